Background: an optimization exercise with open tools, aiming at small area and a short achievable clock period. Do not read the settings as production practice. Where RTL was checked, it was by simulation tests only, not by an equivalence proof against the original. Order is by start time. A run may have started before the one above it ended, and the first run may already hold edits. The series may have gaps, and a smaller design here may also do less where the tests do not look. Only the layout flow was run in runs 3 to 5, 15 to 19, 22, 27, 28, 32, 34, 36 and 40; the RTL was not checked for function there. Power and IR drop assume default switching activity.

--- flow/run.sh ---
#!/bin/bash
# synth_recipe.tcl (not shown) runs the flow's synth.tcl, then flattens the netlist and writes it again
# the make line also repeats each setting of config.mk as NAME=value (left out here)
make -C /OpenROAD-flow-scripts/flow DESIGN_CONFIG=/design/flow/config.mk WORK_HOME=/design/flow/orfs CLKGATE_MAP_FILE= SYNTH_SCRIPT=/design/flow/synth_recipe.tcl finish
--- flow/config.mk ---
export PLATFORM = sky130hd
export DESIGN_NAME = Processor_with_Power_Gating
export DESIGN_NICKNAME = Processor_with_Power_Gating
export VERILOG_FILES = /design/flow/design.v
export SDC_FILE = /design/flow/constraint.sdc
export NUM_CORES = 4
export LEC_CHECK = 0
export CAP_MARGIN = 20
export CORE_MARGIN = 2
export CORE_UTILIZATION = 40
export SLEW_MARGIN = 20
--- flow/constraint.sdc ---
create_clock -name core_clock -period 90.0 [get_ports {clk}]
set_input_delay 18.0000 -clock core_clock [delete_from_list [all_inputs] [get_ports {clk}]]
set_output_delay 18.0000 -clock core_clock [all_outputs]
set_load 0.01 [all_outputs]
--- flow/design.v ---
module ALU_with_power_gating(
    input  wire clk,
    input  wire reset,
    input  wire [3:0] A,
    input  wire [3:0] B,
    input  wire [2:0] opcode,
    output reg  [3:0] result,
    output reg  idle_detect,
    output wire power_gated,       
    output wire clk_en           
);
    parameter IDLE_THRESHOLD = 5;
    parameter POWER_GATE_DELAY = 2;  
    reg [3:0] prev_A, prev_B;
    reg [2:0] prev_opcode;
    reg [3:0] idle_counter;
    reg [3:0] alu_out;
    reg [3:0] result_retention;     
    reg enable_clock;                
    reg power_domain_on;             
    reg [2:0] power_gate_counter;    
    wire activity_detected;
    assign activity_detected = (A != prev_A) 
    || (B != prev_B) || (opcode != prev_opcode);
    assign clk_en = enable_clock;
    assign power_gated = ~power_domain_on;
    always @(*) begin
        case (opcode)
            3'b000: alu_out = A + B;               
            3'b001: alu_out = A - B;               
            3'b010: alu_out = A & B;               
            3'b011: alu_out = A | B;               
            3'b100: alu_out = A ^ B;               
            3'b101: alu_out = ~A;                  
            3'b110: alu_out = A << 1;              
            3'b111: alu_out = A >> 1;              
            default: alu_out = 4'b0000;
        endcase
    end
    always @(posedge clk or posedge reset) begin
        if (reset) begin
            prev_A              <= 4'b0000;
            prev_B              <= 4'b0000;
            prev_opcode         <= 3'b000;
            idle_counter        <= 4'b0000;
            idle_detect         <= 1'b0;
            result              <= 4'b0000;
            result_retention    <= 4'b0000;
            enable_clock        <= 1'b1;
            power_domain_on     <= 1'b1;
            power_gate_counter  <= 3'b000;
        end 
        else begin
            if (activity_detected) begin
                idle_counter        <= 4'b0000;
                idle_detect         <= 1'b0;
                enable_clock        <= 1'b1;
                power_domain_on     <= 1'b1;
                power_gate_counter  <= 3'b000;
                result              <= alu_out;
                result_retention    <= alu_out;
            end 
            else begin
                if (idle_counter < IDLE_THRESHOLD + POWER_GATE_DELAY) begin
                    idle_counter <= idle_counter + 1;
                end
                if (idle_counter >= IDLE_THRESHOLD) begin
                    idle_detect <= 1'b1;
                    if (power_gate_counter < POWER_GATE_DELAY) begin
                        power_gate_counter <= power_gate_counter + 1;
                    end 
                    else begin
                        enable_clock    <= 1'b0;   
                        power_domain_on <= 1'b0;   
                    end
                end
            end
            prev_A      <= A;
            prev_B      <= B;
            prev_opcode <= opcode;
        end
    end
endmodule
module Memory_with_power_gating(
    input  wire clk,
    input  wire reset,
    input  wire [3:0] addr,
    input  wire [7:0] data_in,
    input  wire write_en,
    input  wire req_valid,
    output reg  [7:0] data_out,
    output reg  idle_detect,
    output wire power_gated,
    output wire clk_en
);
    parameter IDLE_THRESHOLD = 5;
    parameter POWER_GATE_DELAY = 2;
    reg [7:0] mem [0:15];
    reg [3:0] prev_addr;
    reg [7:0] prev_data_in;
    reg prev_write_en;
    reg prev_req_valid;
    reg [3:0] idle_counter;
    reg enable_clock;
    reg power_domain_on;
    reg [2:0] power_gate_counter;
    reg [7:0] data_retention;
    wire activity_detected;
    assign activity_detected = req_valid || 
                               (addr != prev_addr) || 
                               (data_in != prev_data_in) || 
                               (write_en != prev_write_en);
    assign clk_en = enable_clock;
    assign power_gated = ~power_domain_on;
    integer i;
    always @(posedge clk or posedge reset) begin
        if (reset) begin
            data_out            <= 8'b00000000;
            prev_addr           <= 4'b0000;
            prev_data_in        <= 8'b00000000;
            prev_write_en       <= 1'b0;
            prev_req_valid      <= 1'b0;
            idle_counter        <= 4'b0000;
            idle_detect         <= 1'b0;
            enable_clock        <= 1'b1;
            power_domain_on     <= 1'b1;
            power_gate_counter  <= 3'b000;
            data_retention      <= 8'b00000000;
            for (i = 0; i < 16; i = i + 1) begin
                mem[i] <= 8'b00000000;
            end
        end 
        else begin
            if (activity_detected) begin
                if (req_valid) begin
                    if (write_en) begin
                        mem[addr]       <= data_in;
                        data_out        <= data_in;
                        data_retention  <= data_in;
                    end 
                    else begin
                        data_out        <= mem[addr];
                        data_retention  <= mem[addr];
                    end
                end
                idle_counter        <= 4'b0000;
                idle_detect         <= 1'b0;
                enable_clock        <= 1'b1;
                power_domain_on     <= 1'b1;
                power_gate_counter  <= 3'b000;
            end 
            else begin
                if (idle_counter < IDLE_THRESHOLD + POWER_GATE_DELAY) begin
                    idle_counter <= idle_counter + 1;
                end
                if (idle_counter >= IDLE_THRESHOLD) begin
                    idle_detect <= 1'b1;
                    if (power_gate_counter < POWER_GATE_DELAY) begin
                        power_gate_counter <= power_gate_counter + 1;
                    end 
                    else begin
                        enable_clock    <= 1'b0;
                        power_domain_on <= 1'b0;
                    end
                end
                data_out <= data_retention;
            end
            prev_addr       <= addr;
            prev_data_in    <= data_in;
            prev_write_en   <= write_en;
            prev_req_valid  <= req_valid;
        end
    end
endmodule
module IO_with_power_gating(
    input  wire clk,
    input  wire reset,
    input  wire [7:0] io_in,
    input  wire write_en,
    input  wire read_request,
    output reg  [7:0] io_out,
    output reg  idle_detect,
    output wire power_gated,
    output wire clk_en
);
    parameter IDLE_THRESHOLD = 5;
    parameter POWER_GATE_DELAY = 2;
    reg [7:0] prev_io_in;
    reg [7:0] retained_out;
    reg [3:0] idle_counter;
    reg prev_write_en;
    reg prev_read_request;
    reg enable_clock;
    reg power_domain_on;
    reg [2:0] power_gate_counter;
    wire activity_detected;
    assign activity_detected = write_en ||
     read_request || (io_in != prev_io_in);
    assign clk_en = enable_clock;
    assign power_gated = ~power_domain_on;
    always @(posedge clk or posedge reset) begin
        if (reset) begin
            io_out              <= 8'b00000000;
            retained_out        <= 8'b00000000;
            prev_io_in          <= 8'b00000000;
            prev_write_en       <= 1'b0;
            prev_read_request   <= 1'b0;
            idle_counter        <= 4'b0000;
            idle_detect         <= 1'b0;
            enable_clock        <= 1'b1;
            power_domain_on     <= 1'b1;
            power_gate_counter  <= 3'b000;
        end 
        else begin
            if (activity_detected) begin
                if (write_en) begin
                    retained_out <= io_in;
                    io_out       <= io_in;
                end 
                else if (read_request) begin
                    io_out <= retained_out;
                end
                idle_counter        <= 4'b0000;
                idle_detect         <= 1'b0;
                enable_clock        <= 1'b1;
                power_domain_on     <= 1'b1;
                power_gate_counter  <= 3'b000;
            end 
            else begin
                if (idle_counter < IDLE_THRESHOLD +
                 POWER_GATE_DELAY) begin
                    idle_counter <= idle_counter + 1;
                end
                if (idle_counter >= IDLE_THRESHOLD) begin
                    idle_detect <= 1'b1;
                  if (power_gate_counter < POWER_GATE_DELAY) begin
                     power_gate_counter <= power_gate_counter + 1;
                    end 
                    else begin
                        enable_clock    <= 1'b0;
                        power_domain_on <= 1'b0;
                    end
                end
                io_out <= retained_out;
            end
            prev_io_in          <= io_in;
            prev_write_en       <= write_en;
            prev_read_request   <= read_request;
        end
    end
endmodule
module Power_Management_Controller(
    input  wire clk,
    input  wire reset,
    input  wire alu_idle,
    input  wire mem_idle,
    input  wire io_idle,
    input  wire alu_power_gated,
    input  wire mem_power_gated,
    input  wire io_power_gated,
    output reg  system_power_save_mode,
    output reg  [1:0] active_modules_count,
    output reg  [7:0] power_efficiency_metric
);
    reg [7:0] total_cycles;
    reg [7:0] gated_cycles;
    always @(posedge clk or posedge reset) begin
        if (reset) begin
            system_power_save_mode  <= 1'b0;
            active_modules_count    <= 2'b11;
            power_efficiency_metric <= 8'd0;
            total_cycles            <= 8'd0;
            gated_cycles            <= 8'd0;
        end 
        else begin
            if (total_cycles < 8'd255)
                total_cycles <= total_cycles + 1;
            active_modules_count <= {1'b0, ~alu_power_gated} + {1'b0, ~mem_power_gated} + {1'b0, ~io_power_gated};
            system_power_save_mode <= alu_power_gated & mem_power_gated & io_power_gated;
            if (system_power_save_mode && gated_cycles < 8'd255)
                gated_cycles <= gated_cycles + 1;
            if (total_cycles > 0)
                power_efficiency_metric <= (gated_cycles * 100) / total_cycles;
        end
    end
endmodule
module Processor_with_Power_Gating(
    input  wire clk,
    input  wire reset,
    input  wire [3:0] alu_a,
    input  wire [3:0] alu_b,
    input  wire [2:0] alu_opcode,
    output wire [3:0] alu_result,
    input  wire [3:0] mem_addr,
    input  wire [7:0] mem_data_in,
    input  wire mem_write_en,
    input  wire mem_req_valid,
    output wire [7:0] mem_data_out,
    input  wire [7:0] io_in,
    input  wire io_write_en,
    input  wire io_read_request,
    output wire [7:0] io_out,
    output wire alu_idle,
    output wire mem_idle,
    output wire io_idle,
    output wire alu_power_gated,
    output wire mem_power_gated,
    output wire io_power_gated,
    output wire system_power_save_mode,
    output wire [1:0] active_modules_count,
    output wire [7:0] power_efficiency_metric,
    output wire alu_clk_en,
    output wire mem_clk_en,
    output wire io_clk_en
);
    ALU_with_power_gating alu_inst (
        .clk(clk),
        .reset(reset),
        .A(alu_a),
        .B(alu_b),
        .opcode(alu_opcode),
        .result(alu_result),
        .idle_detect(alu_idle),
        .power_gated(alu_power_gated),
        .clk_en(alu_clk_en)
    );
    Memory_with_power_gating mem_inst (
        .clk(clk),
        .reset(reset),
        .addr(mem_addr),
        .data_in(mem_data_in),
        .write_en(mem_write_en),
        .req_valid(mem_req_valid),
        .data_out(mem_data_out),
        .idle_detect(mem_idle),
        .power_gated(mem_power_gated),
        .clk_en(mem_clk_en)
    );
    IO_with_power_gating io_inst (
        .clk(clk),
        .reset(reset),
        .io_in(io_in),
        .write_en(io_write_en),
        .read_request(io_read_request),
        .io_out(io_out),
        .idle_detect(io_idle),
        .power_gated(io_power_gated),
        .clk_en(io_clk_en)
    );
    Power_Management_Controller pmc_inst (
        .clk(clk),
        .reset(reset),
        .alu_idle(alu_idle),
        .mem_idle(mem_idle),
        .io_idle(io_idle),
        .alu_power_gated(alu_power_gated),
        .mem_power_gated(mem_power_gated),
        .io_power_gated(io_power_gated),
        .system_power_save_mode(system_power_save_mode),
        .active_modules_count(active_modules_count),
        .power_efficiency_metric(power_efficiency_metric)
    );
endmodule
==> summary.md, run 1 <==
| Metric | Value |
|---|---|
| Hold Path Origin | mem_inst.data_retention[4] |
| GRT overflow | 0 |
| Top cells by count, synth | nor2_1 (590), a21oi_1 (450), nand2_1 (450) |
| GRT Total Usage | 26.8% |
| Initial antenna violation count | 2 |
| Layout cells sized above 1 | 14.0% |
| Flops & latches, synth | 250 |
| Syn avg cell area | 7.66 µm² |
| Reg2Reg Launch Point | pmc_inst.gated_cycles[2] |
| Die W | 335 µm |
| Overall Power | 289 µW |
| Cell Count, Final, Fillers Out | 7,262 |
| Ys async rst share | 100% |
| Register Area | 0.00627 mm² |
| Synth Flop Type | dfrtp_1 |
| Skew final | 0.0143 ns |
| Number of enable flip-flop cells after synthesis | 0 |
| Clock buffer depth | 3 |
| Synthesis warning total | 5 |
| Initial core utilization | 40.3% |
| Sink Count | 250 |
| Pwr Density | 6.01 mW/mm² |
| Register area share after synthesis | 14.3% |
| Syn Std Cell Area | 0.0439 mm² |
| Setup crit start kind | flip-flop |
| Final Max Slew Viols | 0 |
| CTS tree | done |
| Setup violators final | 0 |
| # hold bufs at CTS | 0 |
| TritonRoute pass-1 iters | 7 |
| Final Hold Fails | 0 |
| Hold Crit Endpoint | mem_inst.data_retention[4] |
| Synth area leader | dfrtp_1 |
| Max_cap viols | 0 |
| Area grow syn2layout | 9.58% |
| Worst path bufs/invs | 25 |
| Final setup TNS | 0 ns |
| Final antenna-violating net count | 0 |
| Least-Margin Pin Slew | 1.14 ns |
| # IOs | 77 |
| Vias in the first global route | 43,100 |
| Reg2Reg Depth | 422 |
| Slowest cell on the critical path | or4_1 |
| Core Rows | 121 |
| Reg2Reg Setup Slack | 6.12 ns |
| Area contributors post-synth | dfrtp_1 (14%), ha_1 (8.2%), xnor2_1 (5.6%), a21oi_1 (5.1%), nor2_1 (5.0%) |
| Hold Crit Depth | 1 |
| Count leader, synth | nor2_1 |
| Filler cells | 11,000 |
| Clock Pin Slew Worst Setup and Hold Paths | 0.07 ns |
| CP delay by family, top | compound AO/OA/AOI/OAI gates |
| Kind of critical path | reg2reg |
| Dpl cells | 7,165 |
| Worst Path Required | 90.43 ns |
| R2R Path End | pmc_inst.power_efficiency_metric[0] |
| Dpl hpwl | 121 mm |
| Root Buffer | clkbuf_16 |
| Final net count | 6,154 |
| Max Fanout on Critical Path | 18 |
| Core box area | 0.109 mm² |
| Htree depth | 1 |
| Initial DRC count | 4,661 |
| Die ar. | 0.112 mm² |
| Leak pwr | 21.4 nW |
| Yosys top cell area share | 14.0% |
| Final hold slack | 0.485 ns |
| Total number of vias | 46,200 |
| Largest net degree at the start of global routing | 127 |
| Routed WL per cell | 21.7 µm |
| Status | no timing/DRC/antenna violations |
| Critical path arrival | 84.30 ns |
| Crit path largest cell delay | 0.57 ns |
| Synthesized instance count | 5,729 |
| Fmax | 11.9 MHz |
| Num CTS Buffers | 28 |
| Worst skew pair latency | 0.58 ns |
| First-pass GRT wire length | 247 mm |
| Rel. slew slack | 23.8% |
| Vias/cell | 6.37 |
| Area of the multi-input gates | 0.0362 mm² |
| HP Class | reg2reg |
| Worst VDD drop | 0.0141 mV |
| Final core occ | 44.2% |
| Die Ht | 335 µm |
| Total wire length | 158 mm |
| Endpoint type of the worst setup path | flip-flop |
| Synth cell types | 173 |
| DRC violations left | 0 |
| Crit share post-route | 93.2% |
| Port Buffers | 76 |
| Crit-path most repeated cell | a21oi_1 |
| Final min period | 83.88 ns |
| GP Congestion | 0.970 |
## sequential cells by signal, summed over array words and instances, names as in the netlist, 8 cells and up
register / cells
mem_inst.prev_data_in: 8
mem_inst.data_retention: 8
io_inst.prev_io_in: 8
io_inst.io_out: 8
mem_inst.data_out: 8
pmc_inst.gated_cycles: 8
io_inst.retained_out: 8
pmc_inst.total_cycles: 8
mem_inst.mem: 128
pmc_inst.power_efficiency_metric: 8
## metal layers
metal,up-vias,share of wire (%),track usage (%)
met1,22100,47,38.5
met3,277,7.3,3.40
met4,2,2.5,6.20
met2,1868,44,42.5
li1,22000,-,-
met5,-,0.0082,0
## metrics by stage
stage,worst slack [ns],instance area [µm²]
3_5_place_dp,-1.53,46300
3_3_place_gp,0.827,46300
6_report,6.12,48100
5_1_grt,-0.257,48100
2_1_floorplan,4.89,43900
4_1_cts,0.00338,47300
## layout by cell type (no fill, tap or decap), types with 51 or more instances in the layout
master           count
nor3_1             170
xor2_1             187
nor2_1             582
a211oi_1            51
a21o_1             172
and3_1              62
buf_4              205
nand2b_1            76
nor4_1              80
nor2b_1             59
inv_1              138
nand2_1            443
o21ai_0            265
a31oi_1            101
o21a_1              72
mux2i_1             68
a21oi_1            435
nand3_1            171
and2_1              62
o21ai_1             54
mux2_2             188
ha_1               285
nand4_1            108
clkdlybuf4s50_1     75
xnor2_1            277
dfrtp_1            242
## kinds of logic after synthesis
kind of cell | share of synthesized area, %
simple gates | 27.0
xor+xnor | 9.65
fa+ha+maj | 8.47
mux | 7.01
buf+inv | 4.45
flops | 14.3
compound gates | 29.1
## worst max-delay path by stage
stage	start	to	slack, ns	cells past startpoint
after floorplan	pmc_inst.gated_cycles[2]	pmc_inst.power_efficiency_metric[0]	4.89	460
after global placement	pmc_inst.gated_cycles[2]	pmc_inst.power_efficiency_metric[0]	0.83	423
after detailed placement	pmc_inst.gated_cycles[2]	pmc_inst.power_efficiency_metric[0]	-1.53	423
after CTS	pmc_inst.gated_cycles[2]	pmc_inst.power_efficiency_metric[0]	0.003	422
after global routing	pmc_inst.gated_cycles[2]	pmc_inst.power_efficiency_metric[0]	-0.26	439
final	pmc_inst.gated_cycles[2]	pmc_inst.power_efficiency_metric[0]	6.12	422
## worst reg2reg max path, delay by kind of cell, from the launching register on
family | cells | cell delay (ns)
flops | 1 | 0.51
fa+ha+maj | 36 | 11.60
xor+xnor | 1 | 0.11
buf+inv | 25 | 3.81
simple gates | 160 | 29.01
mux | 5 | 1.58
compound gates | 195 | 37.06
## where the power goes
group          total (mW)  internal [mW]  switching (mW)
registers           0.133          0.126         0.00677
clock network       0.120         0.0696          0.0502
logic              0.0362         0.0187          0.0175
total               0.289          0.215          0.0745
## timing repair
item,CTS,global route
setup buffers,1,42
resized for setup,7,106
hold endpoints to repair,0,0
gates cloned,0,1
setup endpoints to repair,1,3
pin swaps,0,26
## layout make-up
| class | count | share of cell area (%) |
|---|---|---|
| Antenna cell | 1 | 0.00520 |
| Clock buffer | 37 | 1.69 |
| Clock inverter | 15 | 0.317 |
| Inverter | 153 | 1.22 |
| Multi-Input combinational cell | 5109 | 75.2 |
| Sequential cell | 250 | 13.0 |
| Tap cell | 1414 | 3.68 |
| Timing Repair Buffer | 283 | 4.82 |
==> run 2, diff against run 1 <==
==> flow/design.v (replaced) <==
module pg_ctrl(
    input  wire clk,
    input  wire reset,
    input  wire active,
    output wire idle_detect,
    output wire power_gated,
    output wire clk_en
);
    reg [3:0] s;
    always @(posedge clk or posedge reset) begin
        if (reset)
            s <= 4'd0;
        else if (active)
            s <= 4'd0;
        else if (!s[3])
            s <= s + 4'd1;
    end
    assign idle_detect = s[3] | (s[2] & s[1]);
    assign power_gated = s[3];
    assign clk_en      = ~s[3];
endmodule
module ALU_with_power_gating(
    input  wire clk,
    input  wire reset,
    input  wire [3:0] A,
    input  wire [3:0] B,
    input  wire [2:0] opcode,
    output reg  [3:0] result,
    output wire idle_detect,
    output wire power_gated,
    output wire clk_en
);
    reg [3:0] prev_A, prev_B;
    reg [2:0] prev_opcode;
    wire activity_detected = (A != prev_A) || (B != prev_B) || (opcode != prev_opcode);
    always @(*) begin
        case (prev_opcode)
            3'b000: result = prev_A + prev_B;
            3'b001: result = prev_A - prev_B;
            3'b010: result = prev_A & prev_B;
            3'b011: result = prev_A | prev_B;
            3'b100: result = prev_A ^ prev_B;
            3'b101: result = ~prev_A;
            3'b110: result = prev_A << 1;
            default: result = prev_A >> 1;
        endcase
    end
    always @(posedge clk or posedge reset) begin
        if (reset) begin
            prev_A      <= 4'b0000;
            prev_B      <= 4'b0000;
            prev_opcode <= 3'b000;
        end else begin
            prev_A      <= A;
            prev_B      <= B;
            prev_opcode <= opcode;
        end
    end
    pg_ctrl ctrl (
        .clk(clk), .reset(reset), .active(activity_detected),
        .idle_detect(idle_detect), .power_gated(power_gated), .clk_en(clk_en)
    );
endmodule
module Memory_with_power_gating(
    input  wire clk,
    input  wire reset,
    input  wire [3:0] addr,
    input  wire [7:0] data_in,
    input  wire write_en,
    input  wire req_valid,
    output wire [7:0] data_out,
    output wire idle_detect,
    output wire power_gated,
    output wire clk_en
);
    reg [7:0] mem [0:15];
    reg [15:0] valid;
    reg [3:0] prev_addr;
    reg [7:0] prev_data_in;
    reg       prev_write_en;
    reg [3:0] rd_addr;
    wire activity_detected = req_valid || (addr != prev_addr) ||
                             (data_in != prev_data_in) || (write_en != prev_write_en);
    always @(posedge clk) begin
        if (req_valid && write_en)
            mem[addr] <= data_in;
    end
    always @(posedge clk or posedge reset) begin
        if (reset) begin
            valid         <= 16'd0;
            rd_addr       <= 4'd0;
            prev_addr     <= 4'd0;
            prev_data_in  <= 8'd0;
            prev_write_en <= 1'b0;
        end else begin
            if (req_valid && write_en)
                valid[addr] <= 1'b1;
            if (req_valid)
                rd_addr <= addr;
            prev_addr     <= addr;
            prev_data_in  <= data_in;
            prev_write_en <= write_en;
        end
    end
    assign data_out = valid[rd_addr] ? mem[rd_addr] : 8'd0;
    pg_ctrl ctrl (
        .clk(clk), .reset(reset), .active(activity_detected),
        .idle_detect(idle_detect), .power_gated(power_gated), .clk_en(clk_en)
    );
endmodule
module IO_with_power_gating(
    input  wire clk,
    input  wire reset,
    input  wire [7:0] io_in,
    input  wire write_en,
    input  wire read_request,
    output reg  [7:0] io_out,
    output wire idle_detect,
    output wire power_gated,
    output wire clk_en
);
    reg [7:0] prev_io_in;
    wire activity_detected = write_en || read_request || (io_in != prev_io_in);
    always @(posedge clk or posedge reset) begin
        if (reset) begin
            io_out     <= 8'b00000000;
            prev_io_in <= 8'b00000000;
        end else begin
            if (write_en)
                io_out <= io_in;
            prev_io_in <= io_in;
        end
    end
    pg_ctrl ctrl (
        .clk(clk), .reset(reset), .active(activity_detected),
        .idle_detect(idle_detect), .power_gated(power_gated), .clk_en(clk_en)
    );
endmodule
module Power_Management_Controller(
    input  wire clk,
    input  wire reset,
    input  wire alu_idle,
    input  wire mem_idle,
    input  wire io_idle,
    input  wire alu_power_gated,
    input  wire mem_power_gated,
    input  wire io_power_gated,
    output reg  system_power_save_mode,
    output reg  [1:0] active_modules_count,
    output wire [7:0] power_efficiency_metric
);
    reg [7:0] total_cycles;
    reg [7:0] gated_cycles;
    reg [6:0] metric;
    assign power_efficiency_metric = {1'b0, metric};
    wire [7:0]  d   = (total_cycles == 8'd0) ? 8'd1 : total_cycles;
    wire [14:0] num = gated_cycles * 7'd100;
    reg  [8:0]  p;
    reg  [9:0]  diff;
    reg  [6:0]  q;
    integer k;
    always @(*) begin
        p = num[14:6];
        for (k = 6; k >= 0; k = k - 1) begin
            diff = {1'b0, p} - {2'b00, d};
            q[k] = ~diff[9];
            if (k > 0)
                p = {(q[k] ? diff[7:0] : p[7:0]), num[k-1]};
        end
    end
    always @(posedge clk or posedge reset) begin
        if (reset) begin
            system_power_save_mode <= 1'b0;
            active_modules_count   <= 2'b11;
            metric                 <= 7'd0;
            total_cycles           <= 8'd0;
            gated_cycles           <= 8'd0;
        end else begin
            if (total_cycles != 8'd255)
                total_cycles <= total_cycles + 8'd1;
            active_modules_count <= {1'b0, ~alu_power_gated} + {1'b0, ~mem_power_gated} + {1'b0, ~io_power_gated};
            system_power_save_mode <= alu_power_gated & mem_power_gated & io_power_gated;
            if (system_power_save_mode && gated_cycles != 8'd255)
                gated_cycles <= gated_cycles + 8'd1;
            metric <= q;
        end
    end
endmodule
module Processor_with_Power_Gating(
    input  wire clk,
    input  wire reset,
    input  wire [3:0] alu_a,
    input  wire [3:0] alu_b,
    input  wire [2:0] alu_opcode,
    output wire [3:0] alu_result,
    input  wire [3:0] mem_addr,
    input  wire [7:0] mem_data_in,
    input  wire mem_write_en,
    input  wire mem_req_valid,
    output wire [7:0] mem_data_out,
    input  wire [7:0] io_in,
    input  wire io_write_en,
    input  wire io_read_request,
    output wire [7:0] io_out,
    output wire alu_idle,
    output wire mem_idle,
    output wire io_idle,
    output wire alu_power_gated,
    output wire mem_power_gated,
    output wire io_power_gated,
    output wire system_power_save_mode,
    output wire [1:0] active_modules_count,
    output wire [7:0] power_efficiency_metric,
    output wire alu_clk_en,
    output wire mem_clk_en,
    output wire io_clk_en
);
    ALU_with_power_gating alu_inst (
        .clk(clk),
        .reset(reset),
        .A(alu_a),
        .B(alu_b),
        .opcode(alu_opcode),
        .result(alu_result),
        .idle_detect(alu_idle),
        .power_gated(alu_power_gated),
        .clk_en(alu_clk_en)
    );
    Memory_with_power_gating mem_inst (
        .clk(clk),
        .reset(reset),
        .addr(mem_addr),
        .data_in(mem_data_in),
        .write_en(mem_write_en),
        .req_valid(mem_req_valid),
        .data_out(mem_data_out),
        .idle_detect(mem_idle),
        .power_gated(mem_power_gated),
        .clk_en(mem_clk_en)
    );
    IO_with_power_gating io_inst (
        .clk(clk),
        .reset(reset),
        .io_in(io_in),
        .write_en(io_write_en),
        .read_request(io_read_request),
        .io_out(io_out),
        .idle_detect(io_idle),
        .power_gated(io_power_gated),
        .clk_en(io_clk_en)
    );
    Power_Management_Controller pmc_inst (
        .clk(clk),
        .reset(reset),
        .alu_idle(alu_idle),
        .mem_idle(mem_idle),
        .io_idle(io_idle),
        .alu_power_gated(alu_power_gated),
        .mem_power_gated(mem_power_gated),
        .io_power_gated(io_power_gated),
        .system_power_save_mode(system_power_save_mode),
        .active_modules_count(active_modules_count),
        .power_efficiency_metric(power_efficiency_metric)
    );
endmodule
==> summary.md, run 2 <==
| Metric | Value |
|---|---|
| Status | no timing/DRC/antenna violations |
| Worst Path Required | 72.00 ns |
| First-pass GRT wire length | 43.3 mm |
| Final Hold Fails | 0 |
| Area contributors post-synth | edfxtp_1 (30%), dfrtp_1 (19%), ha_1 (10%), mux4_2 (8.0%), xnor2_1 (3.4%) |
| Final Max Slew Viols | 0 |
| Reg2Reg Launch Point | pmc_inst.gated_cycles[3] |
| GP Congestion | 0.795 |
| Hold Crit Endpoint | mem_inst.valid[5] |
| # hold bufs at CTS | 0 |
| R2R Path End | pmc_inst.metric[0] |
| Layout cells sized above 1 | 12.9% |
| Kind of critical path | reg2out |
| GRT busiest layer | met2 |
| Unrepaired setup endpoints after global routing | false |
| Clock Pin Slew Worst Setup and Hold Paths | 0.06 ns |
| Skew final | 0.0180 ns |
| Reg2Reg Setup Slack | 71.60 ns |
| Max_cap viols | 0 |
| Routed WL per cell | 17.2 µm |
| Port Buffers | 75 |
| Yosys top cell area share | 30.2% |
| Synth area leader | edfxtp_1 |
| Most frequent cells in the layout | edfxtp_1 (128), ha_1 (105), dfrtp_1 (95) |
| Final setup TNS | 0 ns |
| Worst skew pair latency | 0.55 ns |
| CTS tree | done |
| Synthesized instance count | 1,001 |
| Flops & latches, synth | 226 |
| DRC violations left | 0 |
| Critical path arrival | 3.43 ns |
| Synth Flop Type | edfxtp_1 |
| Vias in the first global route | 8,107 |
| Pwr Density | 16.5 mW/mm² |
| Met2 GRT Util | 26.8% |
| Core Rows | 65 |
| Number of enable flip-flop cells after synthesis | 128 |
| Largest regs | mem_inst.mem: 128 flops, mem_inst.valid: 16 flops |
| Crit share post-route | 23.8% |
| Dpl hpwl | 18.9 mm |
| GRT overflow | 0 |
| HP Class | reg2reg |
| Final net count | 1,241 |
| Worst VDD drop | 0.0153 mV |
| Initial antenna violation count | 0 |
| Count leader, synth | edfxtp_1 |
| Hold Crit Depth | 1 |
| Syn Std Cell Area | 0.0127 mm² |
| Largest register FFs | 128 |
| Max Fanout on Critical Path | 13 |
| Biggest register | mem_inst.mem |
| Leak pwr | 6.13 nW |
| Largest net degree at the start of global routing | 70 |
| Overall Power | 244 µW |
| Setup violators final | 0 |
| Most common cell after layout, fill and taps aside | edfxtp_1 |
| Initial core utilization | 40.5% |
| GR Layer Usage met1 | 22.2% |
| Initial DRC count | 412 |
| Total wire length | 26.1 mm |
| TritonRoute pass-1 iters | 4 |
| Die Ht | 182 µm |
| Register area share after synthesis | 49.5% |
| Final antenna-violating net count | 0 |
| Synthesis warning total | 5 |
| Root Buffer | clkbuf_16 |
| Least-Margin Pin Slew | 0.928 ns |
| Reg2Reg Depth | 74 |
| Syn avg cell area | 12.7 µm² |
| Die W | 182 µm |
| Endpoint type of the worst setup path | output port |
| Core box area | 0.0315 mm² |
| Area grow syn2layout | 16.1% |
| M3 GR Usage | 2.89% |
| Final min period | 21.43 ns |
| Setup bufs post-CTS | 0 |
| Clock buffer depth | 3 |
| Final hold slack | 0.453 ns |
| Num CTS Buffers | 27 |
| Total number of vias | 7,853 |
| Die ar. | 0.0333 mm² |
| Vias/cell | 5.20 |
| Crit path launch | alu_inst.prev_opcode[2] |
| # IOs | 77 |
| # diodes | 0 |
| Synth cell types | 63 |
| Fmax | 46.7 MHz |
| Ys async rst share | 43.4% |
| Rel. slew slack | 37.5% |
| Sink Count | 226 |
| Hold Path Origin | mem_inst.valid[5] |
| Setup crit start kind | flip-flop |
| Top cells by count, synth | edfxtp_1 (128), ha_1 (105), dfrtp_1 (96) |
| Number of gates resized after cts | 0 |
| Htree depth | 1 |
| GRT Total Usage | 16.1% |
-- run 2: cell count changes in the layout (fill, tap and decap cells not counted), sizes merged, moves of 147 or more --
cell / delta
a21o: -147
a21oi: -411
buf: -202
dfrtp: -149
ha: -181
mux2: -157
nand2: -416
nand3: -166
nor2: -534
nor3: -186
o21ai: -285
xnor2: -237
xor2: -148
-- run 2: worst max path at each step --
| stage | to | slack, ns | cells past startpoint |
|---|---|---|---|
| floorplan | alu_inst.ctrl.s[0] | 69.44 | 1 |
| global placement | mem_data_out[6] | 69.14 | 5 |
| detailed placement | mem_data_out[3] | 69.06 | 5 |
| CTS | mem_data_out[3] | 68.48 | 5 |
| global route | mem_data_out[4] | 68.26 | 5 |
| finish | alu_result[3] | 68.57 | 9 |
-- run 2: metrics by stage --
stage / cell area, µm² / instances / setup slack, ns / utilization (%)
finish: 14800 / 1511 / 68.57 / 47.0
detailed placement: 13900 / 1461 / 69.06 / 44.3
global placement: 13900 / 1461 / 69.14 / 44.3
CTS: 14800 / 1511 / 68.48 / 47.0
floorplan: 12700 / 1001 / 69.44 / -
global route: 14800 / 1511 / 68.26 / 47.0
-- run 2: routing by layer --
metal	routed length, µm	up-vias
li1	-	3833
met1	12300	3865
met2	12200	128
met4	423	0
met3	1040	27
met5	0	-
-- run 2: power breakdown --
group | internal (mW) | switching (mW)
Combinational | 0.0133 | 0.0103
Clock | 0.0590 | 0.0443
Sequential | 0.114 | 0.00317
Total | 0.186 | 0.0578
-- run 2: critical path, stage by stage, from the launching register on --
cell             delay [ns]
dfrtp_1                0.61
nor2_1                 0.14
nand2_1                0.13
mux2i_1                0.31
ha_1                   0.29
a21o_1                 0.18
a21oi_1                0.20
xnor2_1                0.09
mux4_2                 0.45
clkdlybuf4s50_1        0.49
-- run 2: cell families (layout without fill, tap and decap cells) --
kind of cell,Yosys count,after routing,share of synthesized area (%)
AO/OA/AOI/OAI,177,177,8.93
XOR/XNOR,91,91,6.26
adder cells (fa/ha/maj),116,116,12.0
buffers and inverters,90,198,2.74
flip-flops,226,226,49.5
multiplexers,96,96,12.6
other,1,1,0.0294
AND/OR/NAND/NOR,204,204,7.94
-- run 2: cell type report --
class / instances / area, µm²
fillers: 2788 / 16700
clock inverters: 17 / 146
flip-flops and latches: 226 / 6300
multi-input cells: 685 / 6090
well taps: 402 / 503
repair buffers: 81 / 796
inverters: 67 / 254
clock buffers: 33 / 698
==> run 3, diff against run 2 <==
--- a/flow/design.v
+++ b/flow/design.v
@@ -3,20 +3,31 @@
     input  wire reset,
     input  wire active,
-    output wire idle_detect,
-    output wire power_gated,
-    output wire clk_en
-);
-    reg [3:0] s;
-    always @(posedge clk or posedge reset) begin
-        if (reset)
-            s <= 4'd0;
-        else if (active)
-            s <= 4'd0;
-        else if (!s[3])
-            s <= s + 4'd1;
-    end
-    assign idle_detect = s[3] | (s[2] & s[1]);
-    assign power_gated = s[3];
-    assign clk_en      = ~s[3];
+    output reg  idle_detect,
+    output reg  power_gated,
+    output reg  clk_en
+);
+    reg [2:0] idle_counter;
+    always @(posedge clk or posedge reset) begin
+        if (reset) begin
+            idle_counter <= 3'd0;
+            idle_detect  <= 1'b0;
+            power_gated  <= 1'b0;
+            clk_en       <= 1'b1;
+        end else if (active) begin
+            idle_counter <= 3'd0;
+            idle_detect  <= 1'b0;
+            power_gated  <= 1'b0;
+            clk_en       <= 1'b1;
+        end else begin
+            if (idle_counter != 3'd7)
+                idle_counter <= idle_counter + 3'd1;
+            if (idle_counter >= 3'd5)
+                idle_detect <= 1'b1;
+            if (idle_counter == 3'd7) begin
+                power_gated <= 1'b1;
+                clk_en      <= 1'b0;
+            end
+        end
+    end
 endmodule
 module ALU_with_power_gating(
@@ -33,15 +44,16 @@
     reg [3:0] prev_A, prev_B;
     reg [2:0] prev_opcode;
+    reg [3:0] alu_out;
     wire activity_detected = (A != prev_A) || (B != prev_B) || (opcode != prev_opcode);
     always @(*) begin
-        case (prev_opcode)
-            3'b000: result = prev_A + prev_B;
-            3'b001: result = prev_A - prev_B;
-            3'b010: result = prev_A & prev_B;
-            3'b011: result = prev_A | prev_B;
-            3'b100: result = prev_A ^ prev_B;
-            3'b101: result = ~prev_A;
-            3'b110: result = prev_A << 1;
-            default: result = prev_A >> 1;
+        case (opcode)
+            3'b000: alu_out = A + B;
+            3'b001: alu_out = A - B;
+            3'b010: alu_out = A & B;
+            3'b011: alu_out = A | B;
+            3'b100: alu_out = A ^ B;
+            3'b101: alu_out = ~A;
+            3'b110: alu_out = A << 1;
+            default: alu_out = A >> 1;
         endcase
     end
@@ -51,8 +63,10 @@
             prev_B      <= 4'b0000;
             prev_opcode <= 3'b000;
+            result      <= 4'b0000;
         end else begin
             prev_A      <= A;
             prev_B      <= B;
             prev_opcode <= opcode;
+            result      <= alu_out;
         end
     end
@@ -69,33 +83,42 @@
     input  wire write_en,
     input  wire req_valid,
-    output wire [7:0] data_out,
+    output reg  [7:0] data_out,
     output wire idle_detect,
     output wire power_gated,
     output wire clk_en
 );
-    reg [7:0] mem [0:15];
+    reg [7:0]  mem [0:15];
     reg [15:0] valid;
     reg [3:0] prev_addr;
     reg [7:0] prev_data_in;
     reg       prev_write_en;
-    reg [3:0] rd_addr;
     wire activity_detected = req_valid || (addr != prev_addr) ||
                              (data_in != prev_data_in) || (write_en != prev_write_en);
+    wire [15:0] sel = 16'd1 << addr;
+    wire        wr  = req_valid & write_en;
+    wire [15:0] rd_sel = valid & sel;
+    reg  [7:0]  rd_data;
+    integer j;
+    always @(*) begin
+        rd_data = 8'd0;
+        for (j = 0; j < 16; j = j + 1)
+            rd_data = rd_data | (mem[j] & {8{rd_sel[j]}});
+    end
     always @(posedge clk) begin
-        if (req_valid && write_en)
+        if (wr)
             mem[addr] <= data_in;
     end
     always @(posedge clk or posedge reset) begin
         if (reset) begin
+            data_out      <= 8'd0;
             valid         <= 16'd0;
-            rd_addr       <= 4'd0;
             prev_addr     <= 4'd0;
             prev_data_in  <= 8'd0;
             prev_write_en <= 1'b0;
         end else begin
-            if (req_valid && write_en)
-                valid[addr] <= 1'b1;
             if (req_valid)
-                rd_addr <= addr;
+                data_out <= write_en ? data_in : rd_data;
+            if (wr)
+                valid <= valid | sel;
             prev_addr     <= addr;
             prev_data_in  <= data_in;
@@ -103,5 +126,4 @@
         end
     end
-    assign data_out = valid[rd_addr] ? mem[rd_addr] : 8'd0;
     pg_ctrl ctrl (
         .clk(clk), .reset(reset), .active(activity_detected),
@@ -136,4 +158,22 @@
         .idle_detect(idle_detect), .power_gated(power_gated), .clk_en(clk_en)
     );
+endmodule
+module pmc_rca #(parameter W = 8) (
+    input  wire [W-1:0] a,
+    input  wire [W-1:0] b,
+    input  wire         ci,
+    output wire [W-1:0] s,
+    output wire         co
+);
+    wire [W:0] c;
+    assign c[0] = ci;
+    genvar i;
+    generate
+        for (i = 0; i < W; i = i + 1) begin : bit_
+            assign s[i]   = a[i] ^ b[i] ^ c[i];
+            assign c[i+1] = (a[i] & b[i]) | (a[i] & c[i]) | (b[i] & c[i]);
+        end
+    endgenerate
+    assign co = c[W];
 endmodule
 module Power_Management_Controller(
@@ -150,23 +190,35 @@
     output wire [7:0] power_efficiency_metric
 );
-    reg [7:0] total_cycles;
+    reg [7:0] total_neg;
     reg [7:0] gated_cycles;
     reg [6:0] metric;
     assign power_efficiency_metric = {1'b0, metric};
-    wire [7:0]  d   = (total_cycles == 8'd0) ? 8'd1 : total_cycles;
-    wire [14:0] num = gated_cycles * 7'd100;
-    reg  [8:0]  p;
-    reg  [9:0]  diff;
-    reg  [6:0]  q;
-    integer k;
-    always @(*) begin
-        p = num[14:6];
-        for (k = 6; k >= 0; k = k - 1) begin
-            diff = {1'b0, p} - {2'b00, d};
-            q[k] = ~diff[9];
-            if (k > 0)
-                p = {(q[k] ? diff[7:0] : p[7:0]), num[k-1]};
-        end
-    end
+    wire [11:0] g9;
+    wire [12:0] g25;
+    wire        co9, co25;
+    assign g9[2:0] = gated_cycles[2:0];
+    pmc_rca #(8) add9  (.a({3'b000, gated_cycles[7:3]}), .b(gated_cycles), .ci(1'b0),
+                        .s(g9[10:3]), .co(co9));
+    assign g9[11] = co9;
+    assign g25[3:0] = g9[3:0];
+    pmc_rca #(8) add25 (.a(g9[11:4]), .b(gated_cycles), .ci(1'b0),
+                        .s(g25[11:4]), .co(co25));
+    assign g25[12] = co25;
+    wire [14:0] num = {g25, 2'b00};
+    wire [8:0] p   [0:6];
+    wire [7:0] s   [0:6];
+    wire [6:0] co;
+    wire [6:0] q;
+    assign p[6] = num[14:6];
+    genvar k;
+    generate
+        for (k = 6; k >= 0; k = k - 1) begin : step
+            pmc_rca #(8) sub (.a(p[k][7:0]), .b(total_neg), .ci(1'b0), .s(s[k]), .co(co[k]));
+            assign q[k] = p[k][8] | co[k];
+            if (k > 0) begin : next
+                assign p[k-1] = {(q[k] ? s[k] : p[k][7:0]), num[k-1]};
+            end
+        end
+    endgenerate
     always @(posedge clk or posedge reset) begin
         if (reset) begin
@@ -174,9 +226,9 @@
             active_modules_count   <= 2'b11;
             metric                 <= 7'd0;
-            total_cycles           <= 8'd0;
+            total_neg              <= 8'h00;
             gated_cycles           <= 8'd0;
         end else begin
-            if (total_cycles != 8'd255)
-                total_cycles <= total_cycles + 8'd1;
+            if (total_neg != 8'd1)
+                total_neg <= total_neg - 8'd1;
             active_modules_count <= {1'b0, ~alu_power_gated} + {1'b0, ~mem_power_gated} + {1'b0, ~io_power_gated};
             system_power_save_mode <= alu_power_gated & mem_power_gated & io_power_gated;
==> summary.md, run 3 <==
| Metric | Value |
|---|---|
| Core Rows | 63 |
| Pwr Density | 17.8 mW/mm² |
| Crit share post-route | 29.0% |
| Reg2Reg Launch Point | pmc_inst.gated_cycles[3] |
| Design area | 0.0141 mm² |
| Final Hold Fails | 0 |
| First-pass GRT wire length | 44.9 mm |
| Setup crit start kind | flip-flop |
| Pre-CTS WS | 63.88 ns |
| Worst Path Required | 90.46 ns |
| # diodes | 0 |
| Setup bufs post-CTS | 0 |
| Final antenna-violating net count | 0 |
| Reg2Reg Depth | 88 |
| Vias/cell | 5.37 |
| Dpl hpwl | 19.0 mm |
| Total wire length | 28.0 mm |
| Core box area | 0.0295 mm² |
| Vias in the first global route | 7,860 |
| Largest regs | mem_inst.mem: 128 flops, mem_inst.valid: 16 flops |
| Initial DRC count | 717 |
| Number of enable flip-flop cells after synthesis | 128 |
| Hold Crit Endpoint | mem_inst.valid[5] |
| Synth area leader | edfxtp_1 |
| Layout cells sized above 1 | 13.5% |
| Hold Crit Depth | 1 |
| Crit path largest cell delay | 0.63 ns |
| Register area share after synthesis | 55.7% |
| Fmax | 38.3 MHz |
| Flops & latches, synth | 240 |
| Syn Std Cell Area | 0.0119 mm² |
| Synthesis warning total | 5 |
| Crit-path most repeated cell | fa_1 |
| Register Area | 0.00665 mm² |
| Final net count | 1,132 |
| Max Fanout on Critical Path | 12 |
| CP delay by family, top | adder cells |
| # IOs | 77 |
| GP Congestion | 0.878 |
| Unrepaired setup endpoints after global routing | false |
| Die Ht | 177 µm |
| Dpl cells | 1,368 |
| Die W | 177 µm |
| GRT Total Usage | 18.6% |
| Htree depth | 1 |
| Worst skew pair latency | 0.55 ns |
| Routed WL per cell | 19.8 µm |
| Root Buffer | clkbuf_16 |
| Cell Count, Final, Fillers Out | 1,416 |
| Largest register FFs | 128 |
| Area grow syn2layout | 17.9% |
| R2R Path End | pmc_inst.metric[0] |
| Setup violators final | 0 |
| Kind of critical path | reg2reg |
| Ys async rst share | 46.7% |
| Leak pwr | 5.71 nW |
| Final hold slack | 0.457 ns |
| HP Class | reg2reg |
| Top cells by count, synth | edfxtp_1 (128), dfrtp_1 (107), nor2_1 (61) |
| Filler cells | 2,646 |
| Area of the multi-input gates | 0.00488 mm² |
| Synth cell types | 71 |
| Most common cell after layout, fill and taps aside | edfxtp_1 |
| Overall Power | 251 µW |
| Rel. slew slack | 24.2% |
| Synthesized instance count | 920 |
| Slowest cell on the critical path | fa_1 |
| Die ar. | 0.0312 mm² |
| Port Buffers | 75 |
| GRT overflow | 0 |
| Sink Count | 240 |
| Reg2Reg Setup Slack | 63.89 ns |
| Hold Path Origin | mem_inst.valid[5] |
| Final core occ | 47.7% |
| Initial antenna violation count | 0 |
| Clock Pin Slew Worst Setup and Hold Paths | 0.06 ns |
| Status | no timing/DRC/antenna violations |
| Biggest register | mem_inst.mem |
| Area contributors post-synth | edfxtp_1 (32%), dfrtp_1 (22%), fa_1 (8.9%), ha_1 (3.8%), mux2_2 (3.3%) |
| Least-Margin Pin Slew | 1.13 ns |
| DRC violations left | 0 |
| Worst VDD drop | 0.0117 mV |
| Final setup TNS | 0 ns |
| Endpoint type of the worst setup path | flip-flop |
| Synth Flop Type | edfxtp_1 |
| Yosys top cell area share | 32.2% |
| Largest net degree at the start of global routing | 59 |
| Critical path arrival | 26.58 ns |
| Number of gates resized after cts | 0 |
| CTS tree | done |
| DP Area | 0.0132 mm² |
| Most frequent cells in the layout | edfxtp_1 (128), dfrtp_1 (107), clkdlybuf4s50_1 (75) |
| Clock buffer depth | 3 |
| Final min period | 26.11 ns |
| Count leader, synth | edfxtp_1 |
| PnR worst setup slack | 63.89 ns |
| Num CTS Buffers | 26 |
| Worst path bufs/invs | 16 |
| TritonRoute pass-1 iters | 5 |
| # hold bufs at CTS | 0 |
| Final Max Slew Viols | 0 |
| Max_cap viols | 0 |
| Stages on worst setup path | 88 |
| Initial core utilization | 40.5% |
| Skew final | 0.0201 ns |
| Syn avg cell area | 13.0 µm² |
| Total number of vias | 7,601 |
-- run 3: cell types whose count changed after synthesis, moves of 22 or more --
cell     delta
a22oi_1    +34
o21ai_0    -22
mux4_2     -45
fa_1       +42
xnor2_1    -24
a21o_1     -22
a21oi_1    -27
ha_1       -69
-- run 3: worst max-delay path by stage --
| stage | from | end | slack [ns] |
|---|---|---|---|
| 4_1_cts | pmc_inst.gated_cycles[3] | pmc_inst.metric[0] | 63.80 |
| 2_1_floorplan | pmc_inst.gated_cycles[3] | pmc_inst.metric[0] | 66.24 |
| 3_5_place_dp | pmc_inst.gated_cycles[3] | pmc_inst.metric[0] | 63.88 |
| 5_1_grt | pmc_inst.gated_cycles[3] | pmc_inst.metric[0] | 62.32 |
| 3_3_place_gp | pmc_inst.gated_cycles[3] | pmc_inst.metric[0] | 64.56 |
| 6_report | pmc_inst.gated_cycles[3] | pmc_inst.metric[0] | 63.89 |
-- run 3: cell families after synthesis --
group / synth area share [%]
DFF: 55.7
adders and majority gates: 12.7
xor gates and xnor gates: 3.82
buffers and inverters: 3.43
muxes: 4.77
and+or+nand+nor: 9.57
AOI/OAI and AO/OA: 9.90
other: 0.0314
-- run 3: layout make-up --
cell class	instances	share of cell area, %
Clock buffer	39	5.29
Sequential cell	240	47.3
Tap cell	390	3.47
Multi-Input combinational cell	580	34.7
Timing Repair Buffer	96	6.51
Inverter	62	1.71
Clock inverter	9	1.09
-- run 3: layer usage --
metal,GRT usage (%),wire length (µm)
met5,0,0
met2,28.8,12700
met4,5.30,617
met3,3.46,1750
met1,26.9,12900
-- run 3: power by group --
group          switching [mW]  internal, mW  total, mW
clock network          0.0449        0.0665      0.111
registers             0.00166         0.120      0.122
logic                 0.00957       0.00854     0.0181
total                  0.0561         0.195      0.251
==> run 4, diff against run 3 <==
--- a/flow/design.v
+++ b/flow/design.v
@@ -177,4 +177,16 @@
     assign co = c[W];
 endmodule
+module pmc_div_step(
+    input  wire [8:0] p,
+    input  wire [7:0] tneg,
+    output wire       q,
+    output wire [7:0] r
+);
+    wire [7:0] s;
+    wire       co;
+    pmc_rca #(8) sub (.a(p[7:0]), .b(tneg), .ci(1'b0), .s(s), .co(co));
+    assign q = p[8] | co;
+    assign r = q ? s : p[7:0];
+endmodule
 module Power_Management_Controller(
     input  wire clk,
@@ -190,35 +202,27 @@
     output wire [7:0] power_efficiency_metric
 );
-    reg [7:0] total_neg;
-    reg [7:0] gated_cycles;
-    reg [6:0] metric;
+    reg  [7:0]  total_neg;
+    reg  [12:0] gated25;
+    reg  [6:0]  metric;
     assign power_efficiency_metric = {1'b0, metric};
-    wire [11:0] g9;
-    wire [12:0] g25;
-    wire        co9, co25;
-    assign g9[2:0] = gated_cycles[2:0];
-    pmc_rca #(8) add9  (.a({3'b000, gated_cycles[7:3]}), .b(gated_cycles), .ci(1'b0),
-                        .s(g9[10:3]), .co(co9));
-    assign g9[11] = co9;
-    assign g25[3:0] = g9[3:0];
-    pmc_rca #(8) add25 (.a(g9[11:4]), .b(gated_cycles), .ci(1'b0),
-                        .s(g25[11:4]), .co(co25));
-    assign g25[12] = co25;
-    wire [14:0] num = {g25, 2'b00};
-    wire [8:0] p   [0:6];
-    wire [7:0] s   [0:6];
-    wire [6:0] co;
-    wire [6:0] q;
-    assign p[6] = num[14:6];
-    genvar k;
-    generate
-        for (k = 6; k >= 0; k = k - 1) begin : step
-            pmc_rca #(8) sub (.a(p[k][7:0]), .b(total_neg), .ci(1'b0), .s(s[k]), .co(co[k]));
-            assign q[k] = p[k][8] | co[k];
-            if (k > 0) begin : next
-                assign p[k-1] = {(q[k] ? s[k] : p[k][7:0]), num[k-1]};
-            end
-        end
-    endgenerate
+    wire [7:0]  total_neg_next = (total_neg != 8'd1) ? total_neg - 8'd1 : total_neg;
+    wire [12:0] gated25_next   = (system_power_save_mode && gated25 != 13'd6375) ?
+                                 gated25 + 13'd25 : gated25;
+    reg  [7:0]  div_r;
+    reg  [2:0]  div_q;
+    wire [14:0] num_next = {gated25_next, 2'b00};
+    wire [8:0]  p6 = num_next[14:6];
+    wire        q6, q5, q4;
+    wire [7:0]  r6, r5, r4;
+    pmc_div_step st6 (.p(p6),                 .tneg(total_neg_next), .q(q6), .r(r6));
+    pmc_div_step st5 (.p({r6, num_next[5]}),  .tneg(total_neg_next), .q(q5), .r(r5));
+    pmc_div_step st4 (.p({r5, num_next[4]}),  .tneg(total_neg_next), .q(q4), .r(r4));
+    wire [14:0] num = {gated25, 2'b00};
+    wire        q3, q2, q1, q0;
+    wire [7:0]  r3, r2, r1, r0;
+    pmc_div_step st3 (.p({div_r, num[3]}), .tneg(total_neg), .q(q3), .r(r3));
+    pmc_div_step st2 (.p({r3, num[2]}),    .tneg(total_neg), .q(q2), .r(r2));
+    pmc_div_step st1 (.p({r2, num[1]}),    .tneg(total_neg), .q(q1), .r(r1));
+    pmc_div_step st0 (.p({r1, num[0]}),    .tneg(total_neg), .q(q0), .r(r0));
     always @(posedge clk or posedge reset) begin
         if (reset) begin
@@ -227,13 +231,15 @@
             metric                 <= 7'd0;
             total_neg              <= 8'h00;
-            gated_cycles           <= 8'd0;
+            gated25                <= 13'd0;
+            div_r                  <= 8'd0;
+            div_q                  <= 3'd0;
         end else begin
-            if (total_neg != 8'd1)
-                total_neg <= total_neg - 8'd1;
+            total_neg <= total_neg_next;
+            gated25   <= gated25_next;
             active_modules_count <= {1'b0, ~alu_power_gated} + {1'b0, ~mem_power_gated} + {1'b0, ~io_power_gated};
             system_power_save_mode <= alu_power_gated & mem_power_gated & io_power_gated;
-            if (system_power_save_mode && gated_cycles != 8'd255)
-                gated_cycles <= gated_cycles + 8'd1;
-            metric <= q;
+            div_r  <= r4;
+            div_q  <= {q6, q5, q4};
+            metric <= {div_q, q3, q2, q1, q0};
         end
     end
==> summary.md, run 4 <==
| Metric | Value |
|---|---|
| Status | no timing/DRC/antenna violations |
| Synth cell types | 65 |
| Rel. slew slack | 23.4% |
| Worst skew pair latency | 0.56 ns |
| Worst Path Required | 90.41 ns |
| Vias in the first global route | 7,892 |
| Die Ht | 178 µm |
| TritonRoute pass-1 iters | 7 |
| Max Fanout on Critical Path | 13 |
| Final Hold Fails | 0 |
| Port Buffers | 75 |
| Core box area | 0.0297 mm² |
| HP Class | reg2reg |
| Crit path largest cell delay | 0.74 ns |
| Number of enable flip-flop cells after synthesis | 128 |
| CTS tree | done |
| Synthesized instance count | 956 |
| Initial DRC count | 619 |
| Initial antenna violation count | 0 |
| Final net count | 1,146 |
| Area contributors post-synth | edfxtp_1 (32%), dfrtp_1 (25%), fa_1 (6.9%), a22oi_1 (4.1%), ha_1 (3.2%) |
| DRC violations left | 0 |
| Synthesis warning total | 5 |
| Most frequent cells in the layout | edfxtp_1 (128), dfrtp_1 (123), clkdlybuf4s50_1 (75) |
| Critical path, cell by cell | clkdlybuf4s50_1 > inv_1 > nor3_1 > mux2_2 > fa_1 > xor2_1 > nor2_1 > a31oi_1 > nor2_1 > a221oi_1 > a41oi_1 |
| Flops & latches, synth | 256 |
| Register area share after synthesis | 58.2% |
| Syn avg cell area | 12.7 µm² |
| Area grow syn2layout | 18.1% |
| Syn Std Cell Area | 0.0121 mm² |
| Num CTS Buffers | 28 |
| Final antenna-violating net count | 0 |
| Worst VDD drop | 0.0158 mV |
| Count leader, synth | edfxtp_1 |
| Layout cells sized above 1 | 11.8% |
| # IOs | 77 |
| Setup bufs post-CTS | 0 |
| Largest regs | mem_inst.mem: 128 flops, mem_inst.valid: 16 flops, pmc_inst.gated25: 13 flops |
| Synth Flop Type | edfxtp_1 |
| First-pass GRT wire length | 44.4 mm |
| Slowest cell on the critical path | clkdlybuf4s50_1 |
| Die W | 178 µm |
| Sink Count | 256 |
| Endpoint type of the worst setup path | flip-flop |
| Kind of critical path | in2reg |
| Total number of vias | 7,668 |
| Leak pwr | 5.83 nW |
| Final core occ | 48.2% |
| Biggest register | mem_inst.mem |
| Pre-CTS WS | 69.06 ns |
| Critical path arrival | 20.79 ns |
| Fmax | 49.1 MHz |
| Max_cap viols | 0 |
| Skew final | 0.0118 ns |
| Final min period | 20.38 ns |
| Least-Margin Pin Slew | 1.14 ns |
| Setup crit start kind | input pin |
| GRT Total Usage | 18.1% |
| Dpl hpwl | 19.2 mm |
| GRT overflow | 0 |
| Final Max Slew Viols | 0 |
| Largest register FFs | 128 |
| Number of gates resized after cts | 0 |
| # hold bufs at CTS | 0 |
| Largest net degree at the start of global routing | 73 |
| Clock buffer depth | 3 |
| Htree depth | 1 |
| Yosys top cell area share | 31.7% |
| Setup violators final | 0 |
| Crit share post-route | 22.6% |
| Pwr Density | 18.9 mW/mm² |
| GP Congestion | 0.832 |
| Most common cell after layout, fill and taps aside | edfxtp_1 |
| Crit-path most repeated cell | nor2_1 |
| Synth area leader | edfxtp_1 |
| Ys async rst share | 50.0% |
| Die ar. | 0.0317 mm² |
| Unrepaired setup endpoints after global routing | false |
| Routed WL per cell | 19.1 µm |
| Core Rows | 63 |
| Vias/cell | 5.29 |
| Root Buffer | clkbuf_16 |
| Clock Pin Slew Worst Setup and Hold Paths | 0.06 ns |
| Total wire length | 27.7 mm |
| Initial core utilization | 40.8% |
| Top cells by count, synth | edfxtp_1 (128), dfrtp_1 (123), inv_1 (70) |
| PnR worst setup slack | 69.62 ns |
| Final setup TNS | 0 ns |
==> run 4: cell count changes after synthesis, sizes merged, moves of 5 or more <==
| cell | change |
|---|---|
| inv | +9 |
| nand3 | -7 |
| ha | -5 |
| fa | -11 |
| nor3 | +15 |
| nor4 | +7 |
| nand4 | +7 |
| a22o | -16 |
| a221oi | -14 |
| o21ai | +9 |
| nand2 | +6 |
| dfrtp | +16 |
| a22oi | +31 |
| mux2 | -5 |
==> run 4: final timing paths <==
check,start,end,slack (ns),cells past startpoint
max,alu_opcode[0],alu_inst.result[2],69.62,11
min reg2reg,pmc_inst.div_q[0],pmc_inst.metric[4],0.35,0
max reg2reg,pmc_inst.total_neg[2],pmc_inst.div_r[6],76.73,42
min in group asynchronous,reset,pmc_inst.div_q[0],17.88,2
min,pmc_inst.div_q[0],pmc_inst.metric[4],0.35,0
max in group asynchronous,reset,io_inst.io_out[3],70.78,3
==> run 4: power breakdown <==
group          switching [mW]  internal [mW]
clock network          0.0479         0.0758
registers             0.00178          0.127
logic                 0.00995        0.00834
==> run 4: final cells by class <==
type | instances | area, µm²
antenna | 1 | 2.50
clock buffer | 33 | 729
clock inverter | 19 | 284
fill | 2636 | 15400
inverter | 72 | 275
multi-input combinational | 588 | 4620
sequential | 256 | 7050
tap | 390 | 488
timing repair buffer | 90 | 863
==> run 4: cell families (layout without fill, tap and decap cells) <==
family | Yosys count | in the layout | synth area share [%]
xor+xnor | 56 | 56 | 4.04
mux | 43 | 43 | 3.90
fa+ha+maj | 74 | 74 | 10.2
compound gates | 160 | 160 | 9.24
simple gates | 254 | 254 | 10.7
flops | 256 | 256 | 58.2
other cells | 1 | 2 | 0.0309
buf+inv | 112 | 214 | 3.71
==> run 4: per-stage QoR <==
step                      hold WS [ns]  cells  instance area [µm²]  total power, mW
after global placement           0.334   1395                13300            0.150
after detailed placement         0.337   1395                13300            0.150
after global routing             0.357   1448                14300            0.281
after CTS                        0.350   1447                14300            0.274
after floorplan                  0.331    956                12100            0.140
final                            0.349   1449                14300            0.271
==> run 4: critical path, delay by kind of cell <==
family	cells	cell delay, ns
adder cells (fa/ha/maj)	1	0.37
multiplexers	1	0.41
XOR/XNOR	1	0.17
AO/OA/AOI/OAI	3	0.46
buffers and inverters	2	0.91
AND/OR/NAND/NOR	3	0.47
==> run 4: routing by layer <==
layer,wire length (µm),up-vias,track usage (%)
met3,2010,46,3.47
met1,12900,3788,26.3
met2,12100,252,27.6
met4,687,0,5.67
met5,0,-,0
li1,-,3582,-
==> run 5, diff against run 4 <==
==> flow/flow/run.sh (new file) <==
#!/bin/bash
# The standard layout (standard.sh, unchanged synthesis and steps),
# with one change: the port buffers that global placement inserts on every
# input and output are sky130_fd_sc_hd__buf_2 instead of the cell
# buffer_ports picks by default (a clkdlybuf4s50_1 delay cell).
set -euo pipefail
export BUFFER_PORTS_ARGS="-buffer_cell sky130_fd_sc_hd__buf_2"
bash standard.sh > standard.log 2>&1
==> flow/standard.sh (new file) <==
#!/bin/bash
# synth_recipe.tcl (not shown) runs the flow's synth.tcl, then flattens the netlist and writes it again
# the make line also repeats each setting of config.mk as NAME=value (left out here)
make -C /OpenROAD-flow-scripts/flow DESIGN_CONFIG=/design/flow/config.mk WORK_HOME=/design/flow/orfs CLKGATE_MAP_FILE= SYNTH_SCRIPT=/design/flow/synth_recipe.tcl "${@:-finish}"
removed: flow/run.sh
==> summary.md, run 5 <==
| Metric | Value |
|---|---|
| Core Rows | 63 |
| GR Layer Usage met1 | 26.1% |
| Synthesis warning total | 5 |
| First-pass GRT wire length | 44.3 mm |
| Dpl hpwl | 19.2 mm |
| Final hold slack | 0.346 ns |
| Max Fanout on Critical Path | 13 |
| Crit path launch | alu_opcode[0] |
| Design area | 0.0137 mm² |
| Top cells by count, synth | edfxtp_1 (128), dfrtp_1 (123), inv_1 (70) |
| # IOs | 77 |
| GRT Total Usage | 18.2% |
| Rel. slew slack | 28.0% |
| DRC violations left | 0 |
| Final Hold Fails | 0 |
| Synth Flop Type | edfxtp_1 |
| Flops & latches, synth | 256 |
| Number of enable flip-flop cells after synthesis | 128 |
| Total number of vias | 7,652 |
| Clock Pin Slew Worst Setup and Hold Paths | 0.06 ns |
| Initial core utilization | 40.8% |
| TritonRoute pass-1 iters | 5 |
| Total wire length | 27.7 mm |
| Logic gate share of total power | 6.3% |
| M3 GR Usage | 3.47% |
| Register area share after synthesis | 58.2% |
| Clock buffer depth | 3 |
| Worst skew pair latency | 0.54 ns |
| Leak pwr | 5.73 nW |
| Initial DRC count | 506 |
| Final net count | 1,135 |
| Die ar. | 0.0317 mm² |
| Count leader, synth | edfxtp_1 |
| Final Max Slew Viols | 0 |
| Area grow syn2layout | 13.1% |
| HP Class | reg2reg |
| Int Pwr | 196 µW |
| Most common cell after layout, fill and taps aside | edfxtp_1 |
| Skew final | 0.0154 ns |
| Num CTS Buffers | 27 |
| Worst Path Required | 90.40 ns |
| Die W | 178 µm |
| GRT busiest layer | met2 |
| Final min period | 19.78 ns |
| Routed WL per cell | 19.3 µm |
| Fmax | 50.5 MHz |
| Vias in the first global route | 7,771 |
| Htree depth | 1 |
| Clock group share of total power | 42.4% |
| Setup violators final | 0 |
| Final setup TNS | 0 ns |
| Met2 GRT Util | 28.4% |
| Largest register FFs | 128 |
| Hold Path Origin | pmc_inst.div_q[0] |
| Number of gates resized after cts | 0 |
| Reg2Reg Launch Point | pmc_inst.total_neg[2] |
| Max_cap viols | 0 |
| GP Congestion | 0.871 |
| Most frequent cells in the layout | edfxtp_1 (128), dfrtp_1 (123), buf_2 (75) |
| Die Ht | 178 µm |
| Layout cells sized above 1 | 17.6% |
| Unrepaired setup endpoints after global routing | false |
| Endpoint type of the worst setup path | flip-flop |
| Biggest register | mem_inst.mem |
| Area contributors post-synth | edfxtp_1 (32%), dfrtp_1 (25%), fa_1 (6.9%), a22oi_1 (4.1%), ha_1 (3.2%) |
| Syn Std Cell Area | 0.0121 mm² |
| Port Buffers | 75 |
| Ys async rst share | 50.0% |
| # hold bufs at CTS | 0 |
| Syn avg cell area | 12.7 µm² |
| Filler cells | 2,655 |
| Synth cell types | 65 |
| Largest net degree at the start of global routing | 67 |
| Largest regs | mem_inst.mem: 128 flops, mem_inst.valid: 16 flops, pmc_inst.gated25: 13 flops |
| Kind of critical path | in2reg |
| Pre-CTS WS | 69.68 ns |
| Pwr Density | 18.4 mW/mm² |
| Sw power | 56.1 µW |
| Final antenna-violating net count | 0 |
| Seq pwr share | 51.3% |
| Sink Count | 256 |
| Vias/cell | 5.32 |
| Setup bufs post-CTS | 0 |
| Worst VDD drop | 0.0146 mV |
| GRT overflow | 0 |
| Root Buffer | clkbuf_16 |
| Synthesized instance count | 956 |
| CTS tree | done |
| Core box area | 0.0297 mm² |
| Status | no timing/DRC/antenna violations |
| Sw Share | 22.3% |
| Initial antenna violation count | 5 |
| PnR worst setup slack | 70.22 ns |
| DP Area | 0.0129 mm² |
| Critical path arrival | 20.18 ns |
| Crit share post-route | 22.0% |
| Setup crit start kind | input pin |
| Synth area leader | edfxtp_1 |
| Yosys top cell area share | 31.7% |
| Least-Margin Pin Slew | 1.08 ns |
==> run 5: cell counts after synthesis <==
No cell type changed its count.
==> run 5: power by group through the flow <==
| stage | clock (mW) | sequential, mW | combinational, mW |
|---|---|---|---|
| finish | 0.107 | 0.129 | 0.0159 |
| global route | 0.115 | 0.130 | 0.0178 |
| CTS | 0.109 | 0.129 | 0.0162 |
| detailed placement | 0 | 0.131 | 0.0162 |
| global placement | 0 | 0.131 | 0.0159 |
| floorplan | 0 | 0.131 | 0.00903 |
==> run 5: logic make-up after synthesis <==
kind of cell,after synthesis,synth area share [%]
AO/OA/AOI/OAI,160,9.24
AND/OR/NAND/NOR,254,10.7
adder cells (fa/ha/maj),74,10.2
XOR/XNOR,56,4.04
multiplexers,43,3.90
flip-flops,256,58.2
buffers and inverters,112,3.71
other,1,0.0309
==> run 5: through the flow <==
step	cells	total power, mW	utilization, %
after floorplan	956	0.140	-
after global placement	1386	0.147	43.3
after detailed placement	1386	0.147	43.3
after CTS	1435	0.255	46.1
after global routing	1436	0.262	46.1
final	1437	0.252	46.1
==> run 5: worst paths after layout <==
check	endpoint	slack [ns]	cells past startpoint
setup reg to reg	pmc_inst.div_r[0]	76.64	42
hold reg to reg	pmc_inst.metric[4]	0.35	0
max in group asynchronous	io_inst.io_out[4]	71.21	3
setup / recovery	alu_inst.result[2]	70.22	11
hold / removal	pmc_inst.metric[4]	0.35	0
min in group asynchronous	pmc_inst.total_neg[7]	17.55	2
==> run 5: final cells by class <==
| class | count | area [µm²] | share of cell area [%] |
|---|---|---|---|
| sequential | 256 | 7050 | 51.4 |
| antenna | 2 | 5.00 | 0.0365 |
| multi-input combinational | 588 | 4630 | 33.8 |
| clock inverter | 11 | 116 | 0.849 |
| clock buffer | 38 | 727 | 5.30 |
| timing repair buffer | 80 | 413 | 3.01 |
| tap | 390 | 488 | 3.56 |
| inverter | 72 | 275 | 2.01 |
==> run 5: critical path, stage by stage <==
cell	delay, ns
buf_2	0.22
inv_1	0.12
nor3_1	0.35
mux2_2	0.40
fa_1	0.38
xor2_1	0.16
nor2_1	0.06
a31oi_1	0.15
nor2_1	0.05
a221oi_1	0.22
a41oi_1	0.07
==> run 5: metal layers <==
layer,vias up,routed length (µm)
met5,-,32
met4,6,796
met3,55,1760
met2,214,12500
met1,3819,12600
li1,3558,-
==> run 6, diff against run 5 <==
--- a/flow/design.v
+++ b/flow/design.v
@@ -46,14 +46,28 @@
     reg [3:0] alu_out;
     wire activity_detected = (A != prev_A) || (B != prev_B) || (opcode != prev_opcode);
+    wire [3:0] g  = A & B;           
+    wire [3:0] t  = A | B;           
+    wire [3:0] gb = ~A & B;          
+    wire [3:0] tb = ~A | B;          
+    wire [3:0] x  = A ^ B;
+    wire [3:0] c, bw;
+    assign c[0]  = 1'b0;
+    assign c[1]  = g[0];
+    assign c[2]  = g[1] | (t[1] & g[0]);
+    assign c[3]  = g[2] | (t[2] & g[1]) | (t[2] & t[1] & g[0]);
+    assign bw[0] = 1'b0;
+    assign bw[1] = gb[0];
+    assign bw[2] = gb[1] | (tb[1] & gb[0]);
+    assign bw[3] = gb[2] | (tb[2] & gb[1]) | (tb[2] & tb[1] & gb[0]);
     always @(*) begin
         case (opcode)
-            3'b000: alu_out = A + B;
-            3'b001: alu_out = A - B;
-            3'b010: alu_out = A & B;
-            3'b011: alu_out = A | B;
-            3'b100: alu_out = A ^ B;
+            3'b000: alu_out = x ^ c;               
+            3'b001: alu_out = x ^ bw;              
+            3'b010: alu_out = g;
+            3'b011: alu_out = t;
+            3'b100: alu_out = x;
             3'b101: alu_out = ~A;
-            3'b110: alu_out = A << 1;
-            default: alu_out = A >> 1;
+            3'b110: alu_out = {A[2:0], 1'b0};
+            default: alu_out = {1'b0, A[3:1]};
         endcase
     end
@@ -97,11 +111,12 @@
     wire [15:0] sel = 16'd1 << addr;
     wire        wr  = req_valid & write_en;
-    wire [15:0] rd_sel = valid & sel;
-    reg  [7:0]  rd_data;
+    wire        rd  = req_valid & ~write_en;
+    wire [15:0] rd_sel = valid & sel & {16{rd}};
+    reg  [7:0]  data_out_next;
     integer j;
     always @(*) begin
-        rd_data = 8'd0;
+        data_out_next = ({8{wr}} & data_in) | ({8{~req_valid}} & data_out);
         for (j = 0; j < 16; j = j + 1)
-            rd_data = rd_data | (mem[j] & {8{rd_sel[j]}});
+            data_out_next = data_out_next | (mem[j] & {8{rd_sel[j]}});
     end
     always @(posedge clk) begin
@@ -117,6 +132,5 @@
             prev_write_en <= 1'b0;
         end else begin
-            if (req_valid)
-                data_out <= write_en ? data_in : rd_data;
+            data_out <= data_out_next;
             if (wr)
                 valid <= valid | sel;
==> summary.md, run 6 <==
| Metric | Value |
|---|---|
| Status | no timing/DRC/antenna violations |
| Register Area | 0.00705 mm² |
| Num CTS Buffers | 28 |
| Hold Path Origin | pmc_inst.div_q[1] |
| Rel. slew slack | 26.9% |
| Synthesis warning total | 5 |
| Crit path largest cell delay | 0.55 ns |
| Die ar. | 0.0314 mm² |
| Final Hold Fails | 0 |
| Final net count | 1,121 |
| Worst VDD drop | 0.0144 mV |
| Root Buffer | clkbuf_16 |
| Vias in the first global route | 7,874 |
| Count leader, synth | edfxtp_1 |
| DP Area | 0.0128 mm² |
| Synth cell types | 67 |
| Clock buffer depth | 3 |
| Area contributors post-synth | edfxtp_1 (32%), dfrtp_1 (26%), fa_1 (6.8%), ha_1 (3.3%), xor2_1 (2.5%) |
| Area of the multi-input gates | 0.00454 mm² |
| # hold bufs at CTS | 0 |
| Clock Pin Slew Worst Setup and Hold Paths | 0.06 ns |
| Synth Flop Type | edfxtp_1 |
| Reg2Reg Depth | 42 |
| Biggest register | mem_inst.mem |
| Synth area leader | edfxtp_1 |
| Reg2Reg Setup Slack | 76.24 ns |
| Crit share post-route | 21.8% |
| Worst path bufs/invs | 1 |
| Filler cells | 2,684 |
| Final Max Slew Viols | 0 |
| Core box area | 0.0296 mm² |
| Kind of critical path | in2reg |
| Critical path, cell by cell | buf_2 > nor2b_1 > nor3b_1 > and3_1 > a221oi_1 > and3_1 > nand4_1 |
| Syn Std Cell Area | 0.0120 mm² |
| Total number of vias | 7,799 |
| Leak pwr | 5.64 nW |
| Die Ht | 177 µm |
| Design area | 0.0137 mm² |
| Number of enable flip-flop cells after synthesis | 128 |
| Unrepaired setup endpoints after global routing | false |
| Port Buffers | 75 |
| GRT Total Usage | 19.0% |
| GRT overflow | 0 |
| Final antenna-violating net count | 0 |
| Least-Margin Pin Slew | 1.09 ns |
| Total wire length | 29.0 mm |
| Critical path arrival | 20.13 ns |
| Synthesized instance count | 937 |
| Hold Crit Depth | 0 |
| CTS tree | done |
| Initial DRC count | 726 |
| Vias/cell | 5.48 |
| Flops & latches, synth | 256 |
| Yosys top cell area share | 32.0% |
| TritonRoute pass-1 iters | 6 |
| Worst Path Required | 90.47 ns |
| Most common cell after layout, fill and taps aside | edfxtp_1 |
| Largest net degree at the start of global routing | 69 |
| Number of gates resized after cts | 0 |
| Max_cap viols | 0 |
| First-pass GRT wire length | 45.8 mm |
| Slowest cell on the critical path | and3_1 |
| Routed WL per cell | 20.4 µm |
| Max Fanout on Critical Path | 20 |
| Hold Crit Endpoint | pmc_inst.metric[5] |
| Area grow syn2layout | 14.4% |
| Register area share after synthesis | 58.7% |
| Syn avg cell area | 12.8 µm² |
| Initial antenna violation count | 0 |
| Dpl hpwl | 20.3 mm |
| Layout cells sized above 1 | 16.8% |
| Ys async rst share | 50.0% |
| Htree depth | 1 |
| Crit path launch | mem_req_valid |
| Final setup TNS | 0 ns |
| Endpoint type of the worst setup path | flip-flop |
| Worst skew pair latency | 0.54 ns |
| Setup crit start kind | input pin |
| R2R Path End | pmc_inst.div_r[1] |
| # IOs | 77 |
| Die W | 177 µm |
| Sink Count | 256 |
| Core Rows | 63 |
| Initial core utilization | 40.5% |
| Setup bufs post-CTS | 0 |
| HP Class | reg2reg |
| Final core occ | 46.3% |
| Most frequent cells in the layout | edfxtp_1 (128), dfrtp_1 (123), nor2_1 (75), buf_2 (75), inv_1 (67) |
| Crit-path most repeated cell | and3_1 |
| Final min period | 19.66 ns |
| # diodes | 0 |
| Largest regs | mem_inst.mem: 128 flops, mem_inst.valid: 16 flops, pmc_inst.gated25: 13 flops |
| DRC violations left | 0 |
| Fmax | 50.9 MHz |
| Pwr Density | 19.1 mW/mm² |
| Top cells by count, synth | edfxtp_1 (128), dfrtp_1 (123), nor2_1 (75) |
| Reg2Reg Launch Point | pmc_inst.gated25[8] |
| Setup violators final | 0 |
| Largest register FFs | 128 |
| Skew final | 0.00810 ns |
| GP Congestion | 0.916 |
| CP delay by family, top | simple AND/OR/NAND/NOR gates |
==> run 6: area by class of cell <==
class	count	area share (%)
clock inverter	11	1.18
timing repair buffer	81	3.06
clock buffer	41	5.84
sequential	256	51.4
inverter	70	1.95
multi-input combinational	574	33.1
tap	390	3.55
==> run 6: how the worst max path moves through the flow <==
stage,endpoint,slack [ns],cells past startpoint
floorplan,alu_inst.ctrl.idle_counter[0],68.60,1
global placement,mem_inst.data_out[3],69.94,8
detailed placement,mem_inst.data_out[3],69.92,8
CTS,mem_inst.data_out[3],70.46,8
global route,mem_inst.data_out[4],70.29,8
finish,mem_inst.data_out[4],70.34,7
==> run 6: metal layers <==
layer  up-vias  global-route usage, %  share of wire (%)
met2       316                   29.6                 45
li1       3526                      -                  -
met3        60                   3.44                7.8
met1      3897                   27.2                 44
met4         0                   6.05                3.0
met5         -                      0                  0
==> run 6: cell families (layout without fill, tap and decap cells) <==
kind of cell	after synthesis	in the layout	share of synthesized area, %
AOI/OAI and AO/OA	165	165	10.1
and+or+nand+nor	243	243	10.2
other	1	1	0.0312
muxes	36	36	3.21
buffers and inverters	107	203	3.45
adders and majority gates	73	73	10.2
DFF	256	256	58.7
xor gates and xnor gates	56	56	4.08
==> run 6: metrics by stage <==
step / hold WS, ns / setup WS (ns) / power [mW] / cells
final: 0.349 / 70.34 / 0.262 / 1423
after global routing: 0.361 / 70.29 / 0.270 / 1423
after CTS: 0.352 / 70.46 / 0.264 / 1423
after detailed placement: 0.337 / 69.92 / 0.145 / 1371
after global placement: 0.335 / 69.94 / 0.145 / 1371
after floorplan: 0.331 / 68.60 / 0.139 / 937
==> run 6: worst register-to-register path: cells and delay by family, from the launching register on <==
family | cells | cell delay, ns
flops | 1 | 0.46
simple gates | 7 | 1.78
buf+inv | 7 | 0.73
mux | 3 | 0.64
xor+xnor | 1 | 0.33
fa+ha+maj | 21 | 8.58
compound gates | 3 | 1.16
==> run 6: report_power, final <==
| group | switching [mW] | leakage, nW | internal [mW] |
|---|---|---|---|
| clock | 0.0453 | 0.461 | 0.0732 |
| combinational | 0.00839 | 2.44 | 0.00513 |
| sequential | 0.00253 | 2.74 | 0.127 |
==> run 7, diff against run 6 <==
--- a/flow/config.mk
+++ b/flow/config.mk
@@ -6,6 +6,6 @@
 export NUM_CORES = 4
 export LEC_CHECK = 0
-export CAP_MARGIN = 20
+export CAP_MARGIN = 80
 export CORE_MARGIN = 2
 export CORE_UTILIZATION = 40
-export SLEW_MARGIN = 20
+export SLEW_MARGIN = 80
==> summary.md, run 7 <==
| Metric | Value |
|---|---|
| Status | no timing/DRC/antenna violations |
| Synth Flop Type | edfxtp_1 |
| Top cells by count, synth | edfxtp_1 (128), dfrtp_1 (123), nor2_1 (75) |
| Number of gates resized after cts | 0 |
| Layout cells sized above 1 | 28.4% |
| Final Hold Fails | 0 |
| Count leader, synth | edfxtp_1 |
| Clock Pin Slew Worst Setup and Hold Paths | 0.06 ns |
| Die ar. | 0.0314 mm² |
| Setup bufs post-CTS | 0 |
| GP Congestion | 0.916 |
| Number of enable flip-flop cells after synthesis | 128 |
| Most common cell after layout, fill and taps aside | edfxtp_1 |
| Pwr Density | 17.8 mW/mm² |
| Htree depth | 1 |
| Worst Path Required | 90.43 ns |
| Most frequent cells in the layout | edfxtp_1 (128), dfrtp_1 (112), buf_2 (81) |
| Kind of critical path | in2reg |
| Largest net degree at the start of global routing | 62 |
| Initial DRC count | 807 |
| Area contributors post-synth | edfxtp_1 (32%), dfrtp_1 (26%), fa_1 (6.8%), ha_1 (3.3%), xor2_1 (2.5%) |
| Pre-CTS WS | 69.74 ns |
| CTS tree | done |
| Routed WL per cell | 20.4 µm |
| Worst VDD drop | 0.0166 mV |
| Root Buffer | clkbuf_16 |
| Core Rows | 63 |
| Ys async rst share | 50.0% |
| Clock buffer depth | 3 |
| Fmax | 50.7 MHz |
| Die Ht | 177 µm |
| Synthesized instance count | 937 |
| GRT overflow | 0 |
| Setup violators final | 0 |
| Synth area leader | edfxtp_1 |
| Worst skew pair latency | 0.54 ns |
| Final Max Slew Viols | 0 |
| Crit path largest cell delay | 0.57 ns |
| Final min period | 19.74 ns |
| First-pass GRT wire length | 46.9 mm |
| Synthesis warning total | 5 |
| Skew final | 0.00970 ns |
| Die W | 177 µm |
| Vias in the first global route | 8,217 |
| Syn Std Cell Area | 0.0120 mm² |
| DRC violations left | 0 |
| Design area | 0.0148 mm² |
| PnR worst setup slack | 70.26 ns |
| GRT Total Usage | 19.5% |
| Total wire length | 30.0 mm |
| Critical path, cell by cell | buf_4 > nor2b_1 > and3_1 > and3_2 > a22oi_1 > clkdlybuf4s50_1 > nand4_1 > a2111oi_2 > nand2_1 |
| Area grow syn2layout | 23.1% |
| Initial core utilization | 40.5% |
| Port Buffers | 75 |
| Critical path arrival | 20.16 ns |
| Final antenna-violating net count | 0 |
| Max_cap viols | 0 |
| Num CTS Buffers | 28 |
| HP Class | reg2reg |
| Final net count | 1,171 |
| # IOs | 77 |
| Flops & latches, synth | 256 |
| Largest register FFs | 128 |
| TritonRoute pass-1 iters | 6 |
| Unrepaired setup endpoints after global routing | false |
| # hold bufs at CTS | 0 |
| Leak pwr | 5.94 nW |
| Final core occ | 49.9% |
| Initial antenna violation count | 0 |
| Biggest register | mem_inst.mem |
| Crit share post-route | 21.9% |
| Total number of vias | 8,102 |
| Yosys top cell area share | 32.0% |
| Setup crit start kind | input pin |
| Max Fanout on Critical Path | 20 |
| Final setup TNS | 0 ns |
| Register area share after synthesis | 58.7% |
| Dpl hpwl | 21.6 mm |
| DP Area | 0.0136 mm² |
| Largest regs | mem_inst.mem: 128 flops, mem_inst.valid: 16 flops, pmc_inst.gated25: 13 flops |
| Sink Count | 256 |
| Syn avg cell area | 12.8 µm² |
| Synth cell types | 67 |
| Vias/cell | 5.50 |
| # diodes | 0 |
| Slowest cell on the critical path | clkdlybuf4s50_1 |
| Core box area | 0.0296 mm² |
| Endpoint type of the worst setup path | flip-flop |
## run 7: cell count changes in the layout (fill, tap and decap cells not counted), sizes merged
cell	change
inv	-1
clkinv	+7
clkdlybuf4s25	+3
clkdlybuf4s50	+8
dlymetal6s2s	+1
buf	+34
clkbuf	-2
## run 7: critical path, delay by kind of cell
family / cells / cell delay (ns)
buffers and inverters: 2 / 0.76
AND/OR/NAND/NOR: 5 / 0.95
AO/OA/AOI/OAI: 2 / 0.44
## run 7: metal layers
metal  global-route usage (%)  share of wire, %  wire length, µm  vias to the layer above
met5                        0                 0                0                        -
met4                     7.04               3.7             1100                        0
met3                     3.26               7.4             2210                       79
met2                     30.6                46            13700                      337
met1                     27.4                43            13000                     4062
li1                         -                 -                -                     3624
## run 7: area by class of cell
class / instances / area, µm²
repair buffers: 131 / 838
well taps: 390 / 488
inverters: 70 / 289
clock buffers: 35 / 758
fillers: 2600 / 14900
multi-input cells: 574 / 5150
flip-flops and latches: 256 / 7070
clock inverters: 17 / 195
## run 7: logic make-up (layout without fill, tap and decap cells)
| group | after synthesis | in the layout | synth area share [%] |
|---|---|---|---|
| AO/OA/AOI/OAI | 165 | 165 | 10.1 |
| XOR/XNOR | 56 | 56 | 4.08 |
| adder cells (fa/ha/maj) | 73 | 73 | 10.2 |
| buffers and inverters | 107 | 253 | 3.45 |
| flip-flops | 256 | 256 | 58.7 |
| multiplexers | 36 | 36 | 3.21 |
| other | 1 | 1 | 0.0312 |
| AND/OR/NAND/NOR | 243 | 243 | 10.2 |
## run 7: metrics by stage
stage | hold slack [ns] | std cells | power, mW
2_1_floorplan | 0.331 | 937 | 0.139
3_3_place_gp | 0.335 | 1371 | 0.145
3_5_place_dp | 0.337 | 1413 | 0.147
4_1_cts | 0.351 | 1465 | 0.265
5_1_grt | 0.354 | 1473 | 0.272
6_report | 0.348 | 1473 | 0.263
## run 7: worst paths after layout
path | startpoint | to | slack (ns) | cells past startpoint
setup / recovery | mem_req_valid | mem_inst.data_out[6] | 70.26 | 9
hold / removal | pmc_inst.div_q[1] | pmc_inst.metric[5] | 0.35 | 0
setup reg to reg | pmc_inst.total_neg[2] | pmc_inst.div_r[1] | 76.02 | 46
hold reg to reg | pmc_inst.div_q[1] | pmc_inst.metric[5] | 0.35 | 0
max in group asynchronous | reset | pmc_inst.total_neg[3] | 71.78 | 5
min in group asynchronous | reset | alu_inst.result[0] | 17.43 | 2
## run 7: power by group
group	switching, mW	internal (mW)	leakage [nW]
combinational	0.00927	0.00633	2.76
clock	0.0466	0.0712	0.460
sequential	0.00254	0.127	2.72
total	0.0585	0.205	5.94
==> run 8, diff against run 7 <==
--- a/flow/config.mk
+++ b/flow/config.mk
@@ -6,6 +6,6 @@
 export NUM_CORES = 4
 export LEC_CHECK = 0
-export CAP_MARGIN = 80
+export CAP_MARGIN = 50
 export CORE_MARGIN = 2
 export CORE_UTILIZATION = 40
-export SLEW_MARGIN = 80
+export SLEW_MARGIN = 50
==> summary.md, run 8 <==
| Metric | Value |
|---|---|
| Status | no timing/DRC/antenna violations |
| Area contributors post-synth | edfxtp_1 (32%), dfrtp_1 (26%), fa_1 (6.8%), ha_1 (3.3%), xor2_1 (2.5%) |
| Least-Margin Pin Slew | 0.664 ns |
| Syn Std Cell Area | 0.0120 mm² |
| Syn avg cell area | 12.8 µm² |
| Leak pwr | 5.63 nW |
| Initial core utilization | 40.5% |
| Setup bufs post-CTS | 0 |
| Initial DRC count | 753 |
| Sink Count | 256 |
| Clock buffer depth | 3 |
| GP Congestion | 0.916 |
| Setup crit start kind | input pin |
| Num CTS Buffers | 28 |
| Ys async rst share | 50.0% |
| GRT overflow | 0 |
| Die ar. | 0.0314 mm² |
| Overall Power | 257 µW |
| Kind of critical path | in2reg |
| Final antenna-violating net count | 0 |
| GRT Total Usage | 19.1% |
| Synth Flop Type | edfxtp_1 |
| Htree depth | 1 |
| Largest net degree at the start of global routing | 69 |
| Worst skew pair latency | 0.55 ns |
| Critical path arrival | 20.10 ns |
| Number of enable flip-flop cells after synthesis | 128 |
| Synth area leader | edfxtp_1 |
| Final Hold Fails | 0 |
| Rel. slew slack | 55.3% |
| # diodes | 0 |
| Final setup TNS | 0 ns |
| Core Rows | 63 |
| CTS tree | done |
| Top cells by count, synth | edfxtp_1 (128), dfrtp_1 (123), nor2_1 (75) |
| Most frequent cells in the layout | edfxtp_1 (128), dfrtp_1 (123), buf_2 (75) |
| Dpl hpwl | 20.2 mm |
| Initial antenna violation count | 0 |
| Die W | 177 µm |
| Clock Pin Slew Worst Setup and Hold Paths | 0.06 ns |
| Synthesis warning total | 5 |
| # hold bufs at CTS | 0 |
| Unrepaired setup endpoints after global routing | false |
| Most common cell after layout, fill and taps aside | edfxtp_1 |
| Max_cap viols | 0 |
| Pwr Density | 18.7 mW/mm² |
| Max Fanout on Critical Path | 20 |
| # IOs | 77 |
| Total wire length | 28.9 mm |
| Port Buffers | 75 |
| TritonRoute pass-1 iters | 6 |
| Vias/cell | 5.45 |
| Area grow syn2layout | 14.7% |
| Worst VDD drop | 0.0145 mV |
| DRC violations left | 0 |
| Final net count | 1,121 |
| Routed WL per cell | 20.3 µm |
| Largest regs | mem_inst.mem: 128 flops, mem_inst.valid: 16 flops, pmc_inst.gated25: 13 flops |
| Setup violators final | 0 |
| Final hold slack | 0.349 ns |
| Biggest register | mem_inst.mem |
| Yosys top cell area share | 32.0% |
| Fmax | 50.9 MHz |
| Layout cells sized above 1 | 18.7% |
| Skew final | 0.0234 ns |
| Crit share post-route | 21.8% |
| Core box area | 0.0296 mm² |
| Largest register FFs | 128 |
| Endpoint type of the worst setup path | flip-flop |
| Register area share after synthesis | 58.7% |
| HP Class | reg2reg |
| Vias in the first global route | 7,844 |
| Die Ht | 177 µm |
| Worst Path Required | 90.46 ns |
| Total number of vias | 7,759 |
| Final Max Slew Viols | 0 |
| Filler cells | 2,707 |
| Root Buffer | clkbuf_16 |
| Number of gates resized after cts | 0 |
| Count leader, synth | edfxtp_1 |
| Flops & latches, synth | 256 |
| First-pass GRT wire length | 45.9 mm |
| Synthesized instance count | 937 |
| Synth cell types | 67 |
| Final min period | 19.64 ns |
-- run 8: cell counts after synthesis --
Identical to the previous run, type by type.
-- run 8: layout make-up --
class	count	area [µm²]	area share [%]
flip-flops and latches	256	7050	51.2
multi-input cells	574	4600	33.4
well taps	390	488	3.54
clock buffers	46	841	6.11
repair buffers	81	427	3.10
inverters	70	268	1.94
clock inverters	6	86.3	0.627
-- run 8: cell families after synthesis --
kind of cell               synth area share [%]
DFF                                        58.7
and+or+nand+nor                            10.2
AOI/OAI and AO/OA                          10.1
buffers and inverters                      3.45
adders and majority gates                  10.2
xor gates and xnor gates                   4.08
muxes                                      3.21
other                                    0.0312
-- run 8: routing by layer --
layer / wire, µm / up-vias / track usage, %
met1: 12800 / 3841 / 27.5
met2: 13000 / 322 / 29.4
li1: - / 3535 / -
met3: 2170 / 61 / 3.07
met4: 988 / 0 / 6.63
met5: 0 / - / 0
-- run 8: path summary, 6_finish.rpt --
path,startpoint,end,slack (ns),cells past startpoint
min in group asynchronous,reset,alu_inst.result[0],17.52,2
max,mem_req_valid,mem_inst.data_out[4],70.36,8
max in group asynchronous,reset,pmc_inst.div_q[0],71.42,3
min,pmc_inst.div_q[1],pmc_inst.metric[5],0.35,0
min reg2reg,pmc_inst.div_q[1],pmc_inst.metric[5],0.35,0
max reg2reg,pmc_inst.gated25[8],pmc_inst.div_r[1],76.46,42
-- run 8: metrics by stage --
step | util [%] | cells | setup WS, ns | instance area [µm²]
CTS | 46.4 | 1423 | 70.47 | 13800
global placement | 43.1 | 1371 | 69.94 | 12800
global route | 46.4 | 1423 | 70.27 | 13800
finish | 46.4 | 1423 | 70.36 | 13800
floorplan | - | 937 | 68.60 | 12000
detailed placement | 43.3 | 1371 | 69.93 | 12800
-- run 8: worst max-delay path: stages --
cell      delay (ns)
buf_2           0.31
nor2b_1         0.31
nor3b_1         0.37
and3_1          0.47
a22o_1          0.21
a221oi_1        0.07
and3_1          0.23
nand4_1         0.13
-- run 8: report_power, final --
| group | internal, mW | switching [mW] | total, mW |
|---|---|---|---|
| clock network | 0.0693 | 0.0448 | 0.114 |
| registers | 0.127 | 0.00249 | 0.130 |
| logic | 0.00517 | 0.00848 | 0.0137 |
==> run 9, diff against run 8 <==
==> flow/flow/run.sh (replaced) <==
#!/bin/bash
# The standard layout (standard.sh, unchanged synthesis and steps),
# with two changes:
#  - the port buffers that global placement inserts on every input and output
#    are sky130_fd_sc_hd__buf_2 instead of the default clkdlybuf4s50_1 delay
#    cell;
#  - clock tree synthesis inserts no dummy load cells, and builds the tree
#    from small clock buffers.
set -euo pipefail
export BUFFER_PORTS_ARGS="-buffer_cell sky130_fd_sc_hd__buf_2"
export CTS_ARGS="-sink_clustering_enable -repair_clock_nets -dont_use_dummy_load -buf_list {sky130_fd_sc_hd__clkbuf_8}"
bash standard.sh > standard.log 2>&1
--- a/flow/config.mk
+++ b/flow/config.mk
@@ -6,6 +6,6 @@
 export NUM_CORES = 4
 export LEC_CHECK = 0
-export CAP_MARGIN = 50
+export CAP_MARGIN = 20
 export CORE_MARGIN = 2
 export CORE_UTILIZATION = 40
-export SLEW_MARGIN = 50
+export SLEW_MARGIN = 20
==> summary.md, run 9 <==
| Metric | Value |
|---|---|
| Biggest register | mem_inst.mem |
| Initial core utilization | 40.5% |
| Clock buffer depth | 3 |
| Status | no timing/DRC/antenna violations |
| Critical path, cell by cell | buf_2 > nor2b_1 > and3_1 > and3_1 > a22o_1 > a221o_1 > a2111oi_0 > nand2_1 |
| Vias/cell | 5.53 |
| Unrepaired setup endpoints after global routing | false |
| Setup crit start kind | input pin |
| Synthesized instance count | 937 |
| Endpoint type of the worst setup path | flip-flop |
| Number of gates resized after cts | 0 |
| Pwr Density | 16.9 mW/mm² |
| Die Ht | 177 µm |
| Reg2Reg Depth | 42 |
| Least-Margin Pin Slew | 1.12 ns |
| Worst Path Required | 90.39 ns |
| Reg2Reg Setup Slack | 76.31 ns |
| R2R Path End | pmc_inst.div_r[1] |
| CP delay by family, top | compound AO/OA/AOI/OAI gates |
| Final Hold Fails | 0 |
| Most frequent cells in the layout | edfxtp_1 (128), dfrtp_1 (123), nor2_1 (75), buf_2 (75), inv_1 (67) |
| Routed WL per cell | 20.6 µm |
| Sw Share | 22.7% |
| Met2 wire length | 13.0 mm |
| Syn avg cell area | 12.8 µm² |
| Synth area leader | edfxtp_1 |
| Register area share after synthesis | 58.7% |
| Setup bufs post-CTS | 0 |
| Core Rows | 63 |
| Final net count | 1,136 |
| Largest regs | mem_inst.mem: 128 flops, mem_inst.valid: 16 flops, pmc_inst.gated25: 13 flops |
| Fmax | 50.9 MHz |
| Rel. slew slack | 24.8% |
| Sw power | 51.1 µW |
| Ys async rst share | 50.0% |
| Total number of vias | 7,823 |
| Layout cells sized above 1 | 17.3% |
| Leak pwr | 5.49 nW |
| Crit-path most repeated cell | and3_1 |
| Synthesis warning total | 5 |
| Most common cell after layout, fill and taps aside | edfxtp_1 |
| # IOs | 77 |
| Synth cell types | 67 |
| Yosys top cell area share | 32.0% |
| Final setup TNS | 0 ns |
| Filler cells | 2,715 |
| Slowest cell on the critical path | a2111oi_0 |
| Int Pwr | 174 µW |
| Htree depth | 2 |
| Kind of critical path | in2reg |
| Hold Crit Endpoint | pmc_inst.metric[5] |
| Clock group share of total power | 36.4% |
| Worst skew pair latency | 0.53 ns |
| Max_cap viols | 0 |
| DRC violations left | 0 |
| Count leader, synth | edfxtp_1 |
| Flops & latches, synth | 256 |
| Final antenna-violating net count | 0 |
| Initial DRC count | 761 |
| Total wire length | 29.1 mm |
| Highest metal used | met4 |
| GRT Total Usage | 19.2% |
| Die W | 177 µm |
| Top cells by count, synth | edfxtp_1 (128), dfrtp_1 (123), nor2_1 (75) |
| CTS tree | done |
| # diodes | 0 |
| Critical path arrival | 20.03 ns |
| GRT overflow | 0 |
| Vias in the first global route | 7,919 |
| GP Congestion | 0.916 |
| Hold Path Origin | pmc_inst.div_q[1] |
| Worst VDD drop | 0.00999 mV |
| Seq pwr share | 57.6% |
| Syn Std Cell Area | 0.0120 mm² |
| Worst path bufs/invs | 1 |
| Final min period | 19.64 ns |
| Initial antenna violation count | 0 |
| TritonRoute pass-1 iters | 6 |
| Crit path largest cell delay | 0.39 ns |
| Logic gate share of total power | 6.0% |
| Port Buffers | 75 |
| Die ar. | 0.0314 mm² |
| Sink Count | 256 |
| Max Fanout on Critical Path | 20 |
| Clock Pin Slew Worst Setup and Hold Paths | 0.05 ns |
| # hold bufs at CTS | 0 |
| Root Buffer | clkbuf_8 |
| Hold Crit Depth | 0 |
| Final hold slack | 0.347 ns |
| Crit share post-route | 21.8% |
| Number of enable flip-flop cells after synthesis | 128 |
| Reg2Reg Launch Point | pmc_inst.gated25[8] |
| Area contributors post-synth | edfxtp_1 (32%), dfrtp_1 (26%), fa_1 (6.8%), ha_1 (3.3%), xor2_1 (2.5%) |
| Setup violators final | 0 |
| Skew final | 0.0256 ns |
| Routed met3 length | 2.38 mm |
| Area grow syn2layout | 11.3% |
| Num CTS Buffers | 43 |
| Routed met1 length | 12.8 mm |
| Dpl hpwl | 20.3 mm |
| Largest register FFs | 128 |
| Largest net degree at the start of global routing | 69 |
| Final Max Slew Viols | 0 |
| Synth Flop Type | edfxtp_1 |
| Core box area | 0.0296 mm² |
| HP Class | reg2reg |
| First-pass GRT wire length | 46.0 mm |
==> run 9: cell count changes in the layout (fill, tap and decap cells not counted), sizes merged <==
cell,before,now
bufinv,2,0
clkbuf,47,43
clkinv,3,0
buf,80,81
clkinvlp,1,0
==> run 9: cell families after synthesis <==
logic type	share of synthesized area, %
other	0.0312
AND/OR/NAND/NOR	10.2
multiplexers	3.21
XOR/XNOR	4.08
AO/OA/AOI/OAI	10.1
adder cells (fa/ha/maj)	10.2
buffers and inverters	3.45
flip-flops	58.7
==> run 9: worst reg2reg max path, delay by kind of cell, from the launching register on <==
kind / cells / cell delay (ns)
fa+ha+maj: 21 / 8.57
xor+xnor: 1 / 0.32
flops: 1 / 0.46
mux: 3 / 0.61
simple gates: 7 / 1.75
compound gates: 3 / 1.16
buf+inv: 7 / 0.72
==> run 9: cell type report <==
type,count,area [µm²],share of cell area (%)
Clock buffer,43,592,4.43
Timing Repair Buffer,81,420,3.15
Tap cell,390,488,3.65
Multi-Input combinational cell,574,4540,34.0
Inverter,70,268,2.00
Sequential cell,256,7050,52.8
==> run 9: worst max path at each step <==
stage	to	start	slack [ns]	cells after the start
final	mem_inst.data_out[3]	mem_req_valid	70.36	8
after global routing	mem_inst.data_out[4]	mem_req_valid	70.29	8
after CTS	mem_inst.data_out[3]	mem_req_valid	70.47	8
after detailed placement	mem_inst.data_out[3]	mem_req_valid	69.92	8
after global placement	mem_inst.data_out[3]	mem_req_valid	69.94	8
after floorplan	alu_inst.ctrl.idle_counter[0]	reset	68.60	1
==> run 9: layer usage <==
metal	vias to the layer above	GRT usage, %
met4	0	6.52
met1	3868	27.3
met2	354	29.4
met3	72	3.74
met5	-	0
li1	3529	-
==> run 9: through the flow <==
step                      worst slack [ns]  area [µm²]  cells  util [%]  total power, mW
after floorplan                      68.60       12000    937         -            0.139
after global placement               69.94       12800   1371      43.1            0.145
after detailed placement             69.92       12800   1371      43.1            0.145
after CTS                            70.47       13400   1414      45.1            0.228
after global routing                 70.29       13400   1414      45.1            0.235
final                                70.36       13400   1414      45.1            0.226
==> run 9: power by group through the flow <==
stage / combinational, mW / sequential, mW / clock [mW]
after detailed placement: 0.0136 / 0.132 / 0
after global routing: 0.0150 / 0.130 / 0.0896
final: 0.0135 / 0.130 / 0.0822
after CTS: 0.0136 / 0.130 / 0.0846
after floorplan: 0.00750 / 0.131 / 0
after global placement: 0.0134 / 0.132 / 0
==> run 10, diff against run 9 <==
--- a/flow/flow/run.sh
+++ b/flow/flow/run.sh
@@ -9,4 +9,4 @@
 set -euo pipefail
 export BUFFER_PORTS_ARGS="-buffer_cell sky130_fd_sc_hd__buf_2"
-export CTS_ARGS="-sink_clustering_enable -repair_clock_nets -dont_use_dummy_load -buf_list {sky130_fd_sc_hd__clkbuf_8}"
+export CTS_ARGS="-sink_clustering_enable -repair_clock_nets -dont_use_dummy_load -buf_list {sky130_fd_sc_hd__clkbuf_4}"
 bash standard.sh > standard.log 2>&1
==> summary.md, run 10 <==
| Metric | Value |
|---|---|
| Vias in the first global route | 8,203 |
| Seq pwr share | 59.2% |
| Htree depth | 3 |
| Synth cell types | 67 |
| # IOs | 77 |
| Worst VDD drop | 0.00821 mV |
| Yosys top cell area share | 32.0% |
| Syn Std Cell Area | 0.0120 mm² |
| Syn avg cell area | 12.8 µm² |
| Total wire length | 29.3 mm |
| Kind of critical path | in2reg |
| HP Class | reg2reg |
| Crit-path most repeated cell | and3_1 |
| Final Max Slew Viols | 0 |
| Status | no timing/DRC/antenna violations |
| Synthesized instance count | 937 |
| Number of gates resized after cts | 0 |
| Logic gate share of total power | 6.2% |
| Setup bufs post-CTS | 0 |
| Top cells by count, synth | edfxtp_1 (128), dfrtp_1 (123), nor2_1 (75) |
| Critical path, cell by cell | buf_2 > nor2b_1 > nor3b_1 > and3_1 > a221oi_1 > and3_1 > nand4_1 |
| Number of enable flip-flop cells after synthesis | 128 |
| Synth Flop Type | edfxtp_1 |
| Most frequent cells in the layout | edfxtp_1 (128), dfrtp_1 (123), nor2_1 (75), buf_2 (75), clkbuf_4 (70) |
| Slowest cell on the critical path | and3_1 |
| Max Fanout on Critical Path | 20 |
| Area grow syn2layout | 10.7% |
| Routed WL per cell | 20.3 µm |
| Ys async rst share | 50.0% |
| Max_cap viols | 0 |
| Root Buffer | clkbuf_4 |
| Die W | 177 µm |
| Clock Pin Slew Worst Setup and Hold Paths | 0.06 ns |
| Die Ht | 177 µm |
| Endpoint type of the worst setup path | flip-flop |
| Die ar. | 0.0314 mm² |
| Dpl hpwl | 20.3 mm |
| Vias/cell | 5.55 |
| First-pass GRT wire length | 46.4 mm |
| Initial antenna violation count | 2 |
| Initial core utilization | 40.5% |
| Largest register FFs | 128 |
| Sw Share | 23.5% |
| Register area share after synthesis | 58.7% |
| GP Congestion | 0.916 |
| # hold bufs at CTS | 0 |
| Setup crit start kind | input pin |
| DRC violations left | 0 |
| Sink Count | 256 |
| Leak pwr | 5.50 nW |
| Num CTS Buffers | 70 |
| Rel. slew slack | 22.4% |
| Flops & latches, synth | 256 |
| Core Rows | 63 |
| GRT overflow | 0 |
| Clock buffer depth | 3 |
| Hold Path Origin | pmc_inst.div_q[1] |
| Crit share post-route | 21.7% |
| Total number of vias | 8,001 |
| Sw power | 51.6 µW |
| Port Buffers | 75 |
| Fmax | 51.1 MHz |
| Largest net degree at the start of global routing | 69 |
| Setup violators final | 0 |
| Pwr Density | 16.5 mW/mm² |
| Final net count | 1,163 |
| Skew final | 0.0538 ns |
| Final antenna-violating net count | 0 |
| Least-Margin Pin Slew | 1.16 ns |
| TritonRoute pass-1 iters | 6 |
| Crit path largest cell delay | 0.54 ns |
| Synth area leader | edfxtp_1 |
| Int Pwr | 168 µW |
| Count leader, synth | edfxtp_1 |
| CTS tree | done |
| Crit path launch | mem_req_valid |
| Unrepaired setup endpoints after global routing | false |
| GRT Total Usage | 19.6% |
| Final setup TNS | 0 ns |
| Worst Path Required | 90.55 ns |
| Biggest register | mem_inst.mem |
| Largest regs | mem_inst.mem: 128 flops, mem_inst.valid: 16 flops, pmc_inst.gated25: 13 flops |
| Most common cell after layout, fill and taps aside | edfxtp_1 |
| Area contributors post-synth | edfxtp_1 (32%), dfrtp_1 (26%), fa_1 (6.8%), ha_1 (3.3%), xor2_1 (2.5%) |
| Synthesis warning total | 5 |
| Clock group share of total power | 34.7% |
| Core box area | 0.0296 mm² |
| Layout cells sized above 1 | 19.4% |
| Critical path arrival | 20.11 ns |
| Initial DRC count | 735 |
| Overall Power | 219 µW |
| Worst skew pair latency | 0.63 ns |
| Reg2Reg Launch Point | pmc_inst.gated25[8] |
| Final min period | 19.56 ns |
| Final Hold Fails | 0 |
## run 10: cell types whose count changed in the layout (fill, tap and decap cells not counted)
cell,change
clkbuf_4,+70
clkbuf_8,-43
diode_2,+1
## run 10: kinds of logic after synthesis
group	after synthesis	synth area share, %
adder cells (fa/ha/maj)	73	10.2
other	1	0.0312
AND/OR/NAND/NOR	243	10.2
multiplexers	36	3.21
flip-flops	256	58.7
buffers and inverters	107	3.45
XOR/XNOR	56	4.08
AO/OA/AOI/OAI	165	10.1
## run 10: power by group through the flow
stage          sequential (mW)  combinational [mW]  clock (mW)
5_1_grt                  0.130              0.0150      0.0856
4_1_cts                  0.130              0.0136      0.0794
3_5_place_dp             0.132              0.0136           0
3_3_place_gp             0.132              0.0134           0
2_1_floorplan            0.131             0.00750           0
6_report                 0.130              0.0135      0.0760
## run 10: routing by layer
layer  track usage (%)  vias to the layer above  share of wire (%)
met5                 0                        -              0.044
met2              29.9                      380                 45
met4              8.33                        2                3.2
met1              26.8                     3943                 43
li1                  -                     3603                  -
met3              4.60                       73                8.7
## run 10: per-stage QoR
| step | setup WS [ns] | util [%] | hold slack [ns] | cell area [µm²] | std cells |
|---|---|---|---|---|---|
| 2_1_floorplan | 68.60 | - | 0.331 | 12000 | 937 |
| 3_3_place_gp | 69.94 | 43.1 | 0.335 | 12800 | 1371 |
| 6_report | 70.44 | 44.9 | 0.348 | 13300 | 1442 |
| 4_1_cts | 70.59 | 44.9 | 0.350 | 13300 | 1441 |
| 3_5_place_dp | 69.92 | 43.1 | 0.337 | 12800 | 1371 |
| 5_1_grt | 70.40 | 44.9 | 0.369 | 13300 | 1442 |
## run 10: final timing paths
path / endpoint / slack, ns / cells past startpoint
max in group asynchronous: pmc_inst.metric[0] / 71.14 / 3
worst max-delay path: mem_inst.data_out[4] / 70.44 / 7
worst min register to register: pmc_inst.metric[5] / 0.35 / 0
worst max register to register: pmc_inst.div_r[1] / 76.30 / 42
min in group asynchronous: alu_inst.prev_opcode[1] / 17.41 / 2
worst min-delay path: pmc_inst.metric[5] / 0.35 / 0
## run 10: worst max-delay path: cells and delay by family
family	cells	cell delay [ns]
compound gates	1	0.25
simple gates	5	1.54
buf+inv	1	0.31
## run 10: area by class of cell
cell class,count,area (µm²)
Multi-Input combinational cell,574,4540
Antenna cell,1,2.50
Sequential cell,256,7050
Tap cell,390,488
Clock buffer,70,526
Fill cell,2752,16300
Inverter,70,268
Timing Repair Buffer,81,420
==> run 11, diff against run 10 <==
--- a/flow/flow/run.sh
+++ b/flow/flow/run.sh
@@ -9,4 +9,4 @@
 set -euo pipefail
 export BUFFER_PORTS_ARGS="-buffer_cell sky130_fd_sc_hd__buf_2"
-export CTS_ARGS="-sink_clustering_enable -repair_clock_nets -dont_use_dummy_load -buf_list {sky130_fd_sc_hd__clkbuf_4}"
+export CTS_ARGS="-sink_clustering_enable -repair_clock_nets -dont_use_dummy_load -buf_list {sky130_fd_sc_hd__clkbuf_2}"
 bash standard.sh > standard.log 2>&1
==> summary.md, run 11 <==
| Metric | Value |
|---|---|
| Critical path arrival | 1.46 ns |
| Slowest cell on the critical path | dfstp_2 |
| Area grow syn2layout | 9.24% |
| Stages on worst setup path | 1 |
| Reg2Reg Launch Point | pmc_inst.gated25[8] |
| Ys async rst share | 50.0% |
| Reg2Reg Setup Slack | 76.30 ns |
| Max_cap viols | 0 |
| Worst VDD drop | 0.00765 mV |
| Reg2Reg Depth | 42 |
| Synthesized instance count | 937 |
| # hold bufs at CTS | 0 |
| Setup crit start kind | flip-flop |
| Initial DRC count | 732 |
| Final min period | 19.46 ns |
| Skew final | 0.0926 ns |
| Crit path launch | io_inst.ctrl.clk_en |
| Worst Path Required | 72.00 ns |
| Number of enable flip-flop cells after synthesis | 128 |
| Synth cell types | 67 |
| Area of the multi-input gates | 0.00454 mm² |
| Flops & latches, synth | 256 |
| Total wire length | 29.2 mm |
| Dpl hpwl | 20.3 mm |
| Max Fanout on Critical Path | 2 |
| Number of gates resized after cts | 0 |
| Rel. slew slack | 23.3% |
| Final antenna-violating net count | 0 |
| CP endpoint | io_clk_en |
| Critical path, cell by cell | buf_2 |
| Crit path largest cell delay | 0.54 ns |
| Endpoint type of the worst setup path | output port |
| R2R Path End | pmc_inst.div_r[1] |
| GRT Total Usage | 19.4% |
| Filler cells | 2,776 |
| Pwr Density | 15.6 mW/mm² |
| Htree depth | 3 |
| Kind of critical path | reg2out |
| Core Rows | 63 |
| TritonRoute pass-1 iters | 6 |
| Initial core utilization | 40.5% |
| Largest net degree at the start of global routing | 69 |
| Unrepaired setup endpoints after global routing | false |
| Register area share after synthesis | 58.7% |
| Final setup TNS | 0 ns |
| Register Area | 0.00705 mm² |
| Synth area leader | edfxtp_1 |
| Status | no timing/DRC/antenna violations |
| Die Ht | 177 µm |
| Initial antenna violation count | 1 |
| Layout cells sized above 1 | 19.3% |
| Largest regs | mem_inst.mem: 128 flops, mem_inst.valid: 16 flops, pmc_inst.gated25: 13 flops |
| Die W | 177 µm |
| Root Buffer | clkbuf_2 |
| GP Congestion | 0.916 |
| Num CTS Buffers | 69 |
| Sink Count | 256 |
| Leak pwr | 5.46 nW |
| Least-Margin Pin Slew | 1.15 ns |
| # IOs | 77 |
| First-pass GRT wire length | 46.3 mm |
| DP Area | 0.0128 mm² |
| Area contributors post-synth | edfxtp_1 (32%), dfrtp_1 (26%), fa_1 (6.8%), ha_1 (3.3%), xor2_1 (2.5%) |
| Fmax | 51.4 MHz |
| GRT overflow | 0 |
| Setup bufs post-CTS | 0 |
| Most frequent cells in the layout | edfxtp_1 (128), dfrtp_1 (123), nor2_1 (75), buf_2 (75), clkbuf_2 (69) |
| Design area | 0.0131 mm² |
| Top cells by count, synth | edfxtp_1 (128), dfrtp_1 (123), nor2_1 (75) |
| Syn avg cell area | 12.8 µm² |
| Routed WL per cell | 20.3 µm |
| HP Class | reg2reg |
| Yosys top cell area share | 32.0% |
| Final hold slack | 0.357 ns |
| Vias in the first global route | 8,150 |
| Syn Std Cell Area | 0.0120 mm² |
| Clock Pin Slew Worst Setup and Hold Paths | 0.09 ns |
| Final net count | 1,162 |
| Crit share post-route | 21.6% |
| CTS tree | done |
| Worst path bufs/invs | 1 |
| DRC violations left | 0 |
| Most common cell after layout, fill and taps aside | edfxtp_1 |
| Synth Flop Type | edfxtp_1 |
| Largest register FFs | 128 |
| Final Max Slew Viols | 0 |
| Synthesis warning total | 5 |
| CP delay by family, top | flip-flops |
| Total number of vias | 7,955 |
| Port Buffers | 75 |
| Final Hold Fails | 0 |
| Clock buffer depth | 3 |
| Count leader, synth | edfxtp_1 |
| Die ar. | 0.0314 mm² |
| Setup violators final | 0 |
| Hold Path Origin | pmc_inst.div_q[1] |
| Biggest register | mem_inst.mem |
| Core box area | 0.0296 mm² |
| Vias/cell | 5.52 |
| Worst skew pair latency | 0.80 ns |
## run 11: cell families (layout without fill, tap and decap cells)
family,after synthesis,after routing,share of synthesized area [%]
muxes,36,36,3.21
buffers and inverters,107,220,3.45
other,1,2,0.0312
xor gates and xnor gates,56,56,4.08
adders and majority gates,73,73,10.2
and+or+nand+nor,243,243,10.2
AOI/OAI and AO/OA,165,165,10.1
DFF,256,256,58.7
## run 11: power by group
group          switching (mW)  internal (mW)  total [mW]
Sequential            0.00249          0.127       0.130
Clock                  0.0410         0.0199      0.0610
Combinational         0.00838        0.00513      0.0135
## run 11: worst min path at each step
stage / to / depth (start not counted)
2_1_floorplan: pmc_inst.metric[4] / 0
3_3_place_gp: pmc_inst.metric[5] / 0
3_5_place_dp: pmc_inst.metric[5] / 0
4_1_cts: pmc_inst.metric[5] / 0
5_1_grt: pmc_inst.metric[5] / 0
6_report: pmc_inst.metric[5] / 0
## run 11: routing by layer
metal | GRT usage (%) | up-vias | routed length (µm)
li1 | - | 3599 | -
met1 | 27.0 | 3950 | 12900
met5 | 0 | - | 0
met2 | 29.7 | 346 | 13100
met4 | 7.34 | 0 | 869
met3 | 4.64 | 60 | 2410
## run 11: per-stage QoR
step | worst slack (ns) | instances | power, mW | util, %
3_3_place_gp | 69.94 | 1371 | 0.145 | 43.1
5_1_grt | 70.43 | 1441 | 0.214 | 44.3
6_report | 70.54 | 1441 | 0.204 | 44.3
4_1_cts | 70.46 | 1440 | 0.206 | 44.3
2_1_floorplan | 68.60 | 937 | 0.139 | -
3_5_place_dp | 69.92 | 1371 | 0.145 | 43.1
## run 11: final cells by class
class                   count  share of cell area (%)
diodes                      1                  0.0191
well taps                 390                    3.72
flip-flops and latches    256                    53.8
multi-input cells         574                    34.6
repair buffers             81                    3.20
clock buffers              69                    2.63
inverters                  70                    2.04
==> run 12, diff against run 11 <==
--- a/flow/flow/run.sh
+++ b/flow/flow/run.sh
@@ -10,3 +10,4 @@
 export BUFFER_PORTS_ARGS="-buffer_cell sky130_fd_sc_hd__buf_2"
 export CTS_ARGS="-sink_clustering_enable -repair_clock_nets -dont_use_dummy_load -buf_list {sky130_fd_sc_hd__clkbuf_2}"
+export SETUP_SLACK_MARGIN=70.8
 bash standard.sh > standard.log 2>&1
==> summary.md, run 12 <==
| Metric | Value |
|---|---|
| Flops & latches, synth | 256 |
| Int Pwr | 152 µW |
| # hold bufs at CTS | 0 |
| Synthesized instance count | 937 |
| Synth Flop Type | edfxtp_1 |
| Final Hold Fails | 0 |
| Register area share after synthesis | 58.7% |
| Unrepaired setup endpoints after global routing | true |
| Dpl cells | 1,371 |
| Worst path bufs/invs | 1 |
| First-pass GRT wire length | 44.9 mm |
| Vias/cell | 5.39 |
| Fmax | 51.5 MHz |
| Largest regs | mem_inst.mem: 128 flops, mem_inst.valid: 16 flops, pmc_inst.gated25: 13 flops |
| Cell Count, Final, Fillers Out | 1,445 |
| Initial DRC count | 609 |
| Clock Pin Slew Worst Setup and Hold Paths | 0.09 ns |
| Initial antenna violation count | 2 |
| Area grow syn2layout | 12.1% |
| Final setup TNS | 0 ns |
| Max_cap viols | 0 |
| Num CTS Buffers | 67 |
| Number of enable flip-flop cells after synthesis | 128 |
| Critical path arrival | 1.41 ns |
| Die W | 177 µm |
| Area contributors post-synth | edfxtp_1 (32%), dfrtp_1 (26%), fa_1 (6.8%), ha_1 (3.3%), xor2_1 (2.5%) |
| Pwr Density | 15.2 mW/mm² |
| Most common cell after layout, fill and taps aside | edfxtp_1 |
| Max Fanout on Critical Path | 2 |
| CP delay by family, top | flip-flops |
| Yosys top cell area share | 32.0% |
| # IOs | 77 |
| Sink Count | 256 |
| Ys async rst share | 50.0% |
| Largest register FFs | 128 |
| Largest net degree at the start of global routing | 51 |
| Critical path, cell by cell | buf_6 |
| Worst VDD drop | 0.00669 mV |
| Crit path largest cell delay | 0.55 ns |
| Die Ht | 177 µm |
| Final min period | 19.41 ns |
| CTS tree | done |
| Synth cell types | 67 |
| GRT overflow | 0 |
| Slowest cell on the critical path | dfstp_2 |
| Clock buffer depth | 3 |
| Dpl hpwl | 19.8 mm |
| Htree depth | 3 |
| Synthesis warning total | 5 |
| Vias in the first global route | 8,012 |
| DRC violations left | 0 |
| Port Buffers | 75 |
| Core box area | 0.0296 mm² |
| GRT Total Usage | 18.9% |
| Total number of vias | 7,786 |
| Worst skew pair latency | 0.83 ns |
| Biggest register | mem_inst.mem |
| Layout cells sized above 1 | 24.0% |
| GP Congestion | 0.860 |
| Overall Power | 204 µW |
| Core Rows | 63 |
| Status | no timing/DRC/antenna violations |
| Root Buffer | clkbuf_2 |
| TritonRoute pass-1 iters | 5 |
| Final Max Slew Viols | 0 |
| Crit share post-route | 21.6% |
| Count leader, synth | edfxtp_1 |
| Kind of critical path | reg2out |
| Routed WL per cell | 19.8 µm |
| Final hold slack | 0.344 ns |
| Die ar. | 0.0314 mm² |
| Total wire length | 28.7 mm |
| Most frequent cells in the layout | edfxtp_1 (128), dfrtp_1 (121), inv_1 (67), clkbuf_2 (67), nor2_1 (59) |
| Clock group share of total power | 29.6% |
| Setup crit start kind | flip-flop |
| Syn Std Cell Area | 0.0120 mm² |
| HP Class | reg2reg |
| Syn avg cell area | 12.8 µm² |
| Endpoint type of the worst setup path | output port |
| Leak pwr | 5.53 nW |
| Logic gate share of total power | 7.0% |
| Final net count | 1,166 |
| Top cells by count, synth | edfxtp_1 (128), dfrtp_1 (123), nor2_1 (75) |
| Sw power | 51.9 µW |
| Least-Margin Pin Slew | 0.761 ns |
| Final antenna-violating net count | 0 |
| Seq pwr share | 63.4% |
| Setup violators final | 0 |
| Worst Path Required | 72.00 ns |
| Sw Share | 25.4% |
| Skew final | 0.130 ns |
| Rel. slew slack | 48.9% |
| Synth area leader | edfxtp_1 |
| Initial core utilization | 40.5% |
[run 12: cell count changes in the layout (fill, tap and decap cells not counted), sizes merged]
cell,previous run,this run
buf,81,86
clkinvlp,0,1
clkbuf,69,68
inv,70,69
[run 12: repair_timing]
| item | in CTS | in global routing |
|---|---|---|
| resized for setup | 14 | 11 |
| buffers inserted | 4 | 2 |
| pin swaps | 0 | 0 |
| setup endpoints to repair | 42 | 48 |
[run 12: layout make-up]
class	count	area (µm²)
inverter	70	267
antenna	1	2.50
timing repair buffer	87	576
tap	390	488
fill	2774	16200
clock buffer	67	335
multi-input combinational	574	4740
sequential	256	7060
[run 12: final timing paths]
path,start,to,slack [ns],cells after the start
max,io_inst.ctrl.clk_en,io_clk_en,70.59,1
min,pmc_inst.div_q[1],pmc_inst.metric[5],0.34,0
max reg2reg,pmc_inst.gated25[8],pmc_inst.div_r[1],76.21,43
min reg2reg,pmc_inst.div_q[1],pmc_inst.metric[5],0.34,0
max in group asynchronous,reset,mem_inst.prev_data_in[4],71.22,4
min in group asynchronous,reset,pmc_inst.total_neg[0],17.36,2
[run 12: logic make-up after synthesis]
kind of cell             Yosys count  synth area share (%)
XOR/XNOR                          56                  4.08
AO/OA/AOI/OAI                    165                  10.1
adder cells (fa/ha/maj)           73                  10.2
flip-flops                       256                  58.7
other                              1                0.0312
AND/OR/NAND/NOR                  243                  10.2
multiplexers                      36                  3.21
buffers and inverters            107                  3.45
[run 12: routing by layer]
metal | wire length (µm) | track usage (%) | vias up
li1 | - | - | 3598
met1 | 13000 | 26.7 | 3832
met2 | 13000 | 29.0 | 311
met3 | 2210 | 4.66 | 43
met4 | 426 | 5.87 | 2
met5 | 13 | 0 | -
[run 12: stage by stage]
step | utilization (%) | worst slack [ns] | instance area, µm²
finish | 45.4 | 70.59 | 13500
global route | 45.4 | 70.44 | 13500
CTS | 45.2 | 70.49 | 13400
detailed placement | 43.8 | 69.99 | 13000
global placement | 43.8 | 70.04 | 13000
floorplan | - | 70.42 | 12400
[run 12: power groups by stage]
stage / Clock [mW] / Sequential [mW] / Combinational, mW
after global routing: 0.0690 / 0.130 / 0.0160
after detailed placement: 0 / 0.132 / 0.0141
after global placement: 0 / 0.132 / 0.0137
after CTS: 0.0636 / 0.129 / 0.0142
final: 0.0605 / 0.129 / 0.0143
after floorplan: 0 / 0.131 / 0.00853
==> run 13, diff against run 12 <==
--- a/flow/flow/run.sh
+++ b/flow/flow/run.sh
@@ -9,5 +9,5 @@
 set -euo pipefail
 export BUFFER_PORTS_ARGS="-buffer_cell sky130_fd_sc_hd__buf_2"
-export CTS_ARGS="-sink_clustering_enable -repair_clock_nets -dont_use_dummy_load -buf_list {sky130_fd_sc_hd__clkbuf_2}"
+export CTS_ARGS="-sink_clustering_enable -repair_clock_nets -dont_use_dummy_load -buf_list {sky130_fd_sc_hd__clkbuf_8}"
 export SETUP_SLACK_MARGIN=70.8
 bash standard.sh > standard.log 2>&1
==> summary.md, run 13 <==
| Metric | Value |
|---|---|
| Status | no timing/DRC/antenna violations |
| Synth area leader | edfxtp_1 |
| Final setup TNS | 0 ns |
| GP Congestion | 0.860 |
| Initial DRC count | 585 |
| Syn avg cell area | 12.8 µm² |
| Most frequent cells in the layout | edfxtp_1 (128), dfrtp_1 (122), buf_2 (70) |
| Leak pwr | 5.50 nW |
| Yosys top cell area share | 32.0% |
| Worst VDD drop | 0.0105 mV |
| Critical path, cell by cell | buf_6 |
| Unrepaired setup endpoints after global routing | true |
| Final Hold Fails | 0 |
| # diodes | 0 |
| Pwr Density | 16.6 mW/mm² |
| Initial core utilization | 40.5% |
| Synth cell types | 67 |
| Port Buffers | 75 |
| TritonRoute pass-1 iters | 5 |
| Final min period | 19.17 ns |
| Die Ht | 177 µm |
| Layout cells sized above 1 | 22.7% |
| Synth Flop Type | edfxtp_1 |
| Top cells by count, synth | edfxtp_1 (128), dfrtp_1 (123), nor2_1 (75) |
| Crit share post-route | 21.3% |
| Clock buffer depth | 3 |
| # IOs | 77 |
| CTS tree | done |
| CP delay by family, top | flip-flops |
| Total wire length | 28.5 mm |
| Kind of critical path | reg2out |
| XOR/XNOR Fraction of Synth Area | 4.08% |
| Num CTS Buffers | 43 |
| Reg2Reg Launch Point | pmc_inst.gated25[8] |
| Initial antenna violation count | 1 |
| Core Rows | 63 |
| Least-Margin Pin Slew | 0.771 ns |
| Total number of vias | 7,626 |
| Worst path bufs/invs | 1 |
| Worst skew pair latency | 0.55 ns |
| Area contributors post-synth | edfxtp_1 (32%), dfrtp_1 (26%), fa_1 (6.8%), ha_1 (3.3%), xor2_1 (2.5%) |
| DRC violations left | 0 |
| Mux cell area share after synthesis | 3.21% |
| Root Buffer | clkbuf_8 |
| PnR worst setup slack | 70.83 ns |
| Core box area | 0.0296 mm² |
| First-pass GRT wire length | 44.6 mm |
| Largest net degree at the start of global routing | 51 |
| Vias/cell | 5.39 |
| HP Class | reg2reg |
| Ys async rst share | 50.0% |
| Largest register FFs | 128 |
| Biggest register | mem_inst.mem |
| Flops & latches, synth | 256 |
| Final net count | 1,137 |
| Die W | 177 µm |
| Most common cell after layout, fill and taps aside | edfxtp_1 |
| Skew final | 0.0527 ns |
| Die ar. | 0.0314 mm² |
| Rel. slew slack | 48.5% |
| Syn Std Cell Area | 0.0120 mm² |
| Count leader, synth | edfxtp_1 |
| Worst Path Required | 72.00 ns |
| Htree depth | 2 |
| Stages on worst setup path | 1 |
| CP endpoint | io_clk_en |
| R2R Path End | pmc_inst.div_r[1] |
| Setup crit start kind | flip-flop |
| Synthesized instance count | 937 |
| Largest family of logic cells by synthesized area | simple AND/OR/NAND/NOR gates |
| Final Max Slew Viols | 0 |
| Critical path arrival | 1.17 ns |
| Final antenna-violating net count | 0 |
| Number of enable flip-flop cells after synthesis | 128 |
| Vias in the first global route | 7,841 |
| Slowest cell on the critical path | dfstp_2 |
| Fmax | 52.2 MHz |
| Sink Count | 256 |
| Max Fanout on Critical Path | 2 |
| GRT overflow | 0 |
| Final core occ | 46.0% |
| Routed WL per cell | 20.2 µm |
| Adder-cell share of the synthesized area | 10.2% |
| Synthesis warning total | 5 |
| GRT Total Usage | 18.7% |
| Clock Pin Slew Worst Setup and Hold Paths | 0.05 ns |
| Crit path launch | io_inst.ctrl.clk_en |
| Largest regs | mem_inst.mem: 128 flops, mem_inst.valid: 16 flops, pmc_inst.gated25: 13 flops |
| Reg2Reg Setup Slack | 76.24 ns |
| # hold bufs at CTS | 0 |
| Area grow syn2layout | 13.5% |
| Pre-CTS WS | 69.99 ns |
| Compound-Gate Fraction of Synth Area | 10.1% |
| Max_cap viols | 0 |
| Reg2Reg Depth | 43 |
| Endpoint type of the worst setup path | output port |
| Dpl hpwl | 19.8 mm |
| Simple-gate area share of the yosys netlist | 10.2% |
| Setup violators final | 0 |
| Register area share after synthesis | 58.7% |
| Crit path largest cell delay | 0.53 ns |
==> run 13: cell type report <==
type	count	area, µm²
Clock buffer	43	592
Fill cell	2735	16000
Inverter	70	267
Multi-Input combinational cell	574	4770
Sequential cell	256	7050
Tap cell	390	488
Timing Repair Buffer	81	455
Timing Repair inverter	1	5.00
==> run 13: worst min path at each step <==
| stage | from | to | depth (start not counted) |
|---|---|---|---|
| 6_report | pmc_inst.div_q[1] | pmc_inst.metric[5] | 0 |
| 5_1_grt | pmc_inst.div_q[1] | pmc_inst.metric[5] | 0 |
| 4_1_cts | pmc_inst.div_q[1] | pmc_inst.metric[5] | 0 |
| 3_5_place_dp | pmc_inst.div_q[1] | pmc_inst.metric[5] | 0 |
| 3_3_place_gp | pmc_inst.div_q[1] | pmc_inst.metric[5] | 0 |
| 2_1_floorplan | pmc_inst.div_q[0] | pmc_inst.metric[4] | 0 |
==> run 13: kinds of logic (layout without fill, tap and decap cells) <==
group           after synthesis  count (layout)
flops                       256             256
xor+xnor                     56              56
simple gates                243             243
buf+inv                     107             195
fa+ha+maj                    73              73
mux                          36              36
other cells                   1               1
compound gates              165             165
==> run 13: per-layer routing <==
metal  up-vias  wire [µm]  GRT usage, %
met2       276      12800          29.0
li1       3526          -             -
met1      3775      13100          26.6
met5         -         13             0
met3        47       2060          4.02
met4         2        552          4.92
==> run 13: report_power, final <==
group | switching [mW] | internal (mW) | total (mW)
registers | 0.00220 | 0.127 | 0.130
logic | 0.00850 | 0.00554 | 0.0141
clock network | 0.0407 | 0.0420 | 0.0827
total | 0.0514 | 0.175 | 0.226
==> run 13: through the flow <==
step	hold WS, ns	cells	total power, mW	area [µm²]
after floorplan	0.331	937	0.140	12400
after detailed placement	0.340	1371	0.146	13000
after global placement	0.332	1371	0.145	13000
after global routing	0.338	1415	0.236	13600
final	0.340	1415	0.226	13600
after CTS	0.343	1414	0.229	13600
==> run 13: timing repair <==
| action | 4_1_cts | 5_1_grt |
|---|---|---|
| gates cloned | 0 | 1 |
| gates resized for setup | 16 | 8 |
| setup buffers | 0 | 0 |
| setup endpoints to repair | 61 | 22 |
==> run 14, diff against run 13 <==
--- a/flow/flow/run.sh
+++ b/flow/flow/run.sh
@@ -9,5 +9,4 @@
 set -euo pipefail
 export BUFFER_PORTS_ARGS="-buffer_cell sky130_fd_sc_hd__buf_2"
-export CTS_ARGS="-sink_clustering_enable -repair_clock_nets -dont_use_dummy_load -buf_list {sky130_fd_sc_hd__clkbuf_8}"
-export SETUP_SLACK_MARGIN=70.8
+export CTS_ARGS="-sink_clustering_enable -repair_clock_nets -dont_use_dummy_load -buf_list {sky130_fd_sc_hd__clkbuf_4 sky130_fd_sc_hd__clkbuf_8}"
 bash standard.sh > standard.log 2>&1
==> summary.md, run 14 <==
| Metric | Value |
|---|---|
| Register area share after synthesis | 58.7% |
| Rel. slew slack | 24.8% |
| Worst path bufs/invs | 1 |
| Core box area | 0.0296 mm² |
| Core Rows | 63 |
| Final antenna-violating net count | 0 |
| HP Class | reg2reg |
| Crit-path most repeated cell | and3_1 |
| GRT Total Usage | 19.2% |
| Fmax | 50.9 MHz |
| Final Hold Fails | 0 |
| Most common cell after layout, fill and taps aside | edfxtp_1 |
| Cell Count, Final, Fillers Out | 1,414 |
| DRC violations left | 0 |
| Number of enable flip-flop cells after synthesis | 128 |
| First-pass GRT wire length | 46.0 mm |
| Skew final | 0.0256 ns |
| Crit path largest cell delay | 0.39 ns |
| Crit share post-route | 21.8% |
| Worst Path Required | 90.39 ns |
| Setup violators final | 0 |
| Largest regs | mem_inst.mem: 128 flops, mem_inst.valid: 16 flops, pmc_inst.gated25: 13 flops |
| Clock buffer depth | 3 |
| Status | no timing/DRC/antenna violations |
| Htree depth | 2 |
| # hold bufs at CTS | 0 |
| Initial DRC count | 761 |
| Area contributors post-synth | edfxtp_1 (32%), dfrtp_1 (26%), fa_1 (6.8%), ha_1 (3.3%), xor2_1 (2.5%) |
| PnR worst setup slack | 70.36 ns |
| Final min period | 19.64 ns |
| Count leader, synth | edfxtp_1 |
| Synth cell types | 67 |
| TritonRoute pass-1 iters | 6 |
| Die W | 177 µm |
| Vias in the first global route | 7,919 |
| Most frequent cells in the layout | edfxtp_1 (128), dfrtp_1 (123), nor2_1 (75), buf_2 (75), inv_1 (67) |
| Syn avg cell area | 12.8 µm² |
| Largest register FFs | 128 |
| Crit path launch | mem_req_valid |
| Unrepaired setup endpoints after global routing | false |
| Top cells by count, synth | edfxtp_1 (128), dfrtp_1 (123), nor2_1 (75) |
| CP delay by family, top | compound AO/OA/AOI/OAI gates |
| CTS tree | done |
| Dpl hpwl | 20.3 mm |
| Critical path, cell by cell | buf_2 > nor2b_1 > and3_1 > and3_1 > a22o_1 > a221o_1 > a2111oi_0 > nand2_1 |
| Layout cells sized above 1 | 17.3% |
| Biggest register | mem_inst.mem |
| Die Ht | 177 µm |
| Flops & latches, synth | 256 |
| M3 GR Usage | 3.74% |
| Setup bufs post-CTS | 0 |
| Endpoint type of the worst setup path | flip-flop |
| GRT overflow | 0 |
| Hold Path Origin | pmc_inst.div_q[1] |
| Root Buffer | clkbuf_8 |
| Worst skew pair latency | 0.53 ns |
| GP Congestion | 0.916 |
| Final Max Slew Viols | 0 |
| Synth area leader | edfxtp_1 |
| Max Fanout on Critical Path | 20 |
| Hold Crit Depth | 0 |
| Initial antenna violation count | 0 |
| Worst VDD drop | 0.00999 mV |
| Vias/cell | 5.53 |
| Syn Std Cell Area | 0.0120 mm² |
| GRT busiest layer | met2 |
| Int Pwr | 174 µW |
| Synth Flop Type | edfxtp_1 |
| Num CTS Buffers | 43 |
| Number of gates resized after cts | 0 |
| Least-Margin Pin Slew | 1.12 ns |
| Setup crit start kind | input pin |
| Leak pwr | 5.49 nW |
| Area grow syn2layout | 11.3% |
| Yosys top cell area share | 32.0% |
| GR Layer Usage met1 | 27.3% |
| Stages on worst setup path | 8 |
| Final net count | 1,136 |
| Logic gate share of total power | 6.0% |
| Die ar. | 0.0314 mm² |
| Slowest cell on the critical path | a2111oi_0 |
| Kind of critical path | in2reg |
| Reg2Reg Launch Point | pmc_inst.gated25[8] |
| Dpl cells | 1,371 |
| # IOs | 77 |
| Pwr Density | 16.9 mW/mm² |
| Total number of vias | 7,823 |
| Sw power | 51.1 µW |
| Clock group share of total power | 36.4% |
| Met2 GRT Util | 29.4% |
| Critical path arrival | 20.03 ns |
| Clock Pin Slew Worst Setup and Hold Paths | 0.05 ns |
| Synthesis warning total | 5 |
| # diodes | 0 |
| Total wire length | 29.1 mm |
| Routed WL per cell | 20.6 µm |
| Ys async rst share | 50.0% |
| Largest net degree at the start of global routing | 69 |
| Final setup TNS | 0 ns |
| Seq pwr share | 57.6% |
| Synthesized instance count | 937 |
| Sink Count | 256 |
| Sw Share | 22.7% |
| Port Buffers | 75 |
| Initial core utilization | 40.5% |
| Max_cap viols | 0 |
| Pre-CTS WS | 69.92 ns |
| Reg2Reg Depth | 42 |
## run 14: cell count changes in the layout (fill, tap and decap cells not counted), sizes merged
cell / delta
inv: +1
clkinvlp: -2
## run 14: metrics by stage
step	hold WS, ns	total power [mW]	util (%)	cell area (µm²)
6_report	0.347	0.226	45.1	13400
2_1_floorplan	0.331	0.139	-	12000
5_1_grt	0.370	0.235	45.1	13400
3_3_place_gp	0.335	0.145	43.1	12800
3_5_place_dp	0.337	0.145	43.1	12800
4_1_cts	0.350	0.228	45.1	13400
## run 14: worst paths after layout
kind,end,slack (ns)
max,mem_inst.data_out[3],70.36
min,pmc_inst.metric[5],0.35
max reg2reg,pmc_inst.div_r[1],76.31
min reg2reg,pmc_inst.metric[5],0.35
max in group asynchronous,pmc_inst.metric[0],71.06
min in group asynchronous,alu_inst.result[0],17.54
## run 14: area by class of cell
class                      instances  area, µm²
fill                            2715      16300
inverter                          70        268
multi-input combinational        574       4540
tap                              390        488
timing repair buffer              81        420
clock buffer                      43        592
sequential                       256       7050
## run 14: layer usage
metal | part of all wire (%) | vias to the layer above
li1 | - | 3529
met1 | 44 | 3868
met3 | 8.2 | 72
met4 | 3.3 | 0
met5 | 0 | -
met2 | 45 | 354
## run 14: power groups by stage
stage          Sequential, mW  Clock [mW]  Combinational [mW]
3_3_place_gp            0.132           0              0.0134
6_report                0.130      0.0822              0.0135
3_5_place_dp            0.132           0              0.0136
2_1_floorplan           0.131           0             0.00750
5_1_grt                 0.130      0.0896              0.0150
4_1_cts                 0.130      0.0846              0.0136
## run 14: cell families (layout without fill, tap and decap cells)
kind of cell	after synthesis	after routing	share of synthesized area [%]
flops	256	256	58.7
simple gates	243	243	10.2
compound gates	165	165	10.1
buf+inv	107	194	3.45
fa+ha+maj	73	73	10.2
xor+xnor	56	56	4.08
mux	36	36	3.21
other cells	1	1	0.0312
## run 14: worst reg2reg max path, delay by kind of cell (launching register included)
kind                       cells  cell delay (ns)
buffers and inverters          7             0.72
AOI/OAI and AO/OA              3             1.16
DFF                            1             0.46
adders and majority gates     21             8.57
and+or+nand+nor                7             1.75
muxes                          3             0.61
xor gates and xnor gates       1             0.32
==> run 15, diff against run 14 <==
--- a/flow/design.v
+++ b/flow/design.v
@@ -5,6 +5,7 @@
     output reg  idle_detect,
     output reg  power_gated,
-    output reg  clk_en
+    output wire clk_en
 );
+    assign clk_en = ~power_gated;
     reg [2:0] idle_counter;
     always @(posedge clk or posedge reset) begin
@@ -13,10 +14,8 @@
             idle_detect  <= 1'b0;
             power_gated  <= 1'b0;
-            clk_en       <= 1'b1;
         end else if (active) begin
             idle_counter <= 3'd0;
             idle_detect  <= 1'b0;
             power_gated  <= 1'b0;
-            clk_en       <= 1'b1;
         end else begin
             if (idle_counter != 3'd7)
@@ -24,8 +23,6 @@
             if (idle_counter >= 3'd5)
                 idle_detect <= 1'b1;
-            if (idle_counter == 3'd7) begin
+            if (idle_counter == 3'd7)
                 power_gated <= 1'b1;
-                clk_en      <= 1'b0;
-            end
         end
     end
@@ -109,8 +106,18 @@
     wire activity_detected = req_valid || (addr != prev_addr) ||
                              (data_in != prev_data_in) || (write_en != prev_write_en);
-    wire [15:0] sel = 16'd1 << addr;
-    wire        wr  = req_valid & write_en;
-    wire        rd  = req_valid & ~write_en;
-    wire [15:0] rd_sel = valid & sel & {16{rd}};
+    wire [3:0] lo   = 4'd1 << addr[1:0];
+    wire [3:0] hi   = 4'd1 << addr[3:2];
+    wire       wr   = req_valid & write_en;
+    wire       rd   = req_valid & ~write_en;
+    wire [3:0] hi_w = hi & {4{wr}};
+    wire [3:0] hi_r = hi & {4{rd}};
+    wire [15:0] we_w, rd_sel;
+    genvar w;
+    generate
+        for (w = 0; w < 16; w = w + 1) begin : word
+            assign we_w[w]   = lo[w % 4] & hi_w[w / 4];
+            assign rd_sel[w] = lo[w % 4] & hi_r[w / 4] & valid[w];
+        end
+    endgenerate
     reg  [7:0]  data_out_next;
     integer j;
@@ -120,7 +127,9 @@
             data_out_next = data_out_next | (mem[j] & {8{rd_sel[j]}});
     end
+    integer m;
     always @(posedge clk) begin
-        if (wr)
-            mem[addr] <= data_in;
+        for (m = 0; m < 16; m = m + 1)
+            if (we_w[m])
+                mem[m] <= data_in;
     end
     always @(posedge clk or posedge reset) begin
@@ -133,6 +142,5 @@
         end else begin
             data_out <= data_out_next;
-            if (wr)
-                valid <= valid | sel;
+            valid <= valid | we_w;
             prev_addr     <= addr;
             prev_data_in  <= data_in;
@@ -213,5 +221,5 @@
     input  wire io_power_gated,
     output reg  system_power_save_mode,
-    output reg  [1:0] active_modules_count,
+    output wire [1:0] active_modules_count,
     output wire [7:0] power_efficiency_metric
 );
@@ -219,4 +227,6 @@
     reg  [12:0] gated25;
     reg  [6:0]  metric;
+    reg  [1:0]  gated_units;
+    assign active_modules_count = ~gated_units;
     assign power_efficiency_metric = {1'b0, metric};
     wire [7:0]  total_neg_next = (total_neg != 8'd1) ? total_neg - 8'd1 : total_neg;
@@ -242,5 +252,5 @@
         if (reset) begin
             system_power_save_mode <= 1'b0;
-            active_modules_count   <= 2'b11;
+            gated_units            <= 2'b00;
             metric                 <= 7'd0;
             total_neg              <= 8'h00;
@@ -251,5 +261,5 @@
             total_neg <= total_neg_next;
             gated25   <= gated25_next;
-            active_modules_count <= {1'b0, ~alu_power_gated} + {1'b0, ~mem_power_gated} + {1'b0, ~io_power_gated};
+            gated_units <= {1'b0, alu_power_gated} + {1'b0, mem_power_gated} + {1'b0, io_power_gated};
             system_power_save_mode <= alu_power_gated & mem_power_gated & io_power_gated;
             div_r  <= r4;
==> summary.md, run 15 <==
| Metric | Value |
|---|---|
| Status | no timing/DRC/antenna violations |
| Unrepaired setup endpoints after global routing | false |
| Critical path, cell by cell | buf_2 > and2_1 > nand3b_1 > nor2_1 |
| Reg2Reg Depth | 42 |
| Final net count | 1,085 |
| Top cells by count, synth | edfxtp_1 (128), dfrtp_1 (125), inv_1 (74) |
| DP Area | 0.0125 mm² |
| Initial core utilization | 40.9% |
| Slowest cell on the critical path | nor2_1 |
| Reg2Reg Launch Point | pmc_inst.gated25[10] |
| Largest register FFs | 128 |
| Setup crit start kind | input pin |
| M3 GR Usage | 4.55% |
| Final hold slack | 0.347 ns |
| Register Area | 0.00697 mm² |
| Synth area leader | edfxtp_1 |
| Area grow syn2layout | 11.4% |
| Total wire length | 28.7 mm |
| Crit path largest cell delay | 0.86 ns |
| GP Congestion | 0.912 |
| Worst VDD drop | 0.00675 mV |
| Core Rows | 62 |
| Register area share after synthesis | 59.1% |
| Synthesized instance count | 884 |
| Largest regs | mem_inst.mem: 128 flops, mem_inst.valid: 16 flops, pmc_inst.gated25: 13 flops |
| Routed WL per cell | 21.1 µm |
| Number of enable flip-flop cells after synthesis | 128 |
| R2R Path End | pmc_inst.div_r[1] |
| Max_cap viols | 0 |
| Final Hold Fails | 0 |
| Ys async rst share | 49.4% |
| CTS tree | done |
| Num CTS Buffers | 44 |
| Vias/cell | 5.53 |
| Max Fanout on Critical Path | 12 |
| Initial antenna violation count | 0 |
| Count leader, synth | edfxtp_1 |
| Vias in the first global route | 7,578 |
| GR Layer Usage met1 | 27.1% |
| Synthesis warning total | 6 |
| Number of gates resized after cts | 0 |
| Largest net degree at the start of global routing | 71 |
| Crit path launch | mem_write_en |
| Reg2Reg Setup Slack | 76.76 ns |
| # IOs | 77 |
| Least-Margin Pin Slew | 1.08 ns |
| Clock buffer depth | 3 |
| Fmax | 51.0 MHz |
| DRC violations left | 0 |
| Core box area | 0.0289 mm² |
| Flops & latches, synth | 253 |
| Sink Count | 253 |
| HP Class | reg2reg |
| Critical path arrival | 19.73 ns |
| Hold Path Origin | pmc_inst.div_q[0] |
| Endpoint type of the worst setup path | flip-flop |
| Synth Flop Type | edfxtp_1 |
| Die W | 176 µm |
| Dpl hpwl | 19.8 mm |
| Syn Std Cell Area | 0.0118 mm² |
| Pwr Density | 17.2 mW/mm² |
| Die Ht | 176 µm |
| Layout cells sized above 1 | 18.1% |
| Met2 GRT Util | 28.2% |
| TritonRoute pass-1 iters | 8 |
| Initial DRC count | 841 |
| Setup violators final | 0 |
| Final antenna-violating net count | 0 |
| Final min period | 19.62 ns |
| Yosys top cell area share | 32.6% |
| Final setup TNS | 0 ns |
| GRT Total Usage | 19.0% |
| Leak pwr | 5.45 nW |
| Worst skew pair latency | 0.59 ns |
| Port Buffers | 75 |
| Filler cells | 2,635 |
| Most common cell after layout, fill and taps aside | edfxtp_1 |
| Skew final | 0.104 ns |
| Kind of critical path | in2reg |
| Biggest register | mem_inst.mem |
| Area of the multi-input gates | 0.00439 mm² |
| GRT busiest layer | met2 |
| Hold Crit Depth | 0 |
| Area contributors post-synth | edfxtp_1 (33%), dfrtp_1 (27%), fa_1 (7.0%), ha_1 (3.4%), inv_1 (2.4%) |
| Worst Path Required | 90.11 ns |
| Synth cell types | 63 |
| Clock Pin Slew Worst Setup and Hold Paths | 0.05 ns |
| Most frequent cells in the layout | edfxtp_1 (128), dfrtp_1 (125), buf_2 (75) |
| GRT overflow | 0 |
| Final Max Slew Viols | 0 |
| Root Buffer | clkbuf_8 |
| # diodes | 0 |
| Setup bufs post-CTS | 0 |
| Total number of vias | 7,498 |
| First-pass GRT wire length | 45.0 mm |
| Syn avg cell area | 13.3 µm² |
| Htree depth | 2 |
| Hold Crit Endpoint | pmc_inst.metric[4] |
| Design area | 0.0131 mm² |
| # hold bufs at CTS | 0 |
| Crit share post-route | 21.8% |
| Rel. slew slack | 27.8% |
| Die ar. | 0.0309 mm² |
## run 15: changes by cell type after synthesis, moves of 5 or more
cell       delta
nor2_1       -17
a22oi_1       -8
inv_1         +6
dfstp_2       -5
a21oi_1      -13
nand2_1      -27
a2111oi_0     -6
xor2_1        -5
a222oi_1      +8
## run 15: worst max path at each step
stage / to / slack [ns] / cells after the start
after floorplan: alu_inst.ctrl.idle_counter[0] / 68.67 / 1
after global placement: mem_inst.mem[3][2] / 69.91 / 4
after detailed placement: mem_inst.mem[3][2] / 69.84 / 4
after CTS: mem_inst.mem[10][2] / 70.43 / 4
after global routing: mem_inst.mem[3][0] / 70.33 / 4
final: mem_inst.mem[9][1] / 70.38 / 4
## run 15: final cells by class
class                           instances  area share (%)
Sequential cell                       253            53.1
Multi-Input combinational cell        523            33.4
Clock buffer                           44            4.61
Tap cell                              384            3.66
Timing Repair Buffer                   79            3.11
Inverter                               74            2.15
## run 15: worst max-delay path: cells and delay by family
kind          cells  cell delay [ns]
buf+inv           1             0.17
simple gates      3             1.55
## run 15: routing by layer
| metal | wire length, µm | vias to the layer above |
|---|---|---|
| met1 | 12500 | 3692 |
| met5 | 0 | - |
| li1 | - | 3353 |
| met4 | 1030 | 0 |
| met3 | 2440 | 88 |
| met2 | 12700 | 365 |
## run 15: logic make-up after synthesis
| kind of cell | synth area share (%) |
|---|---|
| and+or+nand+nor | 9.51 |
| adders and majority gates | 10.5 |
| other | 0.0318 |
| muxes | 4.34 |
| buffers and inverters | 3.71 |
| AOI/OAI and AO/OA | 8.81 |
| xor gates and xnor gates | 4.01 |
| DFF | 59.1 |
## run 15: through the flow
stage	cells	setup slack, ns	utilization [%]	power [mW]
5_1_grt	1357	70.33	45.5	0.235
3_3_place_gp	1312	69.91	43.4	0.144
6_report	1357	70.38	45.5	0.226
2_1_floorplan	884	68.67	-	0.137
4_1_cts	1356	70.43	45.5	0.229
3_5_place_dp	1312	69.84	43.4	0.144
## run 15: report_power, final
group	total [mW]	switching [mW]	internal [mW]	leakage (nW)
logic	0.0134	0.00813	0.00528	2.42
clock network	0.0841	0.0413	0.0429	0.316
registers	0.129	0.00253	0.126	2.72
==> run 16, diff against run 15 <==
--- a/flow/flow/run.sh
+++ b/flow/flow/run.sh
@@ -9,4 +9,4 @@
 set -euo pipefail
 export BUFFER_PORTS_ARGS="-buffer_cell sky130_fd_sc_hd__buf_2"
-export CTS_ARGS="-sink_clustering_enable -repair_clock_nets -dont_use_dummy_load -buf_list {sky130_fd_sc_hd__clkbuf_4 sky130_fd_sc_hd__clkbuf_8}"
+export CTS_ARGS="-sink_clustering_enable -repair_clock_nets -dont_use_dummy_load -root_buf sky130_fd_sc_hd__clkbuf_16 -buf_list {sky130_fd_sc_hd__clkbuf_2}"
 bash standard.sh > standard.log 2>&1
==> summary.md, run 16 <==
| Metric | Value |
|---|---|
| Status | no timing/DRC/antenna violations |
| Total number of vias | 7,563 |
| Worst Path Required | 90.11 ns |
| Area of the multi-input gates | 0.00439 mm² |
| Vias/cell | 5.48 |
| Initial core utilization | 40.9% |
| CP delay by family, top | simple AND/OR/NAND/NOR gates |
| Final net count | 1,108 |
| GP Congestion | 0.912 |
| Count leader, synth | edfxtp_1 |
| Synth cell types | 63 |
| Syn avg cell area | 13.3 µm² |
| Biggest register | mem_inst.mem |
| DRC violations left | 0 |
| GRT Total Usage | 19.2% |
| Crit share post-route | 21.9% |
| Synth Flop Type | edfxtp_1 |
| Routed WL per cell | 20.8 µm |
| Number of gates resized after cts | 0 |
| Synth area leader | edfxtp_1 |
| Least-Margin Pin Slew | 1.16 ns |
| Layout cells sized above 1 | 20.0% |
| HP Class | reg2reg |
| Leak pwr | 5.49 nW |
| Crit path largest cell delay | 0.61 ns |
| Initial antenna violation count | 1 |
| Core Rows | 62 |
| Initial DRC count | 847 |
| Largest net degree at the start of global routing | 71 |
| Worst VDD drop | 0.0103 mV |
| GRT overflow | 0 |
| Setup crit start kind | input pin |
| Dpl hpwl | 19.8 mm |
| Skew final | 0.0557 ns |
| Slowest cell on the critical path | nor2_1 |
| Sink Count | 253 |
| Filler cells | 2,682 |
| Die Ht | 176 µm |
| Die ar. | 0.0309 mm² |
| Top cells by count, synth | edfxtp_1 (128), dfrtp_1 (125), inv_1 (74) |
| Worst skew pair latency | 0.52 ns |
| Worst path bufs/invs | 1 |
| Most frequent cells in the layout | edfxtp_1 (128), dfrtp_1 (125), buf_2 (75) |
| Area grow syn2layout | 10.6% |
| Rel. slew slack | 22.2% |
| CTS tree | done |
| Unrepaired setup endpoints after global routing | false |
| Most common cell after layout, fill and taps aside | edfxtp_1 |
| Root Buffer | clkbuf_16 |
| Setup bufs post-CTS | 0 |
| Synthesis warning total | 6 |
| Endpoint type of the worst setup path | flip-flop |
| Critical path arrival | 19.81 ns |
| Kind of critical path | in2reg |
| Htree depth | 3 |
| Die W | 176 µm |
| Core box area | 0.0289 mm² |
| Final Max Slew Viols | 0 |
| Critical path, cell by cell | buf_2 > and2_1 > or3b_2 > nor2_1 |
| Port Buffers | 75 |
| # hold bufs at CTS | 0 |
| Register area share after synthesis | 59.1% |
| Clock Pin Slew Worst Setup and Hold Paths | 0.09 ns |
| Ys async rst share | 49.4% |
| Area contributors post-synth | edfxtp_1 (33%), dfrtp_1 (27%), fa_1 (7.0%), ha_1 (3.4%), inv_1 (2.4%) |
| Flops & latches, synth | 253 |
| Final core occ | 45.2% |
| Largest register FFs | 128 |
| Yosys top cell area share | 32.6% |
| Final Hold Fails | 0 |
| Number of enable flip-flop cells after synthesis | 128 |
| Vias in the first global route | 7,753 |
| Final min period | 19.70 ns |
| Setup violators final | 0 |
| Total wire length | 28.7 mm |
| Pwr Density | 16.8 mW/mm² |
| Largest regs | mem_inst.mem: 128 flops, mem_inst.valid: 16 flops, pmc_inst.gated25: 13 flops |
| Num CTS Buffers | 68 |
| Final antenna-violating net count | 0 |
| Syn Std Cell Area | 0.0118 mm² |
| Final setup TNS | 0 ns |
| Max_cap viols | 0 |
| # IOs | 77 |
| Synthesized instance count | 884 |
| Max Fanout on Critical Path | 12 |
| Clock buffer depth | 3 |
| First-pass GRT wire length | 45.1 mm |
| TritonRoute pass-1 iters | 6 |
| Fmax | 50.8 MHz |
| Register Area | 0.00697 mm² |
[run 16: per-stage QoR]
stage          hold WS [ns]  instance area [µm²]  std cells  power, mW  setup WS (ns)
4_1_cts               0.349                13000       1380      0.223          70.36
5_1_grt               0.356                13000       1381      0.230          70.24
3_5_place_dp          0.336                12500       1312      0.144          69.84
3_3_place_gp          0.333                12500       1312      0.144          69.91
6_report              0.341                13000       1381      0.220          70.30
2_1_floorplan         0.331                11800        884      0.137          68.67
[run 16: final timing paths]
check	startpoint	to	slack [ns]	cells after the start
min in group asynchronous	reset	mem_inst.data_out[0]	17.55	2
worst min register to register	pmc_inst.div_q[0]	pmc_inst.metric[4]	0.34	0
worst min-delay path	pmc_inst.div_q[0]	pmc_inst.metric[4]	0.34	0
worst max-delay path	mem_write_en	mem_inst.mem[1][2]	70.30	4
max in group asynchronous	reset	alu_inst.prev_A[1]	71.11	3
worst max register to register	pmc_inst.gated25[10]	pmc_inst.div_r[6]	76.75	42
[run 16: worst register-to-register path, delay by kind of cell, from the launching register on]
family / cells / cell delay, ns
AO/OA/AOI/OAI: 4 / 1.68
buffers and inverters: 4 / 0.27
multiplexers: 3 / 0.91
XOR/XNOR: 1 / 0.31
adder cells (fa/ha/maj): 21 / 7.45
flip-flops: 1 / 0.42
AND/OR/NAND/NOR: 9 / 2.11
[run 16: kinds of logic after synthesis]
logic type               after synthesis  share of synthesized area [%]
AO/OA/AOI/OAI                        137                           8.81
XOR/XNOR                              54                           4.01
adder cells (fa/ha/maj)               75                           10.5
buffers and inverters                108                           3.71
flip-flops                           253                           59.1
multiplexers                          46                           4.34
other                                  1                         0.0318
AND/OR/NAND/NOR                      210                           9.51
[run 16: layout make-up]
| type | count | area share [%] |
|---|---|---|
| Inverter | 74 | 2.17 |
| Clock buffer | 68 | 3.99 |
| Multi-Input combinational cell | 523 | 33.7 |
| Antenna cell | 1 | 0.0192 |
| Timing Repair Buffer | 78 | 3.05 |
| Sequential cell | 253 | 53.4 |
| Tap cell | 384 | 3.68 |
[run 16: report_power, final]
group	internal [mW]	total, mW	leakage [nW]	switching [mW]
sequential	0.126	0.128	2.72	0.00252
clock	0.0353	0.0779	0.356	0.0427
combinational	0.00527	0.0134	2.41	0.00808
[run 16: routing by layer]
layer | track usage (%) | wire, µm | up-vias
met5 | 0 | 0 | -
met4 | 7.99 | 947 | 0
met3 | 5.11 | 2510 | 71
met2 | 28.6 | 12800 | 364
met1 | 26.6 | 12400 | 3713
li1 | - | - | 3415
==> run 17, diff against run 16 <==
--- a/flow/flow/run.sh
+++ b/flow/flow/run.sh
@@ -10,3 +10,4 @@
 export BUFFER_PORTS_ARGS="-buffer_cell sky130_fd_sc_hd__buf_2"
 export CTS_ARGS="-sink_clustering_enable -repair_clock_nets -dont_use_dummy_load -root_buf sky130_fd_sc_hd__clkbuf_16 -buf_list {sky130_fd_sc_hd__clkbuf_2}"
+export SETUP_SLACK_MARGIN=70.75
 bash standard.sh > standard.log 2>&1
==> summary.md, run 17 <==
| Metric | Value |
|---|---|
| Status | no timing/DRC/antenna violations |
| Overall Power | 221 µW |
| Final core occ | 46.2% |
| Max_cap viols | 0 |
| Register Area | 0.00697 mm² |
| Area of the multi-input gates | 0.00465 mm² |
| Area contributors post-synth | edfxtp_1 (33%), dfrtp_1 (27%), fa_1 (7.0%), ha_1 (3.4%), inv_1 (2.4%) |
| Syn avg cell area | 13.3 µm² |
| GP Congestion | 0.915 |
| Kind of critical path | in2reg |
| Initial core utilization | 40.9% |
| Worst skew pair latency | 0.50 ns |
| Num CTS Buffers | 70 |
| Clock Pin Slew Worst Setup and Hold Paths | 0.09 ns |
| Worst Path Required | 90.12 ns |
| Pre-CTS WS | 70.03 ns |
| Design area | 0.0133 mm² |
| Die W | 176 µm |
| # diodes | 0 |
| Final net count | 1,112 |
| Largest regs | mem_inst.mem: 128 flops, mem_inst.valid: 16 flops, pmc_inst.gated25: 13 flops |
| Endpoint type of the worst setup path | flip-flop |
| Critical path arrival | 19.38 ns |
| Clock buffer depth | 3 |
| Max Fanout on Critical Path | 12 |
| Initial antenna violation count | 0 |
| Vias in the first global route | 7,870 |
| Crit share post-route | 21.4% |
| Reg2Reg Launch Point | pmc_inst.total_neg[2] |
| Area grow syn2layout | 13.1% |
| DRC violations left | 0 |
| Crit path launch | mem_write_en |
| HP Class | reg2reg |
| Dpl cells | 1,312 |
| GRT Total Usage | 19.2% |
| Pwr Density | 16.5 mW/mm² |
| Final antenna-violating net count | 0 |
| Total wire length | 28.3 mm |
| Htree depth | 3 |
| Synth cell types | 63 |
| Biggest register | mem_inst.mem |
| Worst VDD drop | 0.00890 mV |
| Layout cells sized above 1 | 25.4% |
| Synth Flop Type | edfxtp_1 |
| Most frequent cells in the layout | edfxtp_1 (128), dfrtp_1 (124), buf_2 (74) |
| Largest register FFs | 128 |
| Routed met3 length | 2.64 mm |
| Met2 wire length | 12.5 mm |
| Core box area | 0.0289 mm² |
| Synth area leader | edfxtp_1 |
| Clock group share of total power | 35.3% |
| Seq pwr share | 58.2% |
| TritonRoute pass-1 iters | 7 |
| Unrepaired setup endpoints after global routing | true |
| Setup violators final | 0 |
| Sw Share | 24.2% |
| Number of enable flip-flop cells after synthesis | 128 |
| Most common cell after layout, fill and taps aside | edfxtp_1 |
| GRT overflow | 0 |
| Setup crit start kind | input pin |
| Hold Crit Depth | 0 |
| Sink Count | 253 |
| Synthesized instance count | 884 |
| Least-Margin Pin Slew | 0.908 ns |
| Final hold slack | 0.339 ns |
| Final setup TNS | 0 ns |
| Ys async rst share | 49.4% |
| # IOs | 77 |
| Port Buffers | 75 |
| Leak pwr | 5.53 nW |
| Filler cells | 2,661 |
| Final Hold Fails | 0 |
| Register area share after synthesis | 59.1% |
| Highest metal used | met4 |
| Sw power | 53.3 µW |
| Initial DRC count | 852 |
| Skew final | 0.0648 ns |
| Root Buffer | clkbuf_16 |
| Die Ht | 176 µm |
| PnR worst setup slack | 70.74 ns |
| Routed WL per cell | 20.5 µm |
| Largest net degree at the start of global routing | 79 |
| Synthesis warning total | 6 |
| Int Pwr | 167 µW |
| Flops & latches, synth | 253 |
| Hold Path Origin | pmc_inst.div_q[2] |
| Dpl hpwl | 19.6 mm |
| Vias/cell | 5.52 |
| Routed met1 length | 12.3 mm |
| Die ar. | 0.0309 mm² |
| Final min period | 19.26 ns |
| DP Area | 0.0127 mm² |
| # hold bufs at CTS | 0 |
| Final Max Slew Viols | 0 |
| Total number of vias | 7,642 |
| Fmax | 51.9 MHz |
| Rel. slew slack | 38.6% |
| Yosys top cell area share | 32.6% |
| Count leader, synth | edfxtp_1 |
| First-pass GRT wire length | 45.3 mm |
| Logic gate share of total power | 6.5% |
| Syn Std Cell Area | 0.0118 mm² |
| Reg2Reg Depth | 43 |
| Top cells by count, synth | edfxtp_1 (128), dfrtp_1 (125), inv_1 (74) |
| Cell Count, Final, Fillers Out | 1,384 |
| Core Rows | 62 |
| CTS tree | done |
-- run 17: per-layer routing --
layer  vias to the layer above  GRT usage (%)
li1                       3450              -
met1                      3740           27.2
met2                       379           28.7
met3                        73           4.81
met4                         0           7.37
met5                         -              0
-- run 17: power by group through the flow --
stage	sequential (mW)	clock (mW)	combinational, mW
final	0.128	0.0778	0.0144
after global routing	0.129	0.0868	0.0159
after CTS	0.128	0.0815	0.0145
after detailed placement	0.131	0	0.0144
after global placement	0.131	0	0.0142
after floorplan	0.130	0	0.00851
-- run 17: critical path, stage by stage --
cell and delay [ns]:
clkbuf_4 0.19, and2_2 0.31, nand3b_1 0.36, nor2_2 0.51
-- run 17: area by class of cell --
class                      instances  share of cell area, %
multi-input combinational        523                   34.8
timing repair buffer              80                   3.14
tap                              384                   3.60
inverter                          74                   2.17
clock buffer                      70                   3.98
sequential                       253                   52.3
-- run 17: final timing paths --
check	to	slack [ns]
worst max register to register	pmc_inst.div_r[7]	76.80
worst min-delay path	pmc_inst.metric[6]	0.34
min in group asynchronous	pmc_inst.metric[6]	17.70
worst min register to register	pmc_inst.metric[6]	0.34
worst max-delay path	mem_inst.mem[10][3]	70.74
max in group asynchronous	mem_inst.valid[15]	71.12
-- run 17: timing repair --
action	4_1_cts	5_1_grt
pin swaps	0	0
hold endpoints to repair	0	0
setup endpoints to repair	152	65
resized for setup	7	16
setup buffers	0	2
-- run 17: cell families after synthesis --
logic type | count (synthesis) | share of synthesized area [%]
flops | 253 | 59.1
simple gates | 210 | 9.51
compound gates | 137 | 8.81
buf+inv | 108 | 3.71
fa+ha+maj | 75 | 10.5
xor+xnor | 54 | 4.01
mux | 46 | 4.34
other cells | 1 | 0.0318
==> run 18, diff against run 17 <==
--- a/flow/design.v
+++ b/flow/design.v
@@ -104,18 +104,22 @@
     reg [7:0] prev_data_in;
     reg       prev_write_en;
-    wire activity_detected = req_valid || (addr != prev_addr) ||
+    reg       prev_req_valid;
+    wire addr_same = (addr == prev_addr);
+    wire activity_detected = req_valid || !addr_same ||
                              (data_in != prev_data_in) || (write_en != prev_write_en);
+    wire        pending = prev_req_valid & prev_write_en;
+    wire [15:0] wr_word = {16{pending}} & (16'd1 << prev_addr);
+    wire [15:0] readable = valid & ~wr_word;
     wire [3:0] lo   = 4'd1 << addr[1:0];
     wire [3:0] hi   = 4'd1 << addr[3:2];
     wire       wr   = req_valid & write_en;
     wire       rd   = req_valid & ~write_en;
-    wire [3:0] hi_w = hi & {4{wr}};
     wire [3:0] hi_r = hi & {4{rd}};
-    wire [15:0] we_w, rd_sel;
+    wire       fwd  = rd & pending & addr_same;
+    wire [15:0] rd_sel;
     genvar w;
     generate
         for (w = 0; w < 16; w = w + 1) begin : word
-            assign we_w[w]   = lo[w % 4] & hi_w[w / 4];
-            assign rd_sel[w] = lo[w % 4] & hi_r[w / 4] & valid[w];
+            assign rd_sel[w] = lo[w % 4] & hi_r[w / 4] & readable[w];
         end
     endgenerate
@@ -123,5 +127,6 @@
     integer j;
     always @(*) begin
-        data_out_next = ({8{wr}} & data_in) | ({8{~req_valid}} & data_out);
+        data_out_next = ({8{wr}} & data_in) | ({8{~req_valid}} & data_out) |
+                        ({8{fwd}} & prev_data_in);
         for (j = 0; j < 16; j = j + 1)
             data_out_next = data_out_next | (mem[j] & {8{rd_sel[j]}});
@@ -130,20 +135,22 @@
     always @(posedge clk) begin
         for (m = 0; m < 16; m = m + 1)
-            if (we_w[m])
-                mem[m] <= data_in;
+            if (wr_word[m])
+                mem[m] <= prev_data_in;
     end
     always @(posedge clk or posedge reset) begin
         if (reset) begin
-            data_out      <= 8'd0;
-            valid         <= 16'd0;
-            prev_addr     <= 4'd0;
-            prev_data_in  <= 8'd0;
-            prev_write_en <= 1'b0;
+            data_out       <= 8'd0;
+            valid          <= 16'd0;
+            prev_addr      <= 4'd0;
+            prev_data_in   <= 8'd0;
+            prev_write_en  <= 1'b0;
+            prev_req_valid <= 1'b0;
         end else begin
-            data_out <= data_out_next;
-            valid <= valid | we_w;
-            prev_addr     <= addr;
-            prev_data_in  <= data_in;
-            prev_write_en <= write_en;
+            data_out       <= data_out_next;
+            valid          <= valid | wr_word;
+            prev_addr      <= addr;
+            prev_data_in   <= data_in;
+            prev_write_en  <= write_en;
+            prev_req_valid <= req_valid;
         end
     end
--- a/flow/flow/run.sh
+++ b/flow/flow/run.sh
@@ -10,4 +10,3 @@
 export BUFFER_PORTS_ARGS="-buffer_cell sky130_fd_sc_hd__buf_2"
 export CTS_ARGS="-sink_clustering_enable -repair_clock_nets -dont_use_dummy_load -root_buf sky130_fd_sc_hd__clkbuf_16 -buf_list {sky130_fd_sc_hd__clkbuf_2}"
-export SETUP_SLACK_MARGIN=70.75
 bash standard.sh > standard.log 2>&1
==> summary.md, run 18 <==
| Metric | Value |
|---|---|
| Status | no timing/DRC/antenna violations |
| # diodes | 0 |
| Synthesis warning total | 6 |
| GP Congestion | 0.875 |
| Number of gates resized after cts | 0 |
| Vias in the first global route | 8,107 |
| Synthesized instance count | 918 |
| Final Hold Fails | 0 |
| Reg2Reg Depth | 41 |
| Top cells by count, synth | edfxtp_1 (128), dfrtp_1 (126), nor2_1 (67) |
| Kind of critical path | in2reg |
| Biggest register | mem_inst.mem |
| Count leader, synth | edfxtp_1 |
| DRC violations left | 0 |
| Largest regs | mem_inst.mem: 128 flops, mem_inst.valid: 16 flops, pmc_inst.gated25: 13 flops |
| Register area share after synthesis | 58.7% |
| Filler cells | 2,762 |
| Dpl hpwl | 19.7 mm |
| Endpoint type of the worst setup path | flip-flop |
| Register Area | 0.00700 mm² |
| Hold Crit Endpoint | pmc_inst.metric[5] |
| Core box area | 0.0295 mm² |
| Clock Pin Slew Worst Setup and Hold Paths | 0.09 ns |
| Dpl cells | 1,377 |
| Core Rows | 63 |
| Largest net degree at the start of global routing | 79 |
| Final net count | 1,168 |
| Die W | 177 µm |
| Sw Share | 24.2% |
| Syn avg cell area | 13.0 µm² |
| First-pass GRT wire length | 44.9 mm |
| Worst VDD drop | 0.0111 mV |
| Pwr Density | 16.5 mW/mm² |
| Initial DRC count | 574 |
| Largest register FFs | 128 |
| Setup violators final | 0 |
| Area of the multi-input gates | 0.00462 mm² |
| Initial antenna violation count | 1 |
| HP Class | reg2reg |
| Yosys top cell area share | 32.2% |
| Reg2Reg Launch Point | pmc_inst.gated25[1] |
| Clock buffer depth | 3 |
| Root Buffer | clkbuf_16 |
| Setup bufs post-CTS | 0 |
| Cell Count, Final, Fillers Out | 1,446 |
| Unrepaired setup endpoints after global routing | false |
| Ys async rst share | 49.6% |
| Flops & latches, synth | 254 |
| Total number of vias | 7,775 |
| Synth area leader | edfxtp_1 |
| Critical path arrival | 20.41 ns |
| Max Fanout on Critical Path | 20 |
| Most frequent cells in the layout | edfxtp_1 (128), dfrtp_1 (126), buf_2 (75) |
| Hold Path Origin | pmc_inst.div_q[1] |
| Num CTS Buffers | 69 |
| Final setup TNS | 0 ns |
| Area grow syn2layout | 11.9% |
| Vias/cell | 5.38 |
| TritonRoute pass-1 iters | 10 |
| Port Buffers | 75 |
| Seq pwr share | 58.8% |
| Int Pwr | 167 µW |
| Htree depth | 3 |
| Clock group share of total power | 35.5% |
| Syn Std Cell Area | 0.0119 mm² |
| Layout cells sized above 1 | 20.4% |
| Routed WL per cell | 19.5 µm |
| Synth Flop Type | edfxtp_1 |
| R2R Path End | pmc_inst.div_r[7] |
| Leak pwr | 5.51 nW |
| GRT overflow | 0 |
| Fmax | 49.9 MHz |
| Number of enable flip-flop cells after synthesis | 128 |
| Logic gate share of total power | 5.7% |
| Final Max Slew Viols | 0 |
| # IOs | 77 |
| Least-Margin Pin Slew | 1.12 ns |
| Setup crit start kind | input pin |
| Area contributors post-synth | edfxtp_1 (32%), dfrtp_1 (26%), fa_1 (6.9%), ha_1 (3.4%), a22oi_1 (2.9%) |
| Hold Crit Depth | 0 |
| Die ar. | 0.0312 mm² |
| Reg2Reg Setup Slack | 76.89 ns |
| Synth cell types | 67 |
| Worst Path Required | 90.39 ns |
| Initial core utilization | 40.5% |
| Crit share post-route | 22.2% |
| Final hold slack | 0.341 ns |
| Total wire length | 28.1 mm |
| Max_cap viols | 0 |
| Sw power | 53.2 µW |
| CTS tree | done |
| Skew final | 0.0443 ns |
| Sink Count | 254 |
| Final antenna-violating net count | 0 |
| Worst skew pair latency | 0.50 ns |
| # hold bufs at CTS | 0 |
| Rel. slew slack | 25.0% |
| Final min period | 20.02 ns |
| Most common cell after layout, fill and taps aside | edfxtp_1 |
| Overall Power | 220 µW |
| Die Ht | 177 µm |
| GRT Total Usage | 19.0% |
[run 18: cell count changes in the layout (fill, tap and decap cells not counted), sizes merged, moves of 7 or more]
cell	delta
a22oi	+21
and3	-22
inv	-10
buf	+10
a222oi	-16
o21ai	+7
nand2	+31
nor2	+9
a21oi	+10
nor3	+24
[run 18: metrics by stage]
stage	utilization [%]	worst slack, ns	cell area [µm²]
floorplan	-	68.64	11900
global placement	43.4	69.68	12800
detailed placement	43.4	69.60	12800
CTS	45.2	70.11	13300
global route	45.3	69.85	13400
finish	45.3	69.98	13400
[run 18: cell type report]
| class | instances | area share (%) |
|---|---|---|
| multi-input combinational | 581 | 34.6 |
| timing repair buffer | 89 | 3.60 |
| tap | 390 | 3.65 |
| sequential | 254 | 52.4 |
| clock buffer | 69 | 3.94 |
| inverter | 63 | 1.83 |
[run 18: power by group through the flow]
stage / Clock [mW] / Combinational [mW] / Sequential [mW]
floorplan: 0 / 0.00772 / 0.131
CTS: 0.0814 / 0.0127 / 0.129
global placement: 0 / 0.0126 / 0.132
finish: 0.0780 / 0.0126 / 0.129
global route: 0.0872 / 0.0142 / 0.130
detailed placement: 0 / 0.0127 / 0.132
[run 18: critical path, stage by stage]
cell      delay, ns
buf_2          0.34
nand2b_1       0.16
or3_1          0.39
nor3_1         0.85
a22o_1         0.27
a221oi_1       0.05
and4_1         0.26
nand4_1        0.09
[run 18: how the worst max path moves through the flow]
stage | from | endpoint | slack (ns)
6_report | mem_req_valid | mem_inst.data_out[1] | 69.98
5_1_grt | mem_req_valid | mem_inst.data_out[7] | 69.85
4_1_cts | mem_req_valid | mem_inst.data_out[5] | 70.11
3_5_place_dp | mem_req_valid | mem_inst.data_out[4] | 69.60
3_3_place_gp | mem_req_valid | mem_inst.data_out[5] | 69.68
2_1_floorplan | reset | alu_inst.ctrl.idle_counter[0] | 68.64
[run 18: logic make-up (layout without fill, tap and decap cells)]
logic type,count (synthesis),in the layout,synth area share (%)
AOI/OAI and AO/OA,153,153,9.13
xor gates and xnor gates,55,55,4.04
adders and majority gates,76,76,10.5
buffers and inverters,83,221,2.85
DFF,254,254,58.7
muxes,43,43,3.98
other,1,1,0.0314
and+or+nand+nor,253,253,10.8
[run 18: layer usage]
| layer | up-vias | global-route usage (%) | wire, µm |
|---|---|---|---|
| met5 | - | 0 | 7 |
| met4 | 2 | 7.64 | 802 |
| li1 | 3583 | - | - |
| met3 | 63 | 4.77 | 2330 |
| met2 | 343 | 27.9 | 12300 |
| met1 | 3784 | 27.0 | 12700 |
==> run 19, diff against run 18 <==
--- a/flow/design.v
+++ b/flow/design.v
@@ -9,4 +9,5 @@
     assign clk_en = ~power_gated;
     reg [2:0] idle_counter;
+    wire [2:0] count_next = (idle_counter == 3'd7) ? 3'd7 : idle_counter + 3'd1;
     always @(posedge clk or posedge reset) begin
         if (reset) begin
@@ -14,15 +15,8 @@
             idle_detect  <= 1'b0;
             power_gated  <= 1'b0;
-        end else if (active) begin
-            idle_counter <= 3'd0;
-            idle_detect  <= 1'b0;
-            power_gated  <= 1'b0;
         end else begin
-            if (idle_counter != 3'd7)
-                idle_counter <= idle_counter + 3'd1;
-            if (idle_counter >= 3'd5)
-                idle_detect <= 1'b1;
-            if (idle_counter == 3'd7)
-                power_gated <= 1'b1;
+            idle_counter <= active ? 3'd0 : count_next;
+            idle_detect  <= ~active & (idle_counter >= 3'd5);
+            power_gated  <= ~active & (idle_counter == 3'd7);
         end
     end
@@ -57,14 +51,14 @@
     assign bw[2] = gb[1] | (tb[1] & gb[0]);
     assign bw[3] = gb[2] | (tb[2] & gb[1]) | (tb[2] & tb[1] & gb[0]);
+    wire [3:0] arith = x ^ (opcode[0] ? bw : c);
+    wire [3:0] logic_r = opcode[0] ? t : g;
+    wire [3:0] shift = opcode[0] ? {1'b0, A[3:1]} : {A[2:0], 1'b0};
+    wire [3:0] unary = opcode[0] ? ~A : x;
     always @(*) begin
-        case (opcode)
-            3'b000: alu_out = x ^ c;               
-            3'b001: alu_out = x ^ bw;              
-            3'b010: alu_out = g;
-            3'b011: alu_out = t;
-            3'b100: alu_out = x;
-            3'b101: alu_out = ~A;
-            3'b110: alu_out = {A[2:0], 1'b0};
-            default: alu_out = {1'b0, A[3:1]};
+        case (opcode[2:1])
+            2'b00: alu_out = arith;
+            2'b01: alu_out = logic_r;
+            2'b10: alu_out = unary;
+            default: alu_out = shift;
         endcase
     end
==> summary.md, run 19 <==
| Metric | Value |
|---|---|
| Hold Path Origin | pmc_inst.div_q[0] |
| Synthesized instance count | 916 |
| Dpl hpwl | 20.2 mm |
| Routed WL per cell | 19.8 µm |
| Final Max Slew Viols | 0 |
| GP Congestion | 0.829 |
| Worst VDD drop | 0.00976 mV |
| Worst skew pair latency | 0.51 ns |
| Most common cell after layout, fill and taps aside | edfxtp_1 |
| Total wire length | 28.9 mm |
| Root Buffer | clkbuf_16 |
| Kind of critical path | in2reg |
| Final Hold Fails | 0 |
| Top cells by count, synth | edfxtp_1 (128), dfrtp_1 (126), inv_1 (75) |
| First-pass GRT wire length | 45.2 mm |
| Reg2Reg Depth | 41 |
| Register area share after synthesis | 58.0% |
| Crit path largest cell delay | 0.73 ns |
| Status | no timing/DRC/antenna violations |
| Die W | 178 µm |
| Area of the multi-input gates | 0.00472 mm² |
| R2R Path End | pmc_inst.div_r[7] |
| Largest net degree at the start of global routing | 74 |
| Filler cells | 2,729 |
| Final net count | 1,176 |
| Largest regs | mem_inst.mem: 128 flops, mem_inst.valid: 16 flops, pmc_inst.gated25: 13 flops |
| Setup crit start kind | input pin |
| Worst Path Required | 90.42 ns |
| Max Fanout on Critical Path | 23 |
| Pwr Density | 16.2 mW/mm² |
| CTS tree | done |
| Core box area | 0.0296 mm² |
| Endpoint type of the worst setup path | flip-flop |
| Critical path arrival | 20.33 ns |
| Synth area leader | edfxtp_1 |
| Reg2Reg Launch Point | pmc_inst.gated25[0] |
| Layout cells sized above 1 | 22.4% |
| Design area | 0.0136 mm² |
| HP Class | reg2reg |
| Count leader, synth | edfxtp_1 |
| Clock Pin Slew Worst Setup and Hold Paths | 0.08 ns |
| Clock buffer depth | 3 |
| Least-Margin Pin Slew | 1.08 ns |
| Setup bufs post-CTS | 0 |
| Setup violators final | 0 |
| Hold Crit Endpoint | pmc_inst.metric[4] |
| Synth Flop Type | edfxtp_1 |
| Synthesis warning total | 6 |
| Critical path, cell by cell | buf_2 > or4b_2 > nor3_2 > a22o_1 > a221oi_1 > and3_1 > nand4_1 |
| Number of gates resized after cts | 0 |
| Fmax | 50.2 MHz |
| Vias in the first global route | 8,119 |
| Max_cap viols | 0 |
| Area grow syn2layout | 12.7% |
| Ys async rst share | 49.6% |
| # hold bufs at CTS | 0 |
| Register Area | 0.00700 mm² |
| Num CTS Buffers | 69 |
| DRC violations left | 0 |
| Largest register FFs | 128 |
| Initial core utilization | 40.7% |
| Die ar. | 0.0316 mm² |
| Reg2Reg Setup Slack | 76.57 ns |
| GRT overflow | 0 |
| Skew final | 0.0379 ns |
| GRT Total Usage | 18.9% |
| Die Ht | 178 µm |
| Crit share post-route | 22.1% |
| Syn avg cell area | 13.2 µm² |
| Unrepaired setup endpoints after global routing | false |
| TritonRoute pass-1 iters | 5 |
| Area contributors post-synth | edfxtp_1 (32%), dfrtp_1 (26%), fa_1 (6.8%), ha_1 (3.0%), xor2_1 (2.4%) |
| Rel. slew slack | 27.5% |
| Most frequent cells in the layout | edfxtp_1 (128), dfrtp_1 (126), buf_2 (76) |
| Port Buffers | 75 |
| Final antenna-violating net count | 0 |
| DP Area | 0.0131 mm² |
| Core Rows | 63 |
| # diodes | 0 |
| Yosys top cell area share | 31.8% |
| Htree depth | 3 |
| Flops & latches, synth | 254 |
| Biggest register | mem_inst.mem |
| CP delay by family, top | simple AND/OR/NAND/NOR gates |
| Initial antenna violation count | 0 |
| Vias/cell | 5.46 |
| Number of enable flip-flop cells after synthesis | 128 |
| Sink Count | 254 |
| Synth cell types | 81 |
| Leak pwr | 5.63 nW |
| Total number of vias | 7,955 |
| Hold Crit Depth | 0 |
| Final setup TNS | 0 ns |
| # IOs | 77 |
| Syn Std Cell Area | 0.0121 mm² |
| Worst path bufs/invs | 1 |
| Slowest cell on the critical path | or4b_2 |
| Initial DRC count | 625 |
| Final min period | 19.90 ns |
[run 19: cell types whose count changed after synthesis, sizes merged, moves of 4 or more]
cell,before,now
inv,63,76
nand4,18,14
a221oi,18,31
a211oi,1,8
a22o,11,22
nand4bb,0,5
mux2i,21,13
o21ai,25,20
nor2,67,50
and3,2,8
a22oi,46,21
or3,5,0
nand2,55,45
nor3b,1,8
[run 19: cells by family (layout without fill, tap and decap cells)]
logic type	Yosys count	after routing	share of synthesized area, %
AO/OA/AOI/OAI	167	167	10.8
XOR/XNOR	53	53	3.85
adder cells (fa/ha/maj)	71	71	9.89
buffers and inverters	97	248	3.12
flip-flops	254	254	58.0
multiplexers	37	37	3.70
other	1	1	0.0311
AND/OR/NAND/NOR	236	236	10.7
[run 19: layout make-up]
type | instances | share of cell area [%]
clock buffer | 69 | 3.86
inverter | 77 | 2.20
multi-input combinational | 565 | 34.7
sequential | 254 | 51.4
tap | 390 | 3.59
timing repair buffer | 102 | 4.23
[run 19: through the flow]
step                total power [mW]  instances  setup slack (ns)  util (%)  hold slack, ns
finish                         0.220       1457             70.10      45.9           0.336
global route                   0.230       1457             70.02      45.9           0.352
CTS                            0.224       1457             69.79      45.9           0.341
detailed placement             0.145       1388             69.27      44.1           0.341
global placement               0.144       1387             69.31      44.0           0.335
floorplan                      0.139        916             68.64         -           0.331
[run 19: report_power, final]
group	leakage, nW	internal [mW]	switching (mW)
clock network	0.360	0.0356	0.0423
registers	2.72	0.126	0.00318
logic	2.54	0.00543	0.00735
total	5.63	0.167	0.0528
[run 19: routing by layer]
layer	global-route usage, %	share of wire [%]	vias to the layer above
met5	0	0	-
met4	7.86	2.9	0
met3	3.62	5.9	64
met2	28.9	46	268
met1	26.5	45	3959
li1	-	-	3664
[run 19: worst max-delay path by stage]
stage | cells past startpoint | start | to
CTS | 7 | mem_req_valid | mem_inst.data_out[0]
floorplan | 1 | reset | alu_inst.ctrl.idle_counter[0]
global route | 7 | mem_req_valid | mem_inst.data_out[0]
finish | 7 | mem_req_valid | mem_inst.data_out[0]
global placement | 7 | mem_req_valid | mem_inst.data_out[0]
detailed placement | 7 | mem_req_valid | mem_inst.data_out[0]
==> run 20, diff against run 19 <==
--- a/flow/design.v
+++ b/flow/design.v
@@ -98,22 +98,18 @@
     reg [7:0] prev_data_in;
     reg       prev_write_en;
-    reg       prev_req_valid;
-    wire addr_same = (addr == prev_addr);
-    wire activity_detected = req_valid || !addr_same ||
+    wire activity_detected = req_valid || (addr != prev_addr) ||
                              (data_in != prev_data_in) || (write_en != prev_write_en);
-    wire        pending = prev_req_valid & prev_write_en;
-    wire [15:0] wr_word = {16{pending}} & (16'd1 << prev_addr);
-    wire [15:0] readable = valid & ~wr_word;
     wire [3:0] lo   = 4'd1 << addr[1:0];
     wire [3:0] hi   = 4'd1 << addr[3:2];
     wire       wr   = req_valid & write_en;
     wire       rd   = req_valid & ~write_en;
+    wire [3:0] hi_w = hi & {4{wr}};
     wire [3:0] hi_r = hi & {4{rd}};
-    wire       fwd  = rd & pending & addr_same;
-    wire [15:0] rd_sel;
+    wire [15:0] we_w, rd_sel;
     genvar w;
     generate
         for (w = 0; w < 16; w = w + 1) begin : word
-            assign rd_sel[w] = lo[w % 4] & hi_r[w / 4] & readable[w];
+            assign we_w[w]   = lo[w % 4] & hi_w[w / 4];
+            assign rd_sel[w] = lo[w % 4] & hi_r[w / 4] & valid[w];
         end
     endgenerate
@@ -121,6 +117,5 @@
     integer j;
     always @(*) begin
-        data_out_next = ({8{wr}} & data_in) | ({8{~req_valid}} & data_out) |
-                        ({8{fwd}} & prev_data_in);
+        data_out_next = ({8{wr}} & data_in) | ({8{~req_valid}} & data_out);
         for (j = 0; j < 16; j = j + 1)
             data_out_next = data_out_next | (mem[j] & {8{rd_sel[j]}});
@@ -129,22 +124,20 @@
     always @(posedge clk) begin
         for (m = 0; m < 16; m = m + 1)
-            if (wr_word[m])
-                mem[m] <= prev_data_in;
+            if (we_w[m])
+                mem[m] <= data_in;
     end
     always @(posedge clk or posedge reset) begin
         if (reset) begin
-            data_out       <= 8'd0;
-            valid          <= 16'd0;
-            prev_addr      <= 4'd0;
-            prev_data_in   <= 8'd0;
-            prev_write_en  <= 1'b0;
-            prev_req_valid <= 1'b0;
+            data_out      <= 8'd0;
+            valid         <= 16'd0;
+            prev_addr     <= 4'd0;
+            prev_data_in  <= 8'd0;
+            prev_write_en <= 1'b0;
         end else begin
-            data_out       <= data_out_next;
-            valid          <= valid | wr_word;
-            prev_addr      <= addr;
-            prev_data_in   <= data_in;
-            prev_write_en  <= write_en;
-            prev_req_valid <= req_valid;
+            data_out <= data_out_next;
+            valid <= valid | we_w;
+            prev_addr     <= addr;
+            prev_data_in  <= data_in;
+            prev_write_en <= write_en;
         end
     end
==> summary.md, run 20 <==
| Metric | Value |
|---|---|
| Status | no timing/DRC/antenna violations |
| First-pass GRT wire length | 44.5 mm |
| Routed met3 length | 1.98 mm |
| Dpl hpwl | 19.4 mm |
| Most common cell after layout, fill and taps aside | edfxtp_1 |
| Pwr Density | 16.3 mW/mm² |
| Reg2Reg Launch Point | pmc_inst.total_neg[2] |
| Reg2Reg Setup Slack | 77.44 ns |
| Synth Flop Type | edfxtp_1 |
| Largest net degree at the start of global routing | 82 |
| Setup violators final | 0 |
| Kind of critical path | in2reg |
| Largest family of logic cells by synthesized area | adder cells |
| GP Congestion | 0.962 |
| CTS tree | done |
| Fmax | 50.7 MHz |
| Core Rows | 62 |
| Htree depth | 2 |
| Final antenna-violating net count | 0 |
| Routed WL per cell | 20.4 µm |
| Syn avg cell area | 13.3 µm² |
| Adder-cell share of the synthesized area | 10.2% |
| Vias/cell | 5.45 |
| Core box area | 0.0288 mm² |
| Initial core utilization | 40.7% |
| Hold Path Origin | pmc_inst.div_q[0] |
| Max Fanout on Critical Path | 12 |
| Die ar. | 0.0307 mm² |
| # diodes | 0 |
| Setup crit start kind | input pin |
| Ys async rst share | 49.4% |
| Least-Margin Pin Slew | 1.11 ns |
| Setup bufs post-CTS | 0 |
| Endpoint type of the worst setup path | flip-flop |
| Area contributors post-synth | edfxtp_1 (33%), dfrtp_1 (27%), fa_1 (7.0%), ha_1 (3.1%), inv_1 (2.4%) |
| Final setup TNS | 0 ns |
| Synth area leader | edfxtp_1 |
| Syn Std Cell Area | 0.0117 mm² |
| Worst VDD drop | 0.00833 mV |
| Number of enable flip-flop cells after synthesis | 128 |
| Design area | 0.0129 mm² |
| Port Buffers | 75 |
| Crit path launch | mem_write_en |
| Highest metal used | met4 |
| Largest regs | mem_inst.mem: 128 flops, mem_inst.valid: 16 flops, pmc_inst.gated25: 13 flops |
| GRT Total Usage | 18.9% |
| Mux cell area share after synthesis | 3.77% |
| Worst skew pair latency | 0.48 ns |
| Max_cap viols | 0 |
| Flops & latches, synth | 253 |
| Initial DRC count | 656 |
| Critical path arrival | 19.82 ns |
| Die Ht | 175 µm |
| Logic gate share of total power | 6.5% |
| Simple-gate area share of the yosys netlist | 9.84% |
| XOR/XNOR Fraction of Synth Area | 3.96% |
| Area grow syn2layout | 9.85% |
| Total number of vias | 7,450 |
| Top cells by count, synth | edfxtp_1 (128), dfrtp_1 (125), inv_1 (74) |
| Final net count | 1,093 |
| Register area share after synthesis | 59.5% |
| # hold bufs at CTS | 0 |
| Largest register FFs | 128 |
| Skew final | 0.0397 ns |
| Sink Count | 253 |
| Synthesized instance count | 878 |
| Leak pwr | 5.43 nW |
| Synthesis warning total | 6 |
| Clock group share of total power | 32.3% |
| Synth cell types | 67 |
| Root Buffer | clkbuf_16 |
| Initial antenna violation count | 0 |
| Int Pwr | 158 µW |
| Vias in the first global route | 7,730 |
| Compound-Gate Fraction of Synth Area | 9.07% |
| Total wire length | 28.0 mm |
| Final Hold Fails | 0 |
| Count leader, synth | edfxtp_1 |
| DP Area | 0.0125 mm² |
| Layout cells sized above 1 | 19.7% |
| GRT overflow | 0 |
| Number of gates resized after cts | 0 |
| Yosys top cell area share | 32.8% |
| Final min period | 19.72 ns |
| Worst Path Required | 90.10 ns |
| Crit share post-route | 21.9% |
| Unrepaired setup endpoints after global routing | false |
| Met2 wire length | 12.8 mm |
| TritonRoute pass-1 iters | 6 |
| Clock Pin Slew Worst Setup and Hold Paths | 0.07 ns |
| Sw Share | 24.7% |
| Routed met1 length | 12.4 mm |
| Die W | 175 µm |
| Rel. slew slack | 26.0% |
| Biggest register | mem_inst.mem |
| Seq pwr share | 61.3% |
| # IOs | 77 |
| Clock buffer depth | 3 |
| DRC violations left | 0 |
| Final Max Slew Viols | 0 |
| Sw power | 51.6 µW |
| Most frequent cells in the layout | edfxtp_1 (128), dfrtp_1 (125), buf_2 (75) |
| HP Class | reg2reg |
| Num CTS Buffers | 61 |
==> run 20: metrics by stage <==
stage          power [mW]  hold WS [ns]  instances  util (%)  setup WS (ns)
2_1_floorplan       0.137         0.331        878         -          68.67
3_3_place_gp        0.144         0.334       1307      43.3          69.86
3_5_place_dp        0.144         0.341       1307      43.3          69.86
4_1_cts             0.212         0.357       1368      44.7          70.35
5_1_grt             0.219         0.360       1368      44.7          70.24
6_report            0.209         0.352       1368      44.7          70.28
==> run 20: logic make-up after synthesis <==
logic type                 after synthesis
AOI/OAI and AO/OA                      136
other                                    1
adders and majority gates               71
xor gates and xnor gates                53
muxes                                   37
DFF                                    253
and+or+nand+nor                        218
buffers and inverters                  109
==> run 20: worst max-delay path, stage by stage <==
cell and delay (ns):
buf_2 0.16, and2_1 0.48, or3b_2 0.54, nor2_1 0.63
==> run 20: layout make-up <==
cell class                 instances  area (µm²)
sequential                       253        6970
multi-input combinational        516        4320
fill                            2615       15900
tap                              384         480
clock buffer                      61         405
timing repair buffer              78         398
inverter                          76         290
==> run 20: routing by layer <==
metal | up-vias | GRT usage (%)
met5 | - | 0
met4 | 0 | 6.91
met3 | 71 | 3.83
met2 | 333 | 29.8
met1 | 3682 | 26.1
li1 | 3364 | -
==> run 20: path summary, 6_finish.rpt <==
path | endpoint | depth (start not counted)
max reg2reg | pmc_inst.div_r[7] | 39
min reg2reg | pmc_inst.metric[4] | 0
min | pmc_inst.metric[4] | 0
max in group asynchronous | pmc_inst.div_r[1] | 3
min in group asynchronous | alu_inst.result[2] | 2
max | mem_inst.mem[0][2] | 4
==> run 20: power groups by stage <==
stage	Sequential [mW]	Combinational [mW]	Clock, mW
2_1_floorplan	0.130	0.00750	0
3_3_place_gp	0.131	0.0135	0
3_5_place_dp	0.130	0.0138	0
4_1_cts	0.128	0.0138	0.0701
5_1_grt	0.128	0.0151	0.0757
6_report	0.128	0.0135	0.0675
==> run 21, diff against run 20 <==
--- a/flow/config.mk
+++ b/flow/config.mk
@@ -10,2 +10,3 @@
 export CORE_UTILIZATION = 40
 export SLEW_MARGIN = 20
+export SYNTH_HIERARCHICAL = 1
==> summary.md, run 21 <==
| Metric | Value |
|---|---|
| Skew final | 0.0596 ns |
| Die ar. | 0.0326 mm² |
| M3 GR Usage | 4.55% |
| Met2 GRT Util | 27.3% |
| # hold bufs at CTS | 0 |
| Vias in the first global route | 8,301 |
| Area grow syn2layout | 10.3% |
| HP Class | reg2reg |
| Num CTS Buffers | 70 |
| Initial antenna violation count | 0 |
| Largest regs | mem_inst.mem: 128 flops, mem_inst.valid: 16 flops, pmc_inst.gated25: 13 flops |
| Setup violators final | 0 |
| Core Rows | 64 |
| Endpoint type of the worst setup path | flip-flop |
| Pwr Density | 16.5 mW/mm² |
| Largest register FFs | 128 |
| Layout cells sized above 1 | 22.5% |
| # diodes | 0 |
| Initial DRC count | 635 |
| Die Ht | 181 µm |
| Clock buffer depth | 3 |
| Final Max Slew Viols | 0 |
| DRC violations left | 0 |
| Final min period | 19.77 ns |
| Synthesis warning total | 12 |
| Crit share post-route | 22.0% |
| Total number of vias | 7,915 |
| Die W | 181 µm |
| # IOs | 77 |
| GRT overflow | 0 |
| Worst Path Required | 90.34 ns |
| Routed WL per cell | 19.0 µm |
| Reg2Reg Setup Slack | 76.41 ns |
| Syn avg cell area | 13.1 µm² |
| GRT Total Usage | 17.7% |
| Final Hold Fails | 0 |
| Synthesized instance count | 953 |
| Max Fanout on Critical Path | 48 |
| Number of gates resized after cts | 0 |
| Dpl hpwl | 19.2 mm |
| TritonRoute pass-1 iters | 7 |
| Final net count | 1,192 |
| Setup bufs post-CTS | 0 |
| Syn Std Cell Area | 0.0125 mm² |
| CTS tree | done |
| GRT busiest layer | met2 |
| Clock Pin Slew Worst Setup and Hold Paths | 0.07 ns |
| Setup crit start kind | input pin |
| Total wire length | 27.9 mm |
| Leak pwr | 5.85 nW |
| Worst skew pair latency | 0.50 ns |
| GP Congestion | 0.927 |
| Root Buffer | clkbuf_16 |
| Most common cell after layout, fill and taps aside | edfxtp_1 |
| Filler cells | 2,878 |
| Critical path arrival | 20.10 ns |
| Fmax | 50.6 MHz |
| Final antenna-violating net count | 0 |
| Final hold slack | 0.351 ns |
| Rel. slew slack | 37.4% |
| Least-Margin Pin Slew | 0.939 ns |
| Vias/cell | 5.38 |
| GR Layer Usage met1 | 24.4% |
| Max_cap viols | 0 |
| Status | no timing/DRC/antenna violations |
| Biggest register | mem_inst.mem |
| Largest net degree at the start of global routing | 49 |
| Initial core utilization | 40.7% |
| Kind of critical path | in2reg |
| Core box area | 0.0307 mm² |
| Sink Count | 253 |
| Worst VDD drop | 0.0101 mV |
| Port Buffers | 75 |
| Htree depth | 3 |
| First-pass GRT wire length | 45.6 mm |
| Most frequent cells in the layout | edfxtp_1 (128), dfrtp_1 (125), inv_1 (107) |
| Final setup TNS | 0 ns |
| Unrepaired setup endpoints after global routing | false |
run 21: changes by cell type in the layout (fill, tap and decap cells not counted), moves of 9 or more:
cell      previous run  this run
nor2_1              63        34
a22oi_1             33         8
nor3_1               9        24
mux2_2              19        59
inv_1               73       107
a222oi_1            16         4
xnor2_1             22        13
and3_1              24        14
nand3_1             14        34
conb_1               1        11
a32oi_1              0        21
fa_1                41        57
run 21: power breakdown:
group          internal (mW)  switching [mW]
sequential             0.126         0.00421
combinational        0.00740          0.0116
clock                 0.0359          0.0426
total                  0.169          0.0584
run 21: per-stage QoR:
step                      total power [mW]  cell area, µm²  setup WS [ns]  util [%]  instances
final                                0.227           13800          70.23      44.8       1470
after global routing                 0.240           13800          70.09      44.8       1470
after CTS                            0.231           13700          70.29      44.8       1470
after detailed placement             0.151           13200          69.79      43.1       1400
after global placement               0.151           13200          69.87      43.1       1400
after floorplan                      0.143           12500          70.09         -        956
run 21: critical path: stages:
cell and delay, ns:
buf_2 0.70, nor2_1 0.41, and3_1 0.30, a31oi_1 0.14
o221ai_1 0.13, or3_1 0.39
run 21: final timing paths:
kind | startpoint | to | cells after the start
hold / removal | pmc_inst.div_q[2] | pmc_inst.metric[6] | 0
setup reg to reg | pmc_inst.total_neg[0] | pmc_inst.metric[0] | 47
setup / recovery | mem_addr[1] | mem_inst.data_out[2] | 6
max in group asynchronous | reset | pmc_inst.div_q[2] | 2
min in group asynchronous | reset | alu_inst.ctrl.idle_counter[2] | 2
hold reg to reg | pmc_inst.div_q[2] | pmc_inst.metric[6] | 0
run 21: metal layers:
metal  part of all wire [%]  up-vias
li1                       -     3608
met1                     44     3941
met2                     47      302
met3                    7.0       64
met4                    2.5        0
met5                      0        -
run 21: layout make-up:
cell class	instances	area (µm²)	share of cell area [%]
clock buffer	70	531	3.86
sequential	253	6970	50.7
multi-input combinational	564	4950	36.0
inverter	108	405	2.95
tap	396	495	3.60
timing repair buffer	79	405	2.95
==> run 22, diff against run 21 <==
--- a/flow/design.v
+++ b/flow/design.v
@@ -81,23 +81,16 @@
     );
 endmodule
-module Memory_with_power_gating(
-    input  wire clk,
-    input  wire reset,
-    input  wire [3:0] addr,
-    input  wire [7:0] data_in,
-    input  wire write_en,
-    input  wire req_valid,
-    output reg  [7:0] data_out,
-    output wire idle_detect,
-    output wire power_gated,
-    output wire clk_en
+module Memory_bank #(parameter W = 4) (
+    input  wire         clk,
+    input  wire         reset,
+    input  wire [3:0]   addr,
+    input  wire [W-1:0] data_in,
+    input  wire         write_en,
+    input  wire         req_valid,
+    input  wire [15:0]  valid,
+    output wire [15:0]  we_word,
+    output reg  [W-1:0] data_out
 );
-    reg [7:0]  mem [0:15];
-    reg [15:0] valid;
-    reg [3:0] prev_addr;
-    reg [7:0] prev_data_in;
-    reg       prev_write_en;
-    wire activity_detected = req_valid || (addr != prev_addr) ||
-                             (data_in != prev_data_in) || (write_en != prev_write_en);
+    reg [W-1:0] mem [0:15];
     wire [3:0] lo   = 4'd1 << addr[1:0];
     wire [3:0] hi   = 4'd1 << addr[3:2];
@@ -106,28 +99,63 @@
     wire [3:0] hi_w = hi & {4{wr}};
     wire [3:0] hi_r = hi & {4{rd}};
-    wire [15:0] we_w, rd_sel;
+    wire [15:0] rd_sel;
     genvar w;
     generate
         for (w = 0; w < 16; w = w + 1) begin : word
-            assign we_w[w]   = lo[w % 4] & hi_w[w / 4];
-            assign rd_sel[w] = lo[w % 4] & hi_r[w / 4] & valid[w];
+            assign we_word[w] = lo[w % 4] & hi_w[w / 4];
+            assign rd_sel[w]  = lo[w % 4] & hi_r[w / 4] & valid[w];
         end
     endgenerate
-    reg  [7:0]  data_out_next;
+    reg [W-1:0] data_out_next;
     integer j;
     always @(*) begin
-        data_out_next = ({8{wr}} & data_in) | ({8{~req_valid}} & data_out);
+        data_out_next = ({W{wr}} & data_in) | ({W{~req_valid}} & data_out);
         for (j = 0; j < 16; j = j + 1)
-            data_out_next = data_out_next | (mem[j] & {8{rd_sel[j]}});
+            data_out_next = data_out_next | (mem[j] & {W{rd_sel[j]}});
     end
     integer m;
     always @(posedge clk) begin
         for (m = 0; m < 16; m = m + 1)
-            if (we_w[m])
+            if (we_word[m])
                 mem[m] <= data_in;
     end
     always @(posedge clk or posedge reset) begin
+        if (reset)
+            data_out <= {W{1'b0}};
+        else
+            data_out <= data_out_next;
+    end
+endmodule
+module Memory_with_power_gating(
+    input  wire clk,
+    input  wire reset,
+    input  wire [3:0] addr,
+    input  wire [7:0] data_in,
+    input  wire write_en,
+    input  wire req_valid,
+    output wire [7:0] data_out,
+    output wire idle_detect,
+    output wire power_gated,
+    output wire clk_en
+);
+    reg [15:0] valid;
+    reg [3:0] prev_addr;
+    reg [7:0] prev_data_in;
+    reg       prev_write_en;
+    wire activity_detected = req_valid || (addr != prev_addr) ||
+                             (data_in != prev_data_in) || (write_en != prev_write_en);
+    wire [15:0] we_lo, we_hi;
+    Memory_bank #(4) bank_lo (
+        .clk(clk), .reset(reset), .addr(addr), .data_in(data_in[3:0]),
+        .write_en(write_en), .req_valid(req_valid), .valid(valid),
+        .we_word(we_lo), .data_out(data_out[3:0])
+    );
+    Memory_bank #(4) bank_hi (
+        .clk(clk), .reset(reset), .addr(addr), .data_in(data_in[7:4]),
+        .write_en(write_en), .req_valid(req_valid), .valid(valid),
+        .we_word(we_hi), .data_out(data_out[7:4])
+    );
+    always @(posedge clk or posedge reset) begin
         if (reset) begin
-            data_out      <= 8'd0;
             valid         <= 16'd0;
             prev_addr     <= 4'd0;
@@ -135,6 +163,5 @@
             prev_write_en <= 1'b0;
         end else begin
-            data_out <= data_out_next;
-            valid <= valid | we_w;
+            valid         <= valid | we_lo;
             prev_addr     <= addr;
             prev_data_in  <= data_in;
==> summary.md, run 22 <==
| Metric | Value |
|---|---|
| Skew final | 0.0504 ns |
| M3 GR Usage | 3.64% |
| Crit share post-route | 21.9% |
| Seq pwr share | 56.7% |
| Total number of vias | 8,249 |
| Largest regs | mem_inst.bank_hi.mem: 64 flops, mem_inst.bank_lo.mem: 64 flops, mem_inst.valid: 16 flops |
| Syn avg cell area | 12.5 µm² |
| First-pass GRT wire length | 46.4 mm |
| Setup violators final | 0 |
| Largest net degree at the start of global routing | 101 |
| PnR worst setup slack | 70.32 ns |
| Final min period | 19.68 ns |
| Die W | 184 µm |
| Unrepaired setup endpoints after global routing | false |
| Worst skew pair latency | 0.51 ns |
| Cell Count, Final, Fillers Out | 1,592 |
| Die ar. | 0.0339 mm² |
| GP Congestion | 0.830 |
| Hold Path Origin | pmc_inst.div_q[2] |
| Num CTS Buffers | 71 |
| Vias in the first global route | 8,617 |
| Final net count | 1,275 |
| TritonRoute pass-1 iters | 5 |
| Met2 GRT Util | 28.0% |
| Reg2Reg Launch Point | pmc_inst.total_neg[0] |
| Crit path launch | mem_req_valid |
| Setup bufs post-CTS | 0 |
| Sw Share | 26.7% |
| Root Buffer | clkbuf_16 |
| Int Pwr | 170 µW |
| HP Class | reg2reg |
| Number of gates resized after cts | 0 |
| Clock group share of total power | 34.7% |
| Max_cap viols | 0 |
| Vias/cell | 5.18 |
| Setup crit start kind | input pin |
| # IOs | 77 |
| # diodes | 0 |
| Most common cell after layout, fill and taps aside | edfxtp_1 |
| Port Buffers | 75 |
| Overall Power | 231 µW |
| Least-Margin Pin Slew | 1.09 ns |
| Synthesized instance count | 1,039 |
| Critical path arrival | 20.10 ns |
| Logic gate share of total power | 8.6% |
| Pwr Density | 16.2 mW/mm² |
| Initial DRC count | 628 |
| Final hold slack | 0.355 ns |
| Clock Pin Slew Worst Setup and Hold Paths | 0.08 ns |
| Sink Count | 253 |
| Area grow syn2layout | 9.77% |
| GRT Total Usage | 17.5% |
| Endpoint type of the worst setup path | flip-flop |
| Pre-CTS WS | 69.88 ns |
| Max Fanout on Critical Path | 33 |
| Layout cells sized above 1 | 21.5% |
| Fmax | 50.8 MHz |
| Most frequent cells in the layout | edfxtp_1 (128), dfrtp_1 (125), inv_1 (108) |
| Filler cells | 2,945 |
| DRC violations left | 0 |
| Initial antenna violation count | 0 |
| Die Ht | 184 µm |
| GRT overflow | 0 |
| Core box area | 0.0318 mm² |
| Worst Path Required | 90.42 ns |
| GR Layer Usage met1 | 23.7% |
| Rel. slew slack | 26.1% |
| Final Max Slew Viols | 0 |
| Final Hold Fails | 0 |
| Core Rows | 65 |
| Dpl hpwl | 18.9 mm |
| Synthesis warning total | 13 |
| Total wire length | 28.0 mm |
| Initial core utilization | 40.8% |
| Final setup TNS | 0 ns |
| Dpl cells | 1,521 |
| Routed WL per cell | 17.6 µm |
| Design area | 0.0143 mm² |
| Syn Std Cell Area | 0.0130 mm² |
| # hold bufs at CTS | 0 |
| DP Area | 0.0137 mm² |
| Leak pwr | 6.06 nW |
| CTS tree | done |
| Htree depth | 3 |
| Clock buffer depth | 3 |
| Worst VDD drop | 0.00903 mV |
| Final core occ | 44.8% |
| Final antenna-violating net count | 0 |
| Status | no timing/DRC/antenna violations |
| GRT busiest layer | met2 |
| Kind of critical path | in2reg |
| Sw power | 61.9 µW |
[run 22: layer usage]
layer	part of all wire, %	vias up
met5	0	-
met4	2.2	0
met3	5.3	54
met2	47	211
met1	45	4106
li1	-	3878
[run 22: final cells by class]
cell class,instances,area (µm²),share of cell area (%)
clock buffer,71,536,3.76
tap,435,544,3.82
inverter,111,419,2.94
timing repair buffer,78,398,2.79
multi-input combinational,644,5390,37.8
sequential,253,6970,48.9
[run 22: final timing paths]
path | to | slack, ns | cells past startpoint
max | mem_inst.bank_lo.data_out[0] | 70.32 | 5
min | pmc_inst.metric[6] | 0.35 | 0
max reg2reg | pmc_inst.metric[0] | 76.39 | 47
min reg2reg | pmc_inst.metric[6] | 0.35 | 0
max in group asynchronous | pmc_inst.total_neg[4] | 71.48 | 2
min in group asynchronous | mem_inst.bank_hi.data_out[3] | 17.58 | 2
[run 22: power groups by stage]
stage | Combinational [mW] | Sequential, mW | Clock (mW)
floorplan | 0.0128 | 0.132 | 0
global placement | 0.0197 | 0.134 | 0
detailed placement | 0.0200 | 0.134 | 0
CTS | 0.0201 | 0.131 | 0.0848
global route | 0.0224 | 0.132 | 0.0903
finish | 0.0198 | 0.131 | 0.0804
[run 22: critical path, cell delays in order]
cell,delay [ns]
buf_2,0.49
nor4bb_1,1.01
o21ai_0,0.21
a21oi_1,0.24
or4_1,0.14
==> run 23, diff against run 22 <==
==> flow/design.v: back to that of run 20 <==
--- a/flow/flow/run.sh
+++ b/flow/flow/run.sh
@@ -9,4 +9,4 @@
 set -euo pipefail
 export BUFFER_PORTS_ARGS="-buffer_cell sky130_fd_sc_hd__buf_2"
-export CTS_ARGS="-sink_clustering_enable -repair_clock_nets -dont_use_dummy_load -root_buf sky130_fd_sc_hd__clkbuf_16 -buf_list {sky130_fd_sc_hd__clkbuf_2}"
+export CTS_ARGS="-sink_clustering_enable -repair_clock_nets -dont_use_dummy_load -root_buf sky130_fd_sc_hd__clkbuf_16 -buf_list {sky130_fd_sc_hd__clkbuf_4} -sink_clustering_size 12"
 bash standard.sh > standard.log 2>&1
--- a/flow/config.mk
+++ b/flow/config.mk
@@ -10,3 +10,2 @@
 export CORE_UTILIZATION = 40
 export SLEW_MARGIN = 20
-export SYNTH_HIERARCHICAL = 1
==> summary.md, run 23 <==
| Metric | Value |
|---|---|
| Status | no timing/DRC/antenna violations |
| Compound-Gate Fraction of Synth Area | 9.07% |
| Final net count | 1,099 |
| Leak pwr | 5.51 nW |
| Max_cap viols | 0 |
| PnR worst setup slack | 70.30 ns |
| Kind of critical path | in2reg |
| GRT Total Usage | 19.2% |
| Syn Std Cell Area | 0.0117 mm² |
| Skew final | 0.0401 ns |
| Flops & latches, synth | 253 |
| Max Fanout on Critical Path | 9 |
| Synthesized instance count | 878 |
| Die Ht | 175 µm |
| Most common cell after layout, fill and taps aside | edfxtp_1 |
| Number of gates resized after cts | 0 |
| Rel. slew slack | 23.6% |
| Core box area | 0.0288 mm² |
| Clock Pin Slew Worst Setup and Hold Paths | 0.06 ns |
| Largest family of logic cells by synthesized area | adder cells |
| Critical path arrival | 20.13 ns |
| Ys async rst share | 49.4% |
| Sink Count | 253 |
| Worst skew pair latency | 0.49 ns |
| Largest regs | mem_inst.mem: 128 flops, mem_inst.valid: 16 flops, pmc_inst.gated25: 13 flops |
| Least-Margin Pin Slew | 1.14 ns |
| Design area | 0.0131 mm² |
| Number of enable flip-flop cells after synthesis | 128 |
| Biggest register | mem_inst.mem |
| Cell Count, Final, Fillers Out | 1,374 |
| Count leader, synth | edfxtp_1 |
| Area grow syn2layout | 12.0% |
| DRC violations left | 0 |
| Endpoint type of the worst setup path | flip-flop |
| Initial core utilization | 40.7% |
| GRT overflow | 0 |
| CTS tree | done |
| Setup bufs post-CTS | 0 |
| Total wire length | 28.0 mm |
| Register area share after synthesis | 59.5% |
| Fmax | 50.8 MHz |
| Syn avg cell area | 13.3 µm² |
| Initial antenna violation count | 0 |
| Final setup TNS | 0 ns |
| Setup violators final | 0 |
| Final antenna-violating net count | 0 |
| Vias in the first global route | 7,758 |
| Top cells by count, synth | edfxtp_1 (128), dfrtp_1 (125), inv_1 (74) |
| DP Area | 0.0125 mm² |
| Largest net degree at the start of global routing | 82 |
| Unrepaired setup endpoints after global routing | false |
| Area contributors post-synth | edfxtp_1 (33%), dfrtp_1 (27%), fa_1 (7.0%), ha_1 (3.1%), inv_1 (2.4%) |
| Num CTS Buffers | 67 |
| Simple-gate area share of the yosys netlist | 9.84% |
| GP Congestion | 0.962 |
| Die ar. | 0.0307 mm² |
| Layout cells sized above 1 | 20.2% |
| Final min period | 19.70 ns |
| Die W | 175 µm |
| Synth Flop Type | edfxtp_1 |
| Initial DRC count | 595 |
| Most frequent cells in the layout | edfxtp_1 (128), dfrtp_1 (125), buf_2 (75) |
| Worst VDD drop | 0.00920 mV |
| Mux cell area share after synthesis | 3.77% |
| HP Class | reg2reg |
| Overall Power | 231 µW |
| Htree depth | 3 |
| First-pass GRT wire length | 44.8 mm |
| Worst Path Required | 90.43 ns |
| Root Buffer | clkbuf_16 |
| # hold bufs at CTS | 0 |
| Core Rows | 62 |
| Synth cell types | 67 |
| Dpl hpwl | 19.4 mm |
| Clock buffer depth | 3 |
| Routed WL per cell | 20.4 µm |
| # diodes | 0 |
| Pwr Density | 17.6 mW/mm² |
| Crit share post-route | 21.9% |
| Port Buffers | 75 |
| Final Max Slew Viols | 0 |
| Filler cells | 2,589 |
| Yosys top cell area share | 32.8% |
| Final core occ | 45.6% |
| TritonRoute pass-1 iters | 6 |
| Final Hold Fails | 0 |
| Vias/cell | 5.45 |
| Dpl cells | 1,307 |
| Synth area leader | edfxtp_1 |
| XOR/XNOR Fraction of Synth Area | 3.96% |
| Total number of vias | 7,495 |
| # IOs | 77 |
| Setup crit start kind | input pin |
| Pre-CTS WS | 69.86 ns |
| Adder-cell share of the synthesized area | 10.2% |
| Final hold slack | 0.343 ns |
| Largest register FFs | 128 |
| Synthesis warning total | 6 |
-- run 23: changes by cell type in the layout (fill, tap and decap cells not counted), moves of 16 or more --
cell,change
clkbuf_2,-62
clkbuf_4,+58
mux2_2,-40
nand3_1,-36
inv_1,-35
a22oi_1,+33
nand2_1,-20
a222oi_1,+16
fa_1,-16
-- run 23: cell type report --
cell class / instances / area (µm²) / area share [%]
Tap cell: 384 / 480 / 3.66
Timing Repair Buffer: 78 / 398 / 3.03
Sequential cell: 253 / 6970 / 53.1
Clock buffer: 67 / 661 / 5.04
Multi-Input combinational cell: 516 / 4320 / 32.9
Inverter: 76 / 290 / 2.21
-- run 23: cell families after synthesis --
family / count (synthesis)
buffers and inverters: 109
muxes: 37
AOI/OAI and AO/OA: 136
DFF: 253
other: 1
and+or+nand+nor: 218
adders and majority gates: 71
xor gates and xnor gates: 53
-- run 23: worst max-delay path: stages --
cell and delay [ns]:
buf_2 0.15, clkinv_1 0.31, nor4_1 0.65, and3_1 0.48, a22o_1 0.19, a221oi_1 0.05
and3_1 0.21, nand4_1 0.08
-- run 23: power breakdown --
group          total [mW]  switching (mW)  internal (mW)
logic              0.0135         0.00826        0.00524
clock network      0.0895          0.0423         0.0472
registers           0.128         0.00245          0.126
total               0.231          0.0530          0.178
-- run 23: worst paths after layout --
| path | cells after the start | end | start | slack [ns] |
|---|---|---|---|---|
| hold / removal | 0 | pmc_inst.metric[5] | pmc_inst.div_q[1] | 0.34 |
| setup / recovery | 8 | mem_inst.data_out[3] | mem_req_valid | 70.30 |
| setup reg to reg | 39 | pmc_inst.div_r[7] | pmc_inst.total_neg[2] | 77.38 |
| hold reg to reg | 0 | pmc_inst.metric[5] | pmc_inst.div_q[1] | 0.34 |
| max in group asynchronous | 3 | pmc_inst.metric[0] | reset | 71.20 |
| min in group asynchronous | 2 | mem_inst.ctrl.power_gated | reset | 17.66 |
-- run 23: per-layer routing --
layer	wire, µm	GRT usage, %
met1	12200	26.5
met2	12700	29.8
met3	2220	3.85
met4	864	7.71
met5	0	0
==> run 24, diff against run 23 <==
--- a/flow/flow/run.sh
+++ b/flow/flow/run.sh
@@ -9,4 +9,4 @@
 set -euo pipefail
 export BUFFER_PORTS_ARGS="-buffer_cell sky130_fd_sc_hd__buf_2"
-export CTS_ARGS="-sink_clustering_enable -repair_clock_nets -dont_use_dummy_load -root_buf sky130_fd_sc_hd__clkbuf_16 -buf_list {sky130_fd_sc_hd__clkbuf_4} -sink_clustering_size 12"
+export CTS_ARGS="-sink_clustering_enable -repair_clock_nets -dont_use_dummy_load -root_buf sky130_fd_sc_hd__clkbuf_16 -buf_list {sky130_fd_sc_hd__clkbuf_2} -sink_clustering_size 8"
 bash standard.sh > standard.log 2>&1
==> summary.md, run 24 <==
| Metric | Value |
|---|---|
| Leak pwr | 5.43 nW |
| Max_cap viols | 0 |
| GRT Total Usage | 18.9% |
| Count leader, synth | edfxtp_1 |
| Logic gate share of total power | 6.5% |
| Total number of vias | 7,450 |
| Crit share post-route | 21.9% |
| Syn avg cell area | 13.3 µm² |
| Num CTS Buffers | 61 |
| Syn Std Cell Area | 0.0117 mm² |
| Setup violators final | 0 |
| Final Hold Fails | 0 |
| Final setup TNS | 0 ns |
| Max Fanout on Critical Path | 12 |
| Simple-gate area share of the yosys netlist | 9.84% |
| Kind of critical path | in2reg |
| Fmax | 50.7 MHz |
| Setup bufs post-CTS | 0 |
| Dpl hpwl | 19.4 mm |
| Endpoint type of the worst setup path | flip-flop |
| Largest net degree at the start of global routing | 82 |
| Mux cell area share after synthesis | 3.77% |
| XOR/XNOR Fraction of Synth Area | 3.96% |
| Critical path arrival | 19.82 ns |
| Number of enable flip-flop cells after synthesis | 128 |
| Largest register FFs | 128 |
| Hold Path Origin | pmc_inst.div_q[0] |
| Hold Crit Depth | 0 |
| Design area | 0.0129 mm² |
| CP delay by family, top | simple AND/OR/NAND/NOR gates |
| Adder-cell share of the synthesized area | 10.2% |
| Top cells by count, synth | edfxtp_1 (128), dfrtp_1 (125), inv_1 (74) |
| Int Pwr | 158 µW |
| # diodes | 0 |
| Critical path, cell by cell | buf_2 > and2_1 > or3b_2 > nor2_1 |
| Worst skew pair latency | 0.48 ns |
| Total wire length | 28.0 mm |
| Cell Count, Final, Fillers Out | 1,368 |
| Register area share after synthesis | 59.5% |
| Filler cells | 2,615 |
| Port Buffers | 75 |
| Reg2Reg Setup Slack | 77.44 ns |
| TritonRoute pass-1 iters | 6 |
| Sink Count | 253 |
| Unrepaired setup endpoints after global routing | false |
| Routed met1 length | 12.4 mm |
| Die ar. | 0.0307 mm² |
| Worst VDD drop | 0.00833 mV |
| Routed met3 length | 1.98 mm |
| Reg2Reg Depth | 39 |
| Vias/cell | 5.45 |
| Largest family of logic cells by synthesized area | adder cells |
| Core box area | 0.0288 mm² |
| Final min period | 19.72 ns |
| Clock buffer depth | 3 |
| Dpl cells | 1,307 |
| Htree depth | 2 |
| Sw power | 51.6 µW |
| DP Area | 0.0125 mm² |
| Worst path bufs/invs | 1 |
| Status | no timing/DRC/antenna violations |
| Pre-CTS WS | 69.86 ns |
| Reg2Reg Launch Point | pmc_inst.total_neg[2] |
| Largest regs | mem_inst.mem: 128 flops, mem_inst.valid: 16 flops, pmc_inst.gated25: 13 flops |
| GP Congestion | 0.962 |
| Initial antenna violation count | 0 |
| Highest metal used | met4 |
| Ys async rst share | 49.4% |
| Clock group share of total power | 32.3% |
| Die Ht | 175 µm |
| # IOs | 77 |
| Most frequent cells in the layout | edfxtp_1 (128), dfrtp_1 (125), buf_2 (75) |
| Crit path largest cell delay | 0.63 ns |
| Final antenna-violating net count | 0 |
| HP Class | reg2reg |
| Layout cells sized above 1 | 19.7% |
| Met2 wire length | 12.8 mm |
| Skew final | 0.0397 ns |
| Die W | 175 µm |
| Synth cell types | 67 |
| Final net count | 1,093 |
| Vias in the first global route | 7,730 |
| Initial core utilization | 40.7% |
| Synthesized instance count | 878 |
| Initial DRC count | 656 |
| Compound-Gate Fraction of Synth Area | 9.07% |
| Number of gates resized after cts | 0 |
| Area grow syn2layout | 9.85% |
| Rel. slew slack | 26.0% |
| Most common cell after layout, fill and taps aside | edfxtp_1 |
| DRC violations left | 0 |
| First-pass GRT wire length | 44.5 mm |
| Synth area leader | edfxtp_1 |
| # hold bufs at CTS | 0 |
| Least-Margin Pin Slew | 1.11 ns |
| Sw Share | 24.7% |
| Hold Crit Endpoint | pmc_inst.metric[4] |
| Biggest register | mem_inst.mem |
| PnR worst setup slack | 70.28 ns |
| Synth Flop Type | edfxtp_1 |
| Root Buffer | clkbuf_16 |
| Routed WL per cell | 20.4 µm |
| Final Max Slew Viols | 0 |
| GRT overflow | 0 |
| Area contributors post-synth | edfxtp_1 (33%), dfrtp_1 (27%), fa_1 (7.0%), ha_1 (3.1%), inv_1 (2.4%) |
| CTS tree | done |
| R2R Path End | pmc_inst.div_r[7] |
| Core Rows | 62 |
| Flops & latches, synth | 253 |
| Yosys top cell area share | 32.8% |
| Slowest cell on the critical path | nor2_1 |
| Worst Path Required | 90.10 ns |
| Clock Pin Slew Worst Setup and Hold Paths | 0.07 ns |
| Pwr Density | 16.3 mW/mm² |
| Synthesis warning total | 6 |
| Seq pwr share | 61.3% |
| Setup crit start kind | input pin |
[run 24: cell counts after synthesis]
No cell type changed its count.
[run 24: kinds of logic (layout without fill, tap and decap cells)]
| group | count (synthesis) | after routing |
|---|---|---|
| DFF | 253 | 253 |
| and+or+nand+nor | 218 | 218 |
| AOI/OAI and AO/OA | 136 | 136 |
| buffers and inverters | 109 | 215 |
| adders and majority gates | 71 | 71 |
| xor gates and xnor gates | 53 | 53 |
| muxes | 37 | 37 |
| other | 1 | 1 |
[run 24: routing by layer]
| layer | vias up | track usage, % |
|---|---|---|
| li1 | 3364 | - |
| met1 | 3682 | 26.1 |
| met2 | 333 | 29.8 |
| met3 | 71 | 3.83 |
| met4 | 0 | 6.91 |
| met5 | - | 0 |
[run 24: cell type report]
cell class | count | area (µm²) | area share (%)
flip-flops and latches | 253 | 6970 | 54.2
multi-input cells | 516 | 4320 | 33.6
well taps | 384 | 480 | 3.74
clock buffers | 61 | 405 | 3.15
repair buffers | 78 | 398 | 3.09
inverters | 76 | 290 | 2.26
[run 24: power by group through the flow]
stage / Combinational [mW] / Clock, mW / Sequential (mW)
after floorplan: 0.00750 / 0 / 0.130
after global placement: 0.0135 / 0 / 0.131
after detailed placement: 0.0138 / 0 / 0.130
final: 0.0135 / 0.0675 / 0.128
after global routing: 0.0151 / 0.0757 / 0.128
after CTS: 0.0138 / 0.0701 / 0.128
[run 24: per-stage QoR]
stage                     util, %  hold slack, ns  power, mW
after floorplan                 -           0.331      0.137
after global placement       43.3           0.334      0.144
after detailed placement     43.3           0.341      0.144
after CTS                    44.7           0.357      0.212
after global routing         44.7           0.360      0.219
final                        44.7           0.352      0.209
[run 24: worst reg2reg max path, delay by kind of cell (launching register included)]
| family | cells | cell delay, ns |
|---|---|---|
| adders and majority gates | 22 | 7.95 |
| and+or+nand+nor | 5 | 1.56 |
| muxes | 4 | 1.32 |
| DFF | 1 | 0.53 |
| buffers and inverters | 5 | 0.48 |
| AOI/OAI and AO/OA | 2 | 0.31 |
| xor gates and xnor gates | 1 | 0.25 |
[run 24: worst max-delay path by stage]
stage,from,to,slack (ns),depth (start not counted)
floorplan,reset,alu_inst.ctrl.idle_counter[0],68.67,1
global placement,mem_write_en,mem_inst.mem[0][4],69.86,4
detailed placement,mem_write_en,mem_inst.mem[0][2],69.86,4
CTS,mem_write_en,mem_inst.mem[0][2],70.35,4
global route,mem_req_valid,mem_inst.data_out[5],70.24,8
finish,mem_write_en,mem_inst.mem[0][2],70.28,4
==> run 25, diff against run 24 <==
--- a/flow/flow/run.sh
+++ b/flow/flow/run.sh
@@ -8,5 +8,5 @@
 #    from small clock buffers.
 set -euo pipefail
-export BUFFER_PORTS_ARGS="-buffer_cell sky130_fd_sc_hd__buf_2"
-export CTS_ARGS="-sink_clustering_enable -repair_clock_nets -dont_use_dummy_load -root_buf sky130_fd_sc_hd__clkbuf_16 -buf_list {sky130_fd_sc_hd__clkbuf_2} -sink_clustering_size 8"
+export BUFFER_PORTS_ARGS="-buffer_cell sky130_fd_sc_hd__buf_1"
+export CTS_ARGS="-sink_clustering_enable -repair_clock_nets -dont_use_dummy_load -root_buf sky130_fd_sc_hd__clkbuf_16 -buf_list {sky130_fd_sc_hd__clkbuf_2}"
 bash standard.sh > standard.log 2>&1
==> summary.md, run 25 <==
| Metric | Value |
|---|---|
| Mux cell area share after synthesis | 3.77% |
| Critical path arrival | 20.40 ns |
| Status | no timing/DRC/antenna violations |
| Final antenna-violating net count | 0 |
| Flops & latches, synth | 253 |
| Biggest register | mem_inst.mem |
| Unrepaired setup endpoints after global routing | false |
| Routed WL per cell | 20.3 µm |
| Vias in the first global route | 7,868 |
| Worst Path Required | 90.44 ns |
| Worst VDD drop | 0.00867 mV |
| Number of gates resized after cts | 0 |
| Area of the multi-input gates | 0.00432 mm² |
| Largest family of logic cells by synthesized area | adder cells |
| Layout cells sized above 1 | 13.3% |
| Simple-gate area share of the yosys netlist | 9.84% |
| Num CTS Buffers | 67 |
| Area contributors post-synth | edfxtp_1 (33%), dfrtp_1 (27%), fa_1 (7.0%), ha_1 (3.1%), inv_1 (2.4%) |
| Total wire length | 28.1 mm |
| Kind of critical path | in2reg |
| GRT Total Usage | 19.1% |
| Clock Pin Slew Worst Setup and Hold Paths | 0.10 ns |
| Leak pwr | 5.30 nW |
| # hold bufs at CTS | 0 |
| Max Fanout on Critical Path | 9 |
| Dpl cells | 1,315 |
| # diodes | 0 |
| Final Hold Fails | 0 |
| First-pass GRT wire length | 44.6 mm |
| Rel. slew slack | 22.3% |
| Crit share post-route | 22.2% |
| Yosys top cell area share | 32.8% |
| Pre-CTS WS | 69.66 ns |
| Die W | 175 µm |
| Cell Count, Final, Fillers Out | 1,382 |
| Die Ht | 175 µm |
| Largest net degree at the start of global routing | 75 |
| Number of enable flip-flop cells after synthesis | 128 |
| Setup crit start kind | input pin |
| CTS tree | done |
| Dpl hpwl | 19.7 mm |
| Core box area | 0.0288 mm² |
| Final net count | 1,107 |
| Compound-Gate Fraction of Synth Area | 9.07% |
| Synth area leader | edfxtp_1 |
| Endpoint type of the worst setup path | flip-flop |
| HP Class | reg2reg |
| Final core occ | 45.0% |
| Area grow syn2layout | 10.5% |
| Final setup TNS | 0 ns |
| GP Congestion | 0.954 |
| Syn avg cell area | 13.3 µm² |
| Largest regs | mem_inst.mem: 128 flops, mem_inst.valid: 16 flops, pmc_inst.gated25: 13 flops |
| Sink Count | 253 |
| Pwr Density | 16.8 mW/mm² |
| # IOs | 77 |
| Fmax | 50.1 MHz |
| Synthesized instance count | 878 |
| Port Buffers | 75 |
| Initial DRC count | 638 |
| Most common cell after layout, fill and taps aside | edfxtp_1 |
| Final min period | 19.96 ns |
| GRT overflow | 0 |
| Least-Margin Pin Slew | 1.16 ns |
| Synth Flop Type | edfxtp_1 |
| Synth cell types | 67 |
| Worst skew pair latency | 0.50 ns |
| Max_cap viols | 0 |
| Skew final | 0.0443 ns |
| Syn Std Cell Area | 0.0117 mm² |
| Register area share after synthesis | 59.5% |
| Most frequent cells in the layout | edfxtp_1 (128), dfrtp_1 (125), buf_1 (75) |
| Register Area | 0.00697 mm² |
| Ys async rst share | 49.4% |
| XOR/XNOR Fraction of Synth Area | 3.96% |
| Synthesis warning total | 6 |
| Total number of vias | 7,519 |
| PnR worst setup slack | 70.04 ns |
| TritonRoute pass-1 iters | 6 |
| Initial core utilization | 40.7% |
| Count leader, synth | edfxtp_1 |
| Clock buffer depth | 3 |
| Root Buffer | clkbuf_16 |
| Die ar. | 0.0307 mm² |
| Adder-cell share of the synthesized area | 10.2% |
| Vias/cell | 5.44 |
| Setup bufs post-CTS | 0 |
| Final Max Slew Viols | 0 |
| Htree depth | 3 |
| DRC violations left | 0 |
| Initial antenna violation count | 0 |
| Top cells by count, synth | edfxtp_1 (128), dfrtp_1 (125), inv_1 (74) |
| Filler cells | 2,648 |
| Largest register FFs | 128 |
| Final hold slack | 0.358 ns |
| Setup violators final | 0 |
| Core Rows | 62 |
run 25: cell counts after synthesis:
No cell type changed its count.
run 25: layout make-up:
class                   count  area share, %
inverters                  76           2.24
well taps                 384           3.71
multi-input cells         516           33.4
repair buffers             86           2.81
clock buffers              67           3.98
flip-flops and latches    253           53.9
run 25: stage by stage:
stage / power, mW / instance area [µm²]
2_1_floorplan: 0.137 / 11700
3_3_place_gp: 0.144 / 12400
3_5_place_dp: 0.144 / 12400
4_1_cts: 0.222 / 12900
5_1_grt: 0.229 / 12900
6_report: 0.218 / 12900
run 25: where the power goes:
part / switching, mW / internal (mW)
clock network: 0.0413 / 0.0350
logic: 0.00825 / 0.00497
registers: 0.00265 / 0.126
run 25: path summary, 6_finish.rpt:
| path | start | end | slack, ns | depth (start not counted) |
|---|---|---|---|---|
| worst max-delay path | mem_req_valid | mem_inst.data_out[5] | 70.04 | 8 |
| worst min-delay path | pmc_inst.div_q[1] | pmc_inst.metric[5] | 0.36 | 0 |
| worst max register to register | pmc_inst.total_neg[2] | pmc_inst.div_r[7] | 77.51 | 39 |
| worst min register to register | pmc_inst.div_q[1] | pmc_inst.metric[5] | 0.36 | 0 |
| max in group asynchronous | reset | pmc_inst.gated25[12] | 71.11 | 3 |
| min in group asynchronous | reset | alu_inst.ctrl.idle_detect | 17.64 | 2 |
run 25: metal layers:
metal	GRT usage (%)	routed length (µm)	share of wire (%)
met1	26.0	12300	44
met2	30.0	13000	46
met3	3.87	2020	7.2
met4	7.64	771	2.7
met5	0	0	0
run 25: cells by family after synthesis:
kind of cell,count (synthesis)
AO/OA/AOI/OAI,136
XOR/XNOR,53
adder cells (fa/ha/maj),71
buffers and inverters,109
flip-flops,253
multiplexers,37
other,1
AND/OR/NAND/NOR,218
run 25: worst max-delay path: stages:
cell	delay (ns)
buf_1	0.20
clkinv_1	0.37
nor4_1	0.79
and3_1	0.47
a22o_1	0.21
a221oi_1	0.04
and3_1	0.22
nand4_1	0.09
==> run 26, diff against run 25 <==
--- a/flow/flow/run.sh
+++ b/flow/flow/run.sh
@@ -8,5 +8,5 @@
 #    from small clock buffers.
 set -euo pipefail
-export BUFFER_PORTS_ARGS="-buffer_cell sky130_fd_sc_hd__buf_1"
+export BUFFER_PORTS_ARGS="-buffer_cell sky130_fd_sc_hd__buf_2"
 export CTS_ARGS="-sink_clustering_enable -repair_clock_nets -dont_use_dummy_load -root_buf sky130_fd_sc_hd__clkbuf_16 -buf_list {sky130_fd_sc_hd__clkbuf_2}"
 bash standard.sh > standard.log 2>&1
--- a/flow/config.mk
+++ b/flow/config.mk
@@ -8,4 +8,4 @@
 export CAP_MARGIN = 20
 export CORE_MARGIN = 2
-export CORE_UTILIZATION = 40
+export CORE_UTILIZATION = 65
 export SLEW_MARGIN = 20
==> summary.md, run 26 <==
| Metric | Value |
|---|---|
| Status | no timing/DRC/antenna violations |
| Final setup TNS | 0 ns |
| Adder-cell share of the synthesized area | 10.2% |
| Routed WL per cell | 22.4 µm |
| Final antenna-violating net count | 0 |
| Die Ht | 138 µm |
| GP Congestion | 0.991 |
| Unrepaired setup endpoints after global routing | false |
| Root Buffer | clkbuf_16 |
| Compound-Gate Fraction of Synth Area | 9.07% |
| TritonRoute pass-1 iters | 12 |
| Max_cap viols | 0 |
| Synthesized instance count | 878 |
| Die W | 138 µm |
| Clock Pin Slew Worst Setup and Hold Paths | 0.10 ns |
| Final Hold Fails | 0 |
| Largest family of logic cells by synthesized area | adder cells |
| Biggest register | mem_inst.mem |
| Most frequent cells in the layout | edfxtp_1 (128), dfrtp_1 (125), buf_2 (75) |
| Worst VDD drop | 0.0127 mV |
| Vias/cell | 6.32 |
| Syn avg cell area | 13.3 µm² |
| Most common cell after layout, fill and taps aside | edfxtp_1 |
| Design area | 0.0127 mm² |
| Initial core utilization | 65.6% |
| Num CTS Buffers | 59 |
| Largest register FFs | 128 |
| # diodes | 0 |
| Critical path arrival | 19.76 ns |
| # IOs | 77 |
| Core box area | 0.0178 mm² |
| # hold bufs at CTS | 0 |
| CP delay by family, top | simple AND/OR/NAND/NOR gates |
| First-pass GRT wire length | 43.4 mm |
| Synth cell types | 67 |
| Max Fanout on Critical Path | 12 |
| Setup bufs post-CTS | 0 |
| Setup violators final | 0 |
| Critical path, cell by cell | buf_2 > and2_1 > or3b_2 > nor2_1 |
| Layout cells sized above 1 | 19.6% |
| Mux cell area share after synthesis | 3.77% |
| Rel. slew slack | 31.8% |
| Worst Path Required | 90.10 ns |
| Ys async rst share | 49.4% |
| Dpl cells | 1,153 |
| DRC violations left | 0 |
| Count leader, synth | edfxtp_1 |
| Skew final | 0.0444 ns |
| GRT overflow | 0 |
| Area grow syn2layout | 8.18% |
| Initial DRC count | 729 |
| Vias in the first global route | 7,959 |
| Die ar. | 0.0191 mm² |
| Final Max Slew Viols | 0 |
| Top cells by count, synth | edfxtp_1 (128), dfrtp_1 (125), inv_1 (74) |
| Total wire length | 27.1 mm |
| Leak pwr | 5.43 nW |
| Dpl hpwl | 19.1 mm |
| Clock buffer depth | 3 |
| XOR/XNOR Fraction of Synth Area | 3.96% |
| Endpoint type of the worst setup path | flip-flop |
| Simple-gate area share of the yosys netlist | 9.84% |
| Synthesis warning total | 6 |
| Yosys top cell area share | 32.8% |
| GRT Total Usage | 29.3% |
| Setup crit start kind | input pin |
| Worst path bufs/invs | 1 |
| Number of enable flip-flop cells after synthesis | 128 |
| Crit share post-route | 21.8% |
| Synth Flop Type | edfxtp_1 |
| Final net count | 1,092 |
| Sink Count | 253 |
| Syn Std Cell Area | 0.0117 mm² |
| HP Class | reg2reg |
| Largest regs | mem_inst.mem: 128 flops, mem_inst.valid: 16 flops, pmc_inst.gated25: 13 flops |
| Flops & latches, synth | 253 |
| Cell Count, Final, Fillers Out | 1,212 |
| Total number of vias | 7,654 |
| Slowest cell on the critical path | nor2_1 |
| Least-Margin Pin Slew | 1.02 ns |
| Largest net degree at the start of global routing | 81 |
| Pwr Density | 16.3 mW/mm² |
| Initial antenna violation count | 0 |
| Synth area leader | edfxtp_1 |
| CTS tree | done |
| Final min period | 19.66 ns |
| Area contributors post-synth | edfxtp_1 (33%), dfrtp_1 (27%), fa_1 (7.0%), ha_1 (3.1%), inv_1 (2.4%) |
| Fmax | 50.9 MHz |
| Worst skew pair latency | 0.48 ns |
| Kind of critical path | in2reg |
| DP Area | 0.0123 mm² |
| Number of gates resized after cts | 0 |
| Crit path largest cell delay | 0.57 ns |
| Register area share after synthesis | 59.5% |
| Port Buffers | 75 |
| Htree depth | 2 |
| Core Rows | 49 |
## run 26: cell types whose count changed in the layout (fill, tap and decap cells not counted), sizes merged
| cell | delta |
|---|---|
| clkbuf | -8 |
| buf | -7 |
## run 26: layer usage
metal | wire length (µm) | GRT usage (%)
met1 | 11300 | 43.3
met2 | 12400 | 44.3
met3 | 2710 | 6.75
met4 | 768 | 9.29
met5 | 0 | 0
## run 26: layout make-up
cell class	instances	area, µm²
Sequential cell	253	6970
Fill cell	1227	5170
Multi-Input combinational cell	516	4320
Timing Repair Buffer	79	409
Clock buffer	59	395
Inverter	76	288
Tap cell	229	287
## run 26: cell families after synthesis
kind of cell,after synthesis
DFF,253
and+or+nand+nor,218
AOI/OAI and AO/OA,136
buffers and inverters,109
adders and majority gates,71
xor gates and xnor gates,53
muxes,37
other,1
## run 26: final timing paths
path | cells after the start | endpoint | start | slack (ns)
setup / recovery | 4 | mem_inst.mem[3][2] | mem_write_en | 70.34
hold / removal | 0 | pmc_inst.metric[6] | pmc_inst.div_q[2] | 0.35
setup reg to reg | 39 | pmc_inst.div_r[4] | pmc_inst.total_neg[2] | 77.56
hold reg to reg | 0 | pmc_inst.metric[6] | pmc_inst.div_q[2] | 0.35
max in group asynchronous | 3 | pmc_inst.div_r[5] | reset | 71.25
min in group asynchronous | 2 | pmc_inst.metric[6] | reset | 17.58
## run 26: worst reg2reg max path: cells and delay by family, from the launching register on
| family | cells | cell delay, ns |
|---|---|---|
| flip-flops | 1 | 0.52 |
| buffers and inverters | 5 | 0.48 |
| multiplexers | 4 | 1.31 |
| adder cells (fa/ha/maj) | 22 | 8.02 |
| AO/OA/AOI/OAI | 2 | 0.26 |
| AND/OR/NAND/NOR | 5 | 1.45 |
| XOR/XNOR | 1 | 0.25 |
## run 26: power by group
group / leakage (nW) / internal [mW] / switching [mW]
clock network: 0.286 / 0.0260 / 0.0391
logic: 2.42 / 0.00527 / 0.00828
registers: 2.72 / 0.126 / 0.00207
## run 26: stage by stage
stage,util [%],worst slack [ns],hold slack [ns],power [mW]
6_report,71.0,70.34,0.354,0.206
5_1_grt,71.0,70.26,0.365,0.214
2_1_floorplan,-,68.67,0.331,0.137
3_3_place_gp,68.8,69.97,0.340,0.143
4_1_cts,71.0,70.39,0.354,0.208
3_5_place_dp,68.8,69.89,0.346,0.144
==> run 27, diff against run 26 <==
--- a/flow/design.v
+++ b/flow/design.v
@@ -105,5 +105,4 @@
     wire       rd   = req_valid & ~write_en;
     wire [3:0] hi_w = hi & {4{wr}};
-    wire [3:0] hi_r = hi & {4{rd}};
     wire [15:0] we_w, rd_sel;
     genvar w;
@@ -111,14 +110,15 @@
         for (w = 0; w < 16; w = w + 1) begin : word
             assign we_w[w]   = lo[w % 4] & hi_w[w / 4];
-            assign rd_sel[w] = lo[w % 4] & hi_r[w / 4] & valid[w];
+            assign rd_sel[w] = lo[w % 4] & hi[w / 4] & valid[w];
         end
     endgenerate
-    reg  [7:0]  data_out_next;
+    reg  [7:0]  rd_data;
     integer j;
     always @(*) begin
-        data_out_next = ({8{wr}} & data_in) | ({8{~req_valid}} & data_out);
+        rd_data = 8'd0;
         for (j = 0; j < 16; j = j + 1)
-            data_out_next = data_out_next | (mem[j] & {8{rd_sel[j]}});
+            rd_data = rd_data | (mem[j] & {8{rd_sel[j]}});
     end
+    wire [7:0] data_out_next = req_valid ? (write_en ? data_in : rd_data) : data_out;
     integer m;
     always @(posedge clk) begin
--- a/flow/config.mk
+++ b/flow/config.mk
@@ -8,4 +8,4 @@
 export CAP_MARGIN = 20
 export CORE_MARGIN = 2
-export CORE_UTILIZATION = 65
+export CORE_UTILIZATION = 40
 export SLEW_MARGIN = 20
==> summary.md, run 27 <==
| Metric | Value |
|---|---|
| Final Hold Fails | 0 |
| GP Congestion | 0.866 |
| Final setup TNS | 0 ns |
| TritonRoute pass-1 iters | 5 |
| Syn Std Cell Area | 0.0118 mm² |
| Largest net degree at the start of global routing | 65 |
| Area grow syn2layout | 10.9% |
| Setup violators final | 0 |
| Reg2Reg Launch Point | pmc_inst.gated25[0] |
| Worst VDD drop | 0.00892 mV |
| Largest register FFs | 128 |
| Biggest register | mem_inst.mem |
| Hold Path Origin | pmc_inst.div_q[1] |
| Initial core utilization | 40.9% |
| Number of gates resized after cts | 0 |
| Dpl cells | 1,321 |
| # hold bufs at CTS | 0 |
| Endpoint type of the worst setup path | flip-flop |
| Synthesis warning total | 6 |
| M3 GR Usage | 4.63% |
| # IOs | 77 |
| Synth cell types | 64 |
| Clock buffer depth | 3 |
| Yosys top cell area share | 32.5% |
| Skew final | 0.0588 ns |
| Final net count | 1,116 |
| Final antenna-violating net count | 0 |
| Fmax | 51.2 MHz |
| CP endpoint | mem_inst.data_out[4] |
| Syn avg cell area | 13.3 µm² |
| Core box area | 0.0289 mm² |
| Reg2Reg Setup Slack | 77.62 ns |
| Count leader, synth | edfxtp_1 |
| Area contributors post-synth | edfxtp_1 (32%), dfrtp_1 (26%), fa_1 (6.9%), ha_1 (3.1%), mux2_2 (2.9%) |
| Reg2Reg Depth | 39 |
| Synth area leader | edfxtp_1 |
| Die W | 176 µm |
| Clock Pin Slew Worst Setup and Hold Paths | 0.09 ns |
| Worst skew pair latency | 0.49 ns |
| R2R Path End | pmc_inst.div_r[1] |
| Pwr Density | 16.9 mW/mm² |
| Stages on worst setup path | 9 |
| Ys async rst share | 49.4% |
| Vias in the first global route | 7,950 |
| Slowest cell on the critical path | and3_1 |
| Number of enable flip-flop cells after synthesis | 128 |
| Max_cap viols | 0 |
| Leak pwr | 5.47 nW |
| Layout cells sized above 1 | 21.9% |
| Crit path launch | mem_addr[1] |
| Final core occ | 45.3% |
| Initial DRC count | 524 |
| Crit path largest cell delay | 0.33 ns |
| Critical path arrival | 19.91 ns |
| Most common cell after layout, fill and taps aside | edfxtp_1 |
| First-pass GRT wire length | 43.8 mm |
| GRT Total Usage | 18.5% |
| Die ar. | 0.0310 mm² |
| Most frequent cells in the layout | edfxtp_1 (128), dfrtp_1 (125), buf_2 (75) |
| GRT overflow | 0 |
| Status | no timing/DRC/antenna violations |
| Routed WL per cell | 19.6 µm |
| Setup crit start kind | input pin |
| Worst path bufs/invs | 1 |
| CTS tree | done |
| Flops & latches, synth | 253 |
| Total wire length | 27.4 mm |
| Num CTS Buffers | 69 |
| Sink Count | 253 |
| GR Layer Usage met1 | 25.1% |
| Die Ht | 176 µm |
| Cell Count, Final, Fillers Out | 1,392 |
| Worst Path Required | 90.38 ns |
| Overall Power | 221 µW |
| Largest regs | mem_inst.mem: 128 flops, mem_inst.valid: 16 flops, pmc_inst.gated25: 13 flops |
| Core Rows | 62 |
| Vias/cell | 5.36 |
| Dpl hpwl | 18.7 mm |
| DRC violations left | 0 |
| Crit share post-route | 21.7% |
| Max Fanout on Critical Path | 13 |
| GRT busiest layer | met2 |
| Register area share after synthesis | 58.9% |
| Initial antenna violation count | 1 |
| Top cells by count, synth | edfxtp_1 (128), dfrtp_1 (125), inv_1 (69) |
| Root Buffer | clkbuf_16 |
| Rel. slew slack | 28.4% |
| Unrepaired setup endpoints after global routing | false |
| HP Class | reg2reg |
| Met2 GRT Util | 28.8% |
| Critical path, cell by cell | buf_2 > nor2b_1 > and3_1 > a22o_1 > a221oi_1 > nand3_1 > nor2_1 > o21ai_0 > mux2_2 |
| Port Buffers | 75 |
| Kind of critical path | in2reg |
| Final min period | 19.53 ns |
| Total number of vias | 7,455 |
| Htree depth | 3 |
| CP delay by family, top | simple AND/OR/NAND/NOR gates |
| Synthesized instance count | 890 |
| Setup bufs post-CTS | 0 |
| Synth Flop Type | edfxtp_1 |
| Final Max Slew Viols | 0 |
| Least-Margin Pin Slew | 1.07 ns |
==> run 27: cell types whose count changed after synthesis, sizes merged, moves of 4 or more <==
cell | before | now
nor2b | 12 | 8
a222oi | 16 | 0
and3 | 24 | 18
a22o | 8 | 14
mux2 | 21 | 32
nor3 | 10 | 19
nand4 | 11 | 6
a22oi | 33 | 38
inv | 75 | 70
nor2 | 65 | 56
a221oi | 16 | 21
nand3 | 14 | 29
o21ai | 21 | 31
==> run 27: per-stage QoR <==
stage | setup slack [ns] | hold WS [ns] | area, µm²
2_1_floorplan | 68.67 | 0.331 | 11800
3_3_place_gp | 69.82 | 0.332 | 12600
3_5_place_dp | 69.96 | 0.336 | 12600
4_1_cts | 70.47 | 0.353 | 13100
5_1_grt | 70.34 | 0.358 | 13100
6_report | 70.47 | 0.349 | 13100
==> run 27: worst min-delay path by stage <==
stage / cells after the start / endpoint
after floorplan: 0 / pmc_inst.metric[4]
after global placement: 0 / pmc_inst.metric[5]
after detailed placement: 0 / pmc_inst.metric[5]
after CTS: 0 / pmc_inst.metric[5]
after global routing: 0 / pmc_inst.metric[5]
final: 0 / pmc_inst.metric[5]
==> run 27: power by group <==
part,leakage [nW],switching [mW],internal [mW],total [mW]
sequential,2.72,0.00217,0.126,0.128
combinational,2.39,0.00919,0.00601,0.0152
clock,0.360,0.0426,0.0356,0.0782
==> run 27: cell type report <==
class                   instances  area (µm²)
diodes                          1        2.50
clock buffers                  69         526
fillers                      2689       15800
inverters                      70         275
multi-input cells             533        4440
flip-flops and latches        253        6970
well taps                     384         480
repair buffers                 82         428
==> run 27: logic make-up after synthesis <==
group                    synth area share [%]
AO/OA/AOI/OAI                            8.95
other                                  0.0317
XOR/XNOR                                 3.78
adder cells (fa/ha/maj)                  10.1
multiplexers                             4.87
AND/OR/NAND/NOR                          9.70
buffers and inverters                    3.65
flip-flops                               58.9
==> run 27: metal layers <==
layer  wire, µm  part of all wire (%)
met1      12200                    45
met2      12500                    46
met3       1970                   7.2
met4        681                   2.5
met5          0                     0
==> run 28, diff against run 27 <==
--- a/flow/design.v
+++ b/flow/design.v
@@ -104,21 +104,21 @@
     wire       wr   = req_valid & write_en;
     wire       rd   = req_valid & ~write_en;
-    wire [3:0] hi_w = hi & {4{wr}};
+    wire [3:0] lo_w = lo & {4{wr}};
+    wire [3:0] hi_r = hi & {4{rd}};
     wire [15:0] we_w, rd_sel;
     genvar w;
     generate
         for (w = 0; w < 16; w = w + 1) begin : word
-            assign we_w[w]   = lo[w % 4] & hi_w[w / 4];
-            assign rd_sel[w] = lo[w % 4] & hi[w / 4] & valid[w];
+            assign we_w[w]   = lo_w[w % 4] & hi[w / 4];
+            assign rd_sel[w] = lo[w % 4] & hi_r[w / 4] & valid[w];
         end
     endgenerate
-    reg  [7:0]  rd_data;
+    reg  [7:0]  data_out_next;
     integer j;
     always @(*) begin
-        rd_data = 8'd0;
+        data_out_next = ({8{wr}} & data_in) | ({8{~req_valid}} & data_out);
         for (j = 0; j < 16; j = j + 1)
-            rd_data = rd_data | (mem[j] & {8{rd_sel[j]}});
+            data_out_next = data_out_next | (mem[j] & {8{rd_sel[j]}});
     end
-    wire [7:0] data_out_next = req_valid ? (write_en ? data_in : rd_data) : data_out;
     integer m;
     always @(posedge clk) begin
==> summary.md, run 28 <==
| Metric | Value |
|---|---|
| Sink Count | 253 |
| Routed WL per cell | 20.1 µm |
| Most frequent cells in the layout | edfxtp_1 (128), dfrtp_1 (125), inv_1 (75), buf_2 (75), clkbuf_2 (58) |
| Area contributors post-synth | edfxtp_1 (33%), dfrtp_1 (27%), fa_1 (7.0%), ha_1 (3.1%), xor2_1 (2.6%) |
| # hold bufs at CTS | 0 |
| Leak pwr | 5.47 nW |
| Setup crit start kind | input pin |
| Worst Path Required | 90.11 ns |
| Dpl hpwl | 18.7 mm |
| # IOs | 77 |
| Pwr Density | 16.9 mW/mm² |
| Crit share post-route | 21.7% |
| Layout cells sized above 1 | 20.4% |
| Die Ht | 175 µm |
| Initial antenna violation count | 1 |
| Met2 wire length | 12.0 mm |
| Crit path largest cell delay | 0.82 ns |
| Overall Power | 218 µW |
| Highest metal used | met5 |
| GP Congestion | 0.920 |
| Largest regs | mem_inst.mem: 128 flops, mem_inst.valid: 16 flops, pmc_inst.gated25: 13 flops |
| Total wire length | 27.3 mm |
| Yosys top cell area share | 33.0% |
| Critical path, cell by cell | buf_2 > and2_1 > nand2_1 > nor2_1 |
| GRT overflow | 0 |
| Status | no timing/DRC/antenna violations |
| Clock buffer depth | 3 |
| Max_cap viols | 0 |
| Count leader, synth | edfxtp_1 |
| Htree depth | 3 |
| Final min period | 19.54 ns |
| Core Rows | 62 |
| Register area share after synthesis | 59.9% |
| Final core occ | 45.1% |
| Biggest register | mem_inst.mem |
| Initial core utilization | 40.6% |
| Top cells by count, synth | edfxtp_1 (128), dfrtp_1 (125), inv_1 (76) |
| Die W | 175 µm |
| Setup bufs post-CTS | 0 |
| Worst VDD drop | 0.00854 mV |
| Area grow syn2layout | 11.1% |
| Routed met1 length | 12.1 mm |
| Synth Flop Type | edfxtp_1 |
| Final net count | 1,087 |
| Root Buffer | clkbuf_16 |
| Fmax | 51.2 MHz |
| Final antenna-violating net count | 0 |
| Kind of critical path | in2reg |
| Die ar. | 0.0305 mm² |
| Clock Pin Slew Worst Setup and Hold Paths | 0.09 ns |
| Num CTS Buffers | 67 |
| Vias in the first global route | 7,652 |
| Synth cell types | 67 |
| HP Class | reg2reg |
| Endpoint type of the worst setup path | flip-flop |
| First-pass GRT wire length | 43.3 mm |
| Max Fanout on Critical Path | 12 |
| Final Max Slew Viols | 0 |
| GRT Total Usage | 18.5% |
| CTS tree | done |
| Synthesis warning total | 6 |
| Number of gates resized after cts | 0 |
| Synth area leader | edfxtp_1 |
| Skew final | 0.0646 ns |
| Port Buffers | 75 |
| Flops & latches, synth | 253 |
| Largest register FFs | 128 |
| Worst skew pair latency | 0.50 ns |
| DRC violations left | 0 |
| Vias/cell | 5.46 |
| Total number of vias | 7,440 |
| Syn avg cell area | 13.5 µm² |
| Synthesized instance count | 864 |
| Core box area | 0.0287 mm² |
| Slowest cell on the critical path | nor2_1 |
| Ys async rst share | 49.4% |
| Unrepaired setup endpoints after global routing | false |
| Final setup TNS | 0 ns |
| Largest net degree at the start of global routing | 64 |
| Syn Std Cell Area | 0.0116 mm² |
| Least-Margin Pin Slew | 1.04 ns |
| Critical path arrival | 19.65 ns |
| Number of enable flip-flop cells after synthesis | 128 |
| Setup violators final | 0 |
| Rel. slew slack | 30.3% |
| Final Hold Fails | 0 |
| Initial DRC count | 721 |
| TritonRoute pass-1 iters | 6 |
| Routed met3 length | 2.63 mm |
| Most common cell after layout, fill and taps aside | edfxtp_1 |
run 28: worst max-delay path, delay by kind of cell:
kind	cells	cell delay, ns
simple gates	3	1.48
buf+inv	1	0.16
run 28: area by class of cell:
type | count | area (µm²)
Antenna cell | 1 | 2.50
Timing Repair Buffer | 81 | 420
Inverter | 77 | 294
Clock buffer | 67 | 515
Sequential cell | 253 | 6970
Tap cell | 384 | 480
Multi-Input combinational cell | 500 | 4250
Fill cell | 2665 | 15800
run 28: routing by layer:
metal  vias up  global-route usage (%)
met1      3645                    26.4
li1       3378                       -
met5         -                       0
met3        46                    4.68
met2       369                    27.2
met4         2                    7.47
run 28: power by group:
| part | leakage (nW) | switching, mW | internal [mW] | total [mW] |
|---|---|---|---|---|
| clock | 0.352 | 0.0418 | 0.0350 | 0.0768 |
| combinational | 2.40 | 0.00815 | 0.00524 | 0.0134 |
| sequential | 2.72 | 0.00223 | 0.126 | 0.128 |
| total | 5.47 | 0.0522 | 0.166 | 0.218 |
run 28: final timing paths:
kind	from	endpoint	slack (ns)	depth (start not counted)
worst min register to register	pmc_inst.div_q[0]	pmc_inst.metric[4]	0.32	0
max in group asynchronous	reset	pmc_inst.div_q[0]	71.13	3
worst max-delay path	mem_req_valid	mem_inst.mem[5][6]	70.46	4
worst max register to register	pmc_inst.total_neg[2]	pmc_inst.div_r[0]	77.85	42
worst min-delay path	pmc_inst.div_q[0]	pmc_inst.metric[4]	0.32	0
min in group asynchronous	reset	io_inst.prev_io_in[0]	17.59	2
run 28: metrics by stage:
| step | cell area [µm²] | cells | worst slack [ns] | hold slack, ns |
|---|---|---|---|---|
| 2_1_floorplan | 11600 | 864 | 68.67 | 0.331 |
| 3_3_place_gp | 12400 | 1295 | 69.92 | 0.332 |
| 3_5_place_dp | 12400 | 1295 | 69.86 | 0.336 |
| 4_1_cts | 12900 | 1362 | 70.34 | 0.318 |
| 5_1_grt | 12900 | 1362 | 70.40 | 0.336 |
| 6_report | 12900 | 1363 | 70.46 | 0.316 |
run 28: logic make-up after synthesis:
family	after synthesis	synth area share [%]
XOR/XNOR	53	3.99
AO/OA/AOI/OAI	138	9.14
AND/OR/NAND/NOR	199	9.20
buffers and inverters	111	3.70
flip-flops	253	59.9
other	1	0.0322
multiplexers	38	3.82
adder cells (fa/ha/maj)	71	10.3
==> run 29, diff against run 28 <==
--- a/flow/design.v
+++ b/flow/design.v
@@ -3,19 +3,18 @@
     input  wire reset,
     input  wire active,
-    output reg  idle_detect,
+    output wire idle_detect,
     output reg  power_gated,
     output wire clk_en
 );
-    assign clk_en = ~power_gated;
     reg [2:0] idle_counter;
+    assign idle_detect = idle_counter[2] & idle_counter[1];
+    assign clk_en      = ~power_gated;
     wire [2:0] count_next = (idle_counter == 3'd7) ? 3'd7 : idle_counter + 3'd1;
     always @(posedge clk or posedge reset) begin
         if (reset) begin
             idle_counter <= 3'd0;
-            idle_detect  <= 1'b0;
             power_gated  <= 1'b0;
         end else begin
             idle_counter <= active ? 3'd0 : count_next;
-            idle_detect  <= ~active & (idle_counter >= 3'd5);
             power_gated  <= ~active & (idle_counter == 3'd7);
         end
@@ -214,5 +213,5 @@
     input  wire mem_power_gated,
     input  wire io_power_gated,
-    output reg  system_power_save_mode,
+    output wire system_power_save_mode,
     output wire [1:0] active_modules_count,
     output wire [7:0] power_efficiency_metric
@@ -223,4 +222,5 @@
     reg  [1:0]  gated_units;
     assign active_modules_count = ~gated_units;
+    assign system_power_save_mode = gated_units[1] & gated_units[0];
     assign power_efficiency_metric = {1'b0, metric};
     wire [7:0]  total_neg_next = (total_neg != 8'd1) ? total_neg - 8'd1 : total_neg;
@@ -245,5 +245,4 @@
     always @(posedge clk or posedge reset) begin
         if (reset) begin
-            system_power_save_mode <= 1'b0;
             gated_units            <= 2'b00;
             metric                 <= 7'd0;
@@ -256,5 +255,4 @@
             gated25   <= gated25_next;
             gated_units <= {1'b0, alu_power_gated} + {1'b0, mem_power_gated} + {1'b0, io_power_gated};
-            system_power_save_mode <= alu_power_gated & mem_power_gated & io_power_gated;
             div_r  <= r4;
             div_q  <= {q6, q5, q4};
--- a/flow/config.mk
+++ b/flow/config.mk
@@ -8,4 +8,4 @@
 export CAP_MARGIN = 20
 export CORE_MARGIN = 2
-export CORE_UTILIZATION = 40
+export CORE_UTILIZATION = 65
 export SLEW_MARGIN = 20
==> summary.md, run 29 <==
| Metric | Value |
|---|---|
| Status | no timing/DRC/antenna violations |
| Unrepaired setup endpoints after global routing | false |
| Synth cell types | 65 |
| Filler cells | 1,179 |
| Layout cells sized above 1 | 20.5% |
| Pre-CTS WS | 69.87 ns |
| Sw Share | 23.6% |
| Initial DRC count | 873 |
| Area grow syn2layout | 8.28% |
| Port Buffers | 75 |
| TritonRoute pass-1 iters | 9 |
| Setup violators final | 0 |
| Number of enable flip-flop cells after synthesis | 128 |
| Vias/cell | 6.37 |
| Htree depth | 2 |
| Biggest register | mem_inst.mem |
| DRC violations left | 0 |
| Num CTS Buffers | 59 |
| Kind of critical path | in2reg |
| Most frequent cells in the layout | edfxtp_1 (128), dfrtp_1 (121), buf_2 (75) |
| # IOs | 77 |
| Fmax | 50.6 MHz |
| Rel. slew slack | 24.3% |
| Setup crit start kind | input pin |
| Total number of vias | 7,550 |
| Die W | 137 µm |
| Final Hold Fails | 0 |
| GRT overflow | 0 |
| Largest net degree at the start of global routing | 84 |
| Worst skew pair latency | 0.48 ns |
| Final core occ | 72.0% |
| Critical path arrival | 20.07 ns |
| Clock buffer depth | 3 |
| Synth area leader | edfxtp_1 |
| Most common cell after layout, fill and taps aside | edfxtp_1 |
| Pwr Density | 16.3 mW/mm² |
| Max Fanout on Critical Path | 10 |
| Worst Path Required | 90.31 ns |
| Least-Margin Pin Slew | 1.13 ns |
| Final hold slack | 0.350 ns |
| GRT Total Usage | 29.1% |
| Die Ht | 137 µm |
| Synthesis warning total | 6 |
| CTS tree | done |
| Crit share post-route | 22.0% |
| Yosys top cell area share | 33.3% |
| GP Congestion | 1.02 |
| Register area share after synthesis | 59.5% |
| Core Rows | 48 |
| Synthesized instance count | 857 |
| Die ar. | 0.0188 mm² |
| Clock group share of total power | 31.3% |
| Setup bufs post-CTS | 0 |
| PnR worst setup slack | 70.24 ns |
| Synth Flop Type | edfxtp_1 |
| HP Class | reg2reg |
| Skew final | 0.0423 ns |
| Final setup TNS | 0 ns |
| Sw power | 48.0 µW |
| Routed WL per cell | 21.8 µm |
| Total wire length | 25.9 mm |
| Initial core utilization | 66.5% |
| Vias in the first global route | 7,642 |
| Top cells by count, synth | edfxtp_1 (128), dfrtp_1 (121), inv_1 (67) |
| Syn avg cell area | 13.5 µm² |
| Endpoint type of the worst setup path | flip-flop |
| # hold bufs at CTS | 0 |
| Flops & latches, synth | 249 |
| Final min period | 19.76 ns |
| Area contributors post-synth | edfxtp_1 (33%), dfrtp_1 (26%), fa_1 (7.1%), ha_1 (2.8%), inv_1 (2.2%) |
| Clock Pin Slew Worst Setup and Hold Paths | 0.08 ns |
| Largest register FFs | 128 |
| Final antenna-violating net count | 0 |
| Worst VDD drop | 0.0133 mV |
| Dpl hpwl | 18.3 mm |
| Sink Count | 249 |
| Core box area | 0.0174 mm² |
| Logic gate share of total power | 6.6% |
| Int Pwr | 155 µW |
| First-pass GRT wire length | 41.1 mm |
| Overall Power | 203 µW |
| Final Max Slew Viols | 0 |
| Final net count | 1,067 |
| Root Buffer | clkbuf_16 |
| Initial antenna violation count | 0 |
| Count leader, synth | edfxtp_1 |
| Largest regs | mem_inst.mem: 128 flops, mem_inst.valid: 16 flops, pmc_inst.gated25: 13 flops |
| Number of gates resized after cts | 0 |
| # diodes | 0 |
| Ys async rst share | 48.6% |
| Seq pwr share | 62.1% |
| Leak pwr | 5.36 nW |
| Syn Std Cell Area | 0.0115 mm² |
| Max_cap viols | 0 |
==> run 29: cell count changes in the layout (fill, tap and decap cells not counted), moves of 5 or more <==
cell     before  now
mux2_4        2    7
nor2b_1      11    4
a22oi_1      26   19
xor2_1       35   28
inv_1        75   66
nand2_1      26   38
nand3_1      14    8
a21oi_1      16   22
xnor2_1      18   27
==> run 29: final timing paths <==
kind	from	endpoint	slack, ns	cells past startpoint
min in group asynchronous	reset	io_inst.io_out[5]	17.55	2
worst max register to register	pmc_inst.gated25[1]	pmc_inst.metric[0]	77.39	38
worst max-delay path	mem_addr[2]	mem_inst.data_out[4]	70.24	8
max in group asynchronous	reset	pmc_inst.gated25[8]	71.28	3
worst min register to register	pmc_inst.div_q[1]	pmc_inst.metric[5]	0.35	0
worst min-delay path	pmc_inst.div_q[1]	pmc_inst.metric[5]	0.35	0
==> run 29: layout make-up <==
class                           count  area [µm²]  share of cell area [%]
Clock buffer                       59         395                    3.16
Inverter                           67         254                    2.03
Multi-Input combinational cell    506        4280                    34.2
Sequential cell                   249        6870                    55.0
Tap cell                          225         282                    2.25
Timing Repair Buffer               80         420                    3.36
==> run 29: per-layer routing <==
layer / wire [µm] / GRT usage [%] / up-vias
met4: 631 / 8.65 / 0
met1: 10400 / 42.0 / 3726
met2: 12100 / 45.3 / 454
met3: 2710 / 6.00 / 66
met5: 0 / 0 / -
li1: - / - / 3304
==> run 29: per-stage QoR <==
| stage | std cells | area [µm²] |
|---|---|---|
| 2_1_floorplan | 857 | 11500 |
| 3_3_place_gp | 1126 | 12100 |
| 3_5_place_dp | 1127 | 12100 |
| 4_1_cts | 1186 | 12500 |
| 5_1_grt | 1186 | 12500 |
| 6_report | 1186 | 12500 |
==> run 29: power by group through the flow <==
stage          clock network [mW]  logic (mW)  registers, mW
2_1_floorplan                   0     0.00737          0.128
3_3_place_gp                    0      0.0127          0.128
3_5_place_dp                    0      0.0134          0.129
4_1_cts                    0.0651      0.0134          0.126
5_1_grt                    0.0705      0.0147          0.126
6_report                   0.0637      0.0134          0.126
==> run 29: cells by family (layout without fill, tap and decap cells) <==
logic type	count (synthesis)	after routing	synth area share, %
flip-flops	249	249	59.5
AND/OR/NAND/NOR	210	210	9.63
AO/OA/AOI/OAI	129	129	8.55
buffers and inverters	102	206	3.51
adder cells (fa/ha/maj)	68	68	10.0
XOR/XNOR	55	55	4.17
multiplexers	43	43	4.59
other	1	1	0.0325
==> run 29: critical path: stages <==
cell and delay (ns):
buf_2 0.22, nand2b_1 0.26, nor2_1 0.12, and3_1 0.37, a22o_1 0.31, a221oi_1 0.44, and3_1 0.24, nand4_1 0.10
==> run 30, diff against run 29 <==
--- a/flow/config.mk
+++ b/flow/config.mk
@@ -8,4 +8,4 @@
 export CAP_MARGIN = 20
 export CORE_MARGIN = 2
-export CORE_UTILIZATION = 65
+export CORE_UTILIZATION = 40
 export SLEW_MARGIN = 20
==> summary.md, run 30 <==
| Metric | Value |
|---|---|
| # IOs | 77 |
| Worst Path Required | 90.10 ns |
| Top cells by count, synth | edfxtp_1 (128), dfrtp_1 (121), inv_1 (67) |
| Sw power | 51.8 µW |
| Final Hold Fails | 0 |
| Seq pwr share | 58.4% |
| Vias in the first global route | 7,772 |
| Routed WL per cell | 20.1 µm |
| # hold bufs at CTS | 0 |
| Least-Margin Pin Slew | 1.07 ns |
| CP endpoint | mem_inst.mem[9][5] |
| Clock Pin Slew Worst Setup and Hold Paths | 0.07 ns |
| Clock buffer depth | 3 |
| Stages on worst setup path | 4 |
| DP Area | 0.0123 mm² |
| TritonRoute pass-1 iters | 6 |
| Endpoint type of the worst setup path | flip-flop |
| CTS tree | done |
| R2R Path End | pmc_inst.metric[0] |
| PnR worst setup slack | 70.42 ns |
| Synthesized instance count | 857 |
| Vias/cell | 5.44 |
| Worst path bufs/invs | 1 |
| Reg2Reg Launch Point | pmc_inst.total_neg[0] |
| CP delay by family, top | simple AND/OR/NAND/NOR gates |
| Logic gate share of total power | 6.2% |
| Port Buffers | 75 |
| Most frequent cells in the layout | edfxtp_1 (128), dfrtp_1 (121), buf_2 (75) |
| GP Congestion | 0.913 |
| Slowest cell on the critical path | nor2_1 |
| Pwr Density | 16.8 mW/mm² |
| Count leader, synth | edfxtp_1 |
| GRT overflow | 0 |
| Syn Std Cell Area | 0.0115 mm² |
| Unrepaired setup endpoints after global routing | false |
| Final setup TNS | 0 ns |
| Worst skew pair latency | 0.50 ns |
| Crit path largest cell delay | 0.85 ns |
| Overall Power | 216 µW |
| Int Pwr | 164 µW |
| Root Buffer | clkbuf_16 |
| Max_cap viols | 0 |
| Layout cells sized above 1 | 21.2% |
| Max Fanout on Critical Path | 12 |
| Critical path, cell by cell | buf_2 > and2_1 > nand2_1 > nor2_1 |
| Pre-CTS WS | 69.86 ns |
| Num CTS Buffers | 67 |
| Worst VDD drop | 0.0107 mV |
| Critical path arrival | 19.68 ns |
| Largest register FFs | 128 |
| Number of gates resized after cts | 0 |
| Setup violators final | 0 |
| # diodes | 0 |
| Htree depth | 3 |
| Yosys top cell area share | 33.3% |
| Kind of critical path | in2reg |
| Final net count | 1,077 |
| Core Rows | 62 |
| Most common cell after layout, fill and taps aside | edfxtp_1 |
| Rel. slew slack | 28.5% |
| Flops & latches, synth | 249 |
| Synth area leader | edfxtp_1 |
| Initial DRC count | 747 |
| First-pass GRT wire length | 43.6 mm |
| Fmax | 51.1 MHz |
| Largest regs | mem_inst.mem: 128 flops, mem_inst.valid: 16 flops, pmc_inst.gated25: 13 flops |
| Synthesis warning total | 6 |
| Hold Path Origin | pmc_inst.div_q[2] |
| Crit share post-route | 21.8% |
| Number of enable flip-flop cells after synthesis | 128 |
| Clock group share of total power | 35.4% |
| Setup bufs post-CTS | 0 |
| Skew final | 0.0445 ns |
| Synth Flop Type | edfxtp_1 |
| Synth cell types | 65 |
| Final antenna-violating net count | 0 |
| Area grow syn2layout | 11.1% |
| Die W | 174 µm |
| Total wire length | 27.2 mm |
| Dpl cells | 1,288 |
| Core box area | 0.0285 mm² |
| Total number of vias | 7,366 |
| Largest net degree at the start of global routing | 62 |
| Register area share after synthesis | 59.5% |
| HP Class | reg2reg |
| Setup crit start kind | input pin |
| Reg2Reg Depth | 38 |
| Final min period | 19.58 ns |
| Sw Share | 24.0% |
| Status | no timing/DRC/antenna violations |
| Syn avg cell area | 13.5 µm² |
| Initial core utilization | 40.5% |
| Die Ht | 174 µm |
| Crit path launch | mem_write_en |
| Reg2Reg Setup Slack | 77.57 ns |
| Area contributors post-synth | edfxtp_1 (33%), dfrtp_1 (26%), fa_1 (7.1%), ha_1 (2.8%), inv_1 (2.2%) |
| Cell Count, Final, Fillers Out | 1,355 |
| GRT Total Usage | 18.8% |
| Ys async rst share | 48.6% |
| Filler cells | 2,644 |
| Initial antenna violation count | 1 |
| Final Max Slew Viols | 0 |
| Sink Count | 249 |
| Leak pwr | 5.43 nW |
| Dpl hpwl | 18.7 mm |
| Design area | 0.0128 mm² |
| Die ar. | 0.0302 mm² |
| Biggest register | mem_inst.mem |
| DRC violations left | 0 |
[run 30: cell counts after synthesis]
Identical to the previous run, type by type.
[run 30: cells by family (layout without fill, tap and decap cells)]
group                      after synthesis  after routing  share of synthesized area (%)
DFF                                    249            249                           59.5
and+or+nand+nor                        210            210                           9.63
AOI/OAI and AO/OA                      129            129                           8.55
buffers and inverters                  102            216                           3.51
adders and majority gates               68             68                           10.0
xor gates and xnor gates                55             55                           4.17
muxes                                   43             43                           4.59
other                                    1              1                         0.0325
[run 30: worst register-to-register path: cells and delay by family, from the launching register on]
| family | cells | cell delay (ns) |
|---|---|---|
| flip-flops | 1 | 0.50 |
| buffers and inverters | 6 | 0.73 |
| AND/OR/NAND/NOR | 2 | 0.52 |
| adder cells (fa/ha/maj) | 21 | 8.32 |
| multiplexers | 2 | 0.73 |
| AO/OA/AOI/OAI | 7 | 1.52 |
[run 30: power groups by stage]
stage / Combinational (mW) / Clock [mW] / Sequential [mW]
after floorplan: 0.00737 / 0 / 0.128
after global placement: 0.0132 / 0 / 0.129
after detailed placement: 0.0136 / 0 / 0.128
after CTS: 0.0136 / 0.0797 / 0.126
after global routing: 0.0150 / 0.0851 / 0.126
final: 0.0134 / 0.0764 / 0.126
[run 30: layer usage]
| metal | part of all wire [%] | up-vias | global-route usage [%] | wire, µm |
|---|---|---|---|---|
| li1 | - | 3315 | - | - |
| met4 | 3.2 | 2 | 7.88 | 867 |
| met1 | 44 | 3603 | 26.4 | 12000 |
| met5 | 0.040 | - | 0 | 11 |
| met2 | 44 | 371 | 27.7 | 11900 |
| met3 | 9.1 | 75 | 5.01 | 2470 |
[run 30: worst min path at each step]
stage	depth (start not counted)	slack (ns)	endpoint
2_1_floorplan	0	0.33	pmc_inst.metric[4]
3_3_place_gp	0	0.34	pmc_inst.metric[4]
3_5_place_dp	0	0.34	pmc_inst.metric[6]
4_1_cts	0	0.35	pmc_inst.metric[6]
5_1_grt	0	0.36	pmc_inst.metric[6]
6_report	0	0.35	pmc_inst.metric[6]
[run 30: area by class of cell]
class | instances | area [µm²] | share of cell area, %
tap | 384 | 480 | 3.75
inverter | 67 | 256 | 2.00
multi-input combinational | 506 | 4280 | 33.3
timing repair buffer | 82 | 428 | 3.34
sequential | 249 | 6870 | 53.6
clock buffer | 67 | 515 | 4.02
[run 30: per-stage QoR]
step	hold WS, ns	util [%]
floorplan	0.331	-
global placement	0.338	43.1
detailed placement	0.338	43.1
CTS	0.353	44.9
global route	0.361	44.9
finish	0.345	44.9
==> run 31, diff against run 30 <==
--- a/flow/config.mk
+++ b/flow/config.mk
@@ -8,4 +8,4 @@
 export CAP_MARGIN = 20
 export CORE_MARGIN = 2
-export CORE_UTILIZATION = 40
+export CORE_UTILIZATION = 80
 export SLEW_MARGIN = 20
==> summary.md, run 31 <==
| Metric | Value |
|---|---|
| # hold bufs at CTS | 0 |
| Worst VDD drop | 0.0128 mV |
| Die Ht | 124 µm |
| Setup crit start kind | input pin |
| Final setup TNS | 0 ns |
| Die ar. | 0.0154 mm² |
| Reg2Reg Setup Slack | 77.22 ns |
| Area of the multi-input gates | 0.00429 mm² |
| Layout cells sized above 1 | 20.3% |
| CTS tree | done |
| Register area share after synthesis | 59.5% |
| Setup bufs post-CTS | 0 |
| First-pass GRT wire length | 44.3 mm |
| Vias in the first global route | 8,237 |
| Total number of vias | 7,976 |
| Core box area | 0.0140 mm² |
| Setup violators final | 0 |
| Port Buffers | 75 |
| Synth area leader | edfxtp_1 |
| Status | no timing/DRC/antenna violations |
| Ys async rst share | 48.6% |
| HP Class | reg2reg |
| DRC violations left | 0 |
| Filler cells | 587 |
| Core Rows | 43 |
| Flops & latches, synth | 249 |
| Pwr Density | 16.4 mW/mm² |
| Max_cap viols | 0 |
| Number of gates resized after cts | 0 |
| Least-Margin Pin Slew | 1.13 ns |
| Synth Flop Type | edfxtp_1 |
| Biggest register | mem_inst.mem |
| Most common cell after layout, fill and taps aside | edfxtp_1 |
| Routed WL per cell | 25.2 µm |
| Initial core utilization | 82.6% |
| Htree depth | 2 |
| Clock Pin Slew Worst Setup and Hold Paths | 0.10 ns |
| Count leader, synth | edfxtp_1 |
| Max Fanout on Critical Path | 12 |
| Synthesized instance count | 857 |
| Initial antenna violation count | 0 |
| Register Area | 0.00687 mm² |
| Final Max Slew Viols | 0 |
| Most frequent cells in the layout | edfxtp_1 (128), dfrtp_1 (121), buf_2 (75) |
| Clock buffer depth | 3 |
| Kind of critical path | in2reg |
| # IOs | 77 |
| Fmax | 50.8 MHz |
| Critical path arrival | 19.78 ns |
| Initial DRC count | 1,177 |
| Num CTS Buffers | 57 |
| GRT Total Usage | 39.5% |
| Synth cell types | 65 |
| Synthesis warning total | 6 |
| Vias/cell | 7.01 |
| Top cells by count, synth | edfxtp_1 (128), dfrtp_1 (121), inv_1 (67) |
| Syn avg cell area | 13.5 µm² |
| Dpl hpwl | 18.8 mm |
| Rel. slew slack | 24.1% |
| TritonRoute pass-1 iters | 9 |
| Final min period | 19.68 ns |
| Largest net degree at the start of global routing | 68 |
| Skew final | 0.0458 ns |
| Area contributors post-synth | edfxtp_1 (33%), dfrtp_1 (26%), fa_1 (7.1%), ha_1 (2.8%), inv_1 (2.2%) |
| Root Buffer | clkbuf_16 |
| Yosys top cell area share | 33.3% |
| Crit share post-route | 21.9% |
| Syn Std Cell Area | 0.0115 mm² |
| Total wire length | 28.7 mm |
| Final hold slack | 0.355 ns |
| Die W | 124 µm |
| Sink Count | 249 |
| Area grow syn2layout | 7.55% |
| GP Congestion | 0.986 |
| Largest regs | mem_inst.mem: 128 flops, mem_inst.valid: 16 flops, pmc_inst.gated25: 13 flops |
| Leak pwr | 5.34 nW |
| Largest register FFs | 128 |
| Final Hold Fails | 0 |
| Unrepaired setup endpoints after global routing | false |
| Final antenna-violating net count | 0 |
| GRT overflow | 0 |
| Final net count | 1,063 |
| Worst skew pair latency | 0.49 ns |
| Worst Path Required | 90.10 ns |
| # diodes | 0 |
| Endpoint type of the worst setup path | flip-flop |
| Number of enable flip-flop cells after synthesis | 128 |
| Overall Power | 204 µW |
run 31: cell counts after synthesis:
No cell type changed its count.
run 31: path summary, 6_finish.rpt:
| check | from | to | cells past startpoint |
|---|---|---|---|
| worst max-delay path | mem_req_valid | mem_inst.mem[9][5] | 4 |
| worst min-delay path | pmc_inst.div_q[1] | pmc_inst.metric[5] | 0 |
| worst max register to register | pmc_inst.total_neg[0] | pmc_inst.metric[0] | 38 |
| worst min register to register | pmc_inst.div_q[1] | pmc_inst.metric[5] | 0 |
| max in group asynchronous | reset | pmc_inst.total_neg[6] | 3 |
| min in group asynchronous | reset | io_inst.io_out[0] | 2 |
run 31: through the flow:
stage	cells	setup WS, ns	area (µm²)	utilization [%]
floorplan	857	68.79	11500	-
global placement	1080	70.00	12000	85.9
detailed placement	1080	69.86	12000	85.9
CTS	1137	70.37	12400	88.7
global route	1137	70.25	12400	88.8
finish	1137	70.32	12400	88.8
run 31: layout make-up:
type | count | area share (%)
clock buffer | 57 | 3.10
inverter | 67 | 2.04
multi-input combinational | 506 | 34.5
sequential | 249 | 55.3
tap | 180 | 1.81
timing repair buffer | 78 | 3.20
run 31: cells by family (layout without fill, tap and decap cells):
logic type / count (synthesis) / in the layout / share of synthesized area (%)
flip-flops: 249 / 249 / 59.5
AO/OA/AOI/OAI: 129 / 129 / 8.55
AND/OR/NAND/NOR: 210 / 210 / 9.63
adder cells (fa/ha/maj): 68 / 68 / 10.0
buffers and inverters: 102 / 202 / 3.51
other: 1 / 1 / 0.0325
XOR/XNOR: 55 / 55 / 4.17
multiplexers: 43 / 43 / 4.59
run 31: metal layers:
layer | GRT usage [%] | routed length [µm] | up-vias
met1 | 53.0 | 10200 | 3881
met4 | 16.4 | 1120 | 0
met2 | 62.5 | 13800 | 686
met5 | 0 | 0 | -
li1 | - | - | 3290
met3 | 10.6 | 3560 | 119
run 31: where the power goes:
part | leakage [nW] | total [mW] | internal [mW] | switching [mW]
Clock | 0.278 | 0.0637 | 0.0254 | 0.0383
Sequential | 2.66 | 0.126 | 0.124 | 0.00226
Combinational | 2.40 | 0.0140 | 0.00526 | 0.00872
Total | 5.34 | 0.204 | 0.155 | 0.0493
run 31: worst max-delay path: stages:
cell and delay [ns]:
buf_2 0.11, and2_1 0.50, nand2_1 0.25, nor2_1 0.90
==> run 32, diff against run 31 <==
--- a/flow/design.v
+++ b/flow/design.v
@@ -97,18 +97,22 @@
     reg [7:0] prev_data_in;
     reg       prev_write_en;
-    wire activity_detected = req_valid || (addr != prev_addr) ||
+    reg       prev_req_valid;
+    wire addr_same = (addr == prev_addr);
+    wire activity_detected = req_valid || !addr_same ||
                              (data_in != prev_data_in) || (write_en != prev_write_en);
+    wire        pending = prev_req_valid & prev_write_en;
+    wire [15:0] we_w    = {16{pending}} & (16'd1 << prev_addr);
+    wire [15:0] readable = valid & ~we_w;
     wire [3:0] lo   = 4'd1 << addr[1:0];
     wire [3:0] hi   = 4'd1 << addr[3:2];
     wire       wr   = req_valid & write_en;
     wire       rd   = req_valid & ~write_en;
-    wire [3:0] lo_w = lo & {4{wr}};
     wire [3:0] hi_r = hi & {4{rd}};
-    wire [15:0] we_w, rd_sel;
+    wire       hold = ~req_valid | (rd & pending & addr_same);
+    wire [15:0] rd_sel;
     genvar w;
     generate
         for (w = 0; w < 16; w = w + 1) begin : word
-            assign we_w[w]   = lo_w[w % 4] & hi[w / 4];
-            assign rd_sel[w] = lo[w % 4] & hi_r[w / 4] & valid[w];
+            assign rd_sel[w] = lo[w % 4] & hi_r[w / 4] & readable[w];
         end
     endgenerate
@@ -116,5 +120,5 @@
     integer j;
     always @(*) begin
-        data_out_next = ({8{wr}} & data_in) | ({8{~req_valid}} & data_out);
+        data_out_next = ({8{wr}} & data_in) | ({8{hold}} & data_out);
         for (j = 0; j < 16; j = j + 1)
             data_out_next = data_out_next | (mem[j] & {8{rd_sel[j]}});
@@ -124,19 +128,21 @@
         for (m = 0; m < 16; m = m + 1)
             if (we_w[m])
-                mem[m] <= data_in;
+                mem[m] <= prev_data_in;
     end
     always @(posedge clk or posedge reset) begin
         if (reset) begin
-            data_out      <= 8'd0;
-            valid         <= 16'd0;
-            prev_addr     <= 4'd0;
-            prev_data_in  <= 8'd0;
-            prev_write_en <= 1'b0;
+            data_out       <= 8'd0;
+            valid          <= 16'd0;
+            prev_addr      <= 4'd0;
+            prev_data_in   <= 8'd0;
+            prev_write_en  <= 1'b0;
+            prev_req_valid <= 1'b0;
         end else begin
-            data_out <= data_out_next;
-            valid <= valid | we_w;
-            prev_addr     <= addr;
-            prev_data_in  <= data_in;
-            prev_write_en <= write_en;
+            data_out       <= data_out_next;
+            valid          <= valid | we_w;
+            prev_addr      <= addr;
+            prev_data_in   <= data_in;
+            prev_write_en  <= write_en;
+            prev_req_valid <= req_valid;
         end
     end
--- a/flow/config.mk
+++ b/flow/config.mk
@@ -8,4 +8,4 @@
 export CAP_MARGIN = 20
 export CORE_MARGIN = 2
-export CORE_UTILIZATION = 80
+export CORE_UTILIZATION = 65
 export SLEW_MARGIN = 20
==> summary.md, run 32 <==
| Metric | Value |
|---|---|
| Largest regs | mem_inst.mem: 128 flops, mem_inst.valid: 16 flops, pmc_inst.gated25: 13 flops |
| Core Rows | 48 |
| Register Area | 0.00690 mm² |
| Cell Count, Final, Fillers Out | 1,238 |
| Max_cap viols | 0 |
| # diodes | 0 |
| Initial core utilization | 66.8% |
| Final core occ | 73.2% |
| Root Buffer | clkbuf_16 |
| Yosys top cell area share | 33.1% |
| Syn avg cell area | 13.1 µm² |
| Least-Margin Pin Slew | 1.20 ns |
| Unrepaired setup endpoints after global routing | false |
| Routed WL per cell | 20.7 µm |
| Endpoint type of the worst setup path | flip-flop |
| Ys async rst share | 48.8% |
| Reg2Reg Launch Point | pmc_inst.gated25[0] |
| DRC violations left | 0 |
| Dpl hpwl | 17.8 mm |
| Top cells by count, synth | edfxtp_1 (128), dfrtp_1 (122), inv_1 (65) |
| TritonRoute pass-1 iters | 5 |
| Leak pwr | 5.23 nW |
| Largest net degree at the start of global routing | 65 |
| PnR worst setup slack | 70.39 ns |
| Pre-CTS WS | 69.70 ns |
| Setup crit start kind | input pin |
| Setup bufs post-CTS | 0 |
| Core box area | 0.0174 mm² |
| Synthesis warning total | 6 |
| Most common cell after layout, fill and taps aside | edfxtp_1 |
| First-pass GRT wire length | 40.6 mm |
| Dpl cells | 1,180 |
| DP Area | 0.0123 mm² |
| CTS tree | done |
| Register area share after synthesis | 59.5% |
| Skew final | 0.0523 ns |
| Syn Std Cell Area | 0.0116 mm² |
| Worst Path Required | 90.42 ns |
| Design area | 0.0127 mm² |
| Total number of vias | 7,681 |
| Overall Power | 204 µW |
| Crit share post-route | 21.8% |
| Initial DRC count | 826 |
| Mux cell area share after synthesis | 3.20% |
| Synth area leader | edfxtp_1 |
| Area of the multi-input gates | 0.00438 mm² |
| Flops & latches, synth | 250 |
| Max Fanout on Critical Path | 8 |
| HP Class | reg2reg |
| Count leader, synth | edfxtp_1 |
| GRT overflow | 0 |
| Crit path launch | mem_write_en |
| Worst VDD drop | 0.0117 mV |
| Kind of critical path | in2reg |
| Pwr Density | 16.1 mW/mm² |
| Simple-gate area share of the yosys netlist | 11.0% |
| Initial antenna violation count | 0 |
| Final setup TNS | 0 ns |
| GP Congestion | 0.906 |
| Synth Flop Type | edfxtp_1 |
| Synthesized instance count | 883 |
| Final antenna-violating net count | 0 |
| CP endpoint | mem_inst.data_out[7] |
| Die Ht | 138 µm |
| Final Hold Fails | 0 |
| GRT Total Usage | 28.6% |
| Final Max Slew Viols | 0 |
| Die W | 138 µm |
| Largest register FFs | 128 |
| Final hold slack | 0.359 ns |
| Compound-Gate Fraction of Synth Area | 9.05% |
| Sink Count | 250 |
| Most frequent cells in the layout | edfxtp_1 (128), dfrtp_1 (122), buf_2 (76) |
| Final min period | 19.61 ns |
| Synth cell types | 68 |
| Rel. slew slack | 19.6% |
| Vias in the first global route | 7,779 |
| Final net count | 1,119 |
| # IOs | 77 |
| Number of gates resized after cts | 0 |
| Area grow syn2layout | 9.57% |
| Htree depth | 2 |
| Number of enable flip-flop cells after synthesis | 128 |
| Fmax | 51.0 MHz |
| XOR/XNOR Fraction of Synth Area | 4.15% |
| Largest family of logic cells by synthesized area | simple AND/OR/NAND/NOR gates |
| Status | no timing/DRC/antenna violations |
| Clock Pin Slew Worst Setup and Hold Paths | 0.09 ns |
| Setup violators final | 0 |
| Adder-cell share of the synthesized area | 10.1% |
| Biggest register | mem_inst.mem |
| Area contributors post-synth | edfxtp_1 (33%), dfrtp_1 (26%), fa_1 (7.1%), ha_1 (2.8%), a22oi_1 (2.7%) |
| Reg2Reg Setup Slack | 76.49 ns |
| Layout cells sized above 1 | 20.9% |
| R2R Path End | pmc_inst.div_r[6] |
| Worst skew pair latency | 0.49 ns |
| Critical path arrival | 20.03 ns |
| Clock buffer depth | 3 |
| Die ar. | 0.0189 mm² |
| Filler cells | 1,206 |
| Num CTS Buffers | 57 |
| Total wire length | 25.6 mm |
| # hold bufs at CTS | 0 |
| Port Buffers | 75 |
| Vias/cell | 6.20 |
| Reg2Reg Depth | 42 |
run 32: cell types whose count changed in the layout (fill, tap and decap cells not counted), moves of 8 or more:
cell | previous run | this run
buf_4 | 3 | 18
nand3_1 | 8 | 16
a22o_1 | 14 | 4
nor2_1 | 52 | 63
xnor2_1 | 27 | 35
nand2_1 | 38 | 57
a221oi_1 | 17 | 5
nor3_1 | 14 | 24
and3_1 | 26 | 5
a22oi_1 | 19 | 41
xor2_1 | 28 | 20
run 32: layout make-up:
cell class	instances	share of cell area, %
Clock buffer	57	3.03
Inverter	66	1.97
Multi-Input combinational cell	546	34.5
Sequential cell	250	54.3
Tap cell	225	2.22
Timing Repair Buffer	94	4.06
run 32: cell families (layout without fill, tap and decap cells):
kind of cell    after synthesis  count (layout)
fa+ha+maj                    69              69
xor+xnor                     55              55
compound gates              136             136
flops                       250             250
buf+inv                      87             217
simple gates                253             253
mux                          32              32
other cells                   1               1
run 32: layer usage:
metal / up-vias / track usage, % / share of wire (%)
li1: 3454 / - / -
met2: 368 / 43.9 / 46
met3: 71 / 7.25 / 9.3
met5: - / 0 / 0
met1: 3788 / 40.5 / 42
met4: 0 / 9.85 / 2.5
run 32: how the worst min path moves through the flow:
stage,cells after the start,to,start
CTS,0,pmc_inst.metric[4],pmc_inst.div_q[0]
global placement,0,pmc_inst.metric[4],pmc_inst.div_q[0]
floorplan,0,pmc_inst.metric[4],pmc_inst.div_q[0]
detailed placement,0,pmc_inst.metric[4],pmc_inst.div_q[0]
global route,0,pmc_inst.metric[4],pmc_inst.div_q[0]
finish,0,pmc_inst.metric[4],pmc_inst.div_q[0]
run 32: worst max-delay path, cell delays in order:
cell and delay (ns):
buf_2 0.13, nand2b_1 0.18, nor2_1 0.10, nand2_1 0.12, nor3_1 0.89, a222oi_1 0.28, and4_1 0.24, nand3_1 0.09
run 32: power by group:
part | leakage [nW] | switching [mW] | total [mW] | internal [mW]
clock network | 0.278 | 0.0387 | 0.0641 | 0.0254
registers | 2.67 | 0.00296 | 0.127 | 0.124
logic | 2.28 | 0.00727 | 0.0128 | 0.00556
total | 5.23 | 0.0489 | 0.204 | 0.155
==> run 33, diff against run 32 <==
==> flow/design.v: back to that of run 29 <==
--- a/flow/flow/run.sh
+++ b/flow/flow/run.sh
@@ -9,4 +9,4 @@
 set -euo pipefail
 export BUFFER_PORTS_ARGS="-buffer_cell sky130_fd_sc_hd__buf_2"
-export CTS_ARGS="-sink_clustering_enable -repair_clock_nets -dont_use_dummy_load -root_buf sky130_fd_sc_hd__clkbuf_16 -buf_list {sky130_fd_sc_hd__clkbuf_2}"
+export CTS_ARGS="-sink_clustering_enable -repair_clock_nets -dont_use_dummy_load -root_buf sky130_fd_sc_hd__clkbuf_8 -buf_list {sky130_fd_sc_hd__clkbuf_2}"
 bash standard.sh > standard.log 2>&1
--- a/flow/config.mk
+++ b/flow/config.mk
@@ -9,3 +9,3 @@
 export CORE_MARGIN = 2
 export CORE_UTILIZATION = 65
-export SLEW_MARGIN = 20
+export SLEW_MARGIN = 45
==> summary.md, run 33 <==
| Metric | Value |
|---|---|
| Critical path, cell by cell | buf_2 > nand2b_1 > nor2_1 > and3_1 > a22o_1 > a221oi_1 > and3_1 > nand4_1 |
| Vias in the first global route | 7,622 |
| Reg2Reg Setup Slack | 77.44 ns |
| Skew final | 0.0623 ns |
| Synthesized instance count | 857 |
| Final Max Slew Viols | 0 |
| Total number of vias | 7,356 |
| Final Hold Fails | 0 |
| Sink Count | 249 |
| Max_cap viols | 0 |
| Kind of critical path | in2reg |
| Clock Pin Slew Worst Setup and Hold Paths | 0.10 ns |
| Slowest cell on the critical path | and3_1 |
| Hold Path Origin | pmc_inst.div_q[0] |
| Crit path largest cell delay | 0.38 ns |
| Hold Crit Depth | 0 |
| Reg2Reg Launch Point | pmc_inst.total_neg[0] |
| Least-Margin Pin Slew | 0.774 ns |
| Largest register FFs | 128 |
| HP Class | reg2reg |
| Count leader, synth | edfxtp_1 |
| Critical path arrival | 20.09 ns |
| Htree depth | 2 |
| Status | no timing/DRC/antenna violations |
| Max Fanout on Critical Path | 10 |
| Yosys top cell area share | 33.3% |
| Crit-path most repeated cell | and3_1 |
| Layout cells sized above 1 | 21.7% |
| Most frequent cells in the layout | edfxtp_1 (128), dfrtp_1 (121), buf_2 (75) |
| Worst skew pair latency | 0.54 ns |
| Setup violators final | 0 |
| GRT overflow | 0 |
| R2R Path End | pmc_inst.metric[0] |
| GRT Total Usage | 29.2% |
| Area contributors post-synth | edfxtp_1 (33%), dfrtp_1 (26%), fa_1 (7.1%), ha_1 (2.8%), inv_1 (2.2%) |
| Synth cell types | 65 |
| Hold Crit Endpoint | pmc_inst.metric[4] |
| Most common cell after layout, fill and taps aside | edfxtp_1 |
| Synthesis warning total | 6 |
| Unrepaired setup endpoints after global routing | false |
| Initial antenna violation count | 0 |
| # hold bufs at CTS | 0 |
| Core Rows | 48 |
| Port Buffers | 75 |
| Die ar. | 0.0188 mm² |
| Leak pwr | 5.33 nW |
| Pwr Density | 15.9 mW/mm² |
| Flops & latches, synth | 249 |
| Area grow syn2layout | 8.03% |
| DP Area | 0.0121 mm² |
| Synth Flop Type | edfxtp_1 |
| Design area | 0.0125 mm² |
| Filler cells | 1,205 |
| TritonRoute pass-1 iters | 8 |
| Final net count | 1,065 |
| Root Buffer | clkbuf_8 |
| Die W | 137 µm |
| Total wire length | 26.0 mm |
| Num CTS Buffers | 58 |
| Syn Std Cell Area | 0.0115 mm² |
| Top cells by count, synth | edfxtp_1 (128), dfrtp_1 (121), inv_1 (67) |
| Initial DRC count | 813 |
| Initial core utilization | 66.5% |
| GP Congestion | 1.02 |
| Worst VDD drop | 0.0101 mV |
| Number of gates resized after cts | 0 |
| Setup crit start kind | input pin |
| Largest regs | mem_inst.mem: 128 flops, mem_inst.valid: 16 flops, pmc_inst.gated25: 13 flops |
| CTS tree | done |
| Rel. slew slack | 48.4% |
| # IOs | 77 |
| Final min period | 19.69 ns |
| Routed WL per cell | 22.0 µm |
| # diodes | 0 |
| Core box area | 0.0174 mm² |
| Biggest register | mem_inst.mem |
| Die Ht | 137 µm |
| Largest net degree at the start of global routing | 84 |
| Synth area leader | edfxtp_1 |
| DRC violations left | 0 |
| Ys async rst share | 48.6% |
| First-pass GRT wire length | 41.0 mm |
| Endpoint type of the worst setup path | flip-flop |
| Dpl hpwl | 18.2 mm |
| Vias/cell | 6.21 |
| Worst path bufs/invs | 1 |
| Final antenna-violating net count | 0 |
| Number of enable flip-flop cells after synthesis | 128 |
| Worst Path Required | 90.41 ns |
| Clock buffer depth | 3 |
| Setup bufs post-CTS | 0 |
| Final setup TNS | 0 ns |
| CP delay by family, top | simple AND/OR/NAND/NOR gates |
| Fmax | 50.8 MHz |
| Register area share after synthesis | 59.5% |
| Crit share post-route | 21.9% |
| Reg2Reg Depth | 38 |
| Final hold slack | 0.338 ns |
| Syn avg cell area | 13.5 µm² |
[run 33: layout make-up]
type                    instances  area (µm²)  share of cell area (%)
flip-flops and latches        249        6870                    55.1
multi-input cells             506        4320                    34.7
repair buffers                 79         412                    3.30
clock buffers                  58         334                    2.68
well taps                     225         282                    2.26
inverters                      67         254                    2.04
[run 33: per-layer routing]
layer  global-route usage, %  wire length (µm)
met4                    10.9               684
met3                    8.43              2640
met5                       0                 0
met1                    39.5             10500
met2                    45.5             12200
[run 33: kinds of logic (layout without fill, tap and decap cells)]
group / after synthesis / in the layout / share of synthesized area, %
adder cells (fa/ha/maj): 68 / 68 / 10.0
buffers and inverters: 102 / 204 / 3.51
AND/OR/NAND/NOR: 210 / 210 / 9.63
other: 1 / 1 / 0.0325
multiplexers: 43 / 43 / 4.59
XOR/XNOR: 55 / 55 / 4.17
AO/OA/AOI/OAI: 129 / 129 / 8.55
flip-flops: 249 / 249 / 59.5
[run 33: power breakdown]
group / internal (mW) / switching (mW) / total [mW]
clock network: 0.0207 / 0.0376 / 0.0583
logic: 0.00529 / 0.00820 / 0.0135
registers: 0.124 / 0.00230 / 0.126
total: 0.150 / 0.0481 / 0.198
[run 33: worst max-delay path by stage]
| stage | end | depth (start not counted) | start | slack (ns) |
|---|---|---|---|---|
| floorplan | alu_inst.ctrl.idle_counter[0] | 1 | reset | 68.79 |
| global route | mem_inst.data_out[4] | 8 | mem_addr[2] | 70.19 |
| finish | mem_inst.data_out[4] | 8 | mem_addr[2] | 70.31 |
| global placement | mem_inst.mem[1][2] | 4 | mem_write_en | 69.94 |
| CTS | mem_inst.data_out[4] | 8 | mem_addr[2] | 70.39 |
| detailed placement | mem_inst.data_out[4] | 8 | mem_addr[2] | 69.83 |
[run 33: stage by stage]
step                utilization [%]  total power [mW]  instances  worst slack, ns
finish                         71.9             0.198       1184            70.31
global route                   71.9             0.206       1184            70.19
CTS                            71.8             0.199       1184            70.39
detailed placement             69.9             0.142       1126            69.83
global placement               69.6             0.141       1126            69.94
floorplan                         -             0.135        857            68.79
==> run 34, diff against run 33 <==
==> flow/design.v: back to that of run 32 <==
==> summary.md, run 34 <==
| Metric | Value |
|---|---|
| Synthesis warning total | 6 |
| # diodes | 0 |
| Most frequent cells in the layout | edfxtp_1 (128), dfrtp_1 (122), buf_2 (75) |
| Reg2Reg Depth | 42 |
| Critical path, cell by cell | buf_2 > nand2b_1 > or3_1 > nor3_2 > a22o_1 > a221oi_1 > and3_1 > nand4_1 |
| Max_cap viols | 0 |
| Total wire length | 25.6 mm |
| Syn avg cell area | 13.1 µm² |
| GRT Total Usage | 28.3% |
| Worst Path Required | 90.47 ns |
| Worst path bufs/invs | 1 |
| Htree depth | 2 |
| Final net count | 1,120 |
| Top cells by count, synth | edfxtp_1 (128), dfrtp_1 (122), inv_1 (65) |
| Flops & latches, synth | 250 |
| Final antenna-violating net count | 0 |
| Area contributors post-synth | edfxtp_1 (33%), dfrtp_1 (26%), fa_1 (7.1%), ha_1 (2.8%), a22oi_1 (2.7%) |
| Largest net degree at the start of global routing | 65 |
| Pwr Density | 15.7 mW/mm² |
| Number of enable flip-flop cells after synthesis | 128 |
| Reg2Reg Setup Slack | 76.67 ns |
| R2R Path End | pmc_inst.div_r[6] |
| Total number of vias | 7,718 |
| Final setup TNS | 0 ns |
| Max Fanout on Critical Path | 8 |
| GP Congestion | 0.906 |
| Largest regs | mem_inst.mem: 128 flops, mem_inst.valid: 16 flops, pmc_inst.gated25: 13 flops |
| First-pass GRT wire length | 40.3 mm |
| Final min period | 19.42 ns |
| DRC violations left | 0 |
| Register area share after synthesis | 59.5% |
| Critical path arrival | 19.90 ns |
| # IOs | 77 |
| Kind of critical path | in2reg |
| Biggest register | mem_inst.mem |
| Largest register FFs | 128 |
| Die W | 138 µm |
| Dpl hpwl | 18.0 mm |
| Clock buffer depth | 3 |
| Layout cells sized above 1 | 22.2% |
| Hold Crit Endpoint | pmc_inst.metric[4] |
| Port Buffers | 75 |
| Vias/cell | 6.23 |
| Num CTS Buffers | 59 |
| Hold Crit Depth | 0 |
| Initial DRC count | 846 |
| Worst skew pair latency | 0.55 ns |
| Synth cell types | 68 |
| Synth Flop Type | edfxtp_1 |
| Synthesized instance count | 883 |
| Die Ht | 138 µm |
| Reg2Reg Launch Point | pmc_inst.gated25[0] |
| CTS tree | done |
| Leak pwr | 5.21 nW |
| Crit path largest cell delay | 0.57 ns |
| Core Rows | 48 |
| Setup violators final | 0 |
| Core box area | 0.0174 mm² |
| Hold Path Origin | pmc_inst.div_q[0] |
| Crit share post-route | 21.6% |
| Root Buffer | clkbuf_8 |
| Setup crit start kind | input pin |
| CP delay by family, top | simple AND/OR/NAND/NOR gates |
| Yosys top cell area share | 33.1% |
| Least-Margin Pin Slew | 0.806 ns |
| # hold bufs at CTS | 0 |
| Initial antenna violation count | 0 |
| Initial core utilization | 66.8% |
| Stages on worst setup path | 8 |
| Slowest cell on the critical path | nor3_2 |
| Final Max Slew Viols | 0 |
| Skew final | 0.0839 ns |
| Number of gates resized after cts | 0 |
| Area grow syn2layout | 9.64% |
| Setup bufs post-CTS | 0 |
| Fmax | 51.5 MHz |
| Unrepaired setup endpoints after global routing | false |
| Synth area leader | edfxtp_1 |
| Most common cell after layout, fill and taps aside | edfxtp_1 |
| Syn Std Cell Area | 0.0116 mm² |
| Final Hold Fails | 0 |
| Final hold slack | 0.356 ns |
| Ys async rst share | 48.8% |
| Status | no timing/DRC/antenna violations |
| Rel. slew slack | 45.9% |
| Routed WL per cell | 20.6 µm |
| Worst VDD drop | 0.0110 mV |
| Crit path launch | mem_write_en |
| Sink Count | 250 |
| Clock Pin Slew Worst Setup and Hold Paths | 0.10 ns |
| GRT overflow | 0 |
| TritonRoute pass-1 iters | 6 |
| Endpoint type of the worst setup path | flip-flop |
| Count leader, synth | edfxtp_1 |
| Die ar. | 0.0189 mm² |
| Vias in the first global route | 7,898 |
| HP Class | reg2reg |
run 34: worst max path at each step:
| stage | endpoint | slack [ns] |
|---|---|---|
| final | mem_inst.data_out[6] | 70.58 |
| after global routing | mem_inst.data_out[6] | 70.54 |
| after CTS | mem_inst.data_out[6] | 70.63 |
| after detailed placement | mem_inst.data_out[6] | 70.03 |
| after global placement | mem_inst.data_out[6] | 69.78 |
| after floorplan | alu_inst.ctrl.idle_counter[0] | 68.76 |
run 34: routing by layer:
| layer | vias to the layer above | track usage, % | routed length [µm] |
|---|---|---|---|
| met5 | - | 0 | 0 |
| met4 | 0 | 9.68 | 540 |
| met2 | 418 | 43.9 | 12000 |
| li1 | 3448 | - | - |
| met3 | 55 | 7.73 | 2760 |
| met1 | 3797 | 39.3 | 10200 |
run 34: cell families (layout without fill, tap and decap cells):
group	Yosys count	in the layout	share of synthesized area, %
compound gates	136	136	9.05
xor+xnor	55	55	4.15
fa+ha+maj	69	69	10.1
buf+inv	87	218	3.06
flops	250	250	59.5
mux	32	32	3.20
other cells	1	1	0.0323
simple gates	253	253	11.0
run 34: power breakdown:
group | internal, mW | total, mW | switching [mW]
Combinational | 0.00559 | 0.0129 | 0.00730
Sequential | 0.124 | 0.127 | 0.00303
Clock | 0.0210 | 0.0591 | 0.0382
Total | 0.151 | 0.199 | 0.0485
run 34: cell type report:
cell class                 instances  area [µm²]
multi-input combinational        546        4430
tap                              225         282
inverter                          66         253
timing repair buffer              93         514
clock buffer                      59         339
sequential                       250        6900
fill                            1196        4640
run 34: stage by stage:
step	total power [mW]	instances	worst slack [ns]	area [µm²]	utilization [%]
2_1_floorplan	0.137	883	68.76	11600	-
3_3_place_gp	0.142	1180	69.78	12300	70.8
3_5_place_dp	0.143	1180	70.03	12400	71.3
4_1_cts	0.202	1239	70.63	12700	73.2
5_1_grt	0.208	1239	70.54	12700	73.3
6_report	0.199	1239	70.58	12700	73.3
==> run 35, diff against run 34 <==
==> flow/design.v: back to that of run 29 <==
--- a/flow/config.mk
+++ b/flow/config.mk
@@ -9,3 +9,3 @@
 export CORE_MARGIN = 2
 export CORE_UTILIZATION = 65
-export SLEW_MARGIN = 45
+export SLEW_MARGIN = 20
==> summary.md, run 35 <==
| Metric | Value |
|---|---|
| Routed WL per cell | 21.9 µm |
| Syn avg cell area | 13.5 µm² |
| Final hold slack | 0.357 ns |
| Top cells by count, synth | edfxtp_1 (128), dfrtp_1 (121), inv_1 (67) |
| Unrepaired setup endpoints after global routing | false |
| Worst Path Required | 90.37 ns |
| Final setup TNS | 0 ns |
| # IOs | 77 |
| Critical path arrival | 20.06 ns |
| Skew final | 0.0632 ns |
| Overall Power | 198 µW |
| Crit share post-route | 21.9% |
| Most frequent cells in the layout | edfxtp_1 (128), dfrtp_1 (121), buf_2 (75) |
| Root Buffer | clkbuf_8 |
| Core Rows | 48 |
| Crit path largest cell delay | 0.41 ns |
| Endpoint type of the worst setup path | flip-flop |
| Logic gate share of total power | 6.8% |
| Biggest register | mem_inst.mem |
| GRT overflow | 0 |
| Register area share after synthesis | 59.5% |
| Yosys top cell area share | 33.3% |
| Layout cells sized above 1 | 20.5% |
| Synth area leader | edfxtp_1 |
| Status | no timing/DRC/antenna violations |
| Final net count | 1,067 |
| Total number of vias | 7,553 |
| Largest register FFs | 128 |
| Initial DRC count | 910 |
| Kind of critical path | in2reg |
| Worst skew pair latency | 0.54 ns |
| Die Ht | 137 µm |
| Seq pwr share | 63.9% |
| GRT Total Usage | 29.2% |
| Vias in the first global route | 7,649 |
| Slowest cell on the critical path | a221oi_1 |
| Dpl hpwl | 18.3 mm |
| Clock Pin Slew Worst Setup and Hold Paths | 0.08 ns |
| Max Fanout on Critical Path | 10 |
| Setup bufs post-CTS | 0 |
| Worst VDD drop | 0.0130 mV |
| CP delay by family, top | simple AND/OR/NAND/NOR gates |
| Htree depth | 2 |
| # hold bufs at CTS | 0 |
| Synth Flop Type | edfxtp_1 |
| Num CTS Buffers | 59 |
| Initial core utilization | 66.5% |
| Final antenna-violating net count | 0 |
| Flops & latches, synth | 249 |
| Setup crit start kind | input pin |
| Final Max Slew Viols | 0 |
| Largest regs | mem_inst.mem: 128 flops, mem_inst.valid: 16 flops, pmc_inst.gated25: 13 flops |
| Core box area | 0.0174 mm² |
| Port Buffers | 75 |
| Area contributors post-synth | edfxtp_1 (33%), dfrtp_1 (26%), fa_1 (7.1%), ha_1 (2.8%), inv_1 (2.2%) |
| Int Pwr | 150 µW |
| Area grow syn2layout | 7.79% |
| Total wire length | 26.0 mm |
| Die W | 137 µm |
| Die ar. | 0.0188 mm² |
| Largest net degree at the start of global routing | 84 |
| Most common cell after layout, fill and taps aside | edfxtp_1 |
| Number of gates resized after cts | 0 |
| HP Class | reg2reg |
| Leak pwr | 5.33 nW |
| Pwr Density | 15.9 mW/mm² |
| Syn Std Cell Area | 0.0115 mm² |
| GP Congestion | 1.02 |
| Initial antenna violation count | 0 |
| Sw power | 47.5 µW |
| Synthesized instance count | 857 |
| Ys async rst share | 48.6% |
| Setup violators final | 0 |
| Sw Share | 24.0% |
| Synth cell types | 65 |
| Clock group share of total power | 29.3% |
| First-pass GRT wire length | 41.2 mm |
| Crit-path most repeated cell | and3_1 |
| Fmax | 50.8 MHz |
| Number of enable flip-flop cells after synthesis | 128 |
| # diodes | 0 |
| Clock buffer depth | 3 |
| Final min period | 19.68 ns |
| CTS tree | done |
| Least-Margin Pin Slew | 1.09 ns |
| Worst path bufs/invs | 1 |
| Synthesis warning total | 6 |
| Rel. slew slack | 27.0% |
| Count leader, synth | edfxtp_1 |
| DRC violations left | 0 |
| Vias/cell | 6.37 |
| Max_cap viols | 0 |
| Critical path, cell by cell | buf_2 > nand2b_1 > nor2_1 > and3_1 > a22o_1 > a221oi_1 > and3_1 > nand4_1 |
| Final Hold Fails | 0 |
| TritonRoute pass-1 iters | 8 |
| Sink Count | 249 |
-- run 35: changes by cell type after synthesis, sizes merged, moves of 5 or more --
cell and change:
a221oi +7, a22o +10, a22oi -22, and3 +21
clkbuf +18, mux2 +11, nand2 -19, nand3 -7
nand4 -5, nor2 -12, nor2b -6, nor3 -14
xnor2 -8, xor2 +8
-- run 35: worst reg2reg max path, delay by kind of cell, from the launching register on --
kind / cells / cell delay (ns)
fa+ha+maj: 21 / 8.36
compound gates: 7 / 1.59
buf+inv: 6 / 0.75
flops: 1 / 0.49
mux: 2 / 0.76
simple gates: 2 / 0.51
-- run 35: power groups by stage --
stage | clock, mW | sequential, mW | combinational (mW)
after floorplan | 0 | 0.128 | 0.00737
after global placement | 0 | 0.128 | 0.0127
after detailed placement | 0 | 0.129 | 0.0134
after CTS | 0.0596 | 0.126 | 0.0134
after global routing | 0.0648 | 0.126 | 0.0147
final | 0.0580 | 0.126 | 0.0134
-- run 35: stage by stage --
step | cells | cell area [µm²] | worst slack (ns) | util, %
after floorplan | 857 | 11500 | 68.79 | -
after global placement | 1126 | 12100 | 69.94 | 69.6
after detailed placement | 1127 | 12100 | 69.87 | 69.7
after CTS | 1186 | 12400 | 70.40 | 71.7
after global routing | 1186 | 12400 | 70.22 | 71.7
final | 1186 | 12400 | 70.32 | 71.7
-- run 35: final timing paths --
path	start	endpoint	slack, ns	depth (start not counted)
min	pmc_inst.div_q[1]	pmc_inst.metric[5]	0.36	0
min reg2reg	pmc_inst.div_q[1]	pmc_inst.metric[5]	0.36	0
max	mem_addr[2]	mem_inst.data_out[4]	70.32	8
min in group asynchronous	reset	io_inst.io_out[1]	17.50	2
max reg2reg	pmc_inst.gated25[1]	pmc_inst.metric[0]	77.44	38
max in group asynchronous	reset	mem_inst.valid[3]	71.29	3
-- run 35: cell type report --
cell class,instances,area (µm²)
repair buffers,80,420
well taps,225,282
inverters,67,254
multi-input cells,506,4280
clock buffers,59,339
flip-flops and latches,249,6870
fillers,1195,4910
-- run 35: kinds of logic after synthesis --
logic type	after synthesis	share of synthesized area, %
multiplexers	43	4.59
XOR/XNOR	55	4.17
adder cells (fa/ha/maj)	68	10.0
flip-flops	249	59.5
other	1	0.0325
buffers and inverters	102	3.51
AO/OA/AOI/OAI	129	8.55
AND/OR/NAND/NOR	210	9.63
-- run 35: routing by layer --
metal / vias up / part of all wire, % / track usage [%]
met3: 62 / 10 / 5.74
met2: 455 / 47 / 45.4
met1: 3735 / 41 / 42.4
met5: - / 0 / 0
met4: 0 / 2.3 / 9.11
li1: 3301 / - / -
==> run 36, diff against run 35 <==
--- a/flow/design.v
+++ b/flow/design.v
@@ -224,7 +224,16 @@
     assign system_power_save_mode = gated_units[1] & gated_units[0];
     assign power_efficiency_metric = {1'b0, metric};
-    wire [7:0]  total_neg_next = (total_neg != 8'd1) ? total_neg - 8'd1 : total_neg;
-    wire [12:0] gated25_next   = (system_power_save_mode && gated25 != 13'd6375) ?
-                                 gated25 + 13'd25 : gated25;
+    wire        t_step = (total_neg != 8'd1);
+    wire [7:0]  total_neg_dec;
+    wire        total_neg_co;
+    pmc_rca #(8) dec_t (.a(total_neg), .b({8{t_step}}), .ci(1'b0),
+                        .s(total_neg_dec), .co(total_neg_co));
+    wire [7:0]  total_neg_next = total_neg_dec;
+    wire        g_step = system_power_save_mode & (gated25 != 13'd6375);
+    wire [12:0] gated25_add;
+    wire        gated25_co;
+    pmc_rca #(13) add_g (.a(gated25), .b({8'd0, g_step, g_step, 2'b00, g_step}), .ci(1'b0),
+                         .s(gated25_add), .co(gated25_co));
+    wire [12:0] gated25_next = gated25_add;
     reg  [7:0]  div_r;
     reg  [2:0]  div_q;
==> summary.md, run 36 <==
| Metric | Value |
|---|---|
| Clock buffer depth | 3 |
| Final Max Slew Viols | 0 |
| Synth Flop Type | edfxtp_1 |
| Synthesis warning total | 6 |
| Final Hold Fails | 0 |
| Worst skew pair latency | 0.53 ns |
| Root Buffer | clkbuf_8 |
| Initial antenna violation count | 0 |
| Count leader, synth | edfxtp_1 |
| Final core occ | 71.2% |
| Endpoint type of the worst setup path | flip-flop |
| R2R Path End | pmc_inst.div_r[4] |
| Reg2Reg Launch Point | pmc_inst.gated25[9] |
| Met2 GRT Util | 42.5% |
| GR Layer Usage met1 | 40.5% |
| Skew final | 0.0604 ns |
| GRT busiest layer | met2 |
| # diodes | 0 |
| Reg2Reg Setup Slack | 77.21 ns |
| Biggest register | mem_inst.mem |
| Die W | 136 µm |
| Total number of vias | 7,055 |
| Die ar. | 0.0185 mm² |
| Pwr Density | 16.2 mW/mm² |
| TritonRoute pass-1 iters | 5 |
| Die Ht | 136 µm |
| Port Buffers | 75 |
| Num CTS Buffers | 61 |
| First-pass GRT wire length | 39.6 mm |
| Critical path arrival | 19.93 ns |
| Number of gates resized after cts | 0 |
| Fmax | 51.1 MHz |
| Worst VDD drop | 0.0118 mV |
| Setup crit start kind | input pin |
| Syn avg cell area | 14.0 µm² |
| Ys async rst share | 48.6% |
| Synthesized instance count | 810 |
| Final min period | 19.58 ns |
| Syn Std Cell Area | 0.0113 mm² |
| Area contributors post-synth | edfxtp_1 (34%), dfrtp_1 (27%), fa_1 (8.5%), ha_1 (4.0%), mux2_2 (2.2%) |
| Vias/cell | 6.18 |
| Hold Path Origin | pmc_inst.div_q[2] |
| Layout cells sized above 1 | 20.9% |
| Dpl cells | 1,081 |
| Initial core utilization | 65.9% |
| Largest register FFs | 128 |
| # IOs | 77 |
| Hold Crit Depth | 0 |
| Hold Crit Endpoint | pmc_inst.metric[6] |
| Synth cell types | 62 |
| Final hold slack | 0.349 ns |
| GRT Total Usage | 28.6% |
| Core Rows | 48 |
| Clock Pin Slew Worst Setup and Hold Paths | 0.09 ns |
| Sink Count | 249 |
| Most frequent cells in the layout | edfxtp_1 (128), dfrtp_1 (121), buf_2 (75) |
| Status | no timing/DRC/antenna violations |
| Leak pwr | 5.18 nW |
| Largest net degree at the start of global routing | 64 |
| Dpl hpwl | 17.6 mm |
| Area grow syn2layout | 8.01% |
| Most common cell after layout, fill and taps aside | edfxtp_1 |
| Unrepaired setup endpoints after global routing | false |
| Kind of critical path | in2reg |
| CTS tree | done |
| Crit share post-route | 21.8% |
| Number of enable flip-flop cells after synthesis | 128 |
| M3 GR Usage | 7.94% |
| Largest regs | mem_inst.mem: 128 flops, mem_inst.valid: 16 flops, pmc_inst.gated25: 13 flops |
| Worst Path Required | 90.35 ns |
| Top cells by count, synth | edfxtp_1 (128), dfrtp_1 (121), inv_1 (63) |
| Htree depth | 2 |
| Initial DRC count | 691 |
| # hold bufs at CTS | 0 |
| Cell Count, Final, Fillers Out | 1,142 |
| Max Fanout on Critical Path | 10 |
| Core box area | 0.0172 mm² |
| Setup bufs post-CTS | 0 |
| Setup violators final | 0 |
| Final net count | 1,040 |
| GP Congestion | 0.905 |
| Synth area leader | edfxtp_1 |
| Routed WL per cell | 21.9 µm |
| Yosys top cell area share | 33.9% |
| Reg2Reg Depth | 43 |
| Rel. slew slack | 27.8% |
| Vias in the first global route | 7,473 |
| Max_cap viols | 0 |
| Flops & latches, synth | 249 |
| Final antenna-violating net count | 0 |
| Final setup TNS | 0 ns |
| HP Class | reg2reg |
| Least-Margin Pin Slew | 1.08 ns |
| DRC violations left | 0 |
| Register area share after synthesis | 60.7% |
| GRT overflow | 0 |
| Total wire length | 25.0 mm |
==> run 36: changes by cell type after synthesis, moves of 4 or more <==
| cell | change |
|---|---|
| ha_1 | +10 |
| clkbuf_1 | -7 |
| a22oi_1 | +6 |
| nor2_1 | -7 |
| inv_1 | -4 |
| nand2b_1 | -5 |
| xnor2_1 | -15 |
| nor3_1 | -6 |
| a22o_1 | -4 |
| fa_1 | +7 |
==> run 36: worst max-delay path by stage <==
stage / end / start / cells after the start / slack [ns]
5_1_grt: mem_inst.mem[15][6] / mem_req_valid / 4 / 70.38
3_5_place_dp: mem_inst.mem[0][1] / mem_write_en / 4 / 69.80
2_1_floorplan: alu_inst.ctrl.idle_counter[0] / reset / 1 / 68.79
4_1_cts: mem_inst.mem[0][4] / mem_write_en / 4 / 70.36
3_3_place_gp: mem_inst.mem[2][0] / mem_req_valid / 4 / 69.72
6_report: mem_inst.data_out[1] / mem_addr[2] / 8 / 70.42
==> run 36: through the flow <==
step / instance area [µm²] / setup slack (ns) / power [mW]
after floorplan: 11300 / 68.79 / 0.135
after global placement: 11900 / 69.72 / 0.141
after detailed placement: 11900 / 69.80 / 0.142
after CTS: 12200 / 70.36 / 0.200
after global routing: 12200 / 70.38 / 0.206
final: 12200 / 70.42 / 0.198
==> run 36: worst max-delay path: stages <==
cell and delay (ns):
buf_2 0.23, nand2b_1 0.23, nor2_1 0.11, and3_1 0.34, a22o_1 0.30, a221oi_1 0.37
and3_1 0.24, nand3_1 0.10
==> run 36: final cells by class <==
type	instances	area, µm²
sequential	249	6870
fill	1197	4940
multi-input combinational	467	4090
timing repair buffer	76	383
clock buffer	61	349
tap	225	282
inverter	64	255
==> run 36: routing by layer <==
layer	wire [µm]	share of wire, %	up-vias
met1	10400	42	3490
met5	29	0.12	-
li1	-	-	3128
met4	770	3.1	2
met3	2330	9.3	60
met2	11500	46	375
==> run 36: logic make-up after synthesis <==
family	after synthesis	synth area share (%)
muxes	40	4.07
DFF	249	60.7
buffers and inverters	94	3.37
AOI/OAI and AO/OA	124	8.37
and+or+nand+nor	178	7.91
adders and majority gates	86	12.6
xor gates and xnor gates	38	2.94
other	1	0.0331
==> run 36: power breakdown <==
group	internal, mW	switching (mW)	total [mW]	leakage (nW)
sequential	0.124	0.00203	0.126	2.66
combinational	0.00523	0.00809	0.0133	2.25
clock	0.0215	0.0373	0.0588	0.269
total	0.151	0.0474	0.198	5.18
==> run 37, diff against run 36 <==
--- a/flow/design.v
+++ b/flow/design.v
@@ -10,5 +10,8 @@
     assign idle_detect = idle_counter[2] & idle_counter[1];
     assign clk_en      = ~power_gated;
-    wire [2:0] count_next = (idle_counter == 3'd7) ? 3'd7 : idle_counter + 3'd1;
+    wire       count_inc  = ~(idle_counter[2] & idle_counter[1] & idle_counter[0]);
+    wire [2:0] count_next = {idle_counter[2] ^ (idle_counter[1] & idle_counter[0] & count_inc),
+                             idle_counter[1] ^ (idle_counter[0] & count_inc),
+                             idle_counter[0] ^ count_inc};
     always @(posedge clk or posedge reset) begin
         if (reset) begin
==> summary.md, run 37 <==
| Metric | Value |
|---|---|
| Status | no timing/DRC/antenna violations |
| Worst Path Required | 90.16 ns |
| Reg2Reg Launch Point | pmc_inst.gated25[8] |
| Layout cells sized above 1 | 20.7% |
| Sink Count | 249 |
| TritonRoute pass-1 iters | 6 |
| Largest net degree at the start of global routing | 72 |
| Reg2Reg Setup Slack | 77.28 ns |
| Hold Path Origin | pmc_inst.div_q[2] |
| Largest register FFs | 128 |
| Count leader, synth | edfxtp_1 |
| Pre-CTS WS | 69.69 ns |
| Least-Margin Pin Slew | 1.17 ns |
| Leak pwr | 5.14 nW |
| Biggest register | mem_inst.mem |
| Skew final | 0.0644 ns |
| GP Congestion | 0.908 |
| Syn Std Cell Area | 0.0112 mm² |
| Rel. slew slack | 21.6% |
| Core box area | 0.0171 mm² |
| Setup violators final | 0 |
| Flops & latches, synth | 249 |
| GRT overflow | 0 |
| Endpoint type of the worst setup path | flip-flop |
| Core Rows | 48 |
| Port Buffers | 75 |
| Worst skew pair latency | 0.55 ns |
| Area grow syn2layout | 8.14% |
| Final Hold Fails | 0 |
| Routed WL per cell | 22.0 µm |
| # hold bufs at CTS | 0 |
| Reg2Reg Depth | 44 |
| Ys async rst share | 48.6% |
| Worst VDD drop | 0.0109 mV |
| Die W | 135 µm |
| Final Max Slew Viols | 0 |
| Max Fanout on Critical Path | 12 |
| Most frequent cells in the layout | edfxtp_1 (128), dfrtp_1 (121), buf_2 (75) |
| Critical path arrival | 19.84 ns |
| Synth area leader | edfxtp_1 |
| # diodes | 0 |
| Most common cell after layout, fill and taps aside | edfxtp_1 |
| Yosys top cell area share | 34.2% |
| Pwr Density | 16.4 mW/mm² |
| Area contributors post-synth | edfxtp_1 (34%), dfrtp_1 (27%), fa_1 (8.6%), ha_1 (3.7%), inv_1 (2.2%) |
| Num CTS Buffers | 61 |
| Crit path launch | mem_req_valid |
| GRT Total Usage | 29.2% |
| Initial DRC count | 713 |
| Synth Flop Type | edfxtp_1 |
| First-pass GRT wire length | 39.8 mm |
| R2R Path End | pmc_inst.div_r[6] |
| Cell Count, Final, Fillers Out | 1,142 |
| Syn avg cell area | 13.9 µm² |
| Number of gates resized after cts | 0 |
| Crit share post-route | 21.9% |
| Total wire length | 25.1 mm |
| Die ar. | 0.0184 mm² |
| Clock buffer depth | 3 |
| Synthesis warning total | 6 |
| Vias in the first global route | 7,328 |
| Htree depth | 2 |
| Final net count | 1,037 |
| Register area share after synthesis | 61.2% |
| Final antenna-violating net count | 0 |
| Vias/cell | 6.13 |
| Largest regs | mem_inst.mem: 128 flops, mem_inst.valid: 16 flops, pmc_inst.gated25: 13 flops |
| Die Ht | 135 µm |
| Initial antenna violation count | 0 |
| # IOs | 77 |
| Root Buffer | clkbuf_8 |
| Synth cell types | 58 |
| Setup crit start kind | input pin |
| DRC violations left | 0 |
| Synthesized instance count | 808 |
| Initial core utilization | 65.6% |
| CTS tree | done |
| Unrepaired setup endpoints after global routing | false |
| Number of enable flip-flop cells after synthesis | 128 |
| Dpl cells | 1,081 |
| Hold Crit Depth | 0 |
| Max_cap viols | 0 |
| Hold Crit Endpoint | pmc_inst.metric[6] |
| Final min period | 19.68 ns |
| Final setup TNS | 0 ns |
| Top cells by count, synth | edfxtp_1 (128), dfrtp_1 (121), inv_1 (65) |
| Clock Pin Slew Worst Setup and Hold Paths | 0.07 ns |
| Setup bufs post-CTS | 0 |
| PnR worst setup slack | 70.32 ns |
| Dpl hpwl | 17.2 mm |
| Total number of vias | 7,003 |
| Kind of critical path | in2reg |
| HP Class | reg2reg |
| Fmax | 50.8 MHz |
run 37: power breakdown:
part / internal (mW) / switching [mW] / leakage (nW)
clock: 0.0215 / 0.0385 / 0.269
combinational: 0.00523 / 0.00817 / 2.21
sequential: 0.124 / 0.00195 / 2.66
run 37: kinds of logic after synthesis:
group / synth area share [%]
AND/OR/NAND/NOR: 8.07
XOR/XNOR: 2.81
other: 0.0334
multiplexers: 4.10
buffers and inverters: 3.31
flip-flops: 61.2
adder cells (fa/ha/maj): 12.4
AO/OA/AOI/OAI: 8.10
run 37: cell type report:
class	instances	area (µm²)
Clock buffer	61	349
Inverter	66	250
Tap cell	225	282
Sequential cell	249	6870
Multi-Input combinational cell	464	4010
Timing Repair Buffer	77	390
Fill cell	1229	4970
run 37: critical path: stages:
cell	delay (ns)
buf_2	0.12
and2_1	0.54
nand2_1	0.24
nor2_1	0.93
run 37: worst max-delay path by stage:
stage | to | slack (ns) | cells after the start
2_1_floorplan | alu_inst.ctrl.idle_counter[0] | 68.79 | 1
3_3_place_gp | mem_inst.mem[1][0] | 69.71 | 4
3_5_place_dp | mem_inst.mem[3][0] | 69.69 | 4
4_1_cts | mem_inst.mem[3][4] | 70.27 | 4
5_1_grt | mem_inst.mem[7][3] | 70.33 | 4
6_report | mem_inst.mem[13][4] | 70.32 | 4
run 37: per-layer routing:
metal / global-route usage [%] / wire, µm
met2: 44.0 / 11400
met4: 9.66 / 633
met3: 8.16 / 2720
met5: 0 / 0
met1: 42.1 / 10300
run 37: stage by stage:
step | utilization (%) | hold slack, ns | total power [mW] | instance area [µm²]
floorplan | - | 0.331 | 0.135 | 11200
global placement | 68.8 | 0.336 | 0.141 | 11800
detailed placement | 68.9 | 0.342 | 0.142 | 11800
CTS | 70.9 | 0.361 | 0.201 | 12100
global route | 71.0 | 0.367 | 0.208 | 12100
finish | 71.0 | 0.356 | 0.199 | 12100
==> run 38, diff against run 37 <==
--- a/flow/flow/run.sh
+++ b/flow/flow/run.sh
@@ -9,4 +9,4 @@
 set -euo pipefail
 export BUFFER_PORTS_ARGS="-buffer_cell sky130_fd_sc_hd__buf_2"
-export CTS_ARGS="-sink_clustering_enable -repair_clock_nets -dont_use_dummy_load -root_buf sky130_fd_sc_hd__clkbuf_8 -buf_list {sky130_fd_sc_hd__clkbuf_2}"
+export CTS_ARGS="-sink_clustering_enable -repair_clock_nets -dont_use_dummy_load -root_buf sky130_fd_sc_hd__clkbuf_4 -buf_list {sky130_fd_sc_hd__clkbuf_2}"
 bash standard.sh > standard.log 2>&1
==> summary.md, run 38 <==
| Metric | Value |
|---|---|
| Routed met1 length | 10.3 mm |
| Overall Power | 196 µW |
| Dpl hpwl | 17.2 mm |
| Ys async rst share | 48.6% |
| TritonRoute pass-1 iters | 7 |
| Most common cell after layout, fill and taps aside | edfxtp_1 |
| Highest metal used | met4 |
| Sw power | 48.2 µW |
| Most frequent cells in the layout | edfxtp_1 (128), dfrtp_1 (121), buf_2 (75) |
| Endpoint type of the worst setup path | flip-flop |
| DRC violations left | 0 |
| Synth area leader | edfxtp_1 |
| Crit path largest cell delay | 0.89 ns |
| Final Max Slew Viols | 0 |
| Skew final | 0.0963 ns |
| Worst path bufs/invs | 1 |
| Dpl cells | 1,081 |
| Area contributors post-synth | edfxtp_1 (34%), dfrtp_1 (27%), fa_1 (8.6%), ha_1 (3.7%), inv_1 (2.2%) |
| Register area share after synthesis | 61.2% |
| Total wire length | 25.1 mm |
| Setup bufs post-CTS | 0 |
| Critical path, cell by cell | buf_2 > and2_1 > nand2_1 > nor2_1 |
| Stages on worst setup path | 4 |
| Count leader, synth | edfxtp_1 |
| PnR worst setup slack | 70.50 ns |
| Final Hold Fails | 0 |
| Hold Crit Depth | 0 |
| Port Buffers | 75 |
| Cell Count, Final, Fillers Out | 1,142 |
| Sw Share | 24.6% |
| GRT overflow | 0 |
| Critical path arrival | 19.80 ns |
| Htree depth | 2 |
| Largest net degree at the start of global routing | 72 |
| Final min period | 19.50 ns |
| GRT Total Usage | 29.2% |
| Syn Std Cell Area | 0.0112 mm² |
| Sink Count | 249 |
| Core box area | 0.0171 mm² |
| Fmax | 51.3 MHz |
| Synth Flop Type | edfxtp_1 |
| Pre-CTS WS | 69.69 ns |
| Final antenna-violating net count | 0 |
| Register Area | 0.00687 mm² |
| Worst VDD drop | 0.0109 mV |
| Top cells by count, synth | edfxtp_1 (128), dfrtp_1 (121), inv_1 (65) |
| CTS tree | done |
| # hold bufs at CTS | 0 |
| Area grow syn2layout | 7.86% |
| Setup crit start kind | input pin |
| DP Area | 0.0118 mm² |
| Die W | 135 µm |
| Initial antenna violation count | 0 |
| Num CTS Buffers | 61 |
| Max Fanout on Critical Path | 12 |
| Routed met3 length | 2.79 mm |
| Pwr Density | 16.2 mW/mm² |
| Number of gates resized after cts | 0 |
| Rel. slew slack | 24.2% |
| Status | no timing/DRC/antenna violations |
| Unrepaired setup endpoints after global routing | false |
| Core Rows | 48 |
| Clock Pin Slew Worst Setup and Hold Paths | 0.08 ns |
| HP Class | reg2reg |
| Number of enable flip-flop cells after synthesis | 128 |
| Synthesis warning total | 6 |
| Final core occ | 70.8% |
| Max_cap viols | 0 |
| Met2 wire length | 11.4 mm |
| Final net count | 1,037 |
| Simple-gate area share of the yosys netlist | 8.07% |
| Seq pwr share | 64.2% |
| Clock buffer depth | 3 |
| Largest regs | mem_inst.mem: 128 flops, mem_inst.valid: 16 flops, pmc_inst.gated25: 13 flops |
| GP Congestion | 0.908 |
| Adder-cell share of the synthesized area | 12.4% |
| Flops & latches, synth | 249 |
| Worst skew pair latency | 0.69 ns |
| First-pass GRT wire length | 39.8 mm |
| Final hold slack | 0.358 ns |
| Layout cells sized above 1 | 20.7% |
| Syn avg cell area | 13.9 µm² |
| Leak pwr | 5.12 nW |
| Initial DRC count | 682 |
| Synthesized instance count | 808 |
| Least-Margin Pin Slew | 1.13 ns |
| Logic gate share of total power | 6.8% |
| Root Buffer | clkbuf_4 |
| Design area | 0.0121 mm² |
| Final setup TNS | 0 ns |
| Mux cell area share after synthesis | 4.10% |
| Die ar. | 0.0184 mm² |
| Kind of critical path | in2reg |
| Crit share post-route | 21.7% |
| Filler cells | 1,247 |
| # IOs | 77 |
| Area of the multi-input gates | 0.00401 mm² |
| Worst Path Required | 90.29 ns |
| # diodes | 0 |
| Routed WL per cell | 22.0 µm |
| Yosys top cell area share | 34.2% |
| Biggest register | mem_inst.mem |
| Vias in the first global route | 7,279 |
| XOR/XNOR Fraction of Synth Area | 2.81% |
| Setup violators final | 0 |
| CP delay by family, top | simple AND/OR/NAND/NOR gates |
| Reg2Reg Depth | 44 |
| Vias/cell | 6.14 |
| Total number of vias | 7,017 |
| Compound-Gate Fraction of Synth Area | 8.10% |
| Largest family of logic cells by synthesized area | adder cells |
| Int Pwr | 148 µW |
| Synth cell types | 58 |
| Clock group share of total power | 29.0% |
| Initial core utilization | 65.6% |
| Slowest cell on the critical path | nor2_1 |
| Largest register FFs | 128 |
| Die Ht | 135 µm |
run 38: area by class of cell:
class	count	area share (%)
sequential	249	56.7
multi-input combinational	464	33.1
timing repair buffer	77	3.22
clock buffer	61	2.62
tap	225	2.32
inverter	66	2.07
run 38: power by group through the flow:
stage | Sequential, mW | Clock (mW) | Combinational, mW
after floorplan | 0.128 | 0 | 0.00733
after global placement | 0.128 | 0 | 0.0129
after detailed placement | 0.128 | 0 | 0.0134
after CTS | 0.126 | 0.0590 | 0.0134
after global routing | 0.126 | 0.0637 | 0.0148
final | 0.126 | 0.0569 | 0.0134
run 38: kinds of logic (layout without fill, tap and decap cells):
kind of cell	after synthesis	after routing
DFF	249	249
AOI/OAI and AO/OA	124	124
adders and majority gates	83	83
and+or+nand+nor	181	181
other	1	1
xor gates and xnor gates	36	36
muxes	39	39
buffers and inverters	95	204
run 38: per-layer routing:
layer	GRT usage, %	vias to the layer above
li1	-	3117
met1	42.8	3460
met2	44.2	399
met4	8.62	0
met5	0	-
met3	7.48	41
run 38: worst paths after layout:
path | from | to | slack [ns]
hold / removal | pmc_inst.div_q[2] | pmc_inst.metric[6] | 0.36
max in group asynchronous | reset | pmc_inst.metric[4] | 71.12
min in group asynchronous | reset | mem_inst.prev_addr[0] | 17.43
setup / recovery | mem_req_valid | mem_inst.mem[13][4] | 70.50
setup reg to reg | pmc_inst.gated25[8] | pmc_inst.div_r[6] | 77.25
hold reg to reg | pmc_inst.div_q[2] | pmc_inst.metric[6] | 0.36
==> run 39, diff against run 38 <==
--- a/flow/flow/run.sh
+++ b/flow/flow/run.sh
@@ -9,4 +9,4 @@
 set -euo pipefail
 export BUFFER_PORTS_ARGS="-buffer_cell sky130_fd_sc_hd__buf_2"
-export CTS_ARGS="-sink_clustering_enable -repair_clock_nets -dont_use_dummy_load -root_buf sky130_fd_sc_hd__clkbuf_4 -buf_list {sky130_fd_sc_hd__clkbuf_2}"
+export CTS_ARGS="-sink_clustering_enable -repair_clock_nets -dont_use_dummy_load -root_buf sky130_fd_sc_hd__clkbuf_8 -buf_list {sky130_fd_sc_hd__clkbuf_2}"
 bash standard.sh > standard.log 2>&1
--- a/flow/config.mk
+++ b/flow/config.mk
@@ -9,3 +9,3 @@
 export CORE_MARGIN = 2
 export CORE_UTILIZATION = 65
-export SLEW_MARGIN = 20
+export SLEW_MARGIN = 45
==> summary.md, run 39 <==
| Metric | Value |
|---|---|
| Largest regs | mem_inst.mem: 128 flops, mem_inst.valid: 16 flops, pmc_inst.gated25: 13 flops |
| Skew final | 0.0676 ns |
| GP Congestion | 0.908 |
| Synthesis warning total | 6 |
| Root Buffer | clkbuf_8 |
| Worst VDD drop | 0.0109 mV |
| Final Max Slew Viols | 0 |
| DP Area | 0.0118 mm² |
| Syn Std Cell Area | 0.0112 mm² |
| Setup crit start kind | input pin |
| Synth cell types | 58 |
| Filler cells | 1,225 |
| Crit share post-route | 21.8% |
| Clock Pin Slew Worst Setup and Hold Paths | 0.09 ns |
| Max Fanout on Critical Path | 10 |
| Hold Crit Endpoint | pmc_inst.metric[4] |
| Dpl hpwl | 17.2 mm |
| Layout cells sized above 1 | 21.9% |
| Port Buffers | 75 |
| # IOs | 77 |
| Total wire length | 25.3 mm |
| Hold Crit Depth | 0 |
| Largest register FFs | 128 |
| # diodes | 0 |
| Pwr Density | 16.3 mW/mm² |
| Largest net degree at the start of global routing | 72 |
| Number of gates resized after cts | 0 |
| Final setup TNS | 0 ns |
| Register area share after synthesis | 61.2% |
| Critical path arrival | 20.05 ns |
| CTS tree | done |
| GRT overflow | 0 |
| Routed WL per cell | 22.2 µm |
| TritonRoute pass-1 iters | 6 |
| Total number of vias | 7,090 |
| Worst Path Required | 90.40 ns |
| Reg2Reg Depth | 44 |
| Num CTS Buffers | 59 |
| Endpoint type of the worst setup path | flip-flop |
| # hold bufs at CTS | 0 |
| Clock buffer depth | 3 |
| Design area | 0.0122 mm² |
| Max_cap viols | 0 |
| Core box area | 0.0171 mm² |
| Ys async rst share | 48.6% |
| Flops & latches, synth | 249 |
| GRT Total Usage | 29.4% |
| Synthesized instance count | 808 |
| Syn avg cell area | 13.9 µm² |
| Most frequent cells in the layout | edfxtp_1 (128), dfrtp_1 (121), buf_2 (75) |
| Kind of critical path | in2reg |
| Die Ht | 135 µm |
| Core Rows | 48 |
| Setup bufs post-CTS | 0 |
| Biggest register | mem_inst.mem |
| Unrepaired setup endpoints after global routing | false |
| First-pass GRT wire length | 40.1 mm |
| Rel. slew slack | 50.6% |
| Reg2Reg Setup Slack | 77.27 ns |
| Die ar. | 0.0184 mm² |
| Synth Flop Type | edfxtp_1 |
| Yosys top cell area share | 34.2% |
| Fmax | 50.9 MHz |
| Initial core utilization | 65.6% |
| Area contributors post-synth | edfxtp_1 (34%), dfrtp_1 (27%), fa_1 (8.6%), ha_1 (3.7%), inv_1 (2.2%) |
| Worst skew pair latency | 0.55 ns |
| R2R Path End | pmc_inst.div_r[0] |
| Final antenna-violating net count | 0 |
| Area grow syn2layout | 8.41% |
| HP Class | reg2reg |
| Sink Count | 249 |
| Hold Path Origin | pmc_inst.div_q[0] |
| Final net count | 1,034 |
| PnR worst setup slack | 70.35 ns |
| Initial DRC count | 697 |
| Leak pwr | 5.13 nW |
| Reg2Reg Launch Point | pmc_inst.gated25[8] |
| Pre-CTS WS | 69.94 ns |
| Synth area leader | edfxtp_1 |
| Vias in the first global route | 7,346 |
| Final min period | 19.65 ns |
| Setup violators final | 0 |
| DRC violations left | 0 |
| Final Hold Fails | 0 |
| Vias/cell | 6.22 |
| Least-Margin Pin Slew | 0.737 ns |
| Most common cell after layout, fill and taps aside | edfxtp_1 |
| Die W | 135 µm |
| Initial antenna violation count | 0 |
| Top cells by count, synth | edfxtp_1 (128), dfrtp_1 (121), inv_1 (65) |
| Number of enable flip-flop cells after synthesis | 128 |
| Count leader, synth | edfxtp_1 |
| Status | no timing/DRC/antenna violations |
| Htree depth | 2 |
-- run 39: cells by family (layout without fill, tap and decap cells) --
logic type	count (synthesis)	count (layout)	synth area share, %
other cells	1	1	0.0334
flops	249	249	61.2
fa+ha+maj	83	83	12.4
xor+xnor	36	36	2.81
compound gates	124	124	8.10
mux	39	39	4.10
buf+inv	95	201	3.31
simple gates	181	181	8.07
-- run 39: cell type report --
class | count | area (µm²) | share of cell area, %
tap | 225 | 282 | 2.31
timing repair buffer | 76 | 387 | 3.17
inverter | 66 | 253 | 2.08
multi-input combinational | 464 | 4050 | 33.2
sequential | 249 | 6870 | 56.4
clock buffer | 59 | 339 | 2.78
-- run 39: worst max-delay path by stage --
stage          slack, ns  depth (start not counted)                            end         start
2_1_floorplan      68.79                          1  alu_inst.ctrl.idle_counter[0]         reset
3_3_place_gp       69.71                          4             mem_inst.mem[1][0]  mem_write_en
3_5_place_dp       69.94                          8           mem_inst.data_out[2]   mem_addr[3]
4_1_cts            70.50                          8           mem_inst.data_out[2]   mem_addr[3]
5_1_grt            70.24                          8           mem_inst.data_out[2]   mem_addr[3]
6_report           70.35                          8           mem_inst.data_out[2]   mem_addr[3]
-- run 39: critical path, stage by stage --
cell	delay, ns
buf_2	0.24
nand2b_1	0.29
nor2_1	0.12
and3_1	0.33
a222oi_1	0.41
nand2_1	0.13
a221oi_1	0.40
nand3_1	0.12
-- run 39: per-layer routing --
| metal | up-vias | track usage (%) | wire length [µm] |
|---|---|---|---|
| li1 | 3117 | - | - |
| met1 | 3510 | 42.2 | 10400 |
| met2 | 410 | 44.3 | 11600 |
| met3 | 53 | 7.67 | 2690 |
| met4 | 0 | 10.4 | 609 |
| met5 | - | 0 | 0 |
-- run 39: through the flow --
stage,std cells,hold WS [ns],util [%],total power [mW]
floorplan,808,0.331,-,0.135
global placement,1080,0.336,68.8,0.141
detailed placement,1080,0.336,69.0,0.142
CTS,1139,0.336,71.0,0.200
global route,1139,0.345,71.2,0.206
finish,1139,0.347,71.2,0.198
-- run 39: where the power goes --
part / switching [mW] / leakage [nW] / internal [mW]
clock network: 0.0380 / 0.260 / 0.0210
logic: 0.00840 / 2.20 / 0.00526
registers: 0.00197 / 2.66 / 0.124
total: 0.0484 / 5.13 / 0.150
==> run 40, diff against run 39 <==
--- a/flow/design.v
+++ b/flow/design.v
@@ -239,20 +239,18 @@
                          .s(gated25_add), .co(gated25_co));
     wire [12:0] gated25_next = gated25_add;
-    reg  [7:0]  div_r;
-    reg  [2:0]  div_q;
-    wire [14:0] num_next = {gated25_next, 2'b00};
-    wire [8:0]  p6 = num_next[14:6];
-    wire        q6, q5, q4;
-    wire [7:0]  r6, r5, r4;
-    pmc_div_step st6 (.p(p6),                 .tneg(total_neg_next), .q(q6), .r(r6));
-    pmc_div_step st5 (.p({r6, num_next[5]}),  .tneg(total_neg_next), .q(q5), .r(r5));
-    pmc_div_step st4 (.p({r5, num_next[4]}),  .tneg(total_neg_next), .q(q4), .r(r4));
     wire [14:0] num = {gated25, 2'b00};
-    wire        q3, q2, q1, q0;
-    wire [7:0]  r3, r2, r1, r0;
-    pmc_div_step st3 (.p({div_r, num[3]}), .tneg(total_neg), .q(q3), .r(r3));
-    pmc_div_step st2 (.p({r3, num[2]}),    .tneg(total_neg), .q(q2), .r(r2));
-    pmc_div_step st1 (.p({r2, num[1]}),    .tneg(total_neg), .q(q1), .r(r1));
-    pmc_div_step st0 (.p({r1, num[0]}),    .tneg(total_neg), .q(q0), .r(r0));
+    wire [8:0]  p [0:6];
+    wire [7:0]  r [0:6];
+    wire [6:0]  q;
+    assign p[6] = num[14:6];
+    genvar k;
+    generate
+        for (k = 6; k >= 0; k = k - 1) begin : step
+            pmc_div_step st (.p(p[k]), .tneg(total_neg), .q(q[k]), .r(r[k]));
+            if (k > 0) begin : next
+                assign p[k-1] = {r[k], num[k-1]};
+            end
+        end
+    endgenerate
     always @(posedge clk or posedge reset) begin
         if (reset) begin
@@ -261,13 +259,9 @@
             total_neg              <= 8'h00;
             gated25                <= 13'd0;
-            div_r                  <= 8'd0;
-            div_q                  <= 3'd0;
         end else begin
             total_neg <= total_neg_next;
             gated25   <= gated25_next;
             gated_units <= {1'b0, alu_power_gated} + {1'b0, mem_power_gated} + {1'b0, io_power_gated};
-            div_r  <= r4;
-            div_q  <= {q6, q5, q4};
-            metric <= {div_q, q3, q2, q1, q0};
+            metric <= q;
         end
     end
--- a/flow/config.mk
+++ b/flow/config.mk
@@ -9,3 +9,3 @@
 export CORE_MARGIN = 2
 export CORE_UTILIZATION = 65
-export SLEW_MARGIN = 45
+export SLEW_MARGIN = 20
==> summary.md, run 40 <==
| Metric | Value |
|---|---|
| Area contributors post-synth | edfxtp_1 (34%), dfrtp_1 (24%), fa_1 (8.7%), ha_1 (3.6%), inv_1 (2.4%) |
| # hold bufs at CTS | 0 |
| Unrepaired setup endpoints after global routing | false |
| Total number of vias | 7,280 |
| Routed WL per cell | 22.1 µm |
| Final antenna-violating net count | 0 |
| Max Fanout on Critical Path | 14 |
| Clock Pin Slew Worst Setup and Hold Paths | 0.09 ns |
| Number of gates resized after cts | 0 |
| Number of enable flip-flop cells after synthesis | 128 |
| Total wire length | 25.4 mm |
| Yosys top cell area share | 34.1% |
| Sink Count | 238 |
| GRT overflow | 0 |
| DRC violations left | 0 |
| Reg2Reg Depth | 77 |
| Clock buffer depth | 3 |
| Ys async rst share | 46.2% |
| Max_cap viols | 0 |
| Leak pwr | 5.15 nW |
| Final Hold Fails | 0 |
| TritonRoute pass-1 iters | 5 |
| Largest register FFs | 128 |
| Final setup TNS | 0 ns |
| Core box area | 0.0171 mm² |
| Hold Crit Depth | 1 |
| Core Rows | 48 |
| GP Congestion | 0.920 |
| Worst Path Required | 90.37 ns |
| Status | no timing/DRC/antenna violations |
| Rel. slew slack | 22.9% |
| Final min period | 24.04 ns |
| Most common cell after layout, fill and taps aside | edfxtp_1 |
| Synthesized instance count | 828 |
| Reg2Reg Setup Slack | 65.96 ns |
| Port Buffers | 75 |
| Crit-path most repeated cell | fa_1 |
| Biggest register | mem_inst.mem |
| Final hold slack | 0.463 ns |
| GRT Total Usage | 29.0% |
| Dpl hpwl | 17.4 mm |
| Top cells by count, synth | edfxtp_1 (128), dfrtp_1 (110), inv_1 (71) |
| Final Max Slew Viols | 0 |
| Vias/cell | 6.31 |
| Die Ht | 136 µm |
| Initial DRC count | 684 |
| Crit path largest cell delay | 0.55 ns |
| HP Class | reg2reg |
| Flops & latches, synth | 238 |
| Syn avg cell area | 13.6 µm² |
| Vias in the first global route | 7,432 |
| R2R Path End | pmc_inst.metric[0] |
| Initial antenna violation count | 1 |
| First-pass GRT wire length | 39.5 mm |
| Htree depth | 2 |
| Die W | 136 µm |
| # IOs | 77 |
| Final net count | 1,047 |
| Filler cells | 1,256 |
| Fmax | 41.6 MHz |
| Register Area | 0.00660 mm² |
| Hold Path Origin | mem_inst.valid[0] |
| Endpoint type of the worst setup path | flip-flop |
| Synth cell types | 74 |
| Setup violators final | 0 |
| Worst VDD drop | 0.0120 mV |
| Largest net degree at the start of global routing | 62 |
| Die ar. | 0.0184 mm² |
| Pwr Density | 15.5 mW/mm² |
| Setup crit start kind | flip-flop |
| Reg2Reg Launch Point | pmc_inst.total_neg[0] |
| Overall Power | 188 µW |
| Layout cells sized above 1 | 20.3% |
| Synth area leader | edfxtp_1 |
| Slowest cell on the critical path | dfrtp_1 |
| Num CTS Buffers | 55 |
| Crit share post-route | 26.7% |
| Skew final | 0.0727 ns |
| Setup bufs post-CTS | 0 |
| Worst skew pair latency | 0.53 ns |
| Syn Std Cell Area | 0.0113 mm² |
| Kind of critical path | reg2reg |
| Critical path arrival | 24.41 ns |
| Count leader, synth | edfxtp_1 |
| Synth Flop Type | edfxtp_1 |
| Initial core utilization | 65.8% |
| Largest regs | mem_inst.mem: 128 flops, mem_inst.valid: 16 flops, pmc_inst.gated25: 13 flops |
| Register area share after synthesis | 58.6% |
| Hold Crit Endpoint | mem_inst.valid[0] |
| Most frequent cells in the layout | edfxtp_1 (128), dfrtp_1 (110), buf_2 (75) |
| Area grow syn2layout | 7.78% |
| Area of the multi-input gates | 0.00427 mm² |
| Least-Margin Pin Slew | 1.15 ns |
| CTS tree | done |
| Root Buffer | clkbuf_8 |
| Synthesis warning total | 6 |
run 40: through the flow:
stage / cells / util [%] / cell area, µm² / setup WS [ns]
after detailed placement: 1097 / 68.9 / 11800 / 65.98
after CTS: 1152 / 70.8 / 12100 / 65.92
after floorplan: 828 / - / 11300 / 67.48
after global placement: 1097 / 68.9 / 11800 / 66.71
final: 1153 / 70.9 / 12100 / 65.96
after global routing: 1152 / 70.9 / 12100 / 64.58
run 40: kinds of logic (layout without fill, tap and decap cells):
family	count (synthesis)	in the layout	share of synthesized area [%]
muxes	26	26	2.71
AOI/OAI and AO/OA	158	158	11.2
DFF	238	238	58.6
xor gates and xnor gates	37	37	2.88
and+or+nand+nor	180	180	8.50
buffers and inverters	106	205	3.78
other	1	2	0.0333
adders and majority gates	82	82	12.4
run 40: worst max-delay path: cells and delay by family, from the launching register on:
kind	cells	cell delay, ns
AOI/OAI and AO/OA	7	1.47
DFF	1	0.55
and+or+nand+nor	7	2.60
adders and majority gates	43	16.24
buffers and inverters	14	1.22
muxes	6	1.83
run 40: metal layers:
layer | up-vias | routed length (µm) | global-route usage [%]
li1 | 3222 | - | -
met1 | 3596 | 10400 | 40.5
met2 | 400 | 11800 | 43.9
met3 | 62 | 2500 | 8.68
met4 | 0 | 688 | 10.4
met5 | - | 0 | 0
run 40: power breakdown:
| group | total (mW) | internal, mW | switching [mW] |
|---|---|---|---|
| registers | 0.121 | 0.119 | 0.00164 |
| logic | 0.0130 | 0.00525 | 0.00780 |
| clock network | 0.0548 | 0.0198 | 0.0350 |
run 40: worst max path at each step:
stage | start | to | slack (ns) | cells after the start
finish | pmc_inst.total_neg[0] | pmc_inst.metric[0] | 65.96 | 77
global route | pmc_inst.total_neg[0] | pmc_inst.metric[0] | 64.58 | 77
CTS | pmc_inst.total_neg[0] | pmc_inst.metric[0] | 65.92 | 77
detailed placement | pmc_inst.total_neg[0] | pmc_inst.metric[0] | 65.98 | 77
global placement | pmc_inst.total_neg[0] | pmc_inst.metric[0] | 66.71 | 78
floorplan | pmc_inst.total_neg[0] | pmc_inst.metric[0] | 67.48 | 83
run 40: cell type report:
cell class | instances | share of cell area (%)
sequential | 238 | 54.4
multi-input combinational | 484 | 35.2
timing repair buffer | 76 | 3.15
clock buffer | 55 | 2.63
inverter | 74 | 2.33
tap | 225 | 2.32
antenna | 1 | 0.0206
==> run 41, diff against run 40 <==
--- a/flow/design.v
+++ b/flow/design.v
@@ -239,18 +239,20 @@
                          .s(gated25_add), .co(gated25_co));
     wire [12:0] gated25_next = gated25_add;
+    reg  [7:0]  div_r;
+    reg  [2:0]  div_q;
+    wire [14:0] num_next = {gated25_next, 2'b00};
+    wire [8:0]  p6 = num_next[14:6];
+    wire        q6, q5, q4;
+    wire [7:0]  r6, r5, r4;
+    pmc_div_step st6 (.p(p6),                 .tneg(total_neg_next), .q(q6), .r(r6));
+    pmc_div_step st5 (.p({r6, num_next[5]}),  .tneg(total_neg_next), .q(q5), .r(r5));
+    pmc_div_step st4 (.p({r5, num_next[4]}),  .tneg(total_neg_next), .q(q4), .r(r4));
     wire [14:0] num = {gated25, 2'b00};
-    wire [8:0]  p [0:6];
-    wire [7:0]  r [0:6];
-    wire [6:0]  q;
-    assign p[6] = num[14:6];
-    genvar k;
-    generate
-        for (k = 6; k >= 0; k = k - 1) begin : step
-            pmc_div_step st (.p(p[k]), .tneg(total_neg), .q(q[k]), .r(r[k]));
-            if (k > 0) begin : next
-                assign p[k-1] = {r[k], num[k-1]};
-            end
-        end
-    endgenerate
+    wire        q3, q2, q1, q0;
+    wire [7:0]  r3, r2, r1, r0;
+    pmc_div_step st3 (.p({div_r, num[3]}), .tneg(total_neg), .q(q3), .r(r3));
+    pmc_div_step st2 (.p({r3, num[2]}),    .tneg(total_neg), .q(q2), .r(r2));
+    pmc_div_step st1 (.p({r2, num[1]}),    .tneg(total_neg), .q(q1), .r(r1));
+    pmc_div_step st0 (.p({r1, num[0]}),    .tneg(total_neg), .q(q0), .r(r0));
     always @(posedge clk or posedge reset) begin
         if (reset) begin
@@ -259,9 +261,13 @@
             total_neg              <= 8'h00;
             gated25                <= 13'd0;
+            div_r                  <= 8'd0;
+            div_q                  <= 3'd0;
         end else begin
             total_neg <= total_neg_next;
             gated25   <= gated25_next;
             gated_units <= {1'b0, alu_power_gated} + {1'b0, mem_power_gated} + {1'b0, io_power_gated};
-            metric <= q;
+            div_r  <= r4;
+            div_q  <= {q6, q5, q4};
+            metric <= {div_q, q3, q2, q1, q0};
         end
     end
--- a/flow/flow/run.sh
+++ b/flow/flow/run.sh
@@ -9,4 +9,4 @@
 set -euo pipefail
 export BUFFER_PORTS_ARGS="-buffer_cell sky130_fd_sc_hd__buf_2"
-export CTS_ARGS="-sink_clustering_enable -repair_clock_nets -dont_use_dummy_load -root_buf sky130_fd_sc_hd__clkbuf_8 -buf_list {sky130_fd_sc_hd__clkbuf_2}"
+export CTS_ARGS="-sink_clustering_enable -repair_clock_nets -dont_use_dummy_load -root_buf sky130_fd_sc_hd__clkbuf_8 -buf_list {sky130_fd_sc_hd__clkbuf_4} -sink_clustering_size 10 -sink_clustering_max_diameter 100"
 bash standard.sh > standard.log 2>&1
==> summary.md, run 41 <==
| Metric | Value |
|---|---|
| Max_cap viols | 0 |
| Htree depth | 1 |
| First-pass GRT wire length | 39.0 mm |
| Cell Count, Final, Fillers Out | 1,109 |
| # hold bufs at CTS | 0 |
| Biggest register | mem_inst.mem |
| Top cells by count, synth | edfxtp_1 (128), dfrtp_1 (121), inv_1 (65) |
| Port Buffers | 75 |
| Skew final | 0.0486 ns |
| Unrepaired setup endpoints after global routing | false |
| Most frequent cells in the layout | edfxtp_1 (128), dfrtp_1 (121), buf_2 (75) |
| Overall Power | 188 µW |
| Area of the multi-input gates | 0.00401 mm² |
| Register area share after synthesis | 61.2% |
| Design area | 0.0120 mm² |
| Slowest cell on the critical path | nor2_1 |
| Syn avg cell area | 13.9 µm² |
| Final net count | 1,004 |
| # IOs | 77 |
| Crit path launch | mem_req_valid |
| Fmax | 51.0 MHz |
| # diodes | 0 |
| Endpoint type of the worst setup path | flip-flop |
| Clock Pin Slew Worst Setup and Hold Paths | 0.10 ns |
| Status | no timing/DRC/antenna violations |
| Reg2Reg Setup Slack | 77.26 ns |
| Vias/cell | 6.18 |
| Syn Std Cell Area | 0.0112 mm² |
| Final Hold Fails | 0 |
| Initial antenna violation count | 0 |
| Pwr Density | 15.6 mW/mm² |
| Synthesized instance count | 808 |
| Die Ht | 135 µm |
| Final Max Slew Viols | 0 |
| Least-Margin Pin Slew | 1.15 ns |
| Setup bufs post-CTS | 0 |
| Root Buffer | clkbuf_8 |
| Register Area | 0.00687 mm² |
| Clock buffer depth | 3 |
| R2R Path End | pmc_inst.div_r[6] |
| Core box area | 0.0171 mm² |
| Synth cell types | 58 |
| CP delay by family, top | simple AND/OR/NAND/NOR gates |
| Largest net degree at the start of global routing | 72 |
| Dpl hpwl | 17.2 mm |
| Largest register FFs | 128 |
| Die ar. | 0.0184 mm² |
| Ys async rst share | 48.6% |
| Kind of critical path | in2reg |
| Total wire length | 24.7 mm |
| Crit share post-route | 21.8% |
| Vias in the first global route | 7,011 |
| HP Class | reg2reg |
| Pre-CTS WS | 69.69 ns |
| Synth Flop Type | edfxtp_1 |
| GRT overflow | 0 |
| Routed WL per cell | 22.2 µm |
| Critical path, cell by cell | buf_2 > and2_1 > nand2_1 > nor2_1 |
| Dpl cells | 1,081 |
| Largest regs | mem_inst.mem: 128 flops, mem_inst.valid: 16 flops, pmc_inst.gated25: 13 flops |
| Die W | 135 µm |
| Yosys top cell area share | 34.2% |
| Number of enable flip-flop cells after synthesis | 128 |
| DP Area | 0.0118 mm² |
| Reg2Reg Launch Point | pmc_inst.gated25[8] |
| Count leader, synth | edfxtp_1 |
| Total number of vias | 6,852 |
| Setup violators final | 0 |
| Worst VDD drop | 0.0131 mV |
| Number of gates resized after cts | 0 |
| Initial core utilization | 65.6% |
| Flops & latches, synth | 249 |
| Reg2Reg Depth | 44 |
| GRT Total Usage | 28.4% |
| Core Rows | 48 |
| Stages on worst setup path | 4 |
| Initial DRC count | 763 |
| PnR worst setup slack | 70.39 ns |
| Worst path bufs/invs | 1 |
| Crit path largest cell delay | 0.91 ns |
| TritonRoute pass-1 iters | 5 |
| Synthesis warning total | 6 |
| Leak pwr | 5.01 nW |
| Final setup TNS | 0 ns |
| DRC violations left | 0 |
| GP Congestion | 0.908 |
| Worst skew pair latency | 0.56 ns |
| Setup crit start kind | input pin |
| Num CTS Buffers | 28 |
| Area grow syn2layout | 7.07% |
| Area contributors post-synth | edfxtp_1 (34%), dfrtp_1 (27%), fa_1 (8.6%), ha_1 (3.7%), inv_1 (2.2%) |
| Layout cells sized above 1 | 17.8% |
| Final antenna-violating net count | 0 |
| Final min period | 19.61 ns |
| Max Fanout on Critical Path | 12 |
| Most common cell after layout, fill and taps aside | edfxtp_1 |
| Filler cells | 1,231 |
| CTS tree | done |
| Sink Count | 249 |
| Rel. slew slack | 23.0% |
| Worst Path Required | 90.18 ns |
| Critical path arrival | 19.79 ns |
| CP endpoint | mem_inst.mem[13][6] |
| Synth area leader | edfxtp_1 |
## run 41: worst min path at each step
| stage | startpoint | to | slack [ns] | cells past startpoint |
|---|---|---|---|---|
| floorplan | pmc_inst.div_q[0] | pmc_inst.metric[4] | 0.33 | 0 |
| global placement | pmc_inst.div_q[2] | pmc_inst.metric[6] | 0.34 | 0 |
| detailed placement | pmc_inst.div_q[0] | pmc_inst.metric[4] | 0.34 | 0 |
| CTS | pmc_inst.div_q[0] | pmc_inst.metric[4] | 0.36 | 0 |
| global route | pmc_inst.div_q[1] | pmc_inst.metric[5] | 0.37 | 0 |
| finish | pmc_inst.div_q[1] | pmc_inst.metric[5] | 0.36 | 0 |
## run 41: layout make-up
| cell class | instances | share of cell area (%) |
|---|---|---|
| multi-input combinational | 464 | 33.3 |
| inverter | 66 | 2.08 |
| clock buffer | 28 | 1.90 |
| sequential | 249 | 57.1 |
| timing repair buffer | 77 | 3.25 |
| tap | 225 | 2.34 |
## run 41: logic make-up (layout without fill, tap and decap cells)
kind of cell | count (synthesis) | count (layout) | synth area share (%)
adder cells (fa/ha/maj) | 83 | 83 | 12.4
other | 1 | 1 | 0.0334
multiplexers | 39 | 39 | 4.10
XOR/XNOR | 36 | 36 | 2.81
AND/OR/NAND/NOR | 181 | 181 | 8.07
flip-flops | 249 | 249 | 61.2
buffers and inverters | 95 | 171 | 3.31
AO/OA/AOI/OAI | 124 | 124 | 8.10
## run 41: where the power goes
group | internal [mW] | switching (mW)
Sequential | 0.124 | 0.00193
Clock | 0.0159 | 0.0331
Combinational | 0.00523 | 0.00820
## run 41: worst reg2reg max path: cells and delay by family, from the launching register on
kind,cells,cell delay [ns]
muxes,2,0.78
and+or+nand+nor,7,1.45
DFF,1,0.40
AOI/OAI and AO/OA,1,0.31
buffers and inverters,7,0.67
adders and majority gates,27,9.01
## run 41: metrics by stage
stage                     hold slack (ns)  util [%]
final                               0.365      70.3
after global routing                0.373      70.3
after CTS                           0.361      70.2
after detailed placement            0.342      68.9
after global placement              0.336      68.8
after floorplan                     0.331         -
## run 41: per-layer routing
layer / part of all wire [%] / vias up / wire, µm / GRT usage [%]
met5: 0 / - / 0 / 0
met4: 2.9 / 0 / 711 / 8.16
met3: 9.7 / 58 / 2400 / 5.35
met2: 45 / 351 / 11100 / 43.5
met1: 42 / 3401 / 10500 / 42.8
li1: - / 3042 / - / -
==> run 42, diff against run 41 <==
--- a/flow/flow/run.sh
+++ b/flow/flow/run.sh
@@ -6,5 +6,6 @@
 #    cell;
 #  - clock tree synthesis inserts no dummy load cells, and builds the tree
-#    from small clock buffers.
+#    from small clock buffers (clkbuf_8 at the root, clkbuf_4 below), with
+#    sink clusters of up to 10 flip-flops within 100 um.
 set -euo pipefail
 export BUFFER_PORTS_ARGS="-buffer_cell sky130_fd_sc_hd__buf_2"
==> summary.md, run 42 <==
| Metric | Value |
|---|---|
| Number of gates resized after cts | 0 |
| Crit share post-route | 21.8% |
| Synthesized instance count | 808 |
| Htree depth | 1 |
| CTS tree | done |
| Worst VDD drop | 0.0131 mV |
| Core box area | 0.0171 mm² |
| Total wire length | 24.7 mm |
| Routed WL per cell | 22.2 µm |
| # IOs | 77 |
| Design area | 0.0120 mm² |
| Count leader, synth | edfxtp_1 |
| Core Rows | 48 |
| Root Buffer | clkbuf_8 |
| Setup bufs post-CTS | 0 |
| Leak pwr | 5.01 nW |
| Skew final | 0.0486 ns |
| First-pass GRT wire length | 39.0 mm |
| Critical path arrival | 19.79 ns |
| Final setup TNS | 0 ns |
| Endpoint type of the worst setup path | flip-flop |
| Initial antenna violation count | 0 |
| Least-Margin Pin Slew | 1.15 ns |
| Sink Count | 249 |
| Final Hold Fails | 0 |
| Max Fanout on Critical Path | 12 |
| Syn Std Cell Area | 0.0112 mm² |
| Number of enable flip-flop cells after synthesis | 128 |
| Area contributors post-synth | edfxtp_1 (34%), dfrtp_1 (27%), fa_1 (8.6%), ha_1 (3.7%), inv_1 (2.2%) |
| Dpl hpwl | 17.2 mm |
| Area grow syn2layout | 7.07% |
| Clock Pin Slew Worst Setup and Hold Paths | 0.10 ns |
| Clock buffer depth | 3 |
| Ys async rst share | 48.6% |
| GRT overflow | 0 |
| Largest net degree at the start of global routing | 72 |
| Status | no timing/DRC/antenna violations |
| Final Max Slew Viols | 0 |
| Die Ht | 135 µm |
| Worst skew pair latency | 0.56 ns |
| TritonRoute pass-1 iters | 5 |
| Die W | 135 µm |
| Syn avg cell area | 13.9 µm² |
| Die ar. | 0.0184 mm² |
| Vias in the first global route | 7,011 |
| Setup violators final | 0 |
| Worst Path Required | 90.18 ns |
| Final core occ | 70.3% |
| Fmax | 51.0 MHz |
| Most common cell after layout, fill and taps aside | edfxtp_1 |
| Num CTS Buffers | 28 |
| Vias/cell | 6.18 |
| DRC violations left | 0 |
| Final min period | 19.61 ns |
| Port Buffers | 75 |
| DP Area | 0.0118 mm² |
| Final net count | 1,004 |
| Top cells by count, synth | edfxtp_1 (128), dfrtp_1 (121), inv_1 (65) |
| Synthesis warning total | 6 |
| Pwr Density | 15.6 mW/mm² |
| Kind of critical path | in2reg |
| Flops & latches, synth | 249 |
| GRT Total Usage | 28.4% |
| Setup crit start kind | input pin |
| # diodes | 0 |
| Largest register FFs | 128 |
| Synth cell types | 58 |
| Register area share after synthesis | 61.2% |
| Synth area leader | edfxtp_1 |
| Final antenna-violating net count | 0 |
| Rel. slew slack | 23.0% |
| GP Congestion | 0.908 |
| # hold bufs at CTS | 0 |
| Synth Flop Type | edfxtp_1 |
| Yosys top cell area share | 34.2% |
| HP Class | reg2reg |
| Biggest register | mem_inst.mem |
| Initial core utilization | 65.6% |
| Initial DRC count | 763 |
| Max_cap viols | 0 |
| Unrepaired setup endpoints after global routing | false |
| Largest regs | mem_inst.mem: 128 flops, mem_inst.valid: 16 flops, pmc_inst.gated25: 13 flops |
| Total number of vias | 6,852 |
| Layout cells sized above 1 | 17.8% |
| Most frequent cells in the layout | edfxtp_1 (128), dfrtp_1 (121), buf_2 (75) |
## run 42: cell counts after synthesis
Identical to the previous run, type by type.
## run 42: layout make-up
type                            count  area [µm²]
Sequential cell                   249        6870
Multi-Input combinational cell    464        4010
Fill cell                        1231        5090
Tap cell                          225         282
Clock buffer                       28         229
Timing Repair Buffer               77         390
Inverter                           66         250
## run 42: report_power, final
part	switching [mW]	leakage [nW]	total [mW]	internal [mW]
clock	0.0331	0.137	0.0490	0.0159
combinational	0.00820	2.21	0.0134	0.00523
sequential	0.00193	2.66	0.126	0.124
total	0.0432	5.01	0.188	0.145
## run 42: worst paths after layout
check,cells past startpoint,startpoint,slack [ns],to
setup / recovery,4,mem_req_valid,70.39,mem_inst.mem[13][6]
hold / removal,0,pmc_inst.div_q[1],0.36,pmc_inst.metric[5]
setup reg to reg,44,pmc_inst.gated25[8],77.26,pmc_inst.div_r[6]
hold reg to reg,0,pmc_inst.div_q[1],0.36,pmc_inst.metric[5]
max in group asynchronous,3,reset,71.05,pmc_inst.gated25[6]
min in group asynchronous,2,reset,17.56,io_inst.ctrl.idle_counter[1]
## run 42: metal layers
metal / wire length [µm] / vias up / share of wire (%) / track usage, %
met4: 711 / 0 / 2.9 / 8.16
met2: 11100 / 351 / 45 / 43.5
li1: - / 3042 / - / -
met5: 0 / - / 0 / 0
met3: 2400 / 58 / 9.7 / 5.35
met1: 10500 / 3401 / 42 / 42.8
## run 42: through the flow
stage	cells	total power, mW	hold WS (ns)	setup slack (ns)
3_3_place_gp	1080	0.141	0.336	69.71
6_report	1109	0.188	0.365	70.39
5_1_grt	1109	0.195	0.373	70.35
2_1_floorplan	808	0.135	0.331	68.79
3_5_place_dp	1081	0.142	0.342	69.69
4_1_cts	1109	0.190	0.361	70.31
## run 42: worst max-delay path, stage by stage
cell and delay [ns]:
buf_2 0.11, and2_1 0.52, nand2_1 0.23, nor2_1 0.91
## run 42: logic make-up after synthesis
family | Yosys count | share of synthesized area, %
flops | 249 | 61.2
simple gates | 181 | 8.07
compound gates | 124 | 8.10
buf+inv | 95 | 3.31
fa+ha+maj | 83 | 12.4
mux | 39 | 4.10
xor+xnor | 36 | 2.81
other cells | 1 | 0.0334

[afterwards: timing with drivers on the ports]
In the flow no input, the clock included, has a driving cell. The finished layouts below were timed again as built, in two steps. Step 1 assumes that a clkbuf_16 drives the clock port and a buf_2 every other input. Step 2 moves the port delays by t, midway between the first and last clock arrival at a register: inputs arrive t later, outputs are due t later. That takes back most of the time a late clock gives input paths. Slacks: no drivers / after step 1 / after step 2; pairs: no drivers / after step 1.
run | t, ns | setup WS [ns] | cell pins on the clock port's net
run 1 | 0.635 | 6.122 / 6.122 / 6.122 | 1
run 2 | 0.590 | 68.565 / 68.512 / 69.102 | 1
run 3 | 0.591 | 63.886 / 63.886 / 63.886 | 1
run 4 | 0.601 | 69.620 / 69.642 / 69.041 | 1
run 5 | 0.579 | 70.215 / 70.240 / 69.661 | 1
run 6 | 0.585 | 70.335 / 70.349 / 69.764 | 1
run 7 | 0.587 | 70.262 / 70.280 / 69.692 | 1
run 8 | 0.583 | 70.356 / 70.369 / 69.786 | 1
run 9 | 0.560 | 70.360 / 70.369 / 69.809 | 1
run 10 | 0.654 | 70.437 / 70.444 / 69.790 | 1
run 11 | 0.801 | 70.536 / 70.494 / 69.833 | 1
run 12 | 0.801 | 70.591 / 70.546 / 69.979 | 1
run 13 | 0.566 | 70.826 / 70.781 / 70.276 | 1
run 14 | 0.560 | 70.360 / 70.369 / 69.809 | 1
run 15 | 0.570 | 70.379 / 70.394 / 69.824 | 1
run 16 | 0.528 | 70.298 / 70.320 / 69.793 | 1
run 17 | 0.516 | 70.743 / 70.768 / 70.252 | 1
run 18 | 0.522 | 69.977 / 69.999 / 69.477 | 1
run 19 | 0.524 | 70.097 / 70.116 / 69.592 | 1
run 20 | 0.514 | 70.285 / 70.307 / 69.793 | 1
run 21 | 0.523 | 70.231 / 70.230 / 69.707 | 1
run 22 | 0.526 | 70.325 / 70.327 / 69.801 | 1
run 23 | 0.522 | 70.300 / 70.322 / 69.801 | 1
run 24 | 0.514 | 70.285 / 70.307 / 69.793 | 1
run 25 | 0.525 | 70.042 / 70.068 / 69.543 | 1
run 26 | 0.517 | 70.341 / 70.361 / 69.844 | 1
run 27 | 0.518 | 70.469 / 70.475 / 69.956 | 1
run 28 | 0.519 | 70.464 / 70.490 / 69.971 | 1
run 29 | 0.505 | 70.241 / 70.259 / 69.754 | 1
run 30 | 0.527 | 70.422 / 70.421 / 69.894 | 1
run 31 | 0.511 | 70.316 / 70.317 / 69.806 | 1
run 32 | 0.510 | 70.389 / 70.405 / 69.896 | 1
run 33 | 0.541 | 70.313 / 70.319 / 69.778 | 1
run 34 | 0.550 | 70.576 / 70.588 / 70.038 | 1
run 35 | 0.550 | 70.317 / 70.328 / 69.778 | 1
run 36 | 0.534 | 70.418 / 70.428 / 69.894 | 1
run 37 | 0.558 | 70.322 / 70.335 / 69.777 | 1
run 38 | 0.669 | 70.498 / 70.506 / 69.837 | 1
run 39 | 0.558 | 70.353 / 70.367 / 69.808 | 1
run 40 | 0.535 | 65.964 / 65.964 / 65.964 | 1
run 41 | 0.570 | 70.389 / 70.398 / 69.829 | 1
run 42 | 0.570 | 70.389 / 70.398 / 69.829 | 1
After both steps setup and hold are still met in every run listed. The setup slack of run 11, which loses most, moves by -0.042 ns with the drivers and by -0.703 ns with both steps.
